What follows belongs to an exercise in optimizing a design on an open flow for small area, a short achievable clock period and few clock cycles; a production flow would make more cautious choices.
RTL that was checked went through simulation tests only; none was proved equivalent to the original.
Runs are listed by start time; runs that overlapped did not see each other's results, and the first one shown may already differ from the original design.
Some runs may be left out. An edit can pass the tests and still lose a function that they never use.
Function not checked in runs 1, 2, 4 to 8, 10 to 12, 22 and 27: the RTL went through the layout flow alone.

--- design/flow/run.sh ---
#!/bin/bash
# synth_recipe.tcl (not shown) runs the flow's synth.tcl, then flattens the netlist and writes it again
# the make line also repeats each setting of config.mk as NAME=value (left out here)
make -C /OpenROAD-flow-scripts/flow DESIGN_CONFIG=/design/flow/config.mk WORK_HOME=/design/flow/orfs CLKGATE_MAP_FILE= SYNTH_SCRIPT=/design/flow/synth_recipe.tcl finish
--- design/flow/config.mk ---
export PLATFORM = sky130hd
export DESIGN_NAME = aoc_day2
export DESIGN_NICKNAME = aoc_day2
export VERILOG_FILES = /design/flow/design.v
export SDC_FILE = /design/flow/constraint.sdc
export NUM_CORES = 4
export LEC_CHECK = 0
export CAP_MARGIN = 20
export CORE_MARGIN = 2
export CORE_UTILIZATION = 40
export SLEW_MARGIN = 20
--- design/flow/constraint.sdc ---
create_clock -name core_clock -period 5.0 [get_ports {clock}]
set_input_delay 1.0000 -clock core_clock [delete_from_list [all_inputs] [get_ports {clock}]]
set_output_delay 1.0000 -clock core_clock [all_outputs]
set_load 0.01 [all_outputs]
--- design/flow/design.v ---
module aoc_div_step #(
    parameter integer pos = 0
) (
    input  [16:0] rem_in,
    input  [33:0] num,
    input  [16:0] divisor,
    input  [16:0] quo_in,
    output [16:0] rem_out,
    output [16:0] quo_out
);
    wire [17:0] t    = {rem_in, num[pos]};
    wire [18:0] diff = {1'b0, t} - {2'b00, divisor};
    wire        fits = ~diff[18];
    assign rem_out = fits ? diff[16:0] : t[16:0];
    assign quo_out = quo_in | ({16'd0, fits} << pos);
endmodule
module aoc_day2 (
    input         clock,
    input         reset,
    input  [63:0] data_value,
    input         data_valid,
    output        data_ready,
    output        result_valid,
    output [63:0] result_value
);
    localparam [16:0] CUT = 17'b01010101010101010;
    reg ready_q;
    reg phase;           
    always @(posedge clock) begin
        if (reset) begin
            ready_q <= 1'b0;
            phase   <= 1'b0;
        end else begin
            ready_q <= 1'b1;
            if (data_valid && ready_q) phase <= ~phase;
        end
    end
    assign data_ready = ready_q;
    reg        a_v, a_e;
    reg [33:0] a_n;
    always @(posedge clock) begin
        a_v <= ~reset & data_valid & ready_q;
        a_e <= phase;
        a_n <= data_value[33:0];
    end
    wire [9:0] ge;
    assign ge[0] = a_n >= 34'd10;
    assign ge[1] = a_n >= 34'd100;
    assign ge[2] = a_n >= 34'd1000;
    assign ge[3] = a_n >= 34'd10000;
    assign ge[4] = a_n >= 34'd100000;
    assign ge[5] = a_n >= 34'd1000000;
    assign ge[6] = a_n >= 34'd10000000;
    assign ge[7] = a_n >= 34'd100000000;
    assign ge[8] = a_n >= 34'd1000000000;
    assign ge[9] = a_n >= 34'd10000000000;
    reg [3:0] a_d;       
    integer j;
    always @* begin
        a_d = 4'd0;
        for (j = 0; j < 10; j = j + 1)
            if (ge[j]) a_d = j + 1;
    end
    reg        b_v, b_e;
    reg [3:0]  b_d;
    reg [33:0] b_n;
    always @(posedge clock) begin
        b_v <= ~reset & a_v;
        b_e <= a_e;
        b_d <= a_d;
        b_n <= a_n;
    end
    function [16:0] divisor_of;
        input [3:0] d;
        case (d)
            4'd1, 4'd2:  divisor_of = 17'd11;
            4'd3, 4'd4:  divisor_of = 17'd101;
            4'd5, 4'd6:  divisor_of = 17'd1001;
            4'd7, 4'd8:  divisor_of = 17'd10001;
            default:     divisor_of = 17'd100001;
        endcase
    endfunction
    wire        s_v   [0:17];
    wire        s_e   [0:17];
    wire [3:0]  s_d   [0:17];
    wire [33:0] s_n   [0:17];
    wire [16:0] s_rem [0:17];
    wire [16:0] s_quo [0:17];
    assign s_v[0]   = b_v;
    assign s_e[0]   = b_e;
    assign s_d[0]   = b_d;
    assign s_n[0]   = b_n;
    assign s_rem[0] = b_n[33:17];
    assign s_quo[0] = 17'd0;
    genvar s;
    generate
        for (s = 0; s < 17; s = s + 1) begin : div
            wire [16:0] rem_o, quo_o;
            aoc_div_step #(.pos(16 - s)) step (
                .rem_in  (s_rem[s]),
                .num     (s_n[s]),
                .divisor (divisor_of(s_d[s])),
                .quo_in  (s_quo[s]),
                .rem_out (rem_o),
                .quo_out (quo_o)
            );
            if (CUT[s]) begin : cut
                reg        v_q, e_q;
                reg [3:0]  d_q;
                reg [33:0] n_q;
                reg [16:0] rem_q, quo_q;
                always @(posedge clock) begin
                    v_q   <= ~reset & s_v[s];
                    e_q   <= s_e[s];
                    d_q   <= s_d[s];
                    n_q   <= s_n[s];
                    rem_q <= rem_o;
                    quo_q <= quo_o;
                end
                assign s_v[s+1]   = v_q;
                assign s_e[s+1]   = e_q;
                assign s_d[s+1]   = d_q;
                assign s_n[s+1]   = n_q;
                assign s_rem[s+1] = rem_q;
                assign s_quo[s+1] = quo_q;
            end else begin : pass
                assign s_v[s+1]   = s_v[s];
                assign s_e[s+1]   = s_e[s];
                assign s_d[s+1]   = s_d[s];
                assign s_n[s+1]   = s_n[s];
                assign s_rem[s+1] = rem_o;
                assign s_quo[s+1] = quo_o;
            end
        end
    endgenerate
    reg        q_v, q_e, q_z;
    reg [3:0]  q_d;
    reg [16:0] q_x;
    always @(posedge clock) begin
        q_v <= ~reset & s_v[17];
        q_e <= s_e[17];
        q_d <= s_d[17];
        q_x <= s_d[17][0] ? s_quo[17] : 17'd0;    
        q_z <= s_d[17][0] & ~s_e[17] & (s_rem[17] == 17'd0);
    end
    wire [33:0] sq = q_x * q_x;
    wire [33:0] sx = q_z ? sq - {17'd0, q_x} : sq + {17'd0, q_x};
    reg        t_v, t_e;
    reg [3:0]  t_d;
    reg [32:0] t_t;
    always @(posedge clock) begin
        t_v <= ~reset & q_v;
        t_e <= q_e;
        t_d <= q_d;
        t_t <= sx[33:1];
    end
    reg [48:0] mt;
    always @* begin
        case (t_d)
            4'd1:    mt = t_t * 49'd11;
            4'd3:    mt = t_t * 49'd101;
            4'd5:    mt = t_t * 49'd1001;
            4'd7:    mt = t_t * 49'd10001;
            default: mt = t_t * 49'd100001;
        endcase
    end
    reg [63:0] kc;
    always @* begin
        case (t_d)
            4'd2:    kc = 64'd495;
            4'd3:    kc = -64'd4050;
            4'd4:    kc = 64'd495900;
            4'd5:    kc = -64'd4459050;
            4'd6:    kc = 64'd495540450;
            4'd7:    kc = -64'd4499959050;
            4'd8:    kc = 64'd495500035950;
            4'd9:    kc = -64'd4504049959050;
            4'd10:   kc = 64'd495495949990950;
            default: kc = 64'd0;
        endcase
    end
    wire [63:0] g = kc + {15'd0, mt};
    reg        m_v, m_e;
    reg [63:0] m_g;
    always @(posedge clock) begin
        m_v <= ~reset & t_v;
        m_e <= t_e;
        m_g <= t_e ? g : -g;
    end
    reg [63:0] total;
    reg        done;
    always @(posedge clock) begin
        if (reset) begin
            total <= 64'd0;
            done  <= 1'b0;
        end else begin
            if (m_v) total <= total + m_g;
            done <= m_v & m_e;
        end
    end
    assign result_valid = done;
    assign result_value = total;
endmodule
==> qor.yml, run 1 <==
global_routing:
  met3_usage_pct: 2.615
  grt_util_met1_pct: 29.66
  antenna_found_initial: 4
  grt_pass1_vias: 71900
  grt-busiest-layer: "met2"
  grtUsageTotal_pct: 24.13
  grt_pass1_wl_mm: 381.5
  use_met2_pct: 43.52
  grt_overflow: 0
  grt_max_degree: 68
timing:
  min_period_ns: 8.589
  rsz0062_at_grt: "true"
  fmax_mhz: 116.4
  hold_violations: 0
  maxSlewHeadroom_pct: 27.18
  finalSetupViolations: 123
  holdWs_ns: 0.2934
  final.setup.worst_slack_ns: -3.589
  period_share_pct: 171.8
  finalMaxSlewViolations: 0
  fin_skew_ns: 0.06654
  max_slew.worst_pin.slew_ns: 1.092
floorplan:
  die_y_microns: 444.3
  initial_core_util_pct: 40.26
  core_sq_um: 192600
  rows: 161
  die-area_sq_um: 197400
  io_pins: 133
  die_x_microns: 444.3
critical_path:
  critical_path_class: "flop to flop"
  crit_top_cell: "fa_1"
  cp_slowest_cell: "fa_1"
  cp-end-kind: "flop"
  cpLargestDelayFamily: "adder cells"
  crit_arrival_ns: 9.17
  critPathBufInv: 9
  cp-start-kind: "flop"
  max_stage_delay_ns: 0.62
  required_ns: 5.58
  cp_max_fo: 7
final_layout:
  fillers: 17660
  nets: 12620
  multiInputGateArea_sq_um: 60690
  stdcell_count: 13380
  drive_gt1_share_pct: 26.18
  regArea_sq_um: 14440
  area_growth_pct: 32.07
worst_hold_path:
  hp-class: "flop to flop"
synthesis:
  synth.most_common_cell: "inv_1"
  synth_area_leader_cell: "dfxtp_1"
  synth.cells.most_frequent: "inv_1 (1,457), ha_1 (1,120), dfxtp_1 (715)"
  syn_area_per_cell_sq_um: 8.692
  synthArstFlopShare_pct: 0
  ys_warn_count: 1
  synthTopCellsByArea: "dfxtp_1 (18%), ha_1 (18%), fa_1 (17%)"
  synth_cell_types: 112
  synthFlopType: "dfxtp_1"
  synth_seq_cells: 715
  netlist_area_sq_um: 77530
  synthCells: 8919
  synth-edff-count: 0
  synth-seq-area-share_pct: 18.46
  synth_top_area_share_pct: 18.46
flow_run:
  cap_violations: 0
placed_design:
  dp_hpwl_mm: 205.0
  place.gp.congestion: 0.9736
  placed_cells: 13110
  port_buffers: 102
clock_tree:
  cts.path.max_buffers: 3
  cts-root-buf: "clkbuf_16"
  cts_made_buffers: 83
  clkSinkCount: 715
  h-tree-depth: 3
  cts_tree: "done"
  clkSlewWorstSetupHoldPaths_ns: 0.07
  worstSkewPairLatency_ns: 0.75
  cts_hold_buf: 0
routing:
  wire_per_inst_microns: 18.06
  vias_per_cell: 5.160
  drc_errors: 0
  drt_iter0_markers: 3286
  final_antenna_net_count: 0
  wirelength_mm: 241.6
  num_vias: 69020
  drt_first_pass_iters: 6
outcome:
  so_faults: "setup timing"
  status: "complete, but fails checks"
==> cell type report <==
type / count / share of cell area, %
Clock buffer: 109 / 2.283
Timing Repair Buffer: 1970 / 15.25
Tap cell: 2526 / 3.087
Inverter: 1463 / 5.439
Multi-Input combinational cell: 6550 / 59.27
Clock inverter: 43 / 0.5609
Sequential cell: 715 / 14.10
Antenna cell: 1 / 0.002444
==> path summary, 6_finish.rpt <==
check                                          start                   end  slack, ns  depth (start not counted)
worst min-delay path            div[3].cut.quo_q[15]  div[5].cut.quo_q[15]       0.29                          0
worst max register to register               t_t[13]               m_g[58]      -3.59                         37
worst min register to register  div[3].cut.quo_q[15]  div[5].cut.quo_q[15]       0.29                          0
worst max-delay path                         t_t[13]               m_g[58]      -3.59                         37
==> stage by stage <==
step	cell area [sq um]	util, %	TNS, ns	setup WS [ns]
CTS	101100	52.48	-225.61	-3.571
finish	102400	53.17	-218.90	-3.589
floorplan	79370	-	-161.57	-3.192
global placement	95900	49.80	-249.44	-3.988
global route	102400	53.17	-283.58	-3.969
detailed placement	95900	49.80	-254.96	-3.994
==> registers in the layout (all words and copies together), names as in the netlist, 8 cells and up <==
register,flops
div.cut.rem_q,136
div.step.divisor,88
div.cut.quo_q,72
div.cut.n_q,64
m_g,64
total,64
kc,35
a_n,34
b_n,34
t_t,33
div.cut.d_q,32
q_x,17
div.cut.e_q,8
div.cut.v_q,8
==> what timing repair did <==
item                                    in CTS  in global routing
buffers inserted                            93                 41
gates resized for setup                    337                235
endpoints found under the setup margin     168                226
pin swaps                                  204                192
==> cells by family after synthesis <==
logic type	share of synthesized area, %
XOR/XNOR	6.720
AO/OA/AOI/OAI	17.63
AND/OR/NAND/NOR	12.04
buffers and inverters	8.077
adder cells (fa/ha/maj)	34.96
flip-flops	18.46
multiplexers	2.098
==> layout by cell type (no fill, tap or decap), types with 39 or more instances in the layout <==
master and count:
o21ai_1 53, nor2_1 521, o21a_1 84, clkdlybuf4s50_1 101, a31oi_1 79, a21oi_2 85
nor2b_1 93, inv_2 60, nand2_1 477, clkbuf_16 85, a211oi_1 68, mux2_2 55
ha_4 80, buf_4 1778, and2_1 88, mux2i_1 94, a21oi_1 526, inv_1 1381
xor2_1 228, xnor2_1 329, o21bai_1 75, nand4_1 57, buf_6 61, fa_1 629
or3_1 43, dfxtp_1 672, o21ai_0 312, nor3_1 95, and3_1 53, o211ai_1 39
ha_1 1030, nand2b_1 99, o31ai_1 48, nand3_1 122, a21o_1 259
==> layer usage <==
metal,routed length (microns),vias up
met5,7,-
met4,9515,2
met3,9312,448
met2,119000,1396
met1,103800,33140
li1,-,34030
Power of run 1 is not shown: default switching activity piles up to over one toggle a cycle in this logic, so the estimate is an artifact.
## Run 2: large edit since run 1, in outline
design/flow/design.v: 203 -> 1503 lines; modules unchanged: 0
  aoc_day2: edited, 187 -> 1503 lines, shown in part
  removed: aoc_div_step
==> module aoc_day2, changes in run 2, first 58 of 1550 lines <==
@@ -39,63 +39,77 @@
     assign ge[8] = a_n >= 34'd1000000000;
     assign ge[9] = a_n >= 34'd10000000000;
-    reg [3:0] a_d;       
+    reg [3:0] a_dg;      
     integer j;
     always @* begin
-        a_d = 4'd0;
+        a_dg = 4'd0;
         for (j = 0; j < 10; j = j + 1)
-            if (ge[j]) a_d = j + 1;
+            if (ge[j]) a_dg = j + 1;
+    end
+    reg [28:0] a_sh;
+    always @* begin
+        case (a_dg)
+            4'd0, 4'd1, 4'd2:  a_sh = a_n[29:1];
+            4'd3, 4'd4:        a_sh = a_n[30:2];
+            4'd5, 4'd6:        a_sh = a_n[31:3];
+            4'd7, 4'd8:        a_sh = a_n[32:4];
+            default:           a_sh = a_n[33:5];
+        endcase
     end
     reg        b_v, b_e;
-    reg [3:0]  b_d;
-    reg [33:0] b_n;
+    reg [3:0]  b_dg;
+    reg [28:0] b_sh;
+    reg [4:0]  b_lo;
     always @(posedge clock) begin
-        b_v <= ~reset & a_v;
-        b_e <= a_e;
-        b_d <= a_d;
-        b_n <= a_n;
-    end
-    function [16:0] divisor_of;
-        input [3:0] d;
-        case (d)
-            4'd1, 4'd2:  divisor_of = 17'd11;
-            4'd3, 4'd4:  divisor_of = 17'd101;
-            4'd5, 4'd6:  divisor_of = 17'd1001;
-            4'd7, 4'd8:  divisor_of = 17'd10001;
-            default:     divisor_of = 17'd100001;
+        b_v  <= ~reset & a_v;
+        b_e  <= a_e;
+        b_dg <= a_dg;
+        b_sh <= a_sh;
+        b_lo <= a_n[4:0];
+    end
+    function [11:0] divisor_of;
+        input [3:0] dg;
+        case (dg)
+            4'd0, 4'd1, 4'd2:  divisor_of = 12'd5;
+            4'd3, 4'd4:        divisor_of = 12'd25;
+            4'd5, 4'd6:        divisor_of = 12'd125;
+            4'd7, 4'd8:        divisor_of = 12'd625;
+            default:           divisor_of = 12'd3125;
         endcase
==> qor.yml, run 2 <==
critical_path:
  cp_max_fo: 6
  cp_slowest_cell: "fa_1"
  reg2reg_from: "v_s"
  cp-start-kind: "flop"
  crit_top_cell: "fa_2"
  reg2reg_depth: 29
  r2r_setup_slack_ns: -3.84
  required_ns: 5.55
  max_stage_delay_ns: 0.46
  r2r-end: "total[59]"
  critical_path_class: "flop to flop"
  crit_arrival_ns: 9.39
  cp-end-kind: "flop"
final_layout:
  final_util_pct: 48.91
  mostFrequentLayoutCells: "dfxtp_1 (788), inv_1 (596), buf_4 (423)"
  fillers: 11640
  nets: 6815
  final_common_cell: "dfxtp_1"
  diodes: 0
  drive_gt1_share_pct: 16.25
  area_growth_pct: 21.49
  largest_register: "div.cut.rem_q"
  largest_reg_flops: 96
clock_tree:
  cts.path.max_buffers: 3
  worstSkewPairLatency_ns: 0.71
  cts_made_buffers: 90
  cts_tree: "done"
  cts-root-buf: "clkbuf_16"
  clkSlewWorstSetupHoldPaths_ns: 0.06
  h-tree-depth: 3
  cts_hold_buf: 0
  clkSinkCount: 797
routing:
  num_vias: 38800
  drc_errors: 0
  drt_first_pass_iters: 7
  wire_per_inst_microns: 16.19
  vias_per_cell: 5.044
  final_antenna_net_count: 0
  drt_iter0_markers: 2078
  wirelength_mm: 124.5
synthesis:
  syn_area_per_cell_sq_um: 9.380
  synthTopCellsByArea: "dfxtp_1 (31%), fa_1 (17%), ha_1 (8.5%)"
  synth-edff-count: 0
  synthArstFlopShare_pct: 0
  synth_area_leader_cell: "dfxtp_1"
  synth_top_area_share_pct: 31.12
  synth.cells.most_frequent: "dfxtp_1 (797), inv_1 (609), fa_1 (443)"
  ys_warn_count: 1
  synth-seq-area-share_pct: 31.12
  netlist_area_sq_um: 51270
  synthCells: 5466
  synthFlopType: "dfxtp_1"
  synth_seq_cells: 797
  synth_cell_types: 92
  synth.most_common_cell: "dfxtp_1"
worst_hold_path:
  whs_endpoint: "div[5].cut.n_q[3]"
  worstHoldStart: "div[3].cut.n_q[3]"
  whs_path_depth: 0
  hp-class: "flop to flop"
placed_design:
  port_buffers: 102
  dp_hpwl_mm: 96.99
  place.gp.congestion: 0.9123
  place_ws_ns: -3.870
global_routing:
  grt_pass1_wl_mm: 201.4
  grtUsageTotal_pct: 18.82
  grt_overflow: 0
  grt_pass1_vias: 38660
  antenna_found_initial: 2
  grt_max_degree: 91
timing:
  finalMaxSlewViolations: 0
  hold_violations: 0
  max_slew.worst_pin.slew_ns: 1.040
  finalSetupViolations: 76
  maxSlewHeadroom_pct: 30.67
  fin_skew_ns: 0.04871
  final.setup.worst_slack_ns: -3.843
  period_share_pct: 176.9
  min_period_ns: 8.843
  rsz0062_at_grt: "true"
  fmax_mhz: 113.1
floorplan:
  die-area_sq_um: 131100
  die_x_microns: 362.0
  initial_core_util_pct: 40.26
  core_sq_um: 127400
  rows: 131
  die_y_microns: 362.0
  io_pins: 133
outcome:
  status: "complete, but fails checks"
  so_faults: "setup timing"
flow_run:
  cap_violations: 0
run 2: cell count changes in the layout (fill, tap and decap cells not counted), sizes merged, moves of 113 or more:
cell,change
a21oi,-324
o21ai,-156
nand2,-128
fa,-211
ha,-770
and2,+122
xor2,-113
inv,-850
buf,-1391
nor2,-238
a21o,-167
run 2: worst max-delay path, delay by kind of cell (launching register included):
family	cells	cell delay (ns)
buf+inv	2	0.26
mux	1	0.15
simple gates	3	0.39
fa+ha+maj	19	6.94
flops	1	0.35
compound gates	2	0.37
xor+xnor	2	0.26
run 2: logic make-up after synthesis:
kind of cell,after synthesis,share of synthesized area (%)
compound gates,1118,14.36
xor+xnor,376,6.453
fa+ha+maj,793,25.84
buf+inv,798,5.884
flops,797,31.12
mux,85,1.752
simple gates,1499,14.59
run 2: worst max path at each step:
stage	start	to	slack [ns]	cells past startpoint
6_report	v_s	total[59]	-3.84	29
5_1_grt	v_s	total[55]	-4.08	28
4_1_cts	v_s	total[55]	-3.76	29
3_5_place_dp	v_s	total[63]	-3.87	28
3_3_place_gp	v_s	total[63]	-3.81	28
2_1_floorplan	v_s	total[63]	-3.72	31
run 2: area by class of cell:
class                      count  area (sq um)  share of cell area [%]
clock buffer                 124          2531                   4.064
sequential                   797         15980                   25.65
tap                         1662          2079                   3.339
clock inverter                43         625.6                   1.004
inverter                     612          2297                   3.688
timing repair buffer         582          4960                   7.963
multi-input combinational   3872         33820                   54.29
run 2: through the flow:
stage / hold slack (ns) / instance area [sq um] / TNS, ns / cells
after floorplan: 0.3096 / 51830 / -112.64 / 5466
after global placement: 0.3098 / 57230 / -122.79 / 7461
after detailed placement: 0.3121 / 57230 / -127.06 / 7461
after CTS: 0.2885 / 61370 / -115.20 / 7664
after global routing: 0.3119 / 62290 / -132.63 / 7692
final: 0.2989 / 62290 / -115.38 / 7692
run 2: layer usage:
layer  vias up  part of all wire (%)  global-route usage, %
met2       714                    48                  32.25
met4         0                   2.5                  5.433
li1      19370                     -                      -
met1     18540                    46                  24.79
met5         -                     0                      0
met3       176                   3.5                  2.424
run 2: timing repair:
item                                    in CTS  in global routing
resized for setup                          143                149
buffers inserted                            37                 39
cloned                                       4                  0
pin swaps                                   98                 98
endpoints found under the setup margin      92                106
Power of run 2 is left out for the same reason.
## Run 3: large edit since run 2, in outline
design/flow/design.v: 1503 -> 1408 lines; modules unchanged: 0
  aoc_div_step: new, 21 lines
  aoc_day2: edited, 1503 -> 1387 lines, shown in part
==> module aoc_div_step as of run 3 <==
module aoc_div_step (
    input  [12:0] t,
    input  [11:0] dv,
    output        fits,
    output [11:0] r
);
    wire [12:0] b  = {1'b1, ~dv};
    wire [12:0] p  = t ^ b;
    wire [12:0] gx = {t[12:1] & b[12:1], t[0] | b[0]};
    wire [12:0] g1 = {gx[12], gx[11] | (p[11] & gx[10]), gx[10], gx[9] | (p[9] & gx[8]), gx[8], gx[7] | (p[7] & gx[6]), gx[6], gx[5] | (p[5] & gx[4]), gx[4], gx[3] | (p[3] & gx[2]), gx[2], gx[1] | (p[1] & gx[0]), gx[0]};
    wire [12:0] p1 = {p[12], p[11] & p[10], p[10], p[9] & p[8], p[8], p[7] & p[6], p[6], p[5] & p[4], p[4], p[3] & p[2], p[2], p[1] & p[0], p[0]};
    wire [12:0] g2 = {g1[12], g1[11] | (p1[11] & g1[9]), g1[10] | (p1[10] & g1[9]), g1[9], g1[8], g1[7] | (p1[7] & g1[5]), g1[6] | (p1[6] & g1[5]), g1[5], g1[4], g1[3] | (p1[3] & g1[1]), g1[2] | (p1[2] & g1[1]), g1[1], g1[0]};
    wire [12:0] p2 = {p1[12], p1[11] & p1[9], p1[10] & p1[9], p1[9], p1[8], p1[7] & p1[5], p1[6] & p1[5], p1[5], p1[4], p1[3] & p1[1], p1[2] & p1[1], p1[1], p1[0]};
    wire [12:0] g3 = {g2[12] | (p2[12] & g2[11]), g2[11], g2[10], g2[9], g2[8], g2[7] | (p2[7] & g2[3]), g2[6] | (p2[6] & g2[3]), g2[5] | (p2[5] & g2[3]), g2[4] | (p2[4] & g2[3]), g2[3], g2[2], g2[1], g2[0]};
    wire [12:0] p3 = {p2[12] & p2[11], p2[11], p2[10], p2[9], p2[8], p2[7] & p2[3], p2[6] & p2[3], p2[5] & p2[3], p2[4] & p2[3], p2[3], p2[2], p2[1], p2[0]};
    wire [12:0] g4 = {g3[12] | (p3[12] & g3[7]), g3[11] | (p3[11] & g3[7]), g3[10] | (p3[10] & g3[7]), g3[9] | (p3[9] & g3[7]), g3[8] | (p3[8] & g3[7]), g3[7], g3[6], g3[5], g3[4], g3[3], g3[2], g3[1], g3[0]};
    wire [12:0] p4 = {p3[12] & p3[7], p3[11] & p3[7], p3[10] & p3[7], p3[9] & p3[7], p3[8] & p3[7], p3[7], p3[6], p3[5], p3[4], p3[3], p3[2], p3[1], p3[0]};
    wire [13:0] c = {g4, 1'b1};
    assign fits = c[13];
    assign r = fits ? (p[11:0] ^ c[11:0]) : t[11:0];
endmodule
==> module aoc_day2, changes in run 3, first 54 of 2290 lines <==
@@ -21,11 +21,5 @@
     end
     assign data_ready = ready_q;
-    reg        a_v, a_e;
-    reg [33:0] a_n;
-    always @(posedge clock) begin
-        a_v <= ~reset & data_valid & ready_q;
-        a_e <= phase;
-        a_n <= data_value[33:0];
-    end
+    wire [33:0] a_n = data_value[33:0];
     wire [9:0] ge;
     assign ge[0] = a_n >= 34'd10;
@@ -39,21 +33,10 @@
     assign ge[8] = a_n >= 34'd1000000000;
     assign ge[9] = a_n >= 34'd10000000000;
-    reg [3:0] a_dg;      
-    integer j;
-    always @* begin
-        a_dg = 4'd0;
-        for (j = 0; j < 10; j = j + 1)
-            if (ge[j]) a_dg = j + 1;
-    end
-    reg [28:0] a_sh;
-    always @* begin
-        case (a_dg)
-            4'd0, 4'd1, 4'd2:  a_sh = a_n[29:1];
-            4'd3, 4'd4:        a_sh = a_n[30:2];
-            4'd5, 4'd6:        a_sh = a_n[31:3];
-            4'd7, 4'd8:        a_sh = a_n[32:4];
-            default:           a_sh = a_n[33:5];
-        endcase
-    end
+    wire [3:0] a_dg = ge[9] ? 4'd10 : ge[8] ? 4'd9 : ge[7] ? 4'd8 :
+                      ge[6] ? 4'd7 : ge[5] ? 4'd6 : ge[4] ? 4'd5 :
+                      ge[3] ? 4'd4 : ge[2] ? 4'd3 : ge[1] ? 4'd2 :
+                      ge[0] ? 4'd1 : 4'd0;
+    wire [28:0] a_sh = ge[8] ? a_n[33:5] : ge[6] ? a_n[32:4] :
+                       ge[4] ? a_n[31:3] : ge[2] ? a_n[30:2] : a_n[29:1];
     reg        b_v, b_e;
     reg [3:0]  b_dg;
@@ -61,6 +44,6 @@
     reg [4:0]  b_lo;
     always @(posedge clock) begin
-        b_v  <= ~reset & a_v;
-        b_e  <= a_e;
+        b_v  <= ~reset & data_valid & ready_q;
+        b_e  <= phase;
         b_dg <= a_dg;
         b_sh <= a_sh;
@@ -69,11 +52,8 @@
     function [11:0] divisor_of;
         input [3:0] dg;
-        case (dg)
==> qor.yml, run 3 <==
synthesis:
  synthArstFlopShare_pct: 0
  ys_warn_count: 1
  synth-seq-area-share_pct: 27.36
  synthCells: 5167
  synthTopCellsByArea: "dfxtp_1 (27%), fa_1 (13%), ha_1 (12%)"
  synth_cell_types: 83
  synth.most_common_cell: "dfxtp_1"
  synth_top_area_share_pct: 27.36
  synthFlopType: "dfxtp_1"
  netlist_area_sq_um: 45870
  synth_seq_cells: 627
  synth-edff-count: 0
  synth.cells.most_frequent: "dfxtp_1 (627), inv_1 (596), ha_1 (451)"
  syn_area_per_cell_sq_um: 8.878
  synth_area_leader_cell: "dfxtp_1"
clock_tree:
  clkSinkCount: 627
  cts-root-buf: "clkbuf_16"
  cts.path.max_buffers: 3
  worstSkewPairLatency_ns: 0.65
  cts_tree: "done"
  h-tree-depth: 3
  cts_hold_buf: 0
  clkSlewWorstSetupHoldPaths_ns: 0.06
  cts_made_buffers: 72
routing:
  drt_first_pass_iters: 5
  vias_per_cell: 5.043
  met1_length_mm: 47.54
  final_antenna_net_count: 0
  drt_iter0_markers: 1783
  met2WireLength_mm: 53.33
  num_vias: 36380
  wire_per_inst_microns: 14.87
  drc_errors: 0
  wirelength_mm: 107.2
  routed.top_layer: "met4"
  met3_length_mm: 2.847
critical_path:
  cp-start-kind: "flop"
  cpLargestDelayFamily: "adder cells"
  critical_path_class: "flop to flop"
  cp_max_fo: 11
  critical_path_depth: 22
  max_stage_delay_ns: 0.57
  critPathBufInv: 6
  required_ns: 5.52
  reg2reg_depth: 22
  crit_arrival_ns: 5.43
  cp_cell_sequence: "buf_12 > clkbuf_16 > a22o_1 > ha_1 > inv_1 > fa_1 > inv_1 > fa_1 > ha_1 > a21o_1 > a21o_1 > a21oi_1 > nor2_1 > nor4_4 > buf_4 > o41ai_4 > o31ai_4 > buf_4 > nor2_2 > or4b_4 > a31oi_4 > xnor2_1"
  cp_slowest_cell: "or4b_4"
  cp-end-kind: "flop"
timing:
  maxSlewHeadroom_pct: 36.73
  fmax_mhz: 203.8
  finalSetupViolations: 0
  fin_skew_ns: 0.03627
  holdWs_ns: 0.3181
  min_period_ns: 4.907
  period_share_pct: 98.13
  finalMaxSlewViolations: 0
  rsz0062_at_grt: "true"
  hold_violations: 0
  max_slew.worst_pin.slew_ns: 0.9490
outcome:
  status: "finished clean"
placed_design:
  dp_hpwl_mm: 86.18
  port_buffers: 102
  place.gp.congestion: 0.9057
worst_hold_path:
  whs_path_depth: 0
  hp-class: "flop to flop"
floorplan:
  die_y_microns: 342.6
  io_pins: 133
  initial_core_util_pct: 40.23
  core_sq_um: 114000
  die-area_sq_um: 117400
  rows: 124
  die_x_microns: 342.6
final_layout:
  largest_register: "div.cut.rem_q"
  drive_gt1_share_pct: 16.00
  largest_reg_flops: 96
  mostFrequentLayoutCells: "dfxtp_1 (592), inv_1 (589), buf_4 (462)"
  nets: 6460
  area_growth_pct: 21.12
  final_common_cell: "dfxtp_1"
  diodes: 0
global_routing:
  grt_pass1_vias: 36610
  grt_overflow: 0
  grtUsageTotal_pct: 18.21
  grt_max_degree: 52
  grt_pass1_wl_mm: 178.8
  antenna_found_initial: 0
flow_run:
  cap_violations: 0
==> run 3: cell types whose count changed after synthesis, moves of 45 or more <==
cell	change
nand2_1	-84
a21o_1	+75
a21oi_1	+97
fa_1	-145
nor3_1	-46
ha_1	+101
dfxtp_1	-170
nand2b_1	+48
nand3_1	-45
==> run 3: cell type report <==
| cell class | count | area, sq um |
|---|---|---|
| inverter | 601 | 2263 |
| timing repair buffer | 587 | 4826 |
| multi-input combinational | 3755 | 31410 |
| clock inverter | 32 | 452.9 |
| tap | 1512 | 1892 |
| fill | 10830 | 58470 |
| sequential | 627 | 12620 |
| clock buffer | 99 | 2106 |
==> run 3: final timing paths <==
kind / endpoint / slack [ns] / from
min: div[3].cut.quo_q[15] / 0.32 / div[1].cut.quo_q[15]
max reg2reg: v_v[47] / 0.09 / u_b1
min reg2reg: div[3].cut.quo_q[15] / 0.32 / div[1].cut.quo_q[15]
max: v_v[47] / 0.09 / u_b1
==> run 3: per-layer routing <==
metal	vias up	global-route usage (%)
li1	18490	-
met2	529	33.15
met5	-	0
met1	17180	22.31
met4	0	5.903
met3	181	1.939
==> run 3: through the flow <==
stage          instance area [sq um]  cells  setup slack (ns)  utilization (%)  setup TNS [ns]
2_1_floorplan                  46160   5167         0.0001696                -               0
3_3_place_gp                   51840   7050           -0.1537            45.46         -0.2286
3_5_place_dp                   51840   7050           -0.1571            45.46         -0.8332
4_1_cts                        54480   7181          0.005579            47.78               0
5_1_grt                        55560   7213          -0.08214            48.72         -0.6508
6_report                       55560   7213           0.09330            48.72               0
==> run 3: timing repair <==
action                     in CTS  in global routing
setup endpoints to repair      35                147
resized for setup              21                244
pin swaps                       3                104
cloned                          0                  2
hold endpoints to repair        0                  0
buffers inserted                0                 31
==> run 3: logic make-up after synthesis <==
logic type | count (synthesis) | share of synthesized area (%)
mux | 122 | 2.763
buf+inv | 786 | 6.453
xor+xnor | 353 | 6.740
simple gates | 1304 | 14.16
flops | 627 | 27.36
fa+ha+maj | 749 | 25.31
compound gates | 1226 | 17.22
Testbench counts for the RTL of run 3, summed over its fixed seeds: cycles 488.
Power of run 3 is left out for the same reason.
==> run 4: changes to the inputs <==
--- a/design/flow/design.v
+++ b/design/flow/design.v
@@ -803,4 +803,17 @@
         u_b1    <= s_dg2 <  4'd5;
     end
+    wire [49:0] u_k =
+        (u_dg == 4'd0) ? 50'h0000000000000 :
+        (u_dg == 4'd1) ? 50'h0000000000000 :
+        (u_dg == 4'd2) ? 50'h00000000001ef :
+        (u_dg == 4'd3) ? 50'h3fffffffff02e :
+        (u_dg == 4'd4) ? 50'h000000007911c :
+        (u_dg == 4'd5) ? 50'h3e7ffffbbf5ee :
+        (u_dg == 4'd6) ? 50'h3e8001d8958fa :
+        (u_dg == 4'd7) ? 50'h3e7fef3c8130e :
+        (u_dg == 4'd8) ? 50'h3e8735e1a8786 :
+        (u_dg == 4'd9) ? 50'h3e3e751b3bf8e :
+        (u_dg == 4'd10) ? 50'h1aaa6a4163c3e :
+        50'd0;
     wire mx613 = (u_b1 & u_u[0]);
     wire mx614 = (u_b1 & u_u[1]);
@@ -935,463 +948,273 @@
     wire vms743 = mx617 ^ u_t[4];
     wire vmc744 = mx617 & u_t[4];
-    wire vms745 = mx618 ^ u_t[5];
-    wire vmc746 = mx618 & u_t[5];
-    wire vms747 = mx619 ^ u_t[6];
-    wire vmc748 = mx619 & u_t[6];
-    wire vms749 = mx620 ^ u_t[7];
-    wire vmc750 = mx620 & u_t[7];
-    wire vms751 = mx621 ^ u_t[8];
-    wire vmc752 = mx621 & u_t[8];
-    wire vms753 = mx622 ^ u_t[9];
-    wire vmc754 = mx622 & u_t[9];
-    wire vms755 = mx623 ^ u_t[10];
-    wire vmc756 = mx623 & u_t[10];
-    wire vms757 = mx624 ^ u_t[11];
-    wire vmc758 = mx624 & u_t[11];
-    wire vms759 = mx625 ^ u_t[12];
-    wire vmc760 = mx625 & u_t[12];
-    wire vms761 = mx626 ^ u_t[13];
-    wire vmc762 = mx626 & u_t[13];
-    wire vms763 = mx627 ^ u_t[14];
-    wire vmc764 = mx627 & u_t[14];
-    wire vms765 = mx628 ^ u_t[15];
-    wire vmc766 = mx628 & u_t[15];
-    wire vms767 = mx629 ^ u_t[16];
-    wire vmc768 = mx629 & u_t[16];
-    wire vms769 = mx630 ^ u_t[17];
-    wire vmc770 = mx630 & u_t[17];
-    wire vms771 = mx631 ^ u_t[18];
-    wire vmc772 = mx631 & u_t[18];
-    wire vms773 = mx632 ^ u_t[19];
-    wire vmc774 = mx632 & u_t[19];
-    wire vms775 = mx633 ^ u_t[20];
-    wire vmc776 = mx633 & u_t[20];
-    wire vms777 = mx634 ^ u_t[21];
-    wire vmc778 = mx634 & u_t[21];
-    wire vms779 = mx635 ^ u_t[22];
-    wire vmc780 = mx635 & u_t[22];
-    wire vms781 = mx636 ^ u_t[23];
-    wire vmc782 = mx636 & u_t[23];
-    wire vms783 = mx637 ^ u_t[24];
-    wire vmc784 = mx637 & u_t[24];
-    wire vms785 = mx638 ^ u_t[25];
-    wire vmc786 = mx638 & u_t[25];
-    wire vms787 = mx639 ^ u_t[26];
-    wire vmc788 = mx639 & u_t[26];
-    wire vms789 = mx640 ^ u_t[27];
-    wire vmc790 = mx640 & u_t[27];
-    wire vms791 = mx641 ^ u_t[28];
-    wire vmc792 = mx641 & u_t[28];
-    wire vms793 = mx642 ^ u_t[29];
-    wire vmc794 = mx642 & u_t[29];
-    wire vms795 = mx643 ^ u_t[30];
-    wire vmc796 = mx643 & u_t[30];
-    wire vms797 = mx644 ^ u_t[31];
-    wire vmc798 = mx644 & u_t[31];
-    wire vms799 = mx645 ^ u_t[32];
-    wire vmc800 = mx645 & u_t[32];
-    wire vms801 = mx616 ^ u_t[3];
-    wire vmc802 = mx616 & u_t[3];
-    wire vms803 = vms743 ^ nu663 ^ u_b1000;
-    wire vmc804 = (vms743 & nu663) | (vms743 & u_b1000) | (nu663 & u_b1000);
-    wire vms805 = vmc744 ^ vms745 ^ nu664;
-    wire vmc806 = (vmc744 & vms745) | (vmc744 & nu664) | (vms745 & nu664);
-    wire vms807 = vmc746 ^ vms747 ^ nu665;
-    wire vmc808 = (vmc746 & vms747) | (vmc746 & nu665) | (vms747 & nu665);
-    wire vms809 = vmc748 ^ vms749 ^ nu666;
-    wire vmc810 = (vmc748 & vms749) | (vmc748 & nu666) | (vms749 & nu666);
-    wire vms811 = vmc750 ^ vms751 ^ nu667;
-    wire vmc812 = (vmc750 & vms751) | (vmc750 & nu667) | (vms751 & nu667);
-    wire vms813 = vmc752 ^ vms753 ^ nu668;
-    wire vmc814 = (vmc752 & vms753) | (vmc752 & nu668) | (vms753 & nu668);
-    wire vms815 = vmc754 ^ vms755 ^ nu669;
-    wire vmc816 = (vmc754 & vms755) | (vmc754 & nu669) | (vms755 & nu669);
-    wire vms817 = vmc756 ^ vms757 ^ nu670;
-    wire vmc818 = (vmc756 & vms757) | (vmc756 & nu670) | (vms757 & nu670);
-    wire vms819 = vmc758 ^ vms759 ^ nu671;
-    wire vmc820 = (vmc758 & vms759) | (vmc758 & nu671) | (vms759 & nu671);
-    wire vms821 = vmc760 ^ vms761 ^ nu672;
-    wire vmc822 = (vmc760 & vms761) | (vmc760 & nu672) | (vms761 & nu672);
-    wire vms823 = vmc762 ^ vms763 ^ nu673;
-    wire vmc824 = (vmc762 & vms763) | (vmc762 & nu673) | (vms763 & nu673);
-    wire vms825 = vmc764 ^ vms765 ^ nu674;
-    wire vmc826 = (vmc764 & vms765) | (vmc764 & nu674) | (vms765 & nu674);
-    wire vms827 = vmc766 ^ vms767 ^ nu675;
-    wire vmc828 = (vmc766 & vms767) | (vmc766 & nu675) | (vms767 & nu675);
-    wire vms829 = vmc768 ^ vms769 ^ nu676;
-    wire vmc830 = (vmc768 & vms769) | (vmc768 & nu676) | (vms769 & nu676);
-    wire vms831 = vmc770 ^ vms771 ^ nu677;
-    wire vmc832 = (vmc770 & vms771) | (vmc770 & nu677) | (vms771 & nu677);
-    wire vms833 = vmc772 ^ vms773 ^ nu678;
-    wire vmc834 = (vmc772 & vms773) | (vmc772 & nu678) | (vms773 & nu678);
-    wire vms835 = vmc774 ^ vms775 ^ nu679;
-    wire vmc836 = (vmc774 & vms775) | (vmc774 & nu679) | (vms775 & nu679);
-    wire vms837 = vmc776 ^ vms777 ^ nu680;
-    wire vmc838 = (vmc776 & vms777) | (vmc776 & nu680) | (vms777 & nu680);
-    wire vms839 = vmc778 ^ vms779 ^ nu681;
-    wire vmc840 = (vmc778 & vms779) | (vmc778 & nu681) | (vms779 & nu681);
-    wire vms841 = vmc780 ^ vms781 ^ nu682;
-    wire vmc842 = (vmc780 & vms781) | (vmc780 & nu682) | (vms781 & nu682);
-    wire vms843 = vmc782 ^ vms783 ^ nu683;
-    wire vmc844 = (vmc782 & vms783) | (vmc782 & nu683) | (vms783 & nu683);
-    wire vms845 = vmc784 ^ vms785 ^ nu684;
-    wire vmc846 = (vmc784 & vms785) | (vmc784 & nu684) | (vms785 & nu684);
-    wire vms847 = vmc786 ^ vms787 ^ nu685;
-    wire vmc848 = (vmc786 & vms787) | (vmc786 & nu685) | (vms787 & nu685);
-    wire vms849 = vmc788 ^ vms789 ^ nu686;
-    wire vmc850 = (vmc788 & vms789) | (vmc788 & nu686) | (vms789 & nu686);
-    wire vms851 = vmc790 ^ vms791 ^ nu687;
-    wire vmc852 = (vmc790 & vms791) | (vmc790 & nu687) | (vms791 & nu687);
-    wire vms853 = vmc792 ^ vms793 ^ nu688;
-    wire vmc854 = (vmc792 & vms793) | (vmc792 & nu688) | (vms793 & nu688);
-    wire vms855 = vmc794 ^ vms795 ^ nu689;
-    wire vmc856 = (vmc794 & vms795) | (vmc794 & nu689) | (vms795 & nu689);
-    wire vms857 = vmc796 ^ vms797 ^ nu690;
-    wire vmc858 = (vmc796 & vms797) | (vmc796 & nu690) | (vms797 & nu690);
-    wire vms859 = vmc798 ^ vms799 ^ nu691;
-    wire vmc860 = (vmc798 & vms799) | (vmc798 & nu691) | (vms799 & nu691);
-    wire vms861 = vmc800 ^ mx646 ^ nu692;
-    wire vmc862 = (vmc800 & mx646) | (vmc800 & nu692) | (mx646 & nu692);
-    wire vms863 = mx647 ^ nu693;
-    wire vmc864 = mx647 & nu693;
-    wire vms865 = mx648 ^ nu694;
-    wire vmc866 = mx648 & nu694;
-    wire vms867 = mx649 ^ nu695;
-    wire vmc868 = mx649 & nu695;
-    wire vms869 = mx650 ^ nu696;
-    wire vmc870 = mx650 & nu696;
-    wire vms871 = mx651 ^ nu697;
-    wire vmc872 = mx651 & nu697;
-    wire vms873 = mx652 ^ nu698;
-    wire vmc874 = mx652 & nu698;
-    wire vms875 = mx653 ^ nu699;
-    wire vmc876 = mx653 & nu699;
-    wire vms877 = mx654 ^ nu700;
-    wire vmc878 = mx654 & nu700;
-    wire vms879 = mx655 ^ nu701;
-    wire vmc880 = mx655 & nu701;
-    wire vms881 = mx656 ^ nu702;
-    wire vmc882 = mx656 & nu702;
-    wire vms883 = mx657 ^ u_b1000;
-    wire vmc884 = mx657 & u_b1000;
-    wire vms885 = mx658 ^ u_b1000;
-    wire vmc886 = mx658 & u_b1000;
-    wire vms887 = mx659 ^ u_b1000;
-    wire vmc888 = mx659 & u_b1000;
-    wire vms889 = mx660 ^ u_b1000;
-    wire vmc890 = mx660 & u_b1000;
-    wire vms891 = mx661 ^ u_b1000;
-    wire vmc892 = mx661 & u_b1000;
-    wire vms893 = mx662 ^ u_b1000;
-    wire vms894 = vms801 ^ nu703;
-    wire vmc895 = vms801 & nu703;
-    wire vms896 = vmc802 ^ vms803 ^ nu704;
-    wire vmc897 = (vmc802 & vms803) | (vmc802 & nu704) | (vms803 & nu704);
-    wire vms898 = vmc804 ^ vms805 ^ nu705;
-    wire vmc899 = (vmc804 & vms805) | (vmc804 & nu705) | (vms805 & nu705);
-    wire vms900 = vmc806 ^ vms807 ^ nu706;
-    wire vmc901 = (vmc806 & vms807) | (vmc806 & nu706) | (vms807 & nu706);
-    wire vms902 = vmc808 ^ vms809 ^ nu707;
-    wire vmc903 = (vmc808 & vms809) | (vmc808 & nu707) | (vms809 & nu707);
-    wire vms904 = vmc810 ^ vms811 ^ nu708;
-    wire vmc905 = (vmc810 & vms811) | (vmc810 & nu708) | (vms811 & nu708);
-    wire vms906 = vmc812 ^ vms813 ^ nu709;
-    wire vmc907 = (vmc812 & vms813) | (vmc812 & nu709) | (vms813 & nu709);
-    wire vms908 = vmc814 ^ vms815 ^ nu710;
-    wire vmc909 = (vmc814 & vms815) | (vmc814 & nu710) | (vms815 & nu710);
-    wire vms910 = vmc816 ^ vms817 ^ nu711;
-    wire vmc911 = (vmc816 & vms817) | (vmc816 & nu711) | (vms817 & nu711);
-    wire vms912 = vmc818 ^ vms819 ^ nu712;
-    wire vmc913 = (vmc818 & vms819) | (vmc818 & nu712) | (vms819 & nu712);
-    wire vms914 = vmc820 ^ vms821 ^ nu713;
-    wire vmc915 = (vmc820 & vms821) | (vmc820 & nu713) | (vms821 & nu713);
-    wire vms916 = vmc822 ^ vms823 ^ nu714;
-    wire vmc917 = (vmc822 & vms823) | (vmc822 & nu714) | (vms823 & nu714);
-    wire vms918 = vmc824 ^ vms825 ^ nu715;
-    wire vmc919 = (vmc824 & vms825) | (vmc824 & nu715) | (vms825 & nu715);
-    wire vms920 = vmc826 ^ vms827 ^ nu716;
-    wire vmc921 = (vmc826 & vms827) | (vmc826 & nu716) | (vms827 & nu716);
-    wire vms922 = vmc828 ^ vms829 ^ nu717;
-    wire vmc923 = (vmc828 & vms829) | (vmc828 & nu717) | (vms829 & nu717);
-    wire vms924 = vmc830 ^ vms831 ^ nu718;
-    wire vmc925 = (vmc830 & vms831) | (vmc830 & nu718) | (vms831 & nu718);
-    wire vms926 = vmc832 ^ vms833 ^ nu719;
-    wire vmc927 = (vmc832 & vms833) | (vmc832 & nu719) | (vms833 & nu719);
-    wire vms928 = vmc834 ^ vms835 ^ nu720;
-    wire vmc929 = (vmc834 & vms835) | (vmc834 & nu720) | (vms835 & nu720);
-    wire vms930 = vmc836 ^ vms837 ^ nu721;
-    wire vmc931 = (vmc836 & vms837) | (vmc836 & nu721) | (vms837 & nu721);
-    wire vms932 = vmc838 ^ vms839 ^ nu722;
-    wire vmc933 = (vmc838 & vms839) | (vmc838 & nu722) | (vms839 & nu722);
-    wire vms934 = vmc840 ^ vms841 ^ nu723;
-    wire vmc935 = (vmc840 & vms841) | (vmc840 & nu723) | (vms841 & nu723);
-    wire vms936 = vmc842 ^ vms843 ^ nu724;
-    wire vmc937 = (vmc842 & vms843) | (vmc842 & nu724) | (vms843 & nu724);
-    wire vms938 = vmc844 ^ vms845 ^ nu725;
-    wire vmc939 = (vmc844 & vms845) | (vmc844 & nu725) | (vms845 & nu725);
-    wire vms940 = vmc846 ^ vms847 ^ nu726;
-    wire vmc941 = (vmc846 & vms847) | (vmc846 & nu726) | (vms847 & nu726);
-    wire vms942 = vmc848 ^ vms849 ^ nu727;
-    wire vmc943 = (vmc848 & vms849) | (vmc848 & nu727) | (vms849 & nu727);
-    wire vms944 = vmc850 ^ vms851 ^ nu728;
-    wire vmc945 = (vmc850 & vms851) | (vmc850 & nu728) | (vms851 & nu728);
-    wire vms946 = vmc852 ^ vms853 ^ nu729;
-    wire vmc947 = (vmc852 & vms853) | (vmc852 & nu729) | (vms853 & nu729);
-    wire vms948 = vmc854 ^ vms855 ^ nu730;
-    wire vmc949 = (vmc854 & vms855) | (vmc854 & nu730) | (vms855 & nu730);
-    wire vms950 = vmc856 ^ vms857 ^ nu731;
-    wire vmc951 = (vmc856 & vms857) | (vmc856 & nu731) | (vms857 & nu731);
-    wire vms952 = vmc858 ^ vms859 ^ nu732;
-    wire vmc953 = (vmc858 & vms859) | (vmc858 & nu732) | (vms859 & nu732);
-    wire vms954 = vmc860 ^ vms861 ^ nu733;
-    wire vmc955 = (vmc860 & vms861) | (vmc860 & nu733) | (vms861 & nu733);
-    wire vms956 = vmc862 ^ vms863 ^ nu734;
-    wire vmc957 = (vmc862 & vms863) | (vmc862 & nu734) | (vms863 & nu734);
-    wire vms958 = vmc864 ^ vms865 ^ nu735;
-    wire vmc959 = (vmc864 & vms865) | (vmc864 & nu735) | (vms865 & nu735);
-    wire vms960 = vmc866 ^ vms867 ^ nu736;
-    wire vmc961 = (vmc866 & vms867) | (vmc866 & nu736) | (vms867 & nu736);
-    wire vms962 = vmc868 ^ vms869 ^ nu737;
-    wire vmc963 = (vmc868 & vms869) | (vmc868 & nu737) | (vms869 & nu737);
-    wire vms964 = vmc870 ^ vms871 ^ nu738;
-    wire vmc965 = (vmc870 & vms871) | (vmc870 & nu738) | (vms871 & nu738);
-    wire vms966 = vmc872 ^ vms873 ^ nu739;
-    wire vmc967 = (vmc872 & vms873) | (vmc872 & nu739) | (vms873 & nu739);
-    wire vms968 = vmc874 ^ vms875 ^ nu740;
-    wire vmc969 = (vmc874 & vms875) | (vmc874 & nu740) | (vms875 & nu740);
-    wire vms970 = vmc876 ^ vms877 ^ nu741;
-    wire vmc971 = (vmc876 & vms877) | (vmc876 & nu741) | (vms877 & nu741);
-    wire vms972 = vmc878 ^ vms879 ^ nu742;
-    wire vmc973 = (vmc878 & vms879) | (vmc878 & nu742) | (vms879 & nu742);
-    wire vms974 = vmc880 ^ vms881 ^ u_b1000;
-    wire vmc975 = (vmc880 & vms881) | (vmc880 & u_b1000) | (vms881 & u_b1000);
-    wire vms976 = vmc882 ^ vms883 ^ u_b1000;
-    wire vmc977 = (vmc882 & vms883) | (vmc882 & u_b1000) | (vms883 & u_b1000);
-    wire vms978 = vmc884 ^ vms885 ^ u_b1000;
-    wire vmc979 = (vmc884 & vms885) | (vmc884 & u_b1000) | (vms885 & u_b1000);
-    wire vms980 = vmc886 ^ vms887 ^ u_b1000;
-    wire vmc981 = (vmc886 & vms887) | (vmc886 & u_b1000) | (vms887 & u_b1000);
-    wire vms982 = vmc888 ^ vms889 ^ u_b1000;
-    wire vmc983 = (vmc888 & vms889) | (vmc888 & u_b1000) | (vms889 & u_b1000);
-    wire vms984 = vmc890 ^ vms891 ^ u_b1000;
-    wire vmc985 = (vmc890 & vms891) | (vmc890 & u_b1000) | (vms891 & u_b1000);
-    wire vms986 = vmc892 ^ vms893 ^ u_b1000;
-    wire [49:0] vmra987 = {vmc985, vmc983, vmc981, vmc979, vmc977, vmc975, vmc973, vmc971, vmc969, vmc967, vmc965, vmc963, vmc961, vmc959, vmc957, vmc955, vmc953, vmc951, vmc949, vmc947, vmc945, vmc943, vmc941, vmc939, vmc937, vmc935, vmc933, vmc931, vmc929, vmc927, vmc925, vmc923, vmc921, vmc919, vmc917, vmc915, vmc913, vmc911, vmc909, vmc907, vmc905, vmc903, vmc901, vmc899, vmc897, vmc895, vms894, mx615, mx614, mx613};
-    wire [49:0] vmrb988 = {vms986, vms984, vms982, vms980, vms978, vms976, vms974, vms972, vms970, vms968, vms966, vms964, vms962, vms960, vms958, vms956, vms954, vms952, vms950, vms948, vms946, vms944, vms942, vms940, vms938, vms936, vms934, vms932, vms930, vms928, vms926, vms924, vms922, vms920, vms918, vms916, vms914, vms912, vms910, vms908, vms906, vms904, vms902, vms900, vms898, vms896, u_b1000, u_t[2], u_t[1], u_t[0]};
-    wire [49:0] vm_v = vmra987 + vmrb988;
+    wire vms745 = mx618 ^ u_t[5] ^ nu664;
+    wire vmc746 = (mx618 & u_t[5]) | (mx618 & nu664) | (u_t[5] & nu664);
+    wire vms747 = mx619 ^ u_t[6] ^ nu665;
+    wire vmc748 = (mx619 & u_t[6]) | (mx619 & nu665) | (u_t[6] & nu665);
+    wire vms749 = mx620 ^ u_t[7] ^ nu666;
+    wire vmc750 = (mx620 & u_t[7]) | (mx620 & nu666) | (u_t[7] & nu666);
+    wire vms751 = mx621 ^ u_t[8] ^ nu667;
+    wire vmc752 = (mx621 & u_t[8]) | (mx621 & nu667) | (u_t[8] & nu667);
+    wire vms753 = mx622 ^ u_t[9] ^ nu668;
+    wire vmc754 = (mx622 & u_t[9]) | (mx622 & nu668) | (u_t[9] & nu668);
+    wire vms755 = mx623 ^ u_t[10] ^ nu669;
+    wire vmc756 = (mx623 & u_t[10]) | (mx623 & nu669) | (u_t[10] & nu669);
+    wire vms757 = mx624 ^ u_t[11] ^ nu670;
+    wire vmc758 = (mx624 & u_t[11]) | (mx624 & nu670) | (u_t[11] & nu670);
+    wire vms759 = mx625 ^ u_t[12] ^ nu671;
+    wire vmc760 = (mx625 & u_t[12]) | (mx625 & nu671) | (u_t[12] & nu671);
+    wire vms761 = mx626 ^ u_t[13] ^ nu672;
+    wire vmc762 = (mx626 & u_t[13]) | (mx626 & nu672) | (u_t[13] & nu672);
+    wire vms763 = mx627 ^ u_t[14] ^ nu673;
+    wire vmc764 = (mx627 & u_t[14]) | (mx627 & nu673) | (u_t[14] & nu673);
+    wire vms765 = mx628 ^ u_t[15] ^ nu674;
+    wire vmc766 = (mx628 & u_t[15]) | (mx628 & nu674) | (u_t[15] & nu674);
+    wire vms767 = mx629 ^ u_t[16] ^ nu675;
+    wire vmc768 = (mx629 & u_t[16]) | (mx629 & nu675) | (u_t[16] & nu675);
+    wire vms769 = mx630 ^ u_t[17] ^ nu676;
+    wire vmc770 = (mx630 & u_t[17]) | (mx630 & nu676) | (u_t[17] & nu676);
+    wire vms771 = mx631 ^ u_t[18] ^ nu677;
+    wire vmc772 = (mx631 & u_t[18]) | (mx631 & nu677) | (u_t[18] & nu677);
+    wire vms773 = mx632 ^ u_t[19] ^ nu678;
+    wire vmc774 = (mx632 & u_t[19]) | (mx632 & nu678) | (u_t[19] & nu678);
+    wire vms775 = mx633 ^ u_t[20] ^ nu679;
+    wire vmc776 = (mx633 & u_t[20]) | (mx633 & nu679) | (u_t[20] & nu679);
+    wire vms777 = mx634 ^ u_t[21] ^ nu680;
+    wire vmc778 = (mx634 & u_t[21]) | (mx634 & nu680) | (u_t[21] & nu680);
+    wire vms779 = mx635 ^ u_t[22] ^ nu681;
+    wire vmc780 = (mx635 & u_t[22]) | (mx635 & nu681) | (u_t[22] & nu681);
+    wire vms781 = mx636 ^ u_t[23] ^ nu682;
+    wire vmc782 = (mx636 & u_t[23]) | (mx636 & nu682) | (u_t[23] & nu682);
+    wire vms783 = mx637 ^ u_t[24] ^ nu683;
+    wire vmc784 = (mx637 & u_t[24]) | (mx637 & nu683) | (u_t[24] & nu683);
+    wire vms785 = mx638 ^ u_t[25] ^ nu684;
+    wire vmc786 = (mx638 & u_t[25]) | (mx638 & nu684) | (u_t[25] & nu684);
+    wire vms787 = mx639 ^ u_t[26] ^ nu685;
+    wire vmc788 = (mx639 & u_t[26]) | (mx639 & nu685) | (u_t[26] & nu685);
+    wire vms789 = mx640 ^ u_t[27] ^ nu686;
+    wire vmc790 = (mx640 & u_t[27]) | (mx640 & nu686) | (u_t[27] & nu686);
+    wire vms791 = mx641 ^ u_t[28] ^ nu687;
+    wire vmc792 = (mx641 & u_t[28]) | (mx641 & nu687) | (u_t[28] & nu687);
+    wire vms793 = mx642 ^ u_t[29] ^ nu688;
+    wire vmc794 = (mx642 & u_t[29]) | (mx642 & nu688) | (u_t[29] & nu688);
+    wire vms795 = mx643 ^ u_t[30] ^ nu689;
+    wire vmc796 = (mx643 & u_t[30]) | (mx643 & nu689) | (u_t[30] & nu689);
+    wire vms797 = mx644 ^ u_t[31] ^ nu690;
+    wire vmc798 = (mx644 & u_t[31]) | (mx644 & nu690) | (u_t[31] & nu690);
+    wire vms799 = mx645 ^ u_t[32] ^ nu691;
+    wire vmc800 = (mx645 & u_t[32]) | (mx645 & nu691) | (u_t[32] & nu691);
+    wire vms801 = mx646 ^ nu692;
+    wire vmc802 = mx646 & nu692;
+    wire vms803 = mx647 ^ nu693;
+    wire vmc804 = mx647 & nu693;
+    wire vms805 = mx648 ^ nu694;
+    wire vmc806 = mx648 & nu694;
+    wire vms807 = mx649 ^ nu695;
+    wire vmc808 = mx649 & nu695;
+    wire vms809 = mx650 ^ nu696;
+    wire vmc810 = mx650 & nu696;
+    wire vms811 = mx651 ^ nu697;
+    wire vmc812 = mx651 & nu697;
+    wire vms813 = mx652 ^ nu698;
+    wire vmc814 = mx652 & nu698;
+    wire vms815 = mx653 ^ nu699;
+    wire vmc816 = mx653 & nu699;
+    wire vms817 = mx654 ^ nu700;
+    wire vmc818 = mx654 & nu700;
+    wire vms819 = mx655 ^ nu701;
+    wire vmc820 = mx655 & nu701;
+    wire vms821 = mx616 ^ u_t[3];
+    wire vmc822 = mx616 & u_t[3];
+    wire vms823 = vms743 ^ nu663 ^ nu704;
+    wire vmc824 = (vms743 & nu663) | (vms743 & nu704) | (nu663 & nu704);
+    wire vms825 = vmc744 ^ vms745 ^ nu705;
+    wire vmc826 = (vmc744 & vms745) | (vmc744 & nu705) | (vms745 & nu705);
+    wire vms827 = vmc746 ^ vms747 ^ nu706;
+    wire vmc828 = (vmc746 & vms747) | (vmc746 & nu706) | (vms747 & nu706);
+    wire vms829 = vmc748 ^ vms749 ^ nu707;
+    wire vmc830 = (vmc748 & vms749) | (vmc748 & nu707) | (vms749 & nu707);
+    wire vms831 = vmc750 ^ vms751 ^ nu708;
+    wire vmc832 = (vmc750 & vms751) | (vmc750 & nu708) | (vms751 & nu708);
+    wire vms833 = vmc752 ^ vms753 ^ nu709;
+    wire vmc834 = (vmc752 & vms753) | (vmc752 & nu709) | (vms753 & nu709);
+    wire vms835 = vmc754 ^ vms755 ^ nu710;
+    wire vmc836 = (vmc754 & vms755) | (vmc754 & nu710) | (vms755 & nu710);
+    wire vms837 = vmc756 ^ vms757 ^ nu711;
+    wire vmc838 = (vmc756 & vms757) | (vmc756 & nu711) | (vms757 & nu711);
+    wire vms839 = vmc758 ^ vms759 ^ nu712;
+    wire vmc840 = (vmc758 & vms759) | (vmc758 & nu712) | (vms759 & nu712);
+    wire vms841 = vmc760 ^ vms761 ^ nu713;
+    wire vmc842 = (vmc760 & vms761) | (vmc760 & nu713) | (vms761 & nu713);
+    wire vms843 = vmc762 ^ vms763 ^ nu714;
+    wire vmc844 = (vmc762 & vms763) | (vmc762 & nu714) | (vms763 & nu714);
+    wire vms845 = vmc764 ^ vms765 ^ nu715;
+    wire vmc846 = (vmc764 & vms765) | (vmc764 & nu715) | (vms765 & nu715);
+    wire vms847 = vmc766 ^ vms767 ^ nu716;
+    wire vmc848 = (vmc766 & vms767) | (vmc766 & nu716) | (vms767 & nu716);
+    wire vms849 = vmc768 ^ vms769 ^ nu717;
+    wire vmc850 = (vmc768 & vms769) | (vmc768 & nu717) | (vms769 & nu717);
+    wire vms851 = vmc770 ^ vms771 ^ nu718;
+    wire vmc852 = (vmc770 & vms771) | (vmc770 & nu718) | (vms771 & nu718);
+    wire vms853 = vmc772 ^ vms773 ^ nu719;
+    wire vmc854 = (vmc772 & vms773) | (vmc772 & nu719) | (vms773 & nu719);
+    wire vms855 = vmc774 ^ vms775 ^ nu720;
+    wire vmc856 = (vmc774 & vms775) | (vmc774 & nu720) | (vms775 & nu720);
+    wire vms857 = vmc776 ^ vms777 ^ nu721;
+    wire vmc858 = (vmc776 & vms777) | (vmc776 & nu721) | (vms777 & nu721);
+    wire vms859 = vmc778 ^ vms779 ^ nu722;
+    wire vmc860 = (vmc778 & vms779) | (vmc778 & nu722) | (vms779 & nu722);
+    wire vms861 = vmc780 ^ vms781 ^ nu723;
+    wire vmc862 = (vmc780 & vms781) | (vmc780 & nu723) | (vms781 & nu723);
+    wire vms863 = vmc782 ^ vms783 ^ nu724;
+    wire vmc864 = (vmc782 & vms783) | (vmc782 & nu724) | (vms783 & nu724);
+    wire vms865 = vmc784 ^ vms785 ^ nu725;
+    wire vmc866 = (vmc784 & vms785) | (vmc784 & nu725) | (vms785 & nu725);
+    wire vms867 = vmc786 ^ vms787 ^ nu726;
+    wire vmc868 = (vmc786 & vms787) | (vmc786 & nu726) | (vms787 & nu726);
+    wire vms869 = vmc788 ^ vms789 ^ nu727;
+    wire vmc870 = (vmc788 & vms789) | (vmc788 & nu727) | (vms789 & nu727);
+    wire vms871 = vmc790 ^ vms791 ^ nu728;
+    wire vmc872 = (vmc790 & vms791) | (vmc790 & nu728) | (vms791 & nu728);
+    wire vms873 = vmc792 ^ vms793 ^ nu729;
+    wire vmc874 = (vmc792 & vms793) | (vmc792 & nu729) | (vms793 & nu729);
+    wire vms875 = vmc794 ^ vms795 ^ nu730;
+    wire vmc876 = (vmc794 & vms795) | (vmc794 & nu730) | (vms795 & nu730);
+    wire vms877 = vmc796 ^ vms797 ^ nu731;
+    wire vmc878 = (vmc796 & vms797) | (vmc796 & nu731) | (vms797 & nu731);
+    wire vms879 = vmc798 ^ vms799 ^ nu732;
+    wire vmc880 = (vmc798 & vms799) | (vmc798 & nu732) | (vms799 & nu732);
+    wire vms881 = vmc800 ^ vms801 ^ nu733;
+    wire vmc882 = (vmc800 & vms801) | (vmc800 & nu733) | (vms801 & nu733);
+    wire vms883 = vmc802 ^ vms803 ^ nu734;
+    wire vmc884 = (vmc802 & vms803) | (vmc802 & nu734) | (vms803 & nu734);
+    wire vms885 = vmc804 ^ vms805 ^ nu735;
+    wire vmc886 = (vmc804 & vms805) | (vmc804 & nu735) | (vms805 & nu735);
+    wire vms887 = vmc806 ^ vms807 ^ nu736;
+    wire vmc888 = (vmc806 & vms807) | (vmc806 & nu736) | (vms807 & nu736);
+    wire vms889 = vmc808 ^ vms809 ^ nu737;
+    wire vmc890 = (vmc808 & vms809) | (vmc808 & nu737) | (vms809 & nu737);
+    wire vms891 = vmc810 ^ vms811 ^ nu738;
+    wire vmc892 = (vmc810 & vms811) | (vmc810 & nu738) | (vms811 & nu738);
+    wire vms893 = vmc812 ^ vms813 ^ nu739;
+    wire vmc894 = (vmc812 & vms813) | (vmc812 & nu739) | (vms813 & nu739);
+    wire vms895 = vmc814 ^ vms815 ^ nu740;
+    wire vmc896 = (vmc814 & vms815) | (vmc814 & nu740) | (vms815 & nu740);
+    wire vms897 = vmc816 ^ vms817 ^ nu741;
+    wire vmc898 = (vmc816 & vms817) | (vmc816 & nu741) | (vms817 & nu741);
+    wire vms899 = vmc818 ^ vms819 ^ nu742;
+    wire vmc900 = (vmc818 & vms819) | (vmc818 & nu742) | (vms819 & nu742);
+    wire vms901 = vmc820 ^ mx656 ^ nu702;
+    wire vmc902 = (vmc820 & mx656) | (vmc820 & nu702) | (mx656 & nu702);
+    wire vms903 = mx613 ^ u_t[0];
+    wire vmc904 = mx613 & u_t[0];
+    wire vms905 = mx614 ^ u_t[1] ^ u_k[1];
+    wire vmc906 = (mx614 & u_t[1]) | (mx614 & u_k[1]) | (u_t[1] & u_k[1]);
+    wire vms907 = mx615 ^ u_t[2] ^ u_k[2];
+    wire vmc908 = (mx615 & u_t[2]) | (mx615 & u_k[2]) | (u_t[2] & u_k[2]);
+    wire vms909 = vms821 ^ nu703 ^ u_k[3];
+    wire vmc910 = (vms821 & nu703) | (vms821 & u_k[3]) | (nu703 & u_k[3]);
+    wire vms911 = vmc822 ^ vms823 ^ u_k[4];
+    wire vmc912 = (vmc822 & vms823) | (vmc822 & u_k[4]) | (vms823 & u_k[4]);
+    wire vms913 = vmc824 ^ vms825 ^ u_k[5];
+    wire vmc914 = (vmc824 & vms825) | (vmc824 & u_k[5]) | (vms825 & u_k[5]);
+    wire vms915 = vmc826 ^ vms827 ^ u_k[6];
+    wire vmc916 = (vmc826 & vms827) | (vmc826 & u_k[6]) | (vms827 & u_k[6]);
+    wire vms917 = vmc828 ^ vms829 ^ u_k[7];
+    wire vmc918 = (vmc828 & vms829) | (vmc828 & u_k[7]) | (vms829 & u_k[7]);
+    wire vms919 = vmc830 ^ vms831 ^ u_k[8];
+    wire vmc920 = (vmc830 & vms831) | (vmc830 & u_k[8]) | (vms831 & u_k[8]);
+    wire vms921 = vmc832 ^ vms833 ^ u_k[9];
+    wire vmc922 = (vmc832 & vms833) | (vmc832 & u_k[9]) | (vms833 & u_k[9]);
+    wire vms923 = vmc834 ^ vms835 ^ u_k[10];
+    wire vmc924 = (vmc834 & vms835) | (vmc834 & u_k[10]) | (vms835 & u_k[10]);
+    wire vms925 = vmc836 ^ vms837 ^ u_k[11];
+    wire vmc926 = (vmc836 & vms837) | (vmc836 & u_k[11]) | (vms837 & u_k[11]);
+    wire vms927 = vmc838 ^ vms839 ^ u_k[12];
+    wire vmc928 = (vmc838 & vms839) | (vmc838 & u_k[12]) | (vms839 & u_k[12]);
+    wire vms929 = vmc840 ^ vms841 ^ u_k[13];
+    wire vmc930 = (vmc840 & vms841) | (vmc840 & u_k[13]) | (vms841 & u_k[13]);
+    wire vms931 = vmc842 ^ vms843 ^ u_k[14];
+    wire vmc932 = (vmc842 & vms843) | (vmc842 & u_k[14]) | (vms843 & u_k[14]);
+    wire vms933 = vmc844 ^ vms845 ^ u_k[15];
+    wire vmc934 = (vmc844 & vms845) | (vmc844 & u_k[15]) | (vms845 & u_k[15]);
+    wire vms935 = vmc846 ^ vms847 ^ u_k[16];
+    wire vmc936 = (vmc846 & vms847) | (vmc846 & u_k[16]) | (vms847 & u_k[16]);
+    wire vms937 = vmc848 ^ vms849 ^ u_k[17];
+    wire vmc938 = (vmc848 & vms849) | (vmc848 & u_k[17]) | (vms849 & u_k[17]);
+    wire vms939 = vmc850 ^ vms851 ^ u_k[18];
+    wire vmc940 = (vmc850 & vms851) | (vmc850 & u_k[18]) | (vms851 & u_k[18]);
+    wire vms941 = vmc852 ^ vms853 ^ u_k[19];
+    wire vmc942 = (vmc852 & vms853) | (vmc852 & u_k[19]) | (vms853 & u_k[19]);
+    wire vms943 = vmc854 ^ vms855 ^ u_k[20];
+    wire vmc944 = (vmc854 & vms855) | (vmc854 & u_k[20]) | (vms855 & u_k[20]);
+    wire vms945 = vmc856 ^ vms857 ^ u_k[21];
+    wire vmc946 = (vmc856 & vms857) | (vmc856 & u_k[21]) | (vms857 & u_k[21]);
+    wire vms947 = vmc858 ^ vms859 ^ u_k[22];
+    wire vmc948 = (vmc858 & vms859) | (vmc858 & u_k[22]) | (vms859 & u_k[22]);
+    wire vms949 = vmc860 ^ vms861 ^ u_k[23];
+    wire vmc950 = (vmc860 & vms861) | (vmc860 & u_k[23]) | (vms861 & u_k[23]);
+    wire vms951 = vmc862 ^ vms863 ^ u_k[24];
+    wire vmc952 = (vmc862 & vms863) | (vmc862 & u_k[24]) | (vms863 & u_k[24]);
+    wire vms953 = vmc864 ^ vms865 ^ u_k[25];
+    wire vmc954 = (vmc864 & vms865) | (vmc864 & u_k[25]) | (vms865 & u_k[25]);
+    wire vms955 = vmc866 ^ vms867 ^ u_k[26];
+    wire vmc956 = (vmc866 & vms867) | (vmc866 & u_k[26]) | (vms867 & u_k[26]);
+    wire vms957 = vmc868 ^ vms869 ^ u_k[27];
+    wire vmc958 = (vmc868 & vms869) | (vmc868 & u_k[27]) | (vms869 & u_k[27]);
+    wire vms959 = vmc870 ^ vms871 ^ u_k[28];
+    wire vmc960 = (vmc870 & vms871) | (vmc870 & u_k[28]) | (vms871 & u_k[28]);
+    wire vms961 = vmc872 ^ vms873 ^ u_k[29];
+    wire vmc962 = (vmc872 & vms873) | (vmc872 & u_k[29]) | (vms873 & u_k[29]);
+    wire vms963 = vmc874 ^ vms875 ^ u_k[30];
+    wire vmc964 = (vmc874 & vms875) | (vmc874 & u_k[30]) | (vms875 & u_k[30]);
+    wire vms965 = vmc876 ^ vms877 ^ u_k[31];
+    wire vmc966 = (vmc876 & vms877) | (vmc876 & u_k[31]) | (vms877 & u_k[31]);
+    wire vms967 = vmc878 ^ vms879 ^ u_k[32];
+    wire vmc968 = (vmc878 & vms879) | (vmc878 & u_k[32]) | (vms879 & u_k[32]);
+    wire vms969 = vmc880 ^ vms881 ^ u_k[33];
+    wire vmc970 = (vmc880 & vms881) | (vmc880 & u_k[33]) | (vms881 & u_k[33]);
+    wire vms971 = vmc882 ^ vms883 ^ u_k[34];
+    wire vmc972 = (vmc882 & vms883) | (vmc882 & u_k[34]) | (vms883 & u_k[34]);
+    wire vms973 = vmc884 ^ vms885 ^ u_k[35];
+    wire vmc974 = (vmc884 & vms885) | (vmc884 & u_k[35]) | (vms885 & u_k[35]);
+    wire vms975 = vmc886 ^ vms887 ^ u_k[36];
+    wire vmc976 = (vmc886 & vms887) | (vmc886 & u_k[36]) | (vms887 & u_k[36]);
+    wire vms977 = vmc888 ^ vms889 ^ u_k[37];
+    wire vmc978 = (vmc888 & vms889) | (vmc888 & u_k[37]) | (vms889 & u_k[37]);
+    wire vms979 = vmc890 ^ vms891 ^ u_k[38];
+    wire vmc980 = (vmc890 & vms891) | (vmc890 & u_k[38]) | (vms891 & u_k[38]);
+    wire vms981 = vmc892 ^ vms893 ^ u_k[39];
+    wire vmc982 = (vmc892 & vms893) | (vmc892 & u_k[39]) | (vms893 & u_k[39]);
+    wire vms983 = vmc894 ^ vms895 ^ u_k[40];
+    wire vmc984 = (vmc894 & vms895) | (vmc894 & u_k[40]) | (vms895 & u_k[40]);
+    wire vms985 = vmc896 ^ vms897 ^ u_k[41];
+    wire vmc986 = (vmc896 & vms897) | (vmc896 & u_k[41]) | (vms897 & u_k[41]);
+    wire vms987 = vmc898 ^ vms899 ^ u_k[42];
+    wire vmc988 = (vmc898 & vms899) | (vmc898 & u_k[42]) | (vms899 & u_k[42]);
+    wire vms989 = vmc900 ^ vms901 ^ u_k[43];
+    wire vmc990 = (vmc900 & vms901) | (vmc900 & u_k[43]) | (vms901 & u_k[43]);
+    wire vms991 = vmc902 ^ mx657 ^ u_k[44];
+    wire vmc992 = (vmc902 & mx657) | (vmc902 & u_k[44]) | (mx657 & u_k[44]);
+    wire vms993 = mx658 ^ u_k[45];
+    wire vmc994 = mx658 & u_k[45];
+    wire vms995 = mx659 ^ u_k[46];
+    wire vmc996 = mx659 & u_k[46];
+    wire vms997 = mx660 ^ u_k[47];
+    wire vmc998 = mx660 & u_k[47];
+    wire vms999 = mx661 ^ u_k[48];
+    wire vmc1000 = mx661 & u_k[48];
+    wire vms1001 = mx662 ^ u_k[49];
+    wire [49:0] vmra1002 = {vmc1000, vmc998, vmc996, vmc994, vmc992, vmc990, vmc988, vmc986, vmc984, vmc982, vmc980, vmc978, vmc976, vmc974, vmc972, vmc970, vmc968, vmc966, vmc964, vmc962, vmc960, vmc958, vmc956, vmc954, vmc952, vmc950, vmc948, vmc946, vmc944, vmc942, vmc940, vmc938, vmc936, vmc934, vmc932, vmc930, vmc928, vmc926, vmc924, vmc922, vmc920, vmc918, vmc916, vmc914, vmc912, vmc910, vmc908, vmc906, vmc904, vms903};
+    wire [49:0] vmrb1003 = {vms1001, vms999, vms997, vms995, vms993, vms991, vms989, vms987, vms985, vms983, vms981, vms979, vms977, vms975, vms973, vms971, vms969, vms967, vms965, vms963, vms961, vms959, vms957, vms955, vms953, vms951, vms949, vms947, vms945, vms943, vms941, vms939, vms937, vms935, vms933, vms931, vms929, vms927, vms925, vms923, vms921, vms919, vms917, vms915, vms913, vms911, vms909, vms907, vms905, u_k[0]};
+    wire [49:0] vm_v = vmra1002 + vmrb1003;
     reg        v_vd, v_s;
-    reg [3:0]  v_dg;
-    reg [49:0] v_v;
+    reg [49:0] v_g;
     always @(posedge clock) begin
         v_vd <= ~reset & u_v;
         v_s  <= ~u_e;
-        v_dg <= u_dg;
-        v_v  <= vm_v;
+        v_g  <= vm_v;
     end
-    wire [63:0] f_k =
-        ({v_dg, v_s} == {4'd0, 1'b0}) ? 64'h0000000000000000 :
-        ({v_dg, v_s} == {4'd0, 1'b1}) ? 64'hfffc000000000001 :
-        ({v_dg, v_s} == {4'd1, 1'b0}) ? 64'h0000000000000000 :
-        ({v_dg, v_s} == {4'd1, 1'b1}) ? 64'hfffc000000000001 :
-        ({v_dg, v_s} == {4'd2, 1'b0}) ? 64'h00000000000001ef :
-        ({v_dg, v_s} == {4'd2, 1'b1}) ? 64'hfffbfffffffffe12 :
-        ({v_dg, v_s} == {4'd3, 1'b0}) ? 64'hfffffffffffff02e :
-        ({v_dg, v_s} == {4'd3, 1'b1}) ? 64'hfffc000000000fd3 :
-        ({v_dg, v_s} == {4'd4, 1'b0}) ? 64'h000000000007911c :
-        ({v_dg, v_s} == {4'd4, 1'b1}) ? 64'hfffbfffffff86ee5 :
-        ({v_dg, v_s} == {4'd5, 1'b0}) ? 64'hffffffffffbbf5d6 :
-        ({v_dg, v_s} == {4'd5, 1'b1}) ? 64'hfffc000000440a2b :
-        ({v_dg, v_s} == {4'd6, 1'b0}) ? 64'h000000001d8958e2 :
-        ({v_dg, v_s} == {4'd6, 1'b1}) ? 64'hfffbffffe276a71f :
-        ({v_dg, v_s} == {4'd7, 1'b0}) ? 64'hfffffffef3c812f6 :
-        ({v_dg, v_s} == {4'd7, 1'b1}) ? 64'hfffc00010c37ed0b :
-        ({v_dg, v_s} == {4'd8, 1'b0}) ? 64'h000000735e1a876e :
-        ({v_dg, v_s} == {4'd8, 1'b1}) ? 64'hfffbff8ca1e57893 :
-        ({v_dg, v_s} == {4'd9, 1'b0}) ? 64'hfffffbe751b3bf76 :
-        ({v_dg, v_s} == {4'd9, 1'b1}) ? 64'hfffc0418ae4c408b :
-        ({v_dg, v_s} == {4'd10, 1'b0}) ? 64'h0001c2a6a4163c26 :
-        ({v_dg, v_s} == {4'd10, 1'b1}) ? 64'hfffa3d595be9c3db :
-        64'd0;
-    reg [63:0] total;
-    wire fv989 = v_v[0] ^ v_s;
-    wire fv990 = v_v[1] ^ v_s;
-    wire fv991 = v_v[2] ^ v_s;
-    wire fv992 = v_v[3] ^ v_s;
-    wire fv993 = v_v[4] ^ v_s;
-    wire fv994 = v_v[5] ^ v_s;
-    wire fv995 = v_v[6] ^ v_s;
-    wire fv996 = v_v[7] ^ v_s;
-    wire fv997 = v_v[8] ^ v_s;
-    wire fv998 = v_v[9] ^ v_s;
-    wire fv999 = v_v[10] ^ v_s;
-    wire fv1000 = v_v[11] ^ v_s;
-    wire fv1001 = v_v[12] ^ v_s;
-    wire fv1002 = v_v[13] ^ v_s;
-    wire fv1003 = v_v[14] ^ v_s;
-    wire fv1004 = v_v[15] ^ v_s;
-    wire fv1005 = v_v[16] ^ v_s;
-    wire fv1006 = v_v[17] ^ v_s;
-    wire fv1007 = v_v[18] ^ v_s;
-    wire fv1008 = v_v[19] ^ v_s;
-    wire fv1009 = v_v[20] ^ v_s;
-    wire fv1010 = v_v[21] ^ v_s;
-    wire fv1011 = v_v[22] ^ v_s;
-    wire fv1012 = v_v[23] ^ v_s;
-    wire fv1013 = v_v[24] ^ v_s;
-    wire fv1014 = v_v[25] ^ v_s;
-    wire fv1015 = v_v[26] ^ v_s;
-    wire fv1016 = v_v[27] ^ v_s;
-    wire fv1017 = v_v[28] ^ v_s;
-    wire fv1018 = v_v[29] ^ v_s;
-    wire fv1019 = v_v[30] ^ v_s;
-    wire fv1020 = v_v[31] ^ v_s;
-    wire fv1021 = v_v[32] ^ v_s;
-    wire fv1022 = v_v[33] ^ v_s;
-    wire fv1023 = v_v[34] ^ v_s;
-    wire fv1024 = v_v[35] ^ v_s;
-    wire fv1025 = v_v[36] ^ v_s;
-    wire fv1026 = v_v[37] ^ v_s;
-    wire fv1027 = v_v[38] ^ v_s;
-    wire fv1028 = v_v[39] ^ v_s;
-    wire fv1029 = v_v[40] ^ v_s;
-    wire fv1030 = v_v[41] ^ v_s;
-    wire fv1031 = v_v[42] ^ v_s;
-    wire fv1032 = v_v[43] ^ v_s;
-    wire fv1033 = v_v[44] ^ v_s;
-    wire fv1034 = v_v[45] ^ v_s;
-    wire fv1035 = v_v[46] ^ v_s;
-    wire fv1036 = v_v[47] ^ v_s;
-    wire fv1037 = v_v[48] ^ v_s;
-    wire fv1038 = v_v[49] ^ v_s;
-    wire fms1039 = total[0] ^ f_k[0];
-    wire fmc1040 = total[0] & f_k[0];
-    wire fms1041 = total[1] ^ f_k[1] ^ fv990;
-    wire fmc1042 = (total[1] & f_k[1]) | (total[1] & fv990) | (f_k[1] & fv990);
-    wire fms1043 = total[2] ^ f_k[2] ^ fv991;
-    wire fmc1044 = (total[2] & f_k[2]) | (total[2] & fv991) | (f_k[2] & fv991);
-    wire fms1045 = total[3] ^ f_k[3] ^ fv992;
-    wire fmc1046 = (total[3] & f_k[3]) | (total[3] & fv992) | (f_k[3] & fv992);
-    wire fms1047 = total[4] ^ f_k[4] ^ fv993;
-    wire fmc1048 = (total[4] & f_k[4]) | (total[4] & fv993) | (f_k[4] & fv993);
-    wire fms1049 = total[5] ^ f_k[5] ^ fv994;
-    wire fmc1050 = (total[5] & f_k[5]) | (total[5] & fv994) | (f_k[5] & fv994);
-    wire fms1051 = total[6] ^ f_k[6] ^ fv995;
-    wire fmc1052 = (total[6] & f_k[6]) | (total[6] & fv995) | (f_k[6] & fv995);
-    wire fms1053 = total[7] ^ f_k[7] ^ fv996;
-    wire fmc1054 = (total[7] & f_k[7]) | (total[7] & fv996) | (f_k[7] & fv996);
-    wire fms1055 = total[8] ^ f_k[8] ^ fv997;
-    wire fmc1056 = (total[8] & f_k[8]) | (total[8] & fv997) | (f_k[8] & fv997);
-    wire fms1057 = total[9] ^ f_k[9] ^ fv998;
-    wire fmc1058 = (total[9] & f_k[9]) | (total[9] & fv998) | (f_k[9] & fv998);
-    wire fms1059 = total[10] ^ f_k[10] ^ fv999;
-    wire fmc1060 = (total[10] & f_k[10]) | (total[10] & fv999) | (f_k[10] & fv999);
-    wire fms1061 = total[11] ^ f_k[11] ^ fv1000;
-    wire fmc1062 = (total[11] & f_k[11]) | (total[11] & fv1000) | (f_k[11] & fv1000);
-    wire fms1063 = total[12] ^ f_k[12] ^ fv1001;
-    wire fmc1064 = (total[12] & f_k[12]) | (total[12] & fv1001) | (f_k[12] & fv1001);
-    wire fms1065 = total[13] ^ f_k[13] ^ fv1002;
-    wire fmc1066 = (total[13] & f_k[13]) | (total[13] & fv1002) | (f_k[13] & fv1002);
-    wire fms1067 = total[14] ^ f_k[14] ^ fv1003;
-    wire fmc1068 = (total[14] & f_k[14]) | (total[14] & fv1003) | (f_k[14] & fv1003);
-    wire fms1069 = total[15] ^ f_k[15] ^ fv1004;
-    wire fmc1070 = (total[15] & f_k[15]) | (total[15] & fv1004) | (f_k[15] & fv1004);
-    wire fms1071 = total[16] ^ f_k[16] ^ fv1005;
-    wire fmc1072 = (total[16] & f_k[16]) | (total[16] & fv1005) | (f_k[16] & fv1005);
-    wire fms1073 = total[17] ^ f_k[17] ^ fv1006;
-    wire fmc1074 = (total[17] & f_k[17]) | (total[17] & fv1006) | (f_k[17] & fv1006);
-    wire fms1075 = total[18] ^ f_k[18] ^ fv1007;
-    wire fmc1076 = (total[18] & f_k[18]) | (total[18] & fv1007) | (f_k[18] & fv1007);
-    wire fms1077 = total[19] ^ f_k[19] ^ fv1008;
-    wire fmc1078 = (total[19] & f_k[19]) | (total[19] & fv1008) | (f_k[19] & fv1008);
-    wire fms1079 = total[20] ^ f_k[20] ^ fv1009;
-    wire fmc1080 = (total[20] & f_k[20]) | (total[20] & fv1009) | (f_k[20] & fv1009);
-    wire fms1081 = total[21] ^ f_k[21] ^ fv1010;
-    wire fmc1082 = (total[21] & f_k[21]) | (total[21] & fv1010) | (f_k[21] & fv1010);
-    wire fms1083 = total[22] ^ f_k[22] ^ fv1011;
-    wire fmc1084 = (total[22] & f_k[22]) | (total[22] & fv1011) | (f_k[22] & fv1011);
-    wire fms1085 = total[23] ^ f_k[23] ^ fv1012;
-    wire fmc1086 = (total[23] & f_k[23]) | (total[23] & fv1012) | (f_k[23] & fv1012);
-    wire fms1087 = total[24] ^ f_k[24] ^ fv1013;
-    wire fmc1088 = (total[24] & f_k[24]) | (total[24] & fv1013) | (f_k[24] & fv1013);
-    wire fms1089 = total[25] ^ f_k[25] ^ fv1014;
-    wire fmc1090 = (total[25] & f_k[25]) | (total[25] & fv1014) | (f_k[25] & fv1014);
-    wire fms1091 = total[26] ^ f_k[26] ^ fv1015;
-    wire fmc1092 = (total[26] & f_k[26]) | (total[26] & fv1015) | (f_k[26] & fv1015);
-    wire fms1093 = total[27] ^ f_k[27] ^ fv1016;
-    wire fmc1094 = (total[27] & f_k[27]) | (total[27] & fv1016) | (f_k[27] & fv1016);
-    wire fms1095 = total[28] ^ f_k[28] ^ fv1017;
-    wire fmc1096 = (total[28] & f_k[28]) | (total[28] & fv1017) | (f_k[28] & fv1017);
-    wire fms1097 = total[29] ^ f_k[29] ^ fv1018;
-    wire fmc1098 = (total[29] & f_k[29]) | (total[29] & fv1018) | (f_k[29] & fv1018);
-    wire fms1099 = total[30] ^ f_k[30] ^ fv1019;
-    wire fmc1100 = (total[30] & f_k[30]) | (total[30] & fv1019) | (f_k[30] & fv1019);
-    wire fms1101 = total[31] ^ f_k[31] ^ fv1020;
-    wire fmc1102 = (total[31] & f_k[31]) | (total[31] & fv1020) | (f_k[31] & fv1020);
-    wire fms1103 = total[32] ^ f_k[32] ^ fv1021;
-    wire fmc1104 = (total[32] & f_k[32]) | (total[32] & fv1021) | (f_k[32] & fv1021);
-    wire fms1105 = total[33] ^ f_k[33] ^ fv1022;
-    wire fmc1106 = (total[33] & f_k[33]) | (total[33] & fv1022) | (f_k[33] & fv1022);
-    wire fms1107 = total[34] ^ f_k[34] ^ fv1023;
-    wire fmc1108 = (total[34] & f_k[34]) | (total[34] & fv1023) | (f_k[34] & fv1023);
-    wire fms1109 = total[35] ^ f_k[35] ^ fv1024;
-    wire fmc1110 = (total[35] & f_k[35]) | (total[35] & fv1024) | (f_k[35] & fv1024);
-    wire fms1111 = total[36] ^ f_k[36] ^ fv1025;
-    wire fmc1112 = (total[36] & f_k[36]) | (total[36] & fv1025) | (f_k[36] & fv1025);
-    wire fms1113 = total[37] ^ f_k[37] ^ fv1026;
-    wire fmc1114 = (total[37] & f_k[37]) | (total[37] & fv1026) | (f_k[37] & fv1026);
-    wire fms1115 = total[38] ^ f_k[38] ^ fv1027;
-    wire fmc1116 = (total[38] & f_k[38]) | (total[38] & fv1027) | (f_k[38] & fv1027);
-    wire fms1117 = total[39] ^ f_k[39] ^ fv1028;
-    wire fmc1118 = (total[39] & f_k[39]) | (total[39] & fv1028) | (f_k[39] & fv1028);
-    wire fms1119 = total[40] ^ f_k[40] ^ fv1029;
-    wire fmc1120 = (total[40] & f_k[40]) | (total[40] & fv1029) | (f_k[40] & fv1029);
-    wire fms1121 = total[41] ^ f_k[41] ^ fv1030;
-    wire fmc1122 = (total[41] & f_k[41]) | (total[41] & fv1030) | (f_k[41] & fv1030);
-    wire fms1123 = total[42] ^ f_k[42] ^ fv1031;
-    wire fmc1124 = (total[42] & f_k[42]) | (total[42] & fv1031) | (f_k[42] & fv1031);
-    wire fms1125 = total[43] ^ f_k[43] ^ fv1032;
-    wire fmc1126 = (total[43] & f_k[43]) | (total[43] & fv1032) | (f_k[43] & fv1032);
-    wire fms1127 = total[44] ^ f_k[44] ^ fv1033;
-    wire fmc1128 = (total[44] & f_k[44]) | (total[44] & fv1033) | (f_k[44] & fv1033);
-    wire fms1129 = total[45] ^ f_k[45] ^ fv1034;
-    wire fmc1130 = (total[45] & f_k[45]) | (total[45] & fv1034) | (f_k[45] & fv1034);
-    wire fms1131 = total[46] ^ f_k[46] ^ fv1035;
-    wire fmc1132 = (total[46] & f_k[46]) | (total[46] & fv1035) | (f_k[46] & fv1035);
-    wire fms1133 = total[47] ^ f_k[47] ^ fv1036;
-    wire fmc1134 = (total[47] & f_k[47]) | (total[47] & fv1036) | (f_k[47] & fv1036);
-    wire fms1135 = total[48] ^ f_k[48] ^ fv1037;
-    wire fmc1136 = (total[48] & f_k[48]) | (total[48] & fv1037) | (f_k[48] & fv1037);
-    wire fms1137 = total[49] ^ f_k[49] ^ fv1038;
-    wire fmc1138 = (total[49] & f_k[49]) | (total[49] & fv1038) | (f_k[49] & fv1038);
-    wire fms1139 = total[50] ^ f_k[50];
-    wire fmc1140 = total[50] & f_k[50];
-    wire fms1141 = total[51] ^ f_k[51];
-    wire fmc1142 = total[51] & f_k[51];
-    wire fms1143 = total[52] ^ f_k[52];
-    wire fmc1144 = total[52] & f_k[52];
-    wire fms1145 = total[53] ^ f_k[53];
-    wire fmc1146 = total[53] & f_k[53];
-    wire fms1147 = total[54] ^ f_k[54];
-    wire fmc1148 = total[54] & f_k[54];
-    wire fms1149 = total[55] ^ f_k[55];
-    wire fmc1150 = total[55] & f_k[55];
-    wire fms1151 = total[56] ^ f_k[56];
-    wire fmc1152 = total[56] & f_k[56];
-    wire fms1153 = total[57] ^ f_k[57];
-    wire fmc1154 = total[57] & f_k[57];
-    wire fms1155 = total[58] ^ f_k[58];
-    wire fmc1156 = total[58] & f_k[58];
-    wire fms1157 = total[59] ^ f_k[59];
-    wire fmc1158 = total[59] & f_k[59];
-    wire fms1159 = total[60] ^ f_k[60];
-    wire fmc1160 = total[60] & f_k[60];
-    wire fms1161 = total[61] ^ f_k[61];
-    wire fmc1162 = total[61] & f_k[61];
-    wire fms1163 = total[62] ^ f_k[62];
-    wire fmc1164 = total[62] & f_k[62];
-    wire fms1165 = total[63] ^ f_k[63];
-    wire [63:0] fmra1166 = {fmc1164, fmc1162, fmc1160, fmc1158, fmc1156, fmc1154, fmc1152, fmc1150, fmc1148, fmc1146, fmc1144, fmc1142, fmc1140, fmc1138, fmc1136, fmc1134, fmc1132, fmc1130, fmc1128, fmc1126, fmc1124, fmc1122, fmc1120, fmc1118, fmc1116, fmc1114, fmc1112, fmc1110, fmc1108, fmc1106, fmc1104, fmc1102, fmc1100, fmc1098, fmc1096, fmc1094, fmc1092, fmc1090, fmc1088, fmc1086, fmc1084, fmc1082, fmc1080, fmc1078, fmc1076, fmc1074, fmc1072, fmc1070, fmc1068, fmc1066, fmc1064, fmc1062, fmc1060, fmc1058, fmc1056, fmc1054, fmc1052, fmc1050, fmc1048, fmc1046, fmc1044, fmc1042, fmc1040, fms1039};
-    wire [63:0] fmrb1167 = {fms1165, fms1163, fms1161, fms1159, fms1157, fms1155, fms1153, fms1151, fms1149, fms1147, fms1145, fms1143, fms1141, fms1139, fms1137, fms1135, fms1133, fms1131, fms1129, fms1127, fms1125, fms1123, fms1121, fms1119, fms1117, fms1115, fms1113, fms1111, fms1109, fms1107, fms1105, fms1103, fms1101, fms1099, fms1097, fms1095, fms1093, fms1091, fms1089, fms1087, fms1085, fms1083, fms1081, fms1079, fms1077, fms1075, fms1073, fms1071, fms1069, fms1067, fms1065, fms1063, fms1061, fms1059, fms1057, fms1055, fms1053, fms1051, fms1049, fms1047, fms1045, fms1043, fms1041, fv989};
-    wire [63:0] fm_sum = fmra1166 + fmrb1167;
+    reg  [63:0] total;
+    wire [64:0] fm_sum = {total, 1'b1} + {{14{v_s}}, v_g ^ {50{v_s}}, v_s};
     reg done;
     always @(posedge clock) begin
@@ -1400,5 +1223,5 @@
             done  <= 1'b0;
         end else begin
-            if (v_vd) total <= fm_sum;
+            if (v_vd) total <= fm_sum[64:1];
             done <= v_vd & ~v_s;
         end
==> qor.yml, run 4 <==
routing:
  drc_errors: 0
  wire_per_inst_microns: 15.07
  drt_first_pass_iters: 5
  num_vias: 35080
  final_antenna_net_count: 0
  vias_per_cell: 5.059
  drt_iter0_markers: 1411
  wirelength_mm: 104.5
global_routing:
  grt_max_degree: 60
  antenna_found_initial: 0
  grt_overflow: 0
  grt_pass1_vias: 35450
  grtUsageTotal_pct: 17.96
  grt_pass1_wl_mm: 174.1
timing:
  finalMaxSlewViolations: 0
  period_share_pct: 96.04
  finalSetupViolations: 0
  fin_skew_ns: 0.02083
  fin_setup_tns_ns: 0
  maxSlewHeadroom_pct: 39.77
  max_slew.worst_pin.slew_ns: 0.9035
  min_period_ns: 4.802
  fmax_mhz: 208.2
  rsz0062_at_grt: "true"
  hold_violations: 0
synthesis:
  netlist_area_sq_um: 45440
  synthCells: 5052
  synth_top_area_share_pct: 27.45
  synth_seq_cells: 623
  synthTopCellsByArea: "dfxtp_1 (27%), fa_1 (13%), ha_1 (11%)"
  synth-edff-count: 0
  ys_warn_count: 1
  synth-seq-area-share_pct: 27.45
  syn_area_per_cell_sq_um: 8.994
  synthArstFlopShare_pct: 0
  synth_cell_types: 107
  synth.most_common_cell: "dfxtp_1"
  synth.cells.most_frequent: "dfxtp_1 (623), inv_1 (529), ha_1 (412)"
  synth_area_leader_cell: "dfxtp_1"
  synthFlopType: "dfxtp_1"
floorplan:
  die-area_sq_um: 116300
  die_y_microns: 341.0
  io_pins: 133
  rows: 123
  die_x_microns: 341.0
  initial_core_util_pct: 40.33
  core_sq_um: 112700
placed_design:
  port_buffers: 102
  dp_hpwl_mm: 84.71
  place.gp.congestion: 0.8990
critical_path:
  reg2reg_from: "u_b1"
  cp_max_fo: 25
  crit_arrival_ns: 5.34
  r2r-end: "v_g[35]"
  required_ns: 5.53
  cp-start-kind: "flop"
  reg2reg_depth: 20
  cp-end-kind: "flop"
  critical_path_class: "flop to flop"
  r2r_setup_slack_ns: 0.20
final_layout:
  mostFrequentLayoutCells: "dfxtp_1 (604), inv_1 (528), ha_1 (410)"
  largest_register: "div.cut.rem_q"
  final_common_cell: "dfxtp_1"
  area_growth_pct: 16.76
  largest_reg_flops: 96
  fillers: 10900
  nets: 6150
  drive_gt1_share_pct: 12.75
flow_run:
  cap_violations: 0
worst_hold_path:
  hp-class: "flop to flop"
  whs_path_depth: 0
  worstHoldStart: "div[9].cut.quo_q[8]"
  whs_endpoint: "div[11].cut.quo_q[8]"
clock_tree:
  worstSkewPairLatency_ns: 0.62
  cts_tree: "done"
  clkSinkCount: 623
  cts.path.max_buffers: 3
  cts_made_buffers: 68
  h-tree-depth: 3
  clkSlewWorstSetupHoldPaths_ns: 0.06
  cts-root-buf: "clkbuf_16"
  cts_hold_buf: 0
outcome:
  status: "finished clean"
[run 4: changes by cell type in the layout (fill, tap and decap cells not counted), moves of 20 or more]
cell	change
a22o_1	-20
and2_1	+22
buf_4	-145
ha_1	-29
inv_1	-61
mux2_2	-26
xnor2_1	-46
xor2_1	+40
[run 4: kinds of logic (layout without fill, tap and decap cells)]
| kind of cell | Yosys count | after routing | synth area share, % |
|---|---|---|---|
| buf+inv | 713 | 1095 | 6.020 |
| fa+ha+maj | 703 | 703 | 24.17 |
| compound gates | 1224 | 1224 | 18.22 |
| xor+xnor | 346 | 346 | 6.669 |
| simple gates | 1326 | 1326 | 14.73 |
| mux | 117 | 117 | 2.740 |
| flops | 623 | 623 | 27.45 |
| other cells | 0 | 1 | 0 |
[run 4: worst max-delay path by stage]
stage | startpoint | to | slack [ns]
finish | u_b1 | v_g[35] | 0.20
global route | div[15].cut.dg_q[2] | q_b | -0.07
global placement | div[13].cut.dg_q[0] | div[15].cut.rem_q[5] | -0.01
floorplan | div[9].cut.dg_q[0] | div[11].cut.rem_q[3] | 0.009
detailed placement | div[13].cut.dg_q[0] | div[15].cut.rem_q[3] | -0.02
CTS | div[7].cut.dg_q[1] | div[9].cut.rem_q[1] | 0.0006
[run 4: critical path: stages (launching register included)]
cell and delay, ns:
dfxtp_1 0.35, buf_12 0.17, and2_1 0.17, fa_1 0.43
fa_1 0.49, inv_1 0.05, fa_1 0.50, inv_1 0.04
ha_1 0.29, buf_4 0.15, a21o_1 0.18, a21oi_1 0.27
nor2_1 0.10, nor3_2 0.28, o21ai_4 0.13, buf_4 0.16
a21boi_2 0.14, o21ai_0 0.17, a31o_2 0.29, a21oi_1 0.18
xnor2_1 0.14
[run 4: repair_timing]
| action | in CTS | in global routing |
|---|---|---|
| buffers inserted | 1 | 20 |
| resized for setup | 2 | 115 |
| setup endpoints to repair | 8 | 119 |
| gates cloned | 0 | 1 |
| pin swaps | 1 | 42 |
[run 4: layout make-up]
cell class	count	area, sq um	share of cell area (%)
Multi-Input combinational cell	3716	30680	57.84
Sequential cell	623	12500	23.56
Timing Repair Buffer	430	3563	6.717
Inverter	540	2039	3.844
Clock buffer	91	1962	3.698
Tap cell	1500	1877	3.538
Clock inverter	33	415.4	0.7830
Timing Repair inverter	1	7.507	0.01415
Antenna cell	1	2.502	0.004717
[run 4: metal layers]
metal / global-route usage (%) / vias up / share of wire [%]
met5: 0 / - / 0
met4: 5.727 / 0 / 2.9
li1: - / 17900 / -
met1: 21.91 / 16520 / 45
met2: 32.84 / 502 / 50
met3: 1.966 / 162 / 2.7
[run 4: per-stage QoR]
step | util (%) | std cells | cell area (sq um) | worst slack [ns] | hold slack, ns
after floorplan | - | 5052 | 45570 | 0.008601 | 0.3096
after global placement | 44.48 | 6788 | 50100 | -0.009889 | 0.3103
after detailed placement | 44.48 | 6788 | 50100 | -0.02089 | 0.3121
after CTS | 46.60 | 6913 | 52490 | 0.0006302 | 0.3212
after global routing | 47.09 | 6934 | 53050 | -0.06731 | 0.3297
final | 47.09 | 6935 | 53050 | 0.1980 | 0.3189
Power of run 4 is left out for the same reason.
==> run 5: changes to the inputs <==
--- a/design/flow/config.mk
+++ b/design/flow/config.mk
@@ -8,4 +8,5 @@
 export CAP_MARGIN = 20
 export CORE_MARGIN = 2
-export CORE_UTILIZATION = 40
+export CORE_UTILIZATION = 65
+export PLACE_DENSITY = 0.75
 export SLEW_MARGIN = 20
==> qor.yml, run 5 <==
critical_path:
  cp_max_fo: 6
  cp_cell_sequence: "and2_1 > fa_1 > fa_1 > inv_1 > fa_1 > inv_1 > fa_1 > fa_1 > ha_1 > o2111a_1 > a21oi_1 > nand2_1 > a31oi_4 > o31ai_2 > nor3_1 > o21bai_1 > xnor2_2"
  critical_path_class: "flop to flop"
  crit_top_cell: "fa_1"
  required_ns: 5.52
  max_stage_delay_ns: 0.55
  cp-end-kind: "flop"
  cp_slowest_cell: "fa_1"
  crit_arrival_ns: 5.34
  cp-start-kind: "flop"
  critPathBufInv: 2
  cpLargestDelayFamily: "adder cells"
routing:
  vias_per_cell: 5.742
  drc_errors: 0
  met3_length_mm: 6.602
  wirelength_mm: 111.3
  final_antenna_net_count: 0
  routed.top_layer: "met5"
  num_vias: 36200
  drt_first_pass_iters: 6
  wire_per_inst_microns: 17.65
  met1_length_mm: 48.17
  met2WireLength_mm: 53.22
  drt_iter0_markers: 2246
worst_hold_path:
  hp-class: "flop to flop"
clock_tree:
  clkSinkCount: 623
  clkSlewWorstSetupHoldPaths_ns: 0.06
  worstSkewPairLatency_ns: 0.62
  cts_made_buffers: 70
  cts_tree: "done"
  cts-root-buf: "clkbuf_16"
  cts.path.max_buffers: 3
  h-tree-depth: 3
floorplan:
  io_pins: 133
  rows: 96
  die-area_sq_um: 72030
  die_x_microns: 268.4
  initial_core_util_pct: 65.90
  die_y_microns: 268.4
  core_sq_um: 68950
synthesis:
  synthFlopType: "dfxtp_1"
  synth.cells.most_frequent: "dfxtp_1 (623), inv_1 (529), ha_1 (412)"
  synthArstFlopShare_pct: 0
  netlist_area_sq_um: 45440
  synth_seq_cells: 623
  ys_warn_count: 1
  synth-seq-area-share_pct: 27.45
  synth.most_common_cell: "dfxtp_1"
  synth_top_area_share_pct: 27.45
  synthTopCellsByArea: "dfxtp_1 (27%), fa_1 (13%), ha_1 (11%)"
  synth-edff-count: 0
  synthCells: 5052
  syn_area_per_cell_sq_um: 8.994
  synth_cell_types: 107
  synth_area_leader_cell: "dfxtp_1"
final_layout:
  nets: 6079
  regArea_sq_um: 12500
  largest_register: "div.cut.rem_q"
  multiInputGateArea_sq_um: 30780
  mostFrequentLayoutCells: "dfxtp_1 (605), inv_1 (525), ha_1 (407)"
  area_growth_pct: 14.45
  final_common_cell: "dfxtp_1"
  drive_gt1_share_pct: 12.02
  fillers: 5146
  largest_reg_flops: 96
  final_area_sq_um: 52000
flow_run:
  cap_violations: 0
global_routing:
  grt_overflow: 0
  grt_pass1_wl_mm: 179.5
  grt_max_degree: 52
  grt_pass1_vias: 35410
  grtUsageTotal_pct: 31.09
  antenna_found_initial: 10
timing:
  max_slew.worst_pin.slew_ns: 0.9702
  finalSetupViolations: 0
  finalMaxSlewViolations: 0
  hold_violations: 0
  maxSlewHeadroom_pct: 35.17
  period_share_pct: 96.26
  fin_skew_ns: 0.04300
  fmax_mhz: 207.8
  min_period_ns: 4.813
placed_design:
  place.gp.congestion: 0.9374
  place_area_sq_um: 48890
  dp_hpwl_mm: 88.06
  port_buffers: 102
outcome:
  status: "finished clean"
run 5: changes by cell type in the layout (fill, tap and decap cells not counted), sizes merged:
cell / delta
inv: +4
buf: -72
clkinvlp: +2
diode: +8
bufinv: +1
clkinv: +1
clkbuf: -6
run 5: logic make-up (layout without fill, tap and decap cells):
group / count (synthesis) / in the layout / synth area share [%]
other: 0 / 9 / 0
buffers and inverters: 713 / 1025 / 6.020
flip-flops: 623 / 623 / 27.45
AO/OA/AOI/OAI: 1224 / 1224 / 18.22
multiplexers: 117 / 117 / 2.740
XOR/XNOR: 346 / 346 / 6.669
adder cells (fa/ha/maj): 703 / 703 / 24.17
AND/OR/NAND/NOR: 1326 / 1326 / 14.73
run 5: worst paths after layout:
| check | startpoint | endpoint | slack [ns] | depth (start not counted) |
|---|---|---|---|---|
| max | q_h[1] | s_t[32] | 0.19 | 17 |
| min | div[1].cut.lo_q[1] | div[3].cut.lo_q[1] | 0.32 | 0 |
| max reg2reg | q_h[1] | s_t[32] | 0.19 | 17 |
| min reg2reg | div[1].cut.lo_q[1] | div[3].cut.lo_q[1] | 0.32 | 0 |
run 5: final cells by class:
class	count	share of cell area, %
sequential	623	24.04
antenna	9	0.04331
inverter	540	3.924
multi-input combinational	3716	59.20
clock inverter	42	1.076
clock buffer	85	3.652
tap	931	2.240
timing repair buffer	358	5.825
run 5: routing by layer:
layer / up-vias / GRT usage, %
li1: 17770 / -
met1: 17350 / 40.19
met2: 893 / 52.82
met3: 178 / 5.791
met4: 4 / 9.174
met5: - / 1.689
run 5: what timing repair did:
action | in CTS | in global routing
buffers inserted | 1 | 15
hold buffers | 0 | 0
gates resized for setup | 8 | 137
endpoints found under the setup margin | 33 | 125
pin swaps | 4 | 55
run 5: through the flow:
| stage | util [%] | cells | worst slack [ns] | hold WS, ns | setup TNS (ns) |
|---|---|---|---|---|---|
| floorplan | - | 5052 | 0.008601 | 0.3096 | 0 |
| global placement | 70.91 | 6152 | 0.009468 | 0.3101 | 0 |
| detailed placement | 70.91 | 6152 | -0.09504 | 0.3121 | -0.8896 |
| CTS | 74.55 | 6280 | 0.01068 | 0.3195 | 0 |
| global route | 75.42 | 6304 | -0.05365 | 0.3198 | -0.5446 |
| finish | 75.42 | 6304 | 0.1870 | 0.3195 | 0 |
Power of run 5 is left out for the same reason.
==> run 6: changes to the inputs <==
--- a/design/flow/config.mk
+++ b/design/flow/config.mk
@@ -6,7 +6,7 @@
 export NUM_CORES = 4
 export LEC_CHECK = 0
-export CAP_MARGIN = 20
+export CAP_MARGIN = 5
 export CORE_MARGIN = 2
 export CORE_UTILIZATION = 65
 export PLACE_DENSITY = 0.75
-export SLEW_MARGIN = 20
+export SLEW_MARGIN = 5
==> qor.yml, run 6 <==
synthesis:
  synth_area_leader_cell: "dfxtp_1"
  synth.most_common_cell: "dfxtp_1"
  synthCells: 5052
  synthTopCellsByArea: "dfxtp_1 (27%), fa_1 (13%), ha_1 (11%)"
  synthArstFlopShare_pct: 0
  synth_seq_cells: 623
  synth.cells.most_frequent: "dfxtp_1 (623), inv_1 (529), ha_1 (412)"
  synth_cell_types: 107
  synth_top_area_share_pct: 27.45
  ys_warn_count: 1
  synth-seq-area-share_pct: 27.45
  netlist_area_sq_um: 45440
  synth-edff-count: 0
  synthFlopType: "dfxtp_1"
  syn_area_per_cell_sq_um: 8.994
floorplan:
  initial_core_util_pct: 65.90
  io_pins: 133
  die_y_microns: 268.4
  core_sq_um: 68950
  die_x_microns: 268.4
  die-area_sq_um: 72030
  rows: 96
routing:
  vias_per_cell: 5.742
  wire_per_inst_microns: 17.65
  routed.top_layer: "met5"
  final_antenna_net_count: 0
  met1_length_mm: 48.17
  drc_errors: 0
  met3_length_mm: 6.602
  wirelength_mm: 111.3
  drt_first_pass_iters: 6
  num_vias: 36200
  drt_iter0_markers: 2246
  met2WireLength_mm: 53.22
clock_tree:
  cts_made_buffers: 70
  h-tree-depth: 3
  cts.path.max_buffers: 3
  cts_hold_buf: 0
  worstSkewPairLatency_ns: 0.62
  clkSinkCount: 623
  clkSlewWorstSetupHoldPaths_ns: 0.06
  cts-root-buf: "clkbuf_16"
  cts_tree: "done"
final_layout:
  final_area_sq_um: 52000
  largest_reg_flops: 96
  nets: 6079
  final_common_cell: "dfxtp_1"
  largest_register: "div.cut.rem_q"
  drive_gt1_share_pct: 12.02
  area_growth_pct: 14.45
  mostFrequentLayoutCells: "dfxtp_1 (605), inv_1 (525), ha_1 (407)"
  stdcell_count: 6304
timing:
  min_period_ns: 4.813
  hold_violations: 0
  finalMaxSlewViolations: 0
  maxSlewHeadroom_pct: 35.17
  period_share_pct: 96.26
  max_slew.worst_pin.slew_ns: 0.9702
  fmax_mhz: 207.8
  finalSetupViolations: 0
  fin_skew_ns: 0.04300
  holdWs_ns: 0.3195
  fin_setup_tns_ns: 0
critical_path:
  cp-end-kind: "flop"
  crit_arrival_ns: 5.34
  critical_path_class: "flop to flop"
  cp-start-kind: "flop"
  cp_max_fo: 6
  reg2reg_from: "q_h[1]"
  required_ns: 5.52
  cp-startpoint: "q_h[1]"
global_routing:
  antenna_found_initial: 10
  grt_pass1_vias: 35410
  grtUsageTotal_pct: 31.09
  grt_overflow: 0
  grt_max_degree: 52
  grt_pass1_wl_mm: 179.5
flow_run:
  cap_violations: 0
worst_hold_path:
  worstHoldStart: "div[1].cut.lo_q[1]"
  hp-class: "flop to flop"
placed_design:
  place.gp.congestion: 0.9374
  dp_hpwl_mm: 88.06
  port_buffers: 102
  placed_cells: 6152
  place_area_sq_um: 48890
outcome:
  status: "finished clean"
-- run 6: cell families after synthesis --
family          count (synthesis)  synth area share (%)
flops                         623                 27.45
simple gates                 1326                 14.73
compound gates               1224                 18.22
fa+ha+maj                     703                 24.17
mux                           117                 2.740
xor+xnor                      346                 6.669
buf+inv                       713                 6.020
-- run 6: layout make-up --
| class | count | area, sq um |
|---|---|---|
| Clock inverter | 42 | 559.3 |
| Timing Repair Buffer | 358 | 3029 |
| Fill cell | 5146 | 16950 |
| Multi-Input combinational cell | 3716 | 30780 |
| Inverter | 540 | 2041 |
| Clock buffer | 85 | 1899 |
| Antenna cell | 9 | 22.52 |
| Sequential cell | 623 | 12500 |
| Tap cell | 931 | 1165 |
-- run 6: through the flow --
step / utilization (%) / worst slack, ns
2_1_floorplan: - / 0.008601
3_3_place_gp: 70.91 / 0.009468
3_5_place_dp: 70.91 / -0.09504
4_1_cts: 74.55 / 0.01068
5_1_grt: 75.42 / -0.05365
6_report: 75.42 / 0.1870
-- run 6: worst max-delay path: stages (launching register included) --
cell	delay (ns)
dfxtp_2	0.37
and2_1	0.17
fa_1	0.45
fa_1	0.55
inv_1	0.06
fa_1	0.41
inv_1	0.09
fa_1	0.44
fa_1	0.48
ha_1	0.37
o2111a_1	0.28
a21oi_1	0.10
nand2_1	0.14
a31oi_4	0.07
o31ai_2	0.34
nor3_1	0.08
o21bai_1	0.21
xnor2_2	0.17
-- run 6: final timing paths --
check,slack (ns),cells after the start,to
max reg2reg,0.19,17,s_t[32]
max,0.19,17,s_t[32]
min reg2reg,0.32,0,div[3].cut.lo_q[1]
min,0.32,0,div[3].cut.lo_q[1]
-- run 6: layer usage --
layer  vias up  global-route usage [%]
met5         -                   1.689
met2       893                   52.82
met3       178                   5.791
li1      17770                       -
met1     17350                   40.19
met4         4                   9.174
-- run 6: timing repair --
item,CTS,global route
hold endpoints to repair,0,0
resized for setup,8,137
pin swaps,4,55
setup endpoints to repair,33,125
setup buffers,1,15
Power of run 6 is left out for the same reason.
==> run 7: changes to the inputs <==
==> design/flow/config.mk (replaced) <==
export PLATFORM = sky130hd
export DESIGN_NAME = aoc_day2
export DESIGN_NICKNAME = aoc_day2
export VERILOG_FILES = /design/flow/design.v
export SDC_FILE = /design/flow/constraint.sdc
export NUM_CORES = 4
export LEC_CHECK = 0
export CAP_MARGIN = 20
export CORE_MARGIN = 2
export CORE_UTILIZATION = 40
export GPL_TIMING_DRIVEN = 0
export SLEW_MARGIN = 20
==> qor.yml, run 7 <==
critical_path:
  cp-start-kind: "flop"
  required_ns: 5.53
  max_stage_delay_ns: 0.37
  crit_arrival_ns: 5.40
  critical_path_class: "flop to flop"
  cp-end-kind: "flop"
  cp_slowest_cell: "dfxtp_4"
  cp-startpoint: "div[7].cut.dg_q[0]"
  reg2reg_from: "div[7].cut.dg_q[0]"
  cp_max_fo: 6
  reg2reg_depth: 27
routing:
  met1_length_mm: 49.66
  wirelength_mm: 112.5
  drc_errors: 0
  routed.top_layer: "met4"
  drt_iter0_markers: 1820
  drt_first_pass_iters: 5
  num_vias: 36100
  final_antenna_net_count: 0
  wire_per_inst_microns: 16.27
  vias_per_cell: 5.221
  met3_length_mm: 4.002
  met2WireLength_mm: 55.76
global_routing:
  antenna_found_initial: 0
  grtUsageTotal_pct: 19.21
  grt_pass1_vias: 36080
  grt_pass1_wl_mm: 184.4
  grt_max_degree: 19
  grt_overflow: 0
flow_run:
  cap_violations: 0
timing:
  rsz0062_at_grt: "true"
  fin_skew_ns: 0.02887
  fmax_mhz: 205.1
  period_share_pct: 97.53
  finalMaxSlewViolations: 0
  fin_setup_tns_ns: 0
  hold_violations: 0
  max_slew.worst_pin.slew_ns: 0.9692
  min_period_ns: 4.876
  maxSlewHeadroom_pct: 35.38
  finalSetupViolations: 0
clock_tree:
  h-tree-depth: 3
  cts_hold_buf: 0
  cts_tree: "done"
  clkSinkCount: 623
  cts.path.max_buffers: 3
  clkSlewWorstSetupHoldPaths_ns: 0.06
  cts_made_buffers: 69
  cts-root-buf: "clkbuf_16"
  worstSkewPairLatency_ns: 0.63
synthesis:
  synth-edff-count: 0
  synth.cells.most_frequent: "dfxtp_1 (623), inv_1 (529), ha_1 (412)"
  synth_top_area_share_pct: 27.45
  synthArstFlopShare_pct: 0
  synthTopCellsByArea: "dfxtp_1 (27%), fa_1 (13%), ha_1 (11%)"
  synthFlopType: "dfxtp_1"
  syn_area_per_cell_sq_um: 8.994
  synth_seq_cells: 623
  ys_warn_count: 1
  synthCells: 5052
  synth-seq-area-share_pct: 27.45
  synth_cell_types: 107
  synth.most_common_cell: "dfxtp_1"
  synth_area_leader_cell: "dfxtp_1"
  netlist_area_sq_um: 45440
final_layout:
  diodes: 0
  largest_register: "div.cut.rem_q"
  multiInputGateArea_sq_um: 31460
  fillers: 10780
  nets: 6132
  regArea_sq_um: 12600
  mostFrequentLayoutCells: "dfxtp_1 (566), inv_1 (520), ha_1 (386)"
  area_growth_pct: 17.82
  drive_gt1_share_pct: 14.02
  final_common_cell: "dfxtp_1"
  largest_reg_flops: 96
placed_design:
  port_buffers: 93
  dp_hpwl_mm: 88.55
  place.gp.congestion: 0.9071
floorplan:
  rows: 123
  die_y_microns: 341.0
  io_pins: 133
  die_x_microns: 341.0
  initial_core_util_pct: 40.33
  core_sq_um: 112700
  die-area_sq_um: 116300
worst_hold_path:
  worstHoldStart: "b_sh[14]"
  hp-class: "flop to flop"
  whs_path_depth: 0
outcome:
  status: "finished clean"
run 7: cell counts after synthesis:
Identical to the previous run, type by type.
run 7: worst max-delay path: cells and delay by family (launching register included):
family	cells	cell delay, ns
compound gates	13	2.63
simple gates	6	0.71
flops	1	0.37
fa+ha+maj	2	0.54
buf+inv	6	0.51
run 7: worst paths after layout:
check / end / slack [ns]
worst max-delay path: div[9].cut.rem_q[4] / 0.12
worst min-delay path: div[1].cut.n_q[14] / 0.32
worst max register to register: div[9].cut.rem_q[4] / 0.12
worst min register to register: div[1].cut.n_q[14] / 0.32
run 7: metrics by stage:
stage          worst slack [ns]  cell area [sq um]  std cells  util [%]  hold WS [ns]
3_5_place_dp             -1.193              48380       6645     42.94        0.3121
4_1_cts               0.0009228              52090       6821     46.24        0.3199
3_3_place_gp             -1.227              48380       6645     42.94        0.3097
6_report                 0.1236              53530       6914     47.52        0.3205
2_1_floorplan          0.008601              45570       5052         -        0.3096
5_1_grt                 -0.1902              53530       6914     47.52        0.3260
run 7: what timing repair did:
item	in CTS	in global routing
setup buffers	71	101
resized for setup	271	256
setup endpoints to repair	201	139
pin swaps	78	126
gates cloned	1	1
run 7: cell families (layout without fill, tap and decap cells):
logic type	count (synthesis)	in the layout	share of synthesized area, %
simple gates	1326	1326	14.73
compound gates	1224	1224	18.22
buf+inv	713	1075	6.020
fa+ha+maj	703	703	24.17
flops	623	623	27.45
xor+xnor	346	346	6.669
mux	117	117	2.740
run 7: layer usage:
| metal | global-route usage, % | up-vias |
|---|---|---|
| met5 | 0 | - |
| met2 | 34.75 | 684 |
| met4 | 5.240 | 0 |
| met3 | 2.184 | 171 |
| li1 | - | 17880 |
| met1 | 24.04 | 17370 |
run 7: cell type report:
cell class / instances / share of cell area [%]
clock buffer: 82 / 3.447
tap: 1500 / 3.506
inverter: 540 / 3.842
multi-input combinational: 3716 / 58.78
sequential: 623 / 23.54
buffer: 145 / 1.631
timing repair buffer: 267 / 4.301
clock inverter: 41 / 0.9583
Power of run 7 is left out for the same reason.
==> run 8: changes to the inputs <==
--- a/design/flow/design.v
+++ b/design/flow/design.v
@@ -1,23 +1,2 @@
-module aoc_div_step (
-    input  [12:0] t,
-    input  [11:0] dv,
-    output        fits,
-    output [11:0] r
-);
-    wire [12:0] b  = {1'b1, ~dv};
-    wire [12:0] p  = t ^ b;
-    wire [12:0] gx = {t[12:1] & b[12:1], t[0] | b[0]};
-    wire [12:0] g1 = {gx[12], gx[11] | (p[11] & gx[10]), gx[10], gx[9] | (p[9] & gx[8]), gx[8], gx[7] | (p[7] & gx[6]), gx[6], gx[5] | (p[5] & gx[4]), gx[4], gx[3] | (p[3] & gx[2]), gx[2], gx[1] | (p[1] & gx[0]), gx[0]};
-    wire [12:0] p1 = {p[12], p[11] & p[10], p[10], p[9] & p[8], p[8], p[7] & p[6], p[6], p[5] & p[4], p[4], p[3] & p[2], p[2], p[1] & p[0], p[0]};
-    wire [12:0] g2 = {g1[12], g1[11] | (p1[11] & g1[9]), g1[10] | (p1[10] & g1[9]), g1[9], g1[8], g1[7] | (p1[7] & g1[5]), g1[6] | (p1[6] & g1[5]), g1[5], g1[4], g1[3] | (p1[3] & g1[1]), g1[2] | (p1[2] & g1[1]), g1[1], g1[0]};
-    wire [12:0] p2 = {p1[12], p1[11] & p1[9], p1[10] & p1[9], p1[9], p1[8], p1[7] & p1[5], p1[6] & p1[5], p1[5], p1[4], p1[3] & p1[1], p1[2] & p1[1], p1[1], p1[0]};
-    wire [12:0] g3 = {g2[12] | (p2[12] & g2[11]), g2[11], g2[10], g2[9], g2[8], g2[7] | (p2[7] & g2[3]), g2[6] | (p2[6] & g2[3]), g2[5] | (p2[5] & g2[3]), g2[4] | (p2[4] & g2[3]), g2[3], g2[2], g2[1], g2[0]};
-    wire [12:0] p3 = {p2[12] & p2[11], p2[11], p2[10], p2[9], p2[8], p2[7] & p2[3], p2[6] & p2[3], p2[5] & p2[3], p2[4] & p2[3], p2[3], p2[2], p2[1], p2[0]};
-    wire [12:0] g4 = {g3[12] | (p3[12] & g3[7]), g3[11] | (p3[11] & g3[7]), g3[10] | (p3[10] & g3[7]), g3[9] | (p3[9] & g3[7]), g3[8] | (p3[8] & g3[7]), g3[7], g3[6], g3[5], g3[4], g3[3], g3[2], g3[1], g3[0]};
-    wire [12:0] p4 = {p3[12] & p3[7], p3[11] & p3[7], p3[10] & p3[7], p3[9] & p3[7], p3[8] & p3[7], p3[7], p3[6], p3[5], p3[4], p3[3], p3[2], p3[1], p3[0]};
-    wire [13:0] c = {g4, 1'b1};
-    assign fits = c[13];
-    assign r = fits ? (p[11:0] ^ c[11:0]) : t[11:0];
-endmodule
 module aoc_day2 (
     input         clock,
@@ -29,5 +8,4 @@
     output [63:0] result_value
 );
-    localparam [16:0] CUT = 17'b01010101010101010;
     reg ready_q;
     reg phase;           
@@ -42,125 +20,336 @@
     end
     assign data_ready = ready_q;
-    wire [33:0] a_n = data_value[33:0];
-    wire [9:0] ge;
-    assign ge[0] = a_n >= 34'd10;
-    assign ge[1] = a_n >= 34'd100;
-    assign ge[2] = a_n >= 34'd1000;
-    assign ge[3] = a_n >= 34'd10000;
-    assign ge[4] = a_n >= 34'd100000;
-    assign ge[5] = a_n >= 34'd1000000;
-    assign ge[6] = a_n >= 34'd10000000;
-    assign ge[7] = a_n >= 34'd100000000;
-    assign ge[8] = a_n >= 34'd1000000000;
-    assign ge[9] = a_n >= 34'd10000000000;
-    wire [3:0] a_dg = ge[9] ? 4'd10 : ge[8] ? 4'd9 : ge[7] ? 4'd8 :
-                      ge[6] ? 4'd7 : ge[5] ? 4'd6 : ge[4] ? 4'd5 :
-                      ge[3] ? 4'd4 : ge[2] ? 4'd3 : ge[1] ? 4'd2 :
-                      ge[0] ? 4'd1 : 4'd0;
-    wire [28:0] a_sh = ge[8] ? a_n[33:5] : ge[6] ? a_n[32:4] :
-                       ge[4] ? a_n[31:3] : ge[2] ? a_n[30:2] : a_n[29:1];
-    reg        b_v, b_e;
-    reg [3:0]  b_dg;
-    reg [28:0] b_sh;
-    reg [4:0]  b_lo;
-    always @(posedge clock) begin
-        b_v  <= ~reset & data_valid & ready_q;
-        b_e  <= phase;
-        b_dg <= a_dg;
-        b_sh <= a_sh;
-        b_lo <= a_n[4:0];
-    end
-    function [11:0] divisor_of;
-        input [3:0] dg;
-        divisor_of = (dg <= 4'd2) ? 12'd5 :
-                     (dg <= 4'd4) ? 12'd25 :
-                     (dg <= 4'd6) ? 12'd125 :
-                     (dg <= 4'd8) ? 12'd625 : 12'd3125;
+    function [3:0] add3;
+        input [3:0] x;
+        add3 = {x[3] | (x[2] & x[0]) | (x[2] & x[1]),
+                (x[3] & x[0]) | (x[2] & ~x[1] & ~x[0]),
+                (x[3] & ~x[0]) | (~x[2] & x[1]) | (x[1] & x[0]),
+                (~x[3] & ~x[2] & x[0]) | (x[2] & x[1] & ~x[0]) | (x[3] & ~x[0])};
     endfunction
-    wire        s_v   [0:17];
-    wire        s_e   [0:17];
-    wire [3:0]  s_dg  [0:17];
-    wire [4:0]  s_lo  [0:17];
-    wire [28:0] s_n   [0:17];
-    wire [11:0] s_rem [0:17];
-    wire [16:0] s_quo [0:17];
-    assign s_v[0]   = b_v;
-    assign s_e[0]   = b_e;
-    assign s_dg[0]  = b_dg;
-    assign s_lo[0]  = b_lo;
-    assign s_n[0]   = b_sh;
-    assign s_rem[0] = b_sh[28:17];
-    assign s_quo[0] = 17'd0;
-    genvar s;
-    generate
-        for (s = 0; s < 17; s = s + 1) begin : div
-            wire [11:0] dv = divisor_of(s_dg[s]);
-            wire        fits;
-            wire [11:0] rem_o;
-            aoc_div_step step (
-                .t    ({s_rem[s], s_n[s][16 - s]}),
-                .dv   (dv),
-                .fits (fits),
-                .r    (rem_o)
-            );
-            wire [16:0] quo_o = s_quo[s] | ({16'd0, fits} << (16 - s));
-            if (CUT[s]) begin : cut
-                reg        v_q, e_q;
-                reg [3:0]  dg_q;
-                reg [4:0]  lo_q;
-                reg [28:0] n_q;
-                reg [11:0] rem_q;
-                reg [16:0] quo_q;
-                always @(posedge clock) begin
-                    v_q   <= ~reset & s_v[s];
-                    e_q   <= s_e[s];
-                    dg_q  <= s_dg[s];
-                    lo_q  <= s_lo[s];
-                    n_q   <= s_n[s];
-                    rem_q <= rem_o;
-                    quo_q <= quo_o;
-                end
-                assign s_v[s+1]   = v_q;
-                assign s_e[s+1]   = e_q;
-                assign s_dg[s+1]  = dg_q;
-                assign s_lo[s+1]  = lo_q;
-                assign s_n[s+1]   = n_q;
-                assign s_rem[s+1] = rem_q;
-                assign s_quo[s+1] = quo_q;
-            end else begin : pass
-                assign s_v[s+1]   = s_v[s];
-                assign s_e[s+1]   = s_e[s];
-                assign s_dg[s+1]  = s_dg[s];
-                assign s_lo[s+1]  = s_lo[s];
-                assign s_n[s+1]   = s_n[s];
-                assign s_rem[s+1] = rem_o;
-                assign s_quo[s+1] = quo_o;
-            end
-        end
-    endgenerate
-    wire [3:0]  z_dg = s_dg[17];
-    wire [11:0] z_r  = s_rem[17];
-    wire [4:0]  z_lo = s_lo[17];
-    reg  [16:0] z_l;
-    always @* begin
-        case (z_dg)
-            4'd0, 4'd1, 4'd2:  z_l = {4'd0, z_r, z_lo[0]};
-            4'd3, 4'd4:        z_l = {3'd0, z_r, z_lo[1:0]};
-            4'd5, 4'd6:        z_l = {2'd0, z_r, z_lo[2:0]};
-            4'd7, 4'd8:        z_l = {1'd0, z_r, z_lo[3:0]};
-            default:           z_l = {z_r, z_lo[4:0]};
-        endcase
+    wire [33:0] a_n = data_value[33:0];
+    wire a_v = ~reset & data_valid & ready_q;
+    wire a_e = phase;
+    wire [3:0] dd1 = add3({1'b0, a_n[33], a_n[32], a_n[31]});
+    wire [3:0] dd2 = add3({dd1[2], dd1[1], dd1[0], a_n[30]});
+    wire [3:0] dd3 = add3({dd2[2], dd2[1], dd2[0], a_n[29]});
+    wire [3:0] dd4 = add3({dd3[2], dd3[1], dd3[0], a_n[28]});
+    wire [3:0] dd5 = add3({1'b0, dd1[3], dd2[3], dd3[3]});
+    wire [3:0] dd6 = add3({dd4[2], dd4[1], dd4[0], a_n[27]});
+    wire [3:0] dd7 = add3({dd5[2], dd5[1], dd5[0], dd4[3]});
+    wire [3:0] dd8 = add3({dd6[2], dd6[1], dd6[0], a_n[26]});
+    wire [3:0] dd9 = add3({dd7[2], dd7[1], dd7[0], dd6[3]});
+    wire [3:0] dd10 = add3({dd8[2], dd8[1], dd8[0], a_n[25]});
+    wire [3:0] dd11 = add3({dd9[2], dd9[1], dd9[0], dd8[3]});
+    wire [3:0] dd12 = add3({1'b0, dd5[3], dd7[3], dd9[3]});
+    reg [12:0] c1_bcd;
+    reg [23:0] c1_n;
+    reg c1_e, c1_v;
+    always @(posedge clock) begin
+        c1_bcd <= {dd12[3], dd12[2], dd12[1], dd12[0], dd11[3], dd11[2], dd11[1], dd11[0], dd10[3], dd10[2], dd10[1], dd10[0], a_n[24]};
+        c1_n <= a_n[23:0];
+        c1_e <= a_e;
+        c1_v <= ~reset & a_v;
+    end
+    wire [3:0] dd13 = add3({c1_bcd[3], c1_bcd[2], c1_bcd[1], c1_bcd[0]});
+    wire [3:0] dd14 = add3({c1_bcd[7], c1_bcd[6], c1_bcd[5], c1_bcd[4]});
+    wire [3:0] dd15 = add3({c1_bcd[11], c1_bcd[10], c1_bcd[9], c1_bcd[8]});
+    wire [3:0] dd16 = add3({dd13[2], dd13[1], dd13[0], c1_n[23]});
+    wire [3:0] dd17 = add3({dd14[2], dd14[1], dd14[0], dd13[3]});
+    wire [3:0] dd18 = add3({dd15[2], dd15[1], dd15[0], dd14[3]});
+    wire [3:0] dd19 = add3({dd16[2], dd16[1], dd16[0], c1_n[22]});
+    wire [3:0] dd20 = add3({dd17[2], dd17[1], dd17[0], dd16[3]});
+    wire [3:0] dd21 = add3({dd18[2], dd18[1], dd18[0], dd17[3]});
+    wire [3:0] dd22 = add3({dd19[2], dd19[1], dd19[0], c1_n[21]});
+    wire [3:0] dd23 = add3({dd20[2], dd20[1], dd20[0], dd19[3]});
+    wire [3:0] dd24 = add3({dd21[2], dd21[1], dd21[0], dd20[3]});
+    wire [3:0] dd25 = add3({c1_bcd[12], dd15[3], dd18[3], dd21[3]});
+    wire [3:0] dd26 = add3({dd22[2], dd22[1], dd22[0], c1_n[20]});
+    wire [3:0] dd27 = add3({dd23[2], dd23[1], dd23[0], dd22[3]});
+    wire [3:0] dd28 = add3({dd24[2], dd24[1], dd24[0], dd23[3]});
+    wire [3:0] dd29 = add3({dd25[2], dd25[1], dd25[0], dd24[3]});
+    wire [3:0] dd30 = add3({dd26[2], dd26[1], dd26[0], c1_n[19]});
+    wire [3:0] dd31 = add3({dd27[2], dd27[1], dd27[0], dd26[3]});
+    wire [3:0] dd32 = add3({dd28[2], dd28[1], dd28[0], dd27[3]});
+    wire [3:0] dd33 = add3({dd29[2], dd29[1], dd29[0], dd28[3]});
+    wire [3:0] dd34 = add3({dd30[2], dd30[1], dd30[0], c1_n[18]});
+    wire [3:0] dd35 = add3({dd31[2], dd31[1], dd31[0], dd30[3]});
+    wire [3:0] dd36 = add3({dd32[2], dd32[1], dd32[0], dd31[3]});
+    wire [3:0] dd37 = add3({dd33[2], dd33[1], dd33[0], dd32[3]});
+    wire [3:0] dd38 = add3({1'b0, dd25[3], dd29[3], dd33[3]});
+    wire [3:0] dd39 = add3({dd34[2], dd34[1], dd34[0], c1_n[17]});
+    wire [3:0] dd40 = add3({dd35[2], dd35[1], dd35[0], dd34[3]});
+    wire [3:0] dd41 = add3({dd36[2], dd36[1], dd36[0], dd35[3]});
+    wire [3:0] dd42 = add3({dd37[2], dd37[1], dd37[0], dd36[3]});
+    wire [3:0] dd43 = add3({dd38[2], dd38[1], dd38[0], dd37[3]});
+    wire [3:0] dd44 = add3({dd39[2], dd39[1], dd39[0], c1_n[16]});
+    wire [3:0] dd45 = add3({dd40[2], dd40[1], dd40[0], dd39[3]});
+    wire [3:0] dd46 = add3({dd41[2], dd41[1], dd41[0], dd40[3]});
+    wire [3:0] dd47 = add3({dd42[2], dd42[1], dd42[0], dd41[3]});
+    wire [3:0] dd48 = add3({dd43[2], dd43[1], dd43[0], dd42[3]});
+    wire [3:0] dd49 = add3({dd44[2], dd44[1], dd44[0], c1_n[15]});
+    wire [3:0] dd50 = add3({dd45[2], dd45[1], dd45[0], dd44[3]});
+    wire [3:0] dd51 = add3({dd46[2], dd46[1], dd46[0], dd45[3]});
+    wire [3:0] dd52 = add3({dd47[2], dd47[1], dd47[0], dd46[3]});
+    wire [3:0] dd53 = add3({dd48[2], dd48[1], dd48[0], dd47[3]});
+    wire [3:0] dd54 = add3({1'b0, dd38[3], dd43[3], dd48[3]});
+    reg [24:0] c2_bcd;
+    reg [13:0] c2_n;
+    reg c2_e, c2_v;
+    always @(posedge clock) begin
+        c2_bcd <= {dd54[3], dd54[2], dd54[1], dd54[0], dd53[3], dd53[2], dd53[1], dd53[0], dd52[3], dd52[2], dd52[1], dd52[0], dd51[3], dd51[2], dd51[1], dd51[0], dd50[3], dd50[2], dd50[1], dd50[0], dd49[3], dd49[2], dd49[1], dd49[0], c1_n[14]};
+        c2_n <= c1_n[13:0];
+        c2_e <= c1_e;
+        c2_v <= ~reset & c1_v;
+    end
+    wire [3:0] dd55 = add3({c2_bcd[3], c2_bcd[2], c2_bcd[1], c2_bcd[0]});
+    wire [3:0] dd56 = add3({c2_bcd[7], c2_bcd[6], c2_bcd[5], c2_bcd[4]});
+    wire [3:0] dd57 = add3({c2_bcd[11], c2_bcd[10], c2_bcd[9], c2_bcd[8]});
+    wire [3:0] dd58 = add3({c2_bcd[15], c2_bcd[14], c2_bcd[13], c2_bcd[12]});
+    wire [3:0] dd59 = add3({c2_bcd[19], c2_bcd[18], c2_bcd[17], c2_bcd[16]});
+    wire [3:0] dd60 = add3({c2_bcd[23], c2_bcd[22], c2_bcd[21], c2_bcd[20]});
+    wire [3:0] dd61 = add3({dd55[2], dd55[1], dd55[0], c2_n[13]});
+    wire [3:0] dd62 = add3({dd56[2], dd56[1], dd56[0], dd55[3]});
+    wire [3:0] dd63 = add3({dd57[2], dd57[1], dd57[0], dd56[3]});
+    wire [3:0] dd64 = add3({dd58[2], dd58[1], dd58[0], dd57[3]});
+    wire [3:0] dd65 = add3({dd59[2], dd59[1], dd59[0], dd58[3]});
+    wire [3:0] dd66 = add3({dd60[2], dd60[1], dd60[0], dd59[3]});
+    wire [3:0] dd67 = add3({dd61[2], dd61[1], dd61[0], c2_n[12]});
+    wire [3:0] dd68 = add3({dd62[2], dd62[1], dd62[0], dd61[3]});
+    wire [3:0] dd69 = add3({dd63[2], dd63[1], dd63[0], dd62[3]});
+    wire [3:0] dd70 = add3({dd64[2], dd64[1], dd64[0], dd63[3]});
+    wire [3:0] dd71 = add3({dd65[2], dd65[1], dd65[0], dd64[3]});
+    wire [3:0] dd72 = add3({dd66[2], dd66[1], dd66[0], dd65[3]});
+    wire [3:0] dd73 = add3({dd67[2], dd67[1], dd67[0], c2_n[11]});
+    wire [3:0] dd74 = add3({dd68[2], dd68[1], dd68[0], dd67[3]});
+    wire [3:0] dd75 = add3({dd69[2], dd69[1], dd69[0], dd68[3]});
+    wire [3:0] dd76 = add3({dd70[2], dd70[1], dd70[0], dd69[3]});
+    wire [3:0] dd77 = add3({dd71[2], dd71[1], dd71[0], dd70[3]});
+    wire [3:0] dd78 = add3({dd72[2], dd72[1], dd72[0], dd71[3]});
+    wire [3:0] dd79 = add3({c2_bcd[24], dd60[3], dd66[3], dd72[3]});
+    wire [3:0] dd80 = add3({dd73[2], dd73[1], dd73[0], c2_n[10]});
+    wire [3:0] dd81 = add3({dd74[2], dd74[1], dd74[0], dd73[3]});
+    wire [3:0] dd82 = add3({dd75[2], dd75[1], dd75[0], dd74[3]});
+    wire [3:0] dd83 = add3({dd76[2], dd76[1], dd76[0], dd75[3]});
+    wire [3:0] dd84 = add3({dd77[2], dd77[1], dd77[0], dd76[3]});
+    wire [3:0] dd85 = add3({dd78[2], dd78[1], dd78[0], dd77[3]});
+    wire [3:0] dd86 = add3({dd79[2], dd79[1], dd79[0], dd78[3]});
+    wire [3:0] dd87 = add3({dd80[2], dd80[1], dd80[0], c2_n[9]});
+    wire [3:0] dd88 = add3({dd81[2], dd81[1], dd81[0], dd80[3]});
+    wire [3:0] dd89 = add3({dd82[2], dd82[1], dd82[0], dd81[3]});
+    wire [3:0] dd90 = add3({dd83[2], dd83[1], dd83[0], dd82[3]});
+    wire [3:0] dd91 = add3({dd84[2], dd84[1], dd84[0], dd83[3]});
+    wire [3:0] dd92 = add3({dd85[2], dd85[1], dd85[0], dd84[3]});
+    wire [3:0] dd93 = add3({dd86[2], dd86[1], dd86[0], dd85[3]});
+    wire [3:0] dd94 = add3({dd87[2], dd87[1], dd87[0], c2_n[8]});
+    wire [3:0] dd95 = add3({dd88[2], dd88[1], dd88[0], dd87[3]});
+    wire [3:0] dd96 = add3({dd89[2], dd89[1], dd89[0], dd88[3]});
+    wire [3:0] dd97 = add3({dd90[2], dd90[1], dd90[0], dd89[3]});
+    wire [3:0] dd98 = add3({dd91[2], dd91[1], dd91[0], dd90[3]});
+    wire [3:0] dd99 = add3({dd92[2], dd92[1], dd92[0], dd91[3]});
+    wire [3:0] dd100 = add3({dd93[2], dd93[1], dd93[0], dd92[3]});
+    wire [3:0] dd101 = add3({1'b0, dd79[3], dd86[3], dd93[3]});
+    wire [3:0] dd102 = add3({dd94[2], dd94[1], dd94[0], c2_n[7]});
+    wire [3:0] dd103 = add3({dd95[2], dd95[1], dd95[0], dd94[3]});
+    wire [3:0] dd104 = add3({dd96[2], dd96[1], dd96[0], dd95[3]});
+    wire [3:0] dd105 = add3({dd97[2], dd97[1], dd97[0], dd96[3]});
+    wire [3:0] dd106 = add3({dd98[2], dd98[1], dd98[0], dd97[3]});
+    wire [3:0] dd107 = add3({dd99[2], dd99[1], dd99[0], dd98[3]});
+    wire [3:0] dd108 = add3({dd100[2], dd100[1], dd100[0], dd99[3]});
+    wire [3:0] dd109 = add3({dd101[2], dd101[1], dd101[0], dd100[3]});
+    wire [3:0] dd110 = add3({dd102[2], dd102[1], dd102[0], c2_n[6]});
+    wire [3:0] dd111 = add3({dd103[2], dd103[1], dd103[0], dd102[3]});
+    wire [3:0] dd112 = add3({dd104[2], dd104[1], dd104[0], dd103[3]});
+    wire [3:0] dd113 = add3({dd105[2], dd105[1], dd105[0], dd104[3]});
+    wire [3:0] dd114 = add3({dd106[2], dd106[1], dd106[0], dd105[3]});
+    wire [3:0] dd115 = add3({dd107[2], dd107[1], dd107[0], dd106[3]});
+    wire [3:0] dd116 = add3({dd108[2], dd108[1], dd108[0], dd107[3]});
+    wire [3:0] dd117 = add3({dd109[2], dd109[1], dd109[0], dd108[3]});
+    wire [3:0] dd118 = add3({dd110[2], dd110[1], dd110[0], c2_n[5]});
+    wire [3:0] dd119 = add3({dd111[2], dd111[1], dd111[0], dd110[3]});
+    wire [3:0] dd120 = add3({dd112[2], dd112[1], dd112[0], dd111[3]});
+    wire [3:0] dd121 = add3({dd113[2], dd113[1], dd113[0], dd112[3]});
+    wire [3:0] dd122 = add3({dd114[2], dd114[1], dd114[0], dd113[3]});
+    wire [3:0] dd123 = add3({dd115[2], dd115[1], dd115[0], dd114[3]});
+    wire [3:0] dd124 = add3({dd116[2], dd116[1], dd116[0], dd115[3]});
+    wire [3:0] dd125 = add3({dd117[2], dd117[1], dd117[0], dd116[3]});
+    wire [3:0] dd126 = add3({1'b0, dd101[3], dd109[3], dd117[3]});
+    reg [36:0] c3_bcd;
+    reg [3:0] c3_n;
+    reg c3_e, c3_v;
+    always @(posedge clock) begin
+        c3_bcd <= {dd126[3], dd126[2], dd126[1], dd126[0], dd125[3], dd125[2], dd125[1], dd125[0], dd124[3], dd124[2], dd124[1], dd124[0], dd123[3], dd123[2], dd123[1], dd123[0], dd122[3], dd122[2], dd122[1], dd122[0], dd121[3], dd121[2], dd121[1], dd121[0], dd120[3], dd120[2], dd120[1], dd120[0], dd119[3], dd119[2], dd119[1], dd119[0], dd118[3], dd118[2], dd118[1], dd118[0], c2_n[4]};
+        c3_n <= c2_n[3:0];
+        c3_e <= c2_e;
+        c3_v <= ~reset & c2_v;
+    end
+    wire [3:0] dd127 = add3({c3_bcd[3], c3_bcd[2], c3_bcd[1], c3_bcd[0]});
+    wire [3:0] dd128 = add3({c3_bcd[7], c3_bcd[6], c3_bcd[5], c3_bcd[4]});
+    wire [3:0] dd129 = add3({c3_bcd[11], c3_bcd[10], c3_bcd[9], c3_bcd[8]});
+    wire [3:0] dd130 = add3({c3_bcd[15], c3_bcd[14], c3_bcd[13], c3_bcd[12]});
+    wire [3:0] dd131 = add3({c3_bcd[19], c3_bcd[18], c3_bcd[17], c3_bcd[16]});
+    wire [3:0] dd132 = add3({c3_bcd[23], c3_bcd[22], c3_bcd[21], c3_bcd[20]});
+    wire [3:0] dd133 = add3({c3_bcd[27], c3_bcd[26], c3_bcd[25], c3_bcd[24]});
+    wire [3:0] dd134 = add3({c3_bcd[31], c3_bcd[30], c3_bcd[29], c3_bcd[28]});
+    wire [3:0] dd135 = add3({c3_bcd[35], c3_bcd[34], c3_bcd[33], c3_bcd[32]});
+    wire [3:0] dd136 = add3({dd127[2], dd127[1], dd127[0], c3_n[3]});
+    wire [3:0] dd137 = add3({dd128[2], dd128[1], dd128[0], dd127[3]});
+    wire [3:0] dd138 = add3({dd129[2], dd129[1], dd129[0], dd128[3]});
+    wire [3:0] dd139 = add3({dd130[2], dd130[1], dd130[0], dd129[3]});
+    wire [3:0] dd140 = add3({dd131[2], dd131[1], dd131[0], dd130[3]});
+    wire [3:0] dd141 = add3({dd132[2], dd132[1], dd132[0], dd131[3]});
+    wire [3:0] dd142 = add3({dd133[2], dd133[1], dd133[0], dd132[3]});
+    wire [3:0] dd143 = add3({dd134[2], dd134[1], dd134[0], dd133[3]});
+    wire [3:0] dd144 = add3({dd135[2], dd135[1], dd135[0], dd134[3]});
+    wire [3:0] dd145 = add3({dd136[2], dd136[1], dd136[0], c3_n[2]});
+    wire [3:0] dd146 = add3({dd137[2], dd137[1], dd137[0], dd136[3]});
+    wire [3:0] dd147 = add3({dd138[2], dd138[1], dd138[0], dd137[3]});
+    wire [3:0] dd148 = add3({dd139[2], dd139[1], dd139[0], dd138[3]});
+    wire [3:0] dd149 = add3({dd140[2], dd140[1], dd140[0], dd139[3]});
+    wire [3:0] dd150 = add3({dd141[2], dd141[1], dd141[0], dd140[3]});
+    wire [3:0] dd151 = add3({dd142[2], dd142[1], dd142[0], dd141[3]});
+    wire [3:0] dd152 = add3({dd143[2], dd143[1], dd143[0], dd142[3]});
+    wire [3:0] dd153 = add3({dd144[2], dd144[1], dd144[0], dd143[3]});
+    wire [3:0] dd154 = add3({dd145[2], dd145[1], dd145[0], c3_n[1]});
+    wire [3:0] dd155 = add3({dd146[2], dd146[1], dd146[0], dd145[3]});
+    wire [3:0] dd156 = add3({dd147[2], dd147[1], dd147[0], dd146[3]});
+    wire [3:0] dd157 = add3({dd148[2], dd148[1], dd148[0], dd147[3]});
+    wire [3:0] dd158 = add3({dd149[2], dd149[1], dd149[0], dd148[3]});
+    wire [3:0] dd159 = add3({dd150[2], dd150[1], dd150[0], dd149[3]});
+    wire [3:0] dd160 = add3({dd151[2], dd151[1], dd151[0], dd150[3]});
+    wire [3:0] dd161 = add3({dd152[2], dd152[1], dd152[0], dd151[3]});
+    wire [3:0] dd162 = add3({dd153[2], dd153[1], dd153[0], dd152[3]});
+    wire [3:0] dd163 = add3({c3_bcd[36], dd135[3], dd144[3], dd153[3]});
+    wire [3:0] z_d0 = {dd154[2], dd154[1], dd154[0], c3_n[0]};
+    wire [3:0] z_d1 = {dd155[2], dd155[1], dd155[0], dd154[3]};
+    wire [3:0] z_d2 = {dd156[2], dd156[1], dd156[0], dd155[3]};
+    wire [3:0] z_d3 = {dd157[2], dd157[1], dd157[0], dd156[3]};
+    wire [3:0] z_d4 = {dd158[2], dd158[1], dd158[0], dd157[3]};
+    wire [3:0] z_d5 = {dd159[2], dd159[1], dd159[0], dd158[3]};
+    wire [3:0] z_d6 = {dd160[2], dd160[1], dd160[0], dd159[3]};
+    wire [3:0] z_d7 = {dd161[2], dd161[1], dd161[0], dd160[3]};
+    wire [3:0] z_d8 = {dd162[2], dd162[1], dd162[0], dd161[3]};
+    wire [3:0] z_d9 = {dd163[2], dd163[1], dd163[0], dd162[3]};
+    wire [3:0] z_d10 = {1'b0, 1'b0, 1'b0, dd163[3]};
+    wire [3:0] z_dg = (z_d10 != 4'd0) ? 4'd10 : (z_d9 != 4'd0) ? 4'd9 : (z_d8 != 4'd0) ? 4'd8 : (z_d7 != 4'd0) ? 4'd7 : (z_d6 != 4'd0) ? 4'd6 : (z_d5 != 4'd0) ? 4'd5 : (z_d4 != 4'd0) ? 4'd4 : (z_d3 != 4'd0) ? 4'd3 : (z_d2 != 4'd0) ? 4'd2 : (z_d1 != 4'd0) ? 4'd1 : 4'd0;
+    wire [2:0] z_k = (z_dg + 4'd1) >> 1;
+    wire z_even = z_dg[0];
+    wire [19:0] z_h = (z_k == 3'd1) ? {16'd0, {z_d1}} : (z_k == 3'd2) ? {12'd0, {z_d3, z_d2}} : (z_k == 3'd3) ? {8'd0, {z_d5, z_d4, z_d3}} : (z_k == 3'd4) ? {4'd0, {z_d7, z_d6, z_d5, z_d4}} : {z_d9, z_d8, z_d7, z_d6, z_d5};
+    wire [19:0] z_l = (z_k == 3'd1) ? {16'd0, {z_d0}} : (z_k == 3'd2) ? {12'd0, {z_d1, z_d0}} : (z_k == 3'd3) ? {8'd0, {z_d2, z_d1, z_d0}} : (z_k == 3'd4) ? {4'd0, {z_d3, z_d2, z_d1, z_d0}} : {z_d4, z_d3, z_d2, z_d1, z_d0};
+    wire z_b = c3_e ? (z_l < z_h) : (z_l <= z_h);
+    reg        y_v, y_e, y_b, y_even;
+    reg [3:0]  y_dg;
+    reg [19:0] y_h;
+    always @(posedge clock) begin
+        y_v    <= ~reset & c3_v;
+        y_e    <= c3_e;
+        y_dg   <= z_dg;
+        y_h    <= z_h;
+        y_b    <= z_b;
+        y_even <= z_even;
     end
-    wire z_even = z_dg[0];                   
-    wire z_b = s_e[17] ? (z_l < s_quo[17]) : (z_l <= s_quo[17]);
+    wire hbs1004 = y_h[7] ^ y_h[9];
+    wire hbc1005 = y_h[7] & y_h[9];
+    wire hbs1006 = y_h[10] ^ y_h[9];
+    wire hbc1007 = y_h[10] & y_h[9];
+    wire hbs1008 = y_h[11] ^ y_h[10] ^ y_h[15];
+    wire hbc1009 = (y_h[11] & y_h[10]) | (y_h[11] & y_h[15]) | (y_h[10] & y_h[15]);
+    wire hbs1010 = y_h[11] ^ y_h[15] ^ y_h[14];
+    wire hbc1011 = (y_h[11] & y_h[15]) | (y_h[11] & y_h[14]) | (y_h[15] & y_h[14]);
+    wire hbs1012 = y_h[15] ^ y_h[14];
+    wire hbc1013 = y_h[15] & y_h[14];
+    wire hbs1014 = y_h[3] ^ y_h[6];
+    wire hbc1015 = y_h[3] & y_h[6];
+    wire hbs1016 = y_h[7] ^ y_h[5] ^ y_h[10];
+    wire hbc1017 = (y_h[7] & y_h[5]) | (y_h[7] & y_h[10]) | (y_h[5] & y_h[10]);
+    wire hbs1018 = y_h[6] ^ y_h[11] ^ y_h[8];
+    wire hbc1019 = (y_h[6] & y_h[11]) | (y_h[6] & y_h[8]) | (y_h[11] & y_h[8]);
+    wire hbs1020 = y_h[14] ^ y_h[12];
+    wire hbc1021 = y_h[14] & y_h[12];
+    wire hbs1022 = hbs1004 ^ y_h[8] ^ y_h[15];
+    wire hbc1023 = (hbs1004 & y_h[8]) | (hbs1004 & y_h[15]) | (y_h[8] & y_h[15]);
+    wire hbs1024 = y_h[13] ^ y_h[12] ^ y_h[18];
+    wire hbc1025 = (y_h[13] & y_h[12]) | (y_h[13] & y_h[18]) | (y_h[12] & y_h[18]);
+    wire hbs1026 = hbc1005 ^ hbs1006 ^ y_h[14];
+    wire hbc1027 = (hbc1005 & hbs1006) | (hbc1005 & y_h[14]) | (hbs1006 & y_h[14]);
+    wire hbs1028 = y_h[13] ^ y_h[12] ^ y_h[19];
+    wire hbc1029 = (y_h[13] & y_h[12]) | (y_h[13] & y_h[19]) | (y_h[12] & y_h[19]);
+    wire hbs1030 = hbc1007 ^ hbs1008 ^ y_h[14];
+    wire hbc1031 = (hbc1007 & hbs1008) | (hbc1007 & y_h[14]) | (hbs1008 & y_h[14]);
+    wire hbs1032 = y_h[13] ^ y_h[12] ^ y_h[16];
+    wire hbc1033 = (y_h[13] & y_h[12]) | (y_h[13] & y_h[16]) | (y_h[12] & y_h[16]);
+    wire hbs1034 = hbc1009 ^ hbs1010 ^ y_h[13];
+    wire hbc1035 = (hbc1009 & hbs1010) | (hbc1009 & y_h[13]) | (hbs1010 & y_h[13]);
+    wire hbs1036 = y_h[12] ^ y_h[17] ^ y_h[16];
+    wire hbc1037 = (y_h[12] & y_h[17]) | (y_h[12] & y_h[16]) | (y_h[17] & y_h[16]);
+    wire hbs1038 = hbc1011 ^ hbs1012 ^ y_h[13];
+    wire hbc1039 = (hbc1011 & hbs1012) | (hbc1011 & y_h[13]) | (hbs1012 & y_h[13]);
+    wire hbs1040 = y_h[18] ^ y_h[17] ^ y_h[16];
+    wire hbc1041 = (y_h[18] & y_h[17]) | (y_h[18] & y_h[16]) | (y_h[17] & y_h[16]);
+    wire hbs1042 = hbc1013 ^ y_h[15] ^ y_h[14];
+    wire hbc1043 = (hbc1013 & y_h[15]) | (hbc1013 & y_h[14]) | (y_h[15] & y_h[14]);
+    wire hbs1044 = y_h[19] ^ y_h[18] ^ y_h[17];
+    wire hbc1045 = (y_h[19] & y_h[18]) | (y_h[19] & y_h[17]) | (y_h[18] & y_h[17]);
+    wire hbs1046 = y_h[15] ^ y_h[19];
+    wire hbc1047 = y_h[15] & y_h[19];
+    wire hbs1048 = hbs1014 ^ y_h[4];
+    wire hbc1049 = hbs1014 & y_h[4];
+    wire hbs1050 = hbc1015 ^ hbs1016 ^ y_h[13];
+    wire hbc1051 = (hbc1015 & hbs1016) | (hbc1015 & y_h[13]) | (hbs1016 & y_h[13]);
+    wire hbs1052 = hbc1017 ^ hbs1018 ^ hbs1020;
+    wire hbc1053 = (hbc1017 & hbs1018) | (hbc1017 & hbs1020) | (hbs1018 & hbs1020);
+    wire hbs1054 = hbc1019 ^ hbc1021 ^ hbs1022;
+    wire hbc1055 = (hbc1019 & hbc1021) | (hbc1019 & hbs1022) | (hbc1021 & hbs1022);
+    wire hbs1056 = hbc1023 ^ hbc1025 ^ hbs1026;
+    wire hbc1057 = (hbc1023 & hbc1025) | (hbc1023 & hbs1026) | (hbc1025 & hbs1026);
+    wire hbs1058 = hbc1027 ^ hbc1029 ^ hbs1030;
+    wire hbc1059 = (hbc1027 & hbc1029) | (hbc1027 & hbs1030) | (hbc1029 & hbs1030);
+    wire hbs1060 = hbc1031 ^ hbc1033 ^ hbs1034;
+    wire hbc1061 = (hbc1031 & hbc1033) | (hbc1031 & hbs1034) | (hbc1033 & hbs1034);
+    wire hbs1062 = hbc1035 ^ hbc1037 ^ hbs1038;
+    wire hbc1063 = (hbc1035 & hbc1037) | (hbc1035 & hbs1038) | (hbc1037 & hbs1038);
+    wire hbs1064 = hbc1039 ^ hbc1041 ^ hbs1042;
+    wire hbc1065 = (hbc1039 & hbc1041) | (hbc1039 & hbs1042) | (hbc1041 & hbs1042);
+    wire hbs1066 = hbc1043 ^ hbc1045 ^ hbs1046;
+    wire hbc1067 = (hbc1043 & hbc1045) | (hbc1043 & hbs1046) | (hbc1045 & hbs1046);
+    wire hbs1068 = hbc1047 ^ y_h[19];
+    wire hbc1069 = hbc1047 & y_h[19];
+    wire hbs1070 = y_h[2] ^ y_h[5];
+    wire hbc1071 = y_h[2] & y_h[5];
+    wire hbs1072 = hbs1048 ^ y_h[9] ^ y_h[12];
+    wire hbc1073 = (hbs1048 & y_h[9]) | (hbs1048 & y_h[12]) | (y_h[9] & y_h[12]);
+    wire hbs1074 = hbc1049 ^ hbs1050 ^ y_h[16];
+    wire hbc1075 = (hbc1049 & hbs1050) | (hbc1049 & y_h[16]) | (hbs1050 & y_h[16]);
+    wire hbs1076 = hbc1051 ^ hbs1052 ^ y_h[17];
+    wire hbc1077 = (hbc1051 & hbs1052) | (hbc1051 & y_h[17]) | (hbs1052 & y_h[17]);
+    wire hbs1078 = hbc1053 ^ hbs1054 ^ hbs1024;
+    wire hbc1079 = (hbc1053 & hbs1054) | (hbc1053 & hbs1024) | (hbs1054 & hbs1024);
+    wire hbs1080 = hbc1055 ^ hbs1056 ^ hbs1028;
+    wire hbc1081 = (hbc1055 & hbs1056) | (hbc1055 & hbs1028) | (hbs1056 & hbs1028);
+    wire hbs1082 = hbc1057 ^ hbs1058 ^ hbs1032;
+    wire hbc1083 = (hbc1057 & hbs1058) | (hbc1057 & hbs1032) | (hbs1058 & hbs1032);
+    wire hbs1084 = hbc1059 ^ hbs1060 ^ hbs1036;
+    wire hbc1085 = (hbc1059 & hbs1060) | (hbc1059 & hbs1036) | (hbs1060 & hbs1036);
+    wire hbs1086 = hbc1061 ^ hbs1062 ^ hbs1040;
+    wire hbc1087 = (hbc1061 & hbs1062) | (hbc1061 & hbs1040) | (hbs1062 & hbs1040);
+    wire hbs1088 = hbc1063 ^ hbs1064 ^ hbs1044;
+    wire hbc1089 = (hbc1063 & hbs1064) | (hbc1063 & hbs1044) | (hbs1064 & hbs1044);
+    wire hbs1090 = hbc1065 ^ hbs1066 ^ y_h[18];
+    wire hbc1091 = (hbc1065 & hbs1066) | (hbc1065 & y_h[18]) | (hbs1066 & y_h[18]);
+    wire hbs1092 = hbc1067 ^ hbs1068 ^ y_h[16];
+    wire hbc1093 = (hbc1067 & hbs1068) | (hbc1067 & y_h[16]) | (hbs1068 & y_h[16]);
+    wire hbs1094 = hbc1069 ^ y_h[17];
+    wire hbc1095 = hbc1069 & y_h[17];
+    wire [16:0] hbra1096 = {y_h[19], hbc1095, hbc1093, hbc1091, hbc1089, hbc1087, hbc1085, hbc1083, hbc1081, hbc1079, hbc1077, hbc1075, hbc1073, hbc1071, hbs1070, y_h[1], y_h[0]};
+    wire [16:0] hbrb1097 = {1'b0, y_h[18], hbs1094, hbs1092, hbs1090, hbs1088, hbs1086, hbs1084, hbs1082, hbs1080, hbs1078, hbs1076, hbs1074, hbs1072, y_h[8], y_h[4], 1'b0};
+    wire [16:0] z_hb = hbra1096 + hbrb1097;
     reg        q_v, q_e, q_b;
     reg [3:0]  q_dg;
     reg [16:0] q_h;
     always @(posedge clock) begin
-        q_v  <= ~reset & s_v[17];
-        q_e  <= s_e[17];
-        q_dg <= z_dg;
-        q_h  <= z_even ? s_quo[17] : 17'd0;
-        q_b  <= z_even & z_b;
+        q_v  <= ~reset & y_v;
+        q_e  <= y_e;
+        q_dg <= y_dg;
+        q_h  <= y_even ? z_hb : 17'd0;
+        q_b  <= y_even & y_b;
     end
     wire pp1 = q_h[0] & q_h[1];
--- a/design/flow/config.mk
+++ b/design/flow/config.mk
@@ -6,7 +6,7 @@
 export NUM_CORES = 4
 export LEC_CHECK = 0
+export ABC_AREA = 1
 export CAP_MARGIN = 20
 export CORE_MARGIN = 2
 export CORE_UTILIZATION = 40
-export GPL_TIMING_DRIVEN = 0
 export SLEW_MARGIN = 20
==> qor.yml, run 8 <==
global_routing:
  grt_pass1_vias: 40740
  grt_pass1_wl_mm: 187.7
  grt_max_degree: 69
  grtUsageTotal_pct: 18.69
  antenna_found_initial: 0
  grt_overflow: 0
final_layout:
  mostFrequentLayoutCells: "nand2_1 (1,802), inv_1 (1,392), nor2_1 (619)"
  nets: 8101
  multiInputGateArea_sq_um: 32250
  largest_reg_flops: 64
  area_growth_pct: 15.11
  stdcell_count: 9024
  regArea_sq_um: 8303
  final_common_cell: "nand2_1"
  drive_gt1_share_pct: 11.33
  diodes: 0
  largest_register: "total"
  fillers: 11830
timing:
  fin_setup_tns_ns: 0
  fin_skew_ns: 0.03046
  hold_violations: 0
  min_period_ns: 4.791
  max_slew.worst_pin.slew_ns: 0.8026
  period_share_pct: 95.82
  finalSetupViolations: 0
  maxSlewHeadroom_pct: 46.50
  rsz0062_at_grt: "true"
  finalMaxSlewViolations: 0
  fmax_mhz: 208.7
critical_path:
  endpoint: "s_t[29]"
  cp_slowest_cell: "fa_1"
  cpLargestDelayFamily: "adder cells"
  crit_top_cell: "inv_1"
  max_stage_delay_ns: 0.57
  r2r-end: "s_t[29]"
  r2r_setup_slack_ns: 0.21
  cp-end-kind: "flop"
  cp-start-kind: "flop"
  reg2reg_depth: 21
  cp-startpoint: "q_h[2]"
  cp_cell_sequence: "buf_4 > nand2_1 > inv_1 > fa_1 > inv_1 > fa_1 > inv_1 > fa_1 > inv_1 > fa_1 > inv_1 > ha_1 > a21oi_1 > nor2_1 > nor2_1 > o221ai_1 > a221oi_2 > o21ai_1 > buf_4 > a31oi_1 > xor2_1"
  critical_path_depth: 21
  reg2reg_from: "q_h[2]"
  critPathBufInv: 7
  required_ns: 5.56
  critical_path_class: "flop to flop"
  crit_arrival_ns: 5.35
  cp_max_fo: 5
synthesis:
  synth.most_common_cell: "nand2_1"
  synth_seq_cells: 413
  synthFlopType: "dfxtp_1"
  synthCells: 7162
  ys_warn_count: 1
  synth-edff-count: 0
  synth_top_area_share_pct: 18.02
  synth-seq-area-share_pct: 18.02
  netlist_area_sq_um: 45890
  syn_area_per_cell_sq_um: 6.407
  synthTopCellsByArea: "dfxtp_1 (18%), nand2_1 (15%), fa_1 (13%)"
  synth.cells.most_frequent: "nand2_1 (1,827), inv_1 (1,398), nor2_1 (636)"
  synthArstFlopShare_pct: 0
  synth_cell_types: 61
  synth_area_leader_cell: "dfxtp_1"
floorplan:
  core_sq_um: 114000
  die-area_sq_um: 117400
  die_y_microns: 342.7
  die_x_microns: 342.7
  rows: 124
  initial_core_util_pct: 40.24
  io_pins: 133
clock_tree:
  clkSlewWorstSetupHoldPaths_ns: 0.06
  cts-root-buf: "clkbuf_16"
  worstSkewPairLatency_ns: 0.64
  cts.path.max_buffers: 3
  clkSinkCount: 413
  cts_tree: "done"
  cts_hold_buf: 0
  cts_made_buffers: 51
  h-tree-depth: 2
routing:
  drt_iter0_markers: 2174
  drc_errors: 0
  wire_per_inst_microns: 12.32
  final_antenna_net_count: 0
  vias_per_cell: 4.837
  wirelength_mm: 111.1
  drt_first_pass_iters: 5
  num_vias: 43650
placed_design:
  place.gp.congestion: 0.9100
  dp_hpwl_mm: 91.85
  placed_cells: 8912
  port_buffers: 102
flow_run:
  cap_violations: 0
worst_hold_path:
  hp-class: "flop to flop"
outcome:
  status: "finished clean"
## run 8: changes by cell type after synthesis, sizes merged, moves of 88 or more
cell / delta
a21o: -167
nand2b: -90
nand3: +547
xnor2: -104
and2: -207
dfxtp: -210
inv: +949
mux2i: -88
ha: -140
o21ai: +146
nor2: +359
nand2: +1639
## run 8: logic make-up (layout without fill, tap and decap cells)
group / Yosys count / in the layout / synth area share (%)
AOI/OAI and AO/OA: 981 / 981 / 12.24
xor gates and xnor gates: 243 / 243 / 4.679
adders and majority gates: 565 / 565 / 20.20
buffers and inverters: 1583 / 1931 / 12.97
DFF: 413 / 413 / 18.02
and+or+nand+nor: 3377 / 3379 / 31.90
## run 8: through the flow
| stage | cell area, sq um | utilization [%] | setup slack [ns] | hold slack (ns) |
|---|---|---|---|---|
| floorplan | 45890 | - | 0.01768 | 0.3096 |
| global placement | 50240 | 44.06 | -0.3406 | 0.3110 |
| detailed placement | 50240 | 44.06 | -0.4032 | 0.3121 |
| global route | 52820 | 46.32 | -0.2219 | 0.3303 |
| finish | 52820 | 46.32 | 0.2090 | 0.3246 |
| CTS | 52150 | 45.74 | -0.01229 | 0.3254 |
## run 8: layer usage
layer / routed length, microns / GRT usage (%)
met1: 53400 / 25.29
met2: 51610 / 32.12
met3: 4185 / 1.900
met4: 1948 / 3.929
met5: 0 / 0
## run 8: final cells by class
| cell class | instances | share of cell area [%] |
|---|---|---|
| inverters | 1490 | 10.59 |
| clock buffers | 62 | 2.608 |
| multi-input cells | 5168 | 61.05 |
| flip-flops and latches | 413 | 15.72 |
| clock inverters | 34 | 0.8646 |
| repair buffers | 345 | 5.585 |
| well taps | 1512 | 3.581 |
## run 8: how the worst min path moves through the flow
stage | start | end | slack (ns) | cells past startpoint
2_1_floorplan | c1_n[14] | c2_bcd[0] | 0.31 | 0
3_3_place_gp | q_dg[0] | s_dg2[0] | 0.31 | 0
3_5_place_dp | c1_n[3] | c2_n[3] | 0.31 | 0
4_1_cts | c1_n[3] | c2_n[3] | 0.33 | 0
5_1_grt | c1_n[3] | c2_n[3] | 0.33 | 0
6_report | c2_n[3] | c3_n[3] | 0.32 | 0
## run 8: worst reg2reg max path, delay by kind of cell, from the launching register on
family                   cells  cell delay [ns]
AO/OA/AOI/OAI                5             0.87
XOR/XNOR                     1             0.19
adder cells (fa/ha/maj)      5             2.50
buffers and inverters        7             0.60
flip-flops                   1             0.31
AND/OR/NAND/NOR              3             0.23
## run 8: repair_timing
action	in CTS	in global routing
gates resized for setup	20	183
pin swaps	4	40
buffers inserted	5	9
setup endpoints to repair	18	36
gates cloned	0	2
Power of run 8 is left out for the same reason.
==> run 9: changes to the inputs <==
--- a/design/flow/design.v
+++ b/design/flow/design.v
@@ -28,4 +28,19 @@
     endfunction
     wire [33:0] a_n = data_value[33:0];
+    wire [9:0] ge;
+    assign ge[0] = a_n >= 34'd10;
+    assign ge[1] = a_n >= 34'd100;
+    assign ge[2] = a_n >= 34'd1000;
+    assign ge[3] = a_n >= 34'd10000;
+    assign ge[4] = a_n >= 34'd100000;
+    assign ge[5] = a_n >= 34'd1000000;
+    assign ge[6] = a_n >= 34'd10000000;
+    assign ge[7] = a_n >= 34'd100000000;
+    assign ge[8] = a_n >= 34'd1000000000;
+    assign ge[9] = a_n >= 34'd10000000000;
+    wire [3:0] a_dg = ge[9] ? 4'd10 : ge[8] ? 4'd9 : ge[7] ? 4'd8 :
+                      ge[6] ? 4'd7 : ge[5] ? 4'd6 : ge[4] ? 4'd5 :
+                      ge[3] ? 4'd4 : ge[2] ? 4'd3 : ge[1] ? 4'd2 :
+                      ge[0] ? 4'd1 : 4'd0;
     wire a_v = ~reset & data_valid & ready_q;
     wire a_e = phase;
@@ -44,8 +59,10 @@
     reg [12:0] c1_bcd;
     reg [23:0] c1_n;
+    reg [3:0] c1_dg;
     reg c1_e, c1_v;
     always @(posedge clock) begin
         c1_bcd <= {dd12[3], dd12[2], dd12[1], dd12[0], dd11[3], dd11[2], dd11[1], dd11[0], dd10[3], dd10[2], dd10[1], dd10[0], a_n[24]};
         c1_n <= a_n[23:0];
+        c1_dg <= a_dg;
         c1_e <= a_e;
         c1_v <= ~reset & a_v;
@@ -95,8 +112,10 @@
     reg [24:0] c2_bcd;
     reg [13:0] c2_n;
+    reg [3:0] c2_dg;
     reg c2_e, c2_v;
     always @(posedge clock) begin
         c2_bcd <= {dd54[3], dd54[2], dd54[1], dd54[0], dd53[3], dd53[2], dd53[1], dd53[0], dd52[3], dd52[2], dd52[1], dd52[0], dd51[3], dd51[2], dd51[1], dd51[0], dd50[3], dd50[2], dd50[1], dd50[0], dd49[3], dd49[2], dd49[1], dd49[0], c1_n[14]};
         c2_n <= c1_n[13:0];
+        c2_dg <= c1_dg;
         c2_e <= c1_e;
         c2_v <= ~reset & c1_v;
@@ -176,8 +195,10 @@
     reg [36:0] c3_bcd;
     reg [3:0] c3_n;
+    reg [3:0] c3_dg;
     reg c3_e, c3_v;
     always @(posedge clock) begin
         c3_bcd <= {dd126[3], dd126[2], dd126[1], dd126[0], dd125[3], dd125[2], dd125[1], dd125[0], dd124[3], dd124[2], dd124[1], dd124[0], dd123[3], dd123[2], dd123[1], dd123[0], dd122[3], dd122[2], dd122[1], dd122[0], dd121[3], dd121[2], dd121[1], dd121[0], dd120[3], dd120[2], dd120[1], dd120[0], dd119[3], dd119[2], dd119[1], dd119[0], dd118[3], dd118[2], dd118[1], dd118[0], c2_n[4]};
         c3_n <= c2_n[3:0];
+        c3_dg <= c2_dg;
         c3_e <= c2_e;
         c3_v <= ~reset & c2_v;
@@ -231,7 +252,6 @@
     wire [3:0] z_d9 = {dd163[2], dd163[1], dd163[0], dd162[3]};
     wire [3:0] z_d10 = {1'b0, 1'b0, 1'b0, dd163[3]};
-    wire [3:0] z_dg = (z_d10 != 4'd0) ? 4'd10 : (z_d9 != 4'd0) ? 4'd9 : (z_d8 != 4'd0) ? 4'd8 : (z_d7 != 4'd0) ? 4'd7 : (z_d6 != 4'd0) ? 4'd6 : (z_d5 != 4'd0) ? 4'd5 : (z_d4 != 4'd0) ? 4'd4 : (z_d3 != 4'd0) ? 4'd3 : (z_d2 != 4'd0) ? 4'd2 : (z_d1 != 4'd0) ? 4'd1 : 4'd0;
-    wire [2:0] z_k = (z_dg + 4'd1) >> 1;
-    wire z_even = z_dg[0];
+    wire [2:0] z_k = (c3_dg + 4'd1) >> 1;
+    wire z_even = c3_dg[0];
     wire [19:0] z_h = (z_k == 3'd1) ? {16'd0, {z_d1}} : (z_k == 3'd2) ? {12'd0, {z_d3, z_d2}} : (z_k == 3'd3) ? {8'd0, {z_d5, z_d4, z_d3}} : (z_k == 3'd4) ? {4'd0, {z_d7, z_d6, z_d5, z_d4}} : {z_d9, z_d8, z_d7, z_d6, z_d5};
     wire [19:0] z_l = (z_k == 3'd1) ? {16'd0, {z_d0}} : (z_k == 3'd2) ? {12'd0, {z_d1, z_d0}} : (z_k == 3'd3) ? {8'd0, {z_d2, z_d1, z_d0}} : (z_k == 3'd4) ? {4'd0, {z_d3, z_d2, z_d1, z_d0}} : {z_d4, z_d3, z_d2, z_d1, z_d0};
@@ -243,5 +263,5 @@
         y_v    <= ~reset & c3_v;
         y_e    <= c3_e;
-        y_dg   <= z_dg;
+        y_dg   <= c3_dg;
         y_h    <= z_h;
         y_b    <= z_b;
==> qor.yml, run 9 <==
synthesis:
  synth_cell_types: 58
  synth-seq-area-share_pct: 18.46
  synthArstFlopShare_pct: 0
  synth_top_area_share_pct: 18.46
  synthCells: 7171
  ys_warn_count: 1
  synthTopCellsByArea: "dfxtp_1 (18%), nand2_1 (14%), fa_1 (13%)"
  synth.most_common_cell: "nand2_1"
  synth_seq_cells: 425
  netlist_area_sq_um: 46080
  syn_area_per_cell_sq_um: 6.426
  synth_area_leader_cell: "dfxtp_1"
  synth-edff-count: 0
  synth.cells.most_frequent: "nand2_1 (1,670), inv_1 (1,348), nor2_1 (778)"
  synthFlopType: "dfxtp_1"
routing:
  met2WireLength_mm: 54.57
  wirelength_mm: 116.0
  drc_errors: 0
  met1_length_mm: 54.78
  vias_per_cell: 4.897
  final_antenna_net_count: 0
  drt_iter0_markers: 2370
  met3_length_mm: 4.408
  num_vias: 43850
  drt_first_pass_iters: 5
  routed.top_layer: "met4"
  wire_per_inst_microns: 12.95
timing:
  max_slew.worst_pin.slew_ns: 1.020
  min_period_ns: 4.785
  finalSetupViolations: 0
  holdWs_ns: 0.3130
  fmax_mhz: 209.0
  fin_setup_tns_ns: 0
  fin_skew_ns: 0.03989
  period_share_pct: 95.71
  hold_violations: 0
  finalMaxSlewViolations: 0
  maxSlewHeadroom_pct: 31.90
clock_tree:
  cts_hold_buf: 0
  clkSlewWorstSetupHoldPaths_ns: 0.06
  cts-root-buf: "clkbuf_16"
  cts.path.max_buffers: 3
  clkSinkCount: 425
  worstSkewPairLatency_ns: 0.67
  cts_made_buffers: 51
  h-tree-depth: 2
  cts_tree: "done"
final_layout:
  fillers: 11810
  multiInputGateArea_sq_um: 32040
  diodes: 0
  area_growth_pct: 12.63
  largest_reg_flops: 64
  drive_gt1_share_pct: 8.801
  final_common_cell: "nand2_1"
  largest_register: "total"
  regArea_sq_um: 8524
  mostFrequentLayoutCells: "nand2_1 (1,670), inv_1 (1,348), nor2_1 (776)"
  nets: 8033
floorplan:
  die_x_microns: 343.4
  io_pins: 133
  die_y_microns: 343.4
  initial_core_util_pct: 40.30
  die-area_sq_um: 117900
  rows: 124
  core_sq_um: 114300
critical_path:
  cp_slowest_cell: "fa_1"
  critPathBufInv: 4
  cpLargestDelayFamily: "adder cells"
  cp_cell_sequence: "buf_4 > nand2_1 > inv_1 > ha_1 > fa_1 > fa_1 > fa_1 > fa_1 > ha_1 > buf_4 > nand2_1 > nor2_1 > a21oi_1 > o21ai_1 > a31oi_1 > o21ai_2 > a21oi_2 > o21ai_1 > buf_4 > xor2_1"
  cp_max_fo: 4
  required_ns: 5.52
  critical_path_class: "flop to flop"
  crit_arrival_ns: 5.31
  cp-end-kind: "flop"
  max_stage_delay_ns: 0.54
  crit_top_cell: "fa_1"
  cp-start-kind: "flop"
global_routing:
  grt_overflow: 0
  grt_pass1_wl_mm: 194.3
  grt_max_degree: 97
  antenna_found_initial: 0
  grt_pass1_vias: 41580
  grtUsageTotal_pct: 19.57
worst_hold_path:
  hp-class: "flop to flop"
placed_design:
  port_buffers: 102
  dp_hpwl_mm: 97.16
  place.gp.congestion: 0.9156
flow_run:
  cap_violations: 0
outcome:
  status: "finished clean"
[run 9: changes by cell type in the layout (fill, tap and decap cells not counted), moves of 30 or more]
cell / change
a21oi_1: +39
inv_1: -44
nor2_1: +157
nand2_1: -132
nand3_2: -30
buf_4: -67
[run 9: through the flow]
stage / std cells / cell area [sq um] / setup WS [ns] / util, %
after global routing: 8954 / 51900 / -0.02637 / 45.39
final: 8954 / 51900 / 0.2145 / 45.39
after global placement: 8856 / 49890 / -0.1818 / 43.63
after floorplan: 7171 / 46100 / -0.03449 / -
after CTS: 8951 / 51710 / 0.009901 / 45.22
after detailed placement: 8856 / 49890 / -0.2491 / 43.63
[run 9: layer usage]
metal  track usage, %  vias up
li1                 -    23030
met4            4.394        0
met2            34.24      638
met5                0        -
met1            25.90    20060
met3            2.039      125
[run 9: kinds of logic (layout without fill, tap and decap cells)]
family                   Yosys count  in the layout  synth area share [%]
adder cells (fa/ha/maj)          566            566                 20.14
buffers and inverters           1514           1785                 12.34
AO/OA/AOI/OAI                   1022           1022                 12.71
flip-flops                       425            425                 18.46
AND/OR/NAND/NOR                 3418           3418                 32.05
XOR/XNOR                         226            226                 4.296
[run 9: layout make-up]
cell class / instances / area share (%)
clock inverter: 36 / 0.9065
multi-input combinational: 5232 / 61.73
timing repair buffer: 269 / 4.426
sequential: 425 / 16.42
clock buffer: 59 / 2.594
tap: 1512 / 3.645
inverter: 1421 / 10.28
[run 9: worst paths after layout]
kind,startpoint,endpoint,slack [ns],cells after the start
setup reg to reg,q_h[14],s_t[29],0.21,20
hold reg to reg,c1_n[7],c2_n[7],0.31,0
setup / recovery,q_h[14],s_t[29],0.21,20
hold / removal,c1_n[7],c2_n[7],0.31,0
[run 9: worst register-to-register path, stage by stage (launching register included)]
cell,delay (ns)
dfxtp_2,0.34
buf_4,0.16
nand2_1,0.06
inv_1,0.04
ha_1,0.29
fa_1,0.49
fa_1,0.46
fa_1,0.54
fa_1,0.42
ha_1,0.34
buf_4,0.16
nand2_1,0.08
nor2_1,0.04
a21oi_1,0.19
o21ai_1,0.11
a31oi_1,0.27
o21ai_2,0.11
a21oi_2,0.18
o21ai_1,0.10
buf_4,0.14
xor2_1,0.13
[run 9: what timing repair did]
action / CTS / global route
buffers inserted: 0 / 3
hold endpoints to repair: 0 / 0
setup endpoints to repair: 15 / 37
gates resized for setup: 7 / 58
pin swaps: 0 / 15
Testbench counts for the RTL of run 9, summed over its fixed seeds: cycles 448.
Power of run 9 is left out for the same reason.
==> run 10: changes to the inputs <==
--- a/design/flow/design.v
+++ b/design/flow/design.v
@@ -28,19 +28,4 @@
     endfunction
     wire [33:0] a_n = data_value[33:0];
-    wire [9:0] ge;
-    assign ge[0] = a_n >= 34'd10;
-    assign ge[1] = a_n >= 34'd100;
-    assign ge[2] = a_n >= 34'd1000;
-    assign ge[3] = a_n >= 34'd10000;
-    assign ge[4] = a_n >= 34'd100000;
-    assign ge[5] = a_n >= 34'd1000000;
-    assign ge[6] = a_n >= 34'd10000000;
-    assign ge[7] = a_n >= 34'd100000000;
-    assign ge[8] = a_n >= 34'd1000000000;
-    assign ge[9] = a_n >= 34'd10000000000;
-    wire [3:0] a_dg = ge[9] ? 4'd10 : ge[8] ? 4'd9 : ge[7] ? 4'd8 :
-                      ge[6] ? 4'd7 : ge[5] ? 4'd6 : ge[4] ? 4'd5 :
-                      ge[3] ? 4'd4 : ge[2] ? 4'd3 : ge[1] ? 4'd2 :
-                      ge[0] ? 4'd1 : 4'd0;
     wire a_v = ~reset & data_valid & ready_q;
     wire a_e = phase;
@@ -57,28 +42,26 @@
     wire [3:0] dd11 = add3({dd9[2], dd9[1], dd9[0], dd8[3]});
     wire [3:0] dd12 = add3({1'b0, dd5[3], dd7[3], dd9[3]});
-    reg [12:0] c1_bcd;
-    reg [23:0] c1_n;
-    reg [3:0] c1_dg;
+    wire [3:0] dd13 = add3({dd10[2], dd10[1], dd10[0], a_n[24]});
+    wire [3:0] dd14 = add3({dd11[2], dd11[1], dd11[0], dd10[3]});
+    wire [3:0] dd15 = add3({dd12[2], dd12[1], dd12[0], dd11[3]});
+    wire [3:0] dd16 = add3({dd13[2], dd13[1], dd13[0], a_n[23]});
+    wire [3:0] dd17 = add3({dd14[2], dd14[1], dd14[0], dd13[3]});
+    wire [3:0] dd18 = add3({dd15[2], dd15[1], dd15[0], dd14[3]});
+    wire [3:0] dd19 = add3({dd16[2], dd16[1], dd16[0], a_n[22]});
+    wire [3:0] dd20 = add3({dd17[2], dd17[1], dd17[0], dd16[3]});
+    wire [3:0] dd21 = add3({dd18[2], dd18[1], dd18[0], dd17[3]});
+    reg [15:0] c1_bcd;
+    reg [20:0] c1_n;
     reg c1_e, c1_v;
     always @(posedge clock) begin
-        c1_bcd <= {dd12[3], dd12[2], dd12[1], dd12[0], dd11[3], dd11[2], dd11[1], dd11[0], dd10[3], dd10[2], dd10[1], dd10[0], a_n[24]};
-        c1_n <= a_n[23:0];
-        c1_dg <= a_dg;
+        c1_bcd <= {dd12[3], dd15[3], dd18[3], dd21[3], dd21[2], dd21[1], dd21[0], dd20[3], dd20[2], dd20[1], dd20[0], dd19[3], dd19[2], dd19[1], dd19[0], a_n[21]};
+        c1_n <= a_n[20:0];
         c1_e <= a_e;
         c1_v <= ~reset & a_v;
     end
-    wire [3:0] dd13 = add3({c1_bcd[3], c1_bcd[2], c1_bcd[1], c1_bcd[0]});
-    wire [3:0] dd14 = add3({c1_bcd[7], c1_bcd[6], c1_bcd[5], c1_bcd[4]});
-    wire [3:0] dd15 = add3({c1_bcd[11], c1_bcd[10], c1_bcd[9], c1_bcd[8]});
-    wire [3:0] dd16 = add3({dd13[2], dd13[1], dd13[0], c1_n[23]});
-    wire [3:0] dd17 = add3({dd14[2], dd14[1], dd14[0], dd13[3]});
-    wire [3:0] dd18 = add3({dd15[2], dd15[1], dd15[0], dd14[3]});
-    wire [3:0] dd19 = add3({dd16[2], dd16[1], dd16[0], c1_n[22]});
-    wire [3:0] dd20 = add3({dd17[2], dd17[1], dd17[0], dd16[3]});
-    wire [3:0] dd21 = add3({dd18[2], dd18[1], dd18[0], dd17[3]});
-    wire [3:0] dd22 = add3({dd19[2], dd19[1], dd19[0], c1_n[21]});
-    wire [3:0] dd23 = add3({dd20[2], dd20[1], dd20[0], dd19[3]});
-    wire [3:0] dd24 = add3({dd21[2], dd21[1], dd21[0], dd20[3]});
-    wire [3:0] dd25 = add3({c1_bcd[12], dd15[3], dd18[3], dd21[3]});
+    wire [3:0] dd22 = add3({c1_bcd[3], c1_bcd[2], c1_bcd[1], c1_bcd[0]});
+    wire [3:0] dd23 = add3({c1_bcd[7], c1_bcd[6], c1_bcd[5], c1_bcd[4]});
+    wire [3:0] dd24 = add3({c1_bcd[11], c1_bcd[10], c1_bcd[9], c1_bcd[8]});
+    wire [3:0] dd25 = add3({c1_bcd[15], c1_bcd[14], c1_bcd[13], c1_bcd[12]});
     wire [3:0] dd26 = add3({dd22[2], dd22[1], dd22[0], c1_n[20]});
     wire [3:0] dd27 = add3({dd23[2], dd23[1], dd23[0], dd22[3]});
@@ -110,22 +93,11 @@
     wire [3:0] dd53 = add3({dd48[2], dd48[1], dd48[0], dd47[3]});
     wire [3:0] dd54 = add3({1'b0, dd38[3], dd43[3], dd48[3]});
-    reg [24:0] c2_bcd;
-    reg [13:0] c2_n;
-    reg [3:0] c2_dg;
-    reg c2_e, c2_v;
-    always @(posedge clock) begin
-        c2_bcd <= {dd54[3], dd54[2], dd54[1], dd54[0], dd53[3], dd53[2], dd53[1], dd53[0], dd52[3], dd52[2], dd52[1], dd52[0], dd51[3], dd51[2], dd51[1], dd51[0], dd50[3], dd50[2], dd50[1], dd50[0], dd49[3], dd49[2], dd49[1], dd49[0], c1_n[14]};
-        c2_n <= c1_n[13:0];
-        c2_dg <= c1_dg;
-        c2_e <= c1_e;
-        c2_v <= ~reset & c1_v;
-    end
-    wire [3:0] dd55 = add3({c2_bcd[3], c2_bcd[2], c2_bcd[1], c2_bcd[0]});
-    wire [3:0] dd56 = add3({c2_bcd[7], c2_bcd[6], c2_bcd[5], c2_bcd[4]});
-    wire [3:0] dd57 = add3({c2_bcd[11], c2_bcd[10], c2_bcd[9], c2_bcd[8]});
-    wire [3:0] dd58 = add3({c2_bcd[15], c2_bcd[14], c2_bcd[13], c2_bcd[12]});
-    wire [3:0] dd59 = add3({c2_bcd[19], c2_bcd[18], c2_bcd[17], c2_bcd[16]});
-    wire [3:0] dd60 = add3({c2_bcd[23], c2_bcd[22], c2_bcd[21], c2_bcd[20]});
-    wire [3:0] dd61 = add3({dd55[2], dd55[1], dd55[0], c2_n[13]});
+    wire [3:0] dd55 = add3({dd49[2], dd49[1], dd49[0], c1_n[14]});
+    wire [3:0] dd56 = add3({dd50[2], dd50[1], dd50[0], dd49[3]});
+    wire [3:0] dd57 = add3({dd51[2], dd51[1], dd51[0], dd50[3]});
+    wire [3:0] dd58 = add3({dd52[2], dd52[1], dd52[0], dd51[3]});
+    wire [3:0] dd59 = add3({dd53[2], dd53[1], dd53[0], dd52[3]});
+    wire [3:0] dd60 = add3({dd54[2], dd54[1], dd54[0], dd53[3]});
+    wire [3:0] dd61 = add3({dd55[2], dd55[1], dd55[0], c1_n[13]});
     wire [3:0] dd62 = add3({dd56[2], dd56[1], dd56[0], dd55[3]});
     wire [3:0] dd63 = add3({dd57[2], dd57[1], dd57[0], dd56[3]});
@@ -133,5 +105,5 @@
     wire [3:0] dd65 = add3({dd59[2], dd59[1], dd59[0], dd58[3]});
     wire [3:0] dd66 = add3({dd60[2], dd60[1], dd60[0], dd59[3]});
-    wire [3:0] dd67 = add3({dd61[2], dd61[1], dd61[0], c2_n[12]});
+    wire [3:0] dd67 = add3({dd61[2], dd61[1], dd61[0], c1_n[12]});
     wire [3:0] dd68 = add3({dd62[2], dd62[1], dd62[0], dd61[3]});
     wire [3:0] dd69 = add3({dd63[2], dd63[1], dd63[0], dd62[3]});
@@ -139,5 +111,5 @@
     wire [3:0] dd71 = add3({dd65[2], dd65[1], dd65[0], dd64[3]});
     wire [3:0] dd72 = add3({dd66[2], dd66[1], dd66[0], dd65[3]});
-    wire [3:0] dd73 = add3({dd67[2], dd67[1], dd67[0], c2_n[11]});
+    wire [3:0] dd73 = add3({dd67[2], dd67[1], dd67[0], c1_n[11]});
     wire [3:0] dd74 = add3({dd68[2], dd68[1], dd68[0], dd67[3]});
     wire [3:0] dd75 = add3({dd69[2], dd69[1], dd69[0], dd68[3]});
@@ -145,6 +117,6 @@
     wire [3:0] dd77 = add3({dd71[2], dd71[1], dd71[0], dd70[3]});
     wire [3:0] dd78 = add3({dd72[2], dd72[1], dd72[0], dd71[3]});
-    wire [3:0] dd79 = add3({c2_bcd[24], dd60[3], dd66[3], dd72[3]});
-    wire [3:0] dd80 = add3({dd73[2], dd73[1], dd73[0], c2_n[10]});
+    wire [3:0] dd79 = add3({dd54[3], dd60[3], dd66[3], dd72[3]});
+    wire [3:0] dd80 = add3({dd73[2], dd73[1], dd73[0], c1_n[10]});
     wire [3:0] dd81 = add3({dd74[2], dd74[1], dd74[0], dd73[3]});
     wire [3:0] dd82 = add3({dd75[2], dd75[1], dd75[0], dd74[3]});
@@ -153,11 +125,20 @@
     wire [3:0] dd85 = add3({dd78[2], dd78[1], dd78[0], dd77[3]});
     wire [3:0] dd86 = add3({dd79[2], dd79[1], dd79[0], dd78[3]});
-    wire [3:0] dd87 = add3({dd80[2], dd80[1], dd80[0], c2_n[9]});
-    wire [3:0] dd88 = add3({dd81[2], dd81[1], dd81[0], dd80[3]});
-    wire [3:0] dd89 = add3({dd82[2], dd82[1], dd82[0], dd81[3]});
-    wire [3:0] dd90 = add3({dd83[2], dd83[1], dd83[0], dd82[3]});
-    wire [3:0] dd91 = add3({dd84[2], dd84[1], dd84[0], dd83[3]});
-    wire [3:0] dd92 = add3({dd85[2], dd85[1], dd85[0], dd84[3]});
-    wire [3:0] dd93 = add3({dd86[2], dd86[1], dd86[0], dd85[3]});
+    reg [29:0] c2_bcd;
+    reg [8:0] c2_n;
+    reg c2_e, c2_v;
+    always @(posedge clock) begin
+        c2_bcd <= {dd79[3], dd86[3], dd86[2], dd86[1], dd86[0], dd85[3], dd85[2], dd85[1], dd85[0], dd84[3], dd84[2], dd84[1], dd84[0], dd83[3], dd83[2], dd83[1], dd83[0], dd82[3], dd82[2], dd82[1], dd82[0], dd81[3], dd81[2], dd81[1], dd81[0], dd80[3], dd80[2], dd80[1], dd80[0], c1_n[9]};
+        c2_n <= c1_n[8:0];
+        c2_e <= c1_e;
+        c2_v <= ~reset & c1_v;
+    end
+    wire [3:0] dd87 = add3({c2_bcd[3], c2_bcd[2], c2_bcd[1], c2_bcd[0]});
+    wire [3:0] dd88 = add3({c2_bcd[7], c2_bcd[6], c2_bcd[5], c2_bcd[4]});
+    wire [3:0] dd89 = add3({c2_bcd[11], c2_bcd[10], c2_bcd[9], c2_bcd[8]});
+    wire [3:0] dd90 = add3({c2_bcd[15], c2_bcd[14], c2_bcd[13], c2_bcd[12]});
+    wire [3:0] dd91 = add3({c2_bcd[19], c2_bcd[18], c2_bcd[17], c2_bcd[16]});
+    wire [3:0] dd92 = add3({c2_bcd[23], c2_bcd[22], c2_bcd[21], c2_bcd[20]});
+    wire [3:0] dd93 = add3({c2_bcd[27], c2_bcd[26], c2_bcd[25], c2_bcd[24]});
     wire [3:0] dd94 = add3({dd87[2], dd87[1], dd87[0], c2_n[8]});
     wire [3:0] dd95 = add3({dd88[2], dd88[1], dd88[0], dd87[3]});
@@ -167,5 +148,5 @@
     wire [3:0] dd99 = add3({dd92[2], dd92[1], dd92[0], dd91[3]});
     wire [3:0] dd100 = add3({dd93[2], dd93[1], dd93[0], dd92[3]});
-    wire [3:0] dd101 = add3({1'b0, dd79[3], dd86[3], dd93[3]});
+    wire [3:0] dd101 = add3({1'b0, c2_bcd[29], c2_bcd[28], dd93[3]});
     wire [3:0] dd102 = add3({dd94[2], dd94[1], dd94[0], c2_n[7]});
     wire [3:0] dd103 = add3({dd95[2], dd95[1], dd95[0], dd94[3]});
@@ -193,25 +174,14 @@
     wire [3:0] dd125 = add3({dd117[2], dd117[1], dd117[0], dd116[3]});
     wire [3:0] dd126 = add3({1'b0, dd101[3], dd109[3], dd117[3]});
-    reg [36:0] c3_bcd;
-    reg [3:0] c3_n;
-    reg [3:0] c3_dg;
-    reg c3_e, c3_v;
-    always @(posedge clock) begin
-        c3_bcd <= {dd126[3], dd126[2], dd126[1], dd126[0], dd125[3], dd125[2], dd125[1], dd125[0], dd124[3], dd124[2], dd124[1], dd124[0], dd123[3], dd123[2], dd123[1], dd123[0], dd122[3], dd122[2], dd122[1], dd122[0], dd121[3], dd121[2], dd121[1], dd121[0], dd120[3], dd120[2], dd120[1], dd120[0], dd119[3], dd119[2], dd119[1], dd119[0], dd118[3], dd118[2], dd118[1], dd118[0], c2_n[4]};
-        c3_n <= c2_n[3:0];
-        c3_dg <= c2_dg;
-        c3_e <= c2_e;
-        c3_v <= ~reset & c2_v;
-    end
-    wire [3:0] dd127 = add3({c3_bcd[3], c3_bcd[2], c3_bcd[1], c3_bcd[0]});
-    wire [3:0] dd128 = add3({c3_bcd[7], c3_bcd[6], c3_bcd[5], c3_bcd[4]});
-    wire [3:0] dd129 = add3({c3_bcd[11], c3_bcd[10], c3_bcd[9], c3_bcd[8]});
-    wire [3:0] dd130 = add3({c3_bcd[15], c3_bcd[14], c3_bcd[13], c3_bcd[12]});
-    wire [3:0] dd131 = add3({c3_bcd[19], c3_bcd[18], c3_bcd[17], c3_bcd[16]});
-    wire [3:0] dd132 = add3({c3_bcd[23], c3_bcd[22], c3_bcd[21], c3_bcd[20]});
-    wire [3:0] dd133 = add3({c3_bcd[27], c3_bcd[26], c3_bcd[25], c3_bcd[24]});
-    wire [3:0] dd134 = add3({c3_bcd[31], c3_bcd[30], c3_bcd[29], c3_bcd[28]});
-    wire [3:0] dd135 = add3({c3_bcd[35], c3_bcd[34], c3_bcd[33], c3_bcd[32]});
-    wire [3:0] dd136 = add3({dd127[2], dd127[1], dd127[0], c3_n[3]});
+    wire [3:0] dd127 = add3({dd118[2], dd118[1], dd118[0], c2_n[4]});
+    wire [3:0] dd128 = add3({dd119[2], dd119[1], dd119[0], dd118[3]});
+    wire [3:0] dd129 = add3({dd120[2], dd120[1], dd120[0], dd119[3]});
+    wire [3:0] dd130 = add3({dd121[2], dd121[1], dd121[0], dd120[3]});
+    wire [3:0] dd131 = add3({dd122[2], dd122[1], dd122[0], dd121[3]});
+    wire [3:0] dd132 = add3({dd123[2], dd123[1], dd123[0], dd122[3]});
+    wire [3:0] dd133 = add3({dd124[2], dd124[1], dd124[0], dd123[3]});
+    wire [3:0] dd134 = add3({dd125[2], dd125[1], dd125[0], dd124[3]});
+    wire [3:0] dd135 = add3({dd126[2], dd126[1], dd126[0], dd125[3]});
+    wire [3:0] dd136 = add3({dd127[2], dd127[1], dd127[0], c2_n[3]});
     wire [3:0] dd137 = add3({dd128[2], dd128[1], dd128[0], dd127[3]});
     wire [3:0] dd138 = add3({dd129[2], dd129[1], dd129[0], dd128[3]});
@@ -222,5 +192,5 @@
     wire [3:0] dd143 = add3({dd134[2], dd134[1], dd134[0], dd133[3]});
     wire [3:0] dd144 = add3({dd135[2], dd135[1], dd135[0], dd134[3]});
-    wire [3:0] dd145 = add3({dd136[2], dd136[1], dd136[0], c3_n[2]});
+    wire [3:0] dd145 = add3({dd136[2], dd136[1], dd136[0], c2_n[2]});
     wire [3:0] dd146 = add3({dd137[2], dd137[1], dd137[0], dd136[3]});
     wire [3:0] dd147 = add3({dd138[2], dd138[1], dd138[0], dd137[3]});
@@ -231,5 +201,5 @@
     wire [3:0] dd152 = add3({dd143[2], dd143[1], dd143[0], dd142[3]});
     wire [3:0] dd153 = add3({dd144[2], dd144[1], dd144[0], dd143[3]});
-    wire [3:0] dd154 = add3({dd145[2], dd145[1], dd145[0], c3_n[1]});
+    wire [3:0] dd154 = add3({dd145[2], dd145[1], dd145[0], c2_n[1]});
     wire [3:0] dd155 = add3({dd146[2], dd146[1], dd146[0], dd145[3]});
     wire [3:0] dd156 = add3({dd147[2], dd147[1], dd147[0], dd146[3]});
@@ -240,6 +210,6 @@
     wire [3:0] dd161 = add3({dd152[2], dd152[1], dd152[0], dd151[3]});
     wire [3:0] dd162 = add3({dd153[2], dd153[1], dd153[0], dd152[3]});
-    wire [3:0] dd163 = add3({c3_bcd[36], dd135[3], dd144[3], dd153[3]});
-    wire [3:0] z_d0 = {dd154[2], dd154[1], dd154[0], c3_n[0]};
+    wire [3:0] dd163 = add3({dd126[3], dd135[3], dd144[3], dd153[3]});
+    wire [3:0] z_d0 = {dd154[2], dd154[1], dd154[0], c2_n[0]};
     wire [3:0] z_d1 = {dd155[2], dd155[1], dd155[0], dd154[3]};
     wire [3:0] z_d2 = {dd156[2], dd156[1], dd156[0], dd155[3]};
@@ -252,16 +222,17 @@
     wire [3:0] z_d9 = {dd163[2], dd163[1], dd163[0], dd162[3]};
     wire [3:0] z_d10 = {1'b0, 1'b0, 1'b0, dd163[3]};
-    wire [2:0] z_k = (c3_dg + 4'd1) >> 1;
-    wire z_even = c3_dg[0];
+    wire [3:0] z_dg = (z_d10 != 4'd0) ? 4'd10 : (z_d9 != 4'd0) ? 4'd9 : (z_d8 != 4'd0) ? 4'd8 : (z_d7 != 4'd0) ? 4'd7 : (z_d6 != 4'd0) ? 4'd6 : (z_d5 != 4'd0) ? 4'd5 : (z_d4 != 4'd0) ? 4'd4 : (z_d3 != 4'd0) ? 4'd3 : (z_d2 != 4'd0) ? 4'd2 : (z_d1 != 4'd0) ? 4'd1 : 4'd0;
+    wire [2:0] z_k = (z_dg + 4'd1) >> 1;
+    wire z_even = z_dg[0];
     wire [19:0] z_h = (z_k == 3'd1) ? {16'd0, {z_d1}} : (z_k == 3'd2) ? {12'd0, {z_d3, z_d2}} : (z_k == 3'd3) ? {8'd0, {z_d5, z_d4, z_d3}} : (z_k == 3'd4) ? {4'd0, {z_d7, z_d6, z_d5, z_d4}} : {z_d9, z_d8, z_d7, z_d6, z_d5};
     wire [19:0] z_l = (z_k == 3'd1) ? {16'd0, {z_d0}} : (z_k == 3'd2) ? {12'd0, {z_d1, z_d0}} : (z_k == 3'd3) ? {8'd0, {z_d2, z_d1, z_d0}} : (z_k == 3'd4) ? {4'd0, {z_d3, z_d2, z_d1, z_d0}} : {z_d4, z_d3, z_d2, z_d1, z_d0};
-    wire z_b = c3_e ? (z_l < z_h) : (z_l <= z_h);
+    wire z_b = c2_e ? (z_l < z_h) : (z_l <= z_h);
     reg        y_v, y_e, y_b, y_even;
     reg [3:0]  y_dg;
     reg [19:0] y_h;
     always @(posedge clock) begin
-        y_v    <= ~reset & c3_v;
-        y_e    <= c3_e;
-        y_dg   <= c3_dg;
+        y_v    <= ~reset & c2_v;
+        y_e    <= c2_e;
+        y_dg   <= z_dg;
         y_h    <= z_h;
         y_b    <= z_b;
==> qor.yml, run 10 <==
final_layout:
  drive_gt1_share_pct: 22.89
  final_common_cell: "nand2_1"
  nets: 7855
  mostFrequentLayoutCells: "nand2_1 (1,454), inv_1 (1,268), buf_4 (570)"
  area_growth_pct: 30.23
  largest_register: "total"
  fillers: 10180
  regArea_sq_um: 7491
  diodes: 0
  multiInputGateArea_sq_um: 32720
  largest_reg_flops: 64
placed_design:
  dp_hpwl_mm: 81.38
  port_buffers: 102
  place.gp.congestion: 0.9052
clock_tree:
  cts_made_buffers: 46
  cts_hold_buf: 0
  h-tree-depth: 2
  cts.path.max_buffers: 3
  clkSinkCount: 370
  worstSkewPairLatency_ns: 0.63
  cts_tree: "done"
  cts-root-buf: "clkbuf_16"
  clkSlewWorstSetupHoldPaths_ns: 0.07
synthesis:
  synthArstFlopShare_pct: 0
  synth.most_common_cell: "nand2_1"
  ys_warn_count: 1
  synthCells: 6532
  synth_top_area_share_pct: 17.59
  synth.cells.most_frequent: "nand2_1 (1,711), inv_1 (1,323), nor2_1 (558)"
  synth-edff-count: 0
  synth_area_leader_cell: "dfxtp_1"
  synth-seq-area-share_pct: 17.59
  synthTopCellsByArea: "dfxtp_1 (18%), nand2_1 (15%), fa_1 (14%)"
  netlist_area_sq_um: 42120
  syn_area_per_cell_sq_um: 6.448
  synthFlopType: "dfxtp_1"
  synth_cell_types: 61
  synth_seq_cells: 370
timing:
  final.setup.worst_slack_ns: -1.105
  fin_skew_ns: 0.02802
  min_period_ns: 6.105
  rsz0062_at_grt: "true"
  max_slew.worst_pin.slew_ns: 0.7436
  finalMaxSlewViolations: 0
  finalSetupViolations: 15
  hold_violations: 0
  holdWs_ns: 0.3057
  period_share_pct: 122.1
  fmax_mhz: 163.8
  maxSlewHeadroom_pct: 50.42
floorplan:
  die_y_microns: 328.5
  io_pins: 133
  die-area_sq_um: 107900
  die_x_microns: 328.5
  core_sq_um: 104800
  rows: 119
  initial_core_util_pct: 40.18
routing:
  drc_errors: 0
  vias_per_cell: 4.712
  wirelength_mm: 103.8
  wire_per_inst_microns: 12.00
  drt_iter0_markers: 1637
  num_vias: 40750
  drt_first_pass_iters: 7
  final_antenna_net_count: 0
critical_path:
  max_stage_delay_ns: 0.40
  cp-startpoint: "c2_bcd[0]"
  crit_arrival_ns: 6.61
  cp_slowest_cell: "dfxtp_4"
  cp-end-kind: "flop"
  cp_max_fo: 11
  cp-start-kind: "flop"
  required_ns: 5.51
  crit_top_cell: "nand2_4"
  reg2reg_from: "c2_bcd[0]"
  critical_path_class: "flop to flop"
global_routing:
  antenna_found_initial: 1
  grt_max_degree: 71
  grt_overflow: 0
  grt_pass1_vias: 38850
  grt_pass1_wl_mm: 170.9
  grtUsageTotal_pct: 18.28
worst_hold_path:
  hp-class: "flop to flop"
  worstHoldStart: "c1_n[3]"
flow_run:
  cap_violations: 0
outcome:
  status: "complete, but fails checks"
  so_faults: "setup timing"
==> run 10: cell types whose count changed in the layout (fill, tap and decap cells not counted), moves of 41 or more <==
| cell | delta |
|---|---|
| nand3_1 | -198 |
| buf_6 | +50 |
| o21ai_2 | +44 |
| nor3_1 | -41 |
| nand2_2 | +101 |
| o21ai_0 | -42 |
| a21oi_1 | -108 |
| buf_4 | +407 |
| inv_1 | -80 |
| nor2_1 | -284 |
| dfxtp_1 | -87 |
| nand3_2 | +74 |
| nand2_4 | +77 |
| nand2_1 | -216 |
==> run 10: what timing repair did <==
item / in CTS / in global routing
resized for setup: 196 / 772
buffers inserted: 40 / 70
gates cloned: 0 / 3
setup endpoints to repair: 42 / 113
pin swaps: 74 / 206
==> run 10: layout make-up <==
type	count	area share (%)
repair buffers	736	11.14
flip-flops and latches	370	13.66
multi-input cells	4681	59.65
inverters	1388	9.565
clock buffers	58	2.290
well taps	1391	3.173
clock inverters	25	0.5178
==> run 10: worst paths after layout <==
check | to | depth (start not counted) | slack (ns)
hold reg to reg | c2_n[3] | 0 | 0.31
setup reg to reg | y_b | 48 | -1.11
hold / removal | c2_n[3] | 0 | 0.31
setup / recovery | y_b | 48 | -1.11
==> run 10: critical path: cells and delay by family, from the launching register on <==
family / cells / cell delay (ns)
adder cells (fa/ha/maj): 2 / 0.48
AND/OR/NAND/NOR: 34 / 3.68
buffers and inverters: 6 / 0.59
AO/OA/AOI/OAI: 6 / 0.81
flip-flops: 1 / 0.40
==> run 10: kinds of logic (layout without fill, tap and decap cells) <==
logic type,count (synthesis),count (layout),synth area share (%)
AO/OA/AOI/OAI,867,867,11.64
XOR/XNOR,250,250,5.199
adder cells (fa/ha/maj),565,565,22.01
buffers and inverters,1483,2207,13.29
flip-flops,370,370,17.59
AND/OR/NAND/NOR,2997,2999,30.27
==> run 10: metrics by stage <==
step | TNS [ns] | util [%] | cells | instance area [sq um] | setup slack [ns]
after floorplan | -0.5146 | - | 6532 | 42490 | -0.3556
after global placement | -8.681 | 46.58 | 8461 | 48830 | -0.9619
after detailed placement | -10.95 | 46.58 | 8461 | 48830 | -1.120
after CTS | -1.100 | 48.98 | 8583 | 51340 | -0.7907
after global routing | -13.60 | 52.33 | 8649 | 54850 | -1.504
final | -2.590 | 52.33 | 8649 | 54850 | -1.105
==> run 10: layer usage <==
metal  wire length [microns]  part of all wire, %  global-route usage [%]
met5                       0                    0                       0
met4                    2159                  2.1                   4.457
met3                    2334                  2.2                   1.767
met2                   51980                   50                   33.84
met1                   47340                   46                   22.60
Power of run 10 is left out for the same reason.
--- run 11: outline of the changes from run 10 ---
design/flow/design.v: 1411 -> 1864 lines; modules unchanged: 0
  aoc_day2: edited, 1411 -> 1864 lines, shown in part
==> module aoc_day2, changes in run 11, first 41 of 3007 lines <==
@@ -28,4 +28,19 @@
     endfunction
     wire [33:0] a_n = data_value[33:0];
+    wire [9:0] ge;
+    assign ge[0] = a_n >= 34'd10;
+    assign ge[1] = a_n >= 34'd100;
+    assign ge[2] = a_n >= 34'd1000;
+    assign ge[3] = a_n >= 34'd10000;
+    assign ge[4] = a_n >= 34'd100000;
+    assign ge[5] = a_n >= 34'd1000000;
+    assign ge[6] = a_n >= 34'd10000000;
+    assign ge[7] = a_n >= 34'd100000000;
+    assign ge[8] = a_n >= 34'd1000000000;
+    assign ge[9] = a_n >= 34'd10000000000;
+    wire [3:0] a_dg = ge[9] ? 4'd10 : ge[8] ? 4'd9 : ge[7] ? 4'd8 :
+                      ge[6] ? 4'd7 : ge[5] ? 4'd6 : ge[4] ? 4'd5 :
+                      ge[3] ? 4'd4 : ge[2] ? 4'd3 : ge[1] ? 4'd2 :
+                      ge[0] ? 4'd1 : 4'd0;
     wire a_v = ~reset & data_valid & ready_q;
     wire a_e = phase;
@@ -37,31 +52,33 @@
     wire [3:0] dd6 = add3({dd4[2], dd4[1], dd4[0], a_n[27]});
     wire [3:0] dd7 = add3({dd5[2], dd5[1], dd5[0], dd4[3]});
-    wire [3:0] dd8 = add3({dd6[2], dd6[1], dd6[0], a_n[26]});
-    wire [3:0] dd9 = add3({dd7[2], dd7[1], dd7[0], dd6[3]});
-    wire [3:0] dd10 = add3({dd8[2], dd8[1], dd8[0], a_n[25]});
+    reg [9:0] c1_bcd;
+    reg [25:0] c1_n;
+    reg [3:0] c1_dg;
+    reg c1_e, c1_v;
+    always @(posedge clock) begin
+        c1_bcd <= {dd5[3], dd7[3], dd7[2], dd7[1], dd7[0], dd6[3], dd6[2], dd6[1], dd6[0], a_n[26]};
+        c1_n <= a_n[25:0];
+        c1_dg <= a_dg;
+        c1_e <= a_e;
+        c1_v <= ~reset & a_v;
+    end
+    wire [3:0] dd8 = add3({c1_bcd[3], c1_bcd[2], c1_bcd[1], c1_bcd[0]});
+    wire [3:0] dd9 = add3({c1_bcd[7], c1_bcd[6], c1_bcd[5], c1_bcd[4]});
+    wire [3:0] dd10 = add3({dd8[2], dd8[1], dd8[0], c1_n[25]});
     wire [3:0] dd11 = add3({dd9[2], dd9[1], dd9[0], dd8[3]});
--- a/design/flow/config.mk
+++ b/design/flow/config.mk
@@ -6,7 +6,7 @@
 export NUM_CORES = 4
 export LEC_CHECK = 0
-export ABC_AREA = 1
 export CAP_MARGIN = 20
 export CORE_MARGIN = 2
 export CORE_UTILIZATION = 40
+export SETUP_SLACK_MARGIN = 1.5
 export SLEW_MARGIN = 20
==> qor.yml, run 11 <==
routing:
  num_vias: 56210
  final_antenna_net_count: 0
  wire_per_inst_microns: 17.26
  wirelength_mm: 175.1
  drt_first_pass_iters: 8
  drc_errors: 0
  vias_per_cell: 5.538
  drt_iter0_markers: 3724
clock_tree:
  cts.path.max_buffers: 3
  cts_tree: "done"
  worstSkewPairLatency_ns: 0.70
  clkSlewWorstSetupHoldPaths_ns: 0.06
  cts_made_buffers: 72
  h-tree-depth: 3
  clkSinkCount: 594
  cts-root-buf: "clkbuf_16"
synthesis:
  synthCells: 7260
  synthArstFlopShare_pct: 0
  synth_top_area_share_pct: 20.73
  synth.most_common_cell: "nor2_1"
  syn_area_per_cell_sq_um: 7.901
  synth_cell_types: 129
  synth-seq-area-share_pct: 20.73
  synth_seq_cells: 594
  synth-edff-count: 0
  ys_warn_count: 1
  synthTopCellsByArea: "dfxtp_1 (21%), fa_1 (15%), ha_1 (5.0%)"
  synth_area_leader_cell: "dfxtp_1"
  synthFlopType: "dfxtp_1"
  netlist_area_sq_um: 57360
  synth.cells.most_frequent: "nor2_1 (658), inv_1 (639), nand2_1 (605)"
final_layout:
  fillers: 12970
  regArea_sq_um: 11990
  stdcell_count: 10150
  nets: 8916
  mostFrequentLayoutCells: "buf_4 (1,038), inv_1 (623), nor2_1 (592)"
  drive_gt1_share_pct: 27.96
  final_common_cell: "buf_4"
  final_util_pct: 53.69
  largest_reg_flops: 64
  multiInputGateArea_sq_um: 46210
  area_growth_pct: 32.84
  largest_register: "total"
  final_area_sq_um: 76200
outcome:
  so_faults: "setup timing"
  status: "complete, but fails checks"
critical_path:
  cp_slowest_cell: "o32a_1"
  reg2reg_depth: 32
  r2r-end: "y_b"
  cp_max_fo: 5
  crit_arrival_ns: 6.45
  r2r_setup_slack_ns: -0.87
  cp-end-kind: "flop"
  reg2reg_from: "c3_bcd[9]"
  required_ns: 5.58
  crit_top_cell: "buf_6"
  max_stage_delay_ns: 0.34
  critical_path_class: "flop to flop"
  cp-start-kind: "flop"
timing:
  rsz0062_at_grt: "true"
  max_slew.worst_pin.slew_ns: 0.8857
  fmax_mhz: 170.2
  period_share_pct: 117.5
  finalMaxSlewViolations: 0
  min_period_ns: 5.874
  final.setup.worst_slack_ns: -0.8740
  finalSetupViolations: 4
  maxSlewHeadroom_pct: 40.33
  hold_violations: 0
  fin_skew_ns: 0.05645
placed_design:
  port_buffers: 102
  dp_hpwl_mm: 132.4
  place.gp.congestion: 0.9090
  place_area_sq_um: 67140
  placed_cells: 9736
global_routing:
  grtUsageTotal_pct: 22.75
  grt_pass1_wl_mm: 278.6
  grt_pass1_vias: 54390
  grt_max_degree: 124
  grt_overflow: 0
  antenna_found_initial: 4
worst_hold_path:
  whs_endpoint: "c3_n[4]"
  whs_path_depth: 0
  worstHoldStart: "c2_n[4]"
  hp-class: "flop to flop"
floorplan:
  io_pins: 133
  rows: 138
  die_x_microns: 382.7
  die_y_microns: 382.7
  die-area_sq_um: 146400
  initial_core_util_pct: 40.41
  core_sq_um: 141900
flow_run:
  cap_violations: 0
==> run 11: cell types whose count changed in the layout (fill, tap and decap cells not counted), moves of 100 or more <==
cell	change
and2_1	+159
nor2_1	+100
nor2b_1	+103
dfxtp_1	+221
nand2_2	-182
nand2b_1	+140
o21ai_0	+104
fa_1	+121
nand3_1	-205
inv_1	-645
nor3_1	+134
buf_4	+468
a21oi_1	+116
nand2_1	-899
==> run 11: through the flow <==
step	hold WS, ns	TNS (ns)	setup slack, ns
global route	0.2952	-3.275	-1.172
finish	0.2771	-1.105	-0.8740
CTS	0.2693	-0.8455	-0.8084
global placement	0.3106	-2.507	-1.108
floorplan	0.3095	-0.6030	-0.6030
detailed placement	0.3121	-3.404	-1.021
==> run 11: kinds of logic (layout without fill, tap and decap cells) <==
logic type               count (synthesis)  after routing  synth area share, %
adder cells (fa/ha/maj)                675            675                20.07
multiplexers                           168            168                3.104
buffers and inverters                 1074           2069                7.275
flip-flops                             594            594                20.73
AND/OR/NAND/NOR                       2363           2364                19.80
other                                    0              2                    0
XOR/XNOR                               265            265                4.046
AO/OA/AOI/OAI                         2121           2122                24.98
==> run 11: critical path, delay by kind of cell (launching register included) <==
kind	cells	cell delay, ns
buffers and inverters	4	0.56
adders and majority gates	2	0.62
DFF	1	0.33
muxes	1	0.29
AOI/OAI and AO/OA	18	3.23
and+or+nand+nor	7	0.73
==> run 11: timing repair <==
action                                  4_1_cts  5_1_grt
hold buffers                                  0        0
pin swaps                                   290      376
buffers inserted                            143      133
endpoints found under the setup margin      253      228
gates resized for setup                     505      527
cloned                                        2        2
==> run 11: layer usage <==
| metal | GRT usage, % | vias to the layer above | share of wire (%) |
|---|---|---|---|
| met4 | 6.700 | 0 | 3.0 |
| met3 | 2.400 | 328 | 3.8 |
| met1 | 27.80 | 27060 | 42 |
| li1 | - | 27460 | - |
| met5 | 0 | - | 0 |
| met2 | 41.80 | 1354 | 51 |
==> run 11: worst max path at each step <==
stage,end,startpoint
4_1_cts,y_b,c3_bcd[8]
2_1_floorplan,y_b,c3_bcd[10]
3_5_place_dp,y_b,c3_bcd[9]
5_1_grt,y_b,c3_bcd[9]
6_report,y_b,c3_bcd[9]
3_3_place_gp,y_b,c3_bcd[9]
==> run 11: final cells by class <==
| cell class | count | area share, % |
|---|---|---|
| Multi-Input combinational cell | 5594 | 60.64 |
| Antenna cell | 2 | 0.006568 |
| Clock buffer | 87 | 2.530 |
| Clock inverter | 43 | 0.7980 |
| Sequential cell | 594 | 15.73 |
| Inverter | 649 | 3.225 |
| Tap cell | 1890 | 3.103 |
| Timing Repair Buffer | 1290 | 13.96 |
Power of run 11 is left out for the same reason.
==> run 12: changes to the inputs <==
--- a/design/flow/config.mk
+++ b/design/flow/config.mk
@@ -6,4 +6,5 @@
 export NUM_CORES = 4
 export LEC_CHECK = 0
+export ABC_AREA = 1
 export CAP_MARGIN = 20
 export CORE_MARGIN = 2
==> qor.yml, run 12 <==
timing:
  fin_skew_ns: 0.03361
  max_slew.worst_pin.slew_ns: 1.087
  finalMaxSlewViolations: 0
  hold_violations: 0
  fin_setup_tns_ns: 0
  period_share_pct: 84.95
  finalSetupViolations: 0
  fmax_mhz: 235.4
  holdWs_ns: 0.3230
  maxSlewHeadroom_pct: 27.44
  rsz0062_at_grt: "true"
  min_period_ns: 4.247
placed_design:
  place_area_sq_um: 53820
  place.gp.congestion: 0.8976
  port_buffers: 102
  dp_hpwl_mm: 99.45
floorplan:
  die_x_microns: 360.6
  initial_core_util_pct: 40.40
  core_sq_um: 125900
  rows: 130
  die-area_sq_um: 130000
  io_pins: 133
  die_y_microns: 360.6
synthesis:
  ys_warn_count: 1
  synth_cell_types: 61
  synth.most_common_cell: "nand2_1"
  synth.cells.most_frequent: "nand2_1 (1,773), inv_1 (1,369), nor2_1 (822)"
  synthArstFlopShare_pct: 0
  synth-edff-count: 0
  synthTopCellsByArea: "dfxtp_1 (23%), fa_1 (16%), nand2_1 (13%)"
  synthFlopType: "dfxtp_1"
  synth_top_area_share_pct: 23.38
  netlist_area_sq_um: 50860
  synth_seq_cells: 594
  syn_area_per_cell_sq_um: 6.898
  synth-seq-area-share_pct: 23.38
  synth_area_leader_cell: "dfxtp_1"
  synthCells: 7373
worst_hold_path:
  hp-class: "flop to flop"
final_layout:
  nets: 8368
  area_growth_pct: 23.10
  diodes: 0
  largest_register: "total"
  final_common_cell: "nand2_1"
  final_area_sq_um: 62610
  mostFrequentLayoutCells: "nand2_1 (1,429), inv_1 (1,279), nor2_1 (692)"
  largest_reg_flops: 64
  drive_gt1_share_pct: 22.23
routing:
  num_vias: 45390
  vias_per_cell: 4.848
  drc_errors: 0
  wire_per_inst_microns: 13.77
  final_antenna_net_count: 0
  wirelength_mm: 128.9
  drt_first_pass_iters: 5
  drt_iter0_markers: 2210
clock_tree:
  cts-root-buf: "clkbuf_16"
  h-tree-depth: 3
  cts_made_buffers: 73
  cts_tree: "done"
  worstSkewPairLatency_ns: 0.68
  cts.path.max_buffers: 3
  clkSlewWorstSetupHoldPaths_ns: 0.06
  clkSinkCount: 594
outcome:
  status: "finished clean"
global_routing:
  grt_overflow: 0
  antenna_found_initial: 1
  grtUsageTotal_pct: 18.99
  grt_pass1_wl_mm: 208.4
  grt_max_degree: 94
  grt_pass1_vias: 43830
critical_path:
  critical_path_class: "flop to flop"
  crit_arrival_ns: 4.80
  cp-end-kind: "flop"
  cp-start-kind: "flop"
  required_ns: 5.55
  cp_max_fo: 3
flow_run:
  cap_violations: 0
-- run 12: final timing paths --
check	from	endpoint	slack [ns]	depth (start not counted)
min	c2_n[6]	c3_bcd[0]	0.32	0
max reg2reg	y_h[5]	q_h[14]	0.75	27
min reg2reg	c2_n[6]	c3_bcd[0]	0.32	0
max	y_h[5]	q_h[14]	0.75	27
-- run 12: cell type report --
cell class | instances | area, sq um
Clock buffer | 86 | 1966
Sequential cell | 594 | 12040
Multi-Input combinational cell | 5265 | 37930
Clock inverter | 47 | 629.4
Fill cell | 12310 | 63290
Inverter | 1416 | 5359
Timing Repair Buffer | 303 | 2620
Tap cell | 1650 | 2064
-- run 12: metal layers --
metal / up-vias / global-route usage [%] / part of all wire, %
li1: 23470 / - / -
met1: 21050 / 24.21 / 45
met2: 661 / 33.79 / 49
met3: 200 / 1.872 / 2.9
met4: 0 / 5.636 / 2.5
met5: - / 0 / 0
-- run 12: critical path: stages, from the launching register on --
cell and delay, ns:
dfxtp_2 0.33, fa_1 0.55, inv_2 0.04, fa_1 0.45, fa_1 0.49, inv_1 0.04
ha_1 0.28, inv_2 0.04, buf_4 0.12, buf_6 0.11, nor2_2 0.09, nor2_1 0.05
o21bai_1 0.21, nand2_1 0.08, nand2_1 0.08, a21oi_2 0.06, nor2_1 0.12, nor2_1 0.06
o21bai_1 0.17, nand2_1 0.10, inv_2 0.08, o21ai_2 0.06, nand2_2 0.10, nand2_1 0.06
nand2_1 0.08, a21oi_2 0.06, o21ai_0 0.15, a21oi_1 0.07
-- run 12: cells by family (layout without fill, tap and decap cells) --
group | count (synthesis) | after routing | synth area share [%]
DFF | 594 | 594 | 23.38
buffers and inverters | 1514 | 1852 | 11.18
adders and majority gates | 648 | 648 | 22.10
and+or+nand+nor | 3537 | 3537 | 30.11
xor gates and xnor gates | 194 | 194 | 3.341
AOI/OAI and AO/OA | 886 | 886 | 9.888
-- run 12: timing repair --
item / CTS / global route
gates resized for setup: 367 / 1050
pin swaps: 96 / 335
setup endpoints to repair: 171 / 215
gates cloned: 0 / 0
hold buffers: 0 / 0
buffers inserted: 64 / 114
-- run 12: stage by stage --
stage	util, %	setup WS [ns]	instances
floorplan	-	1.013	7373
global placement	42.75	0.6539	9050
detailed placement	42.75	0.7505	9050
CTS	46.08	0.8917	9247
global route	49.73	0.5451	9361
finish	49.73	0.7526	9361
Power of run 12 is left out for the same reason.
==> run 13: changes to the inputs <==
--- a/design/flow/design.v
+++ b/design/flow/design.v
@@ -365,14 +365,26 @@
     wire [16:0] hbra93 = {y_h[19], hbc92, hbc90, hbc88, hbc86, hbc84, hbc82, hbc80, hbc78, hbc76, hbc74, hbc72, hbc70, hbc68, hbs67, y_h[1], y_h[0]};
     wire [16:0] hbrb94 = {1'b0, y_h[18], hbs91, hbs89, hbs87, hbs85, hbs83, hbs81, hbs79, hbs77, hbs75, hbs73, hbs71, hbs69, y_h[8], y_h[4], 1'b0};
-    wire [16:0] y_hb = hbra93 + hbrb94;
+    reg        p_v, p_e, p_b, p_even;
+    reg [3:0]  p_dg;
+    reg [16:0] p_ha, p_hb;
+    always @(posedge clock) begin
+        p_v    <= ~reset & y_v;
+        p_e    <= y_e;
+        p_dg   <= y_dg;
+        p_b    <= y_b;
+        p_even <= y_even;
+        p_ha   <= hbra93;
+        p_hb   <= hbrb94;
+    end
+    wire [16:0] y_hb = p_ha + p_hb;
     reg        q_v, q_e, q_b;
     reg [3:0]  q_dg;
     reg [16:0] q_h;
     always @(posedge clock) begin
-        q_v  <= ~reset & y_v;
-        q_e  <= y_e;
-        q_dg <= y_dg;
-        q_h  <= y_even ? y_hb : 17'd0;
-        q_b  <= y_even & y_b;
+        q_v  <= ~reset & p_v;
+        q_e  <= p_e;
+        q_dg <= p_dg;
+        q_h  <= p_even ? y_hb : 17'd0;
+        q_b  <= p_even & p_b;
     end
     wire pp95 = q_h[0] & q_h[1];
--- a/design/flow/config.mk
+++ b/design/flow/config.mk
@@ -10,4 +10,4 @@
 export CORE_MARGIN = 2
 export CORE_UTILIZATION = 40
-export SETUP_SLACK_MARGIN = 1.5
+export SETUP_SLACK_MARGIN = 1.6
 export SLEW_MARGIN = 20
==> qor.yml, run 13 <==
routing:
  final_antenna_net_count: 0
  wire_per_inst_microns: 14.99
  wirelength_mm: 142.4
  num_vias: 46980
  drt_first_pass_iters: 5
  drc_errors: 0
  drt_iter0_markers: 2219
  vias_per_cell: 4.946
final_layout:
  largest_register: "total"
  fillers: 12020
  diodes: 0
  largest_reg_flops: 64
  regArea_sq_um: 12840
  drive_gt1_share_pct: 27.13
  mostFrequentLayoutCells: "nand2_1 (1,310), inv_1 (1,284), nor2_1 (619)"
  final_common_cell: "nand2_1"
  nets: 8493
  final_util_pct: 52.27
  area_growth_pct: 29.39
  multiInputGateArea_sq_um: 40180
timing:
  rsz0062_at_grt: "true"
  fin_setup_tns_ns: 0
  fmax_mhz: 259.5
  period_share_pct: 77.06
  finalSetupViolations: 0
  min_period_ns: 3.853
  maxSlewHeadroom_pct: 36.15
  hold_violations: 0
  finalMaxSlewViolations: 0
  max_slew.worst_pin.slew_ns: 0.9568
  fin_skew_ns: 0.02863
global_routing:
  grt_pass1_vias: 45390
  grt_pass1_wl_mm: 221.3
  antenna_found_initial: 2
  grt_overflow: 0
  grt_max_degree: 94
  grtUsageTotal_pct: 20.27
critical_path:
  cpLargestDelayFamily: "compound AO/OA/AOI/OAI gates"
  cp-end-kind: "flop"
  cp_slowest_cell: "dfxtp_4"
  reg2reg_depth: 28
  crit_arrival_ns: 4.43
  crit_top_cell: "nand2_1"
  max_stage_delay_ns: 0.36
  critPathBufInv: 8
  required_ns: 5.57
  reg2reg_from: "c3_bcd[12]"
  cp-start-kind: "flop"
  cp_max_fo: 4
  r2r-end: "y_b"
  critical_path_class: "flop to flop"
  r2r_setup_slack_ns: 1.15
floorplan:
  die-area_sq_um: 132000
  die_y_microns: 363.3
  core_sq_um: 127800
  die_x_microns: 363.3
  io_pins: 133
  initial_core_util_pct: 40.40
  rows: 131
synthesis:
  synth_seq_cells: 633
  synth_top_area_share_pct: 24.54
  synth_area_leader_cell: "dfxtp_1"
  synth_cell_types: 65
  synthFlopType: "dfxtp_1"
  synthArstFlopShare_pct: 0
  syn_area_per_cell_sq_um: 6.986
  ys_warn_count: 1
  synthTopCellsByArea: "dfxtp_1 (25%), fa_1 (16%), nand2_1 (13%)"
  synth.cells.most_frequent: "nand2_1 (1,789), inv_1 (1,383), nor2_1 (762)"
  synth.most_common_cell: "nand2_1"
  netlist_area_sq_um: 51640
  synth-edff-count: 0
  synthCells: 7393
  synth-seq-area-share_pct: 24.54
worst_hold_path:
  hp-class: "flop to flop"
  worstHoldStart: "y_e"
  whs_endpoint: "p_e"
  whs_path_depth: 0
clock_tree:
  worstSkewPairLatency_ns: 0.70
  cts.path.max_buffers: 3
  cts-root-buf: "clkbuf_16"
  clkSlewWorstSetupHoldPaths_ns: 0.06
  clkSinkCount: 633
  cts_hold_buf: 0
  h-tree-depth: 3
  cts_made_buffers: 76
  cts_tree: "done"
outcome:
  status: "finished clean"
placed_design:
  port_buffers: 102
  dp_hpwl_mm: 105.8
  place.gp.congestion: 0.9116
flow_run:
  cap_violations: 0
==> run 13: cell count changes after synthesis, moves of 15 or more <==
cell      delta
dfxtp_1     +39
nand2_1     +16
nor2_1      -60
a21boi_0    -15
o21ai_0     -23
o211ai_1    +24
xor2_1      -21
==> run 13: per-layer routing <==
metal / up-vias / wire length, microns / GRT usage, %
met5: - / 0 / 0
met4: 0 / 4391 / 6.436
met3: 245 / 4629 / 2.688
met2: 687 / 73290 / 37.07
met1: 22230 / 60100 / 24.43
li1: 23820 / - / -
==> run 13: what timing repair did <==
item,4_1_cts,5_1_grt
setup buffers,112,160
pin swaps,217,531
hold endpoints to repair,0,0
gates cloned,1,2
endpoints found under the setup margin,184,187
resized for setup,479,1459
==> run 13: worst max path at each step <==
| stage | start | to | slack, ns | depth (start not counted) |
|---|---|---|---|---|
| 6_report | c3_bcd[12] | y_b | 1.15 | 28 |
| 5_1_grt | c3_bcd[11] | y_b | 0.92 | 29 |
| 4_1_cts | c3_bcd[31] | y_b | 1.35 | 30 |
| 3_5_place_dp | c3_bcd[20] | y_b | 0.83 | 23 |
| 3_3_place_gp | r4_s | total[47] | 0.89 | 23 |
| 2_1_floorplan | r4_s | total[47] | 1.60 | 24 |
==> run 13: kinds of logic (layout without fill, tap and decap cells) <==
logic type / Yosys count / in the layout / synth area share [%]
AND/OR/NAND/NOR: 3519 / 3519 / 29.72
buffers and inverters: 1540 / 1984 / 11.20
AO/OA/AOI/OAI: 885 / 885 / 9.940
adder cells (fa/ha/maj): 648 / 648 / 21.76
flip-flops: 633 / 633 / 24.54
XOR/XNOR: 168 / 168 / 2.849
==> run 13: area by class of cell <==
cell class / instances / area share [%]
Tap cell: 1662 / 3.112
Inverter: 1446 / 8.221
Clock buffer: 91 / 3.054
Clock inverter: 46 / 0.9867
Timing Repair Buffer: 401 / 5.284
Sequential cell: 633 / 19.21
Multi-Input combinational cell: 5220 / 60.13
==> run 13: through the flow <==
| step | cell area, sq um | instances | worst slack (ns) | hold slack, ns |
|---|---|---|---|---|
| floorplan | 51740 | 7393 | 1.600 | 0.3096 |
| global placement | 54650 | 9087 | 0.8855 | 0.3107 |
| detailed placement | 54650 | 9087 | 0.8255 | 0.3121 |
| CTS | 59900 | 9337 | 1.353 | 0.3072 |
| global route | 66830 | 9499 | 0.9193 | 0.3173 |
| finish | 66830 | 9499 | 1.147 | 0.3094 |
Testbench counts for the RTL of run 13, summed over its fixed seeds: cycles 464.
Power of run 13 is left out for the same reason.
==> run 14: changes to the inputs <==
--- a/design/flow/config.mk
+++ b/design/flow/config.mk
@@ -10,4 +10,4 @@
 export CORE_MARGIN = 2
 export CORE_UTILIZATION = 40
-export SETUP_SLACK_MARGIN = 1.6
+export SETUP_SLACK_MARGIN = 1.2
 export SLEW_MARGIN = 20
==> qor.yml, run 14 <==
outcome:
  status: "finished clean"
placed_design:
  place.gp.congestion: 0.9466
  dp_hpwl_mm: 105.5
  port_buffers: 102
final_layout:
  largest_reg_flops: 64
  nets: 8248
  fillers: 12820
  drive_gt1_share_pct: 10.87
  final_common_cell: "nand2_1"
  largest_register: "total"
  area_growth_pct: 13.91
  mostFrequentLayoutCells: "nand2_1 (1,757), inv_1 (1,371), nor2_1 (725)"
  diodes: 0
synthesis:
  synth.most_common_cell: "nand2_1"
  synthArstFlopShare_pct: 0
  ys_warn_count: 1
  synth_area_leader_cell: "dfxtp_1"
  synth_cell_types: 65
  synth_top_family_by_area: "simple AND/OR/NAND/NOR gates"
  synth_seq_cells: 633
  synth_top_area_share_pct: 24.54
  synthAdderAreaFrac_pct: 21.76
  synth.cells.most_frequent: "nand2_1 (1,789), inv_1 (1,383), nor2_1 (762)"
  synth_compound_gate_area_share_pct: 9.940
  synthCells: 7393
  synth_simple_gate_area_share_pct: 29.72
  synthFlopType: "dfxtp_1"
  muxShareOfSynthArea_pct: 0
  synthTopCellsByArea: "dfxtp_1 (25%), fa_1 (16%), nand2_1 (13%)"
  synthXorXnorAreaFrac_pct: 2.849
  synth-seq-area-share_pct: 24.54
  synth-edff-count: 0
  syn_area_per_cell_sq_um: 6.986
  netlist_area_sq_um: 51640
routing:
  num_vias: 45120
  wirelength_mm: 130.7
  final_antenna_net_count: 0
  wire_per_inst_microns: 14.12
  drc_errors: 0
  vias_per_cell: 4.876
  drt_iter0_markers: 2363
  drt_first_pass_iters: 7
timing:
  fin_setup_tns_ns: 0
  rsz0062_at_grt: "true"
  maxSlewHeadroom_pct: 34.43
  finalMaxSlewViolations: 0
  hold_violations: 0
  min_period_ns: 3.893
  fin_skew_ns: 0.04924
  max_slew.worst_pin.slew_ns: 0.9835
  period_share_pct: 77.87
  fmax_mhz: 256.8
  finalSetupViolations: 0
critical_path:
  max_stage_delay_ns: 0.37
  cp_max_fo: 5
  critical_path_class: "flop to flop"
  cpLargestDelayFamily: "simple AND/OR/NAND/NOR gates"
  cp_slowest_cell: "dfxtp_4"
  crit_arrival_ns: 4.46
  cp-start-kind: "flop"
  required_ns: 5.57
  critPathBufInv: 2
  cp-end-kind: "flop"
  crit_top_cell: "nand2_1"
clock_tree:
  cts.path.max_buffers: 3
  worstSkewPairLatency_ns: 0.70
  clkSinkCount: 633
  cts_made_buffers: 75
  h-tree-depth: 3
  cts_tree: "done"
  clkSlewWorstSetupHoldPaths_ns: 0.06
  cts-root-buf: "clkbuf_16"
worst_hold_path:
  hp-class: "flop to flop"
floorplan:
  initial_core_util_pct: 40.40
  die_x_microns: 363.3
  rows: 131
  die-area_sq_um: 132000
  io_pins: 133
  core_sq_um: 127800
  die_y_microns: 363.3
global_routing:
  grtUsageTotal_pct: 19.56
  grt_pass1_vias: 43890
  grt_overflow: 0
  antenna_found_initial: 2
  grt_max_degree: 94
  grt_pass1_wl_mm: 213.1
flow_run:
  cap_violations: 0
-- run 14: cell counts after synthesis --
No cell type changed its count.
-- run 14: kinds of logic after synthesis --
| logic type | after synthesis |
|---|---|
| AOI/OAI and AO/OA | 885 |
| xor gates and xnor gates | 168 |
| adders and majority gates | 648 |
| buffers and inverters | 1540 |
| DFF | 633 |
| and+or+nand+nor | 3519 |
-- run 14: path summary, 6_finish.rpt --
check             slack (ns)  startpoint        to  cells after the start
hold / removal          0.32     q_dg[3]  r1_dg[3]                      0
hold reg to reg         0.32     q_dg[3]  r1_dg[3]                      0
setup / recovery        1.11  c3_bcd[12]       y_b                     25
setup reg to reg        1.11  c3_bcd[12]       y_b                     25
-- run 14: routing by layer --
metal	part of all wire, %	global-route usage, %	up-vias
met3	3.4	2.575	221
met5	0	0	-
met4	3.4	6.558	0
met1	44	23.68	20870
li1	-	-	23350
met2	49	35.52	674
-- run 14: area by class of cell --
class                   instances  area, sq um  share of cell area, %
clock inverters                39        634.4                  1.078
multi-input cells            5220        34380                  58.44
well taps                    1662         2079                  3.535
inverters                    1446         5433                  9.235
repair buffers                157         1483                  2.520
clock buffers                  96         2098                  3.567
flip-flops and latches        633        12720                  21.62
-- run 14: repair_timing --
item                                   4_1_cts  5_1_grt
pin swaps                                   32       61
endpoints found under the hold margin        0        0
resized for setup                          147      217
buffers inserted                            10       20
hold buffers                                 0        0
setup endpoints to repair                   56      119
cloned                                       0        1
-- run 14: stage by stage --
stage          cells  area, sq um  util (%)  hold slack [ns]  worst slack [ns]
2_1_floorplan   7393        51650         -           0.3096             1.278
3_3_place_gp    9087        54580     42.69           0.3103            0.5633
3_5_place_dp    9087        54580     42.69           0.3121            0.5380
4_1_cts         9232        57850     45.25           0.3240             1.191
5_1_grt         9253        58830     46.01           0.3251            0.7910
6_report        9253        58830     46.01           0.3214             1.107
Power of run 14 is left out for the same reason.
==> run 15: changes to the inputs <==
--- a/design/flow/config.mk
+++ b/design/flow/config.mk
@@ -10,4 +10,4 @@
 export CORE_MARGIN = 2
 export CORE_UTILIZATION = 40
-export SETUP_SLACK_MARGIN = 1.2
+export SETUP_SLACK_MARGIN = 0.8
 export SLEW_MARGIN = 20
==> qor.yml, run 15 <==
outcome:
  status: "finished clean"
synthesis:
  synth-seq-area-share_pct: 24.54
  synth_area_leader_cell: "dfxtp_1"
  synth_top_area_share_pct: 24.54
  syn_area_per_cell_sq_um: 6.986
  synth.cells.most_frequent: "nand2_1 (1,789), inv_1 (1,383), nor2_1 (762)"
  synth-edff-count: 0
  synthFlopType: "dfxtp_1"
  ys_warn_count: 1
  synthCells: 7393
  synth.most_common_cell: "nand2_1"
  synthArstFlopShare_pct: 0
  synth_seq_cells: 633
  netlist_area_sq_um: 51640
  synthTopCellsByArea: "dfxtp_1 (25%), fa_1 (16%), nand2_1 (13%)"
  synth_cell_types: 65
critical_path:
  r2r_setup_slack_ns: 0.96
  crit_arrival_ns: 4.68
  cp_max_fo: 6
  r2r-end: "total[35]"
  critical_path_class: "flop to flop"
  required_ns: 5.64
  reg2reg_depth: 22
  reg2reg_from: "r4_s"
  cp-start-kind: "flop"
  cp-end-kind: "flop"
routing:
  vias_per_cell: 4.853
  drc_errors: 0
  wire_per_inst_microns: 13.99
  num_vias: 44830
  wirelength_mm: 129.2
  drt_iter0_markers: 2333
  drt_first_pass_iters: 8
  final_antenna_net_count: 0
clock_tree:
  h-tree-depth: 3
  cts-root-buf: "clkbuf_16"
  cts.path.max_buffers: 3
  clkSinkCount: 633
  worstSkewPairLatency_ns: 0.69
  cts_tree: "done"
  clkSlewWorstSetupHoldPaths_ns: 0.06
  cts_made_buffers: 76
floorplan:
  rows: 131
  initial_core_util_pct: 40.40
  die_x_microns: 363.3
  die-area_sq_um: 132000
  io_pins: 133
  core_sq_um: 127800
  die_y_microns: 363.3
final_layout:
  nets: 8231
  drive_gt1_share_pct: 8.766
  largest_reg_flops: 64
  largest_register: "total"
  area_growth_pct: 12.28
  final_area_sq_um: 57990
  mostFrequentLayoutCells: "nand2_1 (1,781), inv_1 (1,373), nor2_1 (744)"
  final_common_cell: "nand2_1"
  fillers: 12990
placed_design:
  dp_hpwl_mm: 105.7
  place_area_sq_um: 54620
  port_buffers: 102
  place.gp.congestion: 0.9500
  place_ws_ns: 0.5785
timing:
  fmax_mhz: 247.4
  holdWs_ns: 0.3198
  max_slew.worst_pin.slew_ns: 1.046
  fin_skew_ns: 0.02726
  final.setup.worst_slack_ns: 0.9583
  maxSlewHeadroom_pct: 30.16
  min_period_ns: 4.042
  finalMaxSlewViolations: 0
  rsz0062_at_grt: "true"
  hold_violations: 0
  finalSetupViolations: 0
  period_share_pct: 80.83
  fin_setup_tns_ns: 0
global_routing:
  grtUsageTotal_pct: 19.44
  grt_pass1_vias: 43590
  antenna_found_initial: 2
  grt_overflow: 0
  grt_pass1_wl_mm: 211.9
  grt_max_degree: 94
worst_hold_path:
  whs_endpoint: "p_dg[0]"
  whs_path_depth: 0
  hp-class: "flop to flop"
  worstHoldStart: "y_dg[0]"
flow_run:
  cap_violations: 0
-- run 15: cell counts after synthesis --
Identical to the previous run, type by type.
-- run 15: cells by family after synthesis --
logic type	after synthesis	synth area share, %
AO/OA/AOI/OAI	885	9.940
XOR/XNOR	168	2.849
adder cells (fa/ha/maj)	648	21.76
buffers and inverters	1540	11.20
flip-flops	633	24.54
AND/OR/NAND/NOR	3519	29.72
-- run 15: what timing repair did --
action,CTS,global route
hold buffers,0,0
buffers inserted,2,8
pin swaps,3,25
gates resized for setup,10,170
gates cloned,0,0
setup endpoints to repair,21,40
endpoints found under the hold margin,0,0
-- run 15: through the flow --
| stage | util [%] | cells |
|---|---|---|
| after global placement | 42.72 | 9090 |
| after global routing | 45.35 | 9237 |
| final | 45.36 | 9238 |
| after detailed placement | 42.72 | 9090 |
| after floorplan | - | 7393 |
| after CTS | 44.88 | 9229 |
-- run 15: area by class of cell --
class                   instances  area, sq um  area share [%]
multi-input cells            5220        33750           58.21
flip-flops and latches        633        12690           21.88
inverters                    1446         5428           9.360
clock buffers                 102         2172           3.746
well taps                    1662         2079           3.586
repair buffers                139         1324           2.283
clock inverters                35        539.3          0.9300
diodes                          1        2.502        0.004315
-- run 15: worst max-delay path by stage --
stage | startpoint | end | slack [ns]
finish | r4_s | total[35] | 0.96
global route | c3_bcd[8] | y_b | 0.67
CTS | c3_bcd[16] | y_b | 0.80
detailed placement | r1_b[0] | r2_ub[31] | 0.58
global placement | r1_a[1] | r2_ub[33] | 0.55
floorplan | r4_s | total[35] | 1.07
-- run 15: critical path: stages, from the launching register on --
cell and delay (ns):
dfxtp_4 0.38, xor2_1 0.17, ha_1 0.31, inv_1 0.07, nor2_1 0.12, a21boi_1 0.10, nor2_1 0.10, nor2_1 0.08
o21ai_1 0.26, nand2_1 0.08, nand2_1 0.16, inv_1 0.09, o21ai_1 0.32, a21oi_1 0.20, o21ai_1 0.32, a21oi_1 0.17
buf_4 0.19, o21ai_0 0.36, nand2_1 0.12, nand2_1 0.10, xor2_1 0.15, o21ai_0 0.09, inv_1 0.08
-- run 15: metal layers --
layer	part of all wire, %	GRT usage (%)	wire length [microns]
met5	0	0	0
met4	3.0	6.240	3899
met3	3.5	2.826	4566
met2	49	35.40	63730
met1	44	23.38	57000
Power of run 15 is left out for the same reason.
==> run 16: changes to the inputs <==
--- a/design/flow/design.v
+++ b/design/flow/design.v
@@ -1,2 +1,11 @@
+module aoc_add3 (
+    input  [3:0] x,
+    output [3:0] y
+);
+    assign y = {x[3] | (x[2] & x[0]) | (x[2] & x[1]),
+                (x[3] & x[0]) | (x[2] & ~x[1] & ~x[0]),
+                (x[3] & ~x[0]) | (~x[2] & x[1]) | (x[1] & x[0]),
+                (~x[3] & ~x[2] & x[0]) | (x[2] & x[1] & ~x[0]) | (x[3] & ~x[0])};
+endmodule
 module aoc_day2 (
     input         clock,
@@ -20,11 +29,4 @@
     end
     assign data_ready = ready_q;
-    function [3:0] add3;
-        input [3:0] x;
-        add3 = {x[3] | (x[2] & x[0]) | (x[2] & x[1]),
-                (x[3] & x[0]) | (x[2] & ~x[1] & ~x[0]),
-                (x[3] & ~x[0]) | (~x[2] & x[1]) | (x[1] & x[0]),
-                (~x[3] & ~x[2] & x[0]) | (x[2] & x[1] & ~x[0]) | (x[3] & ~x[0])};
-    endfunction
     wire [33:0] a_n = data_value[33:0];
     wire [9:0] ge;
@@ -45,11 +47,18 @@
     wire a_v = ~reset & data_valid & ready_q;
     wire a_e = phase;
-    wire [3:0] dd1 = add3({1'b0, a_n[33], a_n[32], a_n[31]});
-    wire [3:0] dd2 = add3({dd1[2], dd1[1], dd1[0], a_n[30]});
-    wire [3:0] dd3 = add3({dd2[2], dd2[1], dd2[0], a_n[29]});
-    wire [3:0] dd4 = add3({dd3[2], dd3[1], dd3[0], a_n[28]});
-    wire [3:0] dd5 = add3({1'b0, dd1[3], dd2[3], dd3[3]});
-    wire [3:0] dd6 = add3({dd4[2], dd4[1], dd4[0], a_n[27]});
-    wire [3:0] dd7 = add3({dd5[2], dd5[1], dd5[0], dd4[3]});
+    wire [3:0] dd1;
+    aoc_add3 u_dd1 (.x({1'b0, a_n[33], a_n[32], a_n[31]}), .y(dd1));
+    wire [3:0] dd2;
+    aoc_add3 u_dd2 (.x({dd1[2], dd1[1], dd1[0], a_n[30]}), .y(dd2));
+    wire [3:0] dd3;
+    aoc_add3 u_dd3 (.x({dd2[2], dd2[1], dd2[0], a_n[29]}), .y(dd3));
+    wire [3:0] dd4;
+    aoc_add3 u_dd4 (.x({dd3[2], dd3[1], dd3[0], a_n[28]}), .y(dd4));
+    wire [3:0] dd5;
+    aoc_add3 u_dd5 (.x({1'b0, dd1[3], dd2[3], dd3[3]}), .y(dd5));
+    wire [3:0] dd6;
+    aoc_add3 u_dd6 (.x({dd4[2], dd4[1], dd4[0], a_n[27]}), .y(dd6));
+    wire [3:0] dd7;
+    aoc_add3 u_dd7 (.x({dd5[2], dd5[1], dd5[0], dd4[3]}), .y(dd7));
     reg [9:0] c1_bcd;
     reg [25:0] c1_n;
@@ -63,40 +72,76 @@
         c1_v <= ~reset & a_v;
     end
-    wire [3:0] dd8 = add3({c1_bcd[3], c1_bcd[2], c1_bcd[1], c1_bcd[0]});
-    wire [3:0] dd9 = add3({c1_bcd[7], c1_bcd[6], c1_bcd[5], c1_bcd[4]});
-    wire [3:0] dd10 = add3({dd8[2], dd8[1], dd8[0], c1_n[25]});
-    wire [3:0] dd11 = add3({dd9[2], dd9[1], dd9[0], dd8[3]});
-    wire [3:0] dd12 = add3({1'b0, c1_bcd[9], c1_bcd[8], dd9[3]});
-    wire [3:0] dd13 = add3({dd10[2], dd10[1], dd10[0], c1_n[24]});
-    wire [3:0] dd14 = add3({dd11[2], dd11[1], dd11[0], dd10[3]});
-    wire [3:0] dd15 = add3({dd12[2], dd12[1], dd12[0], dd11[3]});
-    wire [3:0] dd16 = add3({dd13[2], dd13[1], dd13[0], c1_n[23]});
-    wire [3:0] dd17 = add3({dd14[2], dd14[1], dd14[0], dd13[3]});
-    wire [3:0] dd18 = add3({dd15[2], dd15[1], dd15[0], dd14[3]});
-    wire [3:0] dd19 = add3({dd16[2], dd16[1], dd16[0], c1_n[22]});
-    wire [3:0] dd20 = add3({dd17[2], dd17[1], dd17[0], dd16[3]});
-    wire [3:0] dd21 = add3({dd18[2], dd18[1], dd18[0], dd17[3]});
-    wire [3:0] dd22 = add3({dd19[2], dd19[1], dd19[0], c1_n[21]});
-    wire [3:0] dd23 = add3({dd20[2], dd20[1], dd20[0], dd19[3]});
-    wire [3:0] dd24 = add3({dd21[2], dd21[1], dd21[0], dd20[3]});
-    wire [3:0] dd25 = add3({dd12[3], dd15[3], dd18[3], dd21[3]});
-    wire [3:0] dd26 = add3({dd22[2], dd22[1], dd22[0], c1_n[20]});
-    wire [3:0] dd27 = add3({dd23[2], dd23[1], dd23[0], dd22[3]});
-    wire [3:0] dd28 = add3({dd24[2], dd24[1], dd24[0], dd23[3]});
-    wire [3:0] dd29 = add3({dd25[2], dd25[1], dd25[0], dd24[3]});
-    wire [3:0] dd30 = add3({dd26[2], dd26[1], dd26[0], c1_n[19]});
-    wire [3:0] dd31 = add3({dd27[2], dd27[1], dd27[0], dd26[3]});
-    wire [3:0] dd32 = add3({dd28[2], dd28[1], dd28[0], dd27[3]});
-    wire [3:0] dd33 = add3({dd29[2], dd29[1], dd29[0], dd28[3]});
-    wire [3:0] dd34 = add3({dd30[2], dd30[1], dd30[0], c1_n[18]});
-    wire [3:0] dd35 = add3({dd31[2], dd31[1], dd31[0], dd30[3]});
-    wire [3:0] dd36 = add3({dd32[2], dd32[1], dd32[0], dd31[3]});
-    wire [3:0] dd37 = add3({dd33[2], dd33[1], dd33[0], dd32[3]});
-    wire [3:0] dd38 = add3({1'b0, dd25[3], dd29[3], dd33[3]});
-    wire [3:0] dd39 = add3({dd34[2], dd34[1], dd34[0], c1_n[17]});
-    wire [3:0] dd40 = add3({dd35[2], dd35[1], dd35[0], dd34[3]});
-    wire [3:0] dd41 = add3({dd36[2], dd36[1], dd36[0], dd35[3]});
-    wire [3:0] dd42 = add3({dd37[2], dd37[1], dd37[0], dd36[3]});
-    wire [3:0] dd43 = add3({dd38[2], dd38[1], dd38[0], dd37[3]});
+    wire [3:0] dd8;
+    aoc_add3 u_dd8 (.x({c1_bcd[3], c1_bcd[2], c1_bcd[1], c1_bcd[0]}), .y(dd8));
+    wire [3:0] dd9;
+    aoc_add3 u_dd9 (.x({c1_bcd[7], c1_bcd[6], c1_bcd[5], c1_bcd[4]}), .y(dd9));
+    wire [3:0] dd10;
+    aoc_add3 u_dd10 (.x({dd8[2], dd8[1], dd8[0], c1_n[25]}), .y(dd10));
+    wire [3:0] dd11;
+    aoc_add3 u_dd11 (.x({dd9[2], dd9[1], dd9[0], dd8[3]}), .y(dd11));
+    wire [3:0] dd12;
+    aoc_add3 u_dd12 (.x({1'b0, c1_bcd[9], c1_bcd[8], dd9[3]}), .y(dd12));
+    wire [3:0] dd13;
+    aoc_add3 u_dd13 (.x({dd10[2], dd10[1], dd10[0], c1_n[24]}), .y(dd13));
+    wire [3:0] dd14;
+    aoc_add3 u_dd14 (.x({dd11[2], dd11[1], dd11[0], dd10[3]}), .y(dd14));
+    wire [3:0] dd15;
+    aoc_add3 u_dd15 (.x({dd12[2], dd12[1], dd12[0], dd11[3]}), .y(dd15));
+    wire [3:0] dd16;
+    aoc_add3 u_dd16 (.x({dd13[2], dd13[1], dd13[0], c1_n[23]}), .y(dd16));
+    wire [3:0] dd17;
+    aoc_add3 u_dd17 (.x({dd14[2], dd14[1], dd14[0], dd13[3]}), .y(dd17));
+    wire [3:0] dd18;
+    aoc_add3 u_dd18 (.x({dd15[2], dd15[1], dd15[0], dd14[3]}), .y(dd18));
+    wire [3:0] dd19;
+    aoc_add3 u_dd19 (.x({dd16[2], dd16[1], dd16[0], c1_n[22]}), .y(dd19));
+    wire [3:0] dd20;
+    aoc_add3 u_dd20 (.x({dd17[2], dd17[1], dd17[0], dd16[3]}), .y(dd20));
+    wire [3:0] dd21;
+    aoc_add3 u_dd21 (.x({dd18[2], dd18[1], dd18[0], dd17[3]}), .y(dd21));
+    wire [3:0] dd22;
+    aoc_add3 u_dd22 (.x({dd19[2], dd19[1], dd19[0], c1_n[21]}), .y(dd22));
+    wire [3:0] dd23;
+    aoc_add3 u_dd23 (.x({dd20[2], dd20[1], dd20[0], dd19[3]}), .y(dd23));
+    wire [3:0] dd24;
+    aoc_add3 u_dd24 (.x({dd21[2], dd21[1], dd21[0], dd20[3]}), .y(dd24));
+    wire [3:0] dd25;
+    aoc_add3 u_dd25 (.x({dd12[3], dd15[3], dd18[3], dd21[3]}), .y(dd25));
+    wire [3:0] dd26;
+    aoc_add3 u_dd26 (.x({dd22[2], dd22[1], dd22[0], c1_n[20]}), .y(dd26));
+    wire [3:0] dd27;
+    aoc_add3 u_dd27 (.x({dd23[2], dd23[1], dd23[0], dd22[3]}), .y(dd27));
+    wire [3:0] dd28;
+    aoc_add3 u_dd28 (.x({dd24[2], dd24[1], dd24[0], dd23[3]}), .y(dd28));
+    wire [3:0] dd29;
+    aoc_add3 u_dd29 (.x({dd25[2], dd25[1], dd25[0], dd24[3]}), .y(dd29));
+    wire [3:0] dd30;
+    aoc_add3 u_dd30 (.x({dd26[2], dd26[1], dd26[0], c1_n[19]}), .y(dd30));
+    wire [3:0] dd31;
+    aoc_add3 u_dd31 (.x({dd27[2], dd27[1], dd27[0], dd26[3]}), .y(dd31));
+    wire [3:0] dd32;
+    aoc_add3 u_dd32 (.x({dd28[2], dd28[1], dd28[0], dd27[3]}), .y(dd32));
+    wire [3:0] dd33;
+    aoc_add3 u_dd33 (.x({dd29[2], dd29[1], dd29[0], dd28[3]}), .y(dd33));
+    wire [3:0] dd34;
+    aoc_add3 u_dd34 (.x({dd30[2], dd30[1], dd30[0], c1_n[18]}), .y(dd34));
+    wire [3:0] dd35;
+    aoc_add3 u_dd35 (.x({dd31[2], dd31[1], dd31[0], dd30[3]}), .y(dd35));
+    wire [3:0] dd36;
+    aoc_add3 u_dd36 (.x({dd32[2], dd32[1], dd32[0], dd31[3]}), .y(dd36));
+    wire [3:0] dd37;
+    aoc_add3 u_dd37 (.x({dd33[2], dd33[1], dd33[0], dd32[3]}), .y(dd37));
+    wire [3:0] dd38;
+    aoc_add3 u_dd38 (.x({1'b0, dd25[3], dd29[3], dd33[3]}), .y(dd38));
+    wire [3:0] dd39;
+    aoc_add3 u_dd39 (.x({dd34[2], dd34[1], dd34[0], c1_n[17]}), .y(dd39));
+    wire [3:0] dd40;
+    aoc_add3 u_dd40 (.x({dd35[2], dd35[1], dd35[0], dd34[3]}), .y(dd40));
+    wire [3:0] dd41;
+    aoc_add3 u_dd41 (.x({dd36[2], dd36[1], dd36[0], dd35[3]}), .y(dd41));
+    wire [3:0] dd42;
+    aoc_add3 u_dd42 (.x({dd37[2], dd37[1], dd37[0], dd36[3]}), .y(dd42));
+    wire [3:0] dd43;
+    aoc_add3 u_dd43 (.x({dd38[2], dd38[1], dd38[0], dd37[3]}), .y(dd43));
     reg [21:0] c2_bcd;
     reg [15:0] c2_n;
@@ -110,70 +155,136 @@
         c2_v <= ~reset & c1_v;
     end
-    wire [3:0] dd44 = add3({c2_bcd[3], c2_bcd[2], c2_bcd[1], c2_bcd[0]});
-    wire [3:0] dd45 = add3({c2_bcd[7], c2_bcd[6], c2_bcd[5], c2_bcd[4]});
-    wire [3:0] dd46 = add3({c2_bcd[11], c2_bcd[10], c2_bcd[9], c2_bcd[8]});
-    wire [3:0] dd47 = add3({c2_bcd[15], c2_bcd[14], c2_bcd[13], c2_bcd[12]});
-    wire [3:0] dd48 = add3({c2_bcd[19], c2_bcd[18], c2_bcd[17], c2_bcd[16]});
-    wire [3:0] dd49 = add3({dd44[2], dd44[1], dd44[0], c2_n[15]});
-    wire [3:0] dd50 = add3({dd45[2], dd45[1], dd45[0], dd44[3]});
-    wire [3:0] dd51 = add3({dd46[2], dd46[1], dd46[0], dd45[3]});
-    wire [3:0] dd52 = add3({dd47[2], dd47[1], dd47[0], dd46[3]});
-    wire [3:0] dd53 = add3({dd48[2], dd48[1], dd48[0], dd47[3]});
-    wire [3:0] dd54 = add3({1'b0, c2_bcd[21], c2_bcd[20], dd48[3]});
-    wire [3:0] dd55 = add3({dd49[2], dd49[1], dd49[0], c2_n[14]});
-    wire [3:0] dd56 = add3({dd50[2], dd50[1], dd50[0], dd49[3]});
-    wire [3:0] dd57 = add3({dd51[2], dd51[1], dd51[0], dd50[3]});
-    wire [3:0] dd58 = add3({dd52[2], dd52[1], dd52[0], dd51[3]});
-    wire [3:0] dd59 = add3({dd53[2], dd53[1], dd53[0], dd52[3]});
-    wire [3:0] dd60 = add3({dd54[2], dd54[1], dd54[0], dd53[3]});
-    wire [3:0] dd61 = add3({dd55[2], dd55[1], dd55[0], c2_n[13]});
-    wire [3:0] dd62 = add3({dd56[2], dd56[1], dd56[0], dd55[3]});
-    wire [3:0] dd63 = add3({dd57[2], dd57[1], dd57[0], dd56[3]});
-    wire [3:0] dd64 = add3({dd58[2], dd58[1], dd58[0], dd57[3]});
-    wire [3:0] dd65 = add3({dd59[2], dd59[1], dd59[0], dd58[3]});
-    wire [3:0] dd66 = add3({dd60[2], dd60[1], dd60[0], dd59[3]});
-    wire [3:0] dd67 = add3({dd61[2], dd61[1], dd61[0], c2_n[12]});
-    wire [3:0] dd68 = add3({dd62[2], dd62[1], dd62[0], dd61[3]});
-    wire [3:0] dd69 = add3({dd63[2], dd63[1], dd63[0], dd62[3]});
-    wire [3:0] dd70 = add3({dd64[2], dd64[1], dd64[0], dd63[3]});
-    wire [3:0] dd71 = add3({dd65[2], dd65[1], dd65[0], dd64[3]});
-    wire [3:0] dd72 = add3({dd66[2], dd66[1], dd66[0], dd65[3]});
-    wire [3:0] dd73 = add3({dd67[2], dd67[1], dd67[0], c2_n[11]});
-    wire [3:0] dd74 = add3({dd68[2], dd68[1], dd68[0], dd67[3]});
-    wire [3:0] dd75 = add3({dd69[2], dd69[1], dd69[0], dd68[3]});
-    wire [3:0] dd76 = add3({dd70[2], dd70[1], dd70[0], dd69[3]});
-    wire [3:0] dd77 = add3({dd71[2], dd71[1], dd71[0], dd70[3]});
-    wire [3:0] dd78 = add3({dd72[2], dd72[1], dd72[0], dd71[3]});
-    wire [3:0] dd79 = add3({dd54[3], dd60[3], dd66[3], dd72[3]});
-    wire [3:0] dd80 = add3({dd73[2], dd73[1], dd73[0], c2_n[10]});
-    wire [3:0] dd81 = add3({dd74[2], dd74[1], dd74[0], dd73[3]});
-    wire [3:0] dd82 = add3({dd75[2], dd75[1], dd75[0], dd74[3]});
-    wire [3:0] dd83 = add3({dd76[2], dd76[1], dd76[0], dd75[3]});
-    wire [3:0] dd84 = add3({dd77[2], dd77[1], dd77[0], dd76[3]});
-    wire [3:0] dd85 = add3({dd78[2], dd78[1], dd78[0], dd77[3]});
-    wire [3:0] dd86 = add3({dd79[2], dd79[1], dd79[0], dd78[3]});
-    wire [3:0] dd87 = add3({dd80[2], dd80[1], dd80[0], c2_n[9]});
-    wire [3:0] dd88 = add3({dd81[2], dd81[1], dd81[0], dd80[3]});
-    wire [3:0] dd89 = add3({dd82[2], dd82[1], dd82[0], dd81[3]});
-    wire [3:0] dd90 = add3({dd83[2], dd83[1], dd83[0], dd82[3]});
-    wire [3:0] dd91 = add3({dd84[2], dd84[1], dd84[0], dd83[3]});
-    wire [3:0] dd92 = add3({dd85[2], dd85[1], dd85[0], dd84[3]});
-    wire [3:0] dd93 = add3({dd86[2], dd86[1], dd86[0], dd85[3]});
-    wire [3:0] dd94 = add3({dd87[2], dd87[1], dd87[0], c2_n[8]});
-    wire [3:0] dd95 = add3({dd88[2], dd88[1], dd88[0], dd87[3]});
-    wire [3:0] dd96 = add3({dd89[2], dd89[1], dd89[0], dd88[3]});
-    wire [3:0] dd97 = add3({dd90[2], dd90[1], dd90[0], dd89[3]});
-    wire [3:0] dd98 = add3({dd91[2], dd91[1], dd91[0], dd90[3]});
-    wire [3:0] dd99 = add3({dd92[2], dd92[1], dd92[0], dd91[3]});
-    wire [3:0] dd100 = add3({dd93[2], dd93[1], dd93[0], dd92[3]});
-    wire [3:0] dd101 = add3({1'b0, dd79[3], dd86[3], dd93[3]});
-    wire [3:0] dd102 = add3({dd94[2], dd94[1], dd94[0], c2_n[7]});
-    wire [3:0] dd103 = add3({dd95[2], dd95[1], dd95[0], dd94[3]});
-    wire [3:0] dd104 = add3({dd96[2], dd96[1], dd96[0], dd95[3]});
-    wire [3:0] dd105 = add3({dd97[2], dd97[1], dd97[0], dd96[3]});
-    wire [3:0] dd106 = add3({dd98[2], dd98[1], dd98[0], dd97[3]});
-    wire [3:0] dd107 = add3({dd99[2], dd99[1], dd99[0], dd98[3]});
-    wire [3:0] dd108 = add3({dd100[2], dd100[1], dd100[0], dd99[3]});
-    wire [3:0] dd109 = add3({dd101[2], dd101[1], dd101[0], dd100[3]});
+    wire [3:0] dd44;
+    aoc_add3 u_dd44 (.x({c2_bcd[3], c2_bcd[2], c2_bcd[1], c2_bcd[0]}), .y(dd44));
+    wire [3:0] dd45;
+    aoc_add3 u_dd45 (.x({c2_bcd[7], c2_bcd[6], c2_bcd[5], c2_bcd[4]}), .y(dd45));
+    wire [3:0] dd46;
+    aoc_add3 u_dd46 (.x({c2_bcd[11], c2_bcd[10], c2_bcd[9], c2_bcd[8]}), .y(dd46));
+    wire [3:0] dd47;
+    aoc_add3 u_dd47 (.x({c2_bcd[15], c2_bcd[14], c2_bcd[13], c2_bcd[12]}), .y(dd47));
+    wire [3:0] dd48;
+    aoc_add3 u_dd48 (.x({c2_bcd[19], c2_bcd[18], c2_bcd[17], c2_bcd[16]}), .y(dd48));
+    wire [3:0] dd49;
+    aoc_add3 u_dd49 (.x({dd44[2], dd44[1], dd44[0], c2_n[15]}), .y(dd49));
+    wire [3:0] dd50;
+    aoc_add3 u_dd50 (.x({dd45[2], dd45[1], dd45[0], dd44[3]}), .y(dd50));
+    wire [3:0] dd51;
+    aoc_add3 u_dd51 (.x({dd46[2], dd46[1], dd46[0], dd45[3]}), .y(dd51));
+    wire [3:0] dd52;
+    aoc_add3 u_dd52 (.x({dd47[2], dd47[1], dd47[0], dd46[3]}), .y(dd52));
+    wire [3:0] dd53;
+    aoc_add3 u_dd53 (.x({dd48[2], dd48[1], dd48[0], dd47[3]}), .y(dd53));
+    wire [3:0] dd54;
+    aoc_add3 u_dd54 (.x({1'b0, c2_bcd[21], c2_bcd[20], dd48[3]}), .y(dd54));
+    wire [3:0] dd55;
+    aoc_add3 u_dd55 (.x({dd49[2], dd49[1], dd49[0], c2_n[14]}), .y(dd55));
+    wire [3:0] dd56;
+    aoc_add3 u_dd56 (.x({dd50[2], dd50[1], dd50[0], dd49[3]}), .y(dd56));
+    wire [3:0] dd57;
+    aoc_add3 u_dd57 (.x({dd51[2], dd51[1], dd51[0], dd50[3]}), .y(dd57));
+    wire [3:0] dd58;
+    aoc_add3 u_dd58 (.x({dd52[2], dd52[1], dd52[0], dd51[3]}), .y(dd58));
+    wire [3:0] dd59;
+    aoc_add3 u_dd59 (.x({dd53[2], dd53[1], dd53[0], dd52[3]}), .y(dd59));
+    wire [3:0] dd60;
+    aoc_add3 u_dd60 (.x({dd54[2], dd54[1], dd54[0], dd53[3]}), .y(dd60));
+    wire [3:0] dd61;
+    aoc_add3 u_dd61 (.x({dd55[2], dd55[1], dd55[0], c2_n[13]}), .y(dd61));
+    wire [3:0] dd62;
+    aoc_add3 u_dd62 (.x({dd56[2], dd56[1], dd56[0], dd55[3]}), .y(dd62));
+    wire [3:0] dd63;
+    aoc_add3 u_dd63 (.x({dd57[2], dd57[1], dd57[0], dd56[3]}), .y(dd63));
+    wire [3:0] dd64;
+    aoc_add3 u_dd64 (.x({dd58[2], dd58[1], dd58[0], dd57[3]}), .y(dd64));
+    wire [3:0] dd65;
+    aoc_add3 u_dd65 (.x({dd59[2], dd59[1], dd59[0], dd58[3]}), .y(dd65));
+    wire [3:0] dd66;
+    aoc_add3 u_dd66 (.x({dd60[2], dd60[1], dd60[0], dd59[3]}), .y(dd66));
+    wire [3:0] dd67;
+    aoc_add3 u_dd67 (.x({dd61[2], dd61[1], dd61[0], c2_n[12]}), .y(dd67));
+    wire [3:0] dd68;
+    aoc_add3 u_dd68 (.x({dd62[2], dd62[1], dd62[0], dd61[3]}), .y(dd68));
+    wire [3:0] dd69;
+    aoc_add3 u_dd69 (.x({dd63[2], dd63[1], dd63[0], dd62[3]}), .y(dd69));
+    wire [3:0] dd70;
+    aoc_add3 u_dd70 (.x({dd64[2], dd64[1], dd64[0], dd63[3]}), .y(dd70));
+    wire [3:0] dd71;
+    aoc_add3 u_dd71 (.x({dd65[2], dd65[1], dd65[0], dd64[3]}), .y(dd71));
+    wire [3:0] dd72;
+    aoc_add3 u_dd72 (.x({dd66[2], dd66[1], dd66[0], dd65[3]}), .y(dd72));
+    wire [3:0] dd73;
+    aoc_add3 u_dd73 (.x({dd67[2], dd67[1], dd67[0], c2_n[11]}), .y(dd73));
+    wire [3:0] dd74;
+    aoc_add3 u_dd74 (.x({dd68[2], dd68[1], dd68[0], dd67[3]}), .y(dd74));
+    wire [3:0] dd75;
+    aoc_add3 u_dd75 (.x({dd69[2], dd69[1], dd69[0], dd68[3]}), .y(dd75));
+    wire [3:0] dd76;
+    aoc_add3 u_dd76 (.x({dd70[2], dd70[1], dd70[0], dd69[3]}), .y(dd76));
+    wire [3:0] dd77;
+    aoc_add3 u_dd77 (.x({dd71[2], dd71[1], dd71[0], dd70[3]}), .y(dd77));
+    wire [3:0] dd78;
+    aoc_add3 u_dd78 (.x({dd72[2], dd72[1], dd72[0], dd71[3]}), .y(dd78));
+    wire [3:0] dd79;
+    aoc_add3 u_dd79 (.x({dd54[3], dd60[3], dd66[3], dd72[3]}), .y(dd79));
+    wire [3:0] dd80;
+    aoc_add3 u_dd80 (.x({dd73[2], dd73[1], dd73[0], c2_n[10]}), .y(dd80));
+    wire [3:0] dd81;
+    aoc_add3 u_dd81 (.x({dd74[2], dd74[1], dd74[0], dd73[3]}), .y(dd81));
+    wire [3:0] dd82;
+    aoc_add3 u_dd82 (.x({dd75[2], dd75[1], dd75[0], dd74[3]}), .y(dd82));
+    wire [3:0] dd83;
+    aoc_add3 u_dd83 (.x({dd76[2], dd76[1], dd76[0], dd75[3]}), .y(dd83));
+    wire [3:0] dd84;
+    aoc_add3 u_dd84 (.x({dd77[2], dd77[1], dd77[0], dd76[3]}), .y(dd84));
+    wire [3:0] dd85;
+    aoc_add3 u_dd85 (.x({dd78[2], dd78[1], dd78[0], dd77[3]}), .y(dd85));
+    wire [3:0] dd86;
+    aoc_add3 u_dd86 (.x({dd79[2], dd79[1], dd79[0], dd78[3]}), .y(dd86));
+    wire [3:0] dd87;
+    aoc_add3 u_dd87 (.x({dd80[2], dd80[1], dd80[0], c2_n[9]}), .y(dd87));
+    wire [3:0] dd88;
+    aoc_add3 u_dd88 (.x({dd81[2], dd81[1], dd81[0], dd80[3]}), .y(dd88));
+    wire [3:0] dd89;
+    aoc_add3 u_dd89 (.x({dd82[2], dd82[1], dd82[0], dd81[3]}), .y(dd89));
+    wire [3:0] dd90;
+    aoc_add3 u_dd90 (.x({dd83[2], dd83[1], dd83[0], dd82[3]}), .y(dd90));
+    wire [3:0] dd91;
+    aoc_add3 u_dd91 (.x({dd84[2], dd84[1], dd84[0], dd83[3]}), .y(dd91));
+    wire [3:0] dd92;
+    aoc_add3 u_dd92 (.x({dd85[2], dd85[1], dd85[0], dd84[3]}), .y(dd92));
+    wire [3:0] dd93;
+    aoc_add3 u_dd93 (.x({dd86[2], dd86[1], dd86[0], dd85[3]}), .y(dd93));
+    wire [3:0] dd94;
+    aoc_add3 u_dd94 (.x({dd87[2], dd87[1], dd87[0], c2_n[8]}), .y(dd94));
+    wire [3:0] dd95;
+    aoc_add3 u_dd95 (.x({dd88[2], dd88[1], dd88[0], dd87[3]}), .y(dd95));
+    wire [3:0] dd96;
+    aoc_add3 u_dd96 (.x({dd89[2], dd89[1], dd89[0], dd88[3]}), .y(dd96));
+    wire [3:0] dd97;
+    aoc_add3 u_dd97 (.x({dd90[2], dd90[1], dd90[0], dd89[3]}), .y(dd97));
+    wire [3:0] dd98;
+    aoc_add3 u_dd98 (.x({dd91[2], dd91[1], dd91[0], dd90[3]}), .y(dd98));
+    wire [3:0] dd99;
+    aoc_add3 u_dd99 (.x({dd92[2], dd92[1], dd92[0], dd91[3]}), .y(dd99));
+    wire [3:0] dd100;
+    aoc_add3 u_dd100 (.x({dd93[2], dd93[1], dd93[0], dd92[3]}), .y(dd100));
+    wire [3:0] dd101;
+    aoc_add3 u_dd101 (.x({1'b0, dd79[3], dd86[3], dd93[3]}), .y(dd101));
+    wire [3:0] dd102;
+    aoc_add3 u_dd102 (.x({dd94[2], dd94[1], dd94[0], c2_n[7]}), .y(dd102));
+    wire [3:0] dd103;
+    aoc_add3 u_dd103 (.x({dd95[2], dd95[1], dd95[0], dd94[3]}), .y(dd103));
+    wire [3:0] dd104;
+    aoc_add3 u_dd104 (.x({dd96[2], dd96[1], dd96[0], dd95[3]}), .y(dd104));
+    wire [3:0] dd105;
+    aoc_add3 u_dd105 (.x({dd97[2], dd97[1], dd97[0], dd96[3]}), .y(dd105));
+    wire [3:0] dd106;
+    aoc_add3 u_dd106 (.x({dd98[2], dd98[1], dd98[0], dd97[3]}), .y(dd106));
+    wire [3:0] dd107;
+    aoc_add3 u_dd107 (.x({dd99[2], dd99[1], dd99[0], dd98[3]}), .y(dd107));
+    wire [3:0] dd108;
+    aoc_add3 u_dd108 (.x({dd100[2], dd100[1], dd100[0], dd99[3]}), .y(dd108));
+    wire [3:0] dd109;
+    aoc_add3 u_dd109 (.x({dd101[2], dd101[1], dd101[0], dd100[3]}), .y(dd109));
     reg [33:0] c3_bcd;
     reg [5:0] c3_n;
@@ -187,58 +298,112 @@
         c3_v <= ~reset & c2_v;
     end
-    wire [3:0] dd110 = add3({c3_bcd[3], c3_bcd[2], c3_bcd[1], c3_bcd[0]});
-    wire [3:0] dd111 = add3({c3_bcd[7], c3_bcd[6], c3_bcd[5], c3_bcd[4]});
-    wire [3:0] dd112 = add3({c3_bcd[11], c3_bcd[10], c3_bcd[9], c3_bcd[8]});
-    wire [3:0] dd113 = add3({c3_bcd[15], c3_bcd[14], c3_bcd[13], c3_bcd[12]});
-    wire [3:0] dd114 = add3({c3_bcd[19], c3_bcd[18], c3_bcd[17], c3_bcd[16]});
-    wire [3:0] dd115 = add3({c3_bcd[23], c3_bcd[22], c3_bcd[21], c3_bcd[20]});
-    wire [3:0] dd116 = add3({c3_bcd[27], c3_bcd[26], c3_bcd[25], c3_bcd[24]});
-    wire [3:0] dd117 = add3({c3_bcd[31], c3_bcd[30], c3_bcd[29], c3_bcd[28]});
-    wire [3:0] dd118 = add3({dd110[2], dd110[1], dd110[0], c3_n[5]});
-    wire [3:0] dd119 = add3({dd111[2], dd111[1], dd111[0], dd110[3]});
-    wire [3:0] dd120 = add3({dd112[2], dd112[1], dd112[0], dd111[3]});
-    wire [3:0] dd121 = add3({dd113[2], dd113[1], dd113[0], dd112[3]});
-    wire [3:0] dd122 = add3({dd114[2], dd114[1], dd114[0], dd113[3]});
-    wire [3:0] dd123 = add3({dd115[2], dd115[1], dd115[0], dd114[3]});
-    wire [3:0] dd124 = add3({dd116[2], dd116[1], dd116[0], dd115[3]});
-    wire [3:0] dd125 = add3({dd117[2], dd117[1], dd117[0], dd116[3]});
-    wire [3:0] dd126 = add3({1'b0, c3_bcd[33], c3_bcd[32], dd117[3]});
-    wire [3:0] dd127 = add3({dd118[2], dd118[1], dd118[0], c3_n[4]});
-    wire [3:0] dd128 = add3({dd119[2], dd119[1], dd119[0], dd118[3]});
-    wire [3:0] dd129 = add3({dd120[2], dd120[1], dd120[0], dd119[3]});
-    wire [3:0] dd130 = add3({dd121[2], dd121[1], dd121[0], dd120[3]});
-    wire [3:0] dd131 = add3({dd122[2], dd122[1], dd122[0], dd121[3]});
-    wire [3:0] dd132 = add3({dd123[2], dd123[1], dd123[0], dd122[3]});
-    wire [3:0] dd133 = add3({dd124[2], dd124[1], dd124[0], dd123[3]});
-    wire [3:0] dd134 = add3({dd125[2], dd125[1], dd125[0], dd124[3]});
-    wire [3:0] dd135 = add3({dd126[2], dd126[1], dd126[0], dd125[3]});
-    wire [3:0] dd136 = add3({dd127[2], dd127[1], dd127[0], c3_n[3]});
-    wire [3:0] dd137 = add3({dd128[2], dd128[1], dd128[0], dd127[3]});
-    wire [3:0] dd138 = add3({dd129[2], dd129[1], dd129[0], dd128[3]});
-    wire [3:0] dd139 = add3({dd130[2], dd130[1], dd130[0], dd129[3]});
-    wire [3:0] dd140 = add3({dd131[2], dd131[1], dd131[0], dd130[3]});
-    wire [3:0] dd141 = add3({dd132[2], dd132[1], dd132[0], dd131[3]});
-    wire [3:0] dd142 = add3({dd133[2], dd133[1], dd133[0], dd132[3]});
-    wire [3:0] dd143 = add3({dd134[2], dd134[1], dd134[0], dd133[3]});
-    wire [3:0] dd144 = add3({dd135[2], dd135[1], dd135[0], dd134[3]});
-    wire [3:0] dd145 = add3({dd136[2], dd136[1], dd136[0], c3_n[2]});
-    wire [3:0] dd146 = add3({dd137[2], dd137[1], dd137[0], dd136[3]});
-    wire [3:0] dd147 = add3({dd138[2], dd138[1], dd138[0], dd137[3]});
-    wire [3:0] dd148 = add3({dd139[2], dd139[1], dd139[0], dd138[3]});
-    wire [3:0] dd149 = add3({dd140[2], dd140[1], dd140[0], dd139[3]});
-    wire [3:0] dd150 = add3({dd141[2], dd141[1], dd141[0], dd140[3]});
-    wire [3:0] dd151 = add3({dd142[2], dd142[1], dd142[0], dd141[3]});
-    wire [3:0] dd152 = add3({dd143[2], dd143[1], dd143[0], dd142[3]});
-    wire [3:0] dd153 = add3({dd144[2], dd144[1], dd144[0], dd143[3]});
-    wire [3:0] dd154 = add3({dd145[2], dd145[1], dd145[0], c3_n[1]});
-    wire [3:0] dd155 = add3({dd146[2], dd146[1], dd146[0], dd145[3]});
-    wire [3:0] dd156 = add3({dd147[2], dd147[1], dd147[0], dd146[3]});
-    wire [3:0] dd157 = add3({dd148[2], dd148[1], dd148[0], dd147[3]});
-    wire [3:0] dd158 = add3({dd149[2], dd149[1], dd149[0], dd148[3]});
-    wire [3:0] dd159 = add3({dd150[2], dd150[1], dd150[0], dd149[3]});
-    wire [3:0] dd160 = add3({dd151[2], dd151[1], dd151[0], dd150[3]});
-    wire [3:0] dd161 = add3({dd152[2], dd152[1], dd152[0], dd151[3]});
-    wire [3:0] dd162 = add3({dd153[2], dd153[1], dd153[0], dd152[3]});
-    wire [3:0] dd163 = add3({dd126[3], dd135[3], dd144[3], dd153[3]});
+    wire [3:0] dd110;
+    aoc_add3 u_dd110 (.x({c3_bcd[3], c3_bcd[2], c3_bcd[1], c3_bcd[0]}), .y(dd110));
+    wire [3:0] dd111;
+    aoc_add3 u_dd111 (.x({c3_bcd[7], c3_bcd[6], c3_bcd[5], c3_bcd[4]}), .y(dd111));
+    wire [3:0] dd112;
+    aoc_add3 u_dd112 (.x({c3_bcd[11], c3_bcd[10], c3_bcd[9], c3_bcd[8]}), .y(dd112));
+    wire [3:0] dd113;
+    aoc_add3 u_dd113 (.x({c3_bcd[15], c3_bcd[14], c3_bcd[13], c3_bcd[12]}), .y(dd113));
+    wire [3:0] dd114;
+    aoc_add3 u_dd114 (.x({c3_bcd[19], c3_bcd[18], c3_bcd[17], c3_bcd[16]}), .y(dd114));
+    wire [3:0] dd115;
+    aoc_add3 u_dd115 (.x({c3_bcd[23], c3_bcd[22], c3_bcd[21], c3_bcd[20]}), .y(dd115));
+    wire [3:0] dd116;
+    aoc_add3 u_dd116 (.x({c3_bcd[27], c3_bcd[26], c3_bcd[25], c3_bcd[24]}), .y(dd116));
+    wire [3:0] dd117;
+    aoc_add3 u_dd117 (.x({c3_bcd[31], c3_bcd[30], c3_bcd[29], c3_bcd[28]}), .y(dd117));
+    wire [3:0] dd118;
+    aoc_add3 u_dd118 (.x({dd110[2], dd110[1], dd110[0], c3_n[5]}), .y(dd118));
+    wire [3:0] dd119;
+    aoc_add3 u_dd119 (.x({dd111[2], dd111[1], dd111[0], dd110[3]}), .y(dd119));
+    wire [3:0] dd120;
+    aoc_add3 u_dd120 (.x({dd112[2], dd112[1], dd112[0], dd111[3]}), .y(dd120));
+    wire [3:0] dd121;
+    aoc_add3 u_dd121 (.x({dd113[2], dd113[1], dd113[0], dd112[3]}), .y(dd121));
+    wire [3:0] dd122;
+    aoc_add3 u_dd122 (.x({dd114[2], dd114[1], dd114[0], dd113[3]}), .y(dd122));
+    wire [3:0] dd123;
+    aoc_add3 u_dd123 (.x({dd115[2], dd115[1], dd115[0], dd114[3]}), .y(dd123));
+    wire [3:0] dd124;
+    aoc_add3 u_dd124 (.x({dd116[2], dd116[1], dd116[0], dd115[3]}), .y(dd124));
+    wire [3:0] dd125;
+    aoc_add3 u_dd125 (.x({dd117[2], dd117[1], dd117[0], dd116[3]}), .y(dd125));
+    wire [3:0] dd126;
+    aoc_add3 u_dd126 (.x({1'b0, c3_bcd[33], c3_bcd[32], dd117[3]}), .y(dd126));
+    wire [3:0] dd127;
+    aoc_add3 u_dd127 (.x({dd118[2], dd118[1], dd118[0], c3_n[4]}), .y(dd127));
+    wire [3:0] dd128;
+    aoc_add3 u_dd128 (.x({dd119[2], dd119[1], dd119[0], dd118[3]}), .y(dd128));
+    wire [3:0] dd129;
+    aoc_add3 u_dd129 (.x({dd120[2], dd120[1], dd120[0], dd119[3]}), .y(dd129));
+    wire [3:0] dd130;
+    aoc_add3 u_dd130 (.x({dd121[2], dd121[1], dd121[0], dd120[3]}), .y(dd130));
+    wire [3:0] dd131;
+    aoc_add3 u_dd131 (.x({dd122[2], dd122[1], dd122[0], dd121[3]}), .y(dd131));
+    wire [3:0] dd132;
+    aoc_add3 u_dd132 (.x({dd123[2], dd123[1], dd123[0], dd122[3]}), .y(dd132));
+    wire [3:0] dd133;
+    aoc_add3 u_dd133 (.x({dd124[2], dd124[1], dd124[0], dd123[3]}), .y(dd133));
+    wire [3:0] dd134;
+    aoc_add3 u_dd134 (.x({dd125[2], dd125[1], dd125[0], dd124[3]}), .y(dd134));
+    wire [3:0] dd135;
+    aoc_add3 u_dd135 (.x({dd126[2], dd126[1], dd126[0], dd125[3]}), .y(dd135));
+    wire [3:0] dd136;
+    aoc_add3 u_dd136 (.x({dd127[2], dd127[1], dd127[0], c3_n[3]}), .y(dd136));
+    wire [3:0] dd137;
+    aoc_add3 u_dd137 (.x({dd128[2], dd128[1], dd128[0], dd127[3]}), .y(dd137));
+    wire [3:0] dd138;
+    aoc_add3 u_dd138 (.x({dd129[2], dd129[1], dd129[0], dd128[3]}), .y(dd138));
+    wire [3:0] dd139;
+    aoc_add3 u_dd139 (.x({dd130[2], dd130[1], dd130[0], dd129[3]}), .y(dd139));
+    wire [3:0] dd140;
+    aoc_add3 u_dd140 (.x({dd131[2], dd131[1], dd131[0], dd130[3]}), .y(dd140));
+    wire [3:0] dd141;
+    aoc_add3 u_dd141 (.x({dd132[2], dd132[1], dd132[0], dd131[3]}), .y(dd141));
+    wire [3:0] dd142;
+    aoc_add3 u_dd142 (.x({dd133[2], dd133[1], dd133[0], dd132[3]}), .y(dd142));
+    wire [3:0] dd143;
+    aoc_add3 u_dd143 (.x({dd134[2], dd134[1], dd134[0], dd133[3]}), .y(dd143));
+    wire [3:0] dd144;
+    aoc_add3 u_dd144 (.x({dd135[2], dd135[1], dd135[0], dd134[3]}), .y(dd144));
+    wire [3:0] dd145;
+    aoc_add3 u_dd145 (.x({dd136[2], dd136[1], dd136[0], c3_n[2]}), .y(dd145));
+    wire [3:0] dd146;
+    aoc_add3 u_dd146 (.x({dd137[2], dd137[1], dd137[0], dd136[3]}), .y(dd146));
+    wire [3:0] dd147;
+    aoc_add3 u_dd147 (.x({dd138[2], dd138[1], dd138[0], dd137[3]}), .y(dd147));
+    wire [3:0] dd148;
+    aoc_add3 u_dd148 (.x({dd139[2], dd139[1], dd139[0], dd138[3]}), .y(dd148));
+    wire [3:0] dd149;
+    aoc_add3 u_dd149 (.x({dd140[2], dd140[1], dd140[0], dd139[3]}), .y(dd149));
+    wire [3:0] dd150;
+    aoc_add3 u_dd150 (.x({dd141[2], dd141[1], dd141[0], dd140[3]}), .y(dd150));
+    wire [3:0] dd151;
+    aoc_add3 u_dd151 (.x({dd142[2], dd142[1], dd142[0], dd141[3]}), .y(dd151));
+    wire [3:0] dd152;
+    aoc_add3 u_dd152 (.x({dd143[2], dd143[1], dd143[0], dd142[3]}), .y(dd152));
+    wire [3:0] dd153;
+    aoc_add3 u_dd153 (.x({dd144[2], dd144[1], dd144[0], dd143[3]}), .y(dd153));
+    wire [3:0] dd154;
+    aoc_add3 u_dd154 (.x({dd145[2], dd145[1], dd145[0], c3_n[1]}), .y(dd154));
+    wire [3:0] dd155;
+    aoc_add3 u_dd155 (.x({dd146[2], dd146[1], dd146[0], dd145[3]}), .y(dd155));
+    wire [3:0] dd156;
+    aoc_add3 u_dd156 (.x({dd147[2], dd147[1], dd147[0], dd146[3]}), .y(dd156));
+    wire [3:0] dd157;
+    aoc_add3 u_dd157 (.x({dd148[2], dd148[1], dd148[0], dd147[3]}), .y(dd157));
+    wire [3:0] dd158;
+    aoc_add3 u_dd158 (.x({dd149[2], dd149[1], dd149[0], dd148[3]}), .y(dd158));
+    wire [3:0] dd159;
+    aoc_add3 u_dd159 (.x({dd150[2], dd150[1], dd150[0], dd149[3]}), .y(dd159));
+    wire [3:0] dd160;
+    aoc_add3 u_dd160 (.x({dd151[2], dd151[1], dd151[0], dd150[3]}), .y(dd160));
+    wire [3:0] dd161;
+    aoc_add3 u_dd161 (.x({dd152[2], dd152[1], dd152[0], dd151[3]}), .y(dd161));
+    wire [3:0] dd162;
+    aoc_add3 u_dd162 (.x({dd153[2], dd153[1], dd153[0], dd152[3]}), .y(dd162));
+    wire [3:0] dd163;
+    aoc_add3 u_dd163 (.x({dd126[3], dd135[3], dd144[3], dd153[3]}), .y(dd163));
     wire [3:0] z_d0 = {dd154[2], dd154[1], dd154[0], c3_n[0]};
     wire [3:0] z_d1 = {dd155[2], dd155[1], dd155[0], dd154[3]};
--- a/design/flow/config.mk
+++ b/design/flow/config.mk
@@ -10,4 +10,6 @@
 export CORE_MARGIN = 2
 export CORE_UTILIZATION = 40
-export SETUP_SLACK_MARGIN = 0.8
+export SETUP_SLACK_MARGIN = 1.2
 export SLEW_MARGIN = 20
+export SYNTH_HIERARCHICAL = 1
+export SYNTH_MINIMUM_KEEP_SIZE = 0
==> qor.yml, run 16 <==
clock_tree:
  cts_made_buffers: 75
  h-tree-depth: 3
  worstSkewPairLatency_ns: 0.68
  clkSlewWorstSetupHoldPaths_ns: 0.06
  cts.path.max_buffers: 3
  cts_tree: "done"
  cts-root-buf: "clkbuf_16"
  clkSinkCount: 633
placed_design:
  port_buffers: 102
  place.gp.congestion: 0.9666
  dp_hpwl_mm: 118.0
  place_ws_ns: 0.9019
routing:
  final_antenna_net_count: 0
  drt_first_pass_iters: 5
  wire_per_inst_microns: 15.01
  drc_errors: 0
  drt_iter0_markers: 2625
  wirelength_mm: 143.0
  vias_per_cell: 4.907
  num_vias: 46750
critical_path:
  critical_path_depth: 31
  cpLargestDelayFamily: "simple AND/OR/NAND/NOR gates"
  reg2reg_from: "c3_bcd[8]"
  crit_arrival_ns: 4.28
  required_ns: 5.56
  cp_max_fo: 5
  cp-start-kind: "flop"
  r2r_setup_slack_ns: 1.28
  endpoint: "y_b"
  r2r-end: "y_b"
  max_stage_delay_ns: 0.36
  crit_top_cell: "nand2_2"
  reg2reg_depth: 31
  cp-startpoint: "c3_bcd[8]"
  critical_path_class: "flop to flop"
  critPathBufInv: 6
  cp_slowest_cell: "dfxtp_4"
  cp-end-kind: "flop"
timing:
  finalSetupViolations: 0
  fin_setup_tns_ns: 0
  maxSlewHeadroom_pct: 39.53
  max_slew.worst_pin.slew_ns: 0.9058
  finalMaxSlewViolations: 0
  holdWs_ns: 0.3192
  fmax_mhz: 268.7
  rsz0062_at_grt: "true"
  final.setup.worst_slack_ns: 1.278
  min_period_ns: 3.722
  fin_skew_ns: 0.03936
  period_share_pct: 74.44
  hold_violations: 0
global_routing:
  antenna_found_initial: 0
  grt_util_met1_pct: 28.36
  grt_pass1_wl_mm: 228.2
  grt_pass1_vias: 44790
  grt_overflow: 0
  use_met2_pct: 36.02
  met3_usage_pct: 2.656
  grt_max_degree: 94
  grtUsageTotal_pct: 21.28
  grt-busiest-layer: "met2"
final_layout:
  drive_gt1_share_pct: 13.24
  multiInputGateArea_sq_um: 35370
  area_growth_pct: 13.19
  mostFrequentLayoutCells: "nand2_1 (1,965), inv_1 (1,107), nor2_1 (868)"
  largest_reg_flops: 64
  nets: 8439
  diodes: 0
  largest_register: "total"
  regArea_sq_um: 12720
  fillers: 13260
  final_common_cell: "nand2_1"
floorplan:
  io_pins: 133
  core_sq_um: 129300
  die_y_microns: 364.9
  die-area_sq_um: 133100
  rows: 132
  die_x_microns: 364.9
  initial_core_util_pct: 40.29
outcome:
  status: "finished clean"
synthesis:
  synthCells: 7579
  ys_warn_count: 7
  netlist_area_sq_um: 52100
  syn_area_per_cell_sq_um: 6.874
flow_run:
  cap_violations: 0
worst_hold_path:
  hp-class: "flop to flop"
[run 16: final cells by class]
cell class / count / share of cell area, %
Multi-Input combinational cell: 5590 / 59.97
Sequential cell: 633 / 21.57
Inverter: 1282 / 8.169
Tap cell: 1742 / 3.696
Clock buffer: 94 / 3.475
Timing Repair Buffer: 142 / 2.238
Clock inverter: 44 / 0.8826
[run 16: layer usage]
metal | vias up | share of wire, %
li1 | 23820 | -
met1 | 21860 | 46
met2 | 891 | 47
met3 | 178 | 4.1
met4 | 0 | 2.8
met5 | - | 0
[run 16: how the worst min path moves through the flow]
| stage | end | cells past startpoint | slack, ns | startpoint |
|---|---|---|---|---|
| after global placement | q_dg[3] | 0 | 0.31 | p_dg[3] |
| final | c2_n[3] | 0 | 0.32 | c1_n[3] |
| after detailed placement | c2_n[11] | 0 | 0.31 | c1_n[11] |
| after CTS | c2_n[11] | 0 | 0.32 | c1_n[11] |
| after floorplan | c2_bcd[0] | 0 | 0.31 | c1_n[16] |
| after global routing | c2_dg[1] | 0 | 0.32 | c1_dg[1] |
[run 16: stage by stage]
stage / utilization [%] / instances / instance area (sq um)
2_1_floorplan: - / 7606 / 52200
3_3_place_gp: 42.65 / 9372 / 55160
3_5_place_dp: 42.65 / 9372 / 55160
4_1_cts: 44.91 / 9524 / 58080
5_1_grt: 45.60 / 9527 / 58970
6_report: 45.60 / 9527 / 58970
[run 16: repair_timing]
item                       CTS  global route
setup endpoints to repair    1            63
setup buffers               14             3
hold buffers                 0             0
pin swaps                   34            35
resized for setup           59           249
[run 16: worst reg2reg max path: cells and delay by family (launching register included)]
family,cells,cell delay (ns)
compound gates,7,1.05
fa+ha+maj,1,0.29
buf+inv,6,0.62
flops,1,0.36
simple gates,17,1.29
Testbench counts for the RTL of run 16, summed over its fixed seeds: cycles 464.
Power of run 16 is left out for the same reason.
==> run 17: changes to the inputs <==
--- a/design/flow/config.mk
+++ b/design/flow/config.mk
@@ -6,5 +6,4 @@
 export NUM_CORES = 4
 export LEC_CHECK = 0
-export ABC_AREA = 1
 export CAP_MARGIN = 20
 export CORE_MARGIN = 2
==> qor.yml, run 17 <==
outcome:
  status: "finished clean"
placed_design:
  place.gp.congestion: 0.9014
  place_ws_ns: 0.4497
  port_buffers: 102
  dp_hpwl_mm: 89.50
final_layout:
  largest_register: "total"
  diodes: 0
  final_util_pct: 50.38
  area_growth_pct: 25.29
  nets: 6607
  mostFrequentLayoutCells: "inv_1 (665), dfxtp_1 (583), nand2_1 (417)"
  final_common_cell: "inv_1"
  largest_reg_flops: 64
  drive_gt1_share_pct: 21.73
floorplan:
  die_x_microns: 350.6
  die-area_sq_um: 122900
  die_y_microns: 350.6
  rows: 127
  core_sq_um: 119500
  initial_core_util_pct: 40.21
  io_pins: 133
timing:
  period_share_pct: 86.98
  fin_setup_tns_ns: 0
  rsz0062_at_grt: "true"
  finalMaxSlewViolations: 0
  max_slew.worst_pin.slew_ns: 1.061
  finalSetupViolations: 0
  hold_violations: 0
  maxSlewHeadroom_pct: 29.07
  min_period_ns: 4.349
  fin_skew_ns: 0.03513
  final.setup.worst_slack_ns: 0.6511
  fmax_mhz: 229.9
synthesis:
  syn_area_per_cell_sq_um: 8.604
  ys_warn_count: 7
  netlist_area_sq_um: 48050
  synthCells: 5584
clock_tree:
  clkSinkCount: 633
  cts_hold_buf: 0
  cts-root-buf: "clkbuf_16"
  worstSkewPairLatency_ns: 0.65
  clkSlewWorstSetupHoldPaths_ns: 0.07
  h-tree-depth: 3
  cts.path.max_buffers: 3
  cts_made_buffers: 75
  cts_tree: "done"
routing:
  drt_first_pass_iters: 5
  drc_errors: 0
  num_vias: 38840
  drt_iter0_markers: 1684
  final_antenna_net_count: 0
  wirelength_mm: 120.5
  wire_per_inst_microns: 15.94
  vias_per_cell: 5.138
critical_path:
  cp_max_fo: 5
  reg2reg_from: "c3_bcd[8]"
  cp-startpoint: "c3_bcd[8]"
  cp-end-kind: "flop"
  critical_path_class: "flop to flop"
  crit_arrival_ns: 4.92
  required_ns: 5.57
  cp-start-kind: "flop"
worst_hold_path:
  worstHoldStart: "c2_n[1]"
  hp-class: "flop to flop"
global_routing:
  grt_pass1_wl_mm: 189.4
  grt_pass1_vias: 37650
  grt_overflow: 0
  grt_max_degree: 125
  grtUsageTotal_pct: 18.61
  antenna_found_initial: 0
flow_run:
  cap_violations: 0
[run 17: timing repair]
| action | 4_1_cts | 5_1_grt |
|---|---|---|
| endpoints found under the setup margin | 91 | 124 |
| gates cloned | 0 | 0 |
| buffers inserted | 41 | 164 |
| gates resized for setup | 299 | 974 |
| pin swaps | 31 | 277 |
[run 17: cell type report]
type                       instances  area [sq um]
fill                           11040         59300
tap                             1612          2017
inverter                         719          2708
clock buffer                      95          2033
sequential                       633         12760
timing repair buffer             332          2920
clock inverter                    37         426.7
multi-input combinational       4131         37330
[run 17: path summary, 6_finish.rpt]
path / end / slack, ns / depth (start not counted)
worst max-delay path: y_b / 0.65 / 26
worst min-delay path: c3_n[1] / 0.32 / 0
worst max register to register: y_b / 0.65 / 26
worst min register to register: c3_n[1] / 0.32 / 0
[run 17: per-stage QoR]
stage	std cells	hold WS [ns]	cell area [sq um]
after floorplan	5618	0.3096	48440
after global placement	7222	0.3104	51140
after detailed placement	7222	0.3121	51140
after CTS	7395	0.3260	54770
after global routing	7559	0.3266	60200
final	7559	0.3236	60200
[run 17: worst max-delay path: stages (launching register included)]
cell and delay [ns]:
dfxtp_4 0.36, nand2b_4 0.15, a22o_4 0.25, o21a_1 0.20, a21oi_4 0.18, o21ai_2 0.08
nand2b_1 0.17, inv_2 0.07, a22o_4 0.27, o21a_1 0.20, a21oi_2 0.15, buf_4 0.15
o21ai_1 0.06, nand2b_1 0.15, o221ai_1 0.12, a21o_1 0.22, ha_1 0.20, a21o_1 0.17
a21o_1 0.15, a21o_1 0.16, a21o_1 0.15, a21o_1 0.17, a21oi_2 0.12, nor2b_1 0.06
o21ai_1 0.13, a211oi_1 0.09, nor2_1 0.09
[run 17: layer usage]
layer | vias up | share of wire, % | global-route usage, %
met5 | - | 0 | 0
met3 | 170 | 2.7 | 2.062
li1 | 19480 | - | -
met1 | 18610 | 45 | 23.75
met2 | 574 | 50 | 32.90
met4 | 0 | 2.7 | 5.658
Power of run 17 is left out for the same reason.
==> run 18: changes to the inputs <==
--- a/design/flow/config.mk
+++ b/design/flow/config.mk
@@ -9,5 +9,5 @@
 export CORE_MARGIN = 2
 export CORE_UTILIZATION = 40
-export SETUP_SLACK_MARGIN = 1.2
+export SETUP_SLACK_MARGIN = 1.6
 export SLEW_MARGIN = 20
 export SYNTH_HIERARCHICAL = 1
==> qor.yml, run 18 <==
outcome:
  status: "finished clean"
clock_tree:
  h-tree-depth: 3
  cts.path.max_buffers: 3
  cts_hold_buf: 0
  worstSkewPairLatency_ns: 0.67
  cts_tree: "done"
  clkSinkCount: 633
  cts_made_buffers: 74
  cts-root-buf: "clkbuf_16"
  clkSlewWorstSetupHoldPaths_ns: 0.06
global_routing:
  antenna_found_initial: 0
  grt_pass1_vias: 39960
  grt_max_degree: 63
  grtUsageTotal_pct: 19.58
  grt_pass1_wl_mm: 199.2
  grt_overflow: 0
floorplan:
  die_y_microns: 350.6
  rows: 127
  die_x_microns: 350.6
  die-area_sq_um: 122900
  core_sq_um: 119500
  io_pins: 133
  initial_core_util_pct: 40.21
final_layout:
  regArea_sq_um: 12800
  drive_gt1_share_pct: 27.51
  mostFrequentLayoutCells: "inv_1 (652), dfxtp_1 (570), fa_1 (406)"
  largest_reg_flops: 64
  nets: 6793
  multiInputGateArea_sq_um: 38850
  final_common_cell: "inv_1"
  area_growth_pct: 32.27
  fillers: 10530
  largest_register: "total"
timing:
  max_slew.worst_pin.slew_ns: 0.9953
  hold_violations: 0
  rsz0062_at_grt: "true"
  fin_setup_tns_ns: 0
  min_period_ns: 4.293
  finalMaxSlewViolations: 0
  fmax_mhz: 233.0
  period_share_pct: 85.86
  maxSlewHeadroom_pct: 32.94
  finalSetupViolations: 0
  fin_skew_ns: 0.04011
synthesis:
  netlist_area_sq_um: 48050
  synthCells: 5584
  ys_warn_count: 7
  syn_area_per_cell_sq_um: 8.604
critical_path:
  r2r-end: "y_b"
  cp-end-kind: "flop"
  reg2reg_depth: 25
  endpoint: "y_b"
  required_ns: 5.58
  cp-startpoint: "c3_bcd[12]"
  reg2reg_from: "c3_bcd[12]"
  cp-start-kind: "flop"
  crit_arrival_ns: 4.87
  cp_max_fo: 5
  critical_path_class: "flop to flop"
  r2r_setup_slack_ns: 0.71
placed_design:
  dp_hpwl_mm: 88.35
  place.gp.congestion: 0.8730
  port_buffers: 102
routing:
  final_antenna_net_count: 0
  num_vias: 40510
  wire_per_inst_microns: 16.69
  drc_errors: 0
  wirelength_mm: 129.4
  drt_first_pass_iters: 5
  vias_per_cell: 5.227
  drt_iter0_markers: 1680
flow_run:
  cap_violations: 0
worst_hold_path:
  hp-class: "flop to flop"
-- run 18: cell count changes in the layout (fill, tap and decap cells not counted), moves of 15 or more --
cell,previous run,this run
nor2_1,233,205
o21ai_4,37,67
buf_6,23,58
ha_1,220,193
a21oi_4,109,124
buf_4,200,340
nor2_2,6,34
ha_4,2,25
o21ai_1,123,97
-- run 18: repair_timing --
action,4_1_cts,5_1_grt
gates resized for setup,773,670
cloned,3,3
pin swaps,223,292
setup endpoints to repair,177,148
endpoints found under the hold margin,0,0
setup buffers,237,153
-- run 18: through the flow --
stage	hold WS, ns	std cells	utilization (%)	setup slack [ns]	cell area, sq um
after global placement	0.3108	7218	43.05	0.6006	51440
after detailed placement	0.3121	7218	43.05	0.5095	51440
after CTS	0.3004	7593	49.51	0.7622	59160
final	0.3052	7751	53.18	0.7072	63550
after global routing	0.3159	7749	53.18	0.4883	63550
after floorplan	0.3096	5618	-	1.080	48800
-- run 18: final cells by class --
type | instances | share of cell area (%)
antenna | 2 | 0.007875
clock buffer | 98 | 3.264
clock inverter | 37 | 0.7403
inverter | 719 | 4.270
multi-input combinational | 4131 | 61.12
sequential | 633 | 20.13
tap | 1612 | 3.174
timing repair buffer | 519 | 7.284
-- run 18: per-layer routing --
layer  routed length [microns]  vias to the layer above  part of all wire [%]  track usage [%]
li1                          -                    19820                     -                -
met1                     54310                    19680                    42            23.48
met2                     66560                      734                    51            36.15
met3                      4219                      285                   3.3            2.571
met4                      4266                        0                   3.3            5.886
met5                         0                        -                     0                0
-- run 18: worst min path at each step --
stage	start	endpoint	slack [ns]	cells after the start
6_report	p_e	q_e	0.31	0
5_1_grt	p_e	q_e	0.32	0
4_1_cts	p_e	q_e	0.30	0
3_5_place_dp	c1_n[15]	c2_n[15]	0.31	0
3_3_place_gp	r1_e	r2_e	0.31	0
2_1_floorplan	c1_n[16]	c2_bcd[0]	0.31	0
-- run 18: critical path: stages, from the launching register on --
cell	delay, ns
dfxtp_2	0.34
nand2b_4	0.15
a22o_4	0.25
o21a_1	0.20
a21oi_4	0.18
a21oi_2	0.09
a21oi_2	0.23
o21ai_1	0.09
nand2b_1	0.15
inv_1	0.10
a22o_4	0.28
o21a_1	0.18
a21oi_2	0.16
o221ai_1	0.12
a21o_1	0.23
ha_4	0.22
a21o_1	0.15
a21o_1	0.15
a21o_1	0.16
a21o_1	0.15
a21o_1	0.16
a21oi_2	0.11
nor2b_1	0.05
o21ai_1	0.13
a211oi_1	0.08
nor2_1	0.10
Power of run 18 is left out for the same reason.
==> run 19: changes to the inputs <==
--- a/design/flow/config.mk
+++ b/design/flow/config.mk
@@ -6,8 +6,9 @@
 export NUM_CORES = 4
 export LEC_CHECK = 0
+export ABC_AREA = 1
 export CAP_MARGIN = 20
 export CORE_MARGIN = 2
 export CORE_UTILIZATION = 40
-export SETUP_SLACK_MARGIN = 1.6
+export SETUP_SLACK_MARGIN = 1.4
 export SLEW_MARGIN = 20
 export SYNTH_HIERARCHICAL = 1
==> qor.yml, run 19 <==
global_routing:
  grt_pass1_wl_mm: 228.5
  grt_pass1_vias: 44920
  grtUsageTotal_pct: 21.31
  grt_max_degree: 94
  antenna_found_initial: 0
  grt_overflow: 0
final_layout:
  regArea_sq_um: 12730
  final_common_cell: "nand2_1"
  diodes: 0
  drive_gt1_share_pct: 15.76
  largest_register: "total"
  largest_reg_flops: 64
  fillers: 13140
  area_growth_pct: 15.70
  nets: 8472
  mostFrequentLayoutCells: "nand2_1 (1,879), inv_1 (1,106), nor2_1 (866)"
  multiInputGateArea_sq_um: 36360
routing:
  num_vias: 47120
  drt_first_pass_iters: 6
  drc_errors: 0
  final_antenna_net_count: 0
  wire_per_inst_microns: 15.18
  vias_per_cell: 4.929
  wirelength_mm: 145.2
  drt_iter0_markers: 2604
timing:
  fmax_mhz: 263.7
  finalSetupViolations: 0
  max_slew.worst_pin.slew_ns: 0.8918
  rsz0062_at_grt: "true"
  min_period_ns: 3.792
  fin_setup_tns_ns: 0
  hold_violations: 0
  finalMaxSlewViolations: 0
  fin_skew_ns: 0.03865
  maxSlewHeadroom_pct: 40.46
  period_share_pct: 75.84
placed_design:
  port_buffers: 102
  place.gp.congestion: 0.9666
  dp_hpwl_mm: 118.0
critical_path:
  r2r_setup_slack_ns: 1.21
  crit_arrival_ns: 4.35
  required_ns: 5.56
  endpoint: "y_b"
  reg2reg_from: "c3_bcd[8]"
  cp_max_fo: 5
  cp-start-kind: "flop"
  cp-end-kind: "flop"
  critical_path_class: "flop to flop"
  reg2reg_depth: 27
  cp-startpoint: "c3_bcd[8]"
  r2r-end: "y_b"
clock_tree:
  h-tree-depth: 3
  cts_made_buffers: 75
  clkSlewWorstSetupHoldPaths_ns: 0.06
  cts_tree: "done"
  cts.path.max_buffers: 3
  cts_hold_buf: 0
  clkSinkCount: 633
  cts-root-buf: "clkbuf_16"
  worstSkewPairLatency_ns: 0.69
floorplan:
  io_pins: 133
  initial_core_util_pct: 40.29
  die_x_microns: 364.9
  rows: 132
  core_sq_um: 129300
  die_y_microns: 364.9
  die-area_sq_um: 133100
worst_hold_path:
  hp-class: "flop to flop"
outcome:
  status: "finished clean"
synthesis:
  ys_warn_count: 7
  netlist_area_sq_um: 52100
  synthCells: 7579
  syn_area_per_cell_sq_um: 6.874
flow_run:
  cap_violations: 0
[run 19: area by class of cell]
type	count	share of cell area, %
multi-input combinational	5590	60.33
sequential	633	21.13
inverter	1282	8.008
tap	1742	3.616
clock buffer	94	3.400
timing repair buffer	175	2.657
clock inverter	44	0.8635
[run 19: worst min-delay path by stage]
stage                  start        end  slack, ns  depth (start not counted)
floorplan           c1_n[16]  c2_bcd[0]       0.31                          0
global placement     p_dg[3]    q_dg[3]       0.31                          0
finish              c1_n[10]   c2_n[10]       0.32                          0
CTS                 c1_n[11]   c2_n[11]       0.32                          0
global route        c1_dg[1]   c2_dg[1]       0.32                          0
detailed placement  c1_n[11]   c2_n[11]       0.31                          0
[run 19: critical path, stage by stage (launching register included)]
cell and delay (ns):
dfxtp_4 0.36, a21oi_2 0.14, nand2_2 0.10, a21oi_2 0.15, nand2_2 0.11, inv_2 0.08, nand2_2 0.07, nand2_1 0.08
nand2_2 0.11, a21oi_2 0.14, nand2_1 0.10, buf_4 0.16, nand2_2 0.07, o21ai_4 0.07, nor2_1 0.11, nand2_1 0.07
nand3_2 0.08, inv_1 0.06, nand2_1 0.07, o21ai_2 0.10, a2111oi_4 0.38, inv_1 0.13, ha_4 0.29, nand4_1 0.11
nor4_2 0.31, nand2_1 0.10, nand3_1 0.08, nand2_1 0.05
[run 19: stage by stage]
step	instance area, sq um	util (%)	cells	worst slack, ns	hold slack, ns
final	60280	46.61	9560	1.208	0.3197
after detailed placement	55160	42.65	9372	0.9019	0.3121
after CTS	58290	45.08	9531	1.266	0.3179
after global placement	55160	42.65	9372	0.9459	0.3107
after floorplan	52200	-	7606	1.441	0.3096
after global routing	60280	46.61	9560	0.9448	0.3229
[run 19: timing repair]
item | in CTS | in global routing
cloned | 0 | 0
buffers inserted | 21 | 29
endpoints found under the setup margin | 26 | 111
gates resized for setup | 104 | 453
pin swaps | 50 | 122
[run 19: per-layer routing]
| metal | part of all wire, % | vias to the layer above | track usage (%) |
|---|---|---|---|
| met3 | 4.3 | 182 | 2.631 |
| met4 | 2.7 | 0 | 6.134 |
| li1 | - | 23880 | - |
| met2 | 47 | 918 | 36.11 |
| met5 | 0 | - | 0 |
| met1 | 46 | 22140 | 28.38 |
Power of run 19 is left out for the same reason.
==> run 20: changes to the inputs <==
--- a/design/flow/config.mk
+++ b/design/flow/config.mk
@@ -10,5 +10,5 @@
 export CORE_MARGIN = 2
 export CORE_UTILIZATION = 40
-export SETUP_SLACK_MARGIN = 1.4
+export SETUP_SLACK_MARGIN = 1.0
 export SLEW_MARGIN = 20
 export SYNTH_HIERARCHICAL = 1
==> qor.yml, run 20 <==
outcome:
  status: "finished clean"
timing:
  rsz0062_at_grt: "true"
  final.setup.worst_slack_ns: 1.232
  max_slew.worst_pin.slew_ns: 1.010
  fin_setup_tns_ns: 0
  finalSetupViolations: 0
  fin_skew_ns: 0.03955
  min_period_ns: 3.768
  maxSlewHeadroom_pct: 32.65
  hold_violations: 0
  fmax_mhz: 265.4
  finalMaxSlewViolations: 0
  period_share_pct: 75.35
worst_hold_path:
  whs_endpoint: "c2_n[3]"
  whs_path_depth: 0
  worstHoldStart: "c1_n[3]"
  hp-class: "flop to flop"
critical_path:
  cp_slowest_cell: "a2111oi_4"
  crit_top_cell: "nand2_2"
  reg2reg_from: "c3_bcd[8]"
  r2r_setup_slack_ns: 1.23
  critical_path_class: "flop to flop"
  reg2reg_depth: 30
  cp-start-kind: "flop"
  required_ns: 5.61
  cp-end-kind: "flop"
  crit_arrival_ns: 4.38
  max_stage_delay_ns: 0.38
  r2r-end: "y_b"
  cp_max_fo: 5
global_routing:
  grtUsageTotal_pct: 21.24
  grt_overflow: 0
  antenna_found_initial: 0
  grt_max_degree: 94
  grt_pass1_vias: 44720
  grt_pass1_wl_mm: 227.7
clock_tree:
  cts.path.max_buffers: 3
  cts-root-buf: "clkbuf_16"
  clkSinkCount: 633
  clkSlewWorstSetupHoldPaths_ns: 0.06
  cts_tree: "done"
  worstSkewPairLatency_ns: 0.68
  h-tree-depth: 3
  cts_made_buffers: 75
synthesis:
  netlist_area_sq_um: 52100
  synthCells: 7579
  syn_area_per_cell_sq_um: 6.874
  ys_warn_count: 7
floorplan:
  die-area_sq_um: 133100
  initial_core_util_pct: 40.29
  die_y_microns: 364.9
  die_x_microns: 364.9
  rows: 132
  core_sq_um: 129300
  io_pins: 133
final_layout:
  area_growth_pct: 12.03
  nets: 8436
  largest_register: "total"
  final_util_pct: 45.13
  fillers: 13290
  largest_reg_flops: 64
  diodes: 0
  final_common_cell: "nand2_1"
  stdcell_count: 9524
  mostFrequentLayoutCells: "nand2_1 (2,035), inv_1 (1,106), nor2_1 (870)"
  drive_gt1_share_pct: 11.37
routing:
  drc_errors: 0
  drt_iter0_markers: 2601
  wire_per_inst_microns: 14.93
  wirelength_mm: 142.2
  drt_first_pass_iters: 7
  vias_per_cell: 4.881
  num_vias: 46480
  final_antenna_net_count: 0
placed_design:
  place_ws_ns: 0.9019
  placed_cells: 9372
  port_buffers: 102
  place.gp.congestion: 0.9666
  dp_hpwl_mm: 118.0
flow_run:
  cap_violations: 0
-- run 20: routing by layer --
| layer | share of wire [%] | wire length (microns) | global-route usage (%) | up-vias |
|---|---|---|---|---|
| li1 | - | - | - | 23820 |
| met1 | 47 | 66500 | 28.31 | 21620 |
| met2 | 46 | 65990 | 35.93 | 863 |
| met3 | 4.1 | 5829 | 2.665 | 179 |
| met4 | 2.7 | 3876 | 6.134 | 0 |
| met5 | 0 | 0 | 0 | - |
-- run 20: how the worst max path moves through the flow --
stage                     cells past startpoint       start  endpoint  slack [ns]
final                                        30   c3_bcd[8]       y_b        1.23
after detailed placement                     30  c3_bcd[12]       y_b        0.90
after CTS                                    29   c3_bcd[8]       y_b        1.00
after global routing                         30   c3_bcd[8]       y_b        0.94
after global placement                       30  c3_bcd[12]       y_b        0.95
after floorplan                              11    r2_b1000  r3_b[34]        1.44
-- run 20: timing repair --
action                     in CTS  in global routing
pin swaps                       9                 26
setup endpoints to repair       1                 36
cloned                          0                  0
gates resized for setup        17                129
buffers inserted                6                  8
hold buffers                    0                  0
-- run 20: cell type report --
class | count | area (sq um) | area share [%]
Clock buffer | 94 | 2049 | 3.512
Clock inverter | 44 | 520.5 | 0.8918
Inverter | 1282 | 4817 | 8.254
Multi-Input combinational cell | 5590 | 34800 | 59.63
Sequential cell | 633 | 12700 | 21.77
Tap cell | 1742 | 2180 | 3.735
Timing Repair Buffer | 139 | 1294 | 2.217
-- run 20: per-stage QoR --
step / hold WS, ns / instance area, sq um
after global placement: 0.3107 / 55160
after CTS: 0.3179 / 57830
after floorplan: 0.3096 / 52200
after global routing: 0.3228 / 58360
final: 0.3193 / 58360
after detailed placement: 0.3121 / 55160
-- run 20: critical path, delay by kind of cell, from the launching register on --
kind / cells / cell delay, ns
AOI/OAI and AO/OA: 10 / 1.57
and+or+nand+nor: 13 / 0.95
buffers and inverters: 6 / 0.55
DFF: 1 / 0.36
adders and majority gates: 1 / 0.26
Power of run 20 is left out for the same reason.
## Run 21: large edit since run 20, in outline
design/flow/design.v: 2041 -> 2319 lines; modules unchanged: 1
  aoc_day2: edited, 2032 -> 2310 lines, shown in part
==> module aoc_day2, changes in run 21, first 39 of 1784 lines <==
@@ -1184,17 +1184,29 @@
         r2_ub    <= umrb706;
     end
-    wire [49:0] r2_k =
-        (r2_dg == 4'd0) ? 50'h0000000000000 :
-        (r2_dg == 4'd1) ? 50'h0000000000000 :
-        (r2_dg == 4'd2) ? 50'h00000000001ef :
-        (r2_dg == 4'd3) ? 50'h3fffffffff02e :
-        (r2_dg == 4'd4) ? 50'h000000007911c :
-        (r2_dg == 4'd5) ? 50'h33fffffbbf606 :
-        (r2_dg == 4'd6) ? 50'h340001d895912 :
-        (r2_dg == 4'd7) ? 50'h33ffef3c81326 :
-        (r2_dg == 4'd8) ? 50'h340735e1a879e :
-        (r2_dg == 4'd9) ? 50'h33be751b3bfa6 :
-        (r2_dg == 4'd10) ? 50'h102a6a4163c56 :
-        50'h0000000000000;
+    wire [4:0] r2_ks = {r2_dg, ~r2_e};
+    wire [63:0] r2_k =
+        (r2_ks == 5'd0) ? 64'h0000000000000000 :
+        (r2_ks == 5'd1) ? 64'hfffffffffffffffe :
+        (r2_ks == 5'd2) ? 64'h0000000000000000 :
+        (r2_ks == 5'd3) ? 64'hfffffffffffffffe :
+        (r2_ks == 5'd4) ? 64'h00000000000001ef :
+        (r2_ks == 5'd5) ? 64'h00000000000001ed :
+        (r2_ks == 5'd6) ? 64'hfffffffffffff02e :
+        (r2_ks == 5'd7) ? 64'hfffffffffffff02c :
+        (r2_ks == 5'd8) ? 64'h000000000007911c :
+        (r2_ks == 5'd9) ? 64'h000000000007911a :
+        (r2_ks == 5'd10) ? 64'hffff3fffffbbf606 :
+        (r2_ks == 5'd11) ? 64'hffff3fffffbbf604 :
+        (r2_ks == 5'd12) ? 64'hffff40001d895912 :
+        (r2_ks == 5'd13) ? 64'hffff40001d895910 :
+        (r2_ks == 5'd14) ? 64'hffff3ffef3c81326 :
+        (r2_ks == 5'd15) ? 64'hffff3ffef3c81324 :
+        (r2_ks == 5'd16) ? 64'hffff40735e1a879e :
+        (r2_ks == 5'd17) ? 64'hffff40735e1a879c :
+        (r2_ks == 5'd18) ? 64'hffff3be751b3bfa6 :
+        (r2_ks == 5'd19) ? 64'hffff3be751b3bfa4 :
+        (r2_ks == 5'd20) ? 64'h000102a6a4163c56 :
--- a/design/flow/config.mk
+++ b/design/flow/config.mk
@@ -10,5 +10,5 @@
 export CORE_MARGIN = 2
 export CORE_UTILIZATION = 40
-export SETUP_SLACK_MARGIN = 1.0
+export SETUP_SLACK_MARGIN = 1.2
 export SLEW_MARGIN = 20
 export SYNTH_HIERARCHICAL = 1
==> qor.yml, run 21 <==
placed_design:
  port_buffers: 102
  place.gp.congestion: 0.9587
  place_ws_ns: 1.070
  place_area_sq_um: 53410
  dp_hpwl_mm: 114.2
clock_tree:
  clkSlewWorstSetupHoldPaths_ns: 0.06
  worstSkewPairLatency_ns: 0.68
  cts_tree: "done"
  cts_made_buffers: 71
  cts.path.max_buffers: 3
  h-tree-depth: 3
  clkSinkCount: 583
  cts-root-buf: "clkbuf_16"
global_routing:
  antenna_found_initial: 0
  grt_max_degree: 79
  grt_pass1_vias: 43740
  grt_pass1_wl_mm: 222.1
  grt_overflow: 0
  grtUsageTotal_pct: 21.12
floorplan:
  initial_core_util_pct: 40.23
  die-area_sq_um: 129000
  die_x_microns: 359.2
  core_sq_um: 125400
  io_pins: 133
  rows: 130
  die_y_microns: 359.2
synthesis:
  synthCells: 7243
  netlist_area_sq_um: 50460
  ys_warn_count: 7
  syn_area_per_cell_sq_um: 6.966
timing:
  final.setup.worst_slack_ns: 1.278
  fmax_mhz: 268.7
  rsz0062_at_grt: "true"
  fin_skew_ns: 0.02186
  finalMaxSlewViolations: 0
  finalSetupViolations: 0
  max_slew.worst_pin.slew_ns: 0.9411
  maxSlewHeadroom_pct: 37.26
  hold_violations: 0
  fin_setup_tns_ns: 0
  period_share_pct: 74.44
  min_period_ns: 3.722
routing:
  drc_errors: 0
  drt_first_pass_iters: 6
  final_antenna_net_count: 0
  drt_iter0_markers: 2385
  wire_per_inst_microns: 15.17
  wirelength_mm: 137.8
  num_vias: 44580
  vias_per_cell: 4.908
final_layout:
  area_growth_pct: 13.21
  mostFrequentLayoutCells: "nand2_1 (1,946), inv_1 (1,070), nor2_1 (698)"
  largest_reg_flops: 64
  drive_gt1_share_pct: 14.22
  final_util_pct: 45.55
  fillers: 12780
  final_common_cell: "nand2_1"
  nets: 8098
  final_area_sq_um: 57120
  diodes: 0
  largest_register: "total"
critical_path:
  cp_max_fo: 10
  cp-startpoint: "r3_s"
  critical_path_depth: 15
  reg2reg_depth: 15
  critPathBufInv: 3
  required_ns: 5.58
  crit_arrival_ns: 4.30
  cp_cell_sequence: "buf_12 > xor2_1 > fa_1 > ha_1 > nand2_1 > nor2_1 > inv_1 > nor2_1 > nand2_1 > nor3_1 > nand2_1 > nand3_1 > nand3_1 > nand2_1 > inv_1"
  max_stage_delay_ns: 0.53
  cp-start-kind: "flop"
  cp-end-kind: "flop"
  critical_path_class: "flop to flop"
  cp_slowest_cell: "fa_1"
  cpLargestDelayFamily: "simple AND/OR/NAND/NOR gates"
  crit_top_cell: "nand2_1"
  reg2reg_from: "r3_s"
flow_run:
  cap_violations: 0
outcome:
  status: "finished clean"
worst_hold_path:
  worstHoldStart: "c1_n[13]"
  hp-class: "flop to flop"
  whs_path_depth: 0
-- run 21: worst register-to-register path, stage by stage (launching register included) --
cell and delay [ns]:
dfxtp_4 0.38, buf_12 0.15, xor2_1 0.53, fa_1 0.53
ha_1 0.45, nand2_1 0.17, nor2_1 0.17, inv_1 0.07
nor2_1 0.30, nand2_1 0.20, nor3_1 0.17, nand2_1 0.16
nand3_1 0.13, nand3_1 0.08, nand2_1 0.10, inv_1 0.04
-- run 21: path summary, 6_finish.rpt --
kind,end,slack (ns)
worst max-delay path,total[57],1.28
worst min-delay path,c2_n[13],0.32
worst max register to register,total[57],1.28
worst min register to register,c2_n[13],0.32
-- run 21: per-stage QoR --
| stage | instances | hold slack, ns |
|---|---|---|
| after floorplan | 7270 | 0.3096 |
| after global placement | 8939 | 0.3113 |
| after detailed placement | 8939 | 0.3121 |
| after CTS | 9067 | 0.3224 |
| after global routing | 9084 | 0.3273 |
| final | 9084 | 0.3195 |
-- run 21: layout make-up --
class                   count  area (sq um)  area share [%]
clock buffers              89          1924           3.369
inverters                1248          4693           8.217
multi-input cells        5322         34720           60.79
flip-flops and latches    583         11730           20.53
repair buffers            154          1450           2.539
clock inverters            38         539.3          0.9441
well taps                1650          2064           3.614
-- run 21: timing repair --
action	in CTS	in global routing
hold buffers	0	0
resized for setup	7	321
cloned	0	0
pin swaps	0	45
setup buffers	1	17
endpoints found under the setup margin	17	101
-- run 21: routing by layer --
metal	global-route usage [%]	share of wire [%]
met1	26.90	44
met2	37.65	49
met3	2.525	4.0
met4	5.560	2.6
met5	0	0
Testbench counts for the RTL of run 21, summed over its fixed seeds: cycles 456.
Power of run 21 is left out for the same reason.
==> run 22: changes to the inputs <==
--- a/design/flow/design.v
+++ b/design/flow/design.v
@@ -30,19 +30,4 @@
     assign data_ready = ready_q;
     wire [33:0] a_n = data_value[33:0];
-    wire [9:0] ge;
-    assign ge[0] = a_n >= 34'd10;
-    assign ge[1] = a_n >= 34'd100;
-    assign ge[2] = a_n >= 34'd1000;
-    assign ge[3] = a_n >= 34'd10000;
-    assign ge[4] = a_n >= 34'd100000;
-    assign ge[5] = a_n >= 34'd1000000;
-    assign ge[6] = a_n >= 34'd10000000;
-    assign ge[7] = a_n >= 34'd100000000;
-    assign ge[8] = a_n >= 34'd1000000000;
-    assign ge[9] = a_n >= 34'd10000000000;
-    wire [3:0] a_dg = ge[9] ? 4'd10 : ge[8] ? 4'd9 : ge[7] ? 4'd8 :
-                      ge[6] ? 4'd7 : ge[5] ? 4'd6 : ge[4] ? 4'd5 :
-                      ge[3] ? 4'd4 : ge[2] ? 4'd3 : ge[1] ? 4'd2 :
-                      ge[0] ? 4'd1 : 4'd0;
     wire a_v = ~reset & data_valid & ready_q;
     wire a_e = phase;
@@ -63,10 +48,8 @@
     reg [9:0] c1_bcd;
     reg [25:0] c1_n;
-    reg [3:0] c1_dg;
     reg c1_e, c1_v;
     always @(posedge clock) begin
         c1_bcd <= {dd5[3], dd7[3], dd7[2], dd7[1], dd7[0], dd6[3], dd6[2], dd6[1], dd6[0], a_n[26]};
         c1_n <= a_n[25:0];
-        c1_dg <= a_dg;
         c1_e <= a_e;
         c1_v <= ~reset & a_v;
@@ -146,10 +129,8 @@
     reg [21:0] c2_bcd;
     reg [15:0] c2_n;
-    reg [3:0] c2_dg;
     reg c2_e, c2_v;
     always @(posedge clock) begin
         c2_bcd <= {dd38[3], dd43[3], dd43[2], dd43[1], dd43[0], dd42[3], dd42[2], dd42[1], dd42[0], dd41[3], dd41[2], dd41[1], dd41[0], dd40[3], dd40[2], dd40[1], dd40[0], dd39[3], dd39[2], dd39[1], dd39[0], c1_n[16]};
         c2_n <= c1_n[15:0];
-        c2_dg <= c1_dg;
         c2_e <= c1_e;
         c2_v <= ~reset & c1_v;
@@ -289,10 +270,8 @@
     reg [33:0] c3_bcd;
     reg [5:0] c3_n;
-    reg [3:0] c3_dg;
     reg c3_e, c3_v;
     always @(posedge clock) begin
         c3_bcd <= {dd101[3], dd109[3], dd109[2], dd109[1], dd109[0], dd108[3], dd108[2], dd108[1], dd108[0], dd107[3], dd107[2], dd107[1], dd107[0], dd106[3], dd106[2], dd106[1], dd106[0], dd105[3], dd105[2], dd105[1], dd105[0], dd104[3], dd104[2], dd104[1], dd104[0], dd103[3], dd103[2], dd103[1], dd103[0], dd102[3], dd102[2], dd102[1], dd102[0], c2_n[6]};
         c3_n <= c2_n[5:0];
-        c3_dg <= c2_dg;
         c3_e <= c2_e;
         c3_v <= ~reset & c2_v;
@@ -417,9 +396,10 @@
     wire [3:0] z_d9 = {dd163[2], dd163[1], dd163[0], dd162[3]};
     wire [3:0] z_d10 = {1'b0, 1'b0, 1'b0, dd163[3]};
-    wire z_k1 = (c3_dg == 4'd1) | (c3_dg == 4'd2);
-    wire z_k2 = (c3_dg == 4'd3) | (c3_dg == 4'd4);
-    wire z_k3 = (c3_dg == 4'd5) | (c3_dg == 4'd6);
-    wire z_k4 = (c3_dg == 4'd7) | (c3_dg == 4'd8);
-    wire z_even = c3_dg[0];
+    wire [3:0] z_dg = (z_d10 != 4'd0) ? 4'd10 : (z_d9 != 4'd0) ? 4'd9 : (z_d8 != 4'd0) ? 4'd8 : (z_d7 != 4'd0) ? 4'd7 : (z_d6 != 4'd0) ? 4'd6 : (z_d5 != 4'd0) ? 4'd5 : (z_d4 != 4'd0) ? 4'd4 : (z_d3 != 4'd0) ? 4'd3 : (z_d2 != 4'd0) ? 4'd2 : (z_d1 != 4'd0) ? 4'd1 : 4'd0;
+    wire z_k1 = (z_dg == 4'd1) | (z_dg == 4'd2);
+    wire z_k2 = (z_dg == 4'd3) | (z_dg == 4'd4);
+    wire z_k3 = (z_dg == 4'd5) | (z_dg == 4'd6);
+    wire z_k4 = (z_dg == 4'd7) | (z_dg == 4'd8);
+    wire z_even = z_dg[0];
     wire [19:0] z_h = z_k1 ? {16'd0, {z_d1}} : z_k2 ? {12'd0, {z_d3, z_d2}} : z_k3 ? {8'd0, {z_d5, z_d4, z_d3}} : z_k4 ? {4'd0, {z_d7, z_d6, z_d5, z_d4}} : {z_d9, z_d8, z_d7, z_d6, z_d5};
     wire [19:0] z_l = z_k1 ? {16'd0, {z_d0}} : z_k2 ? {12'd0, {z_d1, z_d0}} : z_k3 ? {8'd0, {z_d2, z_d1, z_d0}} : z_k4 ? {4'd0, {z_d3, z_d2, z_d1, z_d0}} : {z_d4, z_d3, z_d2, z_d1, z_d0};
@@ -431,5 +411,5 @@
         y_v    <= ~reset & c3_v;
         y_e    <= c3_e;
-        y_dg   <= c3_dg;
+        y_dg   <= z_dg;
         y_h    <= z_h;
         y_b    <= z_b;
==> qor.yml, run 22 <==
outcome:
  status: "finished clean"
floorplan:
  die-area_sq_um: 125000
  rows: 128
  die_x_microns: 353.6
  core_sq_um: 121600
  die_y_microns: 353.6
  initial_core_util_pct: 40.22
  io_pins: 133
placed_design:
  place_ws_ns: 0.1234
  place.gp.congestion: 0.9345
  dp_hpwl_mm: 102.0
  port_buffers: 102
  placed_cells: 8529
timing:
  maxSlewHeadroom_pct: 39.28
  fin_skew_ns: 0.03920
  finalMaxSlewViolations: 0
  min_period_ns: 4.750
  hold_violations: 0
  final.setup.worst_slack_ns: 0.2503
  max_slew.worst_pin.slew_ns: 0.9096
  finalSetupViolations: 0
  fmax_mhz: 210.5
  rsz0062_at_grt: "true"
  period_share_pct: 94.99
synthesis:
  synth_seq_cells: 571
  synth-edff-count: 0
  synthTopCellsByArea: "dfxtp_1 (23%), fa_1 (19%), nand2_1 (14%)"
  synth_area_leader_cell: "dfxtp_1"
  ys_warn_count: 7
  synth-seq-area-share_pct: 23.38
  synth.most_common_cell: "nand2_1"
  syn_area_per_cell_sq_um: 7.121
  synthArstFlopShare_pct: 0
  synth_cell_types: 63
  netlist_area_sq_um: 48880
  synth.cells.most_frequent: "nand2_1 (1,820), inv_1 (992), nor2_1 (710)"
  synthCells: 6865
  synth_top_area_share_pct: 23.38
  synthFlopType: "dfxtp_1"
critical_path:
  cp-end-kind: "flop"
  r2r_setup_slack_ns: 0.25
  critical_path_class: "flop to flop"
  max_stage_delay_ns: 0.36
  cp-startpoint: "c3_bcd[0]"
  cp_max_fo: 7
  crit_arrival_ns: 5.29
  critical_path_depth: 35
  required_ns: 5.54
  reg2reg_from: "c3_bcd[0]"
  cpLargestDelayFamily: "simple AND/OR/NAND/NOR gates"
  cp_slowest_cell: "dfxtp_4"
  reg2reg_depth: 35
  r2r-end: "y_b"
  cp-start-kind: "flop"
  critPathBufInv: 6
clock_tree:
  cts_made_buffers: 71
  cts-root-buf: "clkbuf_16"
  cts_tree: "done"
  worstSkewPairLatency_ns: 0.67
  clkSlewWorstSetupHoldPaths_ns: 0.06
  clkSinkCount: 571
  h-tree-depth: 3
  cts_hold_buf: 0
  cts.path.max_buffers: 3
worst_hold_path:
  whs_path_depth: 0
  whs_endpoint: "r1_dg[2]"
  hp-class: "flop to flop"
  worstHoldStart: "q_dg[2]"
global_routing:
  grt_overflow: 0
  antenna_found_initial: 1
  grtUsageTotal_pct: 19.93
  use_met2_pct: 36.22
  met3_usage_pct: 2.361
  grt-busiest-layer: "met2"
  grt_util_met1_pct: 24.54
  grt_max_degree: 77
  grt_pass1_vias: 41110
  grt_pass1_wl_mm: 204.8
final_layout:
  largest_register: "total"
  nets: 7775
  mostFrequentLayoutCells: "nand2_1 (1,602), inv_1 (977), nor2_1 (650)"
  drive_gt1_share_pct: 18.89
  stdcell_count: 8740
  largest_reg_flops: 64
  final_common_cell: "nand2_1"
  area_growth_pct: 17.11
routing:
  wirelength_mm: 126.6
  drt_first_pass_iters: 5
  vias_per_cell: 4.797
  drc_errors: 0
  wire_per_inst_microns: 14.48
  num_vias: 41920
  final_antenna_net_count: 0
  drt_iter0_markers: 2012
flow_run:
  cap_violations: 0
run 22: logic make-up after synthesis:
kind of cell	after synthesis	share of synthesized area [%]
adder cells (fa/ha/maj)	651	23.80
multiplexers	1	0.02048
flip-flops	571	23.38
buffers and inverters	1289	10.04
AND/OR/NAND/NOR	3307	28.40
AO/OA/AOI/OAI	849	10.73
XOR/XNOR	196	3.619
other	1	0.007671
run 22: Yosys stat by module, one instance, submodules excluded:
module | flip-flops and latches | area (sq um) | cells inside | times used
aoc_day2 | 571 | 38480 | 4583 | 1
aoc_add3 | 0 | 63.81 | 14 | 163
run 22: worst max-delay path by stage:
stage	to
CTS	y_b
finish	y_b
global route	y_b
detailed placement	y_b
floorplan	y_b
global placement	y_b
run 22: routing by layer:
layer,routed length [microns],vias to the layer above
met5,0,-
met3,3839,197
met1,55690,19440
met2,63090,661
met4,3949,0
li1,-,21630
run 22: repair_timing:
action,CTS,global route
buffers inserted,45,27
gates cloned,6,2
endpoints found under the setup margin,99,150
resized for setup,144,405
pin swaps,87,95
run 22: cell type report:
cell class,count,area [sq um]
diodes,1,2.502
well taps,1625,2033
inverters,1177,4447
repair buffers,199,1924
clock buffers,87,1947
fillers,12000,64310
flip-flops and latches,571,11500
clock inverters,43,590.6
multi-input cells,5037,34810
run 22: per-stage QoR:
| stage | hold WS, ns | cell area (sq um) | util (%) | setup TNS (ns) |
|---|---|---|---|---|
| final | 0.3176 | 57250 | 47.10 | 0 |
| after global routing | 0.3273 | 57250 | 47.09 | -0.1210 |
| after CTS | 0.3134 | 55540 | 45.69 | 0 |
| after detailed placement | 0.3121 | 52000 | 42.78 | 0 |
| after global placement | 0.3108 | 52000 | 42.78 | 0 |
| after floorplan | 0.3095 | 49230 | - | 0 |
Power of run 22 is left out for the same reason.
==> run 23: too many edits to list; what changed since run 22 <==
design/flow/design.v: 2299 -> 2304 lines; modules unchanged: 1
  aoc_day2: edited, 2290 -> 2295 lines, shown in part
==> module aoc_day2, changes in run 23, first 48 of 3714 lines <==
@@ -21,4 +21,19 @@
     assign data_ready = ready_q;
     wire [33:0] a_n = data_value[33:0];
+    wire [9:0] ge;
+    assign ge[0] = a_n >= 34'd10;
+    assign ge[1] = a_n >= 34'd100;
+    assign ge[2] = a_n >= 34'd1000;
+    assign ge[3] = a_n >= 34'd10000;
+    assign ge[4] = a_n >= 34'd100000;
+    assign ge[5] = a_n >= 34'd1000000;
+    assign ge[6] = a_n >= 34'd10000000;
+    assign ge[7] = a_n >= 34'd100000000;
+    assign ge[8] = a_n >= 34'd1000000000;
+    assign ge[9] = a_n >= 34'd10000000000;
+    wire [3:0] a_dg = ge[9] ? 4'd10 : ge[8] ? 4'd9 : ge[7] ? 4'd8 :
+                      ge[6] ? 4'd7 : ge[5] ? 4'd6 : ge[4] ? 4'd5 :
+                      ge[3] ? 4'd4 : ge[2] ? 4'd3 : ge[1] ? 4'd2 :
+                      ge[0] ? 4'd1 : 4'd0;
     wire a_v = ~reset & data_valid & ready_q;
     wire a_e = phase;
@@ -39,8 +54,10 @@
     reg [9:0] c1_bcd;
     reg [25:0] c1_n;
+    reg [3:0] c1_dg;
     reg c1_e, c1_v;
     always @(posedge clock) begin
         c1_bcd <= {dd5[3], dd7[3], dd7[2], dd7[1], dd7[0], dd6[3], dd6[2], dd6[1], dd6[0], a_n[26]};
         c1_n <= a_n[25:0];
+        c1_dg <= a_dg;
         c1_e <= a_e;
         c1_v <= ~reset & a_v;
@@ -120,8 +137,10 @@
     reg [21:0] c2_bcd;
     reg [15:0] c2_n;
+    reg [3:0] c2_dg;
     reg c2_e, c2_v;
     always @(posedge clock) begin
         c2_bcd <= {dd38[3], dd43[3], dd43[2], dd43[1], dd43[0], dd42[3], dd42[2], dd42[1], dd42[0], dd41[3], dd41[2], dd41[1], dd41[0], dd40[3], dd40[2], dd40[1], dd40[0], dd39[3], dd39[2], dd39[1], dd39[0], c1_n[16]};
         c2_n <= c1_n[15:0];
+        c2_dg <= c1_dg;
         c2_e <= c1_e;
         c2_v <= ~reset & c1_v;
@@ -261,8 +280,10 @@
     reg [33:0] c3_bcd;
     reg [5:0] c3_n;
+    reg [3:0] c3_dg;
     reg c3_e, c3_v;
     always @(posedge clock) begin
==> qor.yml, run 23 <==
floorplan:
  core_sq_um: 121900
  die_y_microns: 354.4
  rows: 128
  die-area_sq_um: 125600
  die_x_microns: 354.4
  io_pins: 133
  initial_core_util_pct: 40.30
final_layout:
  largest_register: "total"
  final_common_cell: "nand2_1"
  mostFrequentLayoutCells: "nand2_1 (1,981), inv_1 (1,065), nor2_1 (699)"
  largest_reg_flops: 64
  drive_gt1_share_pct: 13.97
  area_growth_pct: 13.45
  nets: 8003
  stdcell_count: 8975
  final_area_sq_um: 55720
timing:
  rsz0062_at_grt: "true"
  maxSlewHeadroom_pct: 34.48
  min_period_ns: 3.683
  period_share_pct: 73.66
  fmax_mhz: 271.5
  max_slew.worst_pin.slew_ns: 0.9782
  fin_skew_ns: 0.02018
  finalSetupViolations: 0
  finalMaxSlewViolations: 0
  hold_violations: 0
  fin_setup_tns_ns: 0
global_routing:
  grt_pass1_vias: 42650
  antenna_found_initial: 3
  grt_overflow: 0
  grt_max_degree: 72
  grt_pass1_wl_mm: 219.3
  grtUsageTotal_pct: 21.59
critical_path:
  crit_top_cell: "fa_1"
  cp_cell_sequence: "nand2_1 > fa_1 > fa_1 > fa_1 > fa_1 > inv_1 > fa_1"
  r2r-end: "r1_b[19]"
  cp_max_fo: 18
  cp-end-kind: "flop"
  cp_slowest_cell: "dfxtp_1"
  crit_arrival_ns: 4.22
  max_stage_delay_ns: 0.90
  reg2reg_from: "q_h[14]"
  reg2reg_depth: 7
  r2r_setup_slack_ns: 1.32
  required_ns: 5.53
  critical_path_class: "flop to flop"
  cp-start-kind: "flop"
placed_design:
  place_area_sq_um: 52030
  place.gp.congestion: 0.9706
  dp_hpwl_mm: 114.4
  port_buffers: 102
  placed_cells: 8834
routing:
  drt_first_pass_iters: 5
  num_vias: 44030
  wire_per_inst_microns: 15.30
  drc_errors: 0
  drt_iter0_markers: 2449
  wirelength_mm: 137.3
  vias_per_cell: 4.906
  final_antenna_net_count: 0
outcome:
  status: "finished clean"
clock_tree:
  clkSlewWorstSetupHoldPaths_ns: 0.06
  cts_hold_buf: 0
  cts-root-buf: "clkbuf_16"
  worstSkewPairLatency_ns: 0.67
  h-tree-depth: 3
  cts.path.max_buffers: 3
  clkSinkCount: 544
  cts_made_buffers: 68
  cts_tree: "done"
worst_hold_path:
  hp-class: "flop to flop"
  worstHoldStart: "c1_n[11]"
  whs_endpoint: "c2_n[11]"
  whs_path_depth: 0
synthesis:
  synthCells: 7162
  netlist_area_sq_um: 49110
  syn_area_per_cell_sq_um: 6.857
  ys_warn_count: 7
flow_run:
  cap_violations: 0
==> run 23: per-stage QoR <==
stage          hold slack [ns]  worst slack, ns  util, %
2_1_floorplan           0.3096            1.477        -
5_1_grt                 0.3279           0.9563    45.72
3_5_place_dp            0.3121           0.9384    42.69
6_report                0.3193            1.317    45.72
4_1_cts                 0.3177            1.145    44.75
3_3_place_gp            0.3101           0.9302    42.69
==> run 23: cell type report <==
cell class	instances	area, sq um
Fill cell	12510	66160
Multi-Input combinational cell	5291	34240
Sequential cell	544	10940
Inverter	1243	4673
Tap cell	1625	2033
Clock buffer	93	1959
Timing Repair Buffer	145	1400
Clock inverter	33	476.7
Antenna cell	1	2.502
==> run 23: routing by layer <==
layer	GRT usage [%]	routed length, microns	vias to the layer above
met5	0	0	-
met4	5.331	3256	0
met3	2.524	5489	158
met2	38.26	67560	824
met1	27.88	61000	20730
li1	-	-	22320
==> run 23: how the worst max path moves through the flow <==
stage                           from        end  slack, ns  cells past startpoint
after detailed placement        r3_s  total[40]       0.94                     13
final                        q_h[14]   r1_b[19]       1.32                      7
after global placement          r3_s  total[40]       0.93                     13
after CTS                       r3_s  total[40]       1.14                     13
after global routing      c3_bcd[16]        y_b       0.96                     32
after floorplan              q_h[16]   r1_b[19]       1.48                      9
==> run 23: critical path: cells and delay by family, from the launching register on <==
family	cells	cell delay, ns
flops	1	0.90
simple gates	1	0.19
buf+inv	1	0.06
fa+ha+maj	5	2.42
==> run 23: what timing repair did <==
| item | 4_1_cts | 5_1_grt |
|---|---|---|
| resized for setup | 14 | 325 |
| cloned | 0 | 1 |
| pin swaps | 3 | 37 |
| buffers inserted | 4 | 9 |
| endpoints found under the setup margin | 32 | 95 |
Testbench counts for the RTL of run 23, summed over its fixed seeds: cycles 448.
Power of run 23 is left out for the same reason.
==> run 24: changes to the inputs <==
--- a/design/flow/config.mk
+++ b/design/flow/config.mk
@@ -10,5 +10,5 @@
 export CORE_MARGIN = 2
 export CORE_UTILIZATION = 40
-export SETUP_SLACK_MARGIN = 1.2
+export SETUP_SLACK_MARGIN = 1.0
 export SLEW_MARGIN = 20
 export SYNTH_HIERARCHICAL = 1
==> qor.yml, run 24 <==
global_routing:
  grt_pass1_vias: 42630
  grt_overflow: 0
  grtUsageTotal_pct: 21.59
  grt_max_degree: 72
  grt_pass1_wl_mm: 219.2
  antenna_found_initial: 3
floorplan:
  initial_core_util_pct: 40.30
  die_y_microns: 354.4
  rows: 128
  core_sq_um: 121900
  die_x_microns: 354.4
  io_pins: 133
  die-area_sq_um: 125600
critical_path:
  max_stage_delay_ns: 0.66
  crit_arrival_ns: 4.36
  critical_path_class: "flop to flop"
  cp-start-kind: "flop"
  crit_top_cell: "fa_1"
  cp_slowest_cell: "inv_2"
  cp_cell_sequence: "inv_2 > nor2_1 > o21bai_1 > fa_1 > inv_1 > fa_1 > inv_1 > fa_1 > inv_1 > fa_1"
  required_ns: 5.52
  cp_max_fo: 55
  cp-end-kind: "flop"
clock_tree:
  clkSlewWorstSetupHoldPaths_ns: 0.06
  cts_tree: "done"
  cts-root-buf: "clkbuf_16"
  h-tree-depth: 3
  cts_hold_buf: 0
  cts_made_buffers: 68
  worstSkewPairLatency_ns: 0.67
  cts.path.max_buffers: 3
  clkSinkCount: 544
routing:
  wire_per_inst_microns: 15.20
  met2WireLength_mm: 66.77
  met1_length_mm: 60.94
  routed.top_layer: "met4"
  final_antenna_net_count: 0
  drt_first_pass_iters: 6
  wirelength_mm: 136.2
  drt_iter0_markers: 2513
  vias_per_cell: 4.887
  met3_length_mm: 5.436
  num_vias: 43800
  drc_errors: 0
final_layout:
  largest_register: "total"
  mostFrequentLayoutCells: "nand2_1 (2,066), inv_1 (1,066), nor2_1 (706)"
  area_growth_pct: 11.66
  fillers: 12550
  nets: 7992
  regArea_sq_um: 10920
  final_common_cell: "nand2_1"
  final_area_sq_um: 54840
  largest_reg_flops: 64
  multiInputGateArea_sq_um: 33480
  diodes: 0
  drive_gt1_share_pct: 11.20
placed_design:
  place_area_sq_um: 52030
  place.gp.congestion: 0.9706
  dp_hpwl_mm: 114.4
  port_buffers: 102
synthesis:
  netlist_area_sq_um: 49110
  ys_warn_count: 7
  synthCells: 7162
  syn_area_per_cell_sq_um: 6.857
timing:
  fin_setup_tns_ns: 0
  finalMaxSlewViolations: 0
  fmax_mhz: 260.8
  hold_violations: 0
  finalSetupViolations: 0
  maxSlewHeadroom_pct: 34.21
  min_period_ns: 3.835
  max_slew.worst_pin.slew_ns: 0.9823
  period_share_pct: 76.70
  fin_skew_ns: 0.02200
  rsz0062_at_grt: "true"
worst_hold_path:
  hp-class: "flop to flop"
outcome:
  status: "finished clean"
flow_run:
  cap_violations: 0
==> run 24: cell types whose count changed in the layout (fill, tap and decap cells not counted), sizes merged <==
cell	before	now
clkbuf	94	93
buf	43	33
diode	1	0
==> run 24: area by class of cell <==
cell class	instances	area share (%)
flip-flops and latches	544	19.92
well taps	1625	3.708
inverters	1243	8.517
repair buffers	134	2.357
multi-input cells	5291	61.05
clock buffers	93	3.573
clock inverters	33	0.8693
==> run 24: final timing paths <==
| kind | startpoint | end | slack, ns | depth (start not counted) |
|---|---|---|---|---|
| max | r2_b1000 | r3_b[33] | 1.17 | 10 |
| min | c1_n[11] | c2_n[11] | 0.32 | 0 |
| max reg2reg | r2_b1000 | r3_b[33] | 1.17 | 10 |
| min reg2reg | c1_n[11] | c2_n[11] | 0.32 | 0 |
==> run 24: timing repair <==
action | in CTS | in global routing
pin swaps | 0 | 4
setup buffers | 1 | 2
setup endpoints to repair | 1 | 36
gates cloned | 0 | 0
gates resized for setup | 0 | 122
==> run 24: layer usage <==
layer / vias to the layer above / track usage (%)
li1: 22300 / -
met1: 20530 / 27.88
met2: 821 / 38.25
met3: 153 / 2.524
met4: 0 / 5.331
met5: - / 0
==> run 24: metrics by stage <==
stage	util, %	hold slack [ns]	cells	setup slack (ns)
after floorplan	-	0.3096	7189	1.477
after global placement	42.69	0.3101	8834	0.9302
after detailed placement	42.69	0.3121	8834	0.9384
after CTS	44.71	0.3177	8961	1.052
after global routing	44.99	0.3279	8963	0.8008
final	44.99	0.3192	8963	1.165
==> run 24: critical path, delay by kind of cell (launching register included) <==
kind | cells | cell delay (ns)
and+or+nand+nor | 1 | 0.29
DFF | 1 | 0.33
adders and majority gates | 4 | 1.95
AOI/OAI and AO/OA | 1 | 0.27
buffers and inverters | 4 | 0.81
Power of run 24 is left out for the same reason.
==> run 25: changes to the inputs <==
--- a/design/flow/config.mk
+++ b/design/flow/config.mk
@@ -10,5 +10,5 @@
 export CORE_MARGIN = 2
 export CORE_UTILIZATION = 40
-export SETUP_SLACK_MARGIN = 1.0
+export SETUP_SLACK_MARGIN = 1.4
 export SLEW_MARGIN = 20
 export SYNTH_HIERARCHICAL = 1
==> qor.yml, run 25 <==
outcome:
  status: "finished clean"
placed_design:
  port_buffers: 102
  dp_hpwl_mm: 114.4
  place_area_sq_um: 52030
  place.gp.congestion: 0.9706
  placed_cells: 8834
final_layout:
  largest_reg_flops: 64
  nets: 8038
  stdcell_count: 9009
  largest_register: "total"
  final_common_cell: "nand2_1"
  mostFrequentLayoutCells: "nand2_1 (1,862), inv_1 (1,062), nor2_1 (667)"
  final_area_sq_um: 57570
  fillers: 12350
  area_growth_pct: 17.22
  drive_gt1_share_pct: 18.58
  diodes: 0
clock_tree:
  h-tree-depth: 3
  clkSlewWorstSetupHoldPaths_ns: 0.06
  cts_tree: "done"
  cts.path.max_buffers: 3
  clkSinkCount: 544
  cts-root-buf: "clkbuf_16"
  cts_made_buffers: 68
  cts_hold_buf: 0
  worstSkewPairLatency_ns: 0.67
synthesis:
  synthCells: 7162
  ys_warn_count: 7
  netlist_area_sq_um: 49110
  syn_area_per_cell_sq_um: 6.857
timing:
  hold_violations: 0
  fin_setup_tns_ns: 0
  fin_skew_ns: 0.02410
  max_slew.worst_pin.slew_ns: 1.025
  rsz0062_at_grt: "true"
  period_share_pct: 72.99
  min_period_ns: 3.649
  holdWs_ns: 0.3192
  finalMaxSlewViolations: 0
  maxSlewHeadroom_pct: 31.37
  finalSetupViolations: 0
  fmax_mhz: 274.0
routing:
  drc_errors: 0
  num_vias: 44460
  wire_per_inst_microns: 15.47
  drt_first_pass_iters: 6
  drt_iter0_markers: 2408
  final_antenna_net_count: 0
  vias_per_cell: 4.935
  wirelength_mm: 139.3
global_routing:
  grtUsageTotal_pct: 21.75
  grt_overflow: 0
  grt_pass1_wl_mm: 220.9
  grt_max_degree: 72
  grt_pass1_vias: 42940
  antenna_found_initial: 3
floorplan:
  io_pins: 133
  die_y_microns: 354.4
  rows: 128
  die-area_sq_um: 125600
  initial_core_util_pct: 40.30
  die_x_microns: 354.4
  core_sq_um: 121900
critical_path:
  crit_arrival_ns: 4.24
  required_ns: 5.59
  cp_max_fo: 5
  cp-end-kind: "flop"
  max_stage_delay_ns: 0.36
  cp-start-kind: "flop"
  crit_top_cell: "nand2_2"
  critical_path_class: "flop to flop"
  cp_slowest_cell: "dfxtp_4"
flow_run:
  cap_violations: 0
worst_hold_path:
  hp-class: "flop to flop"
run 25: cell types whose count changed in the layout (fill, tap and decap cells not counted), moves of 23 or more:
cell     before   now
nand2_1    2066  1862
nand2_2     221   397
a21oi_1     344   248
a21oi_2      28   122
nand3_1     516   434
nand3_2      12    88
o21ai_4       1    42
buf_4        28    67
nor2_1      706   667
nor2_2        9    44
o21ai_2     167   133
nand2_4       0    28
ha_1        194   171
run 25: worst paths after layout:
check | startpoint | to | slack [ns] | cells after the start
worst max-delay path | c3_bcd[16] | y_b | 1.35 | 29
worst min-delay path | c1_n[11] | c2_n[11] | 0.32 | 0
worst max register to register | c3_bcd[16] | y_b | 1.35 | 29
worst min register to register | c1_n[11] | c2_n[11] | 0.32 | 0
run 25: final cells by class:
cell class | count | area, sq um | area share [%]
well taps | 1625 | 2033 | 3.532
inverters | 1243 | 4691 | 8.148
flip-flops and latches | 544 | 10970 | 19.05
multi-input cells | 5291 | 35740 | 62.08
repair buffers | 180 | 1704 | 2.960
clock inverters | 33 | 476.7 | 0.8280
clock buffers | 93 | 1959 | 3.403
run 25: worst max-delay path: cells and delay by family, from the launching register on:
family | cells | cell delay (ns)
buffers and inverters | 3 | 0.31
flip-flops | 1 | 0.36
AO/OA/AOI/OAI | 8 | 1.18
adder cells (fa/ha/maj) | 1 | 0.36
AND/OR/NAND/NOR | 17 | 1.38
run 25: timing repair:
item,4_1_cts,5_1_grt
setup endpoints to repair,114,111
cloned,0,1
buffers inserted,25,23
pin swaps,44,134
gates resized for setup,119,633
run 25: routing by layer:
layer  global-route usage (%)  routed length, microns
met3                    2.514                    5868
met2                    38.48                   68990
met1                    28.02                   61050
met4                    5.703                    3430
met5                        0                       0
run 25: stage by stage:
stage | setup slack [ns] | utilization (%)
6_report | 1.351 | 47.24
5_1_grt | 1.077 | 47.24
4_1_cts | 1.387 | 45.19
3_5_place_dp | 0.9384 | 42.69
3_3_place_gp | 0.9302 | 42.69
2_1_floorplan | 1.477 | -
Power of run 25 is left out for the same reason.
==> run 26: changes to the inputs <==
--- a/design/flow/config.mk
+++ b/design/flow/config.mk
@@ -9,6 +9,7 @@
 export CAP_MARGIN = 20
 export CORE_MARGIN = 2
-export CORE_UTILIZATION = 40
-export SETUP_SLACK_MARGIN = 1.4
+export CORE_UTILIZATION = 55
+export PLACE_DENSITY = 0.72
+export SETUP_SLACK_MARGIN = 1.2
 export SLEW_MARGIN = 20
 export SYNTH_HIERARCHICAL = 1
==> qor.yml, run 26 <==
outcome:
  status: "finished clean"
synthesis:
  syn_area_per_cell_sq_um: 6.857
  synthCells: 7162
  netlist_area_sq_um: 49110
  ys_warn_count: 7
routing:
  final_antenna_net_count: 0
  drt_iter0_markers: 3079
  wirelength_mm: 131.3
  drt_first_pass_iters: 6
  num_vias: 44580
  vias_per_cell: 5.238
  wire_per_inst_microns: 15.43
  drc_errors: 0
worst_hold_path:
  worstHoldStart: "c1_e"
  hp-class: "flop to flop"
  whs_path_depth: 0
  whs_endpoint: "c2_e"
placed_design:
  port_buffers: 102
  placed_cells: 8369
  place_area_sq_um: 51430
  place.gp.congestion: 0.9709
  dp_hpwl_mm: 106.6
final_layout:
  stdcell_count: 8511
  final_common_cell: "nand2_1"
  final_util_pct: 62.39
  largest_register: "total"
  diodes: 0
  mostFrequentLayoutCells: "nand2_1 (1,957), inv_1 (1,062), nor2_1 (703)"
  final_area_sq_um: 55140
  largest_reg_flops: 64
  drive_gt1_share_pct: 14.12
  nets: 8010
  area_growth_pct: 12.26
floorplan:
  io_pins: 133
  core_sq_um: 88370
  initial_core_util_pct: 55.57
  die_x_microns: 302.8
  die-area_sq_um: 91700
  rows: 109
  die_y_microns: 302.8
timing:
  fmax_mhz: 263.9
  rsz0062_at_grt: "true"
  maxSlewHeadroom_pct: 27.38
  max_slew.worst_pin.slew_ns: 1.084
  fin_skew_ns: 0.02640
  hold_violations: 0
  min_period_ns: 3.789
  period_share_pct: 75.78
  finalMaxSlewViolations: 0
  fin_setup_tns_ns: 0
  finalSetupViolations: 0
clock_tree:
  h-tree-depth: 2
  cts_tree: "done"
  worstSkewPairLatency_ns: 0.66
  cts_made_buffers: 59
  clkSinkCount: 544
  cts_hold_buf: 0
  cts-root-buf: "clkbuf_16"
  clkSlewWorstSetupHoldPaths_ns: 0.06
  cts.path.max_buffers: 3
global_routing:
  grt_max_degree: 97
  grt_pass1_wl_mm: 207.1
  antenna_found_initial: 1
  grtUsageTotal_pct: 28.05
  grt_pass1_vias: 41620
  grt_overflow: 0
critical_path:
  max_stage_delay_ns: 0.36
  cp-start-kind: "flop"
  required_ns: 5.58
  cp-end-kind: "flop"
  cp_max_fo: 5
  critical_path_class: "flop to flop"
  r2r_setup_slack_ns: 1.21
  reg2reg_from: "c3_bcd[12]"
  r2r-end: "y_b"
  crit_arrival_ns: 4.37
  cp_slowest_cell: "dfxtp_4"
  reg2reg_depth: 30
  crit_top_cell: "nand2_1"
flow_run:
  cap_violations: 0
==> run 26: per-stage QoR <==
stage                     hold slack (ns)  setup slack (ns)
after floorplan                    0.3096             1.477
after global placement             0.3099             1.113
after detailed placement           0.3121             1.038
after CTS                          0.3247             1.081
after global routing               0.3232            0.9402
final                              0.3245             1.211
==> run 26: how the worst max path moves through the flow <==
stage,start,slack [ns],depth (start not counted),end
final,c3_bcd[12],1.21,30,y_b
after global routing,c3_bcd[16],0.94,32,y_b
after CTS,c3_bcd[12],1.08,31,y_b
after detailed placement,c3_bcd[12],1.04,29,y_b
after global placement,r3_s,1.11,15,total[62]
after floorplan,q_h[16],1.48,9,r1_b[19]
==> run 26: worst max-delay path, delay by kind of cell, from the launching register on <==
family / cells / cell delay, ns
compound gates: 8 / 1.16
fa+ha+maj: 1 / 0.36
buf+inv: 4 / 0.44
flops: 1 / 0.36
simple gates: 17 / 1.42
==> run 26: final cells by class <==
type / instances / area, sq um
Multi-Input combinational cell: 5291 / 34410
Sequential cell: 544 / 10960
Timing Repair Buffer: 161 / 1515
Tap cell: 1165 / 1458
Clock buffer: 74 / 1615
Inverter: 1243 / 4691
Fill cell: 8115 / 33240
Clock inverter: 33 / 488.0
==> run 26: routing by layer <==
| metal | global-route usage, % | up-vias | wire [microns] |
|---|---|---|---|
| met2 | 47.22 | 1092 | 62090 |
| li1 | - | 22370 | - |
| met1 | 37.08 | 20890 | 56790 |
| met5 | 0 | - | 0 |
| met4 | 10.22 | 0 | 4953 |
| met3 | 3.530 | 231 | 7498 |
==> run 26: repair_timing <==
| item | in CTS | in global routing |
|---|---|---|
| resized for setup | 3 | 392 |
| pin swaps | 0 | 83 |
| setup endpoints to repair | 8 | 97 |
| buffers inserted | 1 | 34 |
Power of run 26 is left out for the same reason.
==> run 27: too many edits to list; what changed since run 26 <==
design/flow/design.v: 2304 -> 2156 lines; modules unchanged: 1
  aoc_day2: edited, 2295 -> 2147 lines, shown in part
==> module aoc_day2 as of run 27, first 50 of 2147 lines <==
module aoc_day2 (
    input         clock,
    input         reset,
    input  [63:0] data_value,
    input         data_valid,
    output        data_ready,
    output        result_valid,
    output [63:0] result_value
);
    reg ready_q;
    reg phase;           
    always @(posedge clock) begin
        if (reset) begin
            ready_q <= 1'b0;
            phase   <= 1'b0;
        end else begin
            ready_q <= 1'b1;
            if (data_valid && ready_q) phase <= ~phase;
        end
    end
    assign data_ready = ready_q;
    wire [33:0] a_n = data_value[33:0];
    wire [9:0] ge;
    assign ge[0] = a_n >= 34'd10;
    assign ge[1] = a_n >= 34'd100;
    assign ge[2] = a_n >= 34'd1000;
    assign ge[3] = a_n >= 34'd10000;
    assign ge[4] = a_n >= 34'd100000;
    assign ge[5] = a_n >= 34'd1000000;
    assign ge[6] = a_n >= 34'd10000000;
    assign ge[7] = a_n >= 34'd100000000;
    assign ge[8] = a_n >= 34'd1000000000;
    assign ge[9] = a_n >= 34'd10000000000;
    wire [3:0] a_dg = ge[9] ? 4'd10 : ge[8] ? 4'd9 : ge[7] ? 4'd8 :
                      ge[6] ? 4'd7 : ge[5] ? 4'd6 : ge[4] ? 4'd5 :
                      ge[3] ? 4'd4 : ge[2] ? 4'd3 : ge[1] ? 4'd2 :
                      ge[0] ? 4'd1 : 4'd0;
    wire a_v = ~reset & data_valid & ready_q;
    wire a_e = phase;
    wire [3:0] dd1;
    aoc_add3 u_dd1 (.x({1'b0, a_n[33], a_n[32], a_n[31]}), .y(dd1));
    wire [3:0] dd2;
    aoc_add3 u_dd2 (.x({dd1[2], dd1[1], dd1[0], a_n[30]}), .y(dd2));
    wire [3:0] dd3;
    aoc_add3 u_dd3 (.x({dd2[2], dd2[1], dd2[0], a_n[29]}), .y(dd3));
    wire [3:0] dd4;
    aoc_add3 u_dd4 (.x({dd3[2], dd3[1], dd3[0], a_n[28]}), .y(dd4));
    wire [3:0] dd5;
    aoc_add3 u_dd5 (.x({1'b0, dd1[3], dd2[3], dd3[3]}), .y(dd5));
    wire [3:0] dd6;
--- a/design/flow/config.mk
+++ b/design/flow/config.mk
@@ -9,6 +9,5 @@
 export CAP_MARGIN = 20
 export CORE_MARGIN = 2
-export CORE_UTILIZATION = 55
-export PLACE_DENSITY = 0.72
+export CORE_UTILIZATION = 40
 export SETUP_SLACK_MARGIN = 1.2
 export SLEW_MARGIN = 20
==> qor.yml, run 27 <==
clock_tree:
  clkSlewWorstSetupHoldPaths_ns: 0.06
  cts_hold_buf: 0
  h-tree-depth: 3
  cts_made_buffers: 68
  clkSinkCount: 544
  cts-root-buf: "clkbuf_16"
  cts_tree: "done"
  worstSkewPairLatency_ns: 0.66
  cts.path.max_buffers: 3
routing:
  drc_errors: 0
  num_vias: 45410
  final_antenna_net_count: 0
  vias_per_cell: 4.903
  drt_iter0_markers: 2955
  wire_per_inst_microns: 15.52
  drt_first_pass_iters: 8
  wirelength_mm: 143.7
timing:
  fin_skew_ns: 0.04138
  min_period_ns: 3.688
  max_slew.worst_pin.slew_ns: 0.9916
  finalMaxSlewViolations: 0
  fmax_mhz: 271.1
  finalSetupViolations: 0
  rsz0062_at_grt: "true"
  period_share_pct: 73.76
  fin_setup_tns_ns: 0
  maxSlewHeadroom_pct: 33.80
  hold_violations: 0
worst_hold_path:
  hp-class: "flop to flop"
outcome:
  status: "finished clean"
global_routing:
  grt_max_degree: 95
  antenna_found_initial: 4
  grt_overflow: 0
  grtUsageTotal_pct: 22.26
  grt_pass1_wl_mm: 227.4
  grt_pass1_vias: 43730
critical_path:
  crit_arrival_ns: 4.24
  crit_top_cell: "nand2_2"
  max_stage_delay_ns: 0.35
  required_ns: 5.55
  cp_slowest_cell: "dfxtp_2"
  cp-start-kind: "flop"
  cp_max_fo: 5
  cp-end-kind: "flop"
  critical_path_class: "flop to flop"
final_layout:
  final_common_cell: "nand2_1"
  mostFrequentLayoutCells: "nand2_1 (2,151), inv_1 (1,184), nor2_1 (636)"
  nets: 8272
  area_growth_pct: 13.54
  largest_register: "total"
  largest_reg_flops: 64
  stdcell_count: 9262
  drive_gt1_share_pct: 14.48
  diodes: 0
synthesis:
  ys_warn_count: 7
  syn_area_per_cell_sq_um: 6.724
  netlist_area_sq_um: 50030
  synthCells: 7441
floorplan:
  die_x_microns: 357.7
  die-area_sq_um: 127900
  die_y_microns: 357.7
  io_pins: 133
  initial_core_util_pct: 40.36
  core_sq_um: 124000
  rows: 129
flow_run:
  cap_violations: 0
placed_design:
  placed_cells: 9121
  port_buffers: 102
  place.gp.congestion: 0.9949
  dp_hpwl_mm: 118.6
## run 27: cell types whose count changed in the layout (fill, tap and decap cells not counted), moves of 20 or more
cell,previous run,this run
nand4_1,33,53
nor2_1,703,636
a21oi_2,51,73
inv_1,1062,1184
nand2_2,304,336
nand3_1,478,520
a21oi_1,321,243
nand2_1,1957,2151
## run 27: path summary, 6_finish.rpt
path / slack (ns) / startpoint / endpoint / cells after the start
worst max-delay path: 1.31 / c3_bcd[6] / y_b / 26
worst min-delay path: 0.32 / r1_e / r2_e / 0
worst max register to register: 1.31 / c3_bcd[6] / y_b / 26
worst min register to register: 0.32 / r1_e / r2_e / 0
## run 27: metal layers
metal / vias up / global-route usage, % / part of all wire [%]
met5: - / 0 / 0
met4: 0 / 5.766 / 2.5
met3: 185 / 2.595 / 4.4
met2: 880 / 39.31 / 49
met1: 21280 / 28.76 / 44
li1: 23070 / - / -
## run 27: final cells by class
| class | count | area, sq um |
|---|---|---|
| Inverter | 1376 | 5182 |
| Clock inverter | 26 | 342.8 |
| Clock buffer | 96 | 2041 |
| Timing Repair Buffer | 143 | 1360 |
| Tap cell | 1637 | 2048 |
| Multi-Input combinational cell | 5440 | 34890 |
| Fill cell | 12700 | 67150 |
| Sequential cell | 544 | 10950 |
## run 27: what timing repair did
action	in CTS	in global routing
cloned	0	0
pin swaps	5	53
endpoints found under the setup margin	68	99
resized for setup	17	377
setup buffers	8	11
## run 27: critical path: cells and delay by family, from the launching register on
family	cells	cell delay (ns)
AOI/OAI and AO/OA	10	1.63
and+or+nand+nor	11	0.90
buffers and inverters	4	0.41
DFF	1	0.35
adders and majority gates	1	0.29
## run 27: through the flow
step	instance area, sq um	util (%)	setup slack, ns	hold WS, ns
3_5_place_dp	52920	42.69	0.9050	0.3121
3_3_place_gp	52920	42.69	0.9351	0.3099
6_report	56810	45.83	1.312	0.3201
4_1_cts	55430	44.72	1.204	0.3223
5_1_grt	56810	45.83	1.054	0.3254
2_1_floorplan	50140	-	1.364	0.3096
Power of run 27 is left out for the same reason.
==> run 28: changes to the inputs <==
==> design/flow/design.v: back to that of run 23 <==
--- a/design/flow/config.mk
+++ b/design/flow/config.mk
@@ -10,4 +10,5 @@
 export CORE_MARGIN = 2
 export CORE_UTILIZATION = 40
+export CTS_BUF_LIST = sky130_fd_sc_hd__clkbuf_4 sky130_fd_sc_hd__clkbuf_8
 export SETUP_SLACK_MARGIN = 1.2
 export SLEW_MARGIN = 20
==> qor.yml, run 28 <==
outcome:
  status: "finished clean"
routing:
  wirelength_mm: 137.4
  drt_iter0_markers: 2567
  drt_first_pass_iters: 6
  final_antenna_net_count: 0
  drc_errors: 0
  wire_per_inst_microns: 15.20
  vias_per_cell: 4.882
  num_vias: 44140
flow_run:
  cap_violations: 0
timing:
  rsz0062_at_grt: "true"
  finalSetupViolations: 0
  fin_skew_ns: 0.04633
  hold_violations: 0
  fin_setup_tns_ns: 0
  max_slew.worst_pin.slew_ns: 1.072
  maxSlewHeadroom_pct: 28.21
  period_share_pct: 74.18
  min_period_ns: 3.709
  finalMaxSlewViolations: 0
  fmax_mhz: 269.6
final_layout:
  final_common_cell: "nand2_1"
  largest_reg_flops: 64
  largest_register: "total"
  nets: 8037
  area_growth_pct: 13.45
  mostFrequentLayoutCells: "nand2_1 (1,978), inv_1 (1,064), nor2_1 (702)"
  drive_gt1_share_pct: 14.67
synthesis:
  syn_area_per_cell_sq_um: 6.857
  netlist_area_sq_um: 49110
  ys_warn_count: 7
  synthCells: 7162
critical_path:
  cp-end-kind: "flop"
  cp_cell_sequence: "nand2_1 > fa_1 > fa_1 > fa_1 > fa_1 > inv_1 > fa_1"
  critical_path_class: "flop to flop"
  required_ns: 5.65
  cpLargestDelayFamily: "adder cells"
  crit_top_cell: "fa_1"
  critPathBufInv: 1
  cp_max_fo: 18
  cp_slowest_cell: "dfxtp_1"
  cp-start-kind: "flop"
  crit_arrival_ns: 4.35
  max_stage_delay_ns: 0.92
clock_tree:
  clkSlewWorstSetupHoldPaths_ns: 0.06
  h-tree-depth: 3
  cts.path.max_buffers: 3
  cts_made_buffers: 100
  cts-root-buf: "clkbuf_8"
  cts_hold_buf: 0
  worstSkewPairLatency_ns: 0.81
  cts_tree: "done"
  clkSinkCount: 544
global_routing:
  grt_pass1_wl_mm: 219.2
  grt_util_met1_pct: 27.67
  grtUsageTotal_pct: 21.61
  met3_usage_pct: 2.936
  antenna_found_initial: 5
  use_met2_pct: 37.83
  grt_pass1_vias: 42980
  grt_max_degree: 72
  grt_overflow: 0
  grt-busiest-layer: "met2"
floorplan:
  die-area_sq_um: 125600
  initial_core_util_pct: 40.30
  die_x_microns: 354.4
  rows: 128
  io_pins: 133
  die_y_microns: 354.4
  core_sq_um: 121900
placed_design:
  place.gp.congestion: 0.9706
  dp_hpwl_mm: 114.4
  port_buffers: 102
worst_hold_path:
  hp-class: "flop to flop"
==> run 28: what timing repair did <==
action                     in CTS  in global routing
buffers inserted                5                 11
resized for setup              17                316
pin swaps                       3                 44
setup endpoints to repair      30                126
==> run 28: cell type report <==
class / count / area (sq um)
Fill cell: 12530 / 66160
Multi-Input combinational cell: 5291 / 34200
Sequential cell: 544 / 10940
Inverter: 1243 / 4676
Tap cell: 1625 / 2033
Clock buffer: 143 / 1837
Timing Repair Buffer: 147 / 1406
Clock inverter: 41 / 605.6
Antenna cell: 6 / 15.01
==> run 28: final timing paths <==
kind              startpoint        to  slack [ns]  depth (start not counted)
hold reg to reg      y_dg[1]   q_dg[1]        0.32                          0
setup reg to reg     q_h[14]  r1_b[19]        1.29                          7
setup / recovery     q_h[14]  r1_b[19]        1.29                          7
hold / removal       y_dg[1]   q_dg[1]        0.32                          0
==> run 28: per-stage QoR <==
step / hold slack (ns) / setup WS, ns / cell area (sq um) / std cells / util (%)
floorplan: 0.3096 / 1.477 / 49210 / 7189 / -
global placement: 0.3101 / 0.9302 / 52030 / 8834 / 42.69
detailed placement: 0.3121 / 0.9384 / 52030 / 8834 / 42.69
CTS: 0.3210 / 1.161 / 54560 / 9023 / 44.77
global route: 0.3238 / 1.031 / 55710 / 9036 / 45.71
finish: 0.3173 / 1.291 / 55720 / 9040 / 45.71
==> run 28: per-layer routing <==
metal  share of wire [%]  vias up
met5                   0        -
met4                 2.9        0
met3                 4.5      198
met2                  49      855
met1                  44    20690
li1                    -    22400
Testbench counts for the RTL of run 28, summed over its fixed seeds: cycles 448.
Power of run 28 is left out for the same reason.
==> run 29: changes to the inputs <==
--- a/design/flow/config.mk
+++ b/design/flow/config.mk
@@ -10,5 +10,5 @@
 export CORE_MARGIN = 2
 export CORE_UTILIZATION = 40
-export CTS_BUF_LIST = sky130_fd_sc_hd__clkbuf_4 sky130_fd_sc_hd__clkbuf_8
+export CTS_BUF_LIST = sky130_fd_sc_hd__clkbuf_8
 export SETUP_SLACK_MARGIN = 1.2
 export SLEW_MARGIN = 20
==> qor.yml, run 29 <==
critical_path:
  cp_cell_sequence: "nand2_1 > fa_1 > fa_1 > fa_1 > fa_1 > inv_1 > fa_1"
  cp-end-kind: "flop"
  cp-start-kind: "flop"
  cp-startpoint: "q_h[14]"
  max_stage_delay_ns: 0.89
  critical_path_class: "flop to flop"
  cp_max_fo: 18
  required_ns: 5.65
  crit_top_cell: "fa_1"
  reg2reg_from: "q_h[14]"
  crit_arrival_ns: 4.32
  cp_slowest_cell: "dfxtp_1"
routing:
  drt_first_pass_iters: 9
  drt_iter0_markers: 2505
  vias_per_cell: 4.895
  final_antenna_net_count: 0
  wire_per_inst_microns: 15.24
  num_vias: 44250
  wirelength_mm: 137.7
  drc_errors: 0
clock_tree:
  cts_tree: "done"
  clkSlewWorstSetupHoldPaths_ns: 0.06
  worstSkewPairLatency_ns: 0.81
  cts_made_buffers: 100
  h-tree-depth: 3
  cts-root-buf: "clkbuf_8"
  cts.path.max_buffers: 3
  clkSinkCount: 544
  cts_hold_buf: 0
flow_run:
  cap_violations: 0
final_layout:
  final_util_pct: 45.72
  final_common_cell: "nand2_1"
  largest_register: "total"
  largest_reg_flops: 64
  drive_gt1_share_pct: 14.63
  area_growth_pct: 13.46
  mostFrequentLayoutCells: "nand2_1 (1,976), inv_1 (1,086), nor2_1 (700)"
  nets: 8039
floorplan:
  die_x_microns: 354.4
  die_y_microns: 354.4
  core_sq_um: 121900
  io_pins: 133
  initial_core_util_pct: 40.30
  die-area_sq_um: 125600
  rows: 128
timing:
  max_slew.worst_pin.slew_ns: 0.9836
  maxSlewHeadroom_pct: 34.12
  fin_setup_tns_ns: 0
  fmax_mhz: 272.6
  hold_violations: 0
  finalSetupViolations: 0
  min_period_ns: 3.668
  finalMaxSlewViolations: 0
  fin_skew_ns: 0.04680
  period_share_pct: 73.37
  rsz0062_at_grt: "true"
synthesis:
  netlist_area_sq_um: 49110
  ys_warn_count: 7
  synthCells: 7162
  syn_area_per_cell_sq_um: 6.857
global_routing:
  grt_pass1_vias: 43000
  grt_overflow: 0
  antenna_found_initial: 5
  grt_max_degree: 72
  grtUsageTotal_pct: 21.61
  grt_pass1_wl_mm: 219.1
worst_hold_path:
  worstHoldStart: "y_dg[1]"
  hp-class: "flop to flop"
placed_design:
  place.gp.congestion: 0.9706
  port_buffers: 102
  dp_hpwl_mm: 114.4
outcome:
  status: "finished clean"
[run 29: changes by cell type in the layout (fill, tap and decap cells not counted), moves of 3 or more]
cell,previous run,this run
xor2_2,5,9
a21oi_2,65,70
clkbuf_4,21,0
a21oi_1,307,302
xor2_1,153,149
diode_2,6,3
inv_1,1064,1086
[run 29: path summary, 6_finish.rpt]
kind	end	slack [ns]	cells after the start
worst min register to register	q_dg[1]	0.32	0
worst max-delay path	r1_b[19]	1.33	7
worst min-delay path	q_dg[1]	0.32	0
worst max register to register	r1_b[19]	1.33	7
[run 29: area by class of cell]
class	instances	area [sq um]
well taps	1625	2033
flip-flops and latches	544	10940
clock inverters	62	684.4
fillers	12530	66160
inverters	1243	4673
diodes	3	7.507
multi-input cells	5291	34270
clock buffers	122	1679
repair buffers	149	1430
[run 29: layer usage]
metal,GRT usage (%),up-vias,part of all wire (%)
met3,3.018,206,4.5
met1,27.60,20740,44
met2,37.82,891,49
li1,-,22410,-
met5,0,-,0
met4,6.339,0,3.0
[run 29: stage by stage]
| step | hold slack [ns] | setup slack, ns | cell area [sq um] | instances |
|---|---|---|---|---|
| 2_1_floorplan | 0.3096 | 1.477 | 49210 | 7189 |
| 3_3_place_gp | 0.3101 | 0.9302 | 52030 | 8834 |
| 3_5_place_dp | 0.3121 | 0.9384 | 52030 | 8834 |
| 4_1_cts | 0.3210 | 1.156 | 54470 | 9022 |
| 5_1_grt | 0.3238 | 1.002 | 55720 | 9038 |
| 6_report | 0.3170 | 1.332 | 55720 | 9039 |
[run 29: repair_timing]
item	4_1_cts	5_1_grt
resized for setup	17	330
setup endpoints to repair	31	126
cloned	0	1
buffers inserted	4	13
pin swaps	3	43
[run 29: worst max-delay path, delay by kind of cell, from the launching register on]
family | cells | cell delay (ns)
and+or+nand+nor | 1 | 0.19
DFF | 1 | 0.89
adders and majority gates | 5 | 2.42
buffers and inverters | 1 | 0.06
Power of run 29 is left out for the same reason.

==> afterwards: timing with drivers on the ports <==
No port has a modelled driver above. Below, the same layouts with a new extraction and two added sets of constraints.
Step 1 assumes that a clkbuf_16 drives the clock port and a buf_2 every other input.
Step 2 moves the port delays by t, midway between the first and last clock arrival at a register: inputs arrive t later, outputs are due t later. That takes back most of the time a late clock gives input paths.
Three values: ideal, step 1, step 2; two values: the first two.
| run | shift t [ns] | slack for setup (ns) | hold WS [ns] | pins driven straight from the clock port |
|---|---|---|---|---|
| run 1 | 0.802 | -3.589 / -3.589 / -3.589 | 0.293 / 0.293 / 0.293 | 1 |
| run 2 | 0.769 | -3.843 / -3.843 / -3.843 | 0.299 / 0.299 / 0.299 | 1 |
| run 3 | 0.691 | 0.093 / 0.093 / 0.093 | 0.318 / 0.318 / 0.318 | 1 |
| run 4 | 0.673 | 0.198 / 0.198 / 0.198 | 0.319 / 0.319 / 0.319 | 1 |
| run 5 | 0.675 | 0.187 / 0.187 / 0.187 | 0.320 / 0.320 / 0.320 | 1 |
| run 6 | 0.675 | 0.187 / 0.187 / 0.187 | 0.320 / 0.320 / 0.320 | 1 |
| run 7 | 0.688 | 0.124 / 0.124 / 0.124 | 0.321 / 0.321 / 0.321 | 1 |
| run 8 | 0.696 | 0.209 / 0.209 / 0.209 | 0.325 / 0.325 / 0.325 | 1 |
| run 9 | 0.716 | 0.215 / 0.215 / 0.215 | 0.313 / 0.313 / 0.313 | 1 |
| run 10 | 0.690 | -1.105 / -1.105 / -1.105 | 0.306 / 0.306 / 0.306 | 1 |
| run 11 | 0.752 | -0.874 / -0.874 / -0.874 | 0.277 / 0.277 / 0.277 | 1 |
| run 12 | 0.732 | 0.753 / 0.753 / 0.753 | 0.323 / 0.323 / 0.323 | 1 |
| run 13 | 0.752 | 1.147 / 1.147 / 1.147 | 0.309 / 0.309 / 0.309 | 1 |
| run 14 | 0.754 | 1.107 / 1.107 / 1.107 | 0.321 / 0.321 / 0.321 | 1 |
| run 15 | 0.753 | 0.958 / 0.958 / 0.958 | 0.320 / 0.320 / 0.320 | 1 |
| run 16 | 0.740 | 1.278 / 1.278 / 1.278 | 0.319 / 0.319 / 0.319 | 1 |
| run 17 | 0.704 | 0.651 / 0.651 / 0.651 | 0.324 / 0.324 / 0.324 | 1 |
| run 18 | 0.724 | 0.707 / 0.707 / 0.707 | 0.305 / 0.305 / 0.305 | 1 |
| run 19 | 0.746 | 1.208 / 1.208 / 1.208 | 0.320 / 0.320 / 0.320 | 1 |
| run 20 | 0.738 | 1.232 / 1.232 / 1.232 | 0.319 / 0.319 / 0.319 | 1 |
| run 21 | 0.738 | 1.278 / 1.278 / 1.278 | 0.319 / 0.319 / 0.319 | 1 |
| run 22 | 0.726 | 0.250 / 0.250 / 0.250 | 0.318 / 0.318 / 0.318 | 1 |
| run 23 | 0.723 | 1.317 / 1.317 / 1.317 | 0.319 / 0.319 / 0.319 | 1 |
| run 24 | 0.723 | 1.165 / 1.165 / 1.165 | 0.319 / 0.319 / 0.319 | 1 |
| run 25 | 0.722 | 1.351 / 1.351 / 1.351 | 0.319 / 0.319 / 0.319 | 1 |
| run 26 | 0.716 | 1.211 / 1.211 / 1.211 | 0.325 / 0.325 / 0.325 | 1 |
| run 27 | 0.722 | 1.312 / 1.312 / 1.312 | 0.320 / 0.320 / 0.320 | 1 |
| run 28 | 0.843 | 1.291 / 1.291 / 1.291 | 0.317 / 0.317 / 0.317 | 1 |
| run 29 | 0.845 | 1.332 / 1.332 / 1.332 | 0.317 / 0.317 / 0.317 | 1 |
